What follows belongs to an exercise in optimizing a design on an open flow for small area, a short achievable clock period and few clock cycles per item; a production flow would make more cautious choices.
RTL that was checked went through simulation tests only; none was proved equivalent to the original.
The runs stand in the order in which they began. Some may have run side by side, so a run need not build on the results above it, and the first need not be the original design.
The series may have gaps, and a smaller design here may also do less where the tests do not look.
The RTL of runs 2, 3, 5, 7, 12, 16 and 19 was laid out without a check of its function.

$ cat design/flow/run.sh
#!/bin/bash
# synth_recipe.tcl (not shown) runs the flow's synth.tcl, then flattens the netlist and writes it again
# the make line also repeats each setting of config.mk as NAME=value (left out here)
make -C /OpenROAD-flow-scripts/flow DESIGN_CONFIG=/design/flow/config.mk WORK_HOME=/design/flow/orfs CLKGATE_MAP_FILE= SYNTH_SCRIPT=/design/flow/synth_recipe.tcl finish
$ cat design/flow/config.mk
export PLATFORM = sky130hd
export DESIGN_NAME = conv_1d
export DESIGN_NICKNAME = conv_1d
export VERILOG_FILES = /design/flow/design.v
export SDC_FILE = /design/flow/constraint.sdc
export NUM_CORES = 4
export LEC_CHECK = 0
export CAP_MARGIN = 20
export CORE_MARGIN = 2
export CORE_UTILIZATION = 40
export SLEW_MARGIN = 20
$ cat design/flow/constraint.sdc
create_clock -name core_clock -period 6.0 [get_ports {clk}]
set_input_delay 1.2000 -clock core_clock [delete_from_list [all_inputs] [get_ports {clk}]]
set_output_delay 1.2000 -clock core_clock [all_outputs]
set_load 0.01 [all_outputs]
$ cat design/flow/design.v
module conv_1d #(
    parameter DATA_WIDTH  = 8,
    parameter KERNEL_SIZE = 16
) (
    input logic clk,
    input logic arst_n,
    input  logic [DATA_WIDTH-1:0] signal_data,
    input  logic                  signal_vld,
    input  logic                  signal_last,
    output logic                  signal_rdy,
    input  logic [KERNEL_SIZE*DATA_WIDTH-1:0] kernel,
    output logic [DATA_WIDTH*2+$clog2(KERNEL_SIZE)-1:0] result_data,
    output logic                    result_vld,
    output logic                    result_last,
    input  logic                    result_rdy
);
  localparam PRODUCT_WIDTH = (DATA_WIDTH * 2);
  localparam RESULT_WIDTH  = PRODUCT_WIDTH + $clog2(KERNEL_SIZE);
  logic [KERNEL_SIZE-1:0][DATA_WIDTH-1:0] signal_buf;
  logic shift_vld;
  logic shift_last;
  always_ff @(posedge clk or negedge arst_n) begin
    if (!arst_n) begin
      signal_buf <= '0;
      shift_vld <= 1'b0;
      shift_last <= 1'b0;
    end else begin 
      if (signal_vld) begin  
        signal_buf <= {signal_data, signal_buf[KERNEL_SIZE-1:1]}; 
      end
      shift_vld <= signal_vld;
      shift_last <= signal_vld & signal_last;
    end
  end
  logic [KERNEL_SIZE-1:0][PRODUCT_WIDTH-1:0] products;
  always_comb begin
    for (int i = 0; i < KERNEL_SIZE; i++) begin
      products[i] = kernel[i*DATA_WIDTH +: DATA_WIDTH] * signal_buf[i];
    end
  end
  logic [KERNEL_SIZE-1:0][PRODUCT_WIDTH-1:0] products_buf;
  logic products_vld;
  logic products_last;
  always_ff @(posedge clk or negedge arst_n) begin
    if (!arst_n) begin
      products_buf <= '0;
      products_vld <= 1'b0;
      products_last <= 1'b0;
    end else begin
      products_buf <= products;
      products_vld <= shift_vld;
      products_last <= shift_last;
    end
  end
  logic [RESULT_WIDTH-1:0] sum;
  always_comb begin
    sum = 0;
    for (int i = 0; i < KERNEL_SIZE; i++) begin
      sum += products_buf[i];
    end
  end
  logic [RESULT_WIDTH-1:0] sum_buf;
  logic sum_vld;
  logic sum_last;
  always_ff @(posedge clk or negedge arst_n) begin
    if (!arst_n) begin
      sum_buf <= '0;
      sum_vld <= 1'b0;
      sum_last <= 1'b0;
    end else begin
      sum_buf <= sum;
      sum_vld <= products_vld;
      sum_last <= products_last;
    end
  end
  assign result_data = sum_buf;
  assign result_vld  = sum_vld;
  assign result_last = sum_last;
  assign signal_rdy  = 1'b1;
endmodule
==> summary.txt, run 1 <==
status timing/DRC/antenna clean; Syn Inst Count 5,167; cts bufs inserted 53; worst r2r path cells 19; Rows 131; vias in the first global route around 37,000; Slowest-stage cell, CP fa_1; full die area 0.131 mm^2; required time of the worst setup path 6.55 ns; Final Max Tran Viols 0; Final Skew 0.0193 ns; Remaining Overflow, GRT 0; crit path DAT 6.26 ns; first-pass GRT wire length between 200,000 and 250,000 um; fillers 12,000; # nets final 6,897; Worst Path Max Fanout 4; crit path time final roughly 5.7 ns; max_slew headroom 0.461; RSZ-0062 raised after global routing no; Worst-Margin Slew 0.809 ns; Primary FF master, synth dfrtp_1; CTS H-tree depth 2; drt pass-1 iters 5; Die H 362 um; total global-route track usage 0.193; achievable frequency 175 MHz; hold path endpoint sum_vld; Die X-Extent roughly 360 um; flop2flop setup slack around 0.29 ns; CP most frequent cell fa_1; critical-path cell list fa_1 -> inv_1 -> fa_1 -> inv_1 -> fa_1 -> fa_1 -> fa_1 -> inv_1 -> fa_1 -> inv_1 -> ha_1 -> fa_1 -> a211oi_2 -> o21ai_0 -> a31oi_2 -> buf_4 -> o221ai_1 -> a21oi_1 -> xnor2_1; Core ar. ~0.13 mm^2; Avg Cell Area, Syn 9.93 um^2; delay-heaviest family, CP adder cells; post-synthesis sequential area ratio 0.200; CTS Sinks a little over 400; CP startpoint kind flip-flop; largest net degree at the start of global routing 125; clock latency on the worst-skew pair 0.64 ns; 1st-iter DRT viols roughly 1,500; CTS root buffer clkbuf_16; Post-synth EDFFs 0; DRT Wirelength 120,000 um; worst min path class reg2reg; reg2reg end sum_buf[16]; Synth async-reset ratio 1.00; FF+latch count, synth 410; Via Count ~35,000; CTS tree yes; Crit Path Class reg2reg; Layout area overhead 11.4%; dpl hpwl 99,800 um; crit path buf inv count 5; Hold Crit Depth 0; synthesized net count ~6,700; via/cell ratio 4.89; Synth warnings 1; CTS clk-pin slew, worst paths 0.06 ns; Synth cell types between 60 and 70; commonest non-fill, non-tap cell in the layout inv_1; layout cells sized above 1 0.0641; # IOs 164; period utilisation layout 0.952; largest stage delay on the critical path 0.60 ns; Setup violations, final 0; Max Cap Violations 0; Bufs on Longest Clock Path 3; post-detailed-route count of antenna-violating nets 0; Routability Congestion 0.854; commonest cells after routing, fill and taps aside inv_1 (1,131), fa_1 (796), ha_1 (605); worst flop-to-flop path startpoint products_buf[98]; worst hold path startpoint products_vld; Port Buffers 161; DRC 0; Routed wire per std cell 17.0 um; Initial Util 0.403; final hold vios 0; total negative setup slack 0 ns; crit path capture type flip-flop; initial antenna violation count 9; post-synthesis cell area 0.0513 mm^2
[area by class of cell]
class	count	area (um^2)	area share
antenna	2	5.00	0.0000876
clock buffer	70	1480	0.0259
clock inverter	29	362	0.00633
inverter	1131	4250	0.0743
multi-input combinational	3501	36300	0.635
sequential	410	10300	0.180
tap	1662	2080	0.0364
timing repair buffer	258	2400	0.0419
[synthesized netlist by cell type (all sizes together) (32+ instances only)]
| master | instances | area [um^2] |
|---|---|---|
| nand2b | 32 | 200 |
| mux2 | 128 | 1440 |
| a21o | 49 | 368 |
| a21oi | 124 | 624 |
| clkbuf | 123 | 462 |
| ha | 605 | 7570 |
| and2 | 556 | 3480 |
| dfrtp | 410 | 10300 |
| nand2 | 548 | 2060 |
| fa | 796 | 15900 |
| nor2 | 99 | 372 |
| o21ai | 92 | 460 |
| xnor2 | 139 | 1220 |
| xor2 | 37 | 324 |
| inv | 1131 | 4250 |
[state kept, by name, summed over array words and instances, names as in the netlist]
| name | flops |
|---|---|
| sum_vld | 1 |
| sum_buf | 20 |
| products_vld | 1 |
| sum_last | 1 |
| products_buf | 256 |
| signal_buf | 128 |
| products_last | 1 |
| shift_vld | 1 |
| shift_last | 1 |
[routing by layer]
layer / up-vias / track usage / routed length [um]
li1: 16200 / - / -
met1: 17600 / 0.275 / 57200
met2: 552 / 0.317 / 56300
met3: 124 / 0.0243 / 4690
met4: 4 / 0.0393 / 2080
met5: - / 0 / 18
[repair_timing]
action | CTS | global route
buffers inserted | 0 | 2
resized for setup | 0 | 2
hold buffers | 0 | 0
endpoints found under the setup margin | 0 | 3
[per-stage QoR]
step                hold WS (ns)  utilization  worst slack (ns)  instance area (um^2)  instances
finish                     0.347        0.449             0.291                 57100       7063
global route               0.366        0.449            0.0304                 57100       7062
CTS                        0.350        0.448             0.100                 57100       7059
floorplan                  0.331            -             0.632                 51300       5167
global placement           0.334        0.434             0.119                 55300       6960
detailed placement         0.337        0.434             0.103                 55300       6960
[cells by family (layout without fill, tap and decap cells)]
family                     after synthesis  in the layout  synth area share
other                                    1              3         0.0000731
xor gates and xnor gates               176            176            0.0301
muxes                                  136            136            0.0297
buffers and inverters                 1256           1488            0.0920
and+or+nand+nor                       1381           1381             0.137
AOI/OAI and AO/OA                      406            406            0.0530
adders and majority gates             1401           1401             0.458
DFF                                    410            410             0.200
[worst register-to-register path, cell delays in order, from the launching register on]
cell	delay, ns
dfrtp_1	0.38
fa_1	0.55
inv_1	0.08
fa_1	0.50
inv_1	0.05
fa_1	0.60
fa_1	0.45
fa_1	0.49
inv_1	0.05
fa_1	0.47
inv_1	0.04
ha_1	0.23
fa_1	0.50
a211oi_2	0.28
o21ai_0	0.16
a31oi_2	0.18
buf_4	0.16
o221ai_1	0.11
a21oi_1	0.19
xnor2_1	0.15
[how the worst max path moves through the flow]
stage,from,end,slack [ns],depth (start not counted)
after floorplan,products_buf[98],sum_buf[18],0.63,18
after global placement,kernel[91],products_buf[191],0.12,14
after detailed placement,kernel[91],products_buf[191],0.10,14
after CTS,products_buf[98],sum_buf[18],0.10,18
after global routing,products_buf[98],sum_buf[18],0.03,19
final,products_buf[98],sum_buf[16],0.29,19
Testbench counts, summed over its fixed seeds: cycles 16,024, items 16,000.
Power of run 1 is not shown: default switching activity piles up to over one toggle a cycle in this logic, so the estimate is an artifact.
## Run 2: large edit since run 1, in outline
design/flow/design.v: 80 -> 5386 lines; modules unchanged: 0
  conv_1d: edited, 80 -> 5374 lines, shown in part
  conv_fa: new, 4 lines
  conv_ha: new, 4 lines
  conv_ha1: new, 4 lines
==> module conv_1d, changes in run 2, first 57 of 5415 lines <==
@@ -14,67 +14,5361 @@
     output logic                    result_last,
     input  logic                    result_rdy
 );
-  localparam PRODUCT_WIDTH = (DATA_WIDTH * 2);
-  localparam RESULT_WIDTH  = PRODUCT_WIDTH + $clog2(KERNEL_SIZE);
-  logic [KERNEL_SIZE-1:0][DATA_WIDTH-1:0] signal_buf;
-  logic shift_vld;
-  logic shift_last;
+  logic [7:0] hist [16];
   always_ff @(posedge clk or negedge arst_n) begin
     if (!arst_n) begin
-      signal_buf <= '0;
-      shift_vld <= 1'b0;
-      shift_last <= 1'b0;
-    end else begin 
-      if (signal_vld) begin  
-        signal_buf <= {signal_data, signal_buf[KERNEL_SIZE-1:1]}; 
-      end
-      shift_vld <= signal_vld;
-      shift_last <= signal_vld & signal_last;
+      for (int i = 0; i < 16; i++) hist[i] <= '0;
+    end else if (signal_vld) begin
+      for (int i = 0; i < 15; i++) hist[i] <= hist[i+1];
+      hist[15] <= signal_data;
     end
   end
-  logic [KERNEL_SIZE-1:0][PRODUCT_WIDTH-1:0] products;
-  always_comb begin
-    for (int i = 0; i < KERNEL_SIZE; i++) begin
-      products[i] = kernel[i*DATA_WIDTH +: DATA_WIDTH] * signal_buf[i];
-    end
-  end
-  logic [KERNEL_SIZE-1:0][PRODUCT_WIDTH-1:0] products_buf;
-  logic products_vld;
-  logic products_last;
-  always_ff @(posedge clk or negedge arst_n) begin
-    if (!arst_n) begin
-      products_buf <= '0;
-      products_vld <= 1'b0;
-      products_last <= 1'b0;
-    end else begin
-      products_buf <= products;
-      products_vld <= shift_vld;
-      products_last <= shift_last;
-    end
-  end
-  logic [RESULT_WIDTH-1:0] sum;
-  always_comb begin
-    sum = 0;
-    for (int i = 0; i < KERNEL_SIZE; i++) begin
-      sum += products_buf[i];
-    end
-  end
-  logic [RESULT_WIDTH-1:0] sum_buf;
-  logic sum_vld;
-  logic sum_last;
==> module conv_fa as of run 2 <==
module conv_fa (input logic a, b, ci, output logic s, co);
  assign s  = a ^ b ^ ci;
  assign co = (a & b) | (a & ci) | (b & ci);
endmodule
==> module conv_ha as of run 2 <==
module conv_ha (input logic a, b, output logic s, co);
  assign s  = a ^ b;
  assign co = a & b;
endmodule
==> module conv_ha1 as of run 2 <==
module conv_ha1 (input logic a, b, output logic s, co);
  assign s  = ~(a ^ b);
  assign co = a | b;
endmodule
--- a/design/flow/config.mk
+++ b/design/flow/config.mk
@@ -9,3 +9,4 @@
 export CORE_MARGIN = 2
 export CORE_UTILIZATION = 40
 export SLEW_MARGIN = 20
+export SYNTH_HIERARCHICAL = 1
==> run 2 against run 1 <==
Net effect:
- wire length is 0.58% higher
- flip-flop and latch count is 24 lower
- final cell count shrank 42%
- synthesized area decreased by 30%
- global-route usage grew 8.1 points
- setup slack improved by 1.2 ns
- clock skew rose by 0.019 ns
- sequential share of layout area grew 3.4 points
==> summary.txt, run 2 <==
drt pass-1 iters 5 (unchanged); Max Cap Violations 0 (unchanged); cts bufs inserted 46 (was 53); Routed wire per std cell 29.5 um (was 17.0 um); DRT Wirelength 121,000 um (was 120,000 um); CTS Hold Bufs 0 (unchanged); Routability Congestion 0.953 (was 0.854); biggest regs r1_q (151), hist (128), r2_q (45) (was products_buf (256), signal_buf (128), sum_buf (20)); Biggest register r1_q (was products_buf); largest net degree at the start of global routing 79 (was 125); Bufs on Longest Clock Path 3 (unchanged); first-pass GRT wire length 176,000 um (was 201,000 um); Inst Count DP 4,021 (was 6,960); FF+latch count, synth 386 (was 410); top cell type's share of synthesized area 0.557 (was 0.311); total negative setup slack 0 ns (unchanged); Synth area leader fa_1 (unchanged); max FFs per register 151 (was 256); pre-CTS setup slack 0.915 ns (was 0.103 ns); Setup Fix Bufs, Post-CTS 0 (unchanged); via/cell ratio 5.47 (was 4.89); fillers 8,166 (was 12,000); Die X-Extent 303 um (was 362 um); Ant. Diodes 0 (was 2); Worst-Margin Slew 0.820 ns (was 0.809 ns); Port Buffers 161 (unchanged); Remaining Overflow, GRT 0 (unchanged); most frequent cell after synthesis nand2_1 (was inv_1); worst flop-to-flop path startpoint hist[3][2] (was products_buf[98]); Avg Cell Area, Syn 12.1 um^2 (was 9.93 um^2); commonest cells after routing, fill and taps aside nand2_1 (1,036), fa_1 (993), dfxtp_1 (248) (was inv_1 (1,131), fa_1 (796), ha_1 (605)); Initial Util 0.404 (was 0.403); Synth cell types 40 (was 65); CTS tree yes (unchanged); reg2reg end r1_q[22] (was sum_buf[16]); layout cells sized above 1 0.0755 (was 0.0641); Worst Path Max Fanout 8 (was 4); achievable frequency 219 MHz (was 175 MHz); worst hold path startpoint r2_q[1] (was products_vld); Synth warnings 8 (was 1); CTS Sinks 386 (was 410); Syn Inst Count 2,962 (was 5,167); vias in the first global route 25,600 (was 37,200); crit path time final 4.56 ns (was 5.71 ns); Hold Crit Depth 0 (unchanged); Rows 109 (was 131); CTS root buffer clkbuf_16 (unchanged); final hold vios 0 (unchanged); status timing/DRC/antenna clean (unchanged); commonest non-fill, non-tap cell in the layout nand2_1 (was inv_1); Final Max Tran Viols 0 (unchanged); Crit Path Class in2reg (was reg2reg); crit path capture type flip-flop (unchanged); worst min path class reg2reg (unchanged); Core ar. 0.0884 mm^2 (was 0.127 mm^2); required time of the worst setup path 6.47 ns (was 6.55 ns); top cells by area, synth fa_1 (56%), dfxtp_1 (14%), nand2_1 (11%) (was fa_1 (31%), dfrtp_1 (20%), ha_1 (15%)); clock latency on the worst-skew pair 0.61 ns (was 0.64 ns); post-detailed-route count of antenna-violating nets 0 (unchanged); DRC 0 (unchanged); # nets final 4,074 (was 6,897); Die H 303 um (was 362 um); Commonest cells post-synth nand2_1 (1,036), fa_1 (993), clkbuf_1 (250) (was inv_1 (1,131), fa_1 (796), ha_1 (605)); post-synthesis cell area 0.0357 mm^2 (was 0.0513 mm^2); Post-synth EDFFs 0 (unchanged); 1st-iter DRT viols 2,097 (was 1,454); fin cells 4,107 (was 7,063); hold path endpoint r3_q[1] (was sum_vld); Synth async-reset ratio 0.358 (was 1.00); post-synthesis sequential area ratio 0.236 (was 0.200); Primary FF master, synth dfxtp_1 (was dfrtp_1); cts repair resizes 0 (unchanged); Final Worst Setup Slack 1.44 ns (was 0.291 ns); crit path DAT 5.03 ns (was 6.26 ns); flop2flop setup slack 2.18 ns (was 0.29 ns); CTS H-tree depth 2 (unchanged); Final Skew 0.0383 ns (was 0.0193 ns); full die area 0.0917 mm^2 (was 0.131 mm^2); # IOs 164 (unchanged); synthesized net count 4,132 (was 6,709); RSZ-0062 raised after global routing no (unchanged); CP startpoint kind primary input (was flip-flop); Layout area overhead 10.4% (was 11.4%); crit path from kernel[27] (was products_buf[98]); Via Count 22,500 (was 34,500); period utilisation layout 0.760 (was 0.952); total global-route track usage 0.274 (was 0.193); initial antenna violation count 2 (was 9); max_slew headroom 0.453 (was 0.461); Setup violations, final 0 (unchanged); CTS clk-pin slew, worst paths 0.07 ns (was 0.06 ns); dpl hpwl 104,000 um (was 99,800 um); worst r2r path cells 6 (was 19)
run 2: changes by cell type after synthesis, moves of 127 or more:
cell,before,now
and2_1,556,1
clkbuf_1,123,250
dfrtp_1,410,138
dfxtp_1,0,248
fa_1,796,993
ha_1,605,36
inv_1,1131,53
nand2_1,548,1036
xnor2_1,139,3
run 2: cell families after synthesis:
family,synth area share
flip-flops,0.236
other,0.000105
AO/OA/AOI/OAI,0.00494
adder cells (fa/ha/maj),0.569
multiplexers,0.0406
AND/OR/NAND/NOR,0.112
buffers and inverters,0.0351
XOR/XNOR,0.00196
run 2: critical path, stage by stage:
cell,delay [ns]
clkdlybuf4s50_1,0.87
nand2_1,0.19
fa_1,0.54
fa_1,0.54
fa_1,0.60
fa_1,0.62
fa_1,0.45
run 2: how the worst max path moves through the flow:
stage	end	slack [ns]	cells past startpoint
2_1_floorplan	r1_q[76]	1.87	7
6_report	r1_q[22]	1.44	7
3_5_place_dp	r1_q[41]	0.91	7
4_1_cts	r1_q[41]	1.55	7
5_1_grt	r1_q[22]	1.47	7
3_3_place_gp	r1_q[41]	0.93	7
run 2: layout make-up:
type                            count  area (um^2)  area share
Inverter                           54          216     0.00549
Tap cell                         1165         1460      0.0370
Timing Repair Buffer              165         1640      0.0417
Clock buffer                       62         1350      0.0341
Sequential cell                   386         8420       0.214
Multi-Input combinational cell   2251        26000       0.661
Clock inverter                     24          295     0.00749
run 2: metrics by stage:
| step | utilization | instance area, um^2 | hold slack, ns |
|---|---|---|---|
| final | 0.446 | 39400 | 0.326 |
| after global routing | 0.446 | 39400 | 0.333 |
| after CTS | 0.446 | 39400 | 0.328 |
| after detailed placement | 0.428 | 37800 | 0.314 |
| after global placement | 0.428 | 37800 | 0.311 |
| after floorplan | - | 35700 | 0.310 |
run 2: metal layers:
metal  wire length [um]  GRT usage  vias up  share of wire
met3              10200     0.0560      309          0.084
met5                 11          0        -       0.000091
met2              59200      0.460     1175           0.49
li1                   -          -     8732              -
met4               4690     0.0969        2          0.039
met1              47000      0.355    12300           0.39
run 2: Yosys stat by module, one instance, submodules excluded:
module	cell area, um^2	flops+latches	cells inside
conv_1d	15400	386	1902
conv_ha1	27.5	0	5
conv_fa	20.0	0	1
conv_ha	12.5	0	1
Power of run 2 is left out for the same reason.
==> run 3: changes to the inputs <==
--- a/design/flow/design.v
+++ b/design/flow/design.v
@@ -2694,6 +2694,7 @@
   logic c2658;
   logic s2659;
   logic c2660;
+  logic [215:0] r1_d, r1_q;
   logic s2661;
   logic c2662;
   logic s2663;
@@ -2824,7 +2825,6 @@
   logic c2788;
   logic s2789;
   logic c2790;
-  logic [150:0] r1_d, r1_q;
   logic s2791;
   logic c2792;
   logic s2793;
@@ -3013,6 +3013,7 @@
   logic c2976;
   logic s2977;
   logic c2978;
+  logic [57:0] r2_d, r2_q;
   logic s2979;
   logic c2980;
   logic s2981;
@@ -3039,7 +3040,6 @@
   logic c3002;
   logic s3003;
   logic c3004;
-  logic [44:0] r2_d, r2_q;
   logic s3005;
   logic c3006;
   logic s3007;
@@ -3092,7 +3092,7 @@
   logic c3054;
   logic s3055;
   logic c3056;
-  logic [31:0] r3_d, r3_q;
+  logic [33:0] r3_d, r3_q;
   assign p1 = ~(kernel[0] & hist[0][0]);
   assign p2 = ~(kernel[0] & hist[0][1]);
   assign p3 = ~(kernel[0] & hist[0][2]);
@@ -4935,269 +4935,334 @@
   conv_fa u_s2655 (.a(c2452), .b(c2454), .ci(s2455), .s(s2655), .co(c2656));
   conv_fa u_s2657 (.a(s2457), .b(c1700), .ci(c1702), .s(s2657), .co(c2658));
   conv_fa u_s2659 (.a(c2456), .b(c2458), .ci(c2152), .s(s2659), .co(c2660));
-  conv_fa u_s2661 (.a(s2459), .b(s1715), .ci(s1055), .s(s2661), .co(c2662));
-  conv_fa u_s2663 (.a(c2460), .b(s2461), .ci(s2463), .s(s2663), .co(c2664));
-  conv_fa u_s2665 (.a(c2462), .b(c2464), .ci(s2465), .s(s2665), .co(c2666));
-  conv_fa u_s2667 (.a(s2467), .b(s2469), .ci(s2471), .s(s2667), .co(c2668));
-  conv_fa u_s2669 (.a(c2466), .b(c2468), .ci(c2470), .s(s2669), .co(c2670));
-  conv_fa u_s2671 (.a(c2472), .b(s2473), .ci(s2475), .s(s2671), .co(c2672));
-  conv_fa u_s2673 (.a(s2477), .b(s2479), .ci(s2481), .s(s2673), .co(c2674));
-  conv_fa u_s2675 (.a(c2474), .b(c2476), .ci(c2478), .s(s2675), .co(c2676));
-  conv_fa u_s2677 (.a(c2480), .b(c2482), .ci(s2483), .s(s2677), .co(c2678));
-  conv_fa u_s2679 (.a(s2485), .b(s2487), .ci(s2489), .s(s2679), .co(c2680));
-  conv_fa u_s2681 (.a(s2491), .b(s2493), .ci(s2495), .s(s2681), .co(c2682));
-  conv_fa u_s2683 (.a(c2484), .b(c2486), .ci(c2488), .s(s2683), .co(c2684));
-  conv_fa u_s2685 (.a(c2490), .b(c2492), .ci(c2494), .s(s2685), .co(c2686));
-  conv_fa u_s2687 (.a(c2496), .b(s2497), .ci(s2499), .s(s2687), .co(c2688));
-  conv_fa u_s2689 (.a(s2501), .b(s2503), .ci(s2505), .s(s2689), .co(c2690));
-  conv_fa u_s2691 (.a(s2507), .b(s2509), .ci(s2511), .s(s2691), .co(c2692));
-  conv_fa u_s2693 (.a(c2498), .b(c2500), .ci(c2502), .s(s2693), .co(c2694));
-  conv_fa u_s2695 (.a(c2504), .b(c2506), .ci(c2508), .s(s2695), .co(c2696));
-  conv_fa u_s2697 (.a(c2510), .b(c2512), .ci(c2514), .s(s2697), .co(c2698));
-  conv_fa u_s2699 (.a(s2515), .b(s2517), .ci(s2519), .s(s2699), .co(c2700));
-  conv_fa u_s2701 (.a(s2521), .b(s2523), .ci(s2525), .s(s2701), .co(c2702));
-  conv_fa u_s2703 (.a(s2527), .b(s2529), .ci(s2531), .s(s2703), .co(c2704));
-  conv_fa u_s2705 (.a(c2516), .b(c2518), .ci(c2520), .s(s2705), .co(c2706));
-  conv_fa u_s2707 (.a(c2522), .b(c2524), .ci(c2526), .s(s2707), .co(c2708));
-  conv_fa u_s2709 (.a(c2528), .b(c2530), .ci(c2532), .s(s2709), .co(c2710));
-  conv_fa u_s2711 (.a(c2534), .b(s2535), .ci(s2537), .s(s2711), .co(c2712));
-  conv_fa u_s2713 (.a(s2539), .b(s2541), .ci(s2543), .s(s2713), .co(c2714));
-  conv_fa u_s2715 (.a(s2545), .b(s2547), .ci(s2549), .s(s2715), .co(c2716));
-  conv_fa u_s2717 (.a(s2551), .b(s2553), .ci(s2555), .s(s2717), .co(c2718));
-  conv_fa u_s2719 (.a(c2536), .b(c2538), .ci(c2540), .s(s2719), .co(c2720));
-  conv_fa u_s2721 (.a(c2542), .b(c2544), .ci(c2546), .s(s2721), .co(c2722));
-  conv_fa u_s2723 (.a(c2548), .b(c2550), .ci(c2552), .s(s2723), .co(c2724));
-  conv_fa u_s2725 (.a(c2554), .b(c2556), .ci(s2557), .s(s2725), .co(c2726));
-  conv_fa u_s2727 (.a(s2559), .b(s2561), .ci(s2563), .s(s2727), .co(c2728));
-  conv_fa u_s2729 (.a(s2565), .b(s2567), .ci(s2569), .s(s2729), .co(c2730));
-  conv_fa u_s2731 (.a(s2571), .b(s2573), .ci(s2575), .s(s2731), .co(c2732));
-  conv_fa u_s2733 (.a(s2577), .b(s2355), .ci(s2357), .s(s2733), .co(c2734));
-  conv_fa u_s2735 (.a(c2558), .b(c2560), .ci(c2562), .s(s2735), .co(c2736));
-  conv_fa u_s2737 (.a(c2564), .b(c2566), .ci(c2568), .s(s2737), .co(c2738));
-  conv_fa u_s2739 (.a(c2570), .b(c2572), .ci(c2574), .s(s2739), .co(c2740));
-  conv_fa u_s2741 (.a(c2576), .b(c2578), .ci(s2579), .s(s2741), .co(c2742));
-  conv_fa u_s2743 (.a(s2581), .b(s2583), .ci(s2585), .s(s2743), .co(c2744));
-  conv_fa u_s2745 (.a(s2587), .b(s2589), .ci(s2591), .s(s2745), .co(c2746));
-  conv_fa u_s2747 (.a(s2593), .b(s2595), .ci(s2597), .s(s2747), .co(c2748));
-  conv_fa u_s2749 (.a(c2580), .b(c2582), .ci(c2584), .s(s2749), .co(c2750));
-  conv_fa u_s2751 (.a(c2586), .b(c2588), .ci(c2590), .s(s2751), .co(c2752));
-  conv_fa u_s2753 (.a(c2592), .b(c2594), .ci(c2596), .s(s2753), .co(c2754));
-  conv_fa u_s2755 (.a(c2598), .b(c2600), .ci(s2601), .s(s2755), .co(c2756));
-  conv_fa u_s2757 (.a(s2603), .b(s2605), .ci(s2607), .s(s2757), .co(c2758));
-  conv_fa u_s2759 (.a(s2609), .b(s2611), .ci(s2613), .s(s2759), .co(c2760));
-  conv_fa u_s2761 (.a(c2602), .b(c2604), .ci(c2606), .s(s2761), .co(c2762));
-  conv_fa u_s2763 (.a(c2608), .b(c2610), .ci(c2612), .s(s2763), .co(c2764));
-  conv_fa u_s2765 (.a(c2614), .b(c2616), .ci(c2618), .s(s2765), .co(c2766));
-  conv_fa u_s2767 (.a(s2619), .b(s2621), .ci(s2623), .s(s2767), .co(c2768));
-  conv_fa u_s2769 (.a(s2625), .b(s2627), .ci(s2629), .s(s2769), .co(c2770));
-  conv_fa u_s2771 (.a(c2620), .b(c2622), .ci(c2624), .s(s2771), .co(c2772));
-  conv_fa u_s2773 (.a(c2626), .b(c2628), .ci(c2630), .s(s2773), .co(c2774));
-  conv_fa u_s2775 (.a(c2632), .b(s2633), .ci(s2635), .s(s2775), .co(c2776));
-  conv_fa u_s2777 (.a(s2637), .b(s2639), .ci(s2641), .s(s2777), .co(c2778));
-  conv_fa u_s2779 (.a(c2634), .b(c2636), .ci(c2638), .s(s2779), .co(c2780));
-  conv_fa u_s2781 (.a(c2640), .b(c2642), .ci(c2644), .s(s2781), .co(c2782));
-  conv_fa u_s2783 (.a(s2645), .b(s2647), .ci(s2649), .s(s2783), .co(c2784));
-  conv_fa u_s2785 (.a(c2646), .b(c2648), .ci(c2650), .s(s2785), .co(c2786));
-  conv_fa u_s2787 (.a(c2652), .b(s2653), .ci(s2655), .s(s2787), .co(c2788));
-  conv_fa u_s2789 (.a(c2654), .b(c2656), .ci(c2658), .s(s2789), .co(c2790));
   assign r1_d[0] = s2153;
-  assign r1_d[1] = s2661;
-  assign r1_d[2] = c2662;
-  assign r1_d[3] = s2663;
-  assign r1_d[4] = s2167;
-  assign r1_d[5] = c2664;
-  assign r1_d[6] = s2665;
-  assign r1_d[7] = s2667;
-  assign r1_d[8] = s1759;
-  assign r1_d[9] = c2666;
-  assign r1_d[10] = c2668;
-  assign r1_d[11] = s2669;
-  assign r1_d[12] = s2671;
-  assign r1_d[13] = s2673;
-  assign r1_d[14] = s2199;
-  assign r1_d[15] = s2201;
-  assign r1_d[16] = c2670;
-  assign r1_d[17] = c2672;
-  assign r1_d[18] = c2674;
-  assign r1_d[19] = s2675;
-  assign r1_d[20] = s2677;
-  assign r1_d[21] = s2679;
-  assign r1_d[22] = s2681;
-  assign r1_d[23] = s2225;
-  assign r1_d[24] = c2676;
-  assign r1_d[25] = c2678;
-  assign r1_d[26] = c2680;
-  assign r1_d[27] = c2682;
-  assign r1_d[28] = s2683;
-  assign r1_d[29] = s2685;
-  assign r1_d[30] = s2687;
-  assign r1_d[31] = s2689;
-  assign r1_d[32] = s2691;
-  assign r1_d[33] = s2513;
-  assign r1_d[34] = c2684;
-  assign r1_d[35] = c2686;
-  assign r1_d[36] = c2688;
-  assign r1_d[37] = c2690;
-  assign r1_d[38] = c2692;
-  assign r1_d[39] = s2693;
-  assign r1_d[40] = s2695;
-  assign r1_d[41] = s2697;
-  assign r1_d[42] = s2699;
-  assign r1_d[43] = s2701;
-  assign r1_d[44] = s2703;
-  assign r1_d[45] = s2533;
-  assign r1_d[46] = s2287;
-  assign r1_d[47] = c2694;
-  assign r1_d[48] = c2696;
-  assign r1_d[49] = c2698;
-  assign r1_d[50] = c2700;
-  assign r1_d[51] = c2702;
-  assign r1_d[52] = c2704;
-  assign r1_d[53] = s2705;
-  assign r1_d[54] = s2707;
-  assign r1_d[55] = s2709;
-  assign r1_d[56] = s2711;
-  assign r1_d[57] = s2713;
-  assign r1_d[58] = s2715;
-  assign r1_d[59] = s2717;
-  assign r1_d[60] = s2321;
-  assign r1_d[61] = s2323;
-  assign r1_d[62] = c2706;
-  assign r1_d[63] = c2708;
-  assign r1_d[64] = c2710;
-  assign r1_d[65] = c2712;
-  assign r1_d[66] = c2714;
-  assign r1_d[67] = c2716;
-  assign r1_d[68] = c2718;
-  assign r1_d[69] = s2719;
-  assign r1_d[70] = s2721;
-  assign r1_d[71] = s2723;
-  assign r1_d[72] = s2725;
-  assign r1_d[73] = s2727;
-  assign r1_d[74] = s2729;
-  assign r1_d[75] = s2731;
-  assign r1_d[76] = s2733;
-  assign r1_d[77] = c2720;
-  assign r1_d[78] = c2722;
-  assign r1_d[79] = c2724;
-  assign r1_d[80] = c2726;
-  assign r1_d[81] = c2728;
-  assign r1_d[82] = c2730;
-  assign r1_d[83] = c2732;
-  assign r1_d[84] = c2734;
-  assign r1_d[85] = s2735;
-  assign r1_d[86] = s2737;
-  assign r1_d[87] = s2739;
-  assign r1_d[88] = s2741;
-  assign r1_d[89] = s2743;
-  assign r1_d[90] = s2745;
-  assign r1_d[91] = s2747;
-  assign r1_d[92] = s2599;
-  assign r1_d[93] = c2736;
-  assign r1_d[94] = c2738;
-  assign r1_d[95] = c2740;
-  assign r1_d[96] = c2742;
-  assign r1_d[97] = c2744;
-  assign r1_d[98] = c2746;
-  assign r1_d[99] = c2748;
-  assign r1_d[100] = s2749;
-  assign r1_d[101] = s2751;
-  assign r1_d[102] = s2753;
-  assign r1_d[103] = s2755;
-  assign r1_d[104] = s2757;
-  assign r1_d[105] = s2759;
-  assign r1_d[106] = s2615;
-  assign r1_d[107] = s2617;
-  assign r1_d[108] = c2750;
-  assign r1_d[109] = c2752;
-  assign r1_d[110] = c2754;
-  assign r1_d[111] = c2756;
-  assign r1_d[112] = c2758;
-  assign r1_d[113] = c2760;
-  assign r1_d[114] = s2761;
-  assign r1_d[115] = s2763;
-  assign r1_d[116] = s2765;
-  assign r1_d[117] = s2767;
-  assign r1_d[118] = s2769;
-  assign r1_d[119] = s2631;
-  assign r1_d[120] = s2429;
-  assign r1_d[121] = c2762;
-  assign r1_d[122] = c2764;
-  assign r1_d[123] = c2766;
-  assign r1_d[124] = c2768;
-  assign r1_d[125] = c2770;
-  assign r1_d[126] = s2771;
-  assign r1_d[127] = s2773;
-  assign r1_d[128] = s2775;
-  assign r1_d[129] = s2777;
-  assign r1_d[130] = s2643;
-  assign r1_d[131] = c2772;
-  assign r1_d[132] = c2774;
-  assign r1_d[133] = c2776;
-  assign r1_d[134] = c2778;
-  assign r1_d[135] = s2779;
-  assign r1_d[136] = s2781;
-  assign r1_d[137] = s2783;
-  assign r1_d[138] = s2651;
-  assign r1_d[139] = c2780;
-  assign r1_d[140] = c2782;
-  assign r1_d[141] = c2784;
-  assign r1_d[142] = s2785;
-  assign r1_d[143] = s2787;
-  assign r1_d[144] = s2657;
-  assign r1_d[145] = c2786;
-  assign r1_d[146] = c2788;
-  assign r1_d[147] = s2789;
-  assign r1_d[148] = s2659;
-  assign r1_d[149] = c2790;
-  assign r1_d[150] = c2660;
-  conv_fa u_s2791 (.a(r1_q[2]), .b(r1_q[3]), .ci(r1_q[4]), .s(s2791), .co(c2792));
-  conv_fa u_s2793 (.a(r1_q[5]), .b(r1_q[6]), .ci(r1_q[7]), .s(s2793), .co(c2794));
-  conv_fa u_s2795 (.a(r1_q[9]), .b(r1_q[10]), .ci(r1_q[11]), .s(s2795), .co(c2796));
-  conv_fa u_s2797 (.a(r1_q[12]), .b(r1_q[13]), .ci(r1_q[14]), .s(s2797), .co(c2798));
-  conv_fa u_s2799 (.a(r1_q[16]), .b(r1_q[17]), .ci(r1_q[18]), .s(s2799), .co(c2800));
-  conv_fa u_s2801 (.a(r1_q[19]), .b(r1_q[20]), .ci(r1_q[21]), .s(s2801), .co(c2802));
-  conv_ha1 u_s2803 (.a(r1_q[22]), .b(r1_q[23]), .s(s2803), .co(c2804));
-  conv_fa u_s2805 (.a(r1_q[24]), .b(r1_q[25]), .ci(r1_q[26]), .s(s2805), .co(c2806));
-  conv_fa u_s2807 (.a(r1_q[27]), .b(r1_q[28]), .ci(r1_q[29]), .s(s2807), .co(c2808));
-  conv_fa u_s2809 (.a(r1_q[30]), .b(r1_q[31]), .ci(r1_q[32]), .s(s2809), .co(c2810));
-  conv_fa u_s2811 (.a(r1_q[34]), .b(r1_q[35]), .ci(r1_q[36]), .s(s2811), .co(c2812));
-  conv_fa u_s2813 (.a(r1_q[37]), .b(r1_q[38]), .ci(r1_q[39]), .s(s2813), .co(c2814));
-  conv_fa u_s2815 (.a(r1_q[40]), .b(r1_q[41]), .ci(r1_q[42]), .s(s2815), .co(c2816));
-  conv_fa u_s2817 (.a(r1_q[43]), .b(r1_q[44]), .ci(r1_q[45]), .s(s2817), .co(c2818));
-  conv_fa u_s2819 (.a(r1_q[47]), .b(r1_q[48]), .ci(r1_q[49]), .s(s2819), .co(c2820));
-  conv_fa u_s2821 (.a(r1_q[50]), .b(r1_q[51]), .ci(r1_q[52]), .s(s2821), .co(c2822));
-  conv_fa u_s2823 (.a(r1_q[53]), .b(r1_q[54]), .ci(r1_q[55]), .s(s2823), .co(c2824));
-  conv_fa u_s2825 (.a(r1_q[56]), .b(r1_q[57]), .ci(r1_q[58]), .s(s2825), .co(c2826));
-  conv_fa u_s2827 (.a(r1_q[59]), .b(r1_q[60]), .ci(r1_q[61]), .s(s2827), .co(c2828));
-  conv_fa u_s2829 (.a(r1_q[62]), .b(r1_q[63]), .ci(r1_q[64]), .s(s2829), .co(c2830));
-  conv_fa u_s2831 (.a(r1_q[65]), .b(r1_q[66]), .ci(r1_q[67]), .s(s2831), .co(c2832));
-  conv_fa u_s2833 (.a(r1_q[68]), .b(r1_q[69]), .ci(r1_q[70]), .s(s2833), .co(c2834));
-  conv_fa u_s2835 (.a(r1_q[71]), .b(r1_q[72]), .ci(r1_q[73]), .s(s2835), .co(c2836));
-  conv_fa u_s2837 (.a(r1_q[74]), .b(r1_q[75]), .ci(r1_q[76]), .s(s2837), .co(c2838));
-  conv_fa u_s2839 (.a(r1_q[77]), .b(r1_q[78]), .ci(r1_q[79]), .s(s2839), .co(c2840));
-  conv_fa u_s2841 (.a(r1_q[80]), .b(r1_q[81]), .ci(r1_q[82]), .s(s2841), .co(c2842));
-  conv_fa u_s2843 (.a(r1_q[83]), .b(r1_q[84]), .ci(r1_q[85]), .s(s2843), .co(c2844));
-  conv_fa u_s2845 (.a(r1_q[86]), .b(r1_q[87]), .ci(r1_q[88]), .s(s2845), .co(c2846));
-  conv_fa u_s2847 (.a(r1_q[89]), .b(r1_q[90]), .ci(r1_q[91]), .s(s2847), .co(c2848));
-  conv_fa u_s2849 (.a(r1_q[93]), .b(r1_q[94]), .ci(r1_q[95]), .s(s2849), .co(c2850));
-  conv_fa u_s2851 (.a(r1_q[96]), .b(r1_q[97]), .ci(r1_q[98]), .s(s2851), .co(c2852));
-  conv_fa u_s2853 (.a(r1_q[99]), .b(r1_q[100]), .ci(r1_q[101]), .s(s2853), .co(c2854));
-  conv_fa u_s2855 (.a(r1_q[102]), .b(r1_q[103]), .ci(r1_q[104]), .s(s2855), .co(c2856));
-  conv_fa u_s2857 (.a(r1_q[105]), .b(r1_q[106]), .ci(r1_q[107]), .s(s2857), .co(c2858));
-  conv_fa u_s2859 (.a(r1_q[108]), .b(r1_q[109]), .ci(r1_q[110]), .s(s2859), .co(c2860));
-  conv_fa u_s2861 (.a(r1_q[111]), .b(r1_q[112]), .ci(r1_q[113]), .s(s2861), .co(c2862));
-  conv_fa u_s2863 (.a(r1_q[114]), .b(r1_q[115]), .ci(r1_q[116]), .s(s2863), .co(c2864));
-  conv_fa u_s2865 (.a(r1_q[117]), .b(r1_q[118]), .ci(r1_q[119]), .s(s2865), .co(c2866));
-  conv_fa u_s2867 (.a(r1_q[121]), .b(r1_q[122]), .ci(r1_q[123]), .s(s2867), .co(c2868));
-  conv_fa u_s2869 (.a(r1_q[124]), .b(r1_q[125]), .ci(r1_q[126]), .s(s2869), .co(c2870));
-  conv_fa u_s2871 (.a(r1_q[127]), .b(r1_q[128]), .ci(r1_q[129]), .s(s2871), .co(c2872));
-  conv_fa u_s2873 (.a(r1_q[131]), .b(r1_q[132]), .ci(r1_q[133]), .s(s2873), .co(c2874));
-  conv_fa u_s2875 (.a(r1_q[134]), .b(r1_q[135]), .ci(r1_q[136]), .s(s2875), .co(c2876));
-  conv_fa u_s2877 (.a(r1_q[139]), .b(r1_q[140]), .ci(r1_q[141]), .s(s2877), .co(c2878));
-  conv_fa u_s2879 (.a(r1_q[142]), .b(r1_q[143]), .ci(r1_q[144]), .s(s2879), .co(c2880));
-  conv_fa u_s2881 (.a(r1_q[145]), .b(r1_q[146]), .ci(r1_q[147]), .s(s2881), .co(c2882));
-  conv_fa u_s2883 (.a(c2792), .b(s2793), .ci(r1_q[8]), .s(s2883), .co(c2884));
+  assign r1_d[1] = s2459;
+  assign r1_d[2] = s1715;
+  assign r1_d[3] = s1055;
+  assign r1_d[4] = c2460;
+  assign r1_d[5] = s2461;
+  assign r1_d[6] = s2463;
+  assign r1_d[7] = s2167;
+  assign r1_d[8] = c2462;
+  assign r1_d[9] = c2464;
+  assign r1_d[10] = s2465;
+  assign r1_d[11] = s2467;
+  assign r1_d[12] = s2469;
+  assign r1_d[13] = s2471;
+  assign r1_d[14] = s1759;
+  assign r1_d[15] = c2466;
+  assign r1_d[16] = c2468;
+  assign r1_d[17] = c2470;
+  assign r1_d[18] = c2472;
+  assign r1_d[19] = s2473;
+  assign r1_d[20] = s2475;
+  assign r1_d[21] = s2477;
+  assign r1_d[22] = s2479;
+  assign r1_d[23] = s2481;
+  assign r1_d[24] = s2199;
+  assign r1_d[25] = s2201;
+  assign r1_d[26] = c2474;
+  assign r1_d[27] = c2476;
+  assign r1_d[28] = c2478;
+  assign r1_d[29] = c2480;
+  assign r1_d[30] = c2482;
+  assign r1_d[31] = s2483;
+  assign r1_d[32] = s2485;
+  assign r1_d[33] = s2487;
+  assign r1_d[34] = s2489;
+  assign r1_d[35] = s2491;
+  assign r1_d[36] = s2493;
+  assign r1_d[37] = s2495;
+  assign r1_d[38] = s2225;
+  assign r1_d[39] = c2484;
+  assign r1_d[40] = c2486;
+  assign r1_d[41] = c2488;
+  assign r1_d[42] = c2490;
+  assign r1_d[43] = c2492;
+  assign r1_d[44] = c2494;
+  assign r1_d[45] = c2496;
+  assign r1_d[46] = s2497;
+  assign r1_d[47] = s2499;
+  assign r1_d[48] = s2501;
+  assign r1_d[49] = s2503;
+  assign r1_d[50] = s2505;
+  assign r1_d[51] = s2507;
+  assign r1_d[52] = s2509;
+  assign r1_d[53] = s2511;
+  assign r1_d[54] = s2513;
+  assign r1_d[55] = c2498;
+  assign r1_d[56] = c2500;
+  assign r1_d[57] = c2502;
+  assign r1_d[58] = c2504;
+  assign r1_d[59] = c2506;
+  assign r1_d[60] = c2508;
+  assign r1_d[61] = c2510;
+  assign r1_d[62] = c2512;
+  assign r1_d[63] = c2514;
+  assign r1_d[64] = s2515;
+  assign r1_d[65] = s2517;
+  assign r1_d[66] = s2519;
+  assign r1_d[67] = s2521;
+  assign r1_d[68] = s2523;
+  assign r1_d[69] = s2525;
+  assign r1_d[70] = s2527;
+  assign r1_d[71] = s2529;
+  assign r1_d[72] = s2531;
+  assign r1_d[73] = s2533;
+  assign r1_d[74] = s2287;
+  assign r1_d[75] = c2516;
+  assign r1_d[76] = c2518;
+  assign r1_d[77] = c2520;
+  assign r1_d[78] = c2522;
+  assign r1_d[79] = c2524;
+  assign r1_d[80] = c2526;
+  assign r1_d[81] = c2528;
+  assign r1_d[82] = c2530;
+  assign r1_d[83] = c2532;
+  assign r1_d[84] = c2534;
+  assign r1_d[85] = s2535;
+  assign r1_d[86] = s2537;
+  assign r1_d[87] = s2539;
+  assign r1_d[88] = s2541;
+  assign r1_d[89] = s2543;
+  assign r1_d[90] = s2545;
+  assign r1_d[91] = s2547;
+  assign r1_d[92] = s2549;
+  assign r1_d[93] = s2551;
+  assign r1_d[94] = s2553;
+  assign r1_d[95] = s2555;
+  assign r1_d[96] = s2321;
+  assign r1_d[97] = s2323;
+  assign r1_d[98] = c2536;
+  assign r1_d[99] = c2538;
+  assign r1_d[100] = c2540;
+  assign r1_d[101] = c2542;
+  assign r1_d[102] = c2544;
+  assign r1_d[103] = c2546;
+  assign r1_d[104] = c2548;
+  assign r1_d[105] = c2550;
+  assign r1_d[106] = c2552;
+  assign r1_d[107] = c2554;
+  assign r1_d[108] = c2556;
+  assign r1_d[109] = s2557;
+  assign r1_d[110] = s2559;
+  assign r1_d[111] = s2561;
+  assign r1_d[112] = s2563;
+  assign r1_d[113] = s2565;
+  assign r1_d[114] = s2567;
+  assign r1_d[115] = s2569;
+  assign r1_d[116] = s2571;
+  assign r1_d[117] = s2573;
+  assign r1_d[118] = s2575;
+  assign r1_d[119] = s2577;
+  assign r1_d[120] = s2355;
+  assign r1_d[121] = s2357;
+  assign r1_d[122] = c2558;
+  assign r1_d[123] = c2560;
+  assign r1_d[124] = c2562;
+  assign r1_d[125] = c2564;
+  assign r1_d[126] = c2566;
+  assign r1_d[127] = c2568;
+  assign r1_d[128] = c2570;
+  assign r1_d[129] = c2572;
+  assign r1_d[130] = c2574;
+  assign r1_d[131] = c2576;
+  assign r1_d[132] = c2578;
+  assign r1_d[133] = s2579;
+  assign r1_d[134] = s2581;
+  assign r1_d[135] = s2583;
+  assign r1_d[136] = s2585;
+  assign r1_d[137] = s2587;
+  assign r1_d[138] = s2589;
+  assign r1_d[139] = s2591;
+  assign r1_d[140] = s2593;
+  assign r1_d[141] = s2595;
+  assign r1_d[142] = s2597;
+  assign r1_d[143] = s2599;
+  assign r1_d[144] = c2580;
+  assign r1_d[145] = c2582;
+  assign r1_d[146] = c2584;
+  assign r1_d[147] = c2586;
+  assign r1_d[148] = c2588;
+  assign r1_d[149] = c2590;
+  assign r1_d[150] = c2592;
+  assign r1_d[151] = c2594;
+  assign r1_d[152] = c2596;
+  assign r1_d[153] = c2598;
+  assign r1_d[154] = c2600;
+  assign r1_d[155] = s2601;
+  assign r1_d[156] = s2603;
+  assign r1_d[157] = s2605;
+  assign r1_d[158] = s2607;
+  assign r1_d[159] = s2609;
+  assign r1_d[160] = s2611;
+  assign r1_d[161] = s2613;
+  assign r1_d[162] = s2615;
+  assign r1_d[163] = s2617;
+  assign r1_d[164] = c2602;
+  assign r1_d[165] = c2604;
+  assign r1_d[166] = c2606;
+  assign r1_d[167] = c2608;
+  assign r1_d[168] = c2610;
+  assign r1_d[169] = c2612;
+  assign r1_d[170] = c2614;
+  assign r1_d[171] = c2616;
+  assign r1_d[172] = c2618;
+  assign r1_d[173] = s2619;
+  assign r1_d[174] = s2621;
+  assign r1_d[175] = s2623;
+  assign r1_d[176] = s2625;
+  assign r1_d[177] = s2627;
+  assign r1_d[178] = s2629;
+  assign r1_d[179] = s2631;
+  assign r1_d[180] = s2429;
+  assign r1_d[181] = c2620;
+  assign r1_d[182] = c2622;
+  assign r1_d[183] = c2624;
+  assign r1_d[184] = c2626;
+  assign r1_d[185] = c2628;
+  assign r1_d[186] = c2630;
+  assign r1_d[187] = c2632;
+  assign r1_d[188] = s2633;
+  assign r1_d[189] = s2635;
+  assign r1_d[190] = s2637;
+  assign r1_d[191] = s2639;
+  assign r1_d[192] = s2641;
+  assign r1_d[193] = s2643;
+  assign r1_d[194] = c2634;
+  assign r1_d[195] = c2636;
+  assign r1_d[196] = c2638;
+  assign r1_d[197] = c2640;
+  assign r1_d[198] = c2642;
+  assign r1_d[199] = c2644;
+  assign r1_d[200] = s2645;
+  assign r1_d[201] = s2647;
+  assign r1_d[202] = s2649;
+  assign r1_d[203] = s2651;
+  assign r1_d[204] = c2646;
+  assign r1_d[205] = c2648;
+  assign r1_d[206] = c2650;
+  assign r1_d[207] = c2652;
+  assign r1_d[208] = s2653;
+  assign r1_d[209] = s2655;
+  assign r1_d[210] = s2657;
+  assign r1_d[211] = c2654;
+  assign r1_d[212] = c2656;
+  assign r1_d[213] = c2658;
+  assign r1_d[214] = s2659;
+  assign r1_d[215] = c2660;
+  conv_fa u_s2661 (.a(r1_q[1]), .b(r1_q[2]), .ci(r1_q[3]), .s(s2661), .co(c2662));
+  conv_fa u_s2663 (.a(r1_q[4]), .b(r1_q[5]), .ci(r1_q[6]), .s(s2663), .co(c2664));
+  conv_fa u_s2665 (.a(r1_q[8]), .b(r1_q[9]), .ci(r1_q[10]), .s(s2665), .co(c2666));
+  conv_fa u_s2667 (.a(r1_q[11]), .b(r1_q[12]), .ci(r1_q[13]), .s(s2667), .co(c2668));
+  conv_fa u_s2669 (.a(r1_q[15]), .b(r1_q[16]), .ci(r1_q[17]), .s(s2669), .co(c2670));
+  conv_fa u_s2671 (.a(r1_q[18]), .b(r1_q[19]), .ci(r1_q[20]), .s(s2671), .co(c2672));
+  conv_fa u_s2673 (.a(r1_q[21]), .b(r1_q[22]), .ci(r1_q[23]), .s(s2673), .co(c2674));
+  conv_fa u_s2675 (.a(r1_q[26]), .b(r1_q[27]), .ci(r1_q[28]), .s(s2675), .co(c2676));
+  conv_fa u_s2677 (.a(r1_q[29]), .b(r1_q[30]), .ci(r1_q[31]), .s(s2677), .co(c2678));
+  conv_fa u_s2679 (.a(r1_q[32]), .b(r1_q[33]), .ci(r1_q[34]), .s(s2679), .co(c2680));
+  conv_fa u_s2681 (.a(r1_q[35]), .b(r1_q[36]), .ci(r1_q[37]), .s(s2681), .co(c2682));
+  conv_fa u_s2683 (.a(r1_q[39]), .b(r1_q[40]), .ci(r1_q[41]), .s(s2683), .co(c2684));
+  conv_fa u_s2685 (.a(r1_q[42]), .b(r1_q[43]), .ci(r1_q[44]), .s(s2685), .co(c2686));
+  conv_fa u_s2687 (.a(r1_q[45]), .b(r1_q[46]), .ci(r1_q[47]), .s(s2687), .co(c2688));
+  conv_fa u_s2689 (.a(r1_q[48]), .b(r1_q[49]), .ci(r1_q[50]), .s(s2689), .co(c2690));
+  conv_fa u_s2691 (.a(r1_q[51]), .b(r1_q[52]), .ci(r1_q[53]), .s(s2691), .co(c2692));
+  conv_fa u_s2693 (.a(r1_q[55]), .b(r1_q[56]), .ci(r1_q[57]), .s(s2693), .co(c2694));
+  conv_fa u_s2695 (.a(r1_q[58]), .b(r1_q[59]), .ci(r1_q[60]), .s(s2695), .co(c2696));
+  conv_fa u_s2697 (.a(r1_q[61]), .b(r1_q[62]), .ci(r1_q[63]), .s(s2697), .co(c2698));
+  conv_fa u_s2699 (.a(r1_q[64]), .b(r1_q[65]), .ci(r1_q[66]), .s(s2699), .co(c2700));
+  conv_fa u_s2701 (.a(r1_q[67]), .b(r1_q[68]), .ci(r1_q[69]), .s(s2701), .co(c2702));
+  conv_fa u_s2703 (.a(r1_q[70]), .b(r1_q[71]), .ci(r1_q[72]), .s(s2703), .co(c2704));
+  conv_fa u_s2705 (.a(r1_q[75]), .b(r1_q[76]), .ci(r1_q[77]), .s(s2705), .co(c2706));
+  conv_fa u_s2707 (.a(r1_q[78]), .b(r1_q[79]), .ci(r1_q[80]), .s(s2707), .co(c2708));
+  conv_fa u_s2709 (.a(r1_q[81]), .b(r1_q[82]), .ci(r1_q[83]), .s(s2709), .co(c2710));
+  conv_fa u_s2711 (.a(r1_q[84]), .b(r1_q[85]), .ci(r1_q[86]), .s(s2711), .co(c2712));
+  conv_fa u_s2713 (.a(r1_q[87]), .b(r1_q[88]), .ci(r1_q[89]), .s(s2713), .co(c2714));
+  conv_fa u_s2715 (.a(r1_q[90]), .b(r1_q[91]), .ci(r1_q[92]), .s(s2715), .co(c2716));
+  conv_fa u_s2717 (.a(r1_q[93]), .b(r1_q[94]), .ci(r1_q[95]), .s(s2717), .co(c2718));
+  conv_fa u_s2719 (.a(r1_q[98]), .b(r1_q[99]), .ci(r1_q[100]), .s(s2719), .co(c2720));
+  conv_fa u_s2721 (.a(r1_q[101]), .b(r1_q[102]), .ci(r1_q[103]), .s(s2721), .co(c2722));
+  conv_fa u_s2723 (.a(r1_q[104]), .b(r1_q[105]), .ci(r1_q[106]), .s(s2723), .co(c2724));
+  conv_fa u_s2725 (.a(r1_q[107]), .b(r1_q[108]), .ci(r1_q[109]), .s(s2725), .co(c2726));
+  conv_fa u_s2727 (.a(r1_q[110]), .b(r1_q[111]), .ci(r1_q[112]), .s(s2727), .co(c2728));
+  conv_fa u_s2729 (.a(r1_q[113]), .b(r1_q[114]), .ci(r1_q[115]), .s(s2729), .co(c2730));
+  conv_fa u_s2731 (.a(r1_q[116]), .b(r1_q[117]), .ci(r1_q[118]), .s(s2731), .co(c2732));
+  conv_fa u_s2733 (.a(r1_q[119]), .b(r1_q[120]), .ci(r1_q[121]), .s(s2733), .co(c2734));
+  conv_fa u_s2735 (.a(r1_q[122]), .b(r1_q[123]), .ci(r1_q[124]), .s(s2735), .co(c2736));
+  conv_fa u_s2737 (.a(r1_q[125]), .b(r1_q[126]), .ci(r1_q[127]), .s(s2737), .co(c2738));
+  conv_fa u_s2739 (.a(r1_q[128]), .b(r1_q[129]), .ci(r1_q[130]), .s(s2739), .co(c2740));
+  conv_fa u_s2741 (.a(r1_q[131]), .b(r1_q[132]), .ci(r1_q[133]), .s(s2741), .co(c2742));
+  conv_fa u_s2743 (.a(r1_q[134]), .b(r1_q[135]), .ci(r1_q[136]), .s(s2743), .co(c2744));
+  conv_fa u_s2745 (.a(r1_q[137]), .b(r1_q[138]), .ci(r1_q[139]), .s(s2745), .co(c2746));
+  conv_fa u_s2747 (.a(r1_q[140]), .b(r1_q[141]), .ci(r1_q[142]), .s(s2747), .co(c2748));
+  conv_fa u_s2749 (.a(r1_q[144]), .b(r1_q[145]), .ci(r1_q[146]), .s(s2749), .co(c2750));
+  conv_fa u_s2751 (.a(r1_q[147]), .b(r1_q[148]), .ci(r1_q[149]), .s(s2751), .co(c2752));
+  conv_fa u_s2753 (.a(r1_q[150]), .b(r1_q[151]), .ci(r1_q[152]), .s(s2753), .co(c2754));
+  conv_fa u_s2755 (.a(r1_q[153]), .b(r1_q[154]), .ci(r1_q[155]), .s(s2755), .co(c2756));
+  conv_fa u_s2757 (.a(r1_q[156]), .b(r1_q[157]), .ci(r1_q[158]), .s(s2757), .co(c2758));
+  conv_fa u_s2759 (.a(r1_q[159]), .b(r1_q[160]), .ci(r1_q[161]), .s(s2759), .co(c2760));
+  conv_fa u_s2761 (.a(r1_q[164]), .b(r1_q[165]), .ci(r1_q[166]), .s(s2761), .co(c2762));
+  conv_fa u_s2763 (.a(r1_q[167]), .b(r1_q[168]), .ci(r1_q[169]), .s(s2763), .co(c2764));
+  conv_fa u_s2765 (.a(r1_q[170]), .b(r1_q[171]), .ci(r1_q[172]), .s(s2765), .co(c2766));
+  conv_fa u_s2767 (.a(r1_q[173]), .b(r1_q[174]), .ci(r1_q[175]), .s(s2767), .co(c2768));
+  conv_fa u_s2769 (.a(r1_q[176]), .b(r1_q[177]), .ci(r1_q[178]), .s(s2769), .co(c2770));
+  conv_fa u_s2771 (.a(r1_q[181]), .b(r1_q[182]), .ci(r1_q[183]), .s(s2771), .co(c2772));
+  conv_fa u_s2773 (.a(r1_q[184]), .b(r1_q[185]), .ci(r1_q[186]), .s(s2773), .co(c2774));
+  conv_fa u_s2775 (.a(r1_q[187]), .b(r1_q[188]), .ci(r1_q[189]), .s(s2775), .co(c2776));
+  conv_fa u_s2777 (.a(r1_q[190]), .b(r1_q[191]), .ci(r1_q[192]), .s(s2777), .co(c2778));
+  conv_fa u_s2779 (.a(r1_q[194]), .b(r1_q[195]), .ci(r1_q[196]), .s(s2779), .co(c2780));
+  conv_fa u_s2781 (.a(r1_q[197]), .b(r1_q[198]), .ci(r1_q[199]), .s(s2781), .co(c2782));
+  conv_fa u_s2783 (.a(r1_q[200]), .b(r1_q[201]), .ci(r1_q[202]), .s(s2783), .co(c2784));
+  conv_fa u_s2785 (.a(r1_q[204]), .b(r1_q[205]), .ci(r1_q[206]), .s(s2785), .co(c2786));
+  conv_fa u_s2787 (.a(r1_q[207]), .b(r1_q[208]), .ci(r1_q[209]), .s(s2787), .co(c2788));
+  conv_fa u_s2789 (.a(r1_q[211]), .b(r1_q[212]), .ci(r1_q[213]), .s(s2789), .co(c2790));
+  conv_fa u_s2791 (.a(c2662), .b(s2663), .ci(r1_q[7]), .s(s2791), .co(c2792));
+  conv_fa u_s2793 (.a(c2664), .b(s2665), .ci(s2667), .s(s2793), .co(c2794));
+  conv_fa u_s2795 (.a(c2666), .b(c2668), .ci(s2669), .s(s2795), .co(c2796));
+  conv_fa u_s2797 (.a(s2671), .b(s2673), .ci(r1_q[24]), .s(s2797), .co(c2798));
+  conv_fa u_s2799 (.a(c2670), .b(c2672), .ci(c2674), .s(s2799), .co(c2800));
+  conv_fa u_s2801 (.a(s2675), .b(s2677), .ci(s2679), .s(s2801), .co(c2802));
+  conv_ha1 u_s2803 (.a(s2681), .b(r1_q[38]), .s(s2803), .co(c2804));
+  conv_fa u_s2805 (.a(c2676), .b(c2678), .ci(c2680), .s(s2805), .co(c2806));
+  conv_fa u_s2807 (.a(c2682), .b(s2683), .ci(s2685), .s(s2807), .co(c2808));
+  conv_fa u_s2809 (.a(s2687), .b(s2689), .ci(s2691), .s(s2809), .co(c2810));
+  conv_fa u_s2811 (.a(c2684), .b(c2686), .ci(c2688), .s(s2811), .co(c2812));
+  conv_fa u_s2813 (.a(c2690), .b(c2692), .ci(s2693), .s(s2813), .co(c2814));
+  conv_fa u_s2815 (.a(s2695), .b(s2697), .ci(s2699), .s(s2815), .co(c2816));
+  conv_fa u_s2817 (.a(s2701), .b(s2703), .ci(r1_q[73]), .s(s2817), .co(c2818));
+  conv_fa u_s2819 (.a(c2694), .b(c2696), .ci(c2698), .s(s2819), .co(c2820));
+  conv_fa u_s2821 (.a(c2700), .b(c2702), .ci(c2704), .s(s2821), .co(c2822));
+  conv_fa u_s2823 (.a(s2705), .b(s2707), .ci(s2709), .s(s2823), .co(c2824));
+  conv_fa u_s2825 (.a(s2711), .b(s2713), .ci(s2715), .s(s2825), .co(c2826));
+  conv_fa u_s2827 (.a(s2717), .b(r1_q[96]), .ci(r1_q[97]), .s(s2827), .co(c2828));
+  conv_fa u_s2829 (.a(c2706), .b(c2708), .ci(c2710), .s(s2829), .co(c2830));
+  conv_fa u_s2831 (.a(c2712), .b(c2714), .ci(c2716), .s(s2831), .co(c2832));
+  conv_fa u_s2833 (.a(c2718), .b(s2719), .ci(s2721), .s(s2833), .co(c2834));
+  conv_fa u_s2835 (.a(s2723), .b(s2725), .ci(s2727), .s(s2835), .co(c2836));
+  conv_fa u_s2837 (.a(s2729), .b(s2731), .ci(s2733), .s(s2837), .co(c2838));
+  conv_fa u_s2839 (.a(c2720), .b(c2722), .ci(c2724), .s(s2839), .co(c2840));
+  conv_fa u_s2841 (.a(c2726), .b(c2728), .ci(c2730), .s(s2841), .co(c2842));
+  conv_fa u_s2843 (.a(c2732), .b(c2734), .ci(s2735), .s(s2843), .co(c2844));
+  conv_fa u_s2845 (.a(s2737), .b(s2739), .ci(s2741), .s(s2845), .co(c2846));
+  conv_fa u_s2847 (.a(s2743), .b(s2745), .ci(s2747), .s(s2847), .co(c2848));
+  conv_fa u_s2849 (.a(c2736), .b(c2738), .ci(c2740), .s(s2849), .co(c2850));
+  conv_fa u_s2851 (.a(c2742), .b(c2744), .ci(c2746), .s(s2851), .co(c2852));
+  conv_fa u_s2853 (.a(c2748), .b(s2749), .ci(s2751), .s(s2853), .co(c2854));
+  conv_fa u_s2855 (.a(s2753), .b(s2755), .ci(s2757), .s(s2855), .co(c2856));
+  conv_fa u_s2857 (.a(s2759), .b(r1_q[162]), .ci(r1_q[163]), .s(s2857), .co(c2858));
+  conv_fa u_s2859 (.a(c2750), .b(c2752), .ci(c2754), .s(s2859), .co(c2860));
+  conv_fa u_s2861 (.a(c2756), .b(c2758), .ci(c2760), .s(s2861), .co(c2862));
+  conv_fa u_s2863 (.a(s2761), .b(s2763), .ci(s2765), .s(s2863), .co(c2864));
+  conv_fa u_s2865 (.a(s2767), .b(s2769), .ci(r1_q[179]), .s(s2865), .co(c2866));
+  conv_fa u_s2867 (.a(c2762), .b(c2764), .ci(c2766), .s(s2867), .co(c2868));
+  conv_fa u_s2869 (.a(c2768), .b(c2770), .ci(s2771), .s(s2869), .co(c2870));
+  conv_fa u_s2871 (.a(s2773), .b(s2775), .ci(s2777), .s(s2871), .co(c2872));
+  conv_fa u_s2873 (.a(c2772), .b(c2774), .ci(c2776), .s(s2873), .co(c2874));
+  conv_fa u_s2875 (.a(c2778), .b(s2779), .ci(s2781), .s(s2875), .co(c2876));
+  conv_fa u_s2877 (.a(c2780), .b(c2782), .ci(c2784), .s(s2877), .co(c2878));
+  conv_fa u_s2879 (.a(s2785), .b(s2787), .ci(r1_q[210]), .s(s2879), .co(c2880));
+  conv_fa u_s2881 (.a(c2786), .b(c2788), .ci(s2789), .s(s2881), .co(c2882));
+  conv_fa u_s2883 (.a(c2792), .b(s2793), .ci(r1_q[14]), .s(s2883), .co(c2884));
   conv_fa u_s2885 (.a(c2794), .b(s2795), .ci(s2797), .s(s2885), .co(c2886));
   conv_fa u_s2887 (.a(c2796), .b(c2798), .ci(s2799), .s(s2887), .co(c2888));
   conv_fa u_s2889 (.a(c2800), .b(c2802), .ci(c2804), .s(s2889), .co(c2890));
@@ -5222,15 +5287,15 @@
   conv_fa u_s2927 (.a(c2860), .b(c2862), .ci(c2864), .s(s2927), .co(c2928));
   conv_fa u_s2929 (.a(c2866), .b(s2867), .ci(s2869), .s(s2929), .co(c2930));
   conv_fa u_s2931 (.a(c2868), .b(c2870), .ci(c2872), .s(s2931), .co(c2932));
-  conv_fa u_s2933 (.a(s2873), .b(s2875), .ci(r1_q[137]), .s(s2933), .co(c2934));
+  conv_fa u_s2933 (.a(s2873), .b(s2875), .ci(s2783), .s(s2933), .co(c2934));
   conv_fa u_s2935 (.a(c2874), .b(c2876), .ci(s2877), .s(s2935), .co(c2936));
   conv_fa u_s2937 (.a(c2878), .b(c2880), .ci(s2881), .s(s2937), .co(c2938));
-  conv_fa u_s2939 (.a(c2882), .b(r1_q[149]), .ci(r1_q[150]), .s(s2939), .co(c2940));
-  conv_fa u_s2941 (.a(c2884), .b(s2885), .ci(r1_q[15]), .s(s2941), .co(c2942));
+  conv_fa u_s2939 (.a(c2882), .b(c2790), .ci(r1_q[215]), .s(s2939), .co(c2940));
+  conv_fa u_s2941 (.a(c2884), .b(s2885), .ci(r1_q[25]), .s(s2941), .co(c2942));
   conv_fa u_s2943 (.a(c2886), .b(s2887), .ci(s2801), .s(s2943), .co(c2944));
   conv_fa u_s2945 (.a(c2888), .b(s2889), .ci(s2891), .s(s2945), .co(c2946));
   conv_fa u_s2947 (.a(c2890), .b(c2892), .ci(s2893), .s(s2947), .co(c2948));
-  conv_fa u_s2949 (.a(s2895), .b(s2817), .ci(r1_q[46]), .s(s2949), .co(c2950));
+  conv_fa u_s2949 (.a(s2895), .b(s2817), .ci(r1_q[74]), .s(s2949), .co(c2950));
   conv_fa u_s2951 (.a(c2894), .b(c2896), .ci(s2897), .s(s2951), .co(c2952));
   conv_fa u_s2953 (.a(c2898), .b(c2900), .ci(c2902), .s(s2953), .co(c2954));
   conv_fa u_s2955 (.a(s2903), .b(s2905), .ci(s2907), .s(s2955), .co(c2956));
@@ -5244,125 +5309,140 @@
   conv_fa u_s2971 (.a(s2927), .b(s2929), .ci(s2871), .s(s2971), .co(c2972));
   conv_fa u_s2973 (.a(c2928), .b(c2930), .ci(s2931), .s(s2973), .co(c2974));
   conv_fa u_s2975 (.a(c2932), .b(c2934), .ci(s2935), .s(s2975), .co(c2976));
-  conv_fa u_s2977 (.a(c2936), .b(s2937), .ci(r1_q[148]), .s(s2977), .co(c2978));
-  conv_fa u_s2979 (.a(c2942), .b(s2943), .ci(s2803), .s(s2979), .co(c2980));
-  conv_fa u_s2981 (.a(c2944), .b(s2945), .ci(r1_q[33]), .s(s2981), .co(c2982));
-  conv_fa u_s2983 (.a(c2946), .b(s2947), .ci(s2949), .s(s2983), .co(c2984));
-  conv_fa u_s2985 (.a(c2948), .b(c2950), .ci(s2951), .s(s2985), .co(c2986));
-  conv_fa u_s2987 (.a(c2952), .b(s2953), .ci(s2955), .s(s2987), .co(c2988));
-  conv_fa u_s2989 (.a(c2954), .b(c2956), .ci(s2957), .s(s2989), .co(c2990));
-  conv_fa u_s2991 (.a(s2959), .b(s2847), .ci(r1_q[92]), .s(s2991), .co(c2992));
-  conv_fa u_s2993 (.a(c2958), .b(c2960), .ci(s2961), .s(s2993), .co(c2994));
-  conv_fa u_s2995 (.a(c2962), .b(c2964), .ci(s2965), .s(s2995), .co(c2996));
-  conv_fa u_s2997 (.a(c2966), .b(c2968), .ci(s2969), .s(s2997), .co(c2998));
-  conv_fa u_s2999 (.a(c2970), .b(c2972), .ci(s2973), .s(s2999), .co(c3000));
-  conv_fa u_s3001 (.a(c2974), .b(s2975), .ci(s2879), .s(s3001), .co(c3002));
-  conv_fa u_s3003 (.a(c2978), .b(c2938), .ci(s2939), .s(s3003), .co(c3004));
+  conv_fa u_s2977 (.a(c2936), .b(s2937), .ci(r1_q[214]), .s(s2977), .co(c2978));
   assign r2_d[0] = r1_q[0];
-  assign r2_d[1] = r1_q[1];
+  assign r2_d[1] = s2661;
   assign r2_d[2] = s2791;
   assign r2_d[3] = s2883;
   assign r2_d[4] = s2941;
-  assign r2_d[5] = s2979;
-  assign r2_d[6] = c2980;
-  assign r2_d[7] = s2981;
-  assign r2_d[8] = c2982;
-  assign r2_d[9] = s2983;
-  assign r2_d[10] = c2984;
-  assign r2_d[11] = s2985;
-  assign r2_d[12] = s2899;
-  assign r2_d[13] = s2901;
-  assign r2_d[14] = c2986;
-  assign r2_d[15] = s2987;
-  assign r2_d[16] = s2837;
-  assign r2_d[17] = c2988;
-  assign r2_d[18] = s2989;
-  assign r2_d[19] = s2991;
-  assign r2_d[20] = c2990;
-  assign r2_d[21] = c2992;
-  assign r2_d[22] = s2993;
-  assign r2_d[23] = s2963;
-  assign r2_d[24] = s2857;
-  assign r2_d[25] = c2994;
-  assign r2_d[26] = s2995;
-  assign r2_d[27] = s2967;
-  assign r2_d[28] = r1_q[120];
-  assign r2_d[29] = c2996;
-  assign r2_d[30] = s2997;
-  assign r2_d[31] = s2971;
-  assign r2_d[32] = r1_q[130];
-  assign r2_d[33] = c2998;
-  assign r2_d[34] = s2999;
-  assign r2_d[35] = s2933;
-  assign r2_d[36] = r1_q[138];
-  assign r2_d[37] = c3000;
-  assign r2_d[38] = s3001;
-  assign r2_d[39] = c3002;
-  assign r2_d[40] = c2976;
-  assign r2_d[41] = s2977;
-  assign r2_d[42] = s3003;
-  assign r2_d[43] = c3004;
-  assign r2_d[44] = c2940;
-  conv_ha u_s3005 (.a(r2_q[20]), .b(r2_q[21]), .s(s3005), .co(c3006));
-  conv_ha u_s3007 (.a(r2_q[25]), .b(r2_q[26]), .s(s3007), .co(c3008));
-  conv_ha u_s3009 (.a(r2_q[29]), .b(r2_q[30]), .s(s3009), .co(c3010));
-  conv_ha u_s3011 (.a(r2_q[33]), .b(r2_q[34]), .s(s3011), .co(c3012));
-  conv_ha u_s3013 (.a(r2_q[10]), .b(r2_q[11]), .s(s3013), .co(c3014));
-  conv_ha u_s3015 (.a(r2_q[14]), .b(r2_q[15]), .s(s3015), .co(c3016));
-  conv_ha u_s3017 (.a(r2_q[17]), .b(r2_q[18]), .s(s3017), .co(c3018));
-  conv_fa u_s3019 (.a(s3005), .b(r2_q[22]), .ci(r2_q[23]), .s(s3019), .co(c3020));
-  conv_fa u_s3021 (.a(c3006), .b(s3007), .ci(r2_q[27]), .s(s3021), .co(c3022));
-  conv_fa u_s3023 (.a(c3008), .b(s3009), .ci(r2_q[31]), .s(s3023), .co(c3024));
-  conv_fa u_s3025 (.a(c3010), .b(s3011), .ci(r2_q[35]), .s(s3025), .co(c3026));
-  conv_ha u_s3027 (.a(c3012), .b(r2_q[37]), .s(s3027), .co(c3028));
-  conv_ha u_s3029 (.a(r2_q[39]), .b(r2_q[40]), .s(s3029), .co(c3030));
-  conv_ha u_s3031 (.a(r2_q[6]), .b(r2_q[7]), .s(s3031), .co(c3032));
-  conv_ha u_s3033 (.a(r2_q[8]), .b(r2_q[9]), .s(s3033), .co(c3034));
-  conv_fa u_s3035 (.a(s3013), .b(r2_q[12]), .ci(r2_q[13]), .s(s3035), .co(c3036));
-  conv_fa u_s3037 (.a(c3014), .b(s3015), .ci(r2_q[16]), .s(s3037), .co(c3038));
-  conv_fa u_s3039 (.a(c3016), .b(s3017), .ci(r2_q[19]), .s(s3039), .co(c3040));
-  conv_fa u_s3041 (.a(c3018), .b(s3019), .ci(r2_q[24]), .s(s3041), .co(c3042));
-  conv_fa u_s3043 (.a(c3020), .b(s3021), .ci(r2_q[28]), .s(s3043), .co(c3044));
-  conv_fa u_s3045 (.a(c3022), .b(s3023), .ci(r2_q[32]), .s(s3045), .co(c3046));
-  conv_fa u_s3047 (.a(c3024), .b(s3025), .ci(r2_q[36]), .s(s3047), .co(c3048));
-  conv_fa u_s3049 (.a(c3026), .b(s3027), .ci(r2_q[38]), .s(s3049), .co(c3050));
-  conv_fa u_s3051 (.a(c3028), .b(s3029), .ci(r2_q[41]), .s(s3051), .co(c3052));
-  conv_ha u_s3053 (.a(c3030), .b(r2_q[42]), .s(s3053), .co(c3054));
-  conv_ha u_s3055 (.a(r2_q[43]), .b(r2_q[44]), .s(s3055), .co(c3056));
+  assign r2_d[5] = c2942;
+  assign r2_d[6] = s2943;
+  assign r2_d[7] = s2803;
+  assign r2_d[8] = c2944;
+  assign r2_d[9] = s2945;
+  assign r2_d[10] = r1_q[54];
+  assign r2_d[11] = c2946;
+  assign r2_d[12] = s2947;
+  assign r2_d[13] = s2949;
+  assign r2_d[14] = c2948;
+  assign r2_d[15] = c2950;
+  assign r2_d[16] = s2951;
+  assign r2_d[17] = s2899;
+  assign r2_d[18] = s2901;
+  assign r2_d[19] = c2952;
+  assign r2_d[20] = s2953;
+  assign r2_d[21] = s2955;
+  assign r2_d[22] = s2837;
+  assign r2_d[23] = c2954;
+  assign r2_d[24] = c2956;
+  assign r2_d[25] = s2957;
+  assign r2_d[26] = s2959;
+  assign r2_d[27] = s2847;
+  assign r2_d[28] = r1_q[143];
+  assign r2_d[29] = c2958;
+  assign r2_d[30] = c2960;
+  assign r2_d[31] = s2961;
+  assign r2_d[32] = s2963;
+  assign r2_d[33] = s2857;
+  assign r2_d[34] = c2962;
+  assign r2_d[35] = c2964;
+  assign r2_d[36] = s2965;
+  assign r2_d[37] = s2967;
+  assign r2_d[38] = r1_q[180];
+  assign r2_d[39] = c2966;
+  assign r2_d[40] = c2968;
+  assign r2_d[41] = s2969;
+  assign r2_d[42] = s2971;
+  assign r2_d[43] = r1_q[193];
+  assign r2_d[44] = c2970;
+  assign r2_d[45] = c2972;
+  assign r2_d[46] = s2973;
+  assign r2_d[47] = s2933;
+  assign r2_d[48] = r1_q[203];
+  assign r2_d[49] = c2974;
+  assign r2_d[50] = s2975;
+  assign r2_d[51] = s2879;
+  assign r2_d[52] = c2976;
+  assign r2_d[53] = s2977;
+  assign r2_d[54] = c2978;
+  assign r2_d[55] = c2938;
+  assign r2_d[56] = s2939;
+  assign r2_d[57] = c2940;
+  conv_ha u_s2979 (.a(r2_q[14]), .b(r2_q[15]), .s(s2979), .co(c2980));
+  conv_ha u_s2981 (.a(r2_q[19]), .b(r2_q[20]), .s(s2981), .co(c2982));
+  conv_fa u_s2983 (.a(r2_q[23]), .b(r2_q[24]), .ci(r2_q[25]), .s(s2983), .co(c2984));
+  conv_ha u_s2985 (.a(r2_q[26]), .b(r2_q[27]), .s(s2985), .co(c2986));
+  conv_fa u_s2987 (.a(r2_q[29]), .b(r2_q[30]), .ci(r2_q[31]), .s(s2987), .co(c2988));
+  conv_ha u_s2989 (.a(r2_q[32]), .b(r2_q[33]), .s(s2989), .co(c2990));
+  conv_fa u_s2991 (.a(r2_q[34]), .b(r2_q[35]), .ci(r2_q[36]), .s(s2991), .co(c2992));
+  conv_ha u_s2993 (.a(r2_q[37]), .b(r2_q[38]), .s(s2993), .co(c2994));
+  conv_fa u_s2995 (.a(r2_q[39]), .b(r2_q[40]), .ci(r2_q[41]), .s(s2995), .co(c2996));
+  conv_ha u_s2997 (.a(r2_q[42]), .b(r2_q[43]), .s(s2997), .co(c2998));
+  conv_fa u_s2999 (.a(r2_q[44]), .b(r2_q[45]), .ci(r2_q[46]), .s(s2999), .co(c3000));
+  conv_ha u_s3001 (.a(r2_q[47]), .b(r2_q[48]), .s(s3001), .co(c3002));
+  conv_ha u_s3003 (.a(r2_q[49]), .b(r2_q[50]), .s(s3003), .co(c3004));
+  conv_ha u_s3005 (.a(r2_q[8]), .b(r2_q[9]), .s(s3005), .co(c3006));
+  conv_ha u_s3007 (.a(r2_q[11]), .b(r2_q[12]), .s(s3007), .co(c3008));
+  conv_fa u_s3009 (.a(s2979), .b(r2_q[16]), .ci(r2_q[17]), .s(s3009), .co(c3010));
+  conv_fa u_s3011 (.a(c2980), .b(s2981), .ci(r2_q[21]), .s(s3011), .co(c3012));
+  conv_fa u_s3013 (.a(c2982), .b(s2983), .ci(s2985), .s(s3013), .co(c3014));
+  conv_fa u_s3015 (.a(c2984), .b(c2986), .ci(s2987), .s(s3015), .co(c3016));
+  conv_fa u_s3017 (.a(c2988), .b(c2990), .ci(s2991), .s(s3017), .co(c3018));
+  conv_fa u_s3019 (.a(c2992), .b(c2994), .ci(s2995), .s(s3019), .co(c3020));
+  conv_fa u_s3021 (.a(c2996), .b(c2998), .ci(s2999), .s(s3021), .co(c3022));
+  conv_fa u_s3023 (.a(c3000), .b(c3002), .ci(s3003), .s(s3023), .co(c3024));
+  conv_ha u_s3025 (.a(c3004), .b(r2_q[52]), .s(s3025), .co(c3026));
+  conv_ha u_s3027 (.a(r2_q[54]), .b(r2_q[55]), .s(s3027), .co(c3028));
+  conv_ha u_s3029 (.a(r2_q[5]), .b(r2_q[6]), .s(s3029), .co(c3030));
+  conv_ha1 u_s3031 (.a(s3005), .b(r2_q[10]), .s(s3031), .co(c3032));
+  conv_fa u_s3033 (.a(c3006), .b(s3007), .ci(r2_q[13]), .s(s3033), .co(c3034));
+  conv_fa u_s3035 (.a(c3008), .b(s3009), .ci(r2_q[18]), .s(s3035), .co(c3036));
+  conv_fa u_s3037 (.a(c3010), .b(s3011), .ci(r2_q[22]), .s(s3037), .co(c3038));
+  conv_fa u_s3039 (.a(c3012), .b(s3013), .ci(r2_q[28]), .s(s3039), .co(c3040));
+  conv_fa u_s3041 (.a(c3014), .b(s3015), .ci(s2989), .s(s3041), .co(c3042));
+  conv_fa u_s3043 (.a(c3016), .b(s3017), .ci(s2993), .s(s3043), .co(c3044));
+  conv_fa u_s3045 (.a(c3018), .b(s3019), .ci(s2997), .s(s3045), .co(c3046));
+  conv_fa u_s3047 (.a(c3020), .b(s3021), .ci(s3001), .s(s3047), .co(c3048));
+  conv_fa u_s3049 (.a(c3022), .b(s3023), .ci(r2_q[51]), .s(s3049), .co(c3050));
+  conv_fa u_s3051 (.a(c3024), .b(s3025), .ci(r2_q[53]), .s(s3051), .co(c3052));
+  conv_fa u_s3053 (.a(c3026), .b(s3027), .ci(r2_q[56]), .s(s3053), .co(c3054));
+  conv_ha u_s3055 (.a(c3028), .b(r2_q[57]), .s(s3055), .co(c3056));
   assign r3_d[0] = r2_q[0];
   assign r3_d[1] = r2_q[1];
   assign r3_d[2] = r2_q[2];
   assign r3_d[3] = r2_q[3];
   assign r3_d[4] = r2_q[4];
-  assign r3_d[5] = r2_q[5];
-  assign r3_d[6] = s3031;
-  assign r3_d[7] = c3032;
-  assign r3_d[8] = s3033;
-  assign r3_d[9] = c3034;
-  assign r3_d[10] = s3035;
-  assign r3_d[11] = c3036;
-  assign r3_d[12] = s3037;
-  assign r3_d[13] = c3038;
-  assign r3_d[14] = s3039;
-  assign r3_d[15] = c3040;
-  assign r3_d[16] = s3041;
-  assign r3_d[17] = c3042;
-  assign r3_d[18] = s3043;
-  assign r3_d[19] = c3044;
-  assign r3_d[20] = s3045;
-  assign r3_d[21] = c3046;
-  assign r3_d[22] = s3047;
-  assign r3_d[23] = c3048;
-  assign r3_d[24] = s3049;
-  assign r3_d[25] = c3050;
-  assign r3_d[26] = s3051;
-  assign r3_d[27] = c3052;
-  assign r3_d[28] = s3053;
-  assign r3_d[29] = c3054;
-  assign r3_d[30] = s3055;
-  assign r3_d[31] = c3056;
-  assign rowa = {r3_q[31], r3_q[29], r3_q[27], r3_q[25], r3_q[23], r3_q[21], r3_q[19], r3_q[17], r3_q[15], r3_q[13], r3_q[11], r3_q[9], r3_q[7], r3_q[6], r3_q[5], r3_q[4], r3_q[3], r3_q[2], r3_q[1], r3_q[0]};
-  assign rowb = {1'b0, r3_q[30], r3_q[28], r3_q[26], r3_q[24], r3_q[22], r3_q[20], r3_q[18], r3_q[16], r3_q[14], r3_q[12], r3_q[10], r3_q[8], 1'b1, 1'b0, 1'b0, 1'b0, 1'b0, 1'b0, 1'b0};
+  assign r3_d[5] = s3029;
+  assign r3_d[6] = r2_q[7];
+  assign r3_d[7] = c3030;
+  assign r3_d[8] = s3031;
+  assign r3_d[9] = c3032;
+  assign r3_d[10] = s3033;
+  assign r3_d[11] = c3034;
+  assign r3_d[12] = s3035;
+  assign r3_d[13] = c3036;
+  assign r3_d[14] = s3037;
+  assign r3_d[15] = c3038;
+  assign r3_d[16] = s3039;
+  assign r3_d[17] = c3040;
+  assign r3_d[18] = s3041;
+  assign r3_d[19] = c3042;
+  assign r3_d[20] = s3043;
+  assign r3_d[21] = c3044;
+  assign r3_d[22] = s3045;
+  assign r3_d[23] = c3046;
+  assign r3_d[24] = s3047;
+  assign r3_d[25] = c3048;
+  assign r3_d[26] = s3049;
+  assign r3_d[27] = c3050;
+  assign r3_d[28] = s3051;
+  assign r3_d[29] = c3052;
+  assign r3_d[30] = s3053;
+  assign r3_d[31] = c3054;
+  assign r3_d[32] = s3055;
+  assign r3_d[33] = c3056;
+  assign rowa = {r3_q[33], r3_q[31], r3_q[29], r3_q[27], r3_q[25], r3_q[23], r3_q[21], r3_q[19], r3_q[17], r3_q[15], r3_q[13], r3_q[11], r3_q[9], r3_q[7], r3_q[5], r3_q[4], r3_q[3], r3_q[2], r3_q[1], r3_q[0]};
+  assign rowb = {1'b0, r3_q[32], r3_q[30], r3_q[28], r3_q[26], r3_q[24], r3_q[22], r3_q[20], r3_q[18], r3_q[16], r3_q[14], r3_q[12], r3_q[10], r3_q[8], r3_q[6], 1'b0, 1'b0, 1'b0, 1'b0, 1'b0};
   always_ff @(posedge clk) r1_q <= r1_d;
   always_ff @(posedge clk) r2_q <= r2_d;
   always_ff @(posedge clk) r3_q <= r3_d;
==> run 3 against run 2 <==
Net effect:
- register-to-register slack improved by 0.45 ns
- sequential share of layout area increased by 2.9 points
- non-clock buffer count decreased by 1
- wire length increased by 3.3%
- largest cell class unchanged
==> summary.txt, run 3 <==
final hold vios 0 (unchanged); CTS clk-pin slew, worst paths 0.06 ns (was 0.07 ns); Syn Inst Count 3,057 (was 2,962); initial antenna violation count 3 (was 2); commonest non-fill, non-tap cell in the layout nand2_1 (unchanged); # nets final 4,177 (was 4,074); Routed wire per std cell 29.0 um (was 29.5 um); synthesized net count 4,229 (was 4,132); Setup Fix Bufs, Post-CTS 0 (unchanged); CTS Hold Bufs 0 (unchanged); critical path endpoint r1_q[73] (was r1_q[22]); dpl hpwl 107,000 um (was 104,000 um); commonest cells after routing, fill and taps aside nand2_1 (1,036), fa_1 (991), dfxtp_1 (328) (was nand2_1 (1,036), fa_1 (993), dfxtp_1 (248)); post-layout util 0.445 (was 0.446); reg2reg end r1_q[37] (was r1_q[22]); Setup violations, final 0 (unchanged); CTS Sinks 466 (was 386); worst flop-to-flop path startpoint hist[3][2] (unchanged); Bufs on Longest Clock Path 3 (unchanged); vias in the first global route 26,200 (was 25,600); Final Worst Setup Slack 1.95 ns (was 1.44 ns); crit path from kernel[42] (was kernel[27]); drt pass-1 iters 7 (was 5); CTS root buffer clkbuf_16 (unchanged); clock latency on the worst-skew pair 0.64 ns (was 0.61 ns); Worst Path Max Fanout 8 (unchanged); Biggest register r1_q (unchanged); RSZ-0062 raised after global routing no (unchanged); Initial Util 0.402 (was 0.404); Via Count 23,100 (was 22,500); status timing/DRC/antenna clean (unchanged); FF+latch count, synth 466 (was 386); cts bufs inserted 54 (was 46); cts repair resizes 0 (unchanged); # IOs 164 (unchanged); Crit Path Class in2reg (unchanged); flop2flop setup slack 2.63 ns (was 2.18 ns); critical-path cell list clkdlybuf4s50_1 -> nand2_1 -> fa_1 -> fa_1 -> fa_1 -> fa_1 (was clkdlybuf4s50_1 -> nand2_1 -> fa_1 -> fa_1 -> fa_1 -> fa_1 -> fa_1); worst r2r path cells 5 (was 6); worst hold path startpoint r1_q[193] (was r2_q[1]); total negative setup slack 0 ns (unchanged); most frequent cell after synthesis nand2_1 (unchanged); largest net degree at the start of global routing 81 (was 79); CTS tree yes (unchanged); Layout area overhead 10.6% (was 10.4%); post-detailed-route count of antenna-violating nets 0 (unchanged); DRC 0 (unchanged); Worst-Margin Slew 0.988 ns (was 0.820 ns); via/cell ratio 5.37 (was 5.47); Routability Congestion 0.946 (was 0.953); largest stage delay on the critical path 0.86 ns (was 0.87 ns); layout cells sized above 1 0.0741 (was 0.0755); full die area 0.0959 mm^2 (was 0.0917 mm^2); top cells by area, synth fa_1 (53%), dfxtp_1 (18%), nand2_1 (10%) (was fa_1 (56%), dfxtp_1 (14%), nand2_1 (11%)); pre-CTS setup slack 1.38 ns (was 0.915 ns); post-synthesis sequential area ratio 0.268 (was 0.236); Synth area leader fa_1 (unchanged); period utilisation layout 0.675 (was 0.760); max FFs per register 216 (was 151); required time of the worst setup path 6.50 ns (was 6.47 ns); DRT Wirelength 125,000 um (was 121,000 um); Max Cap Violations 0 (unchanged); Final Skew 0.0240 ns (was 0.0383 ns); CP most frequent cell fa_1 (unchanged); biggest regs r1_q (216), hist (128), r2_q (58) (was r1_q (151), hist (128), r2_q (45)); top cell type's share of synthesized area 0.531 (was 0.557); first-pass GRT wire length 182,000 um (was 176,000 um); Final Max Tran Viols 0 (unchanged); Die X-Extent 310 um (was 303 um); max_slew headroom 0.341 (was 0.453); fin cells 4,306 (was 4,107); worst min path class reg2reg (unchanged); crit path DAT 4.55 ns (was 5.03 ns); Synth async-reset ratio 0.296 (was 0.358); total global-route track usage 0.271 (was 0.274); Slowest-stage cell, CP clkdlybuf4s50_1 (unchanged); crit path time final 4.05 ns (was 4.56 ns); Hold Crit Depth 0 (unchanged); Rows 112 (was 109); 1st-iter DRT viols 1,935 (was 2,097); Core ar. 0.0929 mm^2 (was 0.0884 mm^2); Remaining Overflow, GRT 0 (unchanged); Synth warnings 8 (unchanged); Post-synth EDFFs 0 (unchanged); Synth cell types 41 (was 40); achievable frequency 247 MHz (was 219 MHz); Avg Cell Area, Syn 12.2 um^2 (was 12.1 um^2); Commonest cells post-synth nand2_1 (1,036), fa_1 (991), dfxtp_1 (328) (was nand2_1 (1,036), fa_1 (993), clkbuf_1 (250)); CTS H-tree depth 2 (unchanged); Die H 310 um (was 303 um); crit path capture type flip-flop (unchanged); CP startpoint kind primary input (unchanged); Primary FF master, synth dfxtp_1 (unchanged); post-synthesis cell area 0.0374 mm^2 (was 0.0357 mm^2); Port Buffers 161 (unchanged); Inst Count DP 4,203 (was 4,021)
-- run 3: worst min-delay path by stage --
stage and end:
2_1_floorplan r2_q[0], 3_3_place_gp r2_q[0], 3_5_place_dp r2_q[43], 4_1_cts r2_q[43]
5_1_grt r3_q[1], 6_report r2_q[43]
-- run 3: layout make-up --
type | count | area (um^2)
clock buffers | 76 | 1560
multi-input cells | 2261 | 26100
fillers | 8477 | 51600
clock inverters | 26 | 224
inverters | 58 | 218
well taps | 1254 | 1570
flip-flops and latches | 466 | 10000
repair buffers | 164 | 1650
diodes | 1 | 2.50
-- run 3: per-stage QoR --
stage          hold WS, ns  area (um^2)
2_1_floorplan        0.310        37400
3_3_place_gp         0.311        39600
3_5_place_dp         0.312        39600
4_1_cts              0.325        41300
6_report             0.326        41300
5_1_grt              0.333        41300
-- run 3: logic make-up (layout without fill, tap and decap cells) --
| kind of cell | count (synthesis) | after routing | synth area share |
|---|---|---|---|
| adders and majority gates | 1031 | 1031 | 0.544 |
| xor gates and xnor gates | 10 | 10 | 0.00234 |
| muxes | 128 | 128 | 0.0386 |
| DFF | 466 | 466 | 0.268 |
| other | 1 | 2 | 0.000100 |
| and+or+nand+nor | 1057 | 1057 | 0.107 |
| AOI/OAI and AO/OA | 34 | 34 | 0.00613 |
| buffers and inverters | 330 | 324 | 0.0336 |
-- run 3: worst max-delay path, delay by kind of cell --
kind,cells,cell delay [ns]
buf+inv,1,0.86
fa+ha+maj,4,2.31
simple gates,1,0.18
-- run 3: per-layer routing --
metal / vias up / wire length (um) / global-route usage
met5: - / 25 / 0
met4: 4 / 5670 / 0.107
met3: 351 / 10200 / 0.0540
met2: 1145 / 61300 / 0.458
met1: 12500 / 47800 / 0.344
li1: 9078 / - / -
-- run 3: per-module statistics from Yosys, one instance, submodules excluded --
module	cell area, um^2	times used	flops+latches	cells inside
conv_1d	17100	1	466	1993
conv_ha1	27.5	12	0	5
conv_fa	20.0	990	0	1
conv_ha	12.5	14	0	1
Power of run 3 is left out for the same reason.
==> run 4: changes to the inputs <==
--- a/design/flow/design.v
+++ b/design/flow/design.v
@@ -2492,6 +2492,7 @@
   logic c2456;
   logic s2457;
   logic c2458;
+  logic [315:0] r1_d, r1_q;
   logic s2459;
   logic c2460;
   logic s2461;
@@ -2694,7 +2695,6 @@
   logic c2658;
   logic s2659;
   logic c2660;
-  logic [215:0] r1_d, r1_q;
   logic s2661;
   logic c2662;
   logic s2663;
@@ -2975,6 +2975,7 @@
   logic c2938;
   logic s2939;
   logic c2940;
+  logic [76:0] r2_d, r2_q;
   logic s2941;
   logic c2942;
   logic s2943;
@@ -3013,7 +3014,6 @@
   logic c2976;
   logic s2977;
   logic c2978;
-  logic [57:0] r2_d, r2_q;
   logic s2979;
   logic c2980;
   logic s2981;
@@ -3068,6 +3068,7 @@
   logic c3030;
   logic s3031;
   logic c3032;
+  logic [35:0] r3_d, r3_q;
   logic s3033;
   logic c3034;
   logic s3035;
@@ -3092,7 +3093,6 @@
   logic c3054;
   logic s3055;
   logic c3056;
-  logic [33:0] r3_d, r3_q;
   assign p1 = ~(kernel[0] & hist[0][0]);
   assign p2 = ~(kernel[0] & hist[0][1]);
   assign p3 = ~(kernel[0] & hist[0][2]);
@@ -4834,407 +4834,507 @@
   conv_fa u_s2453 (.a(s2147), .b(s2149), .ci(p1024), .s(s2453), .co(c2454));
   conv_fa u_s2455 (.a(c2142), .b(c2144), .ci(c2146), .s(s2455), .co(c2456));
   conv_fa u_s2457 (.a(c2148), .b(c2150), .ci(s2151), .s(s2457), .co(c2458));
-  conv_fa u_s2459 (.a(c2154), .b(s2155), .ci(s2157), .s(s2459), .co(c2460));
-  conv_fa u_s2461 (.a(c2156), .b(c2158), .ci(s2159), .s(s2461), .co(c2462));
-  conv_fa u_s2463 (.a(s2161), .b(s2163), .ci(s2165), .s(s2463), .co(c2464));
-  conv_fa u_s2465 (.a(c2160), .b(c2162), .ci(c2164), .s(s2465), .co(c2466));
-  conv_fa u_s2467 (.a(c2166), .b(c2168), .ci(s2169), .s(s2467), .co(c2468));
-  conv_fa u_s2469 (.a(s2171), .b(s2173), .ci(s2175), .s(s2469), .co(c2470));
-  conv_fa u_s2471 (.a(s2177), .b(s2179), .ci(s2181), .s(s2471), .co(c2472));
-  conv_fa u_s2473 (.a(c2170), .b(c2172), .ci(c2174), .s(s2473), .co(c2474));
-  conv_fa u_s2475 (.a(c2176), .b(c2178), .ci(c2180), .s(s2475), .co(c2476));
-  conv_fa u_s2477 (.a(c2182), .b(s2183), .ci(s2185), .s(s2477), .co(c2478));
-  conv_fa u_s2479 (.a(s2187), .b(s2189), .ci(s2191), .s(s2479), .co(c2480));
-  conv_fa u_s2481 (.a(s2193), .b(s2195), .ci(s2197), .s(s2481), .co(c2482));
-  conv_fa u_s2483 (.a(c2184), .b(c2186), .ci(c2188), .s(s2483), .co(c2484));
-  conv_fa u_s2485 (.a(c2190), .b(c2192), .ci(c2194), .s(s2485), .co(c2486));
-  conv_fa u_s2487 (.a(c2196), .b(c2198), .ci(c2200), .s(s2487), .co(c2488));
-  conv_fa u_s2489 (.a(c2202), .b(s2203), .ci(s2205), .s(s2489), .co(c2490));
-  conv_fa u_s2491 (.a(s2207), .b(s2209), .ci(s2211), .s(s2491), .co(c2492));
-  conv_fa u_s2493 (.a(s2213), .b(s2215), .ci(s2217), .s(s2493), .co(c2494));
-  conv_fa u_s2495 (.a(s2219), .b(s2221), .ci(s2223), .s(s2495), .co(c2496));
-  conv_fa u_s2497 (.a(c2204), .b(c2206), .ci(c2208), .s(s2497), .co(c2498));
-  conv_fa u_s2499 (.a(c2210), .b(c2212), .ci(c2214), .s(s2499), .co(c2500));
-  conv_fa u_s2501 (.a(c2216), .b(c2218), .ci(c2220), .s(s2501), .co(c2502));
-  conv_fa u_s2503 (.a(c2222), .b(c2224), .ci(c2226), .s(s2503), .co(c2504));
-  conv_fa u_s2505 (.a(s2227), .b(s2229), .ci(s2231), .s(s2505), .co(c2506));
-  conv_fa u_s2507 (.a(s2233), .b(s2235), .ci(s2237), .s(s2507), .co(c2508));
-  conv_fa u_s2509 (.a(s2239), .b(s2241), .ci(s2243), .s(s2509), .co(c2510));
-  conv_fa u_s2511 (.a(s2245), .b(s2247), .ci(s2249), .s(s2511), .co(c2512));
-  conv_fa u_s2513 (.a(s2251), .b(s2253), .ci(p1009), .s(s2513), .co(c2514));
-  conv_fa u_s2515 (.a(c2228), .b(c2230), .ci(c2232), .s(s2515), .co(c2516));
-  conv_fa u_s2517 (.a(c2234), .b(c2236), .ci(c2238), .s(s2517), .co(c2518));
-  conv_fa u_s2519 (.a(c2240), .b(c2242), .ci(c2244), .s(s2519), .co(c2520));
-  conv_fa u_s2521 (.a(c2246), .b(c2248), .ci(c2250), .s(s2521), .co(c2522));
-  conv_fa u_s2523 (.a(c2252), .b(c2254), .ci(s2255), .s(s2523), .co(c2524));
-  conv_fa u_s2525 (.a(s2257), .b(s2259), .ci(s2261), .s(s2525), .co(c2526));
-  conv_fa u_s2527 (.a(s2263), .b(s2265), .ci(s2267), .s(s2527), .co(c2528));
-  conv_fa u_s2529 (.a(s2269), .b(s2271), .ci(s2273), .s(s2529), .co(c2530));
-  conv_fa u_s2531 (.a(s2275), .b(s2277), .ci(s2279), .s(s2531), .co(c2532));
-  conv_fa u_s2533 (.a(s2281), .b(s2283), .ci(s2285), .s(s2533), .co(c2534));
-  conv_fa u_s2535 (.a(c2256), .b(c2258), .ci(c2260), .s(s2535), .co(c2536));
-  conv_fa u_s2537 (.a(c2262), .b(c2264), .ci(c2266), .s(s2537), .co(c2538));
-  conv_fa u_s2539 (.a(c2268), .b(c2270), .ci(c2272), .s(s2539), .co(c2540));
-  conv_fa u_s2541 (.a(c2274), .b(c2276), .ci(c2278), .s(s2541), .co(c2542));
-  conv_fa u_s2543 (.a(c2280), .b(c2282), .ci(c2284), .s(s2543), .co(c2544));
-  conv_fa u_s2545 (.a(c2286), .b(c2288), .ci(s2289), .s(s2545), .co(c2546));
-  conv_fa u_s2547 (.a(s2291), .b(s2293), .ci(s2295), .s(s2547), .co(c2548));
-  conv_fa u_s2549 (.a(s2297), .b(s2299), .ci(s2301), .s(s2549), .co(c2550));
-  conv_fa u_s2551 (.a(s2303), .b(s2305), .ci(s2307), .s(s2551), .co(c2552));
-  conv_fa u_s2553 (.a(s2309), .b(s2311), .ci(s2313), .s(s2553), .co(c2554));
-  conv_fa u_s2555 (.a(s2315), .b(s2317), .ci(s2319), .s(s2555), .co(c2556));
-  conv_fa u_s2557 (.a(c2290), .b(c2292), .ci(c2294), .s(s2557), .co(c2558));
-  conv_fa u_s2559 (.a(c2296), .b(c2298), .ci(c2300), .s(s2559), .co(c2560));
-  conv_fa u_s2561 (.a(c2302), .b(c2304), .ci(c2306), .s(s2561), .co(c2562));
-  conv_fa u_s2563 (.a(c2308), .b(c2310), .ci(c2312), .s(s2563), .co(c2564));
-  conv_fa u_s2565 (.a(c2314), .b(c2316), .ci(c2318), .s(s2565), .co(c2566));
-  conv_fa u_s2567 (.a(c2320), .b(c2322), .ci(c2324), .s(s2567), .co(c2568));
-  conv_fa u_s2569 (.a(s2325), .b(s2327), .ci(s2329), .s(s2569), .co(c2570));
-  conv_fa u_s2571 (.a(s2331), .b(s2333), .ci(s2335), .s(s2571), .co(c2572));
-  conv_fa u_s2573 (.a(s2337), .b(s2339), .ci(s2341), .s(s2573), .co(c2574));
-  conv_fa u_s2575 (.a(s2343), .b(s2345), .ci(s2347), .s(s2575), .co(c2576));
-  conv_fa u_s2577 (.a(s2349), .b(s2351), .ci(s2353), .s(s2577), .co(c2578));
-  conv_fa u_s2579 (.a(c2326), .b(c2328), .ci(c2330), .s(s2579), .co(c2580));
-  conv_fa u_s2581 (.a(c2332), .b(c2334), .ci(c2336), .s(s2581), .co(c2582));
-  conv_fa u_s2583 (.a(c2338), .b(c2340), .ci(c2342), .s(s2583), .co(c2584));
-  conv_fa u_s2585 (.a(c2344), .b(c2346), .ci(c2348), .s(s2585), .co(c2586));
-  conv_fa u_s2587 (.a(c2350), .b(c2352), .ci(c2354), .s(s2587), .co(c2588));
-  conv_fa u_s2589 (.a(c2356), .b(c2358), .ci(s2359), .s(s2589), .co(c2590));
-  conv_fa u_s2591 (.a(s2361), .b(s2363), .ci(s2365), .s(s2591), .co(c2592));
-  conv_fa u_s2593 (.a(s2367), .b(s2369), .ci(s2371), .s(s2593), .co(c2594));
-  conv_fa u_s2595 (.a(s2373), .b(s2375), .ci(s2377), .s(s2595), .co(c2596));
-  conv_fa u_s2597 (.a(s2379), .b(s2381), .ci(s2383), .s(s2597), .co(c2598));
-  conv_fa u_s2599 (.a(s2385), .b(s1595), .ci(s1597), .s(s2599), .co(c2600));
-  conv_fa u_s2601 (.a(c2360), .b(c2362), .ci(c2364), .s(s2601), .co(c2602));
-  conv_fa u_s2603 (.a(c2366), .b(c2368), .ci(c2370), .s(s2603), .co(c2604));
-  conv_fa u_s2605 (.a(c2372), .b(c2374), .ci(c2376), .s(s2605), .co(c2606));
-  conv_fa u_s2607 (.a(c2378), .b(c2380), .ci(c2382), .s(s2607), .co(c2608));
-  conv_fa u_s2609 (.a(c2384), .b(c2386), .ci(s2387), .s(s2609), .co(c2610));
-  conv_fa u_s2611 (.a(s2389), .b(s2391), .ci(s2393), .s(s2611), .co(c2612));
-  conv_fa u_s2613 (.a(s2395), .b(s2397), .ci(s2399), .s(s2613), .co(c2614));
-  conv_fa u_s2615 (.a(s2401), .b(s2403), .ci(s2405), .s(s2615), .co(c2616));
-  conv_ha1 u_s2617 (.a(s2407), .b(s2409), .s(s2617), .co(c2618));
-  conv_fa u_s2619 (.a(c2388), .b(c2390), .ci(c2392), .s(s2619), .co(c2620));
-  conv_fa u_s2621 (.a(c2394), .b(c2396), .ci(c2398), .s(s2621), .co(c2622));
-  conv_fa u_s2623 (.a(c2400), .b(c2402), .ci(c2404), .s(s2623), .co(c2624));
-  conv_fa u_s2625 (.a(c2406), .b(c2408), .ci(c2410), .s(s2625), .co(c2626));
-  conv_fa u_s2627 (.a(s2411), .b(s2413), .ci(s2415), .s(s2627), .co(c2628));
-  conv_fa u_s2629 (.a(s2417), .b(s2419), .ci(s2421), .s(s2629), .co(c2630));
-  conv_fa u_s2631 (.a(s2423), .b(s2425), .ci(s2427), .s(s2631), .co(c2632));
-  conv_fa u_s2633 (.a(c2412), .b(c2414), .ci(c2416), .s(s2633), .co(c2634));
-  conv_fa u_s2635 (.a(c2418), .b(c2420), .ci(c2422), .s(s2635), .co(c2636));
-  conv_fa u_s2637 (.a(c2424), .b(c2426), .ci(c2428), .s(s2637), .co(c2638));
-  conv_fa u_s2639 (.a(c2430), .b(s2431), .ci(s2433), .s(s2639), .co(c2640));
-  conv_fa u_s2641 (.a(s2435), .b(s2437), .ci(s2439), .s(s2641), .co(c2642));
-  conv_fa u_s2643 (.a(s2441), .b(s2443), .ci(p1023), .s(s2643), .co(c2644));
-  conv_fa u_s2645 (.a(c2432), .b(c2434), .ci(c2436), .s(s2645), .co(c2646));
-  conv_fa u_s2647 (.a(c2438), .b(c2440), .ci(c2442), .s(s2647), .co(c2648));
-  conv_fa u_s2649 (.a(c2444), .b(s2445), .ci(s2447), .s(s2649), .co(c2650));
-  conv_fa u_s2651 (.a(s2449), .b(s2451), .ci(s2453), .s(s2651), .co(c2652));
-  conv_fa u_s2653 (.a(c2446), .b(c2448), .ci(c2450), .s(s2653), .co(c2654));
-  conv_fa u_s2655 (.a(c2452), .b(c2454), .ci(s2455), .s(s2655), .co(c2656));
-  conv_fa u_s2657 (.a(s2457), .b(c1700), .ci(c1702), .s(s2657), .co(c2658));
-  conv_fa u_s2659 (.a(c2456), .b(c2458), .ci(c2152), .s(s2659), .co(c2660));
   assign r1_d[0] = s2153;
-  assign r1_d[1] = s2459;
-  assign r1_d[2] = s1715;
-  assign r1_d[3] = s1055;
-  assign r1_d[4] = c2460;
-  assign r1_d[5] = s2461;
-  assign r1_d[6] = s2463;
-  assign r1_d[7] = s2167;
-  assign r1_d[8] = c2462;
-  assign r1_d[9] = c2464;
-  assign r1_d[10] = s2465;
-  assign r1_d[11] = s2467;
-  assign r1_d[12] = s2469;
-  assign r1_d[13] = s2471;
-  assign r1_d[14] = s1759;
-  assign r1_d[15] = c2466;
-  assign r1_d[16] = c2468;
-  assign r1_d[17] = c2470;
-  assign r1_d[18] = c2472;
-  assign r1_d[19] = s2473;
-  assign r1_d[20] = s2475;
-  assign r1_d[21] = s2477;
-  assign r1_d[22] = s2479;
-  assign r1_d[23] = s2481;
-  assign r1_d[24] = s2199;
-  assign r1_d[25] = s2201;
-  assign r1_d[26] = c2474;
-  assign r1_d[27] = c2476;
-  assign r1_d[28] = c2478;
-  assign r1_d[29] = c2480;
-  assign r1_d[30] = c2482;
-  assign r1_d[31] = s2483;
-  assign r1_d[32] = s2485;
-  assign r1_d[33] = s2487;
-  assign r1_d[34] = s2489;
-  assign r1_d[35] = s2491;
-  assign r1_d[36] = s2493;
-  assign r1_d[37] = s2495;
-  assign r1_d[38] = s2225;
-  assign r1_d[39] = c2484;
-  assign r1_d[40] = c2486;
-  assign r1_d[41] = c2488;
-  assign r1_d[42] = c2490;
-  assign r1_d[43] = c2492;
-  assign r1_d[44] = c2494;
-  assign r1_d[45] = c2496;
-  assign r1_d[46] = s2497;
-  assign r1_d[47] = s2499;
-  assign r1_d[48] = s2501;
-  assign r1_d[49] = s2503;
-  assign r1_d[50] = s2505;
-  assign r1_d[51] = s2507;
-  assign r1_d[52] = s2509;
-  assign r1_d[53] = s2511;
-  assign r1_d[54] = s2513;
-  assign r1_d[55] = c2498;
-  assign r1_d[56] = c2500;
-  assign r1_d[57] = c2502;
-  assign r1_d[58] = c2504;
-  assign r1_d[59] = c2506;
-  assign r1_d[60] = c2508;
-  assign r1_d[61] = c2510;
-  assign r1_d[62] = c2512;
-  assign r1_d[63] = c2514;
-  assign r1_d[64] = s2515;
-  assign r1_d[65] = s2517;
-  assign r1_d[66] = s2519;
-  assign r1_d[67] = s2521;
-  assign r1_d[68] = s2523;
-  assign r1_d[69] = s2525;
-  assign r1_d[70] = s2527;
-  assign r1_d[71] = s2529;
-  assign r1_d[72] = s2531;
-  assign r1_d[73] = s2533;
-  assign r1_d[74] = s2287;
-  assign r1_d[75] = c2516;
-  assign r1_d[76] = c2518;
-  assign r1_d[77] = c2520;
-  assign r1_d[78] = c2522;
-  assign r1_d[79] = c2524;
-  assign r1_d[80] = c2526;
-  assign r1_d[81] = c2528;
-  assign r1_d[82] = c2530;
-  assign r1_d[83] = c2532;
-  assign r1_d[84] = c2534;
-  assign r1_d[85] = s2535;
-  assign r1_d[86] = s2537;
-  assign r1_d[87] = s2539;
-  assign r1_d[88] = s2541;
-  assign r1_d[89] = s2543;
-  assign r1_d[90] = s2545;
-  assign r1_d[91] = s2547;
-  assign r1_d[92] = s2549;
-  assign r1_d[93] = s2551;
-  assign r1_d[94] = s2553;
-  assign r1_d[95] = s2555;
-  assign r1_d[96] = s2321;
-  assign r1_d[97] = s2323;
-  assign r1_d[98] = c2536;
-  assign r1_d[99] = c2538;
-  assign r1_d[100] = c2540;
-  assign r1_d[101] = c2542;
-  assign r1_d[102] = c2544;
-  assign r1_d[103] = c2546;
-  assign r1_d[104] = c2548;
-  assign r1_d[105] = c2550;
-  assign r1_d[106] = c2552;
-  assign r1_d[107] = c2554;
-  assign r1_d[108] = c2556;
-  assign r1_d[109] = s2557;
-  assign r1_d[110] = s2559;
-  assign r1_d[111] = s2561;
-  assign r1_d[112] = s2563;
-  assign r1_d[113] = s2565;
-  assign r1_d[114] = s2567;
-  assign r1_d[115] = s2569;
-  assign r1_d[116] = s2571;
-  assign r1_d[117] = s2573;
-  assign r1_d[118] = s2575;
-  assign r1_d[119] = s2577;
-  assign r1_d[120] = s2355;
-  assign r1_d[121] = s2357;
-  assign r1_d[122] = c2558;
-  assign r1_d[123] = c2560;
-  assign r1_d[124] = c2562;
-  assign r1_d[125] = c2564;
-  assign r1_d[126] = c2566;
-  assign r1_d[127] = c2568;
-  assign r1_d[128] = c2570;
-  assign r1_d[129] = c2572;
-  assign r1_d[130] = c2574;
-  assign r1_d[131] = c2576;
-  assign r1_d[132] = c2578;
-  assign r1_d[133] = s2579;
-  assign r1_d[134] = s2581;
-  assign r1_d[135] = s2583;
-  assign r1_d[136] = s2585;
-  assign r1_d[137] = s2587;
-  assign r1_d[138] = s2589;
-  assign r1_d[139] = s2591;
-  assign r1_d[140] = s2593;
-  assign r1_d[141] = s2595;
-  assign r1_d[142] = s2597;
-  assign r1_d[143] = s2599;
-  assign r1_d[144] = c2580;
-  assign r1_d[145] = c2582;
-  assign r1_d[146] = c2584;
-  assign r1_d[147] = c2586;
-  assign r1_d[148] = c2588;
-  assign r1_d[149] = c2590;
-  assign r1_d[150] = c2592;
-  assign r1_d[151] = c2594;
-  assign r1_d[152] = c2596;
-  assign r1_d[153] = c2598;
-  assign r1_d[154] = c2600;
-  assign r1_d[155] = s2601;
-  assign r1_d[156] = s2603;
-  assign r1_d[157] = s2605;
-  assign r1_d[158] = s2607;
-  assign r1_d[159] = s2609;
-  assign r1_d[160] = s2611;
-  assign r1_d[161] = s2613;
-  assign r1_d[162] = s2615;
-  assign r1_d[163] = s2617;
-  assign r1_d[164] = c2602;
-  assign r1_d[165] = c2604;
-  assign r1_d[166] = c2606;
-  assign r1_d[167] = c2608;
-  assign r1_d[168] = c2610;
-  assign r1_d[169] = c2612;
-  assign r1_d[170] = c2614;
-  assign r1_d[171] = c2616;
-  assign r1_d[172] = c2618;
-  assign r1_d[173] = s2619;
-  assign r1_d[174] = s2621;
-  assign r1_d[175] = s2623;
-  assign r1_d[176] = s2625;
-  assign r1_d[177] = s2627;
-  assign r1_d[178] = s2629;
-  assign r1_d[179] = s2631;
-  assign r1_d[180] = s2429;
-  assign r1_d[181] = c2620;
-  assign r1_d[182] = c2622;
-  assign r1_d[183] = c2624;
-  assign r1_d[184] = c2626;
-  assign r1_d[185] = c2628;
-  assign r1_d[186] = c2630;
-  assign r1_d[187] = c2632;
-  assign r1_d[188] = s2633;
-  assign r1_d[189] = s2635;
-  assign r1_d[190] = s2637;
-  assign r1_d[191] = s2639;
-  assign r1_d[192] = s2641;
-  assign r1_d[193] = s2643;
-  assign r1_d[194] = c2634;
-  assign r1_d[195] = c2636;
-  assign r1_d[196] = c2638;
-  assign r1_d[197] = c2640;
-  assign r1_d[198] = c2642;
-  assign r1_d[199] = c2644;
-  assign r1_d[200] = s2645;
-  assign r1_d[201] = s2647;
-  assign r1_d[202] = s2649;
-  assign r1_d[203] = s2651;
-  assign r1_d[204] = c2646;
-  assign r1_d[205] = c2648;
-  assign r1_d[206] = c2650;
-  assign r1_d[207] = c2652;
-  assign r1_d[208] = s2653;
-  assign r1_d[209] = s2655;
-  assign r1_d[210] = s2657;
-  assign r1_d[211] = c2654;
-  assign r1_d[212] = c2656;
-  assign r1_d[213] = c2658;
-  assign r1_d[214] = s2659;
-  assign r1_d[215] = c2660;
-  conv_fa u_s2661 (.a(r1_q[1]), .b(r1_q[2]), .ci(r1_q[3]), .s(s2661), .co(c2662));
-  conv_fa u_s2663 (.a(r1_q[4]), .b(r1_q[5]), .ci(r1_q[6]), .s(s2663), .co(c2664));
-  conv_fa u_s2665 (.a(r1_q[8]), .b(r1_q[9]), .ci(r1_q[10]), .s(s2665), .co(c2666));
-  conv_fa u_s2667 (.a(r1_q[11]), .b(r1_q[12]), .ci(r1_q[13]), .s(s2667), .co(c2668));
-  conv_fa u_s2669 (.a(r1_q[15]), .b(r1_q[16]), .ci(r1_q[17]), .s(s2669), .co(c2670));
-  conv_fa u_s2671 (.a(r1_q[18]), .b(r1_q[19]), .ci(r1_q[20]), .s(s2671), .co(c2672));
-  conv_fa u_s2673 (.a(r1_q[21]), .b(r1_q[22]), .ci(r1_q[23]), .s(s2673), .co(c2674));
-  conv_fa u_s2675 (.a(r1_q[26]), .b(r1_q[27]), .ci(r1_q[28]), .s(s2675), .co(c2676));
-  conv_fa u_s2677 (.a(r1_q[29]), .b(r1_q[30]), .ci(r1_q[31]), .s(s2677), .co(c2678));
-  conv_fa u_s2679 (.a(r1_q[32]), .b(r1_q[33]), .ci(r1_q[34]), .s(s2679), .co(c2680));
-  conv_fa u_s2681 (.a(r1_q[35]), .b(r1_q[36]), .ci(r1_q[37]), .s(s2681), .co(c2682));
-  conv_fa u_s2683 (.a(r1_q[39]), .b(r1_q[40]), .ci(r1_q[41]), .s(s2683), .co(c2684));
-  conv_fa u_s2685 (.a(r1_q[42]), .b(r1_q[43]), .ci(r1_q[44]), .s(s2685), .co(c2686));
-  conv_fa u_s2687 (.a(r1_q[45]), .b(r1_q[46]), .ci(r1_q[47]), .s(s2687), .co(c2688));
-  conv_fa u_s2689 (.a(r1_q[48]), .b(r1_q[49]), .ci(r1_q[50]), .s(s2689), .co(c2690));
-  conv_fa u_s2691 (.a(r1_q[51]), .b(r1_q[52]), .ci(r1_q[53]), .s(s2691), .co(c2692));
-  conv_fa u_s2693 (.a(r1_q[55]), .b(r1_q[56]), .ci(r1_q[57]), .s(s2693), .co(c2694));
-  conv_fa u_s2695 (.a(r1_q[58]), .b(r1_q[59]), .ci(r1_q[60]), .s(s2695), .co(c2696));
-  conv_fa u_s2697 (.a(r1_q[61]), .b(r1_q[62]), .ci(r1_q[63]), .s(s2697), .co(c2698));
-  conv_fa u_s2699 (.a(r1_q[64]), .b(r1_q[65]), .ci(r1_q[66]), .s(s2699), .co(c2700));
-  conv_fa u_s2701 (.a(r1_q[67]), .b(r1_q[68]), .ci(r1_q[69]), .s(s2701), .co(c2702));
-  conv_fa u_s2703 (.a(r1_q[70]), .b(r1_q[71]), .ci(r1_q[72]), .s(s2703), .co(c2704));
-  conv_fa u_s2705 (.a(r1_q[75]), .b(r1_q[76]), .ci(r1_q[77]), .s(s2705), .co(c2706));
-  conv_fa u_s2707 (.a(r1_q[78]), .b(r1_q[79]), .ci(r1_q[80]), .s(s2707), .co(c2708));
-  conv_fa u_s2709 (.a(r1_q[81]), .b(r1_q[82]), .ci(r1_q[83]), .s(s2709), .co(c2710));
-  conv_fa u_s2711 (.a(r1_q[84]), .b(r1_q[85]), .ci(r1_q[86]), .s(s2711), .co(c2712));
-  conv_fa u_s2713 (.a(r1_q[87]), .b(r1_q[88]), .ci(r1_q[89]), .s(s2713), .co(c2714));
-  conv_fa u_s2715 (.a(r1_q[90]), .b(r1_q[91]), .ci(r1_q[92]), .s(s2715), .co(c2716));
-  conv_fa u_s2717 (.a(r1_q[93]), .b(r1_q[94]), .ci(r1_q[95]), .s(s2717), .co(c2718));
-  conv_fa u_s2719 (.a(r1_q[98]), .b(r1_q[99]), .ci(r1_q[100]), .s(s2719), .co(c2720));
-  conv_fa u_s2721 (.a(r1_q[101]), .b(r1_q[102]), .ci(r1_q[103]), .s(s2721), .co(c2722));
-  conv_fa u_s2723 (.a(r1_q[104]), .b(r1_q[105]), .ci(r1_q[106]), .s(s2723), .co(c2724));
-  conv_fa u_s2725 (.a(r1_q[107]), .b(r1_q[108]), .ci(r1_q[109]), .s(s2725), .co(c2726));
-  conv_fa u_s2727 (.a(r1_q[110]), .b(r1_q[111]), .ci(r1_q[112]), .s(s2727), .co(c2728));
-  conv_fa u_s2729 (.a(r1_q[113]), .b(r1_q[114]), .ci(r1_q[115]), .s(s2729), .co(c2730));
-  conv_fa u_s2731 (.a(r1_q[116]), .b(r1_q[117]), .ci(r1_q[118]), .s(s2731), .co(c2732));
-  conv_fa u_s2733 (.a(r1_q[119]), .b(r1_q[120]), .ci(r1_q[121]), .s(s2733), .co(c2734));
-  conv_fa u_s2735 (.a(r1_q[122]), .b(r1_q[123]), .ci(r1_q[124]), .s(s2735), .co(c2736));
-  conv_fa u_s2737 (.a(r1_q[125]), .b(r1_q[126]), .ci(r1_q[127]), .s(s2737), .co(c2738));
-  conv_fa u_s2739 (.a(r1_q[128]), .b(r1_q[129]), .ci(r1_q[130]), .s(s2739), .co(c2740));
-  conv_fa u_s2741 (.a(r1_q[131]), .b(r1_q[132]), .ci(r1_q[133]), .s(s2741), .co(c2742));
-  conv_fa u_s2743 (.a(r1_q[134]), .b(r1_q[135]), .ci(r1_q[136]), .s(s2743), .co(c2744));
-  conv_fa u_s2745 (.a(r1_q[137]), .b(r1_q[138]), .ci(r1_q[139]), .s(s2745), .co(c2746));
-  conv_fa u_s2747 (.a(r1_q[140]), .b(r1_q[141]), .ci(r1_q[142]), .s(s2747), .co(c2748));
-  conv_fa u_s2749 (.a(r1_q[144]), .b(r1_q[145]), .ci(r1_q[146]), .s(s2749), .co(c2750));
-  conv_fa u_s2751 (.a(r1_q[147]), .b(r1_q[148]), .ci(r1_q[149]), .s(s2751), .co(c2752));
-  conv_fa u_s2753 (.a(r1_q[150]), .b(r1_q[151]), .ci(r1_q[152]), .s(s2753), .co(c2754));
-  conv_fa u_s2755 (.a(r1_q[153]), .b(r1_q[154]), .ci(r1_q[155]), .s(s2755), .co(c2756));
-  conv_fa u_s2757 (.a(r1_q[156]), .b(r1_q[157]), .ci(r1_q[158]), .s(s2757), .co(c2758));
-  conv_fa u_s2759 (.a(r1_q[159]), .b(r1_q[160]), .ci(r1_q[161]), .s(s2759), .co(c2760));
-  conv_fa u_s2761 (.a(r1_q[164]), .b(r1_q[165]), .ci(r1_q[166]), .s(s2761), .co(c2762));
-  conv_fa u_s2763 (.a(r1_q[167]), .b(r1_q[168]), .ci(r1_q[169]), .s(s2763), .co(c2764));
-  conv_fa u_s2765 (.a(r1_q[170]), .b(r1_q[171]), .ci(r1_q[172]), .s(s2765), .co(c2766));
-  conv_fa u_s2767 (.a(r1_q[173]), .b(r1_q[174]), .ci(r1_q[175]), .s(s2767), .co(c2768));
-  conv_fa u_s2769 (.a(r1_q[176]), .b(r1_q[177]), .ci(r1_q[178]), .s(s2769), .co(c2770));
-  conv_fa u_s2771 (.a(r1_q[181]), .b(r1_q[182]), .ci(r1_q[183]), .s(s2771), .co(c2772));
-  conv_fa u_s2773 (.a(r1_q[184]), .b(r1_q[185]), .ci(r1_q[186]), .s(s2773), .co(c2774));
-  conv_fa u_s2775 (.a(r1_q[187]), .b(r1_q[188]), .ci(r1_q[189]), .s(s2775), .co(c2776));
-  conv_fa u_s2777 (.a(r1_q[190]), .b(r1_q[191]), .ci(r1_q[192]), .s(s2777), .co(c2778));
-  conv_fa u_s2779 (.a(r1_q[194]), .b(r1_q[195]), .ci(r1_q[196]), .s(s2779), .co(c2780));
-  conv_fa u_s2781 (.a(r1_q[197]), .b(r1_q[198]), .ci(r1_q[199]), .s(s2781), .co(c2782));
-  conv_fa u_s2783 (.a(r1_q[200]), .b(r1_q[201]), .ci(r1_q[202]), .s(s2783), .co(c2784));
-  conv_fa u_s2785 (.a(r1_q[204]), .b(r1_q[205]), .ci(r1_q[206]), .s(s2785), .co(c2786));
-  conv_fa u_s2787 (.a(r1_q[207]), .b(r1_q[208]), .ci(r1_q[209]), .s(s2787), .co(c2788));
-  conv_fa u_s2789 (.a(r1_q[211]), .b(r1_q[212]), .ci(r1_q[213]), .s(s2789), .co(c2790));
-  conv_fa u_s2791 (.a(c2662), .b(s2663), .ci(r1_q[7]), .s(s2791), .co(c2792));
+  assign r1_d[1] = c2154;
+  assign r1_d[2] = s2155;
+  assign r1_d[3] = s2157;
+  assign r1_d[4] = s1715;
+  assign r1_d[5] = s1055;
+  assign r1_d[6] = c2156;
+  assign r1_d[7] = c2158;
+  assign r1_d[8] = s2159;
+  assign r1_d[9] = s2161;
+  assign r1_d[10] = s2163;
+  assign r1_d[11] = s2165;
+  assign r1_d[12] = s2167;
+  assign r1_d[13] = c2160;
+  assign r1_d[14] = c2162;
+  assign r1_d[15] = c2164;
+  assign r1_d[16] = c2166;
+  assign r1_d[17] = c2168;
+  assign r1_d[18] = s2169;
+  assign r1_d[19] = s2171;
+  assign r1_d[20] = s2173;
+  assign r1_d[21] = s2175;
+  assign r1_d[22] = s2177;
+  assign r1_d[23] = s2179;
+  assign r1_d[24] = s2181;
+  assign r1_d[25] = s1759;
+  assign r1_d[26] = c2170;
+  assign r1_d[27] = c2172;
+  assign r1_d[28] = c2174;
+  assign r1_d[29] = c2176;
+  assign r1_d[30] = c2178;
+  assign r1_d[31] = c2180;
+  assign r1_d[32] = c2182;
+  assign r1_d[33] = s2183;
+  assign r1_d[34] = s2185;
+  assign r1_d[35] = s2187;
+  assign r1_d[36] = s2189;
+  assign r1_d[37] = s2191;
+  assign r1_d[38] = s2193;
+  assign r1_d[39] = s2195;
+  assign r1_d[40] = s2197;
+  assign r1_d[41] = s2199;
+  assign r1_d[42] = s2201;
+  assign r1_d[43] = c2184;
+  assign r1_d[44] = c2186;
+  assign r1_d[45] = c2188;
+  assign r1_d[46] = c2190;
+  assign r1_d[47] = c2192;
+  assign r1_d[48] = c2194;
+  assign r1_d[49] = c2196;
+  assign r1_d[50] = c2198;
+  assign r1_d[51] = c2200;
+  assign r1_d[52] = c2202;
+  assign r1_d[53] = s2203;
+  assign r1_d[54] = s2205;
+  assign r1_d[55] = s2207;
+  assign r1_d[56] = s2209;
+  assign r1_d[57] = s2211;
+  assign r1_d[58] = s2213;
+  assign r1_d[59] = s2215;
+  assign r1_d[60] = s2217;
+  assign r1_d[61] = s2219;
+  assign r1_d[62] = s2221;
+  assign r1_d[63] = s2223;
+  assign r1_d[64] = s2225;
+  assign r1_d[65] = c2204;
+  assign r1_d[66] = c2206;
+  assign r1_d[67] = c2208;
+  assign r1_d[68] = c2210;
+  assign r1_d[69] = c2212;
+  assign r1_d[70] = c2214;
+  assign r1_d[71] = c2216;
+  assign r1_d[72] = c2218;
+  assign r1_d[73] = c2220;
+  assign r1_d[74] = c2222;
+  assign r1_d[75] = c2224;
+  assign r1_d[76] = c2226;
+  assign r1_d[77] = s2227;
+  assign r1_d[78] = s2229;
+  assign r1_d[79] = s2231;
+  assign r1_d[80] = s2233;
+  assign r1_d[81] = s2235;
+  assign r1_d[82] = s2237;
+  assign r1_d[83] = s2239;
+  assign r1_d[84] = s2241;
+  assign r1_d[85] = s2243;
+  assign r1_d[86] = s2245;
+  assign r1_d[87] = s2247;
+  assign r1_d[88] = s2249;
+  assign r1_d[89] = s2251;
+  assign r1_d[90] = s2253;
+  assign r1_d[91] = p1009;
+  assign r1_d[92] = c2228;
+  assign r1_d[93] = c2230;
+  assign r1_d[94] = c2232;
+  assign r1_d[95] = c2234;
+  assign r1_d[96] = c2236;
+  assign r1_d[97] = c2238;
+  assign r1_d[98] = c2240;
+  assign r1_d[99] = c2242;
+  assign r1_d[100] = c2244;
+  assign r1_d[101] = c2246;
+  assign r1_d[102] = c2248;
+  assign r1_d[103] = c2250;
+  assign r1_d[104] = c2252;
+  assign r1_d[105] = c2254;
+  assign r1_d[106] = s2255;
+  assign r1_d[107] = s2257;
+  assign r1_d[108] = s2259;
+  assign r1_d[109] = s2261;
+  assign r1_d[110] = s2263;
+  assign r1_d[111] = s2265;
+  assign r1_d[112] = s2267;
+  assign r1_d[113] = s2269;
+  assign r1_d[114] = s2271;
+  assign r1_d[115] = s2273;
+  assign r1_d[116] = s2275;
+  assign r1_d[117] = s2277;
+  assign r1_d[118] = s2279;
+  assign r1_d[119] = s2281;
+  assign r1_d[120] = s2283;
+  assign r1_d[121] = s2285;
+  assign r1_d[122] = s2287;
+  assign r1_d[123] = c2256;
+  assign r1_d[124] = c2258;
+  assign r1_d[125] = c2260;
+  assign r1_d[126] = c2262;
+  assign r1_d[127] = c2264;
+  assign r1_d[128] = c2266;
+  assign r1_d[129] = c2268;
+  assign r1_d[130] = c2270;
+  assign r1_d[131] = c2272;
+  assign r1_d[132] = c2274;
+  assign r1_d[133] = c2276;
+  assign r1_d[134] = c2278;
+  assign r1_d[135] = c2280;
+  assign r1_d[136] = c2282;
+  assign r1_d[137] = c2284;
+  assign r1_d[138] = c2286;
+  assign r1_d[139] = c2288;
+  assign r1_d[140] = s2289;
+  assign r1_d[141] = s2291;
+  assign r1_d[142] = s2293;
+  assign r1_d[143] = s2295;
+  assign r1_d[144] = s2297;
+  assign r1_d[145] = s2299;
+  assign r1_d[146] = s2301;
+  assign r1_d[147] = s2303;
+  assign r1_d[148] = s2305;
+  assign r1_d[149] = s2307;
+  assign r1_d[150] = s2309;
+  assign r1_d[151] = s2311;
+  assign r1_d[152] = s2313;
+  assign r1_d[153] = s2315;
+  assign r1_d[154] = s2317;
+  assign r1_d[155] = s2319;
+  assign r1_d[156] = s2321;
+  assign r1_d[157] = s2323;
+  assign r1_d[158] = c2290;
+  assign r1_d[159] = c2292;
+  assign r1_d[160] = c2294;
+  assign r1_d[161] = c2296;
+  assign r1_d[162] = c2298;
+  assign r1_d[163] = c2300;
+  assign r1_d[164] = c2302;
+  assign r1_d[165] = c2304;
+  assign r1_d[166] = c2306;
+  assign r1_d[167] = c2308;
+  assign r1_d[168] = c2310;
+  assign r1_d[169] = c2312;
+  assign r1_d[170] = c2314;
+  assign r1_d[171] = c2316;
+  assign r1_d[172] = c2318;
+  assign r1_d[173] = c2320;
+  assign r1_d[174] = c2322;
+  assign r1_d[175] = c2324;
+  assign r1_d[176] = s2325;
+  assign r1_d[177] = s2327;
+  assign r1_d[178] = s2329;
+  assign r1_d[179] = s2331;
+  assign r1_d[180] = s2333;
+  assign r1_d[181] = s2335;
+  assign r1_d[182] = s2337;
+  assign r1_d[183] = s2339;
+  assign r1_d[184] = s2341;
+  assign r1_d[185] = s2343;
+  assign r1_d[186] = s2345;
+  assign r1_d[187] = s2347;
+  assign r1_d[188] = s2349;
+  assign r1_d[189] = s2351;
+  assign r1_d[190] = s2353;
+  assign r1_d[191] = s2355;
+  assign r1_d[192] = s2357;
+  assign r1_d[193] = c2326;
+  assign r1_d[194] = c2328;
+  assign r1_d[195] = c2330;
+  assign r1_d[196] = c2332;
+  assign r1_d[197] = c2334;
+  assign r1_d[198] = c2336;
+  assign r1_d[199] = c2338;
+  assign r1_d[200] = c2340;
+  assign r1_d[201] = c2342;
+  assign r1_d[202] = c2344;
+  assign r1_d[203] = c2346;
+  assign r1_d[204] = c2348;
+  assign r1_d[205] = c2350;
+  assign r1_d[206] = c2352;
+  assign r1_d[207] = c2354;
+  assign r1_d[208] = c2356;
+  assign r1_d[209] = c2358;
+  assign r1_d[210] = s2359;
+  assign r1_d[211] = s2361;
+  assign r1_d[212] = s2363;
+  assign r1_d[213] = s2365;
+  assign r1_d[214] = s2367;
+  assign r1_d[215] = s2369;
+  assign r1_d[216] = s2371;
+  assign r1_d[217] = s2373;
+  assign r1_d[218] = s2375;
+  assign r1_d[219] = s2377;
+  assign r1_d[220] = s2379;
+  assign r1_d[221] = s2381;
+  assign r1_d[222] = s2383;
+  assign r1_d[223] = s2385;
+  assign r1_d[224] = s1595;
+  assign r1_d[225] = s1597;
+  assign r1_d[226] = c2360;
+  assign r1_d[227] = c2362;
+  assign r1_d[228] = c2364;
+  assign r1_d[229] = c2366;
+  assign r1_d[230] = c2368;
+  assign r1_d[231] = c2370;
+  assign r1_d[232] = c2372;
+  assign r1_d[233] = c2374;
+  assign r1_d[234] = c2376;
+  assign r1_d[235] = c2378;
+  assign r1_d[236] = c2380;
+  assign r1_d[237] = c2382;
+  assign r1_d[238] = c2384;
+  assign r1_d[239] = c2386;
+  assign r1_d[240] = s2387;
+  assign r1_d[241] = s2389;
+  assign r1_d[242] = s2391;
+  assign r1_d[243] = s2393;
+  assign r1_d[244] = s2395;
+  assign r1_d[245] = s2397;
+  assign r1_d[246] = s2399;
+  assign r1_d[247] = s2401;
+  assign r1_d[248] = s2403;
+  assign r1_d[249] = s2405;
+  assign r1_d[250] = s2407;
+  assign r1_d[251] = s2409;
+  assign r1_d[252] = c2388;
+  assign r1_d[253] = c2390;
+  assign r1_d[254] = c2392;
+  assign r1_d[255] = c2394;
+  assign r1_d[256] = c2396;
+  assign r1_d[257] = c2398;
+  assign r1_d[258] = c2400;
+  assign r1_d[259] = c2402;
+  assign r1_d[260] = c2404;
+  assign r1_d[261] = c2406;
+  assign r1_d[262] = c2408;
+  assign r1_d[263] = c2410;
+  assign r1_d[264] = s2411;
+  assign r1_d[265] = s2413;
+  assign r1_d[266] = s2415;
+  assign r1_d[267] = s2417;
+  assign r1_d[268] = s2419;
+  assign r1_d[269] = s2421;
+  assign r1_d[270] = s2423;
+  assign r1_d[271] = s2425;
+  assign r1_d[272] = s2427;
+  assign r1_d[273] = s2429;
+  assign r1_d[274] = c2412;
+  assign r1_d[275] = c2414;
+  assign r1_d[276] = c2416;
+  assign r1_d[277] = c2418;
+  assign r1_d[278] = c2420;
+  assign r1_d[279] = c2422;
+  assign r1_d[280] = c2424;
+  assign r1_d[281] = c2426;
+  assign r1_d[282] = c2428;
+  assign r1_d[283] = c2430;
+  assign r1_d[284] = s2431;
+  assign r1_d[285] = s2433;
+  assign r1_d[286] = s2435;
+  assign r1_d[287] = s2437;
+  assign r1_d[288] = s2439;
+  assign r1_d[289] = s2441;
+  assign r1_d[290] = s2443;
+  assign r1_d[291] = p1023;
+  assign r1_d[292] = c2432;
+  assign r1_d[293] = c2434;
+  assign r1_d[294] = c2436;
+  assign r1_d[295] = c2438;
+  assign r1_d[296] = c2440;
+  assign r1_d[297] = c2442;
+  assign r1_d[298] = c2444;
+  assign r1_d[299] = s2445;
+  assign r1_d[300] = s2447;
+  assign r1_d[301] = s2449;
+  assign r1_d[302] = s2451;
+  assign r1_d[303] = s2453;
+  assign r1_d[304] = c2446;
+  assign r1_d[305] = c2448;
+  assign r1_d[306] = c2450;
+  assign r1_d[307] = c2452;
+  assign r1_d[308] = c2454;
+  assign r1_d[309] = s2455;
+  assign r1_d[310] = s2457;
+  assign r1_d[311] = c1700;
+  assign r1_d[312] = c1702;
+  assign r1_d[313] = c2456;
+  assign r1_d[314] = c2458;
+  assign r1_d[315] = c2152;
+  conv_fa u_s2459 (.a(r1_q[1]), .b(r1_q[2]), .ci(r1_q[3]), .s(s2459), .co(c2460));
+  conv_fa u_s2461 (.a(r1_q[6]), .b(r1_q[7]), .ci(r1_q[8]), .s(s2461), .co(c2462));
+  conv_fa u_s2463 (.a(r1_q[9]), .b(r1_q[10]), .ci(r1_q[11]), .s(s2463), .co(c2464));
+  conv_fa u_s2465 (.a(r1_q[13]), .b(r1_q[14]), .ci(r1_q[15]), .s(s2465), .co(c2466));
+  conv_fa u_s2467 (.a(r1_q[16]), .b(r1_q[17]), .ci(r1_q[18]), .s(s2467), .co(c2468));
+  conv_fa u_s2469 (.a(r1_q[19]), .b(r1_q[20]), .ci(r1_q[21]), .s(s2469), .co(c2470));
+  conv_fa u_s2471 (.a(r1_q[22]), .b(r1_q[23]), .ci(r1_q[24]), .s(s2471), .co(c2472));
+  conv_fa u_s2473 (.a(r1_q[26]), .b(r1_q[27]), .ci(r1_q[28]), .s(s2473), .co(c2474));
+  conv_fa u_s2475 (.a(r1_q[29]), .b(r1_q[30]), .ci(r1_q[31]), .s(s2475), .co(c2476));
+  conv_fa u_s2477 (.a(r1_q[32]), .b(r1_q[33]), .ci(r1_q[34]), .s(s2477), .co(c2478));
+  conv_fa u_s2479 (.a(r1_q[35]), .b(r1_q[36]), .ci(r1_q[37]), .s(s2479), .co(c2480));
+  conv_fa u_s2481 (.a(r1_q[38]), .b(r1_q[39]), .ci(r1_q[40]), .s(s2481), .co(c2482));
+  conv_fa u_s2483 (.a(r1_q[43]), .b(r1_q[44]), .ci(r1_q[45]), .s(s2483), .co(c2484));
+  conv_fa u_s2485 (.a(r1_q[46]), .b(r1_q[47]), .ci(r1_q[48]), .s(s2485), .co(c2486));
+  conv_fa u_s2487 (.a(r1_q[49]), .b(r1_q[50]), .ci(r1_q[51]), .s(s2487), .co(c2488));
+  conv_fa u_s2489 (.a(r1_q[52]), .b(r1_q[53]), .ci(r1_q[54]), .s(s2489), .co(c2490));
+  conv_fa u_s2491 (.a(r1_q[55]), .b(r1_q[56]), .ci(r1_q[57]), .s(s2491), .co(c2492));
+  conv_fa u_s2493 (.a(r1_q[58]), .b(r1_q[59]), .ci(r1_q[60]), .s(s2493), .co(c2494));
+  conv_fa u_s2495 (.a(r1_q[61]), .b(r1_q[62]), .ci(r1_q[63]), .s(s2495), .co(c2496));
+  conv_fa u_s2497 (.a(r1_q[65]), .b(r1_q[66]), .ci(r1_q[67]), .s(s2497), .co(c2498));
+  conv_fa u_s2499 (.a(r1_q[68]), .b(r1_q[69]), .ci(r1_q[70]), .s(s2499), .co(c2500));
+  conv_fa u_s2501 (.a(r1_q[71]), .b(r1_q[72]), .ci(r1_q[73]), .s(s2501), .co(c2502));
+  conv_fa u_s2503 (.a(r1_q[74]), .b(r1_q[75]), .ci(r1_q[76]), .s(s2503), .co(c2504));
+  conv_fa u_s2505 (.a(r1_q[77]), .b(r1_q[78]), .ci(r1_q[79]), .s(s2505), .co(c2506));
+  conv_fa u_s2507 (.a(r1_q[80]), .b(r1_q[81]), .ci(r1_q[82]), .s(s2507), .co(c2508));
+  conv_fa u_s2509 (.a(r1_q[83]), .b(r1_q[84]), .ci(r1_q[85]), .s(s2509), .co(c2510));
+  conv_fa u_s2511 (.a(r1_q[86]), .b(r1_q[87]), .ci(r1_q[88]), .s(s2511), .co(c2512));
+  conv_fa u_s2513 (.a(r1_q[89]), .b(r1_q[90]), .ci(r1_q[91]), .s(s2513), .co(c2514));
+  conv_fa u_s2515 (.a(r1_q[92]), .b(r1_q[93]), .ci(r1_q[94]), .s(s2515), .co(c2516));
+  conv_fa u_s2517 (.a(r1_q[95]), .b(r1_q[96]), .ci(r1_q[97]), .s(s2517), .co(c2518));
+  conv_fa u_s2519 (.a(r1_q[98]), .b(r1_q[99]), .ci(r1_q[100]), .s(s2519), .co(c2520));
+  conv_fa u_s2521 (.a(r1_q[101]), .b(r1_q[102]), .ci(r1_q[103]), .s(s2521), .co(c2522));
+  conv_fa u_s2523 (.a(r1_q[104]), .b(r1_q[105]), .ci(r1_q[106]), .s(s2523), .co(c2524));
+  conv_fa u_s2525 (.a(r1_q[107]), .b(r1_q[108]), .ci(r1_q[109]), .s(s2525), .co(c2526));
+  conv_fa u_s2527 (.a(r1_q[110]), .b(r1_q[111]), .ci(r1_q[112]), .s(s2527), .co(c2528));
+  conv_fa u_s2529 (.a(r1_q[113]), .b(r1_q[114]), .ci(r1_q[115]), .s(s2529), .co(c2530));
+  conv_fa u_s2531 (.a(r1_q[116]), .b(r1_q[117]), .ci(r1_q[118]), .s(s2531), .co(c2532));
+  conv_fa u_s2533 (.a(r1_q[119]), .b(r1_q[120]), .ci(r1_q[121]), .s(s2533), .co(c2534));
+  conv_fa u_s2535 (.a(r1_q[123]), .b(r1_q[124]), .ci(r1_q[125]), .s(s2535), .co(c2536));
+  conv_fa u_s2537 (.a(r1_q[126]), .b(r1_q[127]), .ci(r1_q[128]), .s(s2537), .co(c2538));
+  conv_fa u_s2539 (.a(r1_q[129]), .b(r1_q[130]), .ci(r1_q[131]), .s(s2539), .co(c2540));
+  conv_fa u_s2541 (.a(r1_q[132]), .b(r1_q[133]), .ci(r1_q[134]), .s(s2541), .co(c2542));
+  conv_fa u_s2543 (.a(r1_q[135]), .b(r1_q[136]), .ci(r1_q[137]), .s(s2543), .co(c2544));
+  conv_fa u_s2545 (.a(r1_q[138]), .b(r1_q[139]), .ci(r1_q[140]), .s(s2545), .co(c2546));
+  conv_fa u_s2547 (.a(r1_q[141]), .b(r1_q[142]), .ci(r1_q[143]), .s(s2547), .co(c2548));
+  conv_fa u_s2549 (.a(r1_q[144]), .b(r1_q[145]), .ci(r1_q[146]), .s(s2549), .co(c2550));
+  conv_fa u_s2551 (.a(r1_q[147]), .b(r1_q[148]), .ci(r1_q[149]), .s(s2551), .co(c2552));
+  conv_fa u_s2553 (.a(r1_q[150]), .b(r1_q[151]), .ci(r1_q[152]), .s(s2553), .co(c2554));
+  conv_fa u_s2555 (.a(r1_q[153]), .b(r1_q[154]), .ci(r1_q[155]), .s(s2555), .co(c2556));
+  conv_fa u_s2557 (.a(r1_q[158]), .b(r1_q[159]), .ci(r1_q[160]), .s(s2557), .co(c2558));
+  conv_fa u_s2559 (.a(r1_q[161]), .b(r1_q[162]), .ci(r1_q[163]), .s(s2559), .co(c2560));
+  conv_fa u_s2561 (.a(r1_q[164]), .b(r1_q[165]), .ci(r1_q[166]), .s(s2561), .co(c2562));
+  conv_fa u_s2563 (.a(r1_q[167]), .b(r1_q[168]), .ci(r1_q[169]), .s(s2563), .co(c2564));
+  conv_fa u_s2565 (.a(r1_q[170]), .b(r1_q[171]), .ci(r1_q[172]), .s(s2565), .co(c2566));
+  conv_fa u_s2567 (.a(r1_q[173]), .b(r1_q[174]), .ci(r1_q[175]), .s(s2567), .co(c2568));
+  conv_fa u_s2569 (.a(r1_q[176]), .b(r1_q[177]), .ci(r1_q[178]), .s(s2569), .co(c2570));
+  conv_fa u_s2571 (.a(r1_q[179]), .b(r1_q[180]), .ci(r1_q[181]), .s(s2571), .co(c2572));
+  conv_fa u_s2573 (.a(r1_q[182]), .b(r1_q[183]), .ci(r1_q[184]), .s(s2573), .co(c2574));
+  conv_fa u_s2575 (.a(r1_q[185]), .b(r1_q[186]), .ci(r1_q[187]), .s(s2575), .co(c2576));
+  conv_fa u_s2577 (.a(r1_q[188]), .b(r1_q[189]), .ci(r1_q[190]), .s(s2577), .co(c2578));
+  conv_fa u_s2579 (.a(r1_q[193]), .b(r1_q[194]), .ci(r1_q[195]), .s(s2579), .co(c2580));
+  conv_fa u_s2581 (.a(r1_q[196]), .b(r1_q[197]), .ci(r1_q[198]), .s(s2581), .co(c2582));
+  conv_fa u_s2583 (.a(r1_q[199]), .b(r1_q[200]), .ci(r1_q[201]), .s(s2583), .co(c2584));
+  conv_fa u_s2585 (.a(r1_q[202]), .b(r1_q[203]), .ci(r1_q[204]), .s(s2585), .co(c2586));
+  conv_fa u_s2587 (.a(r1_q[205]), .b(r1_q[206]), .ci(r1_q[207]), .s(s2587), .co(c2588));
+  conv_fa u_s2589 (.a(r1_q[208]), .b(r1_q[209]), .ci(r1_q[210]), .s(s2589), .co(c2590));
+  conv_fa u_s2591 (.a(r1_q[211]), .b(r1_q[212]), .ci(r1_q[213]), .s(s2591), .co(c2592));
+  conv_fa u_s2593 (.a(r1_q[214]), .b(r1_q[215]), .ci(r1_q[216]), .s(s2593), .co(c2594));
+  conv_fa u_s2595 (.a(r1_q[217]), .b(r1_q[218]), .ci(r1_q[219]), .s(s2595), .co(c2596));
+  conv_fa u_s2597 (.a(r1_q[220]), .b(r1_q[221]), .ci(r1_q[222]), .s(s2597), .co(c2598));
+  conv_fa u_s2599 (.a(r1_q[223]), .b(r1_q[224]), .ci(r1_q[225]), .s(s2599), .co(c2600));
+  conv_fa u_s2601 (.a(r1_q[226]), .b(r1_q[227]), .ci(r1_q[228]), .s(s2601), .co(c2602));
+  conv_fa u_s2603 (.a(r1_q[229]), .b(r1_q[230]), .ci(r1_q[231]), .s(s2603), .co(c2604));
+  conv_fa u_s2605 (.a(r1_q[232]), .b(r1_q[233]), .ci(r1_q[234]), .s(s2605), .co(c2606));
+  conv_fa u_s2607 (.a(r1_q[235]), .b(r1_q[236]), .ci(r1_q[237]), .s(s2607), .co(c2608));
+  conv_fa u_s2609 (.a(r1_q[238]), .b(r1_q[239]), .ci(r1_q[240]), .s(s2609), .co(c2610));
+  conv_fa u_s2611 (.a(r1_q[241]), .b(r1_q[242]), .ci(r1_q[243]), .s(s2611), .co(c2612));
+  conv_fa u_s2613 (.a(r1_q[244]), .b(r1_q[245]), .ci(r1_q[246]), .s(s2613), .co(c2614));
+  conv_fa u_s2615 (.a(r1_q[247]), .b(r1_q[248]), .ci(r1_q[249]), .s(s2615), .co(c2616));
+  conv_ha1 u_s2617 (.a(r1_q[250]), .b(r1_q[251]), .s(s2617), .co(c2618));
+  conv_fa u_s2619 (.a(r1_q[252]), .b(r1_q[253]), .ci(r1_q[254]), .s(s2619), .co(c2620));
+  conv_fa u_s2621 (.a(r1_q[255]), .b(r1_q[256]), .ci(r1_q[257]), .s(s2621), .co(c2622));
+  conv_fa u_s2623 (.a(r1_q[258]), .b(r1_q[259]), .ci(r1_q[260]), .s(s2623), .co(c2624));
+  conv_fa u_s2625 (.a(r1_q[261]), .b(r1_q[262]), .ci(r1_q[263]), .s(s2625), .co(c2626));
+  conv_fa u_s2627 (.a(r1_q[264]), .b(r1_q[265]), .ci(r1_q[266]), .s(s2627), .co(c2628));
+  conv_fa u_s2629 (.a(r1_q[267]), .b(r1_q[268]), .ci(r1_q[269]), .s(s2629), .co(c2630));
+  conv_fa u_s2631 (.a(r1_q[270]), .b(r1_q[271]), .ci(r1_q[272]), .s(s2631), .co(c2632));
+  conv_fa u_s2633 (.a(r1_q[274]), .b(r1_q[275]), .ci(r1_q[276]), .s(s2633), .co(c2634));
+  conv_fa u_s2635 (.a(r1_q[277]), .b(r1_q[278]), .ci(r1_q[279]), .s(s2635), .co(c2636));
+  conv_fa u_s2637 (.a(r1_q[280]), .b(r1_q[281]), .ci(r1_q[282]), .s(s2637), .co(c2638));
+  conv_fa u_s2639 (.a(r1_q[283]), .b(r1_q[284]), .ci(r1_q[285]), .s(s2639), .co(c2640));
+  conv_fa u_s2641 (.a(r1_q[286]), .b(r1_q[287]), .ci(r1_q[288]), .s(s2641), .co(c2642));
+  conv_fa u_s2643 (.a(r1_q[289]), .b(r1_q[290]), .ci(r1_q[291]), .s(s2643), .co(c2644));
+  conv_fa u_s2645 (.a(r1_q[292]), .b(r1_q[293]), .ci(r1_q[294]), .s(s2645), .co(c2646));
+  conv_fa u_s2647 (.a(r1_q[295]), .b(r1_q[296]), .ci(r1_q[297]), .s(s2647), .co(c2648));
+  conv_fa u_s2649 (.a(r1_q[298]), .b(r1_q[299]), .ci(r1_q[300]), .s(s2649), .co(c2650));
+  conv_fa u_s2651 (.a(r1_q[301]), .b(r1_q[302]), .ci(r1_q[303]), .s(s2651), .co(c2652));
+  conv_fa u_s2653 (.a(r1_q[304]), .b(r1_q[305]), .ci(r1_q[306]), .s(s2653), .co(c2654));
+  conv_fa u_s2655 (.a(r1_q[307]), .b(r1_q[308]), .ci(r1_q[309]), .s(s2655), .co(c2656));
+  conv_fa u_s2657 (.a(r1_q[310]), .b(r1_q[311]), .ci(r1_q[312]), .s(s2657), .co(c2658));
+  conv_fa u_s2659 (.a(r1_q[313]), .b(r1_q[314]), .ci(r1_q[315]), .s(s2659), .co(c2660));
+  conv_fa u_s2661 (.a(s2459), .b(r1_q[4]), .ci(r1_q[5]), .s(s2661), .co(c2662));
+  conv_fa u_s2663 (.a(c2460), .b(s2461), .ci(s2463), .s(s2663), .co(c2664));
+  conv_fa u_s2665 (.a(c2462), .b(c2464), .ci(s2465), .s(s2665), .co(c2666));
+  conv_fa u_s2667 (.a(s2467), .b(s2469), .ci(s2471), .s(s2667), .co(c2668));
+  conv_fa u_s2669 (.a(c2466), .b(c2468), .ci(c2470), .s(s2669), .co(c2670));
+  conv_fa u_s2671 (.a(c2472), .b(s2473), .ci(s2475), .s(s2671), .co(c2672));
+  conv_fa u_s2673 (.a(s2477), .b(s2479), .ci(s2481), .s(s2673), .co(c2674));
+  conv_fa u_s2675 (.a(c2474), .b(c2476), .ci(c2478), .s(s2675), .co(c2676));
+  conv_fa u_s2677 (.a(c2480), .b(c2482), .ci(s2483), .s(s2677), .co(c2678));
+  conv_fa u_s2679 (.a(s2485), .b(s2487), .ci(s2489), .s(s2679), .co(c2680));
+  conv_fa u_s2681 (.a(s2491), .b(s2493), .ci(s2495), .s(s2681), .co(c2682));
+  conv_fa u_s2683 (.a(c2484), .b(c2486), .ci(c2488), .s(s2683), .co(c2684));
+  conv_fa u_s2685 (.a(c2490), .b(c2492), .ci(c2494), .s(s2685), .co(c2686));
+  conv_fa u_s2687 (.a(c2496), .b(s2497), .ci(s2499), .s(s2687), .co(c2688));
+  conv_fa u_s2689 (.a(s2501), .b(s2503), .ci(s2505), .s(s2689), .co(c2690));
+  conv_fa u_s2691 (.a(s2507), .b(s2509), .ci(s2511), .s(s2691), .co(c2692));
+  conv_fa u_s2693 (.a(c2498), .b(c2500), .ci(c2502), .s(s2693), .co(c2694));
+  conv_fa u_s2695 (.a(c2504), .b(c2506), .ci(c2508), .s(s2695), .co(c2696));
+  conv_fa u_s2697 (.a(c2510), .b(c2512), .ci(c2514), .s(s2697), .co(c2698));
+  conv_fa u_s2699 (.a(s2515), .b(s2517), .ci(s2519), .s(s2699), .co(c2700));
+  conv_fa u_s2701 (.a(s2521), .b(s2523), .ci(s2525), .s(s2701), .co(c2702));
+  conv_fa u_s2703 (.a(s2527), .b(s2529), .ci(s2531), .s(s2703), .co(c2704));
+  conv_fa u_s2705 (.a(c2516), .b(c2518), .ci(c2520), .s(s2705), .co(c2706));
+  conv_fa u_s2707 (.a(c2522), .b(c2524), .ci(c2526), .s(s2707), .co(c2708));
+  conv_fa u_s2709 (.a(c2528), .b(c2530), .ci(c2532), .s(s2709), .co(c2710));
+  conv_fa u_s2711 (.a(c2534), .b(s2535), .ci(s2537), .s(s2711), .co(c2712));
+  conv_fa u_s2713 (.a(s2539), .b(s2541), .ci(s2543), .s(s2713), .co(c2714));
+  conv_fa u_s2715 (.a(s2545), .b(s2547), .ci(s2549), .s(s2715), .co(c2716));
+  conv_fa u_s2717 (.a(s2551), .b(s2553), .ci(s2555), .s(s2717), .co(c2718));
+  conv_fa u_s2719 (.a(c2536), .b(c2538), .ci(c2540), .s(s2719), .co(c2720));
+  conv_fa u_s2721 (.a(c2542), .b(c2544), .ci(c2546), .s(s2721), .co(c2722));
+  conv_fa u_s2723 (.a(c2548), .b(c2550), .ci(c2552), .s(s2723), .co(c2724));
+  conv_fa u_s2725 (.a(c2554), .b(c2556), .ci(s2557), .s(s2725), .co(c2726));
+  conv_fa u_s2727 (.a(s2559), .b(s2561), .ci(s2563), .s(s2727), .co(c2728));
+  conv_fa u_s2729 (.a(s2565), .b(s2567), .ci(s2569), .s(s2729), .co(c2730));
+  conv_fa u_s2731 (.a(s2571), .b(s2573), .ci(s2575), .s(s2731), .co(c2732));
+  conv_fa u_s2733 (.a(s2577), .b(r1_q[191]), .ci(r1_q[192]), .s(s2733), .co(c2734));
+  conv_fa u_s2735 (.a(c2558), .b(c2560), .ci(c2562), .s(s2735), .co(c2736));
+  conv_fa u_s2737 (.a(c2564), .b(c2566), .ci(c2568), .s(s2737), .co(c2738));
+  conv_fa u_s2739 (.a(c2570), .b(c2572), .ci(c2574), .s(s2739), .co(c2740));
+  conv_fa u_s2741 (.a(c2576), .b(c2578), .ci(s2579), .s(s2741), .co(c2742));
+  conv_fa u_s2743 (.a(s2581), .b(s2583), .ci(s2585), .s(s2743), .co(c2744));
+  conv_fa u_s2745 (.a(s2587), .b(s2589), .ci(s2591), .s(s2745), .co(c2746));
+  conv_fa u_s2747 (.a(s2593), .b(s2595), .ci(s2597), .s(s2747), .co(c2748));
+  conv_fa u_s2749 (.a(c2580), .b(c2582), .ci(c2584), .s(s2749), .co(c2750));
+  conv_fa u_s2751 (.a(c2586), .b(c2588), .ci(c2590), .s(s2751), .co(c2752));
+  conv_fa u_s2753 (.a(c2592), .b(c2594), .ci(c2596), .s(s2753), .co(c2754));
+  conv_fa u_s2755 (.a(c2598), .b(c2600), .ci(s2601), .s(s2755), .co(c2756));
+  conv_fa u_s2757 (.a(s2603), .b(s2605), .ci(s2607), .s(s2757), .co(c2758));
+  conv_fa u_s2759 (.a(s2609), .b(s2611), .ci(s2613), .s(s2759), .co(c2760));
+  conv_fa u_s2761 (.a(c2602), .b(c2604), .ci(c2606), .s(s2761), .co(c2762));
+  conv_fa u_s2763 (.a(c2608), .b(c2610), .ci(c2612), .s(s2763), .co(c2764));
+  conv_fa u_s2765 (.a(c2614), .b(c2616), .ci(c2618), .s(s2765), .co(c2766));
+  conv_fa u_s2767 (.a(s2619), .b(s2621), .ci(s2623), .s(s2767), .co(c2768));
+  conv_fa u_s2769 (.a(s2625), .b(s2627), .ci(s2629), .s(s2769), .co(c2770));
+  conv_fa u_s2771 (.a(c2620), .b(c2622), .ci(c2624), .s(s2771), .co(c2772));
+  conv_fa u_s2773 (.a(c2626), .b(c2628), .ci(c2630), .s(s2773), .co(c2774));
+  conv_fa u_s2775 (.a(c2632), .b(s2633), .ci(s2635), .s(s2775), .co(c2776));
+  conv_fa u_s2777 (.a(s2637), .b(s2639), .ci(s2641), .s(s2777), .co(c2778));
+  conv_fa u_s2779 (.a(c2634), .b(c2636), .ci(c2638), .s(s2779), .co(c2780));
+  conv_fa u_s2781 (.a(c2640), .b(c2642), .ci(c2644), .s(s2781), .co(c2782));
+  conv_fa u_s2783 (.a(s2645), .b(s2647), .ci(s2649), .s(s2783), .co(c2784));
+  conv_fa u_s2785 (.a(c2646), .b(c2648), .ci(c2650), .s(s2785), .co(c2786));
+  conv_fa u_s2787 (.a(c2652), .b(s2653), .ci(s2655), .s(s2787), .co(c2788));
+  conv_fa u_s2789 (.a(c2654), .b(c2656), .ci(c2658), .s(s2789), .co(c2790));
+  conv_fa u_s2791 (.a(c2662), .b(s2663), .ci(r1_q[12]), .s(s2791), .co(c2792));
   conv_fa u_s2793 (.a(c2664), .b(s2665), .ci(s2667), .s(s2793), .co(c2794));
   conv_fa u_s2795 (.a(c2666), .b(c2668), .ci(s2669), .s(s2795), .co(c2796));
-  conv_fa u_s2797 (.a(s2671), .b(s2673), .ci(r1_q[24]), .s(s2797), .co(c2798));
+  conv_fa u_s2797 (.a(s2671), .b(s2673), .ci(r1_q[41]), .s(s2797), .co(c2798));
   conv_fa u_s2799 (.a(c2670), .b(c2672), .ci(c2674), .s(s2799), .co(c2800));
   conv_fa u_s2801 (.a(s2675), .b(s2677), .ci(s2679), .s(s2801), .co(c2802));
-  conv_ha1 u_s2803 (.a(s2681), .b(r1_q[38]), .s(s2803), .co(c2804));
+  conv_ha1 u_s2803 (.a(s2681), .b(r1_q[64]), .s(s2803), .co(c2804));
   conv_fa u_s2805 (.a(c2676), .b(c2678), .ci(c2680), .s(s2805), .co(c2806));
   conv_fa u_s2807 (.a(c2682), .b(s2683), .ci(s2685), .s(s2807), .co(c2808));
   conv_fa u_s2809 (.a(s2687), .b(s2689), .ci(s2691), .s(s2809), .co(c2810));
   conv_fa u_s2811 (.a(c2684), .b(c2686), .ci(c2688), .s(s2811), .co(c2812));
   conv_fa u_s2813 (.a(c2690), .b(c2692), .ci(s2693), .s(s2813), .co(c2814));
   conv_fa u_s2815 (.a(s2695), .b(s2697), .ci(s2699), .s(s2815), .co(c2816));
-  conv_fa u_s2817 (.a(s2701), .b(s2703), .ci(r1_q[73]), .s(s2817), .co(c2818));
+  conv_fa u_s2817 (.a(s2701), .b(s2703), .ci(s2533), .s(s2817), .co(c2818));
   conv_fa u_s2819 (.a(c2694), .b(c2696), .ci(c2698), .s(s2819), .co(c2820));
   conv_fa u_s2821 (.a(c2700), .b(c2702), .ci(c2704), .s(s2821), .co(c2822));
   conv_fa u_s2823 (.a(s2705), .b(s2707), .ci(s2709), .s(s2823), .co(c2824));
   conv_fa u_s2825 (.a(s2711), .b(s2713), .ci(s2715), .s(s2825), .co(c2826));
-  conv_fa u_s2827 (.a(s2717), .b(r1_q[96]), .ci(r1_q[97]), .s(s2827), .co(c2828));
+  conv_fa u_s2827 (.a(s2717), .b(r1_q[156]), .ci(r1_q[157]), .s(s2827), .co(c2828));
   conv_fa u_s2829 (.a(c2706), .b(c2708), .ci(c2710), .s(s2829), .co(c2830));
   conv_fa u_s2831 (.a(c2712), .b(c2714), .ci(c2716), .s(s2831), .co(c2832));
   conv_fa u_s2833 (.a(c2718), .b(s2719), .ci(s2721), .s(s2833), .co(c2834));
@@ -5249,20 +5349,20 @@
   conv_fa u_s2851 (.a(c2742), .b(c2744), .ci(c2746), .s(s2851), .co(c2852));
   conv_fa u_s2853 (.a(c2748), .b(s2749), .ci(s2751), .s(s2853), .co(c2854));
   conv_fa u_s2855 (.a(s2753), .b(s2755), .ci(s2757), .s(s2855), .co(c2856));
-  conv_fa u_s2857 (.a(s2759), .b(r1_q[162]), .ci(r1_q[163]), .s(s2857), .co(c2858));
+  conv_fa u_s2857 (.a(s2759), .b(s2615), .ci(s2617), .s(s2857), .co(c2858));
   conv_fa u_s2859 (.a(c2750), .b(c2752), .ci(c2754), .s(s2859), .co(c2860));
   conv_fa u_s2861 (.a(c2756), .b(c2758), .ci(c2760), .s(s2861), .co(c2862));
   conv_fa u_s2863 (.a(s2761), .b(s2763), .ci(s2765), .s(s2863), .co(c2864));
-  conv_fa u_s2865 (.a(s2767), .b(s2769), .ci(r1_q[179]), .s(s2865), .co(c2866));
+  conv_fa u_s2865 (.a(s2767), .b(s2769), .ci(s2631), .s(s2865), .co(c2866));
   conv_fa u_s2867 (.a(c2762), .b(c2764), .ci(c2766), .s(s2867), .co(c2868));
   conv_fa u_s2869 (.a(c2768), .b(c2770), .ci(s2771), .s(s2869), .co(c2870));
   conv_fa u_s2871 (.a(s2773), .b(s2775), .ci(s2777), .s(s2871), .co(c2872));
   conv_fa u_s2873 (.a(c2772), .b(c2774), .ci(c2776), .s(s2873), .co(c2874));
   conv_fa u_s2875 (.a(c2778), .b(s2779), .ci(s2781), .s(s2875), .co(c2876));
   conv_fa u_s2877 (.a(c2780), .b(c2782), .ci(c2784), .s(s2877), .co(c2878));
-  conv_fa u_s2879 (.a(s2785), .b(s2787), .ci(r1_q[210]), .s(s2879), .co(c2880));
+  conv_fa u_s2879 (.a(s2785), .b(s2787), .ci(s2657), .s(s2879), .co(c2880));
   conv_fa u_s2881 (.a(c2786), .b(c2788), .ci(s2789), .s(s2881), .co(c2882));
-  conv_fa u_s2883 (.a(c2792), .b(s2793), .ci(r1_q[14]), .s(s2883), .co(c2884));
+  conv_fa u_s2883 (.a(c2792), .b(s2793), .ci(r1_q[25]), .s(s2883), .co(c2884));
   conv_fa u_s2885 (.a(c2794), .b(s2795), .ci(s2797), .s(s2885), .co(c2886));
   conv_fa u_s2887 (.a(c2796), .b(c2798), .ci(s2799), .s(s2887), .co(c2888));
   conv_fa u_s2889 (.a(c2800), .b(c2802), .ci(c2804), .s(s2889), .co(c2890));
@@ -5290,159 +5390,180 @@
   conv_fa u_s2933 (.a(s2873), .b(s2875), .ci(s2783), .s(s2933), .co(c2934));
   conv_fa u_s2935 (.a(c2874), .b(c2876), .ci(s2877), .s(s2935), .co(c2936));
   conv_fa u_s2937 (.a(c2878), .b(c2880), .ci(s2881), .s(s2937), .co(c2938));
-  conv_fa u_s2939 (.a(c2882), .b(c2790), .ci(r1_q[215]), .s(s2939), .co(c2940));
-  conv_fa u_s2941 (.a(c2884), .b(s2885), .ci(r1_q[25]), .s(s2941), .co(c2942));
-  conv_fa u_s2943 (.a(c2886), .b(s2887), .ci(s2801), .s(s2943), .co(c2944));
-  conv_fa u_s2945 (.a(c2888), .b(s2889), .ci(s2891), .s(s2945), .co(c2946));
-  conv_fa u_s2947 (.a(c2890), .b(c2892), .ci(s2893), .s(s2947), .co(c2948));
-  conv_fa u_s2949 (.a(s2895), .b(s2817), .ci(r1_q[74]), .s(s2949), .co(c2950));
-  conv_fa u_s2951 (.a(c2894), .b(c2896), .ci(s2897), .s(s2951), .co(c2952));
-  conv_fa u_s2953 (.a(c2898), .b(c2900), .ci(c2902), .s(s2953), .co(c2954));
-  conv_fa u_s2955 (.a(s2903), .b(s2905), .ci(s2907), .s(s2955), .co(c2956));
-  conv_fa u_s2957 (.a(c2904), .b(c2906), .ci(c2908), .s(s2957), .co(c2958));
-  conv_fa u_s2959 (.a(s2909), .b(s2911), .ci(s2913), .s(s2959), .co(c2960));
-  conv_fa u_s2961 (.a(c2910), .b(c2912), .ci(c2914), .s(s2961), .co(c2962));
-  conv_fa u_s2963 (.a(s2915), .b(s2917), .ci(s2919), .s(s2963), .co(c2964));
-  conv_fa u_s2965 (.a(c2916), .b(c2918), .ci(c2920), .s(s2965), .co(c2966));
-  conv_fa u_s2967 (.a(s2921), .b(s2923), .ci(s2925), .s(s2967), .co(c2968));
-  conv_fa u_s2969 (.a(c2922), .b(c2924), .ci(c2926), .s(s2969), .co(c2970));
-  conv_fa u_s2971 (.a(s2927), .b(s2929), .ci(s2871), .s(s2971), .co(c2972));
-  conv_fa u_s2973 (.a(c2928), .b(c2930), .ci(s2931), .s(s2973), .co(c2974));
-  conv_fa u_s2975 (.a(c2932), .b(c2934), .ci(s2935), .s(s2975), .co(c2976));
-  conv_fa u_s2977 (.a(c2936), .b(s2937), .ci(r1_q[214]), .s(s2977), .co(c2978));
+  conv_fa u_s2939 (.a(c2882), .b(c2790), .ci(c2660), .s(s2939), .co(c2940));
   assign r2_d[0] = r1_q[0];
   assign r2_d[1] = s2661;
   assign r2_d[2] = s2791;
   assign r2_d[3] = s2883;
-  assign r2_d[4] = s2941;
-  assign r2_d[5] = c2942;
-  assign r2_d[6] = s2943;
-  assign r2_d[7] = s2803;
-  assign r2_d[8] = c2944;
-  assign r2_d[9] = s2945;
-  assign r2_d[10] = r1_q[54];
-  assign r2_d[11] = c2946;
-  assign r2_d[12] = s2947;
-  assign r2_d[13] = s2949;
-  assign r2_d[14] = c2948;
-  assign r2_d[15] = c2950;
-  assign r2_d[16] = s2951;
-  assign r2_d[17] = s2899;
-  assign r2_d[18] = s2901;
-  assign r2_d[19] = c2952;
-  assign r2_d[20] = s2953;
-  assign r2_d[21] = s2955;
-  assign r2_d[22] = s2837;
-  assign r2_d[23] = c2954;
-  assign r2_d[24] = c2956;
-  assign r2_d[25] = s2957;
-  assign r2_d[26] = s2959;
-  assign r2_d[27] = s2847;
-  assign r2_d[28] = r1_q[143];
-  assign r2_d[29] = c2958;
-  assign r2_d[30] = c2960;
-  assign r2_d[31] = s2961;
-  assign r2_d[32] = s2963;
-  assign r2_d[33] = s2857;
-  assign r2_d[34] = c2962;
-  assign r2_d[35] = c2964;
-  assign r2_d[36] = s2965;
-  assign r2_d[37] = s2967;
-  assign r2_d[38] = r1_q[180];
-  assign r2_d[39] = c2966;
-  assign r2_d[40] = c2968;
-  assign r2_d[41] = s2969;
-  assign r2_d[42] = s2971;
-  assign r2_d[43] = r1_q[193];
-  assign r2_d[44] = c2970;
-  assign r2_d[45] = c2972;
-  assign r2_d[46] = s2973;
-  assign r2_d[47] = s2933;
-  assign r2_d[48] = r1_q[203];
-  assign r2_d[49] = c2974;
-  assign r2_d[50] = s2975;
-  assign r2_d[51] = s2879;
-  assign r2_d[52] = c2976;
-  assign r2_d[53] = s2977;
-  assign r2_d[54] = c2978;
-  assign r2_d[55] = c2938;
-  assign r2_d[56] = s2939;
-  assign r2_d[57] = c2940;
-  conv_ha u_s2979 (.a(r2_q[14]), .b(r2_q[15]), .s(s2979), .co(c2980));
-  conv_ha u_s2981 (.a(r2_q[19]), .b(r2_q[20]), .s(s2981), .co(c2982));
-  conv_fa u_s2983 (.a(r2_q[23]), .b(r2_q[24]), .ci(r2_q[25]), .s(s2983), .co(c2984));
-  conv_ha u_s2985 (.a(r2_q[26]), .b(r2_q[27]), .s(s2985), .co(c2986));
-  conv_fa u_s2987 (.a(r2_q[29]), .b(r2_q[30]), .ci(r2_q[31]), .s(s2987), .co(c2988));
-  conv_ha u_s2989 (.a(r2_q[32]), .b(r2_q[33]), .s(s2989), .co(c2990));
-  conv_fa u_s2991 (.a(r2_q[34]), .b(r2_q[35]), .ci(r2_q[36]), .s(s2991), .co(c2992));
-  conv_ha u_s2993 (.a(r2_q[37]), .b(r2_q[38]), .s(s2993), .co(c2994));
-  conv_fa u_s2995 (.a(r2_q[39]), .b(r2_q[40]), .ci(r2_q[41]), .s(s2995), .co(c2996));
-  conv_ha u_s2997 (.a(r2_q[42]), .b(r2_q[43]), .s(s2997), .co(c2998));
-  conv_fa u_s2999 (.a(r2_q[44]), .b(r2_q[45]), .ci(r2_q[46]), .s(s2999), .co(c3000));
-  conv_ha u_s3001 (.a(r2_q[47]), .b(r2_q[48]), .s(s3001), .co(c3002));
-  conv_ha u_s3003 (.a(r2_q[49]), .b(r2_q[50]), .s(s3003), .co(c3004));
-  conv_ha u_s3005 (.a(r2_q[8]), .b(r2_q[9]), .s(s3005), .co(c3006));
-  conv_ha u_s3007 (.a(r2_q[11]), .b(r2_q[12]), .s(s3007), .co(c3008));
-  conv_fa u_s3009 (.a(s2979), .b(r2_q[16]), .ci(r2_q[17]), .s(s3009), .co(c3010));
-  conv_fa u_s3011 (.a(c2980), .b(s2981), .ci(r2_q[21]), .s(s3011), .co(c3012));
-  conv_fa u_s3013 (.a(c2982), .b(s2983), .ci(s2985), .s(s3013), .co(c3014));
-  conv_fa u_s3015 (.a(c2984), .b(c2986), .ci(s2987), .s(s3015), .co(c3016));
-  conv_fa u_s3017 (.a(c2988), .b(c2990), .ci(s2991), .s(s3017), .co(c3018));
-  conv_fa u_s3019 (.a(c2992), .b(c2994), .ci(s2995), .s(s3019), .co(c3020));
-  conv_fa u_s3021 (.a(c2996), .b(c2998), .ci(s2999), .s(s3021), .co(c3022));
-  conv_fa u_s3023 (.a(c3000), .b(c3002), .ci(s3003), .s(s3023), .co(c3024));
-  conv_ha u_s3025 (.a(c3004), .b(r2_q[52]), .s(s3025), .co(c3026));
-  conv_ha u_s3027 (.a(r2_q[54]), .b(r2_q[55]), .s(s3027), .co(c3028));
-  conv_ha u_s3029 (.a(r2_q[5]), .b(r2_q[6]), .s(s3029), .co(c3030));
-  conv_ha1 u_s3031 (.a(s3005), .b(r2_q[10]), .s(s3031), .co(c3032));
-  conv_fa u_s3033 (.a(c3006), .b(s3007), .ci(r2_q[13]), .s(s3033), .co(c3034));
-  conv_fa u_s3035 (.a(c3008), .b(s3009), .ci(r2_q[18]), .s(s3035), .co(c3036));
-  conv_fa u_s3037 (.a(c3010), .b(s3011), .ci(r2_q[22]), .s(s3037), .co(c3038));
-  conv_fa u_s3039 (.a(c3012), .b(s3013), .ci(r2_q[28]), .s(s3039), .co(c3040));
-  conv_fa u_s3041 (.a(c3014), .b(s3015), .ci(s2989), .s(s3041), .co(c3042));
-  conv_fa u_s3043 (.a(c3016), .b(s3017), .ci(s2993), .s(s3043), .co(c3044));
-  conv_fa u_s3045 (.a(c3018), .b(s3019), .ci(s2997), .s(s3045), .co(c3046));
-  conv_fa u_s3047 (.a(c3020), .b(s3021), .ci(s3001), .s(s3047), .co(c3048));
-  conv_fa u_s3049 (.a(c3022), .b(s3023), .ci(r2_q[51]), .s(s3049), .co(c3050));
-  conv_fa u_s3051 (.a(c3024), .b(s3025), .ci(r2_q[53]), .s(s3051), .co(c3052));
-  conv_fa u_s3053 (.a(c3026), .b(s3027), .ci(r2_q[56]), .s(s3053), .co(c3054));
-  conv_ha u_s3055 (.a(c3028), .b(r2_q[57]), .s(s3055), .co(c3056));
+  assign r2_d[4] = c2884;
+  assign r2_d[5] = s2885;
+  assign r2_d[6] = r1_q[42];
+  assign r2_d[7] = c2886;
+  assign r2_d[8] = s2887;
+  assign r2_d[9] = s2801;
+  assign r2_d[10] = s2803;
+  assign r2_d[11] = c2888;
+  assign r2_d[12] = s2889;
+  assign r2_d[13] = s2891;
+  assign r2_d[14] = s2513;
+  assign r2_d[15] = c2890;
+  assign r2_d[16] = c2892;
+  assign r2_d[17] = s2893;
+  assign r2_d[18] = s2895;
+  assign r2_d[19] = s2817;
+  assign r2_d[20] = r1_q[122];
+  assign r2_d[21] = c2894;
+  assign r2_d[22] = c2896;
+  assign r2_d[23] = s2897;
+  assign r2_d[24] = s2899;
+  assign r2_d[25] = s2901;
+  assign r2_d[26] = c2898;
+  assign r2_d[27] = c2900;
+  assign r2_d[28] = c2902;
+  assign r2_d[29] = s2903;
+  assign r2_d[30] = s2905;
+  assign r2_d[31] = s2907;
+  assign r2_d[32] = s2837;
+  assign r2_d[33] = c2904;
+  assign r2_d[34] = c2906;
+  assign r2_d[35] = c2908;
+  assign r2_d[36] = s2909;
+  assign r2_d[37] = s2911;
+  assign r2_d[38] = s2913;
+  assign r2_d[39] = s2847;
+  assign r2_d[40] = s2599;
+  assign r2_d[41] = c2910;
+  assign r2_d[42] = c2912;
+  assign r2_d[43] = c2914;
+  assign r2_d[44] = s2915;
+  assign r2_d[45] = s2917;
+  assign r2_d[46] = s2919;
+  assign r2_d[47] = s2857;
+  assign r2_d[48] = c2916;
+  assign r2_d[49] = c2918;
+  assign r2_d[50] = c2920;
+  assign r2_d[51] = s2921;
+  assign r2_d[52] = s2923;
+  assign r2_d[53] = s2925;
+  assign r2_d[54] = r1_q[273];
+  assign r2_d[55] = c2922;
+  assign r2_d[56] = c2924;
+  assign r2_d[57] = c2926;
+  assign r2_d[58] = s2927;
+  assign r2_d[59] = s2929;
+  assign r2_d[60] = s2871;
+  assign r2_d[61] = s2643;
+  assign r2_d[62] = c2928;
+  assign r2_d[63] = c2930;
+  assign r2_d[64] = s2931;
+  assign r2_d[65] = s2933;
+  assign r2_d[66] = s2651;
+  assign r2_d[67] = c2932;
+  assign r2_d[68] = c2934;
+  assign r2_d[69] = s2935;
+  assign r2_d[70] = s2879;
+  assign r2_d[71] = c2936;
+  assign r2_d[72] = s2937;
+  assign r2_d[73] = s2659;
+  assign r2_d[74] = c2938;
+  assign r2_d[75] = s2939;
+  assign r2_d[76] = c2940;
+  conv_fa u_s2941 (.a(r2_q[4]), .b(r2_q[5]), .ci(r2_q[6]), .s(s2941), .co(c2942));
+  conv_fa u_s2943 (.a(r2_q[7]), .b(r2_q[8]), .ci(r2_q[9]), .s(s2943), .co(c2944));
+  conv_fa u_s2945 (.a(r2_q[11]), .b(r2_q[12]), .ci(r2_q[13]), .s(s2945), .co(c2946));
+  conv_fa u_s2947 (.a(r2_q[15]), .b(r2_q[16]), .ci(r2_q[17]), .s(s2947), .co(c2948));
+  conv_fa u_s2949 (.a(r2_q[18]), .b(r2_q[19]), .ci(r2_q[20]), .s(s2949), .co(c2950));
+  conv_fa u_s2951 (.a(r2_q[21]), .b(r2_q[22]), .ci(r2_q[23]), .s(s2951), .co(c2952));
+  conv_fa u_s2953 (.a(r2_q[26]), .b(r2_q[27]), .ci(r2_q[28]), .s(s2953), .co(c2954));
+  conv_fa u_s2955 (.a(r2_q[29]), .b(r2_q[30]), .ci(r2_q[31]), .s(s2955), .co(c2956));
+  conv_fa u_s2957 (.a(r2_q[33]), .b(r2_q[34]), .ci(r2_q[35]), .s(s2957), .co(c2958));
+  conv_fa u_s2959 (.a(r2_q[36]), .b(r2_q[37]), .ci(r2_q[38]), .s(s2959), .co(c2960));
+  conv_fa u_s2961 (.a(r2_q[41]), .b(r2_q[42]), .ci(r2_q[43]), .s(s2961), .co(c2962));
+  conv_fa u_s2963 (.a(r2_q[44]), .b(r2_q[45]), .ci(r2_q[46]), .s(s2963), .co(c2964));
+  conv_fa u_s2965 (.a(r2_q[48]), .b(r2_q[49]), .ci(r2_q[50]), .s(s2965), .co(c2966));
+  conv_fa u_s2967 (.a(r2_q[51]), .b(r2_q[52]), .ci(r2_q[53]), .s(s2967), .co(c2968));
+  conv_fa u_s2969 (.a(r2_q[55]), .b(r2_q[56]), .ci(r2_q[57]), .s(s2969), .co(c2970));
+  conv_fa u_s2971 (.a(r2_q[58]), .b(r2_q[59]), .ci(r2_q[60]), .s(s2971), .co(c2972));
+  conv_fa u_s2973 (.a(r2_q[62]), .b(r2_q[63]), .ci(r2_q[64]), .s(s2973), .co(c2974));
+  conv_fa u_s2975 (.a(r2_q[67]), .b(r2_q[68]), .ci(r2_q[69]), .s(s2975), .co(c2976));
+  conv_fa u_s2977 (.a(r2_q[71]), .b(r2_q[72]), .ci(r2_q[73]), .s(s2977), .co(c2978));
+  conv_fa u_s2979 (.a(c2942), .b(s2943), .ci(r2_q[10]), .s(s2979), .co(c2980));
+  conv_fa u_s2981 (.a(c2944), .b(s2945), .ci(r2_q[14]), .s(s2981), .co(c2982));
+  conv_fa u_s2983 (.a(c2946), .b(s2947), .ci(s2949), .s(s2983), .co(c2984));
+  conv_fa u_s2985 (.a(c2948), .b(c2950), .ci(s2951), .s(s2985), .co(c2986));
+  conv_fa u_s2987 (.a(c2952), .b(s2953), .ci(s2955), .s(s2987), .co(c2988));
+  conv_fa u_s2989 (.a(c2954), .b(c2956), .ci(s2957), .s(s2989), .co(c2990));
+  conv_fa u_s2991 (.a(s2959), .b(r2_q[39]), .ci(r2_q[40]), .s(s2991), .co(c2992));
+  conv_fa u_s2993 (.a(c2958), .b(c2960), .ci(s2961), .s(s2993), .co(c2994));
+  conv_ha u_s2995 (.a(s2963), .b(r2_q[47]), .s(s2995), .co(c2996));
+  conv_fa u_s2997 (.a(c2962), .b(c2964), .ci(s2965), .s(s2997), .co(c2998));
+  conv_ha u_s2999 (.a(s2967), .b(r2_q[54]), .s(s2999), .co(c3000));
+  conv_fa u_s3001 (.a(c2966), .b(c2968), .ci(s2969), .s(s3001), .co(c3002));
+  conv_ha u_s3003 (.a(s2971), .b(r2_q[61]), .s(s3003), .co(c3004));
+  conv_fa u_s3005 (.a(c2970), .b(c2972), .ci(s2973), .s(s3005), .co(c3006));
+  conv_ha u_s3007 (.a(r2_q[65]), .b(r2_q[66]), .s(s3007), .co(c3008));
+  conv_fa u_s3009 (.a(c2974), .b(s2975), .ci(r2_q[70]), .s(s3009), .co(c3010));
+  conv_fa u_s3011 (.a(c2978), .b(r2_q[74]), .ci(r2_q[75]), .s(s3011), .co(c3012));
+  conv_ha1 u_s3013 (.a(c2980), .b(s2981), .s(s3013), .co(c3014));
+  conv_fa u_s3015 (.a(c2984), .b(s2985), .ci(r2_q[24]), .s(s3015), .co(c3016));
+  conv_fa u_s3017 (.a(c2986), .b(s2987), .ci(r2_q[32]), .s(s3017), .co(c3018));
+  conv_fa u_s3019 (.a(c2988), .b(s2989), .ci(s2991), .s(s3019), .co(c3020));
+  conv_fa u_s3021 (.a(c2990), .b(c2992), .ci(s2993), .s(s3021), .co(c3022));
+  conv_fa u_s3023 (.a(c2994), .b(c2996), .ci(s2997), .s(s3023), .co(c3024));
+  conv_fa u_s3025 (.a(c2998), .b(c3000), .ci(s3001), .s(s3025), .co(c3026));
+  conv_fa u_s3027 (.a(c3002), .b(c3004), .ci(s3005), .s(s3027), .co(c3028));
+  conv_fa u_s3029 (.a(c3006), .b(c3008), .ci(s3009), .s(s3029), .co(c3030));
+  conv_fa u_s3031 (.a(c3010), .b(c2976), .ci(s2977), .s(s3031), .co(c3032));
   assign r3_d[0] = r2_q[0];
   assign r3_d[1] = r2_q[1];
   assign r3_d[2] = r2_q[2];
   assign r3_d[3] = r2_q[3];
-  assign r3_d[4] = r2_q[4];
-  assign r3_d[5] = s3029;
-  assign r3_d[6] = r2_q[7];
-  assign r3_d[7] = c3030;
-  assign r3_d[8] = s3031;
-  assign r3_d[9] = c3032;
-  assign r3_d[10] = s3033;
-  assign r3_d[11] = c3034;
-  assign r3_d[12] = s3035;
-  assign r3_d[13] = c3036;
-  assign r3_d[14] = s3037;
-  assign r3_d[15] = c3038;
-  assign r3_d[16] = s3039;
-  assign r3_d[17] = c3040;
-  assign r3_d[18] = s3041;
-  assign r3_d[19] = c3042;
-  assign r3_d[20] = s3043;
-  assign r3_d[21] = c3044;
-  assign r3_d[22] = s3045;
-  assign r3_d[23] = c3046;
-  assign r3_d[24] = s3047;
-  assign r3_d[25] = c3048;
-  assign r3_d[26] = s3049;
-  assign r3_d[27] = c3050;
-  assign r3_d[28] = s3051;
-  assign r3_d[29] = c3052;
-  assign r3_d[30] = s3053;
-  assign r3_d[31] = c3054;
-  assign r3_d[32] = s3055;
-  assign r3_d[33] = c3056;
-  assign rowa = {r3_q[33], r3_q[31], r3_q[29], r3_q[27], r3_q[25], r3_q[23], r3_q[21], r3_q[19], r3_q[17], r3_q[15], r3_q[13], r3_q[11], r3_q[9], r3_q[7], r3_q[5], r3_q[4], r3_q[3], r3_q[2], r3_q[1], r3_q[0]};
-  assign rowb = {1'b0, r3_q[32], r3_q[30], r3_q[28], r3_q[26], r3_q[24], r3_q[22], r3_q[20], r3_q[18], r3_q[16], r3_q[14], r3_q[12], r3_q[10], r3_q[8], r3_q[6], 1'b0, 1'b0, 1'b0, 1'b0, 1'b0};
+  assign r3_d[4] = s2941;
+  assign r3_d[5] = s2979;
+  assign r3_d[6] = s3013;
+  assign r3_d[7] = c3014;
+  assign r3_d[8] = c2982;
+  assign r3_d[9] = s2983;
+  assign r3_d[10] = s3015;
+  assign r3_d[11] = r2_q[25];
+  assign r3_d[12] = c3016;
+  assign r3_d[13] = s3017;
+  assign r3_d[14] = c3018;
+  assign r3_d[15] = s3019;
+  assign r3_d[16] = c3020;
+  assign r3_d[17] = s3021;
+  assign r3_d[18] = s2995;
+  assign r3_d[19] = c3022;
+  assign r3_d[20] = s3023;
+  assign r3_d[21] = s2999;
+  assign r3_d[22] = c3024;
+  assign r3_d[23] = s3025;
+  assign r3_d[24] = s3003;
+  assign r3_d[25] = c3026;
+  assign r3_d[26] = s3027;
+  assign r3_d[27] = s3007;
+  assign r3_d[28] = c3028;
+  assign r3_d[29] = s3029;
+  assign r3_d[30] = c3030;
+  assign r3_d[31] = s3031;
+  assign r3_d[32] = c3032;
+  assign r3_d[33] = s3011;
+  assign r3_d[34] = c3012;
+  assign r3_d[35] = r2_q[76];
+  conv_ha u_s3033 (.a(r3_q[7]), .b(r3_q[8]), .s(s3033), .co(c3034));
+  conv_ha u_s3035 (.a(r3_q[10]), .b(r3_q[11]), .s(s3035), .co(c3036));
+  conv_ha u_s3037 (.a(r3_q[12]), .b(r3_q[13]), .s(s3037), .co(c3038));
+  conv_ha u_s3039 (.a(r3_q[14]), .b(r3_q[15]), .s(s3039), .co(c3040));
+  conv_fa u_s3041 (.a(r3_q[16]), .b(r3_q[17]), .ci(r3_q[18]), .s(s3041), .co(c3042));
+  conv_fa u_s3043 (.a(r3_q[19]), .b(r3_q[20]), .ci(r3_q[21]), .s(s3043), .co(c3044));
+  conv_fa u_s3045 (.a(r3_q[22]), .b(r3_q[23]), .ci(r3_q[24]), .s(s3045), .co(c3046));
+  conv_fa u_s3047 (.a(r3_q[25]), .b(r3_q[26]), .ci(r3_q[27]), .s(s3047), .co(c3048));
+  conv_ha u_s3049 (.a(r3_q[28]), .b(r3_q[29]), .s(s3049), .co(c3050));
+  conv_ha u_s3051 (.a(r3_q[30]), .b(r3_q[31]), .s(s3051), .co(c3052));
+  conv_ha u_s3053 (.a(r3_q[32]), .b(r3_q[33]), .s(s3053), .co(c3054));
+  conv_ha u_s3055 (.a(r3_q[34]), .b(r3_q[35]), .s(s3055), .co(c3056));
+  assign rowa = {c3056, c3054, c3052, c3050, c3048, c3046, c3044, c3042, c3040, c3038, c3036, c3034, s3033, r3_q[6], r3_q[5], r3_q[4], r3_q[3], r3_q[2], r3_q[1], r3_q[0]};
+  assign rowb = {1'b0, s3055, s3053, s3051, s3049, s3047, s3045, s3043, s3041, s3039, s3037, s3035, r3_q[9], 1'b0, 1'b0, 1'b0, 1'b0, 1'b0, 1'b0, 1'b0};
   always_ff @(posedge clk) r1_q <= r1_d;
   always_ff @(posedge clk) r2_q <= r2_d;
   always_ff @(posedge clk) r3_q <= r3_d;
--- a/design/flow/config.mk
+++ b/design/flow/config.mk
@@ -8,5 +8,6 @@
 export CAP_MARGIN = 20
 export CORE_MARGIN = 2
 export CORE_UTILIZATION = 40
+export SETUP_SLACK_MARGIN = 3.4
 export SLEW_MARGIN = 20
 export SYNTH_HIERARCHICAL = 1
==> run 4 against run 3 <==
Net effect:
- first-iteration DRC count up 6.6%
- critical path depth down 1
- highest routed layer is now met4
- worst hold slack worse by 0.0061 ns
- critical path type unchanged
- count of clock-buffer cells in the layout up 34
- via count up 2.6%
- flip-flop and latch count up 121
- critical endpoint is now r1_q[89]
- final cell count up 4.2%
==> summary.txt, run 4 <==
status timing/DRC/antenna clean (unchanged); CTS Sinks 587 (was 466); post-synthesis cell area 0.0398 mm^2 (was 0.0374 mm^2); total negative setup slack 0 ns (unchanged); crit path buf inv count 1 (unchanged); Synth async-reset ratio 0.235 (was 0.296); RSZ-0062 raised after global routing yes (was no); total global-route track usage 0.275 (was 0.271); full die area 0.102 mm^2 (was 0.0959 mm^2); Via Count 23,700 (was 23,100); largest stage delay on the critical path 0.64 ns (was 0.86 ns); delay-heaviest family, CP adder cells (unchanged); CTS root buffer clkbuf_16 (unchanged); layout cells sized above 1 0.343 (was 0.0741); achievable frequency 378 MHz (was 247 MHz); Worst-Margin Slew 0.788 ns (was 0.988 ns); # nets final 4,312 (was 4,177); cts bufs inserted 72 (was 54); post-synthesis sequential area ratio 0.312 (was 0.268); required time of the worst setup path 6.56 ns (was 6.50 ns); max FFs per register 316 (was 216); Synth cell types 49 (was 41); DRT Wirelength 136,000 um (was 125,000 um); worst min path class reg2reg (unchanged); crit path time final 2.65 ns (was 4.05 ns); CTS tree yes (unchanged); top cell type's share of synthesized area 0.499 (was 0.531); clock latency on the worst-skew pair 0.64 ns (about the same); Final Max Tran Viols 0 (unchanged); Setup violations, final 0 (unchanged); crit path capture type flip-flop (unchanged); drt pass-1 iters 5 (was 7); final hold vios 0 (unchanged); synthesized net count 4,346 (was 4,229); Layout area overhead 17.2% (was 10.6%); 1st-iter DRT viols 2,063 (was 1,935); Biggest register r1_q (unchanged); Max Cap Violations 0 (unchanged); Worst Path Max Fanout 8 (unchanged); Bufs on Longest Clock Path 3 (unchanged); Multi-input gate area 0.0282 mm^2 (was 0.0261 mm^2); Routability Congestion 0.948 (was 0.946); period utilisation layout 0.441 (was 0.675); CTS Hold Bufs 0 (unchanged); most frequent cell after synthesis nand2_1 (unchanged); fin cells 4,489 (was 4,306); Final Skew 0.0232 ns (was 0.0240 ns); Die H 320 um (was 310 um); Port Buffers 161 (unchanged); vias in the first global route 26,600 (was 26,200); Final Cell Area 0.0467 mm^2 (was 0.0413 mm^2); Rows 115 (was 112); CP most frequent cell fa_2 (was fa_1); Core ar. 0.0986 mm^2 (was 0.0929 mm^2); post-detailed-route count of antenna-violating nets 0 (unchanged); Remaining Overflow, GRT 0 (unchanged); crit path DAT 3.21 ns (was 4.55 ns); Synth warnings 8 (unchanged); CTS clk-pin slew, worst paths 0.06 ns (about the same); critical-path cell list buf_8 -> nand2_2 -> fa_2 -> fa_2 -> fa_2 (was clkdlybuf4s50_1 -> nand2_1 -> fa_1 -> fa_1 -> fa_1 -> fa_1); DRC 0 (unchanged); Crit Path Class in2reg (unchanged); fillers 8,637 (was 8,477); CTS H-tree depth 3 (was 2); Routed wire per std cell 30.3 um (was 29.0 um); first-pass GRT wire length 196,000 um (was 182,000 um); FF+latch area 0.0125 mm^2 (was 0.0100 mm^2); Post-synth EDFFs 0 (unchanged); CP startpoint kind primary input (unchanged); commonest non-fill, non-tap cell in the layout nand2_1 (unchanged); Synth area leader fa_1 (unchanged); Syn Inst Count 3,176 (was 3,057); max_slew headroom 0.475 (was 0.341); Commonest cells post-synth nand2_1 (1,030), fa_1 (993), dfxtp_1 (449) (was nand2_1 (1,036), fa_1 (991), dfxtp_1 (328)); via/cell ratio 5.29 (was 5.37); largest net degree at the start of global routing 78 (was 81); Primary FF master, synth dfxtp_1 (unchanged); Die X-Extent 320 um (was 310 um); Initial Util 0.404 (was 0.402); commonest cells after routing, fill and taps aside nand2_1 (741), fa_1 (588), dfxtp_1 (439) (was nand2_1 (1,036), fa_1 (991), dfxtp_1 (328)); dpl hpwl 114,000 um (was 107,000 um); # IOs 164 (unchanged); placed inst area 0.0439 mm^2 (was 0.0396 mm^2); Slowest-stage cell, CP fa_2 (was clkdlybuf4s50_1); Inst Count DP 4,353 (was 4,203); initial antenna violation count 1 (was 3); FF+latch count, synth 587 (was 466); top cells by area, synth fa_1 (50%), dfxtp_1 (23%), nand2_1 (9.7%) (was fa_1 (53%), dfxtp_1 (18%), nand2_1 (10%)); Avg Cell Area, Syn 12.5 um^2 (was 12.2 um^2); biggest regs r1_q (316), hist (128), r2_q (77) (was r1_q (216), hist (128), r2_q (58))
[run 4: cell count changes after synthesis, moves of 4 or more]
| cell | previous run | this run |
|---|---|---|
| ha_1 | 40 | 36 |
| mux2_2 | 128 | 88 |
| a21oi_1 | 12 | 7 |
| mux2_1 | 0 | 40 |
| nand2_1 | 1036 | 1030 |
| inv_1 | 58 | 63 |
| dfxtp_1 | 328 | 449 |
| xnor2_1 | 6 | 0 |
[run 4: metrics by stage]
step,util,hold WS [ns],worst slack (ns)
after CTS,0.469,0.322,3.30
after floorplan,-,0.310,3.01
after detailed placement,0.446,0.314,1.83
after global placement,0.446,0.313,1.83
final,0.473,0.320,3.35
after global routing,0.473,0.333,3.34
[run 4: Yosys stat by module (local to each module, per instance)]
| module | cell area [um^2] | flip-flops and latches | times used | cells |
|---|---|---|---|---|
| conv_1d | 19500 | 587 | 1 | 2112 |
| conv_fa | 20.0 | 0 | 992 | 1 |
| conv_ha | 12.5 | 0 | 12 | 1 |
| conv_ha1 | 27.5 | 0 | 12 | 5 |
[run 4: layout make-up]
class / instances / area share
Multi-Input combinational cell: 2252 / 0.604
Sequential cell: 587 / 0.268
Clock inverter: 21 / 0.00609
Inverter: 63 / 0.00507
Clock buffer: 110 / 0.0474
Antenna cell: 3 / 0.000161
Tap cell: 1287 / 0.0345
Timing Repair Buffer: 166 / 0.0342
[run 4: timing repair]
item / 4_1_cts / 5_1_grt
pin swaps: 33 / 58
hold endpoints to repair: 0 / 0
endpoints found under the setup margin: 332 / 56
gates resized for setup: 851 / 145
setup buffers: 0 / 2
[run 4: per-layer routing]
layer,vias to the layer above,share of wire,track usage
met1,13000,0.42,0.374
met5,-,0,0
li1,9468,-,-
met3,249,0.076,0.0590
met2,995,0.46,0.437
met4,0,0.045,0.102
[run 4: logic make-up after synthesis]
family,after synthesis,share of synthesized area
compound gates,33,0.00610
xor+xnor,6,0.00132
fa+ha+maj,1029,0.510
buf+inv,337,0.0323
flops,587,0.312
mux,129,0.0364
other cells,1,0.0000942
simple gates,1054,0.101
[run 4: final timing paths]
kind	slack, ns	cells past startpoint	to	startpoint
setup / recovery	3.35	5	r1_q[89]	kernel[73]
min in group asynchronous	0.61	1	hist[0][2]	arst_n
setup reg to reg	3.37	4	r2_q[25]	r1_q[136]
hold reg to reg	0.32	0	r3_q[2]	r2_q[2]
hold / removal	0.32	0	r3_q[2]	r2_q[2]
max in group asynchronous	4.42	2	hist[7][5]	arst_n
[run 4: worst register-to-register path: stages, from the launching register on]
cell	delay (ns)
dfxtp_1	0.42
fa_1	0.49
fa_1	0.47
fa_1	0.53
fa_1	0.56
Testbench counts for the RTL of run 4, summed over its fixed seeds: cycles 16,040, items 16,000.
Power of run 4 is not shown: the default activity estimate is doubtful for this run.
==> run 5: changes to the inputs <==
==> design/flow/design.v: back to that of run 3 <==
--- a/design/flow/config.mk
+++ b/design/flow/config.mk
@@ -8,6 +8,6 @@
 export CAP_MARGIN = 20
 export CORE_MARGIN = 2
 export CORE_UTILIZATION = 40
-export SETUP_SLACK_MARGIN = 3.4
+export SETUP_SLACK_MARGIN = 3.0
 export SLEW_MARGIN = 20
 export SYNTH_HIERARCHICAL = 1
==> run 5 against run 4 <==
Net effect:
- still clean on timing, DRC and antenna
- register-to-register slack lost 0.43 ns
- synthesized cell count shrank 3.7%
- worst hold slack better by 0.0067 ns
- highest routed layer unchanged
==> summary.txt, run 5 <==
status timing/DRC/antenna clean (unchanged); Routed wire per std cell 30.2 um (was 30.3 um); critical-path cell list buf_8 -> nand2_1 -> fa_1 -> fa_2 -> fa_2 -> fa_1 (was buf_8 -> nand2_2 -> fa_2 -> fa_2 -> fa_2); crit path time final 3.11 ns (was 2.65 ns); Layout area overhead 18.8% (was 17.2%); top cells by area, synth fa_1 (53%), dfxtp_1 (18%), nand2_1 (10%) (was fa_1 (50%), dfxtp_1 (23%), nand2_1 (9.7%)); CP startpoint kind primary input (unchanged); required time of the worst setup path 6.51 ns (was 6.56 ns); total negative setup slack 0 ns (unchanged); largest stage delay on the critical path 0.68 ns (was 0.64 ns); post-synthesis cell area 0.0374 mm^2 (was 0.0398 mm^2); Worst Path Max Fanout 8 (unchanged); Commonest cells post-synth nand2_1 (1,036), fa_1 (991), dfxtp_1 (328) (was nand2_1 (1,030), fa_1 (993), dfxtp_1 (449)); Crit Path Class in2reg (unchanged); via/cell ratio 5.37 (was 5.29); DRC 0 (unchanged); # IOs 164 (unchanged); Bufs on Longest Clock Path 3 (unchanged); dpl hpwl 110,000 um (was 114,000 um); Port Buffers 161 (unchanged); Synth async-reset ratio 0.296 (was 0.235); cts bufs inserted 53 (was 72); Initial Util 0.402 (was 0.404); Primary FF master, synth dfxtp_1 (unchanged); commonest non-fill, non-tap cell in the layout nand2_1 (unchanged); post-layout util 0.478 (was 0.473); CTS root buffer clkbuf_16 (unchanged); FF+latch count, synth 466 (was 587); crit path capture type flip-flop (unchanged); final hold vios 0 (unchanged); Synth warnings 8 (unchanged); # nets final 4,191 (was 4,312); CTS Sinks 466 (was 587); Biggest register r1_q (unchanged); Max Cap Violations 0 (unchanged); Rows 112 (was 115); post-synthesis sequential area ratio 0.268 (was 0.312); achievable frequency 321 MHz (was 378 MHz); Core ar. 0.0929 mm^2 (was 0.0986 mm^2); clock latency on the worst-skew pair 0.65 ns (was 0.64 ns); largest net degree at the start of global routing 80 (was 78); Slowest-stage cell, CP fa_2 (unchanged); max_slew headroom 0.401 (was 0.475); CTS tree yes (unchanged); initial antenna violation count 0 (was 1); flop2flop setup slack 2.94 ns (was 3.37 ns); commonest cells after routing, fill and taps aside nand2_1 (771), fa_1 (549), fa_2 (442) (was nand2_1 (741), fa_1 (588), dfxtp_1 (439)); Syn Inst Count 3,057 (was 3,176); CTS H-tree depth 2 (was 3); top cell type's share of synthesized area 0.531 (was 0.499); RSZ-0062 raised after global routing yes (unchanged); layout cells sized above 1 0.388 (was 0.343); worst min path class reg2reg (unchanged); first-pass GRT wire length 188,000 um (was 196,000 um); Ant. Diodes 0 (was 3); drt pass-1 iters 5 (unchanged); Setup violations, final 0 (unchanged); Die X-Extent 310 um (was 320 um); Final Skew 0.0248 ns (was 0.0232 ns); Synth area leader fa_1 (unchanged); Routability Congestion 0.975 (was 0.948); Worst-Margin Slew 0.898 ns (was 0.788 ns); 1st-iter DRT viols 1,777 (was 2,063); Synth cell types 41 (was 49); synthesized net count 4,229 (was 4,346); post-detailed-route count of antenna-violating nets 0 (unchanged); full die area 0.0959 mm^2 (was 0.102 mm^2); Final Max Tran Viols 0 (unchanged); biggest regs r1_q (216), hist (128), r2_q (58) (was r1_q (316), hist (128), r2_q (77)); total global-route track usage 0.281 (was 0.275); most frequent cell after synthesis nand2_1 (unchanged); Avg Cell Area, Syn 12.2 um^2 (was 12.5 um^2); Die H 310 um (was 320 um); max FFs per register 216 (was 316); Remaining Overflow, GRT 0 (unchanged); CTS clk-pin slew, worst paths 0.06 ns (about the same); Post-synth EDFFs 0 (unchanged); period utilisation layout 0.518 (was 0.441); crit path DAT 3.62 ns (was 3.21 ns); vias in the first global route 26,400 (was 26,600); Via Count 23,200 (was 23,700); DRT Wirelength 130,000 um (was 136,000 um)
==> run 5: cell types whose count changed after synthesis, sizes merged, moves of 4 or more <==
cell / delta
nand2: +6
a21oi: +4
inv: -5
xnor2: +6
dfxtp: -121
ha: +4
==> run 5: cell families after synthesis <==
| family | Yosys count | synth area share |
|---|---|---|
| AND/OR/NAND/NOR | 1057 | 0.107 |
| adder cells (fa/ha/maj) | 1031 | 0.544 |
| flip-flops | 466 | 0.268 |
| buffers and inverters | 330 | 0.0336 |
| multiplexers | 128 | 0.0386 |
| AO/OA/AOI/OAI | 34 | 0.00613 |
| XOR/XNOR | 10 | 0.00234 |
| other | 1 | 0.000100 |
==> run 5: per-layer routing <==
| layer | up-vias | wire, um | GRT usage |
|---|---|---|---|
| met2 | 1093 | 64200 | 0.476 |
| met1 | 12700 | 51100 | 0.360 |
| li1 | 9099 | - | - |
| met5 | - | 0 | 0 |
| met3 | 316 | 9780 | 0.0581 |
| met4 | 0 | 5240 | 0.0972 |
==> run 5: cell type report <==
| cell class | count | area (um^2) |
|---|---|---|
| Clock buffer | 81 | 1580 |
| Multi-Input combinational cell | 2261 | 28200 |
| Clock inverter | 17 | 151 |
| Inverter | 58 | 218 |
| Sequential cell | 466 | 10200 |
| Tap cell | 1254 | 1570 |
| Timing Repair Buffer | 179 | 2480 |
| Fill cell | 8216 | 48500 |
==> run 5: critical path: cells and delay by family <==
kind / cells / cell delay [ns]
buffers and inverters: 1 / 0.13
and+or+nand+nor: 1 / 0.09
adders and majority gates: 4 / 2.20
==> run 5: repair_timing <==
action,4_1_cts,5_1_grt
hold buffers,0,0
pin swaps,96,172
buffers inserted,3,9
resized for setup,1093,232
setup endpoints to repair,213,43
==> run 5: path summary, 6_finish.rpt <==
path,to,start,cells after the start
setup / recovery,r1_q[73],kernel[53],6
hold / removal,r3_q[4],r2_q[4],0
setup reg to reg,r1_q[119],hist[7][2],5
hold reg to reg,r3_q[4],r2_q[4],0
max in group asynchronous,hist[14][7],arst_n,2
min in group asynchronous,last_p[0],arst_n,1
==> run 5: Yosys stat by module, one instance, submodules excluded <==
module,cells,times used,area (um^2),flip-flops and latches
conv_fa,1,990,20.0,0
conv_1d,1993,1,17100,466
conv_ha,1,14,12.5,0
conv_ha1,5,12,27.5,0
==> run 5: stage by stage <==
step | instance area (um^2) | hold WS, ns | cells | setup slack [ns]
after detailed placement | 41200 | 0.313 | 4206 | 1.21
after global placement | 41200 | 0.311 | 4206 | 1.23
after floorplan | 40800 | 0.310 | 3057 | 2.51
final | 44400 | 0.326 | 4316 | 2.89
after CTS | 43600 | 0.326 | 4307 | 2.93
after global routing | 44400 | 0.330 | 4316 | 2.89
Power of run 5 is left out: the tool's default activity adds up to more than one toggle a clock period on the data nets, which glitch-free logic cannot reach.
==> run 6: changes to the inputs <==
==> design/flow/design.v: back to that of run 4 <==
--- a/design/flow/config.mk
+++ b/design/flow/config.mk
@@ -8,6 +8,6 @@
 export CAP_MARGIN = 20
 export CORE_MARGIN = 2
 export CORE_UTILIZATION = 40
-export SETUP_SLACK_MARGIN = 3.0
+export SETUP_SLACK_MARGIN = 3.8
 export SLEW_MARGIN = 20
 export SYNTH_HIERARCHICAL = 1
==> run 6 against run 5 <==
Net effect:
- global-route usage is 0.34 points lower
- clock skew is 0.0053 ns higher
- final area grew 18%
- utilization grew 5.3 points
- worst hold slack got worse by 0.0044 ns
- maximum frequency up 19%
- critical endpoint is now r1_q[289]
- largest cell class unchanged
==> summary.txt, run 6 <==
status timing/DRC/antenna clean (unchanged); post-synthesis cell area 0.0398 mm^2 (was 0.0374 mm^2); via/cell ratio 5.31 (was 5.37); top cells by area, synth fa_1 (50%), dfxtp_1 (23%), nand2_1 (9.7%) (was fa_1 (53%), dfxtp_1 (18%), nand2_1 (10%)); critical-path cell list buf_12 -> nand2_4 -> fa_2 -> fa_2 -> fa_2 (was buf_8 -> nand2_1 -> fa_1 -> fa_2 -> fa_2 -> fa_1); initial antenna violation count 1 (was 0); FF+latch count, synth 587 (was 466); Crit Path Class in2reg (unchanged); vias in the first global route 27,000 (was 26,400); Synth async-reset ratio 0.235 (was 0.296); Initial Util 0.404 (was 0.402); crit path capture type flip-flop (unchanged); Max Cap Violations 0 (unchanged); top cell type's share of synthesized area 0.499 (was 0.531); Core ar. 0.0986 mm^2 (was 0.0929 mm^2); worst min path class reg2reg (unchanged); Primary FF master, synth dfxtp_1 (unchanged); # nets final 4,378 (was 4,191); drt pass-1 iters 5 (unchanged); Routed wire per std cell 30.4 um (was 30.2 um); post-detailed-route count of antenna-violating nets 0 (unchanged); largest stage delay on the critical path 0.75 ns (was 0.68 ns); Biggest register r1_q (unchanged); crit path from kernel[23] (was kernel[53]); Via Count 24,200 (was 23,200); Slowest-stage cell, CP fa_2 (unchanged); Layout area overhead 31.3% (was 18.8%); Die X-Extent 320 um (was 310 um); Synth area leader fa_1 (unchanged); Remaining Overflow, GRT 0 (unchanged); final hold vios 0 (unchanged); Bufs on Longest Clock Path 3 (unchanged); CTS Sinks 587 (was 466); total negative setup slack 0 ns (unchanged); crit path DAT 3.17 ns (was 3.62 ns); RSZ-0062 raised after global routing yes (unchanged); CP most frequent cell fa_2; routed wl met3 10,900 um (was 9780 um); CTS clk-pin slew, worst paths 0.06 ns (about the same); first-pass GRT wire length 198,000 um (was 188,000 um); crit path time final 2.61 ns (was 3.11 ns); CP startpoint kind primary input (unchanged); total global-route track usage 0.278 (was 0.281); required time of the worst setup path 6.56 ns (was 6.51 ns); Commonest cells post-synth nand2_1 (1,030), fa_1 (993), dfxtp_1 (449) (was nand2_1 (1,036), fa_1 (991), dfxtp_1 (328)); CTS H-tree depth 3 (was 2); Synth cell types 49 (was 41); Post-synth EDFFs 0 (unchanged); top sig layer met4 (unchanged); most frequent cell after synthesis nand2_1 (unchanged); Routability Congestion 0.943 (was 0.975); CTS root buffer clkbuf_16 (unchanged); flop2flop setup slack 3.44 ns (was 2.94 ns); DRT Wirelength 139,000 um (was 130,000 um); met2 WL 64,600 um (was 64,200 um); Setup violations, final 0 (unchanged); worst hold path startpoint r2_q[1] (was r2_q[4]); Rows 115 (was 112); CTS Hold Bufs 0 (unchanged); period utilisation layout 0.435 (was 0.518); CTS tree yes (unchanged); Syn Inst Count 3,176 (was 3,057); achievable frequency 383 MHz (was 321 MHz); full die area 0.102 mm^2 (was 0.0959 mm^2); Die H 320 um (was 310 um); critical path endpoint r1_q[289] (was r1_q[73]); Worst-Margin Slew 0.800 ns (was 0.898 ns); worst flop-to-flop path startpoint r1_q[125] (was hist[7][2]); worst r2r path cells 4 (was 5); Avg Cell Area, Syn 12.5 um^2 (was 12.2 um^2); Synth warnings 8 (unchanged); max FFs per register 316 (was 216); reg2reg end r2_q[25] (was r1_q[119]); layout cells sized above 1 0.676 (was 0.388); Multi-input gate area 0.0314 mm^2 (was 0.0282 mm^2); synthesized net count 4,346 (was 4,229); 1st-iter DRT viols 2,023 (was 1,777); hold slack 0.322 ns (was 0.326 ns); largest net degree at the start of global routing 81 (was 80); clock latency on the worst-skew pair 0.64 ns (was 0.65 ns); max_slew headroom 0.466 (was 0.401); Final Skew 0.0301 ns (was 0.0248 ns); Metal-1 WL 56,500 um (was 51,100 um); cts bufs inserted 73 (was 53); dpl hpwl 113,000 um (was 110,000 um); Final Max Tran Viols 0 (unchanged); # IOs 164 (unchanged); Worst Path Max Fanout 7 (was 8); DRC 0 (unchanged); commonest non-fill, non-tap cell in the layout fa_2 (was nand2_1); Port Buffers 161 (unchanged); post-synthesis sequential area ratio 0.312 (was 0.268); commonest cells after routing, fill and taps aside fa_2 (851), nand2_1 (397), nand2_2 (333) (was nand2_1 (771), fa_1 (549), fa_2 (442)); fillers 7,933 (was 8,216); biggest regs r1_q (316), hist (128), r2_q (77) (was r1_q (216), hist (128), r2_q (58)); FF+latch area 0.0129 mm^2 (was 0.0102 mm^2)
run 6: cell count changes in the layout (fill, tap and decap cells not counted), sizes merged, moves of 5 or more:
cell / change
dfxtp: +121
buf: +74
clkbuf: +28
clkdlybuf4s50: -22
inv: +6
nand2: -6
xnor2: -6
clkinv: +5
run 6: logic make-up (layout without fill, tap and decap cells):
family / count (synthesis) / count (layout) / synth area share
flops: 587 / 587 / 0.312
fa+ha+maj: 1029 / 1029 / 0.510
xor+xnor: 6 / 6 / 0.00132
compound gates: 33 / 33 / 0.00610
buf+inv: 337 / 430 / 0.0323
mux: 129 / 129 / 0.0364
simple gates: 1054 / 1054 / 0.101
other cells: 1 / 2 / 0.0000942
run 6: per-module statistics from Yosys (local to each module, per instance):
module    flip-flops and latches  area (um^2)  times used  cells inside
conv_ha1                       0         27.5          12             5
conv_fa                        0         20.0         992             1
conv_ha                        0         12.5          12             1
conv_1d                      587        19500           1          2112
run 6: worst min-delay path by stage:
stage,endpoint,slack [ns],depth (start not counted)
finish,r3_q[1],0.32,0
floorplan,r2_q[0],0.31,0
CTS,r3_q[3],0.32,0
detailed placement,r3_q[0],0.31,0
global placement,r3_q[2],0.31,0
global route,r3_q[1],0.33,0
run 6: what timing repair did:
action                      CTS  global route
pin swaps                   615           391
setup endpoints to repair   448           348
hold endpoints to repair      0             0
resized for setup          2245           370
setup buffers                34            33
run 6: cell type report:
class                      instances  share of cell area
antenna                            1           0.0000478
clock buffer                     109              0.0421
clock inverter                    27             0.00577
inverter                          63             0.00452
multi-input combinational       2252               0.601
sequential                       587               0.246
tap                             1287              0.0308
timing repair buffer             231              0.0696
run 6: through the flow:
stage	setup slack, ns	cells	cell area, um^2	util
global placement	1.90	4353	44200	0.448
detailed placement	1.88	4353	44200	0.448
global route	3.41	4556	52300	0.531
CTS	3.46	4523	50800	0.516
finish	3.39	4557	52300	0.531
floorplan	3.01	3176	44000	-
run 6: routing by layer:
layer	vias to the layer above	track usage
li1	9617	-
met1	13300	0.374
met2	1020	0.436
met3	249	0.0634
met4	0	0.117
met5	-	0
run 6: critical path, delay by kind of cell:
family | cells | cell delay (ns)
and+or+nand+nor | 1 | 0.05
buffers and inverters | 1 | 0.11
adders and majority gates | 3 | 1.78
Testbench counts for the RTL of run 6, summed over its fixed seeds: cycles 16,040, items 16,000.
Power of run 6 is not shown: the default activity estimate is doubtful for this run.
==> run 7: changes to the inputs <==
--- a/design/flow/design.v
+++ b/design/flow/design.v
@@ -23,14 +23,14 @@
       hist[15] <= signal_data;
     end
   end
-  logic [4:0] vld_p, last_p;
+  logic [5:0] vld_p, last_p;
   always_ff @(posedge clk or negedge arst_n) begin
     if (!arst_n) begin
       vld_p  <= '0;
       last_p <= '0;
     end else begin
-      vld_p  <= {vld_p[3:0], signal_vld};
-      last_p <= {last_p[3:0], signal_vld & signal_last};
+      vld_p  <= {vld_p[4:0], signal_vld};
+      last_p <= {last_p[4:0], signal_vld & signal_last};
     end
   end
   logic [19:0] rowa, rowb, res_q;
@@ -2917,6 +2917,7 @@
   logic c2880;
   logic s2881;
   logic c2882;
+  logic [105:0] r2_d, r2_q;
   logic s2883;
   logic c2884;
   logic s2885;
@@ -2975,7 +2976,6 @@
   logic c2938;
   logic s2939;
   logic c2940;
-  logic [76:0] r2_d, r2_q;
   logic s2941;
   logic c2942;
   logic s2943;
@@ -3048,6 +3048,7 @@
   logic c3010;
   logic s3011;
   logic c3012;
+  logic [44:0] r3_d, r3_q;
   logic s3013;
   logic c3014;
   logic s3015;
@@ -3068,7 +3069,6 @@
   logic c3030;
   logic s3031;
   logic c3032;
-  logic [35:0] r3_d, r3_q;
   logic s3033;
   logic c3034;
   logic s3035;
@@ -3093,6 +3093,7 @@
   logic c3054;
   logic s3055;
   logic c3056;
+  logic [31:0] r4_d, r4_q;
   assign p1 = ~(kernel[0] & hist[0][0]);
   assign p2 = ~(kernel[0] & hist[0][1]);
   assign p3 = ~(kernel[0] & hist[0][2]);
@@ -5362,215 +5363,286 @@
   conv_fa u_s2877 (.a(c2780), .b(c2782), .ci(c2784), .s(s2877), .co(c2878));
   conv_fa u_s2879 (.a(s2785), .b(s2787), .ci(s2657), .s(s2879), .co(c2880));
   conv_fa u_s2881 (.a(c2786), .b(c2788), .ci(s2789), .s(s2881), .co(c2882));
-  conv_fa u_s2883 (.a(c2792), .b(s2793), .ci(r1_q[25]), .s(s2883), .co(c2884));
-  conv_fa u_s2885 (.a(c2794), .b(s2795), .ci(s2797), .s(s2885), .co(c2886));
-  conv_fa u_s2887 (.a(c2796), .b(c2798), .ci(s2799), .s(s2887), .co(c2888));
-  conv_fa u_s2889 (.a(c2800), .b(c2802), .ci(c2804), .s(s2889), .co(c2890));
-  conv_fa u_s2891 (.a(s2805), .b(s2807), .ci(s2809), .s(s2891), .co(c2892));
-  conv_fa u_s2893 (.a(c2806), .b(c2808), .ci(c2810), .s(s2893), .co(c2894));
-  conv_fa u_s2895 (.a(s2811), .b(s2813), .ci(s2815), .s(s2895), .co(c2896));
-  conv_fa u_s2897 (.a(c2812), .b(c2814), .ci(c2816), .s(s2897), .co(c2898));
-  conv_fa u_s2899 (.a(c2818), .b(s2819), .ci(s2821), .s(s2899), .co(c2900));
-  conv_fa u_s2901 (.a(s2823), .b(s2825), .ci(s2827), .s(s2901), .co(c2902));
-  conv_fa u_s2903 (.a(c2820), .b(c2822), .ci(c2824), .s(s2903), .co(c2904));
-  conv_fa u_s2905 (.a(c2826), .b(c2828), .ci(s2829), .s(s2905), .co(c2906));
-  conv_fa u_s2907 (.a(s2831), .b(s2833), .ci(s2835), .s(s2907), .co(c2908));
-  conv_fa u_s2909 (.a(c2830), .b(c2832), .ci(c2834), .s(s2909), .co(c2910));
-  conv_fa u_s2911 (.a(c2836), .b(c2838), .ci(s2839), .s(s2911), .co(c2912));
-  conv_fa u_s2913 (.a(s2841), .b(s2843), .ci(s2845), .s(s2913), .co(c2914));
-  conv_fa u_s2915 (.a(c2840), .b(c2842), .ci(c2844), .s(s2915), .co(c2916));
-  conv_fa u_s2917 (.a(c2846), .b(c2848), .ci(s2849), .s(s2917), .co(c2918));
-  conv_fa u_s2919 (.a(s2851), .b(s2853), .ci(s2855), .s(s2919), .co(c2920));
-  conv_fa u_s2921 (.a(c2850), .b(c2852), .ci(c2854), .s(s2921), .co(c2922));
-  conv_fa u_s2923 (.a(c2856), .b(c2858), .ci(s2859), .s(s2923), .co(c2924));
-  conv_fa u_s2925 (.a(s2861), .b(s2863), .ci(s2865), .s(s2925), .co(c2926));
-  conv_fa u_s2927 (.a(c2860), .b(c2862), .ci(c2864), .s(s2927), .co(c2928));
-  conv_fa u_s2929 (.a(c2866), .b(s2867), .ci(s2869), .s(s2929), .co(c2930));
-  conv_fa u_s2931 (.a(c2868), .b(c2870), .ci(c2872), .s(s2931), .co(c2932));
-  conv_fa u_s2933 (.a(s2873), .b(s2875), .ci(s2783), .s(s2933), .co(c2934));
-  conv_fa u_s2935 (.a(c2874), .b(c2876), .ci(s2877), .s(s2935), .co(c2936));
-  conv_fa u_s2937 (.a(c2878), .b(c2880), .ci(s2881), .s(s2937), .co(c2938));
-  conv_fa u_s2939 (.a(c2882), .b(c2790), .ci(c2660), .s(s2939), .co(c2940));
   assign r2_d[0] = r1_q[0];
   assign r2_d[1] = s2661;
   assign r2_d[2] = s2791;
-  assign r2_d[3] = s2883;
-  assign r2_d[4] = c2884;
-  assign r2_d[5] = s2885;
-  assign r2_d[6] = r1_q[42];
-  assign r2_d[7] = c2886;
-  assign r2_d[8] = s2887;
-  assign r2_d[9] = s2801;
-  assign r2_d[10] = s2803;
-  assign r2_d[11] = c2888;
-  assign r2_d[12] = s2889;
-  assign r2_d[13] = s2891;
-  assign r2_d[14] = s2513;
-  assign r2_d[15] = c2890;
-  assign r2_d[16] = c2892;
-  assign r2_d[17] = s2893;
-  assign r2_d[18] = s2895;
-  assign r2_d[19] = s2817;
-  assign r2_d[20] = r1_q[122];
-  assign r2_d[21] = c2894;
-  assign r2_d[22] = c2896;
-  assign r2_d[23] = s2897;
-  assign r2_d[24] = s2899;
-  assign r2_d[25] = s2901;
-  assign r2_d[26] = c2898;
-  assign r2_d[27] = c2900;
-  assign r2_d[28] = c2902;
-  assign r2_d[29] = s2903;
-  assign r2_d[30] = s2905;
-  assign r2_d[31] = s2907;
-  assign r2_d[32] = s2837;
-  assign r2_d[33] = c2904;
-  assign r2_d[34] = c2906;
-  assign r2_d[35] = c2908;
-  assign r2_d[36] = s2909;
-  assign r2_d[37] = s2911;
-  assign r2_d[38] = s2913;
-  assign r2_d[39] = s2847;
-  assign r2_d[40] = s2599;
-  assign r2_d[41] = c2910;
-  assign r2_d[42] = c2912;
-  assign r2_d[43] = c2914;
-  assign r2_d[44] = s2915;
-  assign r2_d[45] = s2917;
-  assign r2_d[46] = s2919;
-  assign r2_d[47] = s2857;
-  assign r2_d[48] = c2916;
-  assign r2_d[49] = c2918;
-  assign r2_d[50] = c2920;
-  assign r2_d[51] = s2921;
-  assign r2_d[52] = s2923;
-  assign r2_d[53] = s2925;
-  assign r2_d[54] = r1_q[273];
-  assign r2_d[55] = c2922;
-  assign r2_d[56] = c2924;
-  assign r2_d[57] = c2926;
-  assign r2_d[58] = s2927;
-  assign r2_d[59] = s2929;
-  assign r2_d[60] = s2871;
-  assign r2_d[61] = s2643;
-  assign r2_d[62] = c2928;
-  assign r2_d[63] = c2930;
-  assign r2_d[64] = s2931;
-  assign r2_d[65] = s2933;
-  assign r2_d[66] = s2651;
-  assign r2_d[67] = c2932;
-  assign r2_d[68] = c2934;
-  assign r2_d[69] = s2935;
-  assign r2_d[70] = s2879;
-  assign r2_d[71] = c2936;
-  assign r2_d[72] = s2937;
-  assign r2_d[73] = s2659;
-  assign r2_d[74] = c2938;
-  assign r2_d[75] = s2939;
-  assign r2_d[76] = c2940;
-  conv_fa u_s2941 (.a(r2_q[4]), .b(r2_q[5]), .ci(r2_q[6]), .s(s2941), .co(c2942));
-  conv_fa u_s2943 (.a(r2_q[7]), .b(r2_q[8]), .ci(r2_q[9]), .s(s2943), .co(c2944));
-  conv_fa u_s2945 (.a(r2_q[11]), .b(r2_q[12]), .ci(r2_q[13]), .s(s2945), .co(c2946));
-  conv_fa u_s2947 (.a(r2_q[15]), .b(r2_q[16]), .ci(r2_q[17]), .s(s2947), .co(c2948));
-  conv_fa u_s2949 (.a(r2_q[18]), .b(r2_q[19]), .ci(r2_q[20]), .s(s2949), .co(c2950));
-  conv_fa u_s2951 (.a(r2_q[21]), .b(r2_q[22]), .ci(r2_q[23]), .s(s2951), .co(c2952));
-  conv_fa u_s2953 (.a(r2_q[26]), .b(r2_q[27]), .ci(r2_q[28]), .s(s2953), .co(c2954));
-  conv_fa u_s2955 (.a(r2_q[29]), .b(r2_q[30]), .ci(r2_q[31]), .s(s2955), .co(c2956));
-  conv_fa u_s2957 (.a(r2_q[33]), .b(r2_q[34]), .ci(r2_q[35]), .s(s2957), .co(c2958));
-  conv_fa u_s2959 (.a(r2_q[36]), .b(r2_q[37]), .ci(r2_q[38]), .s(s2959), .co(c2960));
-  conv_fa u_s2961 (.a(r2_q[41]), .b(r2_q[42]), .ci(r2_q[43]), .s(s2961), .co(c2962));
-  conv_fa u_s2963 (.a(r2_q[44]), .b(r2_q[45]), .ci(r2_q[46]), .s(s2963), .co(c2964));
-  conv_fa u_s2965 (.a(r2_q[48]), .b(r2_q[49]), .ci(r2_q[50]), .s(s2965), .co(c2966));
-  conv_fa u_s2967 (.a(r2_q[51]), .b(r2_q[52]), .ci(r2_q[53]), .s(s2967), .co(c2968));
-  conv_fa u_s2969 (.a(r2_q[55]), .b(r2_q[56]), .ci(r2_q[57]), .s(s2969), .co(c2970));
-  conv_fa u_s2971 (.a(r2_q[58]), .b(r2_q[59]), .ci(r2_q[60]), .s(s2971), .co(c2972));
-  conv_fa u_s2973 (.a(r2_q[62]), .b(r2_q[63]), .ci(r2_q[64]), .s(s2973), .co(c2974));
-  conv_fa u_s2975 (.a(r2_q[67]), .b(r2_q[68]), .ci(r2_q[69]), .s(s2975), .co(c2976));
-  conv_fa u_s2977 (.a(r2_q[71]), .b(r2_q[72]), .ci(r2_q[73]), .s(s2977), .co(c2978));
-  conv_fa u_s2979 (.a(c2942), .b(s2943), .ci(r2_q[10]), .s(s2979), .co(c2980));
-  conv_fa u_s2981 (.a(c2944), .b(s2945), .ci(r2_q[14]), .s(s2981), .co(c2982));
+  assign r2_d[3] = c2792;
+  assign r2_d[4] = s2793;
+  assign r2_d[5] = r1_q[25];
+  assign r2_d[6] = c2794;
+  assign r2_d[7] = s2795;
+  assign r2_d[8] = s2797;
+  assign r2_d[9] = r1_q[42];
+  assign r2_d[10] = c2796;
+  assign r2_d[11] = c2798;
+  assign r2_d[12] = s2799;
+  assign r2_d[13] = s2801;
+  assign r2_d[14] = s2803;
+  assign r2_d[15] = c2800;
+  assign r2_d[16] = c2802;
+  assign r2_d[17] = c2804;
+  assign r2_d[18] = s2805;
+  assign r2_d[19] = s2807;
+  assign r2_d[20] = s2809;
+  assign r2_d[21] = s2513;
+  assign r2_d[22] = c2806;
+  assign r2_d[23] = c2808;
+  assign r2_d[24] = c2810;
+  assign r2_d[25] = s2811;
+  assign r2_d[26] = s2813;
+  assign r2_d[27] = s2815;
+  assign r2_d[28] = s2817;
+  assign r2_d[29] = r1_q[122];
+  assign r2_d[30] = c2812;
+  assign r2_d[31] = c2814;
+  assign r2_d[32] = c2816;
+  assign r2_d[33] = c2818;
+  assign r2_d[34] = s2819;
+  assign r2_d[35] = s2821;
+  assign r2_d[36] = s2823;
+  assign r2_d[37] = s2825;
+  assign r2_d[38] = s2827;
+  assign r2_d[39] = c2820;
+  assign r2_d[40] = c2822;
+  assign r2_d[41] = c2824;
+  assign r2_d[42] = c2826;
+  assign r2_d[43] = c2828;
+  assign r2_d[44] = s2829;
+  assign r2_d[45] = s2831;
+  assign r2_d[46] = s2833;
+  assign r2_d[47] = s2835;
+  assign r2_d[48] = s2837;
+  assign r2_d[49] = c2830;
+  assign r2_d[50] = c2832;
+  assign r2_d[51] = c2834;
+  assign r2_d[52] = c2836;
+  assign r2_d[53] = c2838;
+  assign r2_d[54] = s2839;
+  assign r2_d[55] = s2841;
+  assign r2_d[56] = s2843;
+  assign r2_d[57] = s2845;
+  assign r2_d[58] = s2847;
+  assign r2_d[59] = s2599;
+  assign r2_d[60] = c2840;
+  assign r2_d[61] = c2842;
+  assign r2_d[62] = c2844;
+  assign r2_d[63] = c2846;
+  assign r2_d[64] = c2848;
+  assign r2_d[65] = s2849;
+  assign r2_d[66] = s2851;
+  assign r2_d[67] = s2853;
+  assign r2_d[68] = s2855;
+  assign r2_d[69] = s2857;
+  assign r2_d[70] = c2850;
+  assign r2_d[71] = c2852;
+  assign r2_d[72] = c2854;
+  assign r2_d[73] = c2856;
+  assign r2_d[74] = c2858;
+  assign r2_d[75] = s2859;
+  assign r2_d[76] = s2861;
+  assign r2_d[77] = s2863;
+  assign r2_d[78] = s2865;
+  assign r2_d[79] = r1_q[273];
+  assign r2_d[80] = c2860;
+  assign r2_d[81] = c2862;
+  assign r2_d[82] = c2864;
+  assign r2_d[83] = c2866;
+  assign r2_d[84] = s2867;
+  assign r2_d[85] = s2869;
+  assign r2_d[86] = s2871;
+  assign r2_d[87] = s2643;
+  assign r2_d[88] = c2868;
+  assign r2_d[89] = c2870;
+  assign r2_d[90] = c2872;
+  assign r2_d[91] = s2873;
+  assign r2_d[92] = s2875;
+  assign r2_d[93] = s2783;
+  assign r2_d[94] = s2651;
+  assign r2_d[95] = c2874;
+  assign r2_d[96] = c2876;
+  assign r2_d[97] = s2877;
+  assign r2_d[98] = s2879;
+  assign r2_d[99] = c2878;
+  assign r2_d[100] = c2880;
+  assign r2_d[101] = s2881;
+  assign r2_d[102] = s2659;
+  assign r2_d[103] = c2882;
+  assign r2_d[104] = c2790;
+  assign r2_d[105] = c2660;
+  conv_fa u_s2883 (.a(r2_q[3]), .b(r2_q[4]), .ci(r2_q[5]), .s(s2883), .co(c2884));
+  conv_fa u_s2885 (.a(r2_q[6]), .b(r2_q[7]), .ci(r2_q[8]), .s(s2885), .co(c2886));
+  conv_fa u_s2887 (.a(r2_q[10]), .b(r2_q[11]), .ci(r2_q[12]), .s(s2887), .co(c2888));
+  conv_fa u_s2889 (.a(r2_q[15]), .b(r2_q[16]), .ci(r2_q[17]), .s(s2889), .co(c2890));
+  conv_fa u_s2891 (.a(r2_q[18]), .b(r2_q[19]), .ci(r2_q[20]), .s(s2891), .co(c2892));
+  conv_fa u_s2893 (.a(r2_q[22]), .b(r2_q[23]), .ci(r2_q[24]), .s(s2893), .co(c2894));
+  conv_fa u_s2895 (.a(r2_q[25]), .b(r2_q[26]), .ci(r2_q[27]), .s(s2895), .co(c2896));
+  conv_fa u_s2897 (.a(r2_q[30]), .b(r2_q[31]), .ci(r2_q[32]), .s(s2897), .co(c2898));
+  conv_fa u_s2899 (.a(r2_q[33]), .b(r2_q[34]), .ci(r2_q[35]), .s(s2899), .co(c2900));
+  conv_fa u_s2901 (.a(r2_q[36]), .b(r2_q[37]), .ci(r2_q[38]), .s(s2901), .co(c2902));
+  conv_fa u_s2903 (.a(r2_q[39]), .b(r2_q[40]), .ci(r2_q[41]), .s(s2903), .co(c2904));
+  conv_fa u_s2905 (.a(r2_q[42]), .b(r2_q[43]), .ci(r2_q[44]), .s(s2905), .co(c2906));
+  conv_fa u_s2907 (.a(r2_q[45]), .b(r2_q[46]), .ci(r2_q[47]), .s(s2907), .co(c2908));
+  conv_fa u_s2909 (.a(r2_q[49]), .b(r2_q[50]), .ci(r2_q[51]), .s(s2909), .co(c2910));
+  conv_fa u_s2911 (.a(r2_q[52]), .b(r2_q[53]), .ci(r2_q[54]), .s(s2911), .co(c2912));
+  conv_fa u_s2913 (.a(r2_q[55]), .b(r2_q[56]), .ci(r2_q[57]), .s(s2913), .co(c2914));
+  conv_fa u_s2915 (.a(r2_q[60]), .b(r2_q[61]), .ci(r2_q[62]), .s(s2915), .co(c2916));
+  conv_fa u_s2917 (.a(r2_q[63]), .b(r2_q[64]), .ci(r2_q[65]), .s(s2917), .co(c2918));
+  conv_fa u_s2919 (.a(r2_q[66]), .b(r2_q[67]), .ci(r2_q[68]), .s(s2919), .co(c2920));
+  conv_fa u_s2921 (.a(r2_q[70]), .b(r2_q[71]), .ci(r2_q[72]), .s(s2921), .co(c2922));
+  conv_fa u_s2923 (.a(r2_q[73]), .b(r2_q[74]), .ci(r2_q[75]), .s(s2923), .co(c2924));
+  conv_fa u_s2925 (.a(r2_q[76]), .b(r2_q[77]), .ci(r2_q[78]), .s(s2925), .co(c2926));
+  conv_fa u_s2927 (.a(r2_q[80]), .b(r2_q[81]), .ci(r2_q[82]), .s(s2927), .co(c2928));
+  conv_fa u_s2929 (.a(r2_q[83]), .b(r2_q[84]), .ci(r2_q[85]), .s(s2929), .co(c2930));
+  conv_fa u_s2931 (.a(r2_q[88]), .b(r2_q[89]), .ci(r2_q[90]), .s(s2931), .co(c2932));
+  conv_fa u_s2933 (.a(r2_q[91]), .b(r2_q[92]), .ci(r2_q[93]), .s(s2933), .co(c2934));
+  conv_fa u_s2935 (.a(r2_q[95]), .b(r2_q[96]), .ci(r2_q[97]), .s(s2935), .co(c2936));
+  conv_fa u_s2937 (.a(r2_q[99]), .b(r2_q[100]), .ci(r2_q[101]), .s(s2937), .co(c2938));
+  conv_fa u_s2939 (.a(r2_q[103]), .b(r2_q[104]), .ci(r2_q[105]), .s(s2939), .co(c2940));
+  conv_fa u_s2941 (.a(c2884), .b(s2885), .ci(r2_q[9]), .s(s2941), .co(c2942));
+  conv_fa u_s2943 (.a(c2886), .b(s2887), .ci(r2_q[13]), .s(s2943), .co(c2944));
+  conv_fa u_s2945 (.a(c2888), .b(s2889), .ci(s2891), .s(s2945), .co(c2946));
+  conv_fa u_s2947 (.a(c2890), .b(c2892), .ci(s2893), .s(s2947), .co(c2948));
+  conv_fa u_s2949 (.a(s2895), .b(r2_q[28]), .ci(r2_q[29]), .s(s2949), .co(c2950));
+  conv_fa u_s2951 (.a(c2894), .b(c2896), .ci(s2897), .s(s2951), .co(c2952));
+  conv_fa u_s2953 (.a(c2898), .b(c2900), .ci(c2902), .s(s2953), .co(c2954));
+  conv_fa u_s2955 (.a(s2903), .b(s2905), .ci(s2907), .s(s2955), .co(c2956));
+  conv_fa u_s2957 (.a(c2904), .b(c2906), .ci(c2908), .s(s2957), .co(c2958));
+  conv_fa u_s2959 (.a(s2909), .b(s2911), .ci(s2913), .s(s2959), .co(c2960));
+  conv_fa u_s2961 (.a(c2910), .b(c2912), .ci(c2914), .s(s2961), .co(c2962));
+  conv_fa u_s2963 (.a(s2915), .b(s2917), .ci(s2919), .s(s2963), .co(c2964));
+  conv_fa u_s2965 (.a(c2916), .b(c2918), .ci(c2920), .s(s2965), .co(c2966));
+  conv_fa u_s2967 (.a(s2921), .b(s2923), .ci(s2925), .s(s2967), .co(c2968));
+  conv_fa u_s2969 (.a(c2922), .b(c2924), .ci(c2926), .s(s2969), .co(c2970));
+  conv_fa u_s2971 (.a(s2927), .b(s2929), .ci(r2_q[86]), .s(s2971), .co(c2972));
+  conv_fa u_s2973 (.a(c2928), .b(c2930), .ci(s2931), .s(s2973), .co(c2974));
+  conv_fa u_s2975 (.a(c2932), .b(c2934), .ci(s2935), .s(s2975), .co(c2976));
+  conv_fa u_s2977 (.a(c2936), .b(s2937), .ci(r2_q[102]), .s(s2977), .co(c2978));
+  conv_fa u_s2979 (.a(c2942), .b(s2943), .ci(r2_q[14]), .s(s2979), .co(c2980));
+  conv_fa u_s2981 (.a(c2944), .b(s2945), .ci(r2_q[21]), .s(s2981), .co(c2982));
   conv_fa u_s2983 (.a(c2946), .b(s2947), .ci(s2949), .s(s2983), .co(c2984));
   conv_fa u_s2985 (.a(c2948), .b(c2950), .ci(s2951), .s(s2985), .co(c2986));
   conv_fa u_s2987 (.a(c2952), .b(s2953), .ci(s2955), .s(s2987), .co(c2988));
   conv_fa u_s2989 (.a(c2954), .b(c2956), .ci(s2957), .s(s2989), .co(c2990));
-  conv_fa u_s2991 (.a(s2959), .b(r2_q[39]), .ci(r2_q[40]), .s(s2991), .co(c2992));
+  conv_fa u_s2991 (.a(s2959), .b(r2_q[58]), .ci(r2_q[59]), .s(s2991), .co(c2992));
   conv_fa u_s2993 (.a(c2958), .b(c2960), .ci(s2961), .s(s2993), .co(c2994));
-  conv_ha u_s2995 (.a(s2963), .b(r2_q[47]), .s(s2995), .co(c2996));
+  conv_ha u_s2995 (.a(s2963), .b(r2_q[69]), .s(s2995), .co(c2996));
   conv_fa u_s2997 (.a(c2962), .b(c2964), .ci(s2965), .s(s2997), .co(c2998));
-  conv_ha u_s2999 (.a(s2967), .b(r2_q[54]), .s(s2999), .co(c3000));
+  conv_ha u_s2999 (.a(s2967), .b(r2_q[79]), .s(s2999), .co(c3000));
   conv_fa u_s3001 (.a(c2966), .b(c2968), .ci(s2969), .s(s3001), .co(c3002));
-  conv_ha u_s3003 (.a(s2971), .b(r2_q[61]), .s(s3003), .co(c3004));
+  conv_ha u_s3003 (.a(s2971), .b(r2_q[87]), .s(s3003), .co(c3004));
   conv_fa u_s3005 (.a(c2970), .b(c2972), .ci(s2973), .s(s3005), .co(c3006));
-  conv_ha u_s3007 (.a(r2_q[65]), .b(r2_q[66]), .s(s3007), .co(c3008));
-  conv_fa u_s3009 (.a(c2974), .b(s2975), .ci(r2_q[70]), .s(s3009), .co(c3010));
-  conv_fa u_s3011 (.a(c2978), .b(r2_q[74]), .ci(r2_q[75]), .s(s3011), .co(c3012));
-  conv_ha1 u_s3013 (.a(c2980), .b(s2981), .s(s3013), .co(c3014));
-  conv_fa u_s3015 (.a(c2984), .b(s2985), .ci(r2_q[24]), .s(s3015), .co(c3016));
-  conv_fa u_s3017 (.a(c2986), .b(s2987), .ci(r2_q[32]), .s(s3017), .co(c3018));
-  conv_fa u_s3019 (.a(c2988), .b(s2989), .ci(s2991), .s(s3019), .co(c3020));
-  conv_fa u_s3021 (.a(c2990), .b(c2992), .ci(s2993), .s(s3021), .co(c3022));
-  conv_fa u_s3023 (.a(c2994), .b(c2996), .ci(s2997), .s(s3023), .co(c3024));
-  conv_fa u_s3025 (.a(c2998), .b(c3000), .ci(s3001), .s(s3025), .co(c3026));
-  conv_fa u_s3027 (.a(c3002), .b(c3004), .ci(s3005), .s(s3027), .co(c3028));
-  conv_fa u_s3029 (.a(c3006), .b(c3008), .ci(s3009), .s(s3029), .co(c3030));
-  conv_fa u_s3031 (.a(c3010), .b(c2976), .ci(s2977), .s(s3031), .co(c3032));
+  conv_ha u_s3007 (.a(s2933), .b(r2_q[94]), .s(s3007), .co(c3008));
+  conv_fa u_s3009 (.a(c2974), .b(s2975), .ci(r2_q[98]), .s(s3009), .co(c3010));
+  conv_fa u_s3011 (.a(c2978), .b(c2938), .ci(s2939), .s(s3011), .co(c3012));
   assign r3_d[0] = r2_q[0];
   assign r3_d[1] = r2_q[1];
   assign r3_d[2] = r2_q[2];
-  assign r3_d[3] = r2_q[3];
+  assign r3_d[3] = s2883;
   assign r3_d[4] = s2941;
   assign r3_d[5] = s2979;
-  assign r3_d[6] = s3013;
-  assign r3_d[7] = c3014;
+  assign r3_d[6] = c2980;
+  assign r3_d[7] = s2981;
   assign r3_d[8] = c2982;
   assign r3_d[9] = s2983;
-  assign r3_d[10] = s3015;
-  assign r3_d[11] = r2_q[25];
-  assign r3_d[12] = c3016;
-  assign r3_d[13] = s3017;
-  assign r3_d[14] = c3018;
-  assign r3_d[15] = s3019;
-  assign r3_d[16] = c3020;
-  assign r3_d[17] = s3021;
-  assign r3_d[18] = s2995;
-  assign r3_d[19] = c3022;
-  assign r3_d[20] = s3023;
-  assign r3_d[21] = s2999;
-  assign r3_d[22] = c3024;
-  assign r3_d[23] = s3025;
-  assign r3_d[24] = s3003;
-  assign r3_d[25] = c3026;
-  assign r3_d[26] = s3027;
-  assign r3_d[27] = s3007;
-  assign r3_d[28] = c3028;
-  assign r3_d[29] = s3029;
-  assign r3_d[30] = c3030;
-  assign r3_d[31] = s3031;
-  assign r3_d[32] = c3032;
-  assign r3_d[33] = s3011;
-  assign r3_d[34] = c3012;
-  assign r3_d[35] = r2_q[76];
-  conv_ha u_s3033 (.a(r3_q[7]), .b(r3_q[8]), .s(s3033), .co(c3034));
-  conv_ha u_s3035 (.a(r3_q[10]), .b(r3_q[11]), .s(s3035), .co(c3036));
-  conv_ha u_s3037 (.a(r3_q[12]), .b(r3_q[13]), .s(s3037), .co(c3038));
-  conv_ha u_s3039 (.a(r3_q[14]), .b(r3_q[15]), .s(s3039), .co(c3040));
-  conv_fa u_s3041 (.a(r3_q[16]), .b(r3_q[17]), .ci(r3_q[18]), .s(s3041), .co(c3042));
-  conv_fa u_s3043 (.a(r3_q[19]), .b(r3_q[20]), .ci(r3_q[21]), .s(s3043), .co(c3044));
-  conv_fa u_s3045 (.a(r3_q[22]), .b(r3_q[23]), .ci(r3_q[24]), .s(s3045), .co(c3046));
-  conv_fa u_s3047 (.a(r3_q[25]), .b(r3_q[26]), .ci(r3_q[27]), .s(s3047), .co(c3048));
-  conv_ha u_s3049 (.a(r3_q[28]), .b(r3_q[29]), .s(s3049), .co(c3050));
-  conv_ha u_s3051 (.a(r3_q[30]), .b(r3_q[31]), .s(s3051), .co(c3052));
-  conv_ha u_s3053 (.a(r3_q[32]), .b(r3_q[33]), .s(s3053), .co(c3054));
-  conv_ha u_s3055 (.a(r3_q[34]), .b(r3_q[35]), .s(s3055), .co(c3056));
-  assign rowa = {c3056, c3054, c3052, c3050, c3048, c3046, c3044, c3042, c3040, c3038, c3036, c3034, s3033, r3_q[6], r3_q[5], r3_q[4], r3_q[3], r3_q[2], r3_q[1], r3_q[0]};
-  assign rowb = {1'b0, s3055, s3053, s3051, s3049, s3047, s3045, s3043, s3041, s3039, s3037, s3035, r3_q[9], 1'b0, 1'b0, 1'b0, 1'b0, 1'b0, 1'b0, 1'b0};
+  assign r3_d[10] = c2984;
+  assign r3_d[11] = s2985;
+  assign r3_d[12] = s2899;
+  assign r3_d[13] = s2901;
+  assign r3_d[14] = c2986;
+  assign r3_d[15] = s2987;
+  assign r3_d[16] = r2_q[48];
+  assign r3_d[17] = c2988;
+  assign r3_d[18] = s2989;
+  assign r3_d[19] = s2991;
+  assign r3_d[20] = c2990;
+  assign r3_d[21] = c2992;
+  assign r3_d[22] = s2993;
+  assign r3_d[23] = s2995;
+  assign r3_d[24] = c2994;
+  assign r3_d[25] = c2996;
+  assign r3_d[26] = s2997;
+  assign r3_d[27] = s2999;
+  assign r3_d[28] = c2998;
+  assign r3_d[29] = c3000;
+  assign r3_d[30] = s3001;
+  assign r3_d[31] = s3003;
+  assign r3_d[32] = c3002;
+  assign r3_d[33] = c3004;
+  assign r3_d[34] = s3005;
+  assign r3_d[35] = s3007;
+  assign r3_d[36] = c3006;
+  assign r3_d[37] = c3008;
+  assign r3_d[38] = s3009;
+  assign r3_d[39] = c3010;
+  assign r3_d[40] = c2976;
+  assign r3_d[41] = s2977;
+  assign r3_d[42] = s3011;
+  assign r3_d[43] = c3012;
+  assign r3_d[44] = c2940;
+  conv_ha u_s3013 (.a(r3_q[10]), .b(r3_q[11]), .s(s3013), .co(c3014));
+  conv_ha u_s3015 (.a(r3_q[14]), .b(r3_q[15]), .s(s3015), .co(c3016));
+  conv_ha u_s3017 (.a(r3_q[17]), .b(r3_q[18]), .s(s3017), .co(c3018));
+  conv_fa u_s3019 (.a(r3_q[20]), .b(r3_q[21]), .ci(r3_q[22]), .s(s3019), .co(c3020));
+  conv_fa u_s3021 (.a(r3_q[24]), .b(r3_q[25]), .ci(r3_q[26]), .s(s3021), .co(c3022));
+  conv_fa u_s3023 (.a(r3_q[28]), .b(r3_q[29]), .ci(r3_q[30]), .s(s3023), .co(c3024));
+  conv_fa u_s3025 (.a(r3_q[32]), .b(r3_q[33]), .ci(r3_q[34]), .s(s3025), .co(c3026));
+  conv_ha u_s3027 (.a(r3_q[36]), .b(r3_q[37]), .s(s3027), .co(c3028));
+  conv_ha u_s3029 (.a(r3_q[39]), .b(r3_q[40]), .s(s3029), .co(c3030));
+  conv_ha u_s3031 (.a(r3_q[6]), .b(r3_q[7]), .s(s3031), .co(c3032));
+  conv_ha u_s3033 (.a(r3_q[8]), .b(r3_q[9]), .s(s3033), .co(c3034));
+  conv_fa u_s3035 (.a(s3013), .b(r3_q[12]), .ci(r3_q[13]), .s(s3035), .co(c3036));
+  conv_fa u_s3037 (.a(c3014), .b(s3015), .ci(r3_q[16]), .s(s3037), .co(c3038));
+  conv_fa u_s3039 (.a(c3016), .b(s3017), .ci(r3_q[19]), .s(s3039), .co(c3040));
+  conv_fa u_s3041 (.a(c3018), .b(s3019), .ci(r3_q[23]), .s(s3041), .co(c3042));
+  conv_fa u_s3043 (.a(c3020), .b(s3021), .ci(r3_q[27]), .s(s3043), .co(c3044));
+  conv_fa u_s3045 (.a(c3022), .b(s3023), .ci(r3_q[31]), .s(s3045), .co(c3046));
+  conv_fa u_s3047 (.a(c3024), .b(s3025), .ci(r3_q[35]), .s(s3047), .co(c3048));
+  conv_fa u_s3049 (.a(c3026), .b(s3027), .ci(r3_q[38]), .s(s3049), .co(c3050));
+  conv_fa u_s3051 (.a(c3028), .b(s3029), .ci(r3_q[41]), .s(s3051), .co(c3052));
+  conv_ha u_s3053 (.a(c3030), .b(r3_q[42]), .s(s3053), .co(c3054));
+  conv_ha u_s3055 (.a(r3_q[43]), .b(r3_q[44]), .s(s3055), .co(c3056));
+  assign r4_d[0] = r3_q[0];
+  assign r4_d[1] = r3_q[1];
+  assign r4_d[2] = r3_q[2];
+  assign r4_d[3] = r3_q[3];
+  assign r4_d[4] = r3_q[4];
+  assign r4_d[5] = r3_q[5];
+  assign r4_d[6] = s3031;
+  assign r4_d[7] = c3032;
+  assign r4_d[8] = s3033;
+  assign r4_d[9] = c3034;
+  assign r4_d[10] = s3035;
+  assign r4_d[11] = c3036;
+  assign r4_d[12] = s3037;
+  assign r4_d[13] = c3038;
+  assign r4_d[14] = s3039;
+  assign r4_d[15] = c3040;
+  assign r4_d[16] = s3041;
+  assign r4_d[17] = c3042;
+  assign r4_d[18] = s3043;
+  assign r4_d[19] = c3044;
+  assign r4_d[20] = s3045;
+  assign r4_d[21] = c3046;
+  assign r4_d[22] = s3047;
+  assign r4_d[23] = c3048;
+  assign r4_d[24] = s3049;
+  assign r4_d[25] = c3050;
+  assign r4_d[26] = s3051;
+  assign r4_d[27] = c3052;
+  assign r4_d[28] = s3053;
+  assign r4_d[29] = c3054;
+  assign r4_d[30] = s3055;
+  assign r4_d[31] = c3056;
+  assign rowa = {r4_q[31], r4_q[29], r4_q[27], r4_q[25], r4_q[23], r4_q[21], r4_q[19], r4_q[17], r4_q[15], r4_q[13], r4_q[11], r4_q[9], r4_q[7], r4_q[6], r4_q[5], r4_q[4], r4_q[3], r4_q[2], r4_q[1], r4_q[0]};
+  assign rowb = {1'b0, r4_q[30], r4_q[28], r4_q[26], r4_q[24], r4_q[22], r4_q[20], r4_q[18], r4_q[16], r4_q[14], r4_q[12], r4_q[10], r4_q[8], 1'b1, 1'b0, 1'b0, 1'b0, 1'b0, 1'b0, 1'b0};
   always_ff @(posedge clk) r1_q <= r1_d;
   always_ff @(posedge clk) r2_q <= r2_d;
   always_ff @(posedge clk) r3_q <= r3_d;
+  always_ff @(posedge clk) r4_q <= r4_d;
   always_ff @(posedge clk) res_q <= ~(rowa + rowb);
   assign result_data = res_q;
-  assign result_vld  = vld_p[4];
-  assign result_last = last_p[4];
+  assign result_vld  = vld_p[5];
+  assign result_last = last_p[5];
   assign signal_rdy  = 1'b1;
 endmodule
 module conv_fa (input logic a, b, ci, output logic s, co);
--- a/design/flow/config.mk
+++ b/design/flow/config.mk
@@ -8,6 +8,6 @@
 export CAP_MARGIN = 20
 export CORE_MARGIN = 2
 export CORE_UTILIZATION = 40
-export SETUP_SLACK_MARGIN = 3.8
+export SETUP_SLACK_MARGIN = 3.6
 export SLEW_MARGIN = 20
 export SYNTH_HIERARCHICAL = 1
==> run 7 against run 6 <==
Net effect:
- still clean on timing, DRC and antenna
- die area grew 3.4%
- first-iteration DRC count shrank 3.9%
- wire length grew 0.57%
- final cell count grew 2.5%
- synthesized area grew 3.4%
- critical path depth is the same
- maximum frequency grew 1.9%
- sequential share of layout area grew 3.0 points
- final area shrank 2.3%
- highest routed layer is now met5
==> summary.txt, run 7 <==
largest stage delay on the critical path 0.69 ns (was 0.75 ns); xor and xnor area share after synthesis 0.00170 (was 0.00132); first-pass GRT wire length 201,000 um (was 198,000 um); crit path time final 2.56 ns (was 2.61 ns); layout cells sized above 1 0.468 (was 0.676); Synth cell types 40 (was 49); worst min path class reg2reg (unchanged); fillers 8,792 (was 7,933); Bufs on Longest Clock Path 3 (unchanged); Final Max Tran Viols 0 (unchanged); crit path DAT 3.08 ns (was 3.17 ns); # IOs 164 (unchanged); post-synthesis simple-gate area fraction 0.0975 (was 0.101); achievable frequency 390 MHz (was 383 MHz); Die H 325 um (was 320 um); crit path capture type flip-flop (unchanged); biggest regs r1_q (316), hist (128), r2_q (106) (was r1_q (316), hist (128), r2_q (77)); initial antenna violation count 4 (was 1); Primary FF master, synth dfxtp_1 (unchanged); Post-synth EDFFs 0 (unchanged); post-synthesis sequential area ratio 0.337 (was 0.312); total global-route track usage 0.270 (was 0.278); Biggest register r1_q (unchanged); Hold Crit Depth 0 (unchanged); largest family of logic cells by synthesized area adder cells (unchanged); commonest cells after routing, fill and taps aside nand2_1 (574), dfxtp_1 (518), fa_2 (503) (was fa_2 (851), nand2_1 (397), nand2_2 (333)); post-synthesis cell area 0.0412 mm^2 (was 0.0398 mm^2); commonest non-fill, non-tap cell in the layout nand2_1 (was fa_2); Rows 117 (was 115); Synth warnings 8 (unchanged); Crit Path Class in2reg (unchanged); Avg Cell Area, Syn 12.7 um^2 (was 12.5 um^2); Setup violations, final 0 (unchanged); Worst-Margin Slew 0.908 ns (was 0.800 ns); Routability Congestion 0.920 (was 0.943); clock latency on the worst-skew pair 0.67 ns (was 0.64 ns); Synth area leader fa_1 (unchanged); mux contribution to synthesized area 0.0352 (was 0.0364); required time of the worst setup path 6.51 ns (was 6.56 ns); worst hold path startpoint r3_q[2] (was r2_q[1]); Initial Util 0.404 (about the same); CTS Sinks 659 (was 587); Core ar. 0.102 mm^2 (was 0.0986 mm^2); CTS clk-pin slew, worst paths 0.06 ns (about the same); reg2reg end r1_q[271] (was r2_q[25]); vias in the first global route 27,000 (about the same); CTS root buffer clkbuf_16 (unchanged); Synth Area in Compound Gates 0.00428 (was 0.00610); CTS tree yes (unchanged); top cells by area, synth fa_1 (48%), dfxtp_1 (25%), nand2_1 (9.4%) (was fa_1 (50%), dfxtp_1 (23%), nand2_1 (9.7%)); 1st-iter DRT viols 1,944 (was 2,023); Commonest cells post-synth nand2_1 (1,036), fa_1 (993), dfxtp_1 (519) (was nand2_1 (1,030), fa_1 (993), dfxtp_1 (449)); RSZ-0062 raised after global routing yes (unchanged); Layout area overhead 24.0% (was 31.3%); hold path endpoint r4_q[2] (was r3_q[1]); max_slew headroom 0.395 (was 0.466); Remaining Overflow, GRT 0 (unchanged); total negative setup slack 0 ns (unchanged); Die X-Extent 325 um (was 320 um); top cell type's share of synthesized area 0.483 (was 0.499); full die area 0.106 mm^2 (was 0.102 mm^2); cts bufs inserted 78 (was 73); post-detailed-route count of antenna-violating nets 0 (unchanged); Syn Inst Count 3,235 (was 3,176); largest net degree at the start of global routing 79 (was 81); Worst Path Max Fanout 8 (was 7); Max Cap Violations 0 (unchanged); DRT Wirelength 139,000 um (about the same); Final Skew 0.0277 ns (was 0.0301 ns); dpl hpwl 115,000 um (was 113,000 um); CP startpoint kind primary input (unchanged); most frequent cell after synthesis nand2_1 (unchanged); Slowest-stage cell, CP fa_2 (unchanged); FF+latch area 0.0141 mm^2 (was 0.0129 mm^2); FF+latch count, synth 659 (was 587); via/cell ratio 5.23 (was 5.31); CTS H-tree depth 3 (unchanged); final hold vios 0 (unchanged); # nets final 4,410 (was 4,378); period utilisation layout 0.427 (was 0.435); Via Count 24,500 (was 24,200); status timing/DRC/antenna clean (unchanged); Synth async-reset ratio 0.212 (was 0.235); synthesized net count 4,405 (was 4,346); Adder-Cell Fraction of Synth Area 0.494 (was 0.510); max FFs per register 316 (unchanged); Routed wire per std cell 29.9 um (was 30.4 um); drt pass-1 iters 5 (unchanged); critical-path cell list buf_12 -> nand2_1 -> fa_2 -> fa_2 -> fa_2 (was buf_12 -> nand2_4 -> fa_2 -> fa_2 -> fa_2); worst flop-to-flop path startpoint hist[1][5] (was r1_q[125]); worst r2r path cells 4 (unchanged); DRC 0 (unchanged); flop2flop setup slack 3.50 ns (was 3.44 ns); Port Buffers 161 (unchanged); Multi-input gate area 0.0294 mm^2 (was 0.0314 mm^2); CP most frequent cell fa_2 (unchanged)
run 7: cell types whose count changed after synthesis, moves of 4 or more:
| cell | previous run | this run |
|---|---|---|
| dfxtp_1 | 449 | 519 |
| inv_1 | 63 | 53 |
| mux2_1 | 40 | 0 |
| mux2_2 | 88 | 128 |
| nand2_1 | 1030 | 1036 |
| nor2_1 | 4 | 8 |
run 7: layer usage:
layer  GRT usage  wire (um)  vias to the layer above
met2       0.423      65100                     1055
li1            -          -                     9728
met1       0.369      57200                    13400
met5           0         10                        -
met4       0.116       6380                        2
met3      0.0540      10900                      227
run 7: cell type report:
cell class | count | share of cell area
Antenna cell | 2 | 0.0000980
Sequential cell | 659 | 0.275
Timing Repair Buffer | 196 | 0.0584
Tap cell | 1368 | 0.0335
Multi-Input combinational cell | 2251 | 0.575
Inverter | 54 | 0.00424
Clock inverter | 32 | 0.00933
Clock buffer | 110 | 0.0437
run 7: repair_timing:
item | in CTS | in global routing
setup buffers | 28 | 5
hold buffers | 0 | 0
endpoints found under the setup margin | 333 | 118
pin swaps | 247 | 206
gates resized for setup | 1553 | 224
run 7: worst max path at each step:
stage | to | startpoint | slack (ns)
after detailed placement | r1_q[303] | kernel[7] | 1.81
after CTS | r1_q[3] | kernel[56] | 3.47
final | r1_q[23] | kernel[48] | 3.44
after global placement | r1_q[303] | kernel[7] | 1.83
after floorplan | r1_q[119] | kernel[50] | 3.01
after global routing | r1_q[3] | kernel[48] | 3.46
run 7: worst max-delay path, delay by kind of cell:
kind | cells | cell delay, ns
simple gates | 1 | 0.08
buf+inv | 1 | 0.12
fa+ha+maj | 3 | 1.67
run 7: Yosys stat by module (local to each module, per instance):
| module | area, um^2 | flip-flops and latches | times used | cells inside |
|---|---|---|---|---|
| conv_ha | 12.5 | 0 | 13 | 1 |
| conv_ha1 | 27.5 | 0 | 11 | 5 |
| conv_1d | 20900 | 659 | 1 | 2175 |
| conv_fa | 20.0 | 0 | 992 | 1 |
run 7: kinds of logic (layout without fill, tap and decap cells):
logic type               Yosys count  count (layout)
AND/OR/NAND/NOR                 1059            1059
adder cells (fa/ha/maj)         1029            1029
flip-flops                       659             659
buffers and inverters            325             392
multiplexers                     129             129
AO/OA/AOI/OAI                     25              25
XOR/XNOR                           8               8
other                              1               3
run 7: through the flow:
| step | utilization | setup slack [ns] | instances | area (um^2) | hold slack [ns] |
|---|---|---|---|---|---|
| 5_1_grt | 0.501 | 3.46 | 4670 | 51100 | 0.331 |
| 6_report | 0.501 | 3.44 | 4672 | 51100 | 0.325 |
| 3_3_place_gp | 0.447 | 1.83 | 4495 | 45500 | 0.311 |
| 3_5_place_dp | 0.447 | 1.81 | 4495 | 45500 | 0.312 |
| 4_1_cts | 0.493 | 3.47 | 4665 | 50300 | 0.326 |
| 2_1_floorplan | - | 3.01 | 3235 | 45200 | 0.310 |
Power of run 7 is not shown: the default activity estimate is doubtful for this run.
==> run 8: changes to the inputs <==
==> design/flow/design.v: back to that of run 4 <==
--- a/design/flow/config.mk
+++ b/design/flow/config.mk
@@ -8,6 +8,8 @@
 export CAP_MARGIN = 20
 export CORE_MARGIN = 2
 export CORE_UTILIZATION = 40
-export SETUP_SLACK_MARGIN = 3.6
+export CTS_BUF_LIST = sky130_fd_sc_hd__clkbuf_4 sky130_fd_sc_hd__clkbuf_8
+export CTS_CLUSTER_SIZE = 24
+export SETUP_SLACK_MARGIN = 3.4
 export SLEW_MARGIN = 20
 export SYNTH_HIERARCHICAL = 1
==> run 8 against run 7 <==
Net effect:
- still clean
- count of clock-buffer cells in the layout increased by 52
- clock skew rose by 0.017 ns
- setup slack got worse by 0.096 ns
- first-iteration DRC count up 3.1%
- register-to-register slack got worse by 0.09 ns
- final cell count down 2.4%
- synthesized area is 3.3% lower
- non-clock buffer count fell by 32
- via count decreased by 1.7%
- flip-flop and latch count decreased by 72
- largest cell class unchanged
- highest routed layer unchanged
==> summary.txt, run 8 <==
status timing/DRC/antenna clean (unchanged); Via Count 24,000 (was 24,500); top cells by area, synth fa_1 (50%), dfxtp_1 (23%), nand2_1 (9.7%) (was fa_1 (48%), dfxtp_1 (25%), nand2_1 (9.4%)); DRT Wirelength 136,000 um (was 139,000 um); CTS Hold Bufs 0 (unchanged); GR Util met3 0.0653 (was 0.0540); Die X-Extent 320 um (was 325 um); period utilisation layout 0.443 (was 0.427); Routed wire per std cell 29.8 um (was 29.9 um); Slowest-stage cell, CP fa_2 (unchanged); CTS clk-pin slew, worst paths 0.06 ns (about the same); # IOs 164 (unchanged); flop2flop setup slack 3.41 ns (was 3.50 ns); CTS H-tree depth 3 (unchanged); Initial Util 0.404 (about the same); placed inst area 0.0439 mm^2 (was 0.0455 mm^2); Top Usage Layer GRT met2 (unchanged); Final Cell Area 0.0461 mm^2 (was 0.0511 mm^2); Primary FF master, synth dfxtp_1 (unchanged); Setup violations, final 0 (unchanged); synthesized net count 4,346 (was 4,405); commonest non-fill, non-tap cell in the layout nand2_1 (unchanged); crit path from kernel[125] (was kernel[48]); drt pass-1 iters 7 (was 5); CP most frequent cell fa_2 (unchanged); Post-synth EDFFs 0 (unchanged); max FFs per register 316 (unchanged); worst flop-to-flop path startpoint r1_q[150] (was hist[1][5]); top cell type's share of synthesized area 0.499 (was 0.483); Rows 115 (was 117); cts bufs inserted 107 (was 78); Avg Cell Area, Syn 12.5 um^2 (was 12.7 um^2); layout cells sized above 1 0.352 (was 0.468); crit path DAT 3.28 ns (was 3.08 ns); biggest regs r1_q (316), hist (128), r2_q (77) (was r1_q (316), hist (128), r2_q (106)); clock latency on the worst-skew pair 0.78 ns (was 0.67 ns); dpl hpwl 114,000 um (was 115,000 um); commonest cells after routing, fill and taps aside nand2_1 (762), fa_1 (607), dfxtp_1 (437) (was nand2_1 (574), dfxtp_1 (518), fa_2 (503)); CTS tree yes (unchanged); met2 Track Usage GR 0.433 (was 0.423); max_slew headroom 0.469 (was 0.395); crit path time final 2.66 ns (was 2.56 ns); CP startpoint kind primary input (unchanged); 1st-iter DRT viols 2,004 (was 1,944); Layout area overhead 15.8% (was 24.0%); via/cell ratio 5.28 (was 5.23); total negative setup slack 0 ns (unchanged); met1 global-route usage 0.368 (was 0.369); critical path endpoint r1_q[90] (was r1_q[23]); RSZ-0062 raised after global routing yes (unchanged); Synth warnings 8 (unchanged); Synth area leader fa_1 (unchanged); hold slack 0.326 ns (was 0.325 ns); total global-route track usage 0.275 (was 0.270); Die H 320 um (was 325 um); post-synthesis sequential area ratio 0.312 (was 0.337); CTS root buffer clkbuf_8 (was clkbuf_16); critical-path cell list clkdlybuf4s18_2 -> nand2_2 -> fa_2 -> fa_2 -> fa_1 (was buf_12 -> nand2_1 -> fa_2 -> fa_2 -> fa_2); post-detailed-route count of antenna-violating nets 0 (unchanged); Final Max Tran Viols 0 (unchanged); initial antenna violation count 8 (was 4); Crit Path Class in2reg (unchanged); Worst path depth 5 (unchanged); crit path capture type flip-flop (unchanged); Syn Inst Count 3,176 (was 3,235); most frequent cell after synthesis nand2_1 (unchanged); worst min path class reg2reg (unchanged); Worst Path Max Fanout 8 (unchanged); full die area 0.102 mm^2 (was 0.106 mm^2); Core ar. 0.0986 mm^2 (was 0.102 mm^2); Max Cap Violations 0 (unchanged); DRC 0 (unchanged); required time of the worst setup path 6.62 ns (was 6.51 ns); largest net degree at the start of global routing 78 (was 79); Port Buffers 161 (unchanged); delay-heaviest family, CP adder cells (unchanged); Bufs on Longest Clock Path 3 (unchanged); crit path buf inv count 1 (unchanged); Remaining Overflow, GRT 0 (unchanged); Biggest register r1_q (unchanged); Synth async-reset ratio 0.235 (was 0.212); Routability Congestion 0.948 (was 0.920); Worst-Margin Slew 0.797 ns (was 0.908 ns); # nets final 4,345 (was 4,410); CTS Sinks 587 (was 659); Final Skew 0.0449 ns (was 0.0277 ns); fillers 8,748 (was 8,792); largest stage delay on the critical path 0.63 ns (was 0.69 ns); first-pass GRT wire length 196,000 um (was 201,000 um); post-synthesis cell area 0.0398 mm^2 (was 0.0412 mm^2); final hold vios 0 (unchanged); FF+latch count, synth 587 (was 659); Synth cell types 49 (was 40); worst r2r path cells 4 (unchanged); Setup Fix Bufs, Post-CTS 0 (was 28); Commonest cells post-synth nand2_1 (1,030), fa_1 (993), dfxtp_1 (449) (was nand2_1 (1,036), fa_1 (993), dfxtp_1 (519)); achievable frequency 376 MHz (was 390 MHz); reg2reg end r2_q[25] (was r1_q[271]); vias in the first global route 26,900 (was 27,000)
run 8: how the worst min path moves through the flow:
stage	startpoint	end	slack, ns	cells past startpoint
global route	r2_q[2]	r3_q[2]	0.34	0
detailed placement	r2_q[0]	r3_q[0]	0.31	0
CTS	r2_q[0]	r3_q[0]	0.33	0
floorplan	r1_q[0]	r2_q[0]	0.31	0
global placement	r2_q[0]	r3_q[0]	0.31	0
finish	r2_q[0]	r3_q[0]	0.33	0
run 8: per-stage QoR:
| stage | setup WS, ns | util | instances |
|---|---|---|---|
| after CTS | 3.33 | 0.469 | 4551 |
| after global placement | 1.83 | 0.446 | 4353 |
| final | 3.34 | 0.468 | 4558 |
| after floorplan | 3.01 | - | 3176 |
| after detailed placement | 1.83 | 0.446 | 4353 |
| after global routing | 3.33 | 0.468 | 4556 |
run 8: layout make-up:
| class | instances | area [um^2] | area share |
|---|---|---|---|
| multi-input combinational | 2252 | 28100 | 0.610 |
| inverter | 63 | 236 | 0.00513 |
| sequential | 587 | 12500 | 0.272 |
| timing repair buffer | 164 | 1180 | 0.0255 |
| tap | 1287 | 1610 | 0.0349 |
| clock inverter | 36 | 418 | 0.00907 |
| clock buffer | 162 | 2020 | 0.0438 |
| antenna | 7 | 17.5 | 0.000380 |
run 8: cells by family after synthesis:
group | count (synthesis) | share of synthesized area
AO/OA/AOI/OAI | 33 | 0.00610
XOR/XNOR | 6 | 0.00132
adder cells (fa/ha/maj) | 1029 | 0.510
buffers and inverters | 337 | 0.0323
flip-flops | 587 | 0.312
multiplexers | 129 | 0.0364
other | 1 | 0.0000942
AND/OR/NAND/NOR | 1054 | 0.101
run 8: repair_timing:
action / in CTS / in global routing
gates resized for setup: 581 / 170
endpoints found under the hold margin: 0 / 0
pin swaps: 8 / 6
endpoints found under the setup margin: 330 / 86
run 8: layer usage:
| metal | vias to the layer above | part of all wire |
|---|---|---|
| met5 | - | 0.00023 |
| met3 | 275 | 0.082 |
| met2 | 1079 | 0.46 |
| li1 | 9570 | - |
| met1 | 13100 | 0.41 |
| met4 | 4 | 0.046 |
run 8: per-module statistics from Yosys (local to each module, per instance):
module	copies in the design	cell area [um^2]	flip-flops and latches
conv_ha	12	12.5	0
conv_1d	1	19500	587
conv_ha1	12	27.5	0
conv_fa	992	20.0	0
Testbench counts for the RTL of run 8, summed over its fixed seeds: cycles 16,040, items 16,000.
Power of run 8 is not shown: the default activity estimate is doubtful for this run.
==> run 9: changes to the inputs <==
--- a/design/flow/config.mk
+++ b/design/flow/config.mk
@@ -10,6 +10,7 @@
 export CORE_UTILIZATION = 40
 export CTS_BUF_LIST = sky130_fd_sc_hd__clkbuf_4 sky130_fd_sc_hd__clkbuf_8
 export CTS_CLUSTER_SIZE = 24
-export SETUP_SLACK_MARGIN = 3.4
+export PLACE_DENSITY = 0.75
+export SETUP_SLACK_MARGIN = 3.3
 export SLEW_MARGIN = 20
 export SYNTH_HIERARCHICAL = 1
==> run 9 against run 8 <==
Net effect:
- via count rose by 1.5%
- final area barely moved
- highest routed layer unchanged
- maximum frequency fell by 3.6%
==> summary.txt, run 9 <==
Synth async-reset ratio 0.235 (unchanged); max FFs per register 316 (unchanged); Worst-Margin Slew 1.10 ns (was 0.797 ns); largest stage delay on the critical path 0.61 ns (was 0.63 ns); top cells by area, synth fa_1 (50%), dfxtp_1 (23%), nand2_1 (9.7%) (unchanged); top cell type's share of synthesized area 0.499 (unchanged); Post-synth EDFFs 0 (unchanged); largest net degree at the start of global routing 131 (was 78); crit path time final 2.76 ns (was 2.66 ns); Routability Congestion 0.983 (was 0.948); post-detailed-route count of antenna-violating nets 0 (unchanged); Initial Util 0.404 (unchanged); crit path buf inv count 1 (unchanged); biggest regs r1_q (316), hist (128), r2_q (77) (unchanged); worst min path class reg2reg (unchanged); # nets final 4,337 (was 4,345); CTS root buffer clkbuf_8 (unchanged); fillers 8,457 (was 8,748); critical-path cell list clkdlybuf4s15_2 -> nand2_1 -> fa_2 -> fa_1 -> fa_1 (was clkdlybuf4s18_2 -> nand2_2 -> fa_2 -> fa_2 -> fa_1); Remaining Overflow, GRT 0 (unchanged); DRC 0 (unchanged); max_slew headroom 0.270 (was 0.469); final hold vios 0 (unchanged); delay-heaviest family, CP adder cells (unchanged); Bufs on Longest Clock Path 3 (unchanged); full die area 0.102 mm^2 (unchanged); Crit Path Class in2reg (unchanged); first-pass GRT wire length 190,000 um (was 196,000 um); initial antenna violation count 10 (was 8); CP startpoint kind primary input (unchanged); crit path capture type flip-flop (unchanged); DRT Wirelength 131,000 um (was 136,000 um); Setup violations, final 0 (unchanged); CP most frequent cell fa_1 (was fa_2); Primary FF master, synth dfxtp_1 (unchanged); commonest non-fill, non-tap cell in the layout nand2_1 (unchanged); CTS clk-pin slew, worst paths 0.06 ns (about the same); CTS tree yes (unchanged); clock latency on the worst-skew pair 0.75 ns (was 0.78 ns); FF+latch count, synth 587 (unchanged); RSZ-0062 raised after global routing no (was yes); status timing/DRC/antenna clean (unchanged); total negative setup slack 0 ns (unchanged); # IOs 164 (unchanged); post-synthesis sequential area ratio 0.312 (unchanged); post-synthesis cell area 0.0398 mm^2 (unchanged); CTS Sinks 587 (unchanged); Die X-Extent 320 um (unchanged); Syn Inst Count 3,176 (unchanged); Port Buffers 161 (unchanged); Synth area leader fa_1 (unchanged); vias in the first global route 27,400 (was 26,900); commonest cells after routing, fill and taps aside nand2_1 (764), fa_1 (630), dfxtp_1 (447) (was nand2_1 (762), fa_1 (607), dfxtp_1 (437)); via/cell ratio 5.37 (was 5.28); Final Max Tran Viols 0 (unchanged); CTS Hold Bufs 0 (unchanged); Synth warnings 8 (unchanged); crit path DAT 3.34 ns (was 3.28 ns); required time of the worst setup path 6.59 ns (was 6.62 ns); Layout area overhead 15.8% (about the same); period utilisation layout 0.459 (was 0.443); Synth cell types 49 (unchanged); drt pass-1 iters 7 (unchanged); Worst Path Max Fanout 8 (unchanged); achievable frequency 363 MHz (was 376 MHz); Commonest cells post-synth nand2_1 (1,030), fa_1 (993), dfxtp_1 (449) (unchanged); Via Count 24,400 (was 24,000); Core ar. 0.0986 mm^2 (unchanged); total global-route track usage 0.263 (was 0.275); layout cells sized above 1 0.324 (was 0.352); Routed wire per std cell 28.8 um (was 29.8 um); cts bufs inserted 100 (was 107); Max Cap Violations 0 (unchanged); synthesized net count 4,346 (unchanged); dpl hpwl 109,000 um (was 114,000 um); Rows 115 (unchanged); 1st-iter DRT viols 2,262 (was 2,004); Avg Cell Area, Syn 12.5 um^2 (unchanged); Slowest-stage cell, CP fa_2 (unchanged); Biggest register r1_q (unchanged); CTS H-tree depth 3 (unchanged); most frequent cell after synthesis nand2_1 (unchanged); Die H 320 um (unchanged); Final Skew 0.0447 ns (was 0.0449 ns)
[run 9: cell counts after synthesis]
No cell type changed its count.
[run 9: layout make-up]
type	instances	area (um^2)	area share
clock buffer	153	1960	0.0425
tap	1287	1610	0.0349
timing repair buffer	163	1430	0.0311
inverter	63	236	0.00513
clock inverter	31	388	0.00841
antenna	6	15.0	0.000326
multi-input combinational	2252	28000	0.608
sequential	587	12500	0.270
[run 9: metrics by stage]
step                cells  instance area [um^2]  utilization  worst slack (ns)  hold WS (ns)
floorplan            3176                 43700            -              3.01         0.310
global placement     4352                 43900        0.445              1.86         0.313
detailed placement   4352                 43900        0.445              1.84         0.313
CTS                  4536                 46300        0.470              3.28         0.321
global route         4540                 46100        0.468              3.28         0.321
finish               4542                 46100        0.468              3.24         0.319
[run 9: Yosys stat by module (local to each module, per instance)]
module	flops+latches	area (um^2)	copies in the design	cells inside
conv_ha1	0	27.5	12	5
conv_1d	587	19500	1	2112
conv_fa	0	20.0	992	1
conv_ha	0	12.5	12	1
[run 9: final timing paths]
check	start	endpoint	slack, ns	cells past startpoint
setup / recovery	kernel[0]	r1_q[61]	3.24	5
hold / removal	r2_q[2]	r3_q[2]	0.32	0
setup reg to reg	hist[9][5]	r1_q[89]	3.31	4
hold reg to reg	r2_q[2]	r3_q[2]	0.32	0
max in group asynchronous	arst_n	hist[7][4]	4.54	2
min in group asynchronous	arst_n	hist[15][0]	0.49	1
[run 9: routing by layer]
metal,track usage,up-vias,share of wire
met5,0,-,0.00050
met2,0.417,1333,0.47
li1,-,9535,-
met1,0.331,13200,0.38
met4,0.138,12,0.062
met3,0.0683,353,0.091
[run 9: kinds of logic (layout without fill, tap and decap cells)]
| group | count (synthesis) | count (layout) | share of synthesized area |
|---|---|---|---|
| compound gates | 33 | 33 | 0.00610 |
| xor+xnor | 6 | 6 | 0.00132 |
| fa+ha+maj | 1029 | 1029 | 0.510 |
| buf+inv | 337 | 410 | 0.0323 |
| flops | 587 | 587 | 0.312 |
| mux | 129 | 129 | 0.0364 |
| other cells | 1 | 7 | 0.0000942 |
| simple gates | 1054 | 1054 | 0.101 |
[run 9: what timing repair did]
item	in CTS	in global routing
resized for setup	421	117
buffers inserted	0	0
pin swaps	1	4
setup endpoints to repair	329	62
[run 9: worst register-to-register path: cells and delay by family (launching register included)]
kind / cells / cell delay, ns
flops: 1 / 0.67
simple gates: 1 / 0.18
fa+ha+maj: 3 / 1.70
Power of run 9 is not shown: the default activity estimate is doubtful for this run.
==> run 10: changes to the inputs <==
==> design/flow/config.mk (replaced) <==
export PLATFORM = sky130hd
export DESIGN_NAME = conv_1d
export DESIGN_NICKNAME = conv_1d
export VERILOG_FILES = /design/flow/design.v
export SDC_FILE = /design/flow/constraint.sdc
export NUM_CORES = 4
export LEC_CHECK = 0
export CAP_MARGIN = 20
export CORE_MARGIN = 2
export CORE_UTILIZATION = 40
export CTS_BUF_LIST = sky130_fd_sc_hd__clkbuf_16
export CTS_CLUSTER_DIAMETER = 60
export CTS_CLUSTER_SIZE = 20
export SETUP_SLACK_MARGIN = 3.4
export SLEW_MARGIN = 20
export SYNTH_HIERARCHICAL = 1
==> run 10 against run 9 <==
Net effect:
- still clean on timing, DRC and antenna
- final cell count is 1.3% lower
- synthesized cell count stayed put
- worst hold slack better by 0.010 ns
- clock skew is 0.0070 ns lower
- critical path type unchanged
- wire length is 3.7% higher
==> summary.txt, run 10 <==
status timing/DRC/antenna clean (unchanged); max_slew headroom 0.463 (was 0.270); Synth cell types 49 (unchanged); Rows 115 (unchanged); Layout area overhead 16.7% (was 15.8%); Multi-input gate area 0.0282 mm^2 (was 0.0280 mm^2); post-synthesis sequential area ratio 0.312 (unchanged); Max Cap Violations 0 (unchanged); dpl hpwl 114,000 um (was 109,000 um); synthesized net count 4,346 (unchanged); FF+latch count, synth 587 (unchanged); worst flop-to-flop path startpoint hist[3][5] (was hist[9][5]); layout cells sized above 1 0.341 (was 0.324); total negative setup slack 0 ns (unchanged); hold path endpoint r3_q[0] (was r3_q[2]); Avg Cell Area, Syn 12.5 um^2 (unchanged); Final Skew 0.0378 ns (was 0.0447 ns); Inst Count DP 4,353 (was 4,352); CTS clk-pin slew, worst paths 0.07 ns (was 0.06 ns); Hold Crit Depth 0 (unchanged); critical-path cell list buf_8 -> nand2_2 -> fa_2 -> fa_2 -> fa_2 (was clkdlybuf4s15_2 -> nand2_1 -> fa_2 -> fa_1 -> fa_1); initial antenna violation count 3 (was 10); first-pass GRT wire length 196,000 um (was 190,000 um); Bufs on Longest Clock Path 3 (unchanged); Synth area leader fa_1 (unchanged); cts bufs inserted 69 (was 100); CTS Sinks 587 (unchanged); required time of the worst setup path 6.57 ns (was 6.59 ns); largest net degree at the start of global routing 78 (was 131); Via Count 23,700 (was 24,400); clock latency on the worst-skew pair 0.65 ns (was 0.75 ns); via/cell ratio 5.29 (was 5.37); Synth warnings 8 (unchanged); CP most frequent cell fa_2 (was fa_1); CTS tree yes (unchanged); CTS root buffer clkbuf_16 (was clkbuf_8); reg2reg end r1_q[272] (was r1_q[89]); Core ar. 0.0986 mm^2 (unchanged); largest stage delay on the critical path 0.64 ns (was 0.61 ns); post-synthesis cell area 0.0398 mm^2 (unchanged); most frequent cell after synthesis nand2_1 (unchanged); Crit Path Class in2reg (unchanged); Die X-Extent 320 um (unchanged); full die area 0.102 mm^2 (unchanged); Routed wire per std cell 30.2 um (was 28.8 um); Syn Inst Count 3,176 (unchanged); commonest non-fill, non-tap cell in the layout nand2_1 (unchanged); achievable frequency 379 MHz (was 363 MHz); DRC 0 (unchanged); Biggest register r1_q (unchanged); worst hold path startpoint r2_q[0] (was r2_q[2]); top cells by area, synth fa_1 (50%), dfxtp_1 (23%), nand2_1 (9.7%) (unchanged); Commonest cells post-synth nand2_1 (1,030), fa_1 (993), dfxtp_1 (449) (unchanged); Worst-Margin Slew 0.805 ns (was 1.10 ns); period utilisation layout 0.439 (was 0.459); FF+latch area 0.0125 mm^2 (about the same); crit path time final 2.64 ns (was 2.76 ns); # IOs 164 (unchanged); flop2flop setup slack 3.40 ns (was 3.31 ns); drt pass-1 iters 5 (was 7); Final Max Tran Viols 0 (unchanged); fillers 8,670 (was 8,457); 1st-iter DRT viols 2,076 (was 2,262); top cell type's share of synthesized area 0.499 (unchanged); max FFs per register 316 (unchanged); RSZ-0062 raised after global routing yes (was no); biggest regs r1_q (316), hist (128), r2_q (77) (unchanged); CP startpoint kind primary input (unchanged); Primary FF master, synth dfxtp_1 (unchanged); commonest cells after routing, fill and taps aside nand2_1 (751), fa_1 (592), dfxtp_1 (437) (was nand2_1 (764), fa_1 (630), dfxtp_1 (447)); Remaining Overflow, GRT 0 (unchanged); Post-synth EDFFs 0 (unchanged); final hold vios 0 (unchanged); hold slack 0.329 ns (was 0.319 ns); Die H 320 um (unchanged); Initial Util 0.404 (unchanged); Synth async-reset ratio 0.235 (unchanged); post-detailed-route count of antenna-violating nets 0 (unchanged); worst min path class reg2reg (unchanged); CTS H-tree depth 3 (unchanged); Slowest-stage cell, CP fa_2 (unchanged); fin cells 4,485 (was 4,542); Worst Path Max Fanout 8 (unchanged); # nets final 4,310 (was 4,337); Port Buffers 161 (unchanged); DRT Wirelength 136,000 um (was 131,000 um); Setup violations, final 0 (unchanged); total global-route track usage 0.275 (was 0.263); worst r2r path cells 4 (unchanged); Routability Congestion 0.948 (was 0.983); crit path capture type flip-flop (unchanged); CTS Hold Bufs 0 (unchanged); vias in the first global route 26,600 (was 27,400); crit path DAT 3.21 ns (was 3.34 ns)
## run 10: cell families after synthesis
group | after synthesis | synth area share
and+or+nand+nor | 1054 | 0.101
adders and majority gates | 1029 | 0.510
DFF | 587 | 0.312
buffers and inverters | 337 | 0.0323
muxes | 129 | 0.0364
AOI/OAI and AO/OA | 33 | 0.00610
xor gates and xnor gates | 6 | 0.00132
other | 1 | 0.0000942
## run 10: repair_timing
action / in CTS / in global routing
buffers inserted: 0 / 3
pin swaps: 25 / 58
setup endpoints to repair: 332 / 75
gates resized for setup: 820 / 147
hold endpoints to repair: 0 / 0
## run 10: area by class of cell
class,count,share of cell area
antenna,2,0.000108
clock buffer,72,0.0388
clock inverter,55,0.0128
inverter,63,0.00509
multi-input combinational,2252,0.606
sequential,587,0.269
tap,1287,0.0346
timing repair buffer,167,0.0333
## run 10: how the worst max path moves through the flow
stage / from / endpoint / cells past startpoint
after detailed placement: kernel[73] / r1_q[89] / 5
final: kernel[73] / r1_q[89] / 5
after global placement: kernel[73] / r1_q[89] / 5
after CTS: kernel[70] / r1_q[89] / 5
after global routing: kernel[73] / r1_q[89] / 5
after floorplan: kernel[92] / r1_q[191] / 5
## run 10: through the flow
stage / setup slack (ns) / instance area, um^2 / util
after floorplan: 3.01 / 43700 / -
after global placement: 1.83 / 43900 / 0.446
after detailed placement: 1.83 / 43900 / 0.446
after CTS: 3.32 / 46100 / 0.467
after global routing: 3.31 / 46500 / 0.472
final: 3.36 / 46500 / 0.472
## run 10: per-layer routing
layer  vias up  global-route usage  routed length (um)
li1       9489                   -                   -
met1     13000               0.369               55800
met2      1009               0.435               62700
met3       259              0.0644               10800
met4         4               0.108                6190
met5         -                   0                  29
## run 10: modules after synthesis, one instance, submodules excluded
module	cell area [um^2]	flops+latches
conv_ha	12.5	0
conv_fa	20.0	0
conv_1d	19500	587
conv_ha1	27.5	0
## run 10: worst max-delay path, delay by kind of cell
family | cells | cell delay, ns
fa+ha+maj | 3 | 1.77
buf+inv | 1 | 0.14
simple gates | 1 | 0.08
Power of run 10 is not shown: the default activity estimate is doubtful for this run.
==> run 11: changes to the inputs <==
==> design/flow/flow/run.sh (new file) <==
#!/bin/bash
# The standard layout, with two changes: ports are buffered with plain
# buffers (buf_2, which the resizer may then size) instead of delay cells,
# and clock tree synthesis inserts no dummy loads.
set -euo pipefail
export BUFFER_PORTS_ARGS="-buffer_cell sky130_fd_sc_hd__buf_2"
export CTS_ARGS="-sink_clustering_enable -repair_clock_nets -dont_use_dummy_load"
bash standard.sh > standard.log 2>&1
==> design/flow/standard.sh (new file) <==
#!/bin/bash
# synth_recipe.tcl (not shown) runs the flow's synth.tcl, then flattens the netlist and writes it again
# the make line also repeats each setting of config.mk as NAME=value (left out here)
make -C /OpenROAD-flow-scripts/flow DESIGN_CONFIG=/design/flow/config.mk WORK_HOME=/design/flow/orfs CLKGATE_MAP_FILE= SYNTH_SCRIPT=/design/flow/synth_recipe.tcl "${@:-finish}"
--- a/design/flow/config.mk
+++ b/design/flow/config.mk
@@ -8,9 +8,6 @@
 export CAP_MARGIN = 20
 export CORE_MARGIN = 2
 export CORE_UTILIZATION = 40
-export CTS_BUF_LIST = sky130_fd_sc_hd__clkbuf_16
-export CTS_CLUSTER_DIAMETER = 60
-export CTS_CLUSTER_SIZE = 20
 export SETUP_SLACK_MARGIN = 3.4
 export SLEW_MARGIN = 20
 export SYNTH_HIERARCHICAL = 1
removed: design/flow/run.sh
==> run 11 against run 10 <==
Net effect:
- still clean
- synthesized area stayed put
- die area stayed put
- non-clock buffer count is 1 lower
- clock skew is 0.016 ns higher
- final cell count is 1.3% lower
- setup slack better by 0.0036 ns
- maximum frequency is 0.14% higher
- global-route usage is 0.37 points lower
- count of clock-buffer cells in the layout is 3 lower
- critical endpoint unchanged
==> summary.txt, run 11 <==
status timing/DRC/antenna clean (unchanged); period utilisation layout 0.439 (about the same); layout cells sized above 1 0.344 (was 0.341); post-synthesis cell area 0.0398 mm^2 (unchanged); Post-synth EDFFs 0 (unchanged); synthesized net count 4,346 (unchanged); cts bufs inserted 69 (unchanged); drt pass-1 iters 7 (was 5); Max Cap Violations 0 (unchanged); FF+latch count, synth 587 (unchanged); Biggest register r1_q (unchanged); DRC 0 (unchanged); biggest regs r1_q (316), hist (128), r2_q (77) (unchanged); xor and xnor area share after synthesis 0.00132 (unchanged); Inst Count DP 4,352 (was 4,353); top cells by area, synth fa_1 (50%), dfxtp_1 (23%), nand2_1 (9.7%) (unchanged); Remaining Overflow, GRT 0 (unchanged); CP startpoint kind primary input (unchanged); total global-route track usage 0.271 (was 0.275); most frequent cell after synthesis nand2_1 (unchanged); commonest non-fill, non-tap cell in the layout nand2_1 (unchanged); Core ar. 0.0986 mm^2 (unchanged); Avg Cell Area, Syn 12.5 um^2 (unchanged); max_slew headroom 0.446 (was 0.463); Synth cell types 49 (unchanged); worst min path class reg2reg (unchanged); Worst-Margin Slew 0.831 ns (was 0.805 ns); Die H 320 um (unchanged); crit path DAT 3.10 ns (was 3.21 ns); vias in the first global route 26,700 (was 26,600); CTS root buffer clkbuf_16 (unchanged); Bufs on Longest Clock Path 3 (unchanged); # nets final 4,309 (was 4,310); Rows 115 (unchanged); Syn Inst Count 3,176 (unchanged); Die X-Extent 320 um (unchanged); largest family of logic cells by synthesized area adder cells (unchanged); CTS tree yes (unchanged); clock latency on the worst-skew pair 0.63 ns (was 0.65 ns); fin cells 4,425 (was 4,485); initial antenna violation count 2 (was 3); Multi-input gate area 0.0282 mm^2 (about the same); Synth area leader fa_1 (unchanged); crit path time final 2.63 ns (was 2.64 ns); full die area 0.102 mm^2 (unchanged); Final Max Tran Viols 0 (unchanged); Routed wire per std cell 30.2 um (about the same); Via Count 23,600 (was 23,700); achievable frequency 380 MHz (was 379 MHz); Port Buffers 161 (unchanged); Worst Path Max Fanout 8 (unchanged); CTS clk-pin slew, worst paths 0.05 ns (was 0.07 ns); post-synthesis simple-gate area fraction 0.101 (unchanged); CTS H-tree depth 3 (unchanged); Initial Util 0.404 (unchanged); post-detailed-route count of antenna-violating nets 0 (unchanged); crit path capture type flip-flop (unchanged); Synth warnings 8 (unchanged); required time of the worst setup path 6.47 ns (was 6.57 ns); Layout area overhead 14.9% (was 16.7%); final hold vios 0 (unchanged); CTS Sinks 587 (unchanged); Final Skew 0.0541 ns (was 0.0378 ns); via/cell ratio 5.32 (was 5.29); DRT Wirelength 134,000 um (was 136,000 um); top cell type's share of synthesized area 0.499 (unchanged); Synth Area in Compound Gates 0.00610 (unchanged); commonest cells after routing, fill and taps aside nand2_1 (739), fa_1 (588), dfxtp_1 (441) (was nand2_1 (751), fa_1 (592), dfxtp_1 (437)); post-synthesis sequential area ratio 0.312 (unchanged); mux contribution to synthesized area 0.0364 (unchanged); dpl hpwl 113,000 um (was 114,000 um); Adder-Cell Fraction of Synth Area 0.510 (unchanged); first-pass GRT wire length 194,000 um (was 196,000 um); total negative setup slack 0 ns (unchanged); 1st-iter DRT viols 1,889 (was 2,076); Synth async-reset ratio 0.235 (unchanged); FF+latch area 0.0125 mm^2 (about the same); max FFs per register 316 (unchanged); CTS Hold Bufs 0 (unchanged); Commonest cells post-synth nand2_1 (1,030), fa_1 (993), dfxtp_1 (449) (unchanged); fillers 8,711 (was 8,670); # IOs 164 (unchanged); largest net degree at the start of global routing 80 (was 78); RSZ-0062 raised after global routing yes (unchanged); Routability Congestion 0.940 (was 0.948); Crit Path Class in2reg (unchanged); Setup violations, final 0 (unchanged); Primary FF master, synth dfxtp_1 (unchanged)
run 11: cell count changes in the layout (fill, tap and decap cells not counted), moves of 10 or more:
cell	previous run	this run
buf_2	7	35
buf_6	35	45
dlygate4sd2_1	22	0
nand2_1	751	739
nand2_2	206	219
run 11: final timing paths:
path	end	start	slack, ns	cells past startpoint
worst max-delay path	r1_q[89]	kernel[73]	3.37	5
worst min-delay path	r2_q[6]	r1_q[42]	0.33	0
worst max register to register	r2_q[25]	r1_q[152]	3.37	4
worst min register to register	r2_q[6]	r1_q[42]	0.33	0
max in group asynchronous	hist[7][5]	arst_n	4.39	2
min in group asynchronous	hist[15][0]	arst_n	0.60	1
run 11: kinds of logic after synthesis:
| group | Yosys count |
|---|---|
| simple gates | 1054 |
| fa+ha+maj | 1029 |
| flops | 587 |
| buf+inv | 337 |
| mux | 129 |
| compound gates | 33 |
| xor+xnor | 6 |
| other cells | 1 |
run 11: metrics by stage:
stage,worst slack (ns),area [um^2],utilization,hold slack [ns]
finish,3.37,45800,0.464,0.327
CTS,3.35,45300,0.460,0.325
global placement,2.47,43200,0.438,0.312
global route,3.32,45800,0.464,0.336
floorplan,3.01,43700,-,0.310
detailed placement,2.47,43200,0.438,0.315
run 11: per-module statistics from Yosys (local to each module, per instance):
module    times used  flip-flops and latches  cells inside  area, um^2
conv_1d            1                     587          2112       19500
conv_ha1          12                       0             5        27.5
conv_fa          992                       0             1        20.0
conv_ha           12                       0             1        12.5
run 11: repair_timing:
item	4_1_cts	5_1_grt
buffers inserted	0	3
gates resized for setup	175	159
cloned	0	0
setup endpoints to repair	109	62
pin swaps	30	84
run 11: final cells by class:
class                           count  area share
Clock buffer                       69      0.0377
Sequential cell                   587       0.273
Tap cell                         1287      0.0352
Inverter                           63     0.00517
Timing Repair Buffer              166      0.0327
Multi-Input combinational cell   2252       0.616
Antenna cell                        1   0.0000547
run 11: layer usage:
metal | global-route usage | wire, um | up-vias
li1 | - | - | 9407
met1 | 0.353 | 54100 | 13000
met2 | 0.437 | 63000 | 985
met3 | 0.0724 | 11200 | 208
met4 | 0.0986 | 5590 | 0
met5 | 0 | 0 | -
run 11: critical path, stage by stage:
cell and delay (ns):
buf_12 0.11, nand2_2 0.07, fa_2 0.64, fa_2 0.52, fa_1 0.55
Power of run 11 is not shown: the default activity estimate is doubtful for this run.
--- run 12: outline of the changes from run 11 ---
design/flow/design.v: 5587 -> 5711 lines; modules unchanged: 3
  conv_1d: edited, 5575 -> 5699 lines, shown in part
==> module conv_1d, changes in run 12, first 76 of 3100 lines <==
@@ -23,14 +23,14 @@
       hist[15] <= signal_data;
     end
   end
-  logic [4:0] vld_p, last_p;
+  logic [5:0] vld_p, last_p;
   always_ff @(posedge clk or negedge arst_n) begin
     if (!arst_n) begin
       vld_p  <= '0;
       last_p <= '0;
     end else begin
-      vld_p  <= {vld_p[3:0], signal_vld};
-      last_p <= {last_p[3:0], signal_vld & signal_last};
+      vld_p  <= {vld_p[4:0], signal_vld};
+      last_p <= {last_p[4:0], signal_vld & signal_last};
     end
   end
   logic [19:0] rowa, rowb, res_q;
@@ -2416,6 +2416,7 @@
   logic c2380;
   logic s2381;
   logic c2382;
+  logic [356:0] r1_d, r1_q;
   logic s2383;
   logic c2384;
   logic s2385;
@@ -2492,7 +2493,6 @@
   logic c2456;
   logic s2457;
   logic c2458;
-  logic [315:0] r1_d, r1_q;
   logic s2459;
   logic c2460;
   logic s2461;
@@ -2897,6 +2897,7 @@
   logic c2860;
   logic s2861;
   logic c2862;
+  logic [116:0] r2_d, r2_q;
   logic s2863;
   logic c2864;
   logic s2865;
@@ -2975,7 +2976,6 @@
   logic c2938;
   logic s2939;
   logic c2940;
-  logic [76:0] r2_d, r2_q;
   logic s2941;
   logic c2942;
   logic s2943;
@@ -3038,6 +3038,7 @@
   logic c3000;
   logic s3001;
   logic c3002;
+  logic [46:0] r3_d, r3_q;
   logic s3003;
   logic c3004;
   logic s3005;
@@ -3068,11 +3069,11 @@
   logic c3030;
   logic s3031;
   logic c3032;
-  logic [35:0] r3_d, r3_q;
   logic s3033;
   logic c3034;
   logic s3035;
   logic c3036;
+  logic [29:0] r4_d, r4_q;
   logic s3037;
   logic c3038;
   logic s3039;
@@ -4117,1459 +4118,1582 @@
   assign p1022 = ~(kernel[127] & hist[15][5]);
   assign p1023 = ~(kernel[127] & hist[15][6]);
   assign p1024 = ~(kernel[127] & hist[15][7]);
-  conv_fa u_s1025 (.a(p1), .b(p65), .ci(p129), .s(s1025), .co(c1026));
--- a/design/flow/config.mk
+++ b/design/flow/config.mk
@@ -8,6 +8,6 @@
 export CAP_MARGIN = 20
 export CORE_MARGIN = 2
 export CORE_UTILIZATION = 40
-export SETUP_SLACK_MARGIN = 3.4
+export SETUP_SLACK_MARGIN = 3.6
 export SLEW_MARGIN = 20
 export SYNTH_HIERARCHICAL = 1
==> run 12 against run 11 <==
Net effect:
- worst hold slack got worse by 0.0026 ns
- utilization up 1.5 points
- synthesized area is 5.6% higher
- register-to-register slack better by 0.16 ns
- setup slack improved by 0.13 ns
- largest cell class unchanged
- non-clock buffer count is 4 higher
- final cell count is 4.4% higher
- critical path depth did not move
- via count is 4.0% higher
==> summary.txt, run 12 <==
# IOs 164 (unchanged); Die H 328 um (was 320 um); drt pass-1 iters 5 (was 7); largest net degree at the start of global routing 75 (was 80); hold slack 0.324 ns (was 0.327 ns); via/cell ratio 5.30 (was 5.32); DRC 0 (unchanged); vias in the first global route 27,300 (was 26,700); Die X-Extent 328 um (was 320 um); Final Cell Area 0.0498 mm^2 (was 0.0458 mm^2); crit path time final 2.50 ns (was 2.63 ns); most frequent cell after synthesis nand2_1 (unchanged); post-synthesis sequential area ratio 0.355 (was 0.312); initial antenna violation count 3 (was 2); fillers 9,109 (was 8,711); max_slew headroom 0.492 (was 0.446); worst flop-to-flop path startpoint hist[5][2] (was r1_q[152]); final hold vios 0 (unchanged); 1st-iter DRT viols 2,029 (was 1,889); worst min path class reg2reg (unchanged); status timing/DRC/antenna clean (unchanged); Syn Inst Count 3,258 (was 3,176); period utilisation layout 0.417 (was 0.439); layout cells sized above 1 0.437 (was 0.344); RSZ-0062 raised after global routing yes (unchanged); dpl hpwl 122,000 um (was 113,000 um); FF+latch area 0.0151 mm^2 (was 0.0125 mm^2); commonest cells after routing, fill and taps aside nand2_1 (636), dfxtp_1 (571), fa_2 (538) (was nand2_1 (739), fa_1 (588), dfxtp_1 (441)); crit path DAT 3.02 ns (was 3.10 ns); post-detailed-route count of antenna-violating nets 0 (unchanged); Final Worst Setup Slack 3.50 ns (was 3.37 ns); Rows 118 (was 115); Remaining Overflow, GRT 0 (unchanged); pre-CTS setup slack 2.58 ns (was 2.47 ns); DRT Wirelength 147,000 um (was 134,000 um); achievable frequency 400 MHz (was 380 MHz); worst hold path startpoint r2_q[0] (was r1_q[42]); Synth cell types 30 (was 49); Final Skew 0.0494 ns (was 0.0541 ns); worst r2r path cells 4 (unchanged); Crit Path Class in2reg (unchanged); CTS root buffer clkbuf_16 (unchanged); Bufs on Longest Clock Path 3 (unchanged); Core ar. 0.104 mm^2 (was 0.0986 mm^2); CTS H-tree depth 3 (unchanged); CTS Sinks 711 (was 587); Setup violations, final 0 (unchanged); Synth warnings 8 (unchanged); Via Count 24,500 (was 23,600); Worst-Margin Slew 0.762 ns (was 0.831 ns); Routability Congestion 0.952 (was 0.940); first-pass GRT wire length 209,000 um (was 194,000 um); # nets final 4,408 (was 4,309); Max Cap Violations 0 (unchanged); CTS clk-pin slew, worst paths 0.06 ns (was 0.05 ns); FF+latch count, synth 711 (was 587); Synth area leader fa_1 (unchanged); commonest non-fill, non-tap cell in the layout nand2_1 (unchanged); Biggest register r1_q (unchanged); cts bufs inserted 82 (was 69); reg2reg end r1_q[32] (was r2_q[25]); Post-synth EDFFs 0 (unchanged); hold path endpoint r3_q[0] (was r2_q[6]); Port Buffers 161 (unchanged); Primary FF master, synth dfxtp_1 (unchanged); Multi-input gate area 0.0289 mm^2 (was 0.0282 mm^2); flop2flop setup slack 3.53 ns (was 3.37 ns); Layout area overhead 18.4% (was 14.9%); CTS tree yes (unchanged); required time of the worst setup path 6.51 ns (was 6.47 ns); Synth async-reset ratio 0.197 (was 0.235); Worst Path Max Fanout 8 (unchanged); max FFs per register 357 (was 316); clock latency on the worst-skew pair 0.66 ns (was 0.63 ns); crit path capture type flip-flop (unchanged); Initial Util 0.405 (was 0.404); top cell type's share of synthesized area 0.474 (was 0.499); full die area 0.108 mm^2 (was 0.102 mm^2); synthesized net count 4,425 (was 4,346); Hold Crit Depth 0 (unchanged); Final Max Tran Viols 0 (unchanged); top cells by area, synth fa_1 (47%), dfxtp_1 (27%), nand2_1 (9.2%) (was fa_1 (50%), dfxtp_1 (23%), nand2_1 (9.7%)); total global-route track usage 0.282 (was 0.271); Avg Cell Area, Syn 12.9 um^2 (was 12.5 um^2); total negative setup slack 0 ns (unchanged); CP startpoint kind primary input (unchanged); Routed wire per std cell 31.8 um (was 30.2 um); biggest regs r1_q (357), hist (128), r2_q (117) (was r1_q (316), hist (128), r2_q (77)); Commonest cells post-synth nand2_1 (1,026), fa_1 (996), dfxtp_1 (571) (was nand2_1 (1,030), fa_1 (993), dfxtp_1 (449)); placed inst area 0.0463 mm^2 (was 0.0432 mm^2); post-synthesis cell area 0.0421 mm^2 (was 0.0398 mm^2)
[run 12: cell types whose count changed in the layout (fill, tap and decap cells not counted), moves of 55 or more]
cell | previous run | this run
fa_1 | 588 | 458
dfrtp_1 | 97 | 40
dfrtp_2 | 41 | 96
nand2_1 | 739 | 636
nand2_4 | 72 | 135
dfxtp_1 | 441 | 571
fa_2 | 405 | 538
[run 12: cell families (layout without fill, tap and decap cells)]
| group | after synthesis | in the layout | share of synthesized area |
|---|---|---|---|
| compound gates | 11 | 11 | 0.00241 |
| xor+xnor | 8 | 8 | 0.00167 |
| fa+ha+maj | 1026 | 1026 | 0.483 |
| buf+inv | 334 | 315 | 0.0303 |
| flops | 711 | 711 | 0.355 |
| mux | 128 | 128 | 0.0343 |
| other cells | 1 | 3 | 0.0000891 |
| simple gates | 1039 | 1039 | 0.0933 |
[run 12: timing repair]
action                     in CTS  in global routing
setup endpoints to repair     175                 81
cloned                          0                  0
hold buffers                    0                  0
gates resized for setup       316                178
setup buffers                   0                  7
pin swaps                      66                121
[run 12: modules after synthesis, one instance, submodules excluded]
module	cells	flops+latches	copies in the design	area, um^2
conv_ha1	5	0	12	27.5
conv_fa	1	0	995	20.0
conv_ha	1	0	9	12.5
conv_1d	2194	711	1	21700
[run 12: per-layer routing]
layer | global-route usage | vias to the layer above | wire length (um)
li1 | - | 9663 | -
met1 | 0.377 | 13500 | 58400
met2 | 0.445 | 1086 | 68900
met3 | 0.0566 | 249 | 11900
met4 | 0.133 | 0 | 7900
met5 | 0 | - | 0
[run 12: worst max-delay path: stages]
cell and delay, ns:
buf_12 0.12, nand2_4 0.06, fa_2 0.42, fa_2 0.69, fa_2 0.53
[run 12: how the worst max path moves through the flow]
stage               slack [ns]        from        end  cells after the start
floorplan                 3.12  kernel[66]  r1_q[149]                      5
global placement          2.58  kernel[56]   r1_q[53]                      5
detailed placement        2.58  kernel[56]   r1_q[53]                      5
CTS                       3.55  kernel[42]   r1_q[32]                      5
global route              3.55  kernel[49]   r1_q[32]                      5
finish                    3.50  kernel[49]   r1_q[32]                      5
[run 12: stage by stage]
step	instances	util
6_report	4621	0.479
5_1_grt	4619	0.479
4_1_cts	4612	0.473
3_5_place_dp	4530	0.446
3_3_place_gp	4530	0.446
2_1_floorplan	3258	-
[run 12: cell type report]
cell class | count | share of cell area
multi-input cells | 2213 | 0.580
diodes | 2 | 0.000101
well taps | 1380 | 0.0347
clock buffers | 82 | 0.0412
inverters | 63 | 0.00475
repair buffers | 170 | 0.0366
flip-flops and latches | 711 | 0.303
Power of run 12 is not shown: the default activity estimate is doubtful for this run.
==> run 13: changes to the inputs <==
==> design/flow/design.v: back to that of run 4 <==
==> design/flow/flow/run.sh (replaced) <==
#!/bin/bash
# The standard layout, with two changes: ports are buffered with plain
# buffers (buf_2, which the resizer may then size) instead of delay cells,
# and clock tree synthesis inserts no dummy loads.
set -euo pipefail
export BUFFER_PORTS_ARGS="-buffer_cell sky130_fd_sc_hd__buf_2"
export CTS_ARGS="-sink_clustering_enable -repair_clock_nets -dont_use_dummy_load -sink_clustering_size 25 -sink_clustering_max_diameter 80"
bash standard.sh > standard.log 2>&1
--- a/design/flow/config.mk
+++ b/design/flow/config.mk
@@ -8,6 +8,7 @@
 export CAP_MARGIN = 20
 export CORE_MARGIN = 2
 export CORE_UTILIZATION = 40
-export SETUP_SLACK_MARGIN = 3.6
+export PLACE_DENSITY = 0.7
+export SETUP_SLACK_MARGIN = 3.4
 export SLEW_MARGIN = 20
 export SYNTH_HIERARCHICAL = 1
==> run 13 against run 12 <==
Net effect:
- still clean
- non-clock buffer count is 6 lower
- wire length is 10% lower
- setup slack worse by 0.18 ns
- clock skew increased by 0.0051 ns
- final area is 9.5% lower
- worst hold slack better by 0.0068 ns
- highest routed layer is now met5
==> summary.txt, run 13 <==
CP startpoint kind primary input (unchanged); # nets final 4,276 (was 4,408); achievable frequency 373 MHz (was 400 MHz); total negative setup slack 0 ns (unchanged); post-synthesis cell area 0.0398 mm^2 (was 0.0421 mm^2); CTS Hold Bufs 0 (unchanged); Final Max Tran Viols 0 (unchanged); post-detailed-route count of antenna-violating nets 0 (unchanged); Syn Inst Count 3,176 (was 3,258); Routability Congestion 0.973 (was 0.952); 1st-iter DRT viols 2,490 (was 2,029); biggest regs r1_q (316), hist (128), r2_q (77) (was r1_q (357), hist (128), r2_q (117)); initial antenna violation count 3 (unchanged); Initial Util 0.404 (was 0.405); CTS Sinks 587 (was 711); CTS clk-pin slew, worst paths 0.08 ns (was 0.06 ns); largest net degree at the start of global routing 131 (was 75); crit path DAT 3.19 ns (was 3.02 ns); Via Count 23,900 (was 24,500); Core ar. 0.0986 mm^2 (was 0.104 mm^2); largest stage delay on the critical path 0.61 ns (was 0.69 ns); CTS H-tree depth 2 (was 3); Max Cap Violations 0 (unchanged); Crit Path Class in2reg (unchanged); layout cells sized above 1 0.337 (was 0.437); Rows 115 (was 118); Synth warnings 8 (unchanged); commonest cells after routing, fill and taps aside nand2_1 (734), fa_1 (588), dfxtp_1 (440) (was nand2_1 (636), dfxtp_1 (571), fa_2 (538)); CTS root buffer clkbuf_16 (unchanged); Routed wire per std cell 30.1 um (was 31.8 um); clock latency on the worst-skew pair 0.61 ns (was 0.66 ns); crit path time final 2.68 ns (was 2.50 ns); worst min path class reg2reg (unchanged); Final Skew 0.0545 ns (was 0.0494 ns); cts bufs inserted 38 (was 82); DRC 0 (unchanged); Port Buffers 161 (unchanged); Biggest register r1_q (unchanged); delay-heaviest family, CP adder cells (unchanged); synthesized net count 4,346 (was 4,425); RSZ-0062 raised after global routing yes (unchanged); fillers 8,668 (was 9,109); top cell type's share of synthesized area 0.499 (was 0.474); Slowest-stage cell, CP fa_2 (unchanged); crit path buf inv count 1 (unchanged); Layout area overhead 13.1% (was 18.4%); Commonest cells post-synth nand2_1 (1,030), fa_1 (993), dfxtp_1 (449) (was nand2_1 (1,026), fa_1 (996), dfxtp_1 (571)); placed inst area 0.0432 mm^2 (was 0.0463 mm^2); Avg Cell Area, Syn 12.5 um^2 (was 12.9 um^2); most frequent cell after synthesis nand2_1 (unchanged); Synth async-reset ratio 0.235 (was 0.197); top cells by area, synth fa_1 (50%), dfxtp_1 (23%), nand2_1 (9.7%) (was fa_1 (47%), dfxtp_1 (27%), nand2_1 (9.2%)); Remaining Overflow, GRT 0 (unchanged); Multi-input gate area 0.0282 mm^2 (was 0.0289 mm^2); status timing/DRC/antenna clean (unchanged); max FFs per register 316 (was 357); Die X-Extent 320 um (was 328 um); Primary FF master, synth dfxtp_1 (unchanged); first-pass GRT wire length 191,000 um (was 209,000 um); Worst-Margin Slew 1.01 ns (was 0.762 ns); CP most frequent cell fa_2 (unchanged); Post-synth EDFFs 0 (unchanged); FF+latch area 0.0125 mm^2 (was 0.0151 mm^2); total global-route track usage 0.265 (was 0.282); required time of the worst setup path 6.51 ns (about the same); via/cell ratio 5.44 (was 5.30); final hold vios 0 (unchanged); Synth area leader fa_1 (unchanged); post-synthesis sequential area ratio 0.312 (was 0.355); commonest non-fill, non-tap cell in the layout nand2_1 (unchanged); full die area 0.102 mm^2 (was 0.108 mm^2); Bufs on Longest Clock Path 3 (unchanged); Setup violations, final 0 (unchanged); crit path capture type flip-flop (unchanged); vias in the first global route 26,300 (was 27,300); Worst Path Max Fanout 8 (unchanged); # IOs 164 (unchanged); Die H 320 um (was 328 um); period utilisation layout 0.447 (was 0.417); DRT Wirelength 132,000 um (was 147,000 um); drt pass-1 iters 6 (was 5); CTS tree yes (unchanged); max_slew headroom 0.327 (was 0.492); Synth cell types 49 (was 30); Final Cell Area 0.0451 mm^2 (was 0.0498 mm^2); critical-path cell list buf_6 -> nand2_2 -> fa_2 -> fa_2 -> fa_2 (was buf_12 -> nand2_4 -> fa_2 -> fa_2 -> fa_2); FF+latch count, synth 587 (was 711); dpl hpwl 111,000 um (was 122,000 um)
[run 13: cell count changes in the layout (fill, tap and decap cells not counted), moves of 30 or more]
cell	previous run	this run
fa_2	538	405
dfxtp_1	571	440
fa_1	458	588
nand2_1	636	734
nand2_4	135	71
dfrtp_1	40	103
dfrtp_2	96	35
clkbuf_16	82	38
mux2_1	0	40
mux2_2	128	88
nand2_2	255	225
[run 13: kinds of logic after synthesis]
logic type,share of synthesized area
fa+ha+maj,0.510
mux,0.0364
compound gates,0.00610
flops,0.312
xor+xnor,0.00132
other cells,0.0000942
buf+inv,0.0323
simple gates,0.101
[run 13: layer usage]
layer / track usage / vias to the layer above / part of all wire
met5: 0 / - / 0.000091
met4: 0.120 / 2 / 0.056
met3: 0.0545 / 275 / 0.087
met2: 0.425 / 1312 / 0.47
met1: 0.348 / 13000 / 0.39
li1: - / 9334 / -
[run 13: worst paths after layout]
path	start	endpoint	slack, ns	cells after the start
setup reg to reg	hist[8][0]	r1_q[89]	3.37	4
max in group asynchronous	arst_n	hist[4][7]	4.08	2
hold / removal	r1_q[122]	r2_q[20]	0.33	0
setup / recovery	kernel[74]	r1_q[89]	3.32	5
min in group asynchronous	arst_n	hist[15][0]	0.59	1
hold reg to reg	r1_q[122]	r2_q[20]	0.33	0
[run 13: metrics by stage]
stage	setup WS, ns	std cells	utilization	hold slack (ns)
floorplan	3.01	3176	-	0.310
global placement	2.47	4353	0.438	0.313
detailed placement	2.46	4353	0.438	0.312
CTS	3.31	4391	0.453	0.331
global route	3.32	4392	0.457	0.334
finish	3.32	4392	0.457	0.331
[run 13: what timing repair did]
action / in CTS / in global routing
pin swaps: 48 / 97
buffers inserted: 0 / 0
endpoints found under the setup margin: 111 / 42
gates resized for setup: 210 / 142
[run 13: layout make-up]
cell class / count / area share
clock buffer: 38 / 0.0211
sequential: 587 / 0.277
inverter: 63 / 0.00525
timing repair buffer: 164 / 0.0343
tap: 1287 / 0.0357
multi-input combinational: 2252 / 0.626
antenna: 1 / 0.0000555
[run 13: per-module statistics from Yosys (local to each module, per instance)]
module	area [um^2]	times used
conv_1d	19500	1
conv_fa	20.0	992
conv_ha	12.5	12
conv_ha1	27.5	12
[run 13: worst register-to-register path, stage by stage, from the launching register on]
cell	delay, ns
dfrtp_1	0.66
nand2_1	0.16
fa_1	0.51
fa_2	0.65
fa_2	0.50
Testbench counts for the RTL of run 13, summed over its fixed seeds: cycles 16,040, items 16,000.
Power of run 13 is not shown: the default activity estimate is doubtful for this run.
==> run 14: changes to the inputs <==
--- a/design/flow/config.mk
+++ b/design/flow/config.mk
@@ -8,7 +8,6 @@
 export CAP_MARGIN = 20
 export CORE_MARGIN = 2
 export CORE_UTILIZATION = 40
-export PLACE_DENSITY = 0.7
 export SETUP_SLACK_MARGIN = 3.4
 export SLEW_MARGIN = 20
 export SYNTH_HIERARCHICAL = 1
==> run 14 against run 13 <==
Net effect:
- still clean on timing, DRC and antenna
- wire length is 0.63% higher
- synthesized cell count stayed put
- non-clock buffer count is 4 higher
- sequential share of layout area is 0.052 points lower
- final cell count is 0.14% higher
- count of clock-buffer cells in the layout is 1 higher
- first-iteration DRC count is 19% lower
- flip-flop and latch count stayed put
- critical path depth stayed put
- largest cell class unchanged
==> summary.txt, run 14 <==
Rows 115 (unchanged); post-synthesis sequential area ratio 0.312 (unchanged); Hold Crit Depth 0 (unchanged); full die area 0.102 mm^2 (unchanged); Worst-Margin Slew 0.846 ns (was 1.01 ns); Core ar. 0.0986 mm^2 (unchanged); total negative setup slack 0 ns (unchanged); final hold vios 0 (unchanged); CTS H-tree depth 2 (unchanged); layout cells sized above 1 0.337 (about the same); synthesized net count 4,346 (unchanged); top cells by area, synth fa_1 (50%), dfxtp_1 (23%), nand2_1 (9.7%) (unchanged); flop2flop setup slack 3.38 ns (was 3.37 ns); reg2reg end r2_q[25] (was r1_q[89]); Synth warnings 8 (unchanged); Die H 320 um (unchanged); Primary FF master, synth dfxtp_1 (unchanged); max_slew headroom 0.436 (was 0.327); crit path DAT 3.09 ns (was 3.19 ns); worst min path class reg2reg (unchanged); commonest non-fill, non-tap cell in the layout nand2_1 (unchanged); Crit Path Class in2reg (unchanged); RSZ-0062 raised after global routing yes (unchanged); commonest cells after routing, fill and taps aside nand2_1 (735), fa_1 (587), dfxtp_1 (442) (was nand2_1 (734), fa_1 (588), dfxtp_1 (440)); FF+latch count, synth 587 (unchanged); CP most frequent cell fa_2 (unchanged); Synth async-reset ratio 0.235 (unchanged); Biggest register r1_q (unchanged); CTS tree yes (unchanged); hold slack 0.328 ns (was 0.331 ns); CTS clk-pin slew, worst paths 0.07 ns (was 0.08 ns); largest net degree at the start of global routing 80 (was 131); top cell type's share of synthesized area 0.499 (unchanged); Synth area leader fa_1 (unchanged); 1st-iter DRT viols 2,008 (was 2,490); critical path endpoint r1_q[89] (unchanged); cts bufs inserted 39 (was 38); Remaining Overflow, GRT 0 (unchanged); Slowest-stage cell, CP fa_2 (unchanged); Final Max Tran Viols 0 (unchanged); Worst Path Max Fanout 8 (unchanged); Via Count 23,400 (was 23,900); crit path from kernel[73] (was kernel[74]); post-synthesis cell area 0.0398 mm^2 (unchanged); worst r2r path cells 4 (unchanged); Post-synth EDFFs 0 (unchanged); crit path capture type flip-flop (unchanged); CTS root buffer clkbuf_16 (unchanged); status timing/DRC/antenna clean (unchanged); vias in the first global route 26,400 (was 26,300); period utilisation layout 0.440 (was 0.447); Syn Inst Count 3,176 (unchanged); DRT Wirelength 133,000 um (was 132,000 um); Avg Cell Area, Syn 12.5 um^2 (unchanged); Inst Count DP 4,352 (was 4,353); Initial Util 0.404 (unchanged); dpl hpwl 113,000 um (was 111,000 um); most frequent cell after synthesis nand2_1 (unchanged); largest stage delay on the critical path 0.63 ns (was 0.61 ns); Setup violations, final 0 (unchanged); first-pass GRT wire length 193,000 um (was 191,000 um); fin cells 4,398 (was 4,392); Synth cell types 49 (unchanged); Routed wire per std cell 30.2 um (was 30.1 um); Layout area overhead 13.3% (was 13.1%); CP startpoint kind primary input (unchanged); Max Cap Violations 0 (unchanged); Commonest cells post-synth nand2_1 (1,030), fa_1 (993), dfxtp_1 (449) (unchanged); Routability Congestion 0.940 (was 0.973); worst hold path startpoint r1_q[42] (was r1_q[122]); Die X-Extent 320 um (unchanged); clock latency on the worst-skew pair 0.62 ns (was 0.61 ns); critical-path cell list buf_12 -> nand2_4 -> fa_2 -> fa_2 -> fa_1 (was buf_6 -> nand2_2 -> fa_2 -> fa_2 -> fa_2); max FFs per register 316 (unchanged); DRC 0 (unchanged); biggest regs r1_q (316), hist (128), r2_q (77) (unchanged); post-detailed-route count of antenna-violating nets 0 (unchanged); achievable frequency 379 MHz (was 373 MHz); CTS Hold Bufs 0 (unchanged); Port Buffers 161 (unchanged); drt pass-1 iters 5 (was 6); worst flop-to-flop path startpoint r1_q[147] (was hist[8][0]); crit path time final 2.64 ns (was 2.68 ns); required time of the worst setup path 6.45 ns (was 6.51 ns); Final Skew 0.0590 ns (was 0.0545 ns); initial antenna violation count 3 (unchanged); total global-route track usage 0.269 (was 0.265); CTS Sinks 587 (unchanged); Bufs on Longest Clock Path 3 (unchanged); post-layout util 0.458 (was 0.457); via/cell ratio 5.31 (was 5.44); # nets final 4,281 (was 4,276); # IOs 164 (unchanged)
-- run 14: changes by cell type in the layout (fill, tap and decap cells not counted), sizes merged --
cell	delta
buf	-7
clkbuf	+12
diode	+1
-- run 14: worst max-delay path, delay by kind of cell --
family,cells,cell delay (ns)
adders and majority gates,3,1.70
buffers and inverters,1,0.11
and+or+nand+nor,1,0.06
-- run 14: per-stage QoR --
stage / setup WS (ns) / cell area [um^2]
global route: 3.33 / 45100
finish: 3.36 / 45100
CTS: 3.34 / 44600
global placement: 2.47 / 43200
detailed placement: 2.47 / 43200
floorplan: 3.01 / 43700
-- run 14: final cells by class --
type | count | area (um^2)
antenna | 2 | 5.00
tap | 1287 | 1610
fill | 8784 | 53400
clock buffer | 39 | 976
sequential | 587 | 12500
multi-input combinational | 2252 | 28200
inverter | 63 | 236
timing repair buffer | 168 | 1580
-- run 14: worst min path at each step --
stage / slack, ns / end
2_1_floorplan: 0.31 / r2_q[0]
3_3_place_gp: 0.31 / r3_q[0]
5_1_grt: 0.34 / r2_q[6]
6_report: 0.33 / r2_q[6]
4_1_cts: 0.33 / r2_q[6]
3_5_place_dp: 0.32 / r2_q[54]
-- run 14: logic make-up after synthesis --
family | after synthesis | synth area share
XOR/XNOR | 6 | 0.00132
buffers and inverters | 337 | 0.0323
other | 1 | 0.0000942
AND/OR/NAND/NOR | 1054 | 0.101
AO/OA/AOI/OAI | 33 | 0.00610
adder cells (fa/ha/maj) | 1029 | 0.510
flip-flops | 587 | 0.312
multiplexers | 129 | 0.0364
-- run 14: layer usage --
| layer | track usage | share of wire |
|---|---|---|
| met1 | 0.357 | 0.41 |
| met3 | 0.0622 | 0.079 |
| met4 | 0.0899 | 0.042 |
| met2 | 0.435 | 0.47 |
| met5 | 0 | 0 |
-- run 14: what timing repair did --
| action | in CTS | in global routing |
|---|---|---|
| setup buffers | 0 | 5 |
| endpoints found under the setup margin | 128 | 62 |
| pin swaps | 42 | 95 |
| resized for setup | 189 | 164 |
| gates cloned | 0 | 0 |
-- run 14: per-module statistics from Yosys (local to each module, per instance) --
module / cells / copies in the design
conv_ha: 1 / 12
conv_fa: 1 / 992
conv_1d: 2112 / 1
conv_ha1: 5 / 12
Power of run 14 is not shown: the default activity estimate is doubtful for this run.
==> run 15: changes to the inputs <==
--- a/design/flow/config.mk
+++ b/design/flow/config.mk
@@ -8,6 +8,7 @@
 export CAP_MARGIN = 20
 export CORE_MARGIN = 2
 export CORE_UTILIZATION = 40
-export SETUP_SLACK_MARGIN = 3.4
+export SETUP_SLACK_MARGIN = 3.6
 export SLEW_MARGIN = 20
 export SYNTH_HIERARCHICAL = 1
+export TNS_END_PERCENT = 10
==> run 15 against run 14 <==
Net effect:
- count of clock-buffer cells in the layout increased by 1
- die area unchanged
- setup slack better by 0.014 ns
- utilization rose by 0.49 points
- final area rose by 1.1%
- synthesized area did not move
- register-to-register slack better by 0.03 ns
- flip-flop and latch count is the same
- maximum frequency grew 0.55%
- final cell count grew 0.39%
- critical path type unchanged
==> summary.txt, run 15 <==
status timing/DRC/antenna clean (unchanged); Routed wire per std cell 30.1 um (was 30.2 um); Commonest cells post-synth nand2_1 (1,030), fa_1 (993), dfxtp_1 (449) (unchanged); FF+latch count, synth 587 (unchanged); RSZ-0062 raised after global routing yes (unchanged); Adder-Cell Fraction of Synth Area 0.510 (unchanged); top cells by area, synth fa_1 (50%), dfxtp_1 (23%), nand2_1 (9.7%) (unchanged); post-detailed-route count of antenna-violating nets 0 (unchanged); critical-path cell list buf_12 -> nand2_4 -> fa_1 -> fa_2 -> fa_2 (was buf_12 -> nand2_4 -> fa_2 -> fa_2 -> fa_1); total negative setup slack 0 ns (unchanged); Crit Path Class in2reg (unchanged); commonest non-fill, non-tap cell in the layout fa_1 (was nand2_1); # IOs 164 (unchanged); # nets final 4,300 (was 4,281); commonest cells after routing, fill and taps aside fa_1 (816), nand2_1 (736), dfxtp_1 (408) (was nand2_1 (735), fa_1 (587), dfxtp_1 (442)); via/cell ratio 5.37 (was 5.31); cts bufs inserted 40 (was 39); post-synthesis cell area 0.0398 mm^2 (unchanged); largest net degree at the start of global routing 49 (was 80); Final Skew 0.0547 ns (was 0.0590 ns); Die H 320 um (unchanged); 1st-iter DRT viols 1,948 (was 2,008); achievable frequency 381 MHz (was 379 MHz); most frequent cell after synthesis nand2_1 (unchanged); largest family of logic cells by synthesized area adder cells (unchanged); CTS Sinks 587 (unchanged); Synth Area in Compound Gates 0.00610 (unchanged); full die area 0.102 mm^2 (unchanged); layout cells sized above 1 0.290 (was 0.337); clock latency on the worst-skew pair 0.62 ns (about the same); Syn Inst Count 3,176 (unchanged); crit path capture type flip-flop (unchanged); Slowest-stage cell, CP fa_2 (unchanged); Post-synth EDFFs 0 (unchanged); Initial Util 0.404 (unchanged); CTS Hold Bufs 0 (unchanged); Core ar. 0.0986 mm^2 (unchanged); total global-route track usage 0.268 (was 0.269); required time of the worst setup path 6.49 ns (was 6.45 ns); dpl hpwl 111,000 um (was 113,000 um); crit path time final 2.62 ns (was 2.64 ns); Ant. Diodes 0 (was 2); period utilisation layout 0.437 (was 0.440); DRC 0 (unchanged); CTS tree yes (unchanged); worst min path class reg2reg (unchanged); first-pass GRT wire length 193,000 um (about the same); Synth area leader fa_1 (unchanged); Via Count 23,700 (was 23,400); synthesized net count 4,346 (unchanged); drt pass-1 iters 5 (unchanged); max FFs per register 316 (unchanged); CP startpoint kind primary input (unchanged); Rows 115 (unchanged); Worst-Margin Slew 0.753 ns (was 0.846 ns); Bufs on Longest Clock Path 3 (unchanged); post-synthesis simple-gate area fraction 0.101 (unchanged); final hold vios 0 (unchanged); top cell type's share of synthesized area 0.499 (unchanged); Biggest register r1_q (unchanged); biggest regs r1_q (316), hist (128), r2_q (77) (unchanged); Worst Path Max Fanout 7 (was 8); CP most frequent cell fa_2 (unchanged); Synth cell types 49 (unchanged); mux contribution to synthesized area 0.0364 (unchanged); Synth async-reset ratio 0.235 (unchanged); Primary FF master, synth dfxtp_1 (unchanged); DRT Wirelength 133,000 um (about the same); Routability Congestion 0.952 (was 0.940); CTS clk-pin slew, worst paths 0.10 ns (was 0.07 ns); xor and xnor area share after synthesis 0.00132 (unchanged); max_slew headroom 0.498 (was 0.436); initial antenna violation count 0 (was 3); crit path DAT 3.11 ns (was 3.09 ns); CTS H-tree depth 2 (unchanged); Final Max Tran Viols 0 (unchanged); Remaining Overflow, GRT 0 (unchanged); CTS root buffer clkbuf_16 (unchanged); Port Buffers 161 (unchanged); vias in the first global route 26,200 (was 26,400); post-synthesis sequential area ratio 0.312 (unchanged); Synth warnings 8 (unchanged); Layout area overhead 14.5% (was 13.3%); Avg Cell Area, Syn 12.5 um^2 (unchanged); Max Cap Violations 0 (unchanged); Die X-Extent 320 um (unchanged); Setup violations, final 0 (unchanged); largest stage delay on the critical path 0.69 ns (was 0.63 ns)
[run 15: changes by cell type in the layout (fill, tap and decap cells not counted), sizes merged]
cell    before  now
diode        2    0
buf        153  185
clkbuf      54   41
[run 15: final timing paths]
kind	endpoint	slack, ns	depth (start not counted)	start
worst min register to register	r2_q[20]	0.33	0	r1_q[122]
worst min-delay path	r2_q[20]	0.33	0	r1_q[122]
max in group asynchronous	hist[3][6]	4.18	2	arst_n
worst max register to register	r2_q[25]	3.41	4	r1_q[143]
min in group asynchronous	vld_p[2]	0.58	1	arst_n
worst max-delay path	r1_q[41]	3.38	5	kernel[67]
[run 15: logic make-up after synthesis]
group | Yosys count
AO/OA/AOI/OAI | 33
XOR/XNOR | 6
adder cells (fa/ha/maj) | 1029
buffers and inverters | 337
flip-flops | 587
multiplexers | 129
other | 1
AND/OR/NAND/NOR | 1054
[run 15: metrics by stage]
step                hold WS, ns  cell area [um^2]  worst slack (ns)  instances  utilization
floorplan                 0.310             42000              3.01       3176            -
global placement          0.311             41800              2.49       4354        0.424
detailed placement        0.315             41800              2.47       4354        0.424
CTS                       0.329             44800              3.40       4405        0.454
global route              0.328             45600              3.39       4415        0.463
finish                    0.329             45600              3.38       4415        0.463
[run 15: Yosys stat by module (local to each module, per instance)]
module | copies in the design | flops+latches | area [um^2] | cells inside
conv_ha | 12 | 0 | 12.5 | 1
conv_fa | 992 | 0 | 20.0 | 1
conv_ha1 | 12 | 0 | 27.5 | 5
conv_1d | 1 | 587 | 19500 | 2112
[run 15: repair_timing]
item | in CTS | in global routing
pin swaps | 191 | 152
resized for setup | 624 | 265
setup endpoints to repair | 343 | 324
buffers inserted | 11 | 10
[run 15: cell type report]
cell class	instances	area, um^2
multi-input cells	2252	27700
inverters	63	236
clock buffers	40	1000
well taps	1287	1610
flip-flops and latches	587	12600
repair buffers	186	2470
fillers	8742	53000
[run 15: worst max-delay path: cells and delay by family]
| family | cells | cell delay (ns) |
|---|---|---|
| simple gates | 1 | 0.06 |
| buf+inv | 1 | 0.12 |
| fa+ha+maj | 3 | 1.72 |
[run 15: per-layer routing]
layer  wire [um]  track usage  share of wire  vias up
met4        7180        0.118          0.054        0
met5           0            0              0        -
li1            -            -              -     9379
met1       52600        0.357           0.40    13000
met2       62200        0.423           0.47     1045
met3       11000       0.0558          0.083      247
Power of run 15 is not shown: the default activity estimate is doubtful for this run.
==> run 16: changes to the inputs <==
==> design/flow/design.v: back to that of run 12 <==
==> run 16 against run 15 <==
Net effect:
- synthesized area rose by 5.6%
- register-to-register slack better by 0.17 ns
- count of clock-buffer cells in the layout increased by 5
- maximum frequency grew 5.8%
- global-route usage rose by 1.2 points
- highest routed layer unchanged
- via count grew 2.7%
==> summary.txt, run 16 <==
full die area 0.108 mm^2 (was 0.102 mm^2); Primary FF master, synth dfxtp_1 (unchanged); top cell type's share of synthesized area 0.474 (was 0.499); Final Max Tran Viols 0 (unchanged); status timing/DRC/antenna clean (unchanged); Biggest register r1_q (unchanged); largest stage delay on the critical path 0.53 ns (was 0.69 ns); commonest cells after routing, fill and taps aside nand2_1 (837), dfxtp_1 (571), fa_1 (570) (was fa_1 (816), nand2_1 (736), dfxtp_1 (408)); Final Skew 0.0832 ns (was 0.0547 ns); CTS Hold Bufs 0 (unchanged); Core ar. 0.104 mm^2 (was 0.0986 mm^2); clock latency on the worst-skew pair 0.68 ns (was 0.62 ns); Synth async-reset ratio 0.197 (was 0.235); Inst Count DP 4,532 (was 4,354); Max Cap Violations 0 (unchanged); Slowest-stage cell, CP fa_1 (was fa_2); vias in the first global route 27,100 (was 26,200); Die H 328 um (was 320 um); CTS tree yes (unchanged); total global-route track usage 0.279 (was 0.268); FF+latch count, synth 711 (was 587); crit path DAT 3.00 ns (was 3.11 ns); max_slew headroom 0.545 (was 0.498); 1st-iter DRT viols 2,432 (was 1,948); required time of the worst setup path 6.52 ns (was 6.49 ns); CTS clk-pin slew, worst paths 0.10 ns (about the same); top cells by area, synth fa_1 (47%), dfxtp_1 (27%), nand2_1 (9.2%) (was fa_1 (50%), dfxtp_1 (23%), nand2_1 (9.7%)); post-detailed-route count of antenna-violating nets 0 (unchanged); Worst Path Max Fanout 8 (was 7); final hold vios 0 (unchanged); worst min path class reg2reg (unchanged); Remaining Overflow, GRT 0 (unchanged); achievable frequency 403 MHz (was 381 MHz); delay-heaviest family, CP adder cells (unchanged); Initial Util 0.405 (was 0.404); Avg Cell Area, Syn 12.9 um^2 (was 12.5 um^2); period utilisation layout 0.413 (was 0.437); Post-synth EDFFs 0 (unchanged); post-layout util 0.457 (was 0.463); flop2flop setup slack 3.58 ns (was 3.41 ns); crit path buf inv count 1 (unchanged); Setup violations, final 0 (unchanged); commonest non-fill, non-tap cell in the layout nand2_1 (was fa_1); Rows 118 (was 115); Synth cell types 30 (was 49); biggest regs r1_q (357), hist (128), r2_q (117) (was r1_q (316), hist (128), r2_q (77)); crit path capture type flip-flop (unchanged); # nets final 4,375 (was 4,300); fin cells 4,587 (was 4,415); CP startpoint kind primary input (unchanged); Port Buffers 161 (unchanged); drt pass-1 iters 6 (was 5); DRC 0 (unchanged); Synth area leader fa_1 (unchanged); post-synthesis cell area 0.0421 mm^2 (was 0.0398 mm^2); dpl hpwl 120,000 um (was 111,000 um); CTS Sinks 711 (was 587); post-synthesis sequential area ratio 0.355 (was 0.312); initial antenna violation count 3 (was 0); Worst-Margin Slew 0.682 ns (was 0.753 ns); largest net degree at the start of global routing 60 (was 49); Layout area overhead 12.8% (was 14.5%); Routability Congestion 0.965 (was 0.952); Commonest cells post-synth nand2_1 (1,026), fa_1 (996), dfxtp_1 (571) (was nand2_1 (1,030), fa_1 (993), dfxtp_1 (449)); # IOs 164 (unchanged); Syn Inst Count 3,258 (was 3,176); Synth warnings 8 (unchanged); via/cell ratio 5.31 (was 5.37); synthesized net count 4,425 (was 4,346); crit path time final 2.48 ns (was 2.62 ns); total negative setup slack 0 ns (unchanged); hold slack 0.315 ns (was 0.329 ns); layout cells sized above 1 0.328 (was 0.290); CTS H-tree depth 2 (unchanged); RSZ-0062 raised after global routing yes (unchanged); most frequent cell after synthesis nand2_1 (unchanged); DRT Wirelength 146,000 um (was 133,000 um); max FFs per register 357 (was 316); CP most frequent cell fa_1 (was fa_2); cts bufs inserted 45 (was 40); first-pass GRT wire length 206,000 um (was 193,000 um); Via Count 24,400 (was 23,700); Die X-Extent 328 um (was 320 um); critical-path cell list buf_4 -> nand2_1 -> fa_1 -> fa_1 -> fa_1 (was buf_12 -> nand2_4 -> fa_1 -> fa_2 -> fa_2); CTS root buffer clkbuf_16 (unchanged); Routed wire per std cell 31.8 um (was 30.1 um); Crit Path Class in2reg (unchanged); Bufs on Longest Clock Path 3 (unchanged)
-- run 16: modules after synthesis (local to each module, per instance) --
module    cells inside  copies in the design  cell area [um^2]
conv_1d           2194                     1             21700
conv_fa              1                   995              20.0
conv_ha1             5                    12              27.5
conv_ha              1                     9              12.5
-- run 16: cells by family (layout without fill, tap and decap cells) --
logic type	after synthesis	in the layout	synth area share
simple gates	1039	1039	0.0933
fa+ha+maj	1026	1026	0.483
flops	711	711	0.355
buf+inv	334	282	0.0303
mux	128	128	0.0343
compound gates	11	11	0.00241
xor+xnor	8	8	0.00167
other cells	1	2	0.0000891
-- run 16: metrics by stage --
stage | instance area [um^2] | setup WS [ns]
global placement | 45100 | 2.59
CTS | 46900 | 3.50
finish | 47500 | 3.52
global route | 47500 | 3.56
floorplan | 45200 | 3.12
detailed placement | 45100 | 2.57
-- run 16: timing repair --
action	CTS	global route
resized for setup	257	195
pin swaps	46	73
buffers inserted	0	9
endpoints found under the setup margin	177	128
-- run 16: cell type report --
type | instances | area [um^2]
multi-input cells | 2213 | 27700
flip-flops and latches | 711 | 15000
fillers | 9393 | 56500
inverters | 63 | 236
repair buffers | 174 | 1620
well taps | 1380 | 1730
clock buffers | 45 | 1130
diodes | 1 | 2.50
-- run 16: worst paths after layout --
| path | start | endpoint | cells after the start |
|---|---|---|---|
| max in group asynchronous | arst_n | hist[3][1] | 2 |
| min in group asynchronous | arst_n | vld_p[2] | 1 |
| hold / removal | r3_q[3] | r4_q[3] | 0 |
| hold reg to reg | r3_q[3] | r4_q[3] | 0 |
| setup reg to reg | hist[12][5] | r1_q[312] | 4 |
| setup / recovery | kernel[84] | r1_q[138] | 5 |
-- run 16: metal layers --
metal / track usage / wire length, um
met3: 0.0649 / 12300
met4: 0.127 / 8290
met1: 0.371 / 58000
met2: 0.437 / 67400
met5: 0 / 0
Power of run 16 is not shown: the default activity estimate is doubtful for this run.
==> run 17: changes to the inputs <==
==> design/flow/design.v: back to that of run 4 <==
--- a/design/flow/config.mk
+++ b/design/flow/config.mk
@@ -8,7 +8,7 @@
 export CAP_MARGIN = 20
 export CORE_MARGIN = 2
 export CORE_UTILIZATION = 40
-export SETUP_SLACK_MARGIN = 3.6
+export SETUP_SLACK_MARGIN = 3.2
 export SLEW_MARGIN = 20
 export SYNTH_HIERARCHICAL = 1
 export TNS_END_PERCENT = 10
==> run 17 against run 16 <==
Net effect:
- final area decreased by 9.9%
- count of clock-buffer cells in the layout decreased by 5
- first-iteration DRC count decreased by 14%
- flip-flop and latch count decreased by 124
- utilization decreased by 2.3 points
- sequential share of layout area decreased by 2.6 points
- setup slack got worse by 0.40 ns
- synthesized cell count decreased by 2.5%
- die area decreased by 5.3%
- synthesized area decreased by 5.3%
- via count decreased by 3.5%
- global-route usage decreased by 1.3 points
==> summary.txt, run 17 <==
period utilisation layout 0.480 (was 0.413); required time of the worst setup path 6.47 ns (was 6.52 ns); total global-route track usage 0.266 (was 0.279); cts bufs inserted 40 (was 45); Bufs on Longest Clock Path 3 (unchanged); 1st-iter DRT viols 2,088 (was 2,432); final hold vios 0 (unchanged); Die H 320 um (was 328 um); vias in the first global route 26,100 (was 27,100); most frequent cell after synthesis nand2_1 (unchanged); drt pass-1 iters 5 (was 6); Max Cap Violations 0 (unchanged); post-detailed-route count of antenna-violating nets 0 (unchanged); reg2reg end r1_q[63] (was r1_q[312]); fin cells 4,396 (was 4,587); Post-synth EDFFs 0 (unchanged); initial antenna violation count 15 (was 3); via/cell ratio 5.35 (was 5.31); # IOs 164 (unchanged); max FFs per register 316 (was 357); # nets final 4,279 (was 4,375); post-layout util 0.434 (was 0.457); flop2flop setup slack 3.18 ns (was 3.58 ns); FF+latch count, synth 587 (was 711); Final Skew 0.0509 ns (was 0.0832 ns); status timing/DRC/antenna clean (unchanged); Routability Congestion 0.952 (was 0.965); worst r2r path cells 4 (unchanged); Die X-Extent 320 um (was 328 um); worst flop-to-flop path startpoint hist[9][4] (was hist[12][5]); Commonest cells post-synth nand2_1 (1,030), fa_1 (993), dfxtp_1 (449) (was nand2_1 (1,026), fa_1 (996), dfxtp_1 (571)); CTS root buffer clkbuf_16 (unchanged); critical path endpoint r1_q[290] (was r1_q[138]); DRC 0 (unchanged); Port Buffers 161 (unchanged); Inst Count DP 4,354 (was 4,532); max_slew headroom 0.496 (was 0.545); Setup Fix Bufs, Post-CTS 0 (unchanged); Setup violations, final 0 (unchanged); CTS tree yes (unchanged); Worst Path Max Fanout 8 (unchanged); achievable frequency 347 MHz (was 403 MHz); Core ar. 0.0986 mm^2 (was 0.104 mm^2); Rows 115 (was 118); Synth async-reset ratio 0.235 (was 0.197); layout cells sized above 1 0.147 (was 0.328); largest net degree at the start of global routing 49 (was 60); CTS Sinks 587 (was 711); commonest non-fill, non-tap cell in the layout fa_1 (was nand2_1); synthesized net count 4,346 (was 4,425); clock latency on the worst-skew pair 0.61 ns (was 0.68 ns); Final Worst Setup Slack 3.12 ns (was 3.52 ns); top cell type's share of synthesized area 0.499 (was 0.474); Layout area overhead 7.42% (was 12.8%); pre-CTS setup slack 2.47 ns (was 2.57 ns); crit path capture type flip-flop (unchanged); crit path from kernel[30] (was kernel[84]); Synth cell types 49 (was 30); CTS H-tree depth 2 (unchanged); post-synthesis sequential area ratio 0.312 (was 0.355); CTS clk-pin slew, worst paths 0.08 ns (was 0.10 ns); Avg Cell Area, Syn 12.5 um^2 (was 12.9 um^2); Remaining Overflow, GRT 0 (unchanged); Synth warnings 8 (unchanged); Synth area leader fa_1 (unchanged); Worst-Margin Slew 0.756 ns (was 0.682 ns); crit path time final 2.88 ns (was 2.48 ns); Routed wire per std cell 30.0 um (was 31.8 um); RSZ-0062 raised after global routing yes (unchanged); DRT Wirelength 132,000 um (was 146,000 um); Biggest register r1_q (unchanged); first-pass GRT wire length 192,000 um (was 206,000 um); Via Count 23,500 (was 24,400); Crit Path Class in2reg (unchanged); dpl hpwl 111,000 um (was 120,000 um); full die area 0.102 mm^2 (was 0.108 mm^2); Final Max Tran Viols 0 (unchanged); Initial Util 0.404 (was 0.405); Primary FF master, synth dfxtp_1 (unchanged); commonest cells after routing, fill and taps aside fa_1 (988), nand2_1 (880), dfxtp_1 (449) (was nand2_1 (837), dfxtp_1 (571), fa_1 (570)); total negative setup slack 0 ns (unchanged); Syn Inst Count 3,176 (was 3,258); crit path DAT 3.35 ns (was 3.00 ns); worst min path class reg2reg (unchanged); top cells by area, synth fa_1 (50%), dfxtp_1 (23%), nand2_1 (9.7%) (was fa_1 (47%), dfxtp_1 (27%), nand2_1 (9.2%)); post-synthesis cell area 0.0398 mm^2 (was 0.0421 mm^2); biggest regs r1_q (316), hist (128), r2_q (77) (was r1_q (357), hist (128), r2_q (117)); CP startpoint kind primary input (unchanged)
[run 17: cell count changes after synthesis, sizes merged, moves of 3 or more]
cell and change:
dfxtp -122, nand2 +4, fa -3, ha +6, clkbuf +3, o21ai +5
and3 +3, a21oi +6
[run 17: layout make-up]
| cell class | instances | area (um^2) |
|---|---|---|
| diodes | 2 | 5.00 |
| inverters | 63 | 236 |
| repair buffers | 165 | 851 |
| well taps | 1287 | 1610 |
| clock buffers | 40 | 1000 |
| multi-input cells | 2252 | 26600 |
| fillers | 8992 | 55800 |
| flip-flops and latches | 587 | 12400 |
[run 17: critical path: stages]
cell and delay (ns):
buf_2 0.21, nand2_1 0.11, fa_1 0.79, fa_1 0.57
fa_1 0.46
[run 17: how the worst min path moves through the flow]
stage	depth (start not counted)	end	start
final	0	r2_q[6]	r1_q[42]
after global routing	0	r2_q[6]	r1_q[42]
after CTS	0	r2_q[6]	r1_q[42]
after detailed placement	0	r3_q[2]	r2_q[2]
after global placement	0	r3_q[0]	r2_q[0]
after floorplan	0	r2_q[0]	r1_q[0]
[run 17: per-module statistics from Yosys, one instance, submodules excluded]
module    times used  cells inside
conv_ha           12             1
conv_1d            1          2112
conv_fa          992             1
conv_ha1          12             5
[run 17: routing by layer]
metal	track usage	up-vias	wire, um
met3	0.0602	229	10700
met5	0	-	98
li1	-	9344	-
met4	0.109	16	6360
met1	0.353	12900	52900
met2	0.424	1028	61900
[run 17: repair_timing]
action                                  4_1_cts  5_1_grt
hold buffers                                  0        0
gates resized for setup                       3        3
endpoints found under the setup margin        7       17
pin swaps                                     0        0
[run 17: per-stage QoR]
stage | instance area, um^2 | hold slack [ns]
2_1_floorplan | 42000 | 0.310
6_report | 42800 | 0.327
4_1_cts | 42800 | 0.329
3_5_place_dp | 41800 | 0.315
3_3_place_gp | 41800 | 0.311
5_1_grt | 42800 | 0.328
[run 17: kinds of logic after synthesis]
logic type | after synthesis | synth area share
simple gates | 1054 | 0.101
mux | 129 | 0.0364
other cells | 1 | 0.0000942
compound gates | 33 | 0.00610
buf+inv | 337 | 0.0323
flops | 587 | 0.312
fa+ha+maj | 1029 | 0.510
xor+xnor | 6 | 0.00132
Testbench counts for the RTL of run 17, summed over its fixed seeds: cycles 16,040, items 16,000.
Power of run 17 is not shown: the default activity estimate is doubtful for this run.
==> run 18: changes to the inputs <==
--- a/design/flow/config.mk
+++ b/design/flow/config.mk
@@ -8,7 +8,7 @@
 export CAP_MARGIN = 20
 export CORE_MARGIN = 2
 export CORE_UTILIZATION = 40
-export SETUP_SLACK_MARGIN = 3.2
+export SETUP_SLACK_MARGIN = 3.4
 export SLEW_MARGIN = 20
 export SYNTH_HIERARCHICAL = 1
-export TNS_END_PERCENT = 10
+export TNS_END_PERCENT = 2
==> run 18 against run 17 <==
Net effect:
- still clean on timing, DRC and antenna
- wire length shrank 0.58%
- synthesized area did not move
- final area increased by 0.62%
- sequential share of layout area decreased by 0.16 points
- critical path depth is the same
- utilization is 0.27 points higher
- critical endpoint is now r1_q[90]
- highest routed layer unchanged
- via count barely moved
- worst hold slack gained 0.0024 ns
- maximum frequency up 5.7%
- critical path type unchanged
- first-iteration DRC count down 2.0%
==> summary.txt, run 18 <==
status timing/DRC/antenna clean (unchanged); required time of the worst setup path 6.45 ns (was 6.47 ns); Max Cap Violations 0 (unchanged); synthesized net count 4,346 (unchanged); Final Skew 0.0551 ns (was 0.0509 ns); vias in the first global route 26,300 (was 26,100); CP startpoint kind primary input (unchanged); Routed wire per std cell 29.9 um (was 30.0 um); max_slew headroom 0.437 (was 0.496); Worst-Margin Slew 0.844 ns (was 0.756 ns); worst flop-to-flop path startpoint hist[7][2] (was hist[9][4]); post-detailed-route count of antenna-violating nets 0 (unchanged); Die H 320 um (unchanged); top cell type's share of synthesized area 0.499 (unchanged); CTS clk-pin slew, worst paths 0.09 ns (was 0.08 ns); initial antenna violation count 6 (was 15); first-pass GRT wire length 191,000 um (was 192,000 um); final hold vios 0 (unchanged); Initial Util 0.404 (unchanged); clock latency on the worst-skew pair 0.62 ns (was 0.61 ns); fillers 8,898 (was 8,992); Synth cell types 49 (unchanged); Commonest cells post-synth nand2_1 (1,030), fa_1 (993), dfxtp_1 (449) (unchanged); Biggest register r1_q (unchanged); post-synthesis cell area 0.0398 mm^2 (unchanged); total negative setup slack 0 ns (unchanged); via/cell ratio 5.34 (was 5.35); Die X-Extent 320 um (unchanged); CTS H-tree depth 2 (unchanged); Multi-input gate area 0.0266 mm^2 (about the same); CTS root buffer clkbuf_16 (unchanged); top cells by area, synth fa_1 (50%), dfxtp_1 (23%), nand2_1 (9.7%) (unchanged); CTS tree yes (unchanged); crit path capture type flip-flop (unchanged); total global-route track usage 0.266 (about the same); most frequent cell after synthesis nand2_1 (unchanged); biggest regs r1_q (316), hist (128), r2_q (77) (unchanged); FF+latch count, synth 587 (unchanged); commonest non-fill, non-tap cell in the layout fa_1 (unchanged); CTS Hold Bufs 0 (unchanged); Worst Path Max Fanout 8 (unchanged); Avg Cell Area, Syn 12.5 um^2 (unchanged); FF+latch area 0.0125 mm^2 (was 0.0124 mm^2); commonest cells after routing, fill and taps aside fa_1 (929), nand2_1 (899), dfxtp_1 (449) (was fa_1 (988), nand2_1 (880), dfxtp_1 (449)); crit path from kernel[123] (was kernel[30]); Rows 115 (unchanged); # nets final 4,279 (unchanged); dpl hpwl 110,000 um (was 111,000 um); Layout area overhead 8.09% (was 7.42%); Primary FF master, synth dfxtp_1 (unchanged); Setup Fix Bufs, Post-CTS 0 (unchanged); largest net degree at the start of global routing 73 (was 49); Setup violations, final 0 (unchanged); Crit Path Class in2reg (unchanged); cts bufs inserted 41 (was 40); Routability Congestion 0.940 (was 0.952); Via Count 23,500 (about the same); full die area 0.102 mm^2 (unchanged); drt pass-1 iters 5 (unchanged); CTS Sinks 587 (unchanged); DRC 0 (unchanged); Remaining Overflow, GRT 0 (unchanged); Synth area leader fa_1 (unchanged); Synth async-reset ratio 0.235 (unchanged); 1st-iter DRT viols 2,046 (was 2,088); # IOs 164 (unchanged); post-synthesis sequential area ratio 0.312 (unchanged); achievable frequency 367 MHz (was 347 MHz); Bufs on Longest Clock Path 3 (unchanged); crit path DAT 3.18 ns (was 3.35 ns); max FFs per register 316 (unchanged); Synth warnings 8 (unchanged); RSZ-0062 raised after global routing yes (unchanged); DRT Wirelength 131,000 um (was 132,000 um); crit path time final 2.72 ns (was 2.88 ns); Core ar. 0.0986 mm^2 (unchanged); layout cells sized above 1 0.163 (was 0.147); Post-synth EDFFs 0 (unchanged); worst min path class reg2reg (unchanged); period utilisation layout 0.454 (was 0.480); Syn Inst Count 3,176 (unchanged); Final Max Tran Viols 0 (unchanged); Port Buffers 161 (unchanged); worst hold path startpoint r1_q[42] (unchanged)
==> run 18: modules after synthesis, one instance, submodules excluded <==
| module | flip-flops and latches | cells inside |
|---|---|---|
| conv_1d | 587 | 2112 |
| conv_ha1 | 0 | 5 |
| conv_ha | 0 | 1 |
| conv_fa | 0 | 1 |
==> run 18: repair_timing <==
action                                  4_1_cts  5_1_grt
endpoints found under the setup margin      172      171
pin swaps                                    18       13
resized for setup                           111       60
==> run 18: kinds of logic (layout without fill, tap and decap cells) <==
group,Yosys count,after routing,synth area share
buffers and inverters,337,268,0.0323
other,1,2,0.0000942
AO/OA/AOI/OAI,33,33,0.00610
adder cells (fa/ha/maj),1029,1029,0.510
AND/OR/NAND/NOR,1054,1054,0.101
XOR/XNOR,6,6,0.00132
multiplexers,129,129,0.0364
flip-flops,587,587,0.312
==> run 18: final cells by class <==
type,count,area share
inverter,63,0.00549
timing repair buffer,164,0.0253
multi-input combinational,2252,0.619
clock buffer,41,0.0238
tap,1287,0.0374
antenna,1,0.0000581
sequential,587,0.289
==> run 18: metal layers <==
metal	share of wire	GRT usage
met2	0.47	0.432
met5	0.00036	0
met1	0.40	0.348
met3	0.083	0.0631
met4	0.044	0.0968
==> run 18: path summary, 6_finish.rpt <==
kind                            slack (ns)     endpoint  cells after the start
worst min-delay path                  0.33      r2_q[6]                      0
min in group asynchronous             0.63  hist[15][0]                      1
worst max register to register        3.33     r1_q[23]                      4
worst max-delay path                  3.28     r1_q[90]                      5
max in group asynchronous             4.42   hist[8][1]                      2
worst min register to register        0.33      r2_q[6]                      0
==> run 18: worst max-delay path, cell delays in order <==
cell,delay [ns]
buf_2,0.25
nand2_1,0.14
fa_2,0.61
fa_1,0.45
fa_1,0.51
==> run 18: metrics by stage <==
| stage | cell area [um^2] | instances | worst slack (ns) | hold WS [ns] | util |
|---|---|---|---|---|---|
| floorplan | 41500 | 3176 | 3.01 | 0.310 | - |
| detailed placement | 41600 | 4353 | 2.47 | 0.314 | 0.422 |
| CTS | 42900 | 4394 | 3.32 | 0.331 | 0.435 |
| global route | 43000 | 4394 | 3.29 | 0.340 | 0.437 |
| global placement | 41600 | 4353 | 2.49 | 0.310 | 0.422 |
| finish | 43000 | 4395 | 3.28 | 0.330 | 0.437 |
Power of run 18 is not shown: the default activity estimate is doubtful for this run.
==> run 19: too many edits to list; what changed since run 18 <==
design/flow/design.v: 5587 -> 5664 lines; modules unchanged: 3
  conv_1d: edited, 5575 -> 5652 lines, shown in part
==> module conv_1d, changes in run 19, first 78 of 5095 lines <==
@@ -23,17 +23,19 @@
       hist[15] <= signal_data;
     end
   end
-  logic [4:0] vld_p, last_p;
+  logic [5:0] vld_p, last_p;
   always_ff @(posedge clk or negedge arst_n) begin
     if (!arst_n) begin
       vld_p  <= '0;
       last_p <= '0;
     end else begin
-      vld_p  <= {vld_p[3:0], signal_vld};
-      last_p <= {last_p[3:0], signal_vld & signal_last};
+      vld_p  <= {vld_p[4:0], signal_vld};
+      last_p <= {last_p[4:0], signal_vld & signal_last};
     end
   end
   logic [19:0] rowa, rowb, res_q;
+  logic [KERNEL_SIZE*DATA_WIDTH-1:0] kq;
+  always_ff @(posedge clk) kq <= kernel;
   logic p1;
   logic p2;
   logic p3;
@@ -2492,7 +2494,7 @@
   logic c2456;
   logic s2457;
   logic c2458;
-  logic [315:0] r1_d, r1_q;
+  logic [318:0] r1_d, r1_q;
   logic s2459;
   logic c2460;
   logic s2461;
@@ -2917,6 +2919,7 @@
   logic c2880;
   logic s2881;
   logic c2882;
+  logic [106:0] r2_d, r2_q;
   logic s2883;
   logic c2884;
   logic s2885;
@@ -2975,7 +2978,6 @@
   logic c2938;
   logic s2939;
   logic c2940;
-  logic [76:0] r2_d, r2_q;
   logic s2941;
   logic c2942;
   logic s2943;
@@ -3040,6 +3042,7 @@
   logic c3002;
   logic s3003;
   logic c3004;
+  logic [45:0] r3_d, r3_q;
   logic s3005;
   logic c3006;
   logic s3007;
@@ -3068,11 +3071,11 @@
   logic c3030;
   logic s3031;
   logic c3032;
-  logic [35:0] r3_d, r3_q;
   logic s3033;
   logic c3034;
   logic s3035;
   logic c3036;
+  logic [29:0] r4_d, r4_q;
   logic s3037;
   logic c3038;
   logic s3039;
@@ -3093,2483 +3096,2557 @@
   logic c3054;
   logic s3055;
   logic c3056;
-  assign p1 = ~(kernel[0] & hist[0][0]);
-  assign p2 = ~(kernel[0] & hist[0][1]);
-  assign p3 = ~(kernel[0] & hist[0][2]);
-  assign p4 = ~(kernel[0] & hist[0][3]);
-  assign p5 = ~(kernel[0] & hist[0][4]);
--- a/design/flow/config.mk
+++ b/design/flow/config.mk
@@ -8,7 +8,7 @@
 export CAP_MARGIN = 20
 export CORE_MARGIN = 2
 export CORE_UTILIZATION = 40
-export SETUP_SLACK_MARGIN = 3.4
+export SETUP_SLACK_MARGIN = 3.6
 export SLEW_MARGIN = 20
 export SYNTH_HIERARCHICAL = 1
-export TNS_END_PERCENT = 2
+export TNS_END_PERCENT = 10
==> run 19 against run 18 <==
Net effect:
- clock skew is 0.030 ns higher
- utilization up 0.69 points
- final area up 12%
- maximum frequency grew 9.1%
- die area rose by 9.5%
- global-route usage is 0.070 points lower
- non-clock buffer count increased by 128
- final cell count rose by 9.8%
- count of clock-buffer cells in the layout grew 11
- worst hold slack got worse by 0.027 ns
- largest cell class unchanged
==> summary.txt, run 19 <==
Top Usage Layer GRT met2 (unchanged); CTS H-tree depth 2 (unchanged); post-synthesis sequential area ratio 0.378 (was 0.312); CP startpoint kind flip-flop (was primary input); largest net degree at the start of global routing 71 (was 73); # IOs 164 (unchanged); Routed wire per std cell 30.2 um (was 29.9 um); Synth Area in Compound Gates 0.00232 (was 0.00610); 1st-iter DRT viols 2,675 (was 2,046); Rows 121 (was 115); top cells by area, synth fa_1 (46%), dfxtp_1 (30%), nand2_1 (8.8%) (was fa_1 (50%), dfxtp_1 (23%), nand2_1 (9.7%)); total negative setup slack 0 ns (unchanged); Final Cell Area 0.0482 mm^2 (was 0.0430 mm^2); Biggest register r1_q (unchanged); most frequent cell after synthesis nand2_1 (unchanged); Crit Path Class reg2reg (was in2reg); Avg Cell Area, Syn 13.1 um^2 (was 12.5 um^2); mux contribution to synthesized area 0.0330 (was 0.0364); synthesized net count 4,504 (was 4,346); largest family of logic cells by synthesized area adder cells (unchanged); via/cell ratio 5.27 (was 5.34); Remaining Overflow, GRT 0 (unchanged); status timing/DRC/antenna clean (unchanged); Final Max Tran Viols 0 (unchanged); post-synthesis cell area 0.0436 mm^2 (was 0.0398 mm^2); Die H 334 um (was 320 um); biggest regs r1_q (319), hist (128), kq (128) (was r1_q (316), hist (128), r2_q (77)); Synth area leader fa_1 (unchanged); Worst Path Max Fanout 5 (was 8); Syn Inst Count 3,337 (was 3,176); total global-route track usage 0.265 (was 0.266); met1 global-route usage 0.352 (was 0.348); crit path DAT 3.05 ns (was 3.18 ns); dpl hpwl 117,000 um (was 110,000 um); cts bufs inserted 52 (was 41); Initial Util 0.402 (was 0.404); max FFs per register 319 (was 316); vias in the first global route 27,300 (was 26,300); # nets final 4,579 (was 4,279); Worst-Margin Slew 0.907 ns (was 0.844 ns); CTS tree yes (unchanged); GR Util met3 0.0560 (was 0.0631); drt pass-1 iters 7 (was 5); Core ar. 0.109 mm^2 (was 0.0986 mm^2); Synth cell types 30 (was 49); Port Buffers 161 (unchanged); hold slack 0.303 ns (was 0.330 ns); crit path capture type flip-flop (unchanged); flop2flop setup slack 3.50 ns (was 3.33 ns); top cell type's share of synthesized area 0.457 (was 0.499); Adder-Cell Fraction of Synth Area 0.465 (was 0.510); Via Count 25,400 (was 23,500); period utilisation layout 0.416 (was 0.454); required time of the worst setup path 6.56 ns (was 6.45 ns); CTS root buffer clkbuf_16 (unchanged); CTS Sinks 790 (was 587); Routability Congestion 0.957 (was 0.940); DRT Wirelength 146,000 um (was 131,000 um); RSZ-0062 raised after global routing yes (unchanged); worst min path class reg2reg (unchanged); Synth async-reset ratio 0.177 (was 0.235); achievable frequency 401 MHz (was 367 MHz); commonest non-fill, non-tap cell in the layout nand2_1 (was fa_1); full die area 0.112 mm^2 (was 0.102 mm^2); Final Skew 0.0848 ns (was 0.0551 ns); Die X-Extent 334 um (was 320 um); DRC 0 (unchanged); commonest cells after routing, fill and taps aside nand2_1 (1,016), fa_1 (950), dfxtp_1 (526) (was fa_1 (929), nand2_1 (899), dfxtp_1 (449)); FF+latch count, synth 790 (was 587); Commonest cells post-synth nand2_1 (1,026), fa_1 (996), dfxtp_1 (650) (was nand2_1 (1,030), fa_1 (993), dfxtp_1 (449)); Synth warnings 8 (unchanged); post-synthesis simple-gate area fraction 0.0899 (was 0.101); CTS clk-pin slew, worst paths 0.10 ns (was 0.09 ns); xor and xnor area share after synthesis 0.00161 (was 0.00132); layout cells sized above 1 0.230 (was 0.163); max_slew headroom 0.395 (was 0.437); Bufs on Longest Clock Path 3 (unchanged); final hold vios 0 (unchanged); Primary FF master, synth dfxtp_1 (unchanged); Post-synth EDFFs 0 (unchanged); post-detailed-route count of antenna-violating nets 0 (unchanged); first-pass GRT wire length 205,000 um (was 191,000 um); Setup violations, final 0 (unchanged); clock latency on the worst-skew pair 0.69 ns (was 0.62 ns); met2 Track Usage GR 0.412 (was 0.432); initial antenna violation count 7 (was 6); crit path time final 2.50 ns (was 2.72 ns); placed inst area 0.0452 mm^2 (was 0.0416 mm^2); Layout area overhead 10.3% (was 8.09%); Max Cap Violations 0 (unchanged)
run 19: changes by cell type in the layout (fill, tap and decap cells not counted), sizes merged, moves of 3 or more:
| cell | previous run | this run |
|---|---|---|
| dfxtp | 449 | 650 |
| buf | 140 | 285 |
| a21oi | 9 | 3 |
| clkbuf | 65 | 59 |
| ha | 36 | 30 |
| o21ai | 6 | 1 |
| nand2 | 1030 | 1026 |
| and3 | 3 | 0 |
| fa | 993 | 996 |
run 19: per-layer routing:
layer | wire length (um) | part of all wire
met1 | 56000 | 0.38
met2 | 66400 | 0.46
met4 | 9560 | 0.066
met5 | 11 | 0.000076
met3 | 13600 | 0.093
run 19: worst max-delay path: stages (launching register included):
cell and delay, ns:
dfrtp_2 0.42, buf_2 0.20, nand2_1 0.09, fa_2 0.61
fa_2 0.54, fa_1 0.51
run 19: worst paths after layout:
path | start | endpoint | cells past startpoint
worst max-delay path | hist[3][2] | r1_q[24] | 5
worst min-delay path | vld_p[3] | vld_p[4] | 0
worst max register to register | hist[3][2] | r1_q[24] | 5
worst min register to register | vld_p[3] | vld_p[4] | 0
max in group asynchronous | arst_n | hist[1][5] | 2
min in group asynchronous | arst_n | last_p[3] | 1
run 19: kinds of logic (layout without fill, tap and decap cells):
kind of cell,count (synthesis),in the layout
XOR/XNOR,8,8
buffers and inverters,334,407
adder cells (fa/ha/maj),1026,1026
multiplexers,128,128
AND/OR/NAND/NOR,1039,1039
flip-flops,790,790
other,1,3
AO/OA/AOI/OAI,11,11
run 19: what timing repair did:
| item | in CTS | in global routing |
|---|---|---|
| endpoints found under the hold margin | 0 | 0 |
| pin swaps | 10 | 13 |
| hold buffers | 0 | 0 |
| resized for setup | 246 | 97 |
| buffers inserted | 55 | 73 |
| setup endpoints to repair | 245 | 178 |
run 19: layout make-up:
type | instances | area, um^2
inverters | 63 | 236
clock buffers | 52 | 1300
repair buffers | 292 | 1940
well taps | 1414 | 1770
fillers | 9829 | 60400
multi-input cells | 2213 | 26000
diodes | 2 | 5.00
flip-flops and latches | 790 | 16900
run 19: per-module statistics from Yosys (local to each module, per instance):
module	cell area [um^2]	cells	flip-flops and latches
conv_ha1	27.5	5	0
conv_fa	20.0	1	0
conv_1d	23300	2273	790
conv_ha	12.5	1	0
run 19: metrics by stage:
stage / instances / setup WS, ns / util
2_1_floorplan: 3337 / 3.73 / -
3_3_place_gp: 4644 / 3.24 / 0.417
3_5_place_dp: 4644 / 3.21 / 0.417
4_1_cts: 4751 / 3.50 / 0.436
5_1_grt: 4824 / 3.50 / 0.444
6_report: 4826 / 3.50 / 0.444
Power of run 19 is not shown: the default activity estimate is doubtful for this run.
==> run 20: changes to the inputs <==
==> design/flow/design.v: back to that of run 4 <==
--- a/design/flow/config.mk
+++ b/design/flow/config.mk
@@ -8,7 +8,7 @@
 export CAP_MARGIN = 20
 export CORE_MARGIN = 2
 export CORE_UTILIZATION = 40
-export SETUP_SLACK_MARGIN = 3.6
+export SETUP_SLACK_MARGIN = 3.4
 export SLEW_MARGIN = 20
 export SYNTH_HIERARCHICAL = 1
 export TNS_END_PERCENT = 10
==> run 20 against run 19 <==
Net effect:
- still clean on timing, DRC and antenna
- non-clock buffer count is 126 lower
- synthesized area is 8.8% lower
- synthesized cell count is 4.8% lower
==> summary.txt, run 20 <==
Via Count 23,500 (was 25,400); synthesized net count 4,346 (was 4,504); Inst Count DP 4,354 (was 4,644); CTS Hold Bufs 0 (unchanged); FF+latch count, synth 587 (was 790); via/cell ratio 5.35 (was 5.27); CTS H-tree depth 2 (unchanged); CTS tree yes (unchanged); period utilisation layout 0.449 (was 0.416); CTS Sinks 587 (was 790); Die X-Extent 320 um (was 334 um); FF+latch area 0.0125 mm^2 (was 0.0169 mm^2); commonest cells after routing, fill and taps aside fa_1 (931), nand2_1 (857), dfxtp_1 (449) (was nand2_1 (1,016), fa_1 (950), dfxtp_1 (526)); vias in the first global route 26,000 (was 27,300); Synth cell types 49 (was 30); Adder-Cell Fraction of Synth Area 0.510 (was 0.465); commonest non-fill, non-tap cell in the layout fa_1 (was nand2_1); largest family of logic cells by synthesized area adder cells (unchanged); placed inst area 0.0418 mm^2 (was 0.0452 mm^2); Remaining Overflow, GRT 0 (unchanged); Bufs on Longest Clock Path 3 (unchanged); status timing/DRC/antenna clean (unchanged); Die H 320 um (was 334 um); post-synthesis simple-gate area fraction 0.101 (was 0.0899); DRC 0 (unchanged); Multi-input gate area 0.0269 mm^2 (was 0.0260 mm^2); largest net degree at the start of global routing 49 (was 71); # nets final 4,280 (was 4,579); Biggest register r1_q (unchanged); Crit Path Class in2reg (was reg2reg); Port Buffers 161 (unchanged); DRT Wirelength 132,000 um (was 146,000 um); fin cells 4,398 (was 4,826); RSZ-0062 raised after global routing yes (unchanged); fillers 8,886 (was 9,829); Synth warnings 8 (unchanged); clock latency on the worst-skew pair 0.61 ns (was 0.69 ns); Worst-Margin Slew 0.743 ns (was 0.907 ns); biggest regs r1_q (316), hist (128), r2_q (77) (was r1_q (319), hist (128), kq (128)); max_slew headroom 0.505 (was 0.395); first-pass GRT wire length 192,000 um (was 205,000 um); Synth async-reset ratio 0.235 (was 0.177); Post-synth EDFFs 0 (unchanged); required time of the worst setup path 6.49 ns (was 6.56 ns); Worst Path Max Fanout 8 (was 5); Rows 115 (was 121); Commonest cells post-synth nand2_1 (1,030), fa_1 (993), dfxtp_1 (449) (was nand2_1 (1,026), fa_1 (996), dfxtp_1 (650)); CTS root buffer clkbuf_16 (unchanged); Final Cell Area 0.0437 mm^2 (was 0.0482 mm^2); Synth area leader fa_1 (unchanged); crit path DAT 3.18 ns (was 3.05 ns); Avg Cell Area, Syn 12.5 um^2 (was 13.1 um^2); mux contribution to synthesized area 0.0364 (was 0.0330); Core ar. 0.0986 mm^2 (was 0.109 mm^2); post-synthesis sequential area ratio 0.312 (was 0.378); Layout area overhead 9.65% (was 10.3%); top cell type's share of synthesized area 0.499 (was 0.457); 1st-iter DRT viols 2,318 (was 2,675); Primary FF master, synth dfxtp_1 (unchanged); cts bufs inserted 40 (was 52); CP startpoint kind primary input (was flip-flop); worst min path class reg2reg (unchanged); initial antenna violation count 5 (was 7); post-synthesis cell area 0.0398 mm^2 (was 0.0436 mm^2); achievable frequency 371 MHz (was 401 MHz); Final Skew 0.0534 ns (was 0.0848 ns); total global-route track usage 0.266 (was 0.265); top cells by area, synth fa_1 (50%), dfxtp_1 (23%), nand2_1 (9.7%) (was fa_1 (46%), dfxtp_1 (30%), nand2_1 (8.8%)); Routability Congestion 0.952 (was 0.957); crit path capture type flip-flop (unchanged); Syn Inst Count 3,176 (was 3,337); Final Max Tran Viols 0 (unchanged); dpl hpwl 111,000 um (was 117,000 um); max FFs per register 316 (was 319); drt pass-1 iters 6 (was 7); full die area 0.102 mm^2 (was 0.112 mm^2); layout cells sized above 1 0.179 (was 0.230); Setup violations, final 0 (unchanged); final hold vios 0 (unchanged); most frequent cell after synthesis nand2_1 (unchanged); crit path time final 2.69 ns (was 2.50 ns); # IOs 164 (unchanged); post-layout util 0.443 (was 0.444); post-detailed-route count of antenna-violating nets 0 (unchanged); Initial Util 0.404 (was 0.402); CTS clk-pin slew, worst paths 0.08 ns (was 0.10 ns); Routed wire per std cell 30.0 um (was 30.2 um); total negative setup slack 0 ns (unchanged); Max Cap Violations 0 (unchanged); xor and xnor area share after synthesis 0.00132 (was 0.00161); Synth Area in Compound Gates 0.00610 (was 0.00232)
run 20: cell types whose count changed after synthesis, moves of 4 or more:
| cell | change |
|---|---|
| ha_1 | +6 |
| a21oi_1 | +6 |
| mux2_1 | +40 |
| dfxtp_1 | -201 |
| nand2_1 | +4 |
| mux2_2 | -40 |
run 20: final timing paths:
kind | from | to | slack (ns) | depth (start not counted)
min in group asynchronous | arst_n | vld_p[2] | 0.58 | 1
max | kernel[50] | r1_q[11] | 3.31 | 5
max reg2reg | r1_q[139] | r2_q[25] | 3.34 | 4
max in group asynchronous | arst_n | hist[6][2] | 4.18 | 2
min | r1_q[122] | r2_q[20] | 0.33 | 0
min reg2reg | r1_q[122] | r2_q[20] | 0.33 | 0
run 20: logic make-up (layout without fill, tap and decap cells):
logic type | after synthesis | in the layout
fa+ha+maj | 1029 | 1029
xor+xnor | 6 | 6
buf+inv | 337 | 269
simple gates | 1054 | 1054
other cells | 1 | 4
mux | 129 | 129
compound gates | 33 | 33
flops | 587 | 587
run 20: area by class of cell:
cell class / instances / area share
timing repair buffer: 166 / 0.0342
tap: 1287 / 0.0369
sequential: 587 / 0.285
multi-input combinational: 2252 / 0.615
clock buffer: 40 / 0.0229
inverter: 63 / 0.00542
antenna: 3 / 0.000172
run 20: per-module statistics from Yosys, one instance, submodules excluded:
module	cells inside	copies in the design	area, um^2
conv_1d	2112	1	19500
conv_fa	1	992	20.0
conv_ha	1	12	12.5
conv_ha1	5	12	27.5
run 20: routing by layer:
metal / track usage / wire length (um) / vias to the layer above
met5: 0 / 13 / -
met4: 0.108 / 6660 / 2
met3: 0.0572 / 11200 / 239
met2: 0.425 / 61800 / 1089
met1: 0.355 / 52300 / 12900
li1: - / - / 9348
run 20: critical path: stages:
cell,delay [ns]
buf_6,0.13
nand2_2,0.07
fa_1,0.62
fa_2,0.72
fa_1,0.43
run 20: per-stage QoR:
step                worst slack [ns]  hold slack (ns)
global route                    3.31            0.328
global placement                2.49            0.311
floorplan                       3.01            0.310
detailed placement              2.47            0.315
CTS                             3.31            0.329
finish                          3.31            0.328
run 20: repair_timing:
action | CTS | global route
endpoints found under the setup margin | 156 | 124
endpoints found under the hold margin | 0 | 0
resized for setup | 197 | 135
pin swaps | 47 | 50
setup buffers | 0 | 1
Testbench counts for the RTL of run 20, summed over its fixed seeds: cycles 16,040, items 16,000.
Power of run 20 is not shown: the default activity estimate is doubtful for this run.
==> run 21: changes to the inputs <==
--- a/design/flow/config.mk
+++ b/design/flow/config.mk
@@ -5,6 +5,7 @@
 export SDC_FILE = /design/flow/constraint.sdc
 export NUM_CORES = 4
 export LEC_CHECK = 0
+export ABC_AREA = 1
 export CAP_MARGIN = 20
 export CORE_MARGIN = 2
 export CORE_UTILIZATION = 40
==> run 21 against run 20 <==
Net effect:
- still clean
- wire length shrank 2.3%
- synthesized area increased by 0.32%
- setup slack worse by 0.042 ns
- count of clock-buffer cells in the layout is 2 lower
- die area rose by 0.31%
- utilization shrank 0.48 points
- non-clock buffer count fell by 3
- synthesized cell count rose by 6.5%
- global-route usage decreased by 0.49 points
- via count increased by 1.6%
- flip-flop and latch count did not move
- final area shrank 0.95%
- largest cell class unchanged
==> summary.txt, run 21 <==
status timing/DRC/antenna clean (unchanged); Biggest register r1_q (unchanged); # IOs 164 (unchanged); hold path endpoint r3_q[35] (was r2_q[20]); Final Skew 0.0856 ns (was 0.0534 ns); biggest regs r1_q (316), hist (128), r2_q (77) (unchanged); top cell type's share of synthesized area 0.498 (was 0.499); via/cell ratio 5.21 (was 5.35); full die area 0.102 mm^2 (about the same); CP startpoint kind primary input (unchanged); Rows 115 (unchanged); CTS root buffer clkbuf_16 (unchanged); reg2reg end r2_q[25] (unchanged); Synth warnings 8 (unchanged); Hold Crit Depth 0 (unchanged); Die X-Extent 320 um (about the same); required time of the worst setup path 6.46 ns (was 6.49 ns); most frequent cell after synthesis nand2_1 (unchanged); initial antenna violation count 14 (was 5); first-pass GRT wire length 190,000 um (was 192,000 um); Routed wire per std cell 28.1 um (was 30.0 um); crit path capture type flip-flop (unchanged); Commonest cells post-synth nand2_1 (1,132), fa_1 (993), dfxtp_1 (449) (was nand2_1 (1,030), fa_1 (993), dfxtp_1 (449)); Routability Congestion 0.941 (was 0.952); Core ar. 0.0987 mm^2 (was 0.0986 mm^2); post-synthesis cell area 0.0400 mm^2 (was 0.0398 mm^2); drt pass-1 iters 9 (was 6); flop2flop setup slack 3.29 ns (was 3.34 ns); worst hold path startpoint r2_q[76] (was r1_q[122]); max_slew headroom 0.454 (was 0.505); Worst-Margin Slew 0.818 ns (was 0.743 ns); Synth cell types 24 (was 49); FF+latch count, synth 587 (unchanged); Avg Cell Area, Syn 11.8 um^2 (was 12.5 um^2); period utilisation layout 0.456 (was 0.449); crit path DAT 3.19 ns (was 3.18 ns); DRT Wirelength 129,000 um (was 132,000 um); Synth area leader fa_1 (unchanged); CTS Hold Bufs 0 (unchanged); Initial Util 0.405 (was 0.404); crit path time final 2.73 ns (was 2.69 ns); Remaining Overflow, GRT 0 (unchanged); CTS tree yes (unchanged); commonest cells after routing, fill and taps aside nand2_1 (977), fa_1 (951), dfxtp_1 (432) (was fa_1 (931), nand2_1 (857), dfxtp_1 (449)); worst min path class reg2reg (unchanged); fillers 9,150 (was 8,886); Port Buffers 161 (unchanged); Layout area overhead 8.27% (was 9.65%); Via Count 23,900 (was 23,500); Setup violations, final 0 (unchanged); vias in the first global route 27,400 (was 26,000); Setup Fix Bufs, Post-CTS 0 (unchanged); final hold vios 0 (unchanged); CTS clk-pin slew, worst paths 0.09 ns (was 0.08 ns); largest net degree at the start of global routing 133 (was 49); Bufs on Longest Clock Path 3 (unchanged); Post-synth EDFFs 0 (unchanged); CTS Sinks 587 (unchanged); post-detailed-route count of antenna-violating nets 0 (unchanged); clock latency on the worst-skew pair 0.63 ns (was 0.61 ns); total negative setup slack 0 ns (unchanged); Max Cap Violations 0 (unchanged); Die H 320 um (about the same); worst flop-to-flop path startpoint r1_q[132] (was r1_q[139]); Worst Path Max Fanout 8 (unchanged); commonest non-fill, non-tap cell in the layout nand2_1 (was fa_1); 1st-iter DRT viols 1,799 (was 2,318); achievable frequency 366 MHz (was 371 MHz); worst r2r path cells 4 (unchanged); Final Max Tran Viols 0 (unchanged); CTS H-tree depth 2 (unchanged); top cells by area, synth fa_1 (50%), dfxtp_1 (22%), nand2_1 (11%) (was fa_1 (50%), dfxtp_1 (23%), nand2_1 (9.7%)); max FFs per register 316 (unchanged); # nets final 4,473 (was 4,280); layout cells sized above 1 0.143 (was 0.179); cts bufs inserted 38 (was 40); dpl hpwl 111,000 um (about the same); Syn Inst Count 3,382 (was 3,176); total global-route track usage 0.261 (was 0.266); Crit Path Class in2reg (unchanged); RSZ-0062 raised after global routing yes (unchanged); Primary FF master, synth dfxtp_1 (unchanged); DRC 0 (unchanged); synthesized net count 4,552 (was 4,346); post-synthesis sequential area ratio 0.311 (was 0.312); Synth async-reset ratio 0.235 (unchanged)
[run 21: changes by cell type in the layout (fill, tap and decap cells not counted), sizes merged, moves of 42 or more]
cell / before / now
mux2: 128 / 32
a21oi: 9 / 53
nor2: 4 / 55
o21ai: 6 / 48
nand2: 1030 / 1133
inv: 63 / 139
[run 21: cell families (layout without fill, tap and decap cells)]
logic type	after synthesis	in the layout	share of synthesized area
other	1	7	0.0000939
AO/OA/AOI/OAI	101	101	0.0127
adder cells (fa/ha/maj)	1029	1029	0.509
AND/OR/NAND/NOR	1205	1205	0.114
multiplexers	32	32	0.00902
buffers and inverters	421	340	0.0424
flip-flops	587	587	0.311
XOR/XNOR	6	6	0.00132
[run 21: how the worst max path moves through the flow]
stage	to	slack (ns)	cells past startpoint	from
after floorplan	r1_q[222]	3.01	5	kernel[77]
after global placement	r1_q[117]	2.39	5	kernel[125]
after detailed placement	r1_q[117]	2.37	5	kernel[125]
after CTS	r1_q[249]	3.29	5	kernel[118]
after global routing	r2_q[25]	3.29	4	r1_q[129]
final	r1_q[190]	3.27	5	kernel[43]
[run 21: per-stage QoR]
stage	instance area [um^2]	hold WS, ns	util	setup slack [ns]	std cells
global placement	41800	0.310	0.423	2.39	4550
global route	43200	0.335	0.438	3.29	4589
CTS	43000	0.322	0.435	3.29	4588
floorplan	42100	0.310	-	3.01	3382
finish	43300	0.324	0.438	3.27	4594
detailed placement	41800	0.312	0.423	2.37	4550
[run 21: per-module statistics from Yosys (local to each module, per instance)]
module | cells inside | area (um^2)
conv_fa | 1 | 20.0
conv_ha | 1 | 12.5
conv_ha1 | 5 | 27.5
conv_1d | 2318 | 19600
[run 21: area by class of cell]
class | count | area, um^2 | area share
well taps | 1287 | 1610 | 0.0372
repair buffers | 163 | 1220 | 0.0282
clock buffers | 38 | 951 | 0.0220
inverters | 139 | 522 | 0.0121
flip-flops and latches | 587 | 12500 | 0.289
multi-input cells | 2374 | 26400 | 0.611
diodes | 6 | 15.0 | 0.000347
[run 21: timing repair]
action                                  in CTS  in global routing
endpoints found under the setup margin     122                134
pin swaps                                   21                 27
gates resized for setup                    114                108
cloned                                       0                  0
[run 21: metal layers]
| layer | GRT usage | up-vias | share of wire |
|---|---|---|---|
| met5 | 0 | - | 0.00064 |
| met3 | 0.0599 | 288 | 0.077 |
| met2 | 0.444 | 918 | 0.49 |
| met1 | 0.330 | 12900 | 0.39 |
| li1 | - | 9810 | - |
| met4 | 0.0884 | 14 | 0.037 |
[run 21: worst max-delay path, stage by stage]
cell     delay, ns
buf_2         0.29
nand2_1       0.13
fa_1          0.52
fa_1          0.61
fa_1          0.43
Power of run 21 is not shown: the default activity estimate is doubtful for this run.
==> run 22: changes to the inputs <==
--- a/design/flow/config.mk
+++ b/design/flow/config.mk
@@ -5,10 +5,10 @@
 export SDC_FILE = /design/flow/constraint.sdc
 export NUM_CORES = 4
 export LEC_CHECK = 0
-export ABC_AREA = 1
 export CAP_MARGIN = 20
 export CORE_MARGIN = 2
-export CORE_UTILIZATION = 40
+export CORE_UTILIZATION = 55
+export PLACE_DENSITY = 0.65
 export SETUP_SLACK_MARGIN = 3.4
 export SLEW_MARGIN = 20
 export SYNTH_HIERARCHICAL = 1
==> run 22 against run 21 <==
Net effect:
- first-iteration DRC count increased by 7.9%
- clock skew decreased by 0.016 ns
- flip-flop and latch count stayed put
- via count rose by 0.16%
- non-clock buffer count grew 2
- global-route usage up 11 points
- wire length rose by 1.8%
- critical path type unchanged
- final area down 0.49%
- maximum frequency hardly changed
- utilization up 16 points
- final cell count fell by 12%
- still clean
- sequential share of layout area up 0.072 points
==> summary.txt, run 22 <==
pre-CTS setup slack 2.47 ns (was 2.37 ns); Metal-1 WL 48,800 um (was 50,500 um); largest net degree at the start of global routing 69 (was 133); vias in the first global route 27,200 (was 27,400); 1st-iter DRT viols 1,941 (was 1,799); Routed wire per std cell 32.3 um (was 28.1 um); Commonest cells post-synth nand2_1 (1,030), fa_1 (993), dfxtp_1 (449) (was nand2_1 (1,132), fa_1 (993), dfxtp_1 (449)); max_slew headroom 0.453 (was 0.454); required time of the worst setup path 6.48 ns (was 6.46 ns); Hold Crit Depth 0 (unchanged); Ant. Diodes 0 (was 6); Final Skew 0.0693 ns (was 0.0856 ns); top cell type's share of synthesized area 0.499 (was 0.498); DRT Wirelength 131,000 um (was 129,000 um); Final Worst Setup Slack 3.27 ns (about the same); via/cell ratio 5.90 (was 5.21); max FFs per register 316 (unchanged); drt pass-1 iters 7 (was 9); hold path endpoint r3_q[0] (was r3_q[35]); Worst path depth 5 (unchanged); Avg Cell Area, Syn 12.5 um^2 (was 11.8 um^2); post-synthesis cell area 0.0398 mm^2 (was 0.0400 mm^2); dpl hpwl 112,000 um (was 111,000 um); commonest cells after routing, fill and taps aside fa_1 (935), nand2_1 (870), dfxtp_1 (449) (was nand2_1 (977), fa_1 (951), dfxtp_1 (432)); Die X-Extent 273 um (was 320 um); crit path capture type flip-flop (unchanged); CTS Sinks 587 (unchanged); crit path time final 2.73 ns (about the same); Worst-Margin Slew 0.821 ns (was 0.818 ns); cts bufs inserted 41 (was 38); Port Buffers 161 (unchanged); Max Cap Violations 0 (unchanged); delay-heaviest family, CP adder cells (unchanged); synthesized net count 4,346 (was 4,552); initial antenna violation count 6 (was 14); post-detailed-route count of antenna-violating nets 0 (unchanged); reg2reg end r2_q[25] (unchanged); crit path DAT 3.21 ns (was 3.19 ns); Syn Inst Count 3,176 (was 3,382); Crit Path Class in2reg (unchanged); Final Max Tran Viols 0 (unchanged); total negative setup slack 0 ns (unchanged); Biggest register r1_q (unchanged); Die H 273 um (was 320 um); Synth warnings 8 (unchanged); Rows 98 (was 115); worst r2r path cells 4 (unchanged); flop2flop setup slack 3.37 ns (was 3.29 ns); CP startpoint kind primary input (unchanged); # nets final 4,280 (was 4,473); total global-route track usage 0.369 (was 0.261); commonest non-fill, non-tap cell in the layout fa_1 (was nand2_1); Slowest-stage cell, CP fa_1 (unchanged); DRC 0 (unchanged); FF+latch count, synth 587 (unchanged); critical-path cell list buf_2 -> nand2_4 -> fa_1 -> fa_1 -> fa_1 (was buf_2 -> nand2_1 -> fa_1 -> fa_1 -> fa_1); largest stage delay on the critical path 0.71 ns (was 0.61 ns); met2 WL 63,100 um (was 63,500 um); Routability Congestion 0.990 (was 0.941); CTS H-tree depth 2 (unchanged); RSZ-0062 raised after global routing yes (unchanged); CTS clk-pin slew, worst paths 0.09 ns (about the same); CTS tree yes (unchanged); Layout area overhead 8.08% (was 8.27%); final hold vios 0 (unchanged); post-synthesis sequential area ratio 0.312 (was 0.311); Synth area leader fa_1 (unchanged); first-pass GRT wire length 191,000 um (was 190,000 um); full die area 0.0746 mm^2 (was 0.102 mm^2); worst min path class reg2reg (unchanged); clock latency on the worst-skew pair 0.62 ns (was 0.63 ns); Setup violations, final 0 (unchanged); Bufs on Longest Clock Path 3 (unchanged); top sig layer met5 (unchanged); layout cells sized above 1 0.172 (was 0.143); Worst Path Max Fanout 8 (unchanged); Core ar. 0.0716 mm^2 (was 0.0987 mm^2); status timing/DRC/antenna clean (unchanged); top cells by area, synth fa_1 (50%), dfxtp_1 (23%), nand2_1 (9.7%) (was fa_1 (50%), dfxtp_1 (22%), nand2_1 (11%)); Synth cell types 49 (was 24); most frequent cell after synthesis nand2_1 (unchanged); crit path buf inv count 1 (unchanged); worst hold path startpoint r2_q[0] (was r2_q[76]); post-layout util 0.601 (was 0.438); Via Count 24,000 (was 23,900); period utilisation layout 0.456 (about the same); CTS root buffer clkbuf_16 (unchanged); Remaining Overflow, GRT 0 (unchanged); worst flop-to-flop path startpoint r1_q[123] (was r1_q[132]); biggest regs r1_q (316), hist (128), r2_q (77) (unchanged); Initial Util 0.556 (was 0.405); Post-synth EDFFs 0 (unchanged); Inst Count DP 4,017 (was 4,550); # IOs 164 (unchanged); achievable frequency 366 MHz (about the same); Primary FF master, synth dfxtp_1 (unchanged); routed wl met3 13,500 um (was 9970 um); CP most frequent cell fa_1 (unchanged); Synth async-reset ratio 0.235 (unchanged); fin cells 4,058 (was 4,594)
[run 22: cells by family (layout without fill, tap and decap cells)]
| group | after synthesis | after routing | synth area share |
|---|---|---|---|
| buffers and inverters | 337 | 269 | 0.0323 |
| xor gates and xnor gates | 6 | 6 | 0.00132 |
| muxes | 129 | 129 | 0.0364 |
| other | 1 | 1 | 0.0000942 |
| and+or+nand+nor | 1054 | 1054 | 0.101 |
| adders and majority gates | 1029 | 1029 | 0.510 |
| AOI/OAI and AO/OA | 33 | 33 | 0.00610 |
| DFF | 587 | 587 | 0.312 |
[run 22: metrics by stage]
stage,instance area (um^2),hold slack (ns)
floorplan,42000,0.310
global placement,41300,0.311
detailed placement,41300,0.312
CTS,42700,0.301
global route,43000,0.301
finish,43000,0.304
[run 22: worst max path at each step]
stage,startpoint,to,slack (ns)
3_5_place_dp,kernel[123],r1_q[117],2.47
5_1_grt,kernel[29],r1_q[62],3.27
4_1_cts,kernel[116],r1_q[271],3.30
6_report,kernel[58],r1_q[155],3.27
2_1_floorplan,kernel[92],r1_q[191],3.01
3_3_place_gp,kernel[123],r1_q[117],2.49
[run 22: metal layers]
layer  vias to the layer above  track usage
li1                       9340            -
met1                     13100        0.479
met2                      1204        0.601
met3                       319        0.103
met4                        12        0.131
met5                         -            0
[run 22: Yosys stat by module (local to each module, per instance)]
module,flops+latches,area (um^2)
conv_fa,0,20.0
conv_ha,0,12.5
conv_1d,587,19500
conv_ha1,0,27.5
[run 22: final cells by class]
cell class	instances	area, um^2
fillers	5677	28600
well taps	950	1190
multi-input cells	2252	26800
flip-flops and latches	587	12500
clock buffers	41	1030
inverters	63	236
repair buffers	165	1320
[run 22: timing repair]
action	in CTS	in global routing
setup endpoints to repair	194	152
pin swaps	28	50
endpoints found under the hold margin	0	0
hold buffers	0	0
resized for setup	142	123
setup buffers	0	0
Power of run 22 is not shown: the default activity estimate is doubtful for this run.

-- separate check: timing with driven ports --
Ports are ideal in the flow. The routed layouts listed here were re-timed in OpenROAD.
Step 1: set_driving_cell puts a clkbuf_16 on clk and a buf_2 on each other input, an assumption about the parent block.
Step 2 moves the port delays by t, midway between the first and last clock arrival at a register: inputs arrive t later, outputs are due t later. That takes back most of the time a late clock gives input paths.
Three values: no drivers, after step 1, after step 2; two values: the first two.
run	shift t [ns]	setup WS [ns]	latest minus earliest clock arrival (ns)
run 1	0.702	0.291 / 0.291 / 0.108	0.024 / 0.025
run 2	0.654	1.442 / 1.458 / 0.804	0.038 / 0.038
run 3	0.698	1.950 / 1.977 / 1.280	0.025 / 0.025
run 4	0.694	3.354 / 3.347 / 2.653	0.027 / 0.027
run 5	0.699	2.889 / 2.859 / 2.160	0.026 / 0.026
run 6	0.695	3.391 / 3.390 / 2.696	0.032 / 0.033
run 7	0.714	3.439 / 3.410 / 2.696	0.030 / 0.029
run 8	0.821	3.343 / 3.364 / 2.543	0.046 / 0.046
run 9	0.795	3.245 / 3.246 / 2.451	0.049 / 0.048
run 10	0.705	3.363 / 3.361 / 2.656	0.039 / 0.038
run 11	0.674	3.367 / 3.350 / 2.675	0.055 / 0.055
run 12	0.709	3.497 / 3.476 / 2.767	0.055 / 0.055
run 13	0.651	3.316 / 3.337 / 2.686	0.055 / 0.055
run 14	0.660	3.362 / 3.337 / 2.677	0.062 / 0.062
run 15	0.658	3.376 / 3.334 / 2.676	0.056 / 0.056
run 16	0.712	3.521 / 3.535 / 2.823	0.084 / 0.084
run 17	0.655	3.122 / 3.120 / 2.464	0.051 / 0.051
run 18	0.658	3.278 / 3.293 / 2.635	0.056 / 0.056
run 19	0.719	3.505 / 3.505 / 3.163	0.087 / 0.086
run 20	0.655	3.308 / 3.286 / 2.631	0.054 / 0.054
run 21	0.659	3.265 / 3.287 / 2.643	0.086 / 0.087
run 22	0.654	3.266 / 3.302 / 2.648	0.069 / 0.070
After both steps setup and hold are still met in every run listed. The setup slack of run 8, which loses most, moves by +0.021 ns with the drivers and by -0.800 ns with both steps.
